Background: an optimization exercise with open tools, aiming at small area. Do not read the settings as production practice.
RTL that was checked went through simulation tests only; none was proved equivalent to the original.
Runs are listed by start time; runs that overlapped did not see each other's results, and the first one shown may already differ from the original design.
Not every run is shown, and edits may drop behaviour that the tests do not exercise.
For runs 3, 5 to 7, 10, 16 and 19 to 22, only the layout was checked, not whether the RTL still works.
Power figures rest on the tool's default switching activity, not on a simulated workload.

==> flow/design.v <==
module tpumac
 #(parameter BITS_AB=8,
   parameter BITS_C=16)
  (
   input clk, rst_n, WrEn, en,
   input signed [BITS_AB-1:0] Ain,
   input signed [BITS_AB-1:0] Bin,
   input signed [BITS_C-1:0] Cin,
   output reg signed [BITS_AB-1:0] Aout,
   output reg signed [BITS_AB-1:0] Bout,
   output reg signed [BITS_C-1:0] Cout
  );
  reg signed [BITS_C-1:0] Mult;
  reg [BITS_C-1:0] Adder, CMux;
  assign Mult = Ain * Bin;
  assign Adder = Mult + Cout;
  assign CMux = WrEn ? Cin : Adder;
  always@(posedge clk, negedge rst_n) begin
	if (!rst_n) begin
		Aout <= '0;
		Bout <= '0;
		Cout <= '0;
	end
	else if (en) begin
		Aout <= Ain;
		Bout <= Bin;
		Cout <= CMux;
	end
  end
endmodule
==> flow/run.sh <==
#!/bin/bash
# synth_recipe.tcl (not shown) runs the flow's synth.tcl, then flattens the netlist and writes it again
# the make line also repeats each setting of config.mk as NAME=value (left out here)
make -C /OpenROAD-flow-scripts/flow DESIGN_CONFIG=/design/flow/config.mk WORK_HOME=/design/flow/orfs CLKGATE_MAP_FILE= SYNTH_SCRIPT=/design/flow/synth_recipe.tcl finish
==> flow/config.mk <==
export PLATFORM = sky130hd
export DESIGN_NAME = tpumac
export DESIGN_NICKNAME = tpumac
export VERILOG_FILES = /design/flow/design.v
export SDC_FILE = /design/flow/constraint.sdc
export NUM_CORES = 4
export LEC_CHECK = 0
export CAP_MARGIN = 20
export CORE_MARGIN = 2
export CORE_UTILIZATION = 40
export SLEW_MARGIN = 20
==> flow/constraint.sdc <==
create_clock -name core_clock -period 5.2 [get_ports {clk}]
set_input_delay 1.0400 -clock core_clock [delete_from_list [all_inputs] [get_ports {clk}]]
set_output_delay 1.0400 -clock core_clock [all_outputs]
set_load 0.01 [all_outputs]
==> results of run 1 <==
-- layout make-up --
type / count / share of cell area (%)
well taps: 136 / 3.108
clock buffers: 5 / 1.257
clock inverters: 3 / 0.3428
flip-flops and latches: 32 / 14.63
inverters: 75 / 5.165
multi-input cells: 288 / 57.02
repair buffers: 115 / 18.49
-- path summary, 6_finish.rpt --
kind,slack (ns),cells after the start,end,start
setup / recovery,0.16,19,Cout[15],Bin[6]
hold reg to reg,0.51,1,Aout[3],Aout[3]
setup reg to reg,0.79,17,Cout[14],Cout[4]
hold / removal,0.51,1,Aout[3],Aout[3]
min in group asynchronous,1.14,2,Bout[0],rst_n
max in group asynchronous,3.75,2,Cout[12],rst_n
-- cell families (layout without fill, tap and decap cells) --
| kind of cell | count (synthesis) | in the layout | share of synthesized area, % |
|---|---|---|---|
| and+or+nand+nor | 94 | 94 | 11.31 |
| DFF | 32 | 32 | 19.14 |
| AOI/OAI and AO/OA | 43 | 43 | 6.581 |
| buffers and inverters | 86 | 198 | 7.718 |
| adders and majority gates | 108 | 108 | 45.05 |
| xor gates and xnor gates | 19 | 19 | 3.978 |
| muxes | 24 | 24 | 6.222 |
-- cells in the final DEF (no fill, tap or decap), types with 3 or more instances in the layout --
master	Yosys	routed
nand3_1	3	3
clkdlybuf4s50_1	0	50
clkbuf_8	0	5
dfrtp_1	32	32
inv_1	74	74
a21oi_1	17	17
fa_1	71	68
and2_1	32	30
a21o_1	5	5
nand2_1	26	25
o21ai_0	6	5
buf_6	0	3
mux2i_1	8	8
nor2_1	21	21
clkinv_2	0	3
buf_2	0	6
ha_1	37	35
fa_2	0	3
clkdlybuf4s15_2	0	6
xnor2_1	18	18
mux2_2	16	16
nand2b_1	4	3
buf_4	0	45
o211ai_1	3	3
-- critical path: stages --
cell           delay (ns)
dlygate4sd2_1        0.25
buf_4                0.16
and2_1               0.18
fa_1                 0.51
inv_1                0.05
fa_1                 0.50
inv_1                0.05
fa_1                 0.48
inv_1                0.05
fa_1                 0.47
inv_1                0.04
ha_1                 0.27
ha_1                 0.29
a21o_1               0.17
a21o_1               0.15
a21oi_1              0.14
a31oi_1              0.07
xnor2_1              0.16
o221ai_1             0.14
-- state kept, by name, indices dropped and copies added (netlist names) --
| signal | cells |
|---|---|
| Cout | 16 |
| Aout | 8 |
| Bout | 8 |
-- what timing repair did --
item | 4_1_cts | 5_1_grt
buffers inserted | 1 | 0
setup endpoints to repair | 9 | 7
resized for setup | 48 | 15
pin swaps | 11 | 8
-- routing by layer --
layer	global-route usage [%]	routed length [um]	vias up
li1	-	-	1497
met1	22.58	3884	1528
met2	30.31	4728	50
met3	2.636	266	5
met4	2.538	58	0
met5	0	0	-
-- metrics by stage --
step / util, % / setup TNS (ns) / cells / setup slack [ns] / hold WS, ns
2_1_floorplan: - / -0.008672 / 406 / -0.008672 / 0.5512
3_3_place_gp: 52.24 / -4.398 / 645 / -0.5703 / 0.4909
3_5_place_dp: 52.24 / -4.957 / 645 / -0.6533 / 0.4957
4_1_cts: 53.27 / 0 / 654 / 0.0006275 / 0.5151
5_1_grt: 53.52 / 0 / 654 / 0.002376 / 0.5280
6_report: 53.52 / 0 / 654 / 0.1620 / 0.5103
==> flow_summary.json, run 1 <==
{
  "status": "no timing/DRC/antenna violations",
  "fp.dieArea_mm2": 0.01129,
  "cp-end-kind": "flop",
  "synth_edf_count": 0,
  "synth_area_mm2": 0.004183,
  "pin_count": 68,
  "setup_viol": 0,
  "fmax_ghz": 0.1985,
  "yosysTopAreaCellShare_pct": 33.98,
  "place_hpwl_um": 7603,
  "insertion_delay_ns": 0.30,
  "diodes": 0,
  "die_h_um": 106.3,
  "drc_errors": 0,
  "ys_types": 33,
  "via_count": 3080,
  "cts_tree": "built",
  "rsz0062_at_grt": "no",
  "crit_required_ns": 5.35,
  "wirelength_um": 8937,
  "synth_fp_nets": 550,
  "vias_per_cell": 4.709,
  "placed_area_mm2": 0.005345,
  "routabilityCongestion": 0.7912,
  "drive_above_1_share_pct": 19.11,
  "criticalPathCategory": "in -> reg",
  "crit_arrival_ns": 5.18,
  "drtPass1Iterations": 4,
  "grt_usage_pct": 17.09,
  "multiInputGateArea_mm2": 0.003122,
  "cts_buffer_depth": 2,
  "finalNetCount": 661,
  "postCtsHoldBufs": 0,
  "cts_made_buffers": 5,
  "antenna_found_initial": 0,
  "fill_cells": 947,
  "fin_crit_ns": 5.038,
  "drt_iter0_drc": 62,
  "gr-total-overflow": 0,
  "post_drt_wl_per_cell_um": 13.67,
  "path_max_fanout": 7,
  "grt_max_degree": 52,
  "cts.clk_slew.worst_paths_ns": 0.09,
  "syn_area_per_cell_um2": 10.30,
  "ys_top_cells_by_area": "fa_1, dfrtp_1, ha_1, inv_1, and2_1",
  "hp-class": "reg -> reg",
  "rows": 37,
  "synth_common_cells": "inv_1, fa_1, ha_1",
  "yosysWarningCount": 4,
  "cts.sinks": 32,
  "yosysMostFrequentCell": "inv_1",
  "coreArea_mm2": 0.01023,
  "ant_nets": 0,
  "yosys.area.top_type": "fa_1",
  "synth-main-ff-cell": "dfrtp_1",
  "cts.htree.levels": 2,
  "finalHoldViolCount": 0,
  "relSlewSlack_pct": 32.73,
  "syn_to_final_growth_pct": 30.90,
  "fin_crit_sh_pct": 96.88,
  "regArea_um2": 800.8,
  "cp-start-kind": "input port",
  "synth-seq-cells": 32,
  "synth_seq_area_share_pct": 19.14,
  "die_x_um": 106.3,
  "syn-instance-count": 406,
  "cap_violations": 0,
  "fin_area_mm2": 0.005475,
  "grt_pass1_wl_um": 15210,
  "max_slew.worst_pin.slew_ns": 1.006,
  "port_buffers": 67,
  "grt_pass1_vias": 3204,
  "slew_viol_final": 0,
  "synthArstFlopShare_pct": 100.0,
  "clock_skew_ns": 0.009445,
  "root_buffer": "clkbuf_8",
  "start_util_pct": 40.88
}
Power of run 1 is not shown: the default activity estimate is doubtful for this run.
==> inputs of run 2 (changes only) <==
--- a/flow/config.mk
+++ b/flow/config.mk
@@ -8,4 +8,5 @@
 export CAP_MARGIN = 20
 export CORE_MARGIN = 2
 export CORE_UTILIZATION = 40
+export GPL_TIMING_DRIVEN = 0
 export SLEW_MARGIN = 20
==> run 2 against run 1 <==
Against the previous run:
- still clean
- final cell count is 5.5% lower
- wire length rose by 1.1%
- register-to-register slack worse by 0.04 ns
==> flow_summary.json, run 2 <==
{
  "ys_top_cells_by_area": "fa_1, dfrtp_1, ha_1, inv_1, and2_1",
  "synth_fp_nets": 550,
  "detailedPlace.worstSlack_ns": -0.9653,
  "insertion_delay_ns": 0.29,
  "fin_area_mm2": 0.005171,
  "cts_tree": "built",
  "synth_seq_area_share_pct": 19.14,
  "syn-instance-count": 406,
  "cp-start-kind": "input port",
  "yosysMostFrequentCell": "inv_1",
  "drc_errors": 0,
  "fin_crit_ns": 5.029,
  "finalNetCount": 625,
  "top_regs": "Cout: 16 flops, Aout: 8 flops, Bout: 8 flops",
  "slew_viol_final": 0,
  "synthArstFlopShare_pct": 100.0,
  "diodes": 0,
  "cts.sinks": 32,
  "setup_viol": 0,
  "grt_pass1_wl_um": 15600,
  "top_register": "Cout",
  "cap_violations": 0,
  "setup_slack_ns": 0.1709,
  "fmax_ghz": 0.1988,
  "synth_fa_ha_area_share_pct": 45.05,
  "synth_top_family_by_area": "adder cells",
  "synth_area_mm2": 0.004183,
  "synth-main-ff-cell": "dfrtp_1",
  "hp-class": "reg -> reg",
  "max_slew.worst_pin.slew_ns": 0.6687,
  "yosys.area.top_type": "fa_1",
  "relSlewSlack_pct": 55.42,
  "die_x_um": 106.3,
  "mostFrequentLayoutCells": "inv_1, fa_1, clkdlybuf4s50_1",
  "die_h_um": 106.3,
  "crit_arrival_ns": 5.19,
  "synth_simple_gate_area_share_pct": 11.31,
  "mostFrequentLayoutCell": "inv_1",
  "grt_pass1_vias": 3222,
  "postCtsHoldBufs": 0,
  "synth-seq-cells": 32,
  "drive_above_1_share_pct": 12.45,
  "syn_area_per_cell_um2": 10.30,
  "cts_buffer_depth": 2,
  "fin_crit_sh_pct": 96.71,
  "cts.clk_slew.worst_paths_ns": 0.08,
  "wirelength_um": 9032,
  "synthMuxAreaShare_pct": 6.222,
  "dp.cells": 606,
  "ant_nets": 0,
  "rows": 37,
  "grt_max_degree": 18,
  "synth_edf_count": 0,
  "placed_area_mm2": 0.005024,
  "yosysWarningCount": 4,
  "rsz0062_at_grt": "yes",
  "root_buffer": "clkbuf_8",
  "yosysTopAreaCellShare_pct": 33.98,
  "cp-end-kind": "flop",
  "finalHoldViolCount": 0,
  "via_count": 3004,
  "cts_made_buffers": 5,
  "criticalPathCategory": "in -> reg",
  "post_drt_wl_per_cell_um": 14.61,
  "vias_per_cell": 4.861,
  "crit_required_ns": 5.36,
  "place_hpwl_um": 7529,
  "grt_usage_pct": 17.56,
  "path_max_fanout": 9,
  "cts.htree.levels": 2,
  "fin_hold_ws_ns": 0.5100,
  "antenna_found_initial": 0,
  "drt_iter0_drc": 78,
  "syn_to_final_growth_pct": 23.63,
  "gr-total-overflow": 0,
  "synth-compound-area-share_pct": 6.581,
  "pin_count": 68,
  "final_cell_count_no_fill": 618,
  "port_buffers": 63,
  "synth_xor_area_share_pct": 3.978,
  "drtPass1Iterations": 4,
  "fill_cells": 985,
  "coreArea_mm2": 0.01023,
  "start_util_pct": 40.88,
  "clock_skew_ns": 0.005445,
  "synth_common_cells": "inv_1, fa_1, ha_1",
  "routabilityCongestion": 0.8315,
  "status": "no timing/DRC/antenna violations",
  "ys_types": 33,
  "fp.dieArea_mm2": 0.01129,
  "largest_reg_flops": 16
}
==> run 2: cell counts after synthesis <==
Identical to the previous run, type by type.
==> run 2: cells by family after synthesis <==
family	count (synthesis)
and+or+nand+nor	94
adders and majority gates	108
xor gates and xnor gates	19
buffers and inverters	86
DFF	32
AOI/OAI and AO/OA	43
muxes	24
==> run 2: final timing paths <==
path / startpoint / to / slack, ns / cells after the start
setup / recovery: Ain[7] / Cout[15] / 0.17 / 14
hold / removal: Aout[3] / Aout[3] / 0.51 / 1
setup reg to reg: Cout[6] / Cout[10] / 0.75 / 16
hold reg to reg: Aout[3] / Aout[3] / 0.51 / 1
max in group asynchronous: rst_n / Aout[6] / 4.09 / 2
min in group asynchronous: rst_n / Cout[0] / 0.68 / 1
==> run 2: per-stage QoR <==
step                       TNS [ns]  util (%)
after floorplan           -0.008672         -
after global placement       -6.383     48.88
after detailed placement     -6.911     49.10
after CTS                  -0.02212     50.09
after global routing       -0.02314     50.54
final                             0     50.54
==> run 2: area by class of cell <==
| type | count | area [um^2] | share of cell area [%] |
|---|---|---|---|
| sequential | 32 | 800.8 | 15.49 |
| clock buffer | 5 | 68.82 | 1.331 |
| buffer | 11 | 56.30 | 1.089 |
| multi-input combinational | 288 | 3117 | 60.27 |
| inverter | 75 | 286.5 | 5.541 |
| clock inverter | 3 | 18.77 | 0.3629 |
| tap | 136 | 170.2 | 3.291 |
| timing repair buffer | 68 | 653.1 | 12.63 |
==> run 2: per-layer routing <==
| metal | part of all wire (%) | vias up | track usage [%] |
|---|---|---|---|
| li1 | - | 1425 | - |
| met1 | 42 | 1516 | 22.72 |
| met5 | 0 | - | 0 |
| met2 | 53 | 57 | 31.64 |
| met3 | 3.5 | 6 | 2.207 |
| met4 | 1.0 | 0 | 3.477 |
==> run 2: worst max-delay path, cell delays in order <==
cell	delay [ns]
buf_4	0.15
and2_4	0.16
buf_4	0.18
fa_1	0.56
fa_1	0.45
fa_1	0.56
fa_1	0.45
ha_1	0.30
ha_1	0.25
or3_1	0.39
o211ai_1	0.25
a31oi_1	0.15
xnor2_1	0.17
o221ai_1	0.12
==> run 2: timing repair <==
action,4_1_cts,5_1_grt
pin swaps,4,12
resized for setup,49,46
setup buffers,1,3
setup endpoints to repair,9,7
Power of run 2 is not shown: the default activity estimate is doubtful for this run.
==> inputs of run 3 (changes only) <==
==> flow/design.v (replaced) <==
module tpumac
 #(parameter BITS_AB=8,
   parameter BITS_C=16)
  (
   input clk, rst_n, WrEn, en,
   input signed [BITS_AB-1:0] Ain,
   input signed [BITS_AB-1:0] Bin,
   input signed [BITS_C-1:0] Cin,
   output reg signed [BITS_AB-1:0] Aout,
   output reg signed [BITS_AB-1:0] Bout,
   output reg signed [BITS_C-1:0] Cout
  );
  wire acc = en & ~WrEn;           
  wire ld = en & WrEn;             
  wire [7:0] ag = Ain & {8{acc}};  
  wire [15:0] M = ld ? Cin : Cout;
  wire [15:0] X, Y, S;
  wire pp1;
  wire pp2;
  wire pp3;
  wire pp4;
  wire pp5;
  wire pp6;
  wire pp7;
  wire pp8;
  wire pp9;
  wire pp10;
  wire pp11;
  wire pp12;
  wire pp13;
  wire pp14;
  wire pp15;
  wire pp16;
  wire pp17;
  wire pp18;
  wire pp19;
  wire pp20;
  wire pp21;
  wire pp22;
  wire pp23;
  wire pp24;
  wire pp25;
  wire pp26;
  wire pp27;
  wire pp28;
  wire pp29;
  wire pp30;
  wire pp31;
  wire pp32;
  wire pp33;
  wire pp34;
  wire pp35;
  wire pp36;
  wire pp37;
  wire pp38;
  wire pp39;
  wire pp40;
  wire pp41;
  wire pp42;
  wire pp43;
  wire pp44;
  wire pp45;
  wire pp46;
  wire pp47;
  wire pp48;
  wire pp49;
  wire pp50;
  wire pp51;
  wire pp52;
  wire pp53;
  wire pp54;
  wire pp55;
  wire pp56;
  wire pp57;
  wire pp58;
  wire pp59;
  wire pp60;
  wire pp61;
  wire pp62;
  wire pp63;
  wire pp64;
  wire ci65;
  wire ci66;
  wire s67;
  wire c68;
  wire s69;
  wire c70;
  wire s71;
  wire c72;
  wire s73;
  wire c74;
  wire s75;
  wire c76;
  wire s77;
  wire c78;
  wire s79;
  wire c80;
  wire s81;
  wire c82;
  wire s83;
  wire c84;
  wire s85;
  wire c86;
  wire s87;
  wire c88;
  wire s89;
  wire c90;
  wire s91;
  wire c92;
  wire s93;
  wire c94;
  wire s95;
  wire c96;
  wire s97;
  wire c98;
  wire s99;
  wire c100;
  wire s101;
  wire c102;
  wire s103;
  wire c104;
  wire s105;
  wire c106;
  wire s107;
  wire c108;
  wire s109;
  wire c110;
  wire s111;
  wire c112;
  wire s113;
  wire c114;
  wire s115;
  wire c116;
  wire s117;
  wire c118;
  wire s119;
  wire c120;
  wire s121;
  wire c122;
  wire s123;
  wire c124;
  wire s125;
  wire c126;
  wire s127;
  wire c128;
  wire s129;
  wire c130;
  wire s131;
  wire c132;
  wire s133;
  wire c134;
  wire s135;
  wire c136;
  wire s137;
  wire c138;
  wire s139;
  wire c140;
  wire s141;
  wire c142;
  wire s143;
  wire c144;
  wire s145;
  wire c146;
  wire s147;
  wire c148;
  wire s149;
  wire c150;
  wire s151;
  wire c152;
  wire s153;
  wire c154;
  wire s155;
  wire c156;
  wire s157;
  wire c158;
  wire s159;
  wire c160;
  wire s161;
  wire c162;
  wire s163;
  wire c164;
  wire s165;
  wire c166;
  wire s167;
  wire c168;
  wire s169;
  wire c170;
  wire s171;
  wire c172;
  wire s173;
  wire c174;
  wire s175;
  wire c176;
  wire s177;
  wire c178;
  wire s179;
  wire c180;
  wire s181;
  wire c182;
  wire s183;
  wire c184;
  wire s185;
  wire c186;
  wire s187;
  wire c188;
  wire s189;
  wire c190;
  wire s191;
  wire c192;
  assign pp1 = ag[0] & Bin[0];
  assign pp2 = ag[0] & Bin[1];
  assign pp3 = ag[0] & Bin[2];
  assign pp4 = ag[0] & Bin[3];
  assign pp5 = ag[0] & Bin[4];
  assign pp6 = ag[0] & Bin[5];
  assign pp7 = ag[0] & Bin[6];
  assign pp8 = ~(ag[0] & Bin[7]);
  assign pp9 = ag[1] & Bin[0];
  assign pp10 = ag[1] & Bin[1];
  assign pp11 = ag[1] & Bin[2];
  assign pp12 = ag[1] & Bin[3];
  assign pp13 = ag[1] & Bin[4];
  assign pp14 = ag[1] & Bin[5];
  assign pp15 = ag[1] & Bin[6];
  assign pp16 = ~(ag[1] & Bin[7]);
  assign pp17 = ag[2] & Bin[0];
  assign pp18 = ag[2] & Bin[1];
  assign pp19 = ag[2] & Bin[2];
  assign pp20 = ag[2] & Bin[3];
  assign pp21 = ag[2] & Bin[4];
  assign pp22 = ag[2] & Bin[5];
  assign pp23 = ag[2] & Bin[6];
  assign pp24 = ~(ag[2] & Bin[7]);
  assign pp25 = ag[3] & Bin[0];
  assign pp26 = ag[3] & Bin[1];
  assign pp27 = ag[3] & Bin[2];
  assign pp28 = ag[3] & Bin[3];
  assign pp29 = ag[3] & Bin[4];
  assign pp30 = ag[3] & Bin[5];
  assign pp31 = ag[3] & Bin[6];
  assign pp32 = ~(ag[3] & Bin[7]);
  assign pp33 = ag[4] & Bin[0];
  assign pp34 = ag[4] & Bin[1];
  assign pp35 = ag[4] & Bin[2];
  assign pp36 = ag[4] & Bin[3];
  assign pp37 = ag[4] & Bin[4];
  assign pp38 = ag[4] & Bin[5];
  assign pp39 = ag[4] & Bin[6];
  assign pp40 = ~(ag[4] & Bin[7]);
  assign pp41 = ag[5] & Bin[0];
  assign pp42 = ag[5] & Bin[1];
  assign pp43 = ag[5] & Bin[2];
  assign pp44 = ag[5] & Bin[3];
  assign pp45 = ag[5] & Bin[4];
  assign pp46 = ag[5] & Bin[5];
  assign pp47 = ag[5] & Bin[6];
  assign pp48 = ~(ag[5] & Bin[7]);
  assign pp49 = ag[6] & Bin[0];
  assign pp50 = ag[6] & Bin[1];
  assign pp51 = ag[6] & Bin[2];
  assign pp52 = ag[6] & Bin[3];
  assign pp53 = ag[6] & Bin[4];
  assign pp54 = ag[6] & Bin[5];
  assign pp55 = ag[6] & Bin[6];
  assign pp56 = ~(ag[6] & Bin[7]);
  assign pp57 = ~(ag[7] & Bin[0]);
  assign pp58 = ~(ag[7] & Bin[1]);
  assign pp59 = ~(ag[7] & Bin[2]);
  assign pp60 = ~(ag[7] & Bin[3]);
  assign pp61 = ~(ag[7] & Bin[4]);
  assign pp62 = ~(ag[7] & Bin[5]);
  assign pp63 = ~(ag[7] & Bin[6]);
  assign pp64 = ag[7] & Bin[7];
  assign ci65 = ~pp16;
  assign ci66 = ~M[15];
  assign s67 = pp6 ^ pp13;
  assign c68 = pp6 & pp13;
  assign s69 = pp7 ^ pp14 ^ pp21;
  assign c70 = (pp7 & pp14) | (pp7 & pp21) | (pp14 & pp21);
  assign s71 = pp28 ^ pp35;
  assign c72 = pp28 & pp35;
  assign s73 = pp8 ^ pp15 ^ pp22;
  assign c74 = (pp8 & pp15) | (pp8 & pp22) | (pp15 & pp22);
  assign s75 = pp29 ^ pp36 ^ pp43;
  assign c76 = (pp29 & pp36) | (pp29 & pp43) | (pp36 & pp43);
  assign s77 = pp50 ^ pp57;
  assign c78 = pp50 & pp57;
  assign s79 = pp23 ^ pp30 ^ pp37;
  assign c80 = (pp23 & pp30) | (pp23 & pp37) | (pp30 & pp37);
  assign s81 = pp44 ^ pp51 ^ pp58;
  assign c82 = (pp44 & pp51) | (pp44 & pp58) | (pp51 & pp58);
  assign s83 = ci65 ^ M[8];
  assign c84 = ci65 & M[8];
  assign s85 = pp24 ^ pp31 ^ pp38;
  assign c86 = (pp24 & pp31) | (pp24 & pp38) | (pp31 & pp38);
  assign s87 = pp45 ^ pp52 ^ pp59;
  assign c88 = (pp45 & pp52) | (pp45 & pp59) | (pp52 & pp59);
  assign s89 = pp16 ^ M[9];
  assign c90 = pp16 & M[9];
  assign s91 = pp32 ^ pp39 ^ pp46;
  assign c92 = (pp32 & pp39) | (pp32 & pp46) | (pp39 & pp46);
  assign s93 = pp53 ^ pp60;
  assign c94 = pp53 & pp60;
  assign s95 = pp40 ^ pp47;
  assign c96 = pp40 & pp47;
  assign s97 = pp4 ^ pp11;
  assign c98 = pp4 & pp11;
  assign s99 = pp5 ^ pp12 ^ pp19;
  assign c100 = (pp5 & pp12) | (pp5 & pp19) | (pp12 & pp19);
  assign s101 = pp26 ^ pp33;
  assign c102 = pp26 & pp33;
  assign s103 = pp20 ^ pp27 ^ pp34;
  assign c104 = (pp20 & pp27) | (pp20 & pp34) | (pp27 & pp34);
  assign s105 = pp41 ^ M[5] ^ s67;
  assign c106 = (pp41 & M[5]) | (pp41 & s67) | (M[5] & s67);
  assign s107 = pp42 ^ pp49 ^ M[6];
  assign c108 = (pp42 & pp49) | (pp42 & M[6]) | (pp49 & M[6]);
  assign s109 = c68 ^ s71 ^ s69;
  assign c110 = (c68 & s71) | (c68 & s69) | (s71 & s69);
  assign s111 = M[7] ^ c72 ^ s77;
  assign c112 = (M[7] & c72) | (M[7] & s77) | (c72 & s77);
  assign s113 = c70 ^ s73 ^ s75;
  assign c114 = (c70 & s73) | (c70 & s75) | (s73 & s75);
  assign s115 = c78 ^ c74 ^ c76;
  assign c116 = (c78 & c74) | (c78 & c76) | (c74 & c76);
  assign s117 = s83 ^ s79 ^ s81;
  assign c118 = (s83 & s79) | (s83 & s81) | (s79 & s81);
  assign s119 = c84 ^ c80 ^ c82;
  assign c120 = (c84 & c80) | (c84 & c82) | (c80 & c82);
  assign s121 = s89 ^ s85 ^ s87;
  assign c122 = (s89 & s85) | (s89 & s87) | (s85 & s87);
  assign s123 = M[10] ^ s93 ^ c90;
  assign c124 = (M[10] & s93) | (M[10] & c90) | (s93 & c90);
  assign s125 = c86 ^ c88 ^ s91;
  assign c126 = (c86 & c88) | (c86 & s91) | (c88 & s91);
  assign s127 = pp54 ^ pp61 ^ M[11];
  assign c128 = (pp54 & pp61) | (pp54 & M[11]) | (pp61 & M[11]);
  assign s129 = c94 ^ s95 ^ c92;
  assign c130 = (c94 & s95) | (c94 & c92) | (s95 & c92);
  assign s131 = pp48 ^ pp55 ^ pp62;
  assign c132 = (pp48 & pp55) | (pp48 & pp62) | (pp55 & pp62);
  assign s133 = M[12] ^ c96;
  assign c134 = M[12] & c96;
  assign s135 = pp56 ^ pp63;
  assign c136 = pp56 & pp63;
  assign s137 = pp3 ^ pp10;
  assign c138 = pp3 & pp10;
  assign s139 = pp18 ^ pp25 ^ M[3];
  assign c140 = (pp18 & pp25) | (pp18 & M[3]) | (pp25 & M[3]);
  assign s141 = M[4] ^ c98 ^ s101;
  assign c142 = (M[4] & c98) | (M[4] & s101) | (c98 & s101);
  assign s143 = c102 ^ c100 ^ s103;
  assign c144 = (c102 & c100) | (c102 & s103) | (c100 & s103);
  assign s145 = c104 ^ s107 ^ c106;
  assign c146 = (c104 & s107) | (c104 & c106) | (s107 & c106);
  assign s147 = c108 ^ s111 ^ c110;
  assign c148 = (c108 & s111) | (c108 & c110) | (s111 & c110);
  assign s149 = c112 ^ s115 ^ c114;
  assign c150 = (c112 & s115) | (c112 & c114) | (s115 & c114);
  assign s151 = c116 ^ s119 ^ c118;
  assign c152 = (c116 & s119) | (c116 & c118) | (s119 & c118);
  assign s153 = c120 ^ s123 ^ c122;
  assign c154 = (c120 & s123) | (c120 & c122) | (s123 & c122);
  assign s155 = s127 ^ c124 ^ s129;
  assign c156 = (s127 & c124) | (s127 & s129) | (c124 & s129);
  assign s157 = s131 ^ s133 ^ c128;
  assign c158 = (s131 & s133) | (s131 & c128) | (s133 & c128);
  assign s159 = M[13] ^ s135 ^ c132;
  assign c160 = (M[13] & s135) | (M[13] & c132) | (s135 & c132);
  assign s161 = pp64 ^ M[14];
  assign c162 = pp64 & M[14];
  assign s163 = pp2 ^ pp9;
  assign c164 = pp2 & pp9;
  assign s165 = pp17 ^ M[2] ^ s137;
  assign c166 = (pp17 & M[2]) | (pp17 & s137) | (M[2] & s137);
  assign s167 = c138 ^ s97 ^ s139;
  assign c168 = (c138 & s97) | (c138 & s139) | (s97 & s139);
  assign s169 = s99 ^ c140 ^ s141;
  assign c170 = (s99 & c140) | (s99 & s141) | (c140 & s141);
  assign s171 = c142 ^ s105 ^ s143;
  assign c172 = (c142 & s105) | (c142 & s143) | (s105 & s143);
  assign s173 = c144 ^ s109 ^ s145;
  assign c174 = (c144 & s109) | (c144 & s145) | (s109 & s145);
  assign s175 = s113 ^ c146 ^ s147;
  assign c176 = (s113 & c146) | (s113 & s147) | (c146 & s147);
  assign s177 = s117 ^ c148 ^ s149;
  assign c178 = (s117 & c148) | (s117 & s149) | (c148 & s149);
  assign s179 = s121 ^ c150 ^ s151;
  assign c180 = (s121 & c150) | (s121 & s151) | (c150 & s151);
  assign s181 = s125 ^ c152 ^ s153;
  assign c182 = (s125 & c152) | (s125 & s153) | (c152 & s153);
  assign s183 = c126 ^ c154 ^ s155;
  assign c184 = (c126 & c154) | (c126 & s155) | (c154 & s155);
  assign s185 = c130 ^ s157 ^ c156;
  assign c186 = (c130 & s157) | (c130 & c156) | (s157 & c156);
  assign s187 = c134 ^ s159 ^ c158;
  assign c188 = (c134 & s159) | (c134 & c158) | (s159 & c158);
  assign s189 = c136 ^ s161 ^ c160;
  assign c190 = (c136 & s161) | (c136 & c160) | (s161 & c160);
  assign s191 = ci66 ^ c162;
  assign X = {s191, s189, s187, s185, c182, c180, c178, c176, c174, c172, c170, c168, c166, c164, M[1], pp1};
  assign Y = {c190, c188, c186, c184, s183, s181, s179, s177, s175, s173, s171, s169, s167, s165, s163, M[0]};
  assign S = X + Y;
  always @(posedge clk, negedge rst_n) begin
    if (!rst_n) begin
      Aout <= '0;
      Bout <= '0;
      Cout <= '0;
    end else begin
      if (en) begin
        Aout <= Ain;
        Bout <= Bin;
      end
      Cout <= S;
    end
  end
endmodule
==> run 3 against run 2 <==
Against the previous run:
- synthesized cell count is 8.4% lower
- non-clock buffer count rose by 3
- critical path depth grew 2
- clock skew fell by 0.0019 ns
- still clean
- register-to-register slack improved by 0.70 ns
- fmax fell by 0.49%
- via count shrank 1.4%
- core utilization increased by 1.6 points
==> flow_summary.json, run 3 <==
{
  "timing.rr.end": "Cout[15]",
  "start_util_pct": 41.03,
  "wirelength_um": 9126,
  "place_hpwl_um": 7186,
  "fp.dieArea_mm2": 0.01018,
  "syn_area_per_cell_um2": 10.09,
  "synth-seq-cells": 32,
  "yosysMostFrequentCell": "inv_1",
  "top_register": "Cout",
  "synth_xor_area_share_pct": 3.499,
  "pwr-share-comb_pct": 73.9,
  "diodes": 0,
  "fill_cells": 855,
  "r2r_start": "Cout[9]",
  "drtPass1Iterations": 4,
  "swShare_pct": 45.31,
  "multiInputGateArea_mm2": 0.002630,
  "synth_fp_nets": 486,
  "coreArea_mm2": 0.009153,
  "power_frac_clock_pct": 10.3,
  "status": "no timing/DRC/antenna violations",
  "pin_count": 68,
  "yosysTopAreaCellShare_pct": 26.12,
  "regArea_um2": 800.8,
  "yosysWarningCount": 1,
  "synth-main-ff-cell": "dfrtp_1",
  "worstPathCellList": "clkdlybuf4s50_1 > nand3_1 > fa_2 > fa_1 > inv_1 > fa_1 > inv_1 > fa_1 > inv_1 > ha_1 > buf_4 > a21oi_2 > o21ai_1 > a311oi_2 > o41ai_2 > xor2_1",
  "worstSetupPathDepth": 16,
  "p_leak_uw": 0.002456,
  "port_buffers": 65,
  "yosys.area.top_type": "fa_1",
  "die_x_um": 100.9,
  "cp-end-kind": "flop",
  "cts.sinks": 32,
  "postCtsHoldBufs": 0,
  "cts.htree.levels": 2,
  "synth_simple_gate_area_share_pct": 12.33,
  "vdd_drop_max_mv": 0.4897,
  "vias_per_cell": 5.310,
  "crit_arrival_ns": 5.21,
  "crit_required_ns": 5.36,
  "fin_crit_ns": 5.054,
  "synth_area_mm2": 0.003755,
  "hold_path_depth": 1,
  "synth_edf_count": 0,
  "p_switching_uw": 1095,
  "cap_violations": 0,
  "cts_made_buffers": 5,
  "synthMuxAreaShare_pct": 9.364,
  "via_count": 2963,
  "top_regs": "Cout: 16 flops, Aout: 8 flops, Bout: 8 flops",
  "cts.clk_slew.worst_paths_ns": 0.08,
  "max_stage_delay_ns": 0.68,
  "setup_viol": 0,
  "fmax_ghz": 0.1979,
  "antenna_found_initial": 0,
  "syn-instance-count": 372,
  "synth-compound-area-share_pct": 7.664,
  "drc_errors": 0,
  "slew_viol_final": 0,
  "power_frac_seq_pct": 15.8,
  "synth_fa_ha_area_share_pct": 35.79,
  "r2r_cells": 14,
  "synth_top_family_by_area": "adder cells",
  "cts_tree": "built",
  "ys_top_cells_by_area": "fa_1, dfrtp_1, ha_1, inv_1, mux2_2",
  "ys_types": 39,
  "p_int_uw": 1321,
  "power_uw": 2416,
  "clock_skew_ns": 0.003521,
  "path_max_fanout": 9,
  "synth_common_cells": "inv_1, fa_1, and3_1",
  "synth_seq_area_share_pct": 21.33,
  "finalNetCount": 560,
  "post_drt_wl_per_cell_um": 16.35,
  "hp-class": "reg -> reg",
  "routabilityCongestion": 0.8132,
  "root_buffer": "clkbuf_8",
  "syn_to_final_growth_pct": 27.06,
  "fin_crit_sh_pct": 97.19,
  "mostFrequentLayoutCells": "inv_1, clkdlybuf4s50_1, fa_1",
  "relSlewSlack_pct": 69.15,
  "rows": 35,
  "max_slew.worst_pin.slew_ns": 0.4579,
  "ant_nets": 0,
  "reg2reg_slack_ns": 1.45,
  "die_h_um": 100.9,
  "synthArstFlopShare_pct": 100.0,
  "finalHoldViolCount": 0,
  "largest_reg_flops": 16,
  "cts_buffer_depth": 2,
  "grt_max_degree": 20,
  "hold_start": "Bout[1]",
  "insertion_delay_ns": 0.29,
  "crit_family": "adder cells",
  "gr-total-overflow": 0,
  "mostFrequentLayoutCell": "inv_1",
  "drive_above_1_share_pct": 15.21,
  "cp-start-kind": "input port",
  "whs_endpoint": "Bout[1]",
  "critPathBufInv": 5,
  "grt_pass1_vias": 2920,
  "powerDensity_mw_per_mm2": 506.4,
  "drt_iter0_drc": 181,
  "criticalPathCategory": "in -> reg",
  "critPathSlowestCell": "clkdlybuf4s50_1",
  "grt_pass1_wl_um": 14570,
  "grt_usage_pct": 18.58,
  "fin_hold_ws_ns": 0.5095
}
[run 3: changes by cell type after synthesis, sizes merged, moves of 6 or more]
cell   before  now
fa         71   49
a21oi      18    9
nand3       3   20
xnor2      18    8
nor2       21    3
ha         37   29
and3        0   43
and2       32    2
inv        74   80
xor2        1    7
nand2      26   11
mux2       16   25
[run 3: metal layers]
metal / vias to the layer above / share of wire, % / GRT usage, %
met5: - / 0 / 0
li1: 1356 / - / -
met2: 114 / 51 / 30.82
met3: 14 / 7.5 / 3.398
met4: 0 / 1.7 / 5.479
met1: 1479 / 40 / 24.80
[run 3: cells by family after synthesis]
family / count (synthesis)
AO/OA/AOI/OAI: 37
flip-flops: 32
multiplexers: 32
AND/OR/NAND/NOR: 83
buffers and inverters: 95
XOR/XNOR: 15
adder cells (fa/ha/maj): 78
[run 3: final cells by class]
class | instances | area share (%)
Clock buffer | 5 | 1.442
Sequential cell | 32 | 16.78
Inverter | 80 | 6.294
Tap cell | 111 | 2.911
Multi-Input combinational cell | 245 | 55.13
Timing Repair Buffer | 67 | 14.29
Buffer | 15 | 2.255
Clock inverter | 3 | 0.8917
[run 3: power groups by stage]
stage                     combinational, uW  clock (uW)  sequential, uW
final                                  1790         248             383
after global routing                   2010         268             392
after CTS                              1760         255             384
after detailed placement               1740           0             387
after global placement                 1720           0             387
after floorplan                        1230           0             423
[run 3: worst register-to-register path, stage by stage (launching register included)]
cell and delay, ns:
dfrtp_1 0.38, mux2_2 0.28, ha_1 0.29, inv_1 0.05, fa_1 0.41, inv_1 0.07, fa_1 0.42, fa_1 0.44
ha_1 0.29, clkbuf_4 0.18, a21o_2 0.22, a31oi_4 0.16, o31ai_4 0.11, a31oi_1 0.24, xnor2_1 0.14
[run 3: how the worst max path moves through the flow]
stage	startpoint	to	slack, ns
floorplan	en	Cout[14]	0.02
global placement	WrEn	Cout[14]	-0.78
detailed placement	WrEn	Cout[14]	-0.80
CTS	en	Cout[14]	0.07
global route	Ain[2]	Cout[14]	-0.02
finish	Ain[2]	Cout[14]	0.15
[run 3: stage by stage]
step / util [%] / setup TNS (ns) / area, um^2 / worst slack, ns / std cells
5_1_grt: 52.13 / -0.02179 / 4771 / -0.02179 / 558
2_1_floorplan: - / 0 / 3767 / 0.02394 / 372
6_report: 52.13 / 0 / 4771 / 0.1462 / 558
4_1_cts: 51.65 / 0 / 4727 / 0.06617 / 558
3_5_place_dp: 50.03 / -4.720 / 4579 / -0.7957 / 549
3_3_place_gp: 49.79 / -4.749 / 4557 / -0.7834 / 548
[run 3: timing repair]
action,4_1_cts,5_1_grt
setup endpoints to repair,8,3
buffers inserted,1,0
gates resized for setup,12,13
pin swaps,1,2
==> inputs of run 4 (changes only) <==
==> flow/design.v (replaced) <==
module tpumac
 #(parameter BITS_AB=8,
   parameter BITS_C=16)
  (
   input clk, rst_n, WrEn, en,
   input signed [BITS_AB-1:0] Ain,
   input signed [BITS_AB-1:0] Bin,
   input signed [BITS_C-1:0] Cin,
   output reg signed [BITS_AB-1:0] Aout,
   output reg signed [BITS_AB-1:0] Bout,
   output reg signed [BITS_C-1:0] Cout
  );
  wire ld0, ag1, ag2, ag3, ag4, ag5, ag6, ag7, ag8, bg9, bg10, bg11, bg12, bg13, bg14, bg15, bg16, mn17, mn18, mn19, mn20, mn21, mn22, mn23, mn24, mn25, mn26, mn27, mn28, mn29, mn30, mn31, mn32, pp33, pp34, pp35, pp36, pp37, pp38, pp39, pp40, pp41, pp42, pp43, pp44, pp45, pp46, pp47, pp48, pp49, pp50, pp51, pp52, pp53, pp54, pp55, pp56, pp57, pp58, pp59, pp60, pp61, pp62, pp63, pp64, pp65, pp66, pp67, pp68, pp69, pp70, pp71, pp72, pp73, pp74, pp75, pp76, pp77, pp78, pp79, pp80, pp81, pp82, pp83, pp84, pp85, pp86, pp87, pp88, pp89, pp90, pp91, pp92, pp93, pp94, pp95, pp96, pp97, hs98, hc99, f100, f101, hs102, hc103, f104, f105, f106, f107, hs108, hc109, f110, f111, f112, f113, hs114, hc115, f116, f117, f118, f119, hs120, hc121, f122, f123, hs124, hc125, hs126, hc127, hs128, hc129, f130, f131, hs132, hc133, f134, f135, f136, f137, f138, f139, f140, f141, f142, f143, f144, f145, f146, f147, f148, f149, f150, f151, f152, f153, f154, f155, f156, f157, f158, f159, f160, f161, f162, f163, hs164, hc165, hs166, hc167, hs168, hc169, f170, f171, f172, f173, f174, f175, f176, f177, f178, f179, f180, f181, f182, f183, f184, f185, f186, f187, f188, f189, f190, f191, hs192, hc193, hs194, hc195, f196, f197, f198, f199, f200, f201, f202, f203, f204, f205, f206, f207, f208, f209, f210, f211, f212, f213, f214, f215, f216, f217, f218, f219, f220, f221, hs222, hc223, g224, t225, p226, g227, t228, p229, g230, t231, p232, g233, t234, p235, g236, t237, p238, g239, t240, p241, g242, t243, p244, g245, t246, p247, g248, t249, p250, g251, t252, p253, g254, t255, p256, g257, t258, p259, g260, t261, p262, g263, t264, p265, g266, t267, p268, g269, t270, p271, G272, G273, T274, G275, T276, G277, T278, G279, T280, G281, T282, G283, T284, G285, T286, G287, G288, G289, T290, G291, T292, G293, T294, G295, T296, G297, T298, G299, T300, G301, G302, G303, G304, G305, T306, G307, T308, G309, T310, G311, T312, G313, G314, G315, G316, G317, G318, G319, G320, s321, s322, s323, s324, s325, s326, s327, s328, s329, s330, s331, s332, s333, s334, s335;
  assign ld0 = en & WrEn;
  assign ag1 = Ain[0] & en;
  assign ag2 = Ain[1] & en;
  assign ag3 = Ain[2] & en;
  assign ag4 = Ain[3] & en;
  assign ag5 = Ain[4] & en;
  assign ag6 = Ain[5] & en;
  assign ag7 = Ain[6] & en;
  assign ag8 = Ain[7] & en;
  assign bg9 = ~WrEn & Bin[0];
  assign bg10 = ~WrEn & Bin[1];
  assign bg11 = ~WrEn & Bin[2];
  assign bg12 = ~WrEn & Bin[3];
  assign bg13 = ~WrEn & Bin[4];
  assign bg14 = ~WrEn & Bin[5];
  assign bg15 = ~WrEn & Bin[6];
  assign bg16 = ~WrEn & Bin[7];
  assign mn17 = ~(ld0 ? Cin[0] : Cout[0]);
  assign mn18 = ~(ld0 ? Cin[1] : Cout[1]);
  assign mn19 = ~(ld0 ? Cin[2] : Cout[2]);
  assign mn20 = ~(ld0 ? Cin[3] : Cout[3]);
  assign mn21 = ~(ld0 ? Cin[4] : Cout[4]);
  assign mn22 = ~(ld0 ? Cin[5] : Cout[5]);
  assign mn23 = ~(ld0 ? Cin[6] : Cout[6]);
  assign mn24 = ~(ld0 ? Cin[7] : Cout[7]);
  assign mn25 = ~(ld0 ? Cin[8] : Cout[8]);
  assign mn26 = ~(ld0 ? Cin[9] : Cout[9]);
  assign mn27 = ~(ld0 ? Cin[10] : Cout[10]);
  assign mn28 = ~(ld0 ? Cin[11] : Cout[11]);
  assign mn29 = ~(ld0 ? Cin[12] : Cout[12]);
  assign mn30 = ~(ld0 ? Cin[13] : Cout[13]);
  assign mn31 = ~(ld0 ? Cin[14] : Cout[14]);
  assign mn32 = ~(ld0 ? Cin[15] : Cout[15]);
  assign pp33 = ~(ag1 & bg9);
  assign pp34 = ~(ag1 & bg10);
  assign pp35 = ~(ag1 & bg11);
  assign pp36 = ~(ag1 & bg12);
  assign pp37 = ~(ag1 & bg13);
  assign pp38 = ~(ag1 & bg14);
  assign pp39 = ~(ag1 & bg15);
  assign pp40 = ag1 & bg16;
  assign pp41 = ~(ag2 & bg9);
  assign pp42 = ~(ag2 & bg10);
  assign pp43 = ~(ag2 & bg11);
  assign pp44 = ~(ag2 & bg12);
  assign pp45 = ~(ag2 & bg13);
  assign pp46 = ~(ag2 & bg14);
  assign pp47 = ~(ag2 & bg15);
  assign pp48 = ag2 & bg16;
  assign pp49 = ~(ag3 & bg9);
  assign pp50 = ~(ag3 & bg10);
  assign pp51 = ~(ag3 & bg11);
  assign pp52 = ~(ag3 & bg12);
  assign pp53 = ~(ag3 & bg13);
  assign pp54 = ~(ag3 & bg14);
  assign pp55 = ~(ag3 & bg15);
  assign pp56 = ag3 & bg16;
  assign pp57 = ~(ag4 & bg9);
  assign pp58 = ~(ag4 & bg10);
  assign pp59 = ~(ag4 & bg11);
  assign pp60 = ~(ag4 & bg12);
  assign pp61 = ~(ag4 & bg13);
  assign pp62 = ~(ag4 & bg14);
  assign pp63 = ~(ag4 & bg15);
  assign pp64 = ag4 & bg16;
  assign pp65 = ~(ag5 & bg9);
  assign pp66 = ~(ag5 & bg10);
  assign pp67 = ~(ag5 & bg11);
  assign pp68 = ~(ag5 & bg12);
  assign pp69 = ~(ag5 & bg13);
  assign pp70 = ~(ag5 & bg14);
  assign pp71 = ~(ag5 & bg15);
  assign pp72 = ag5 & bg16;
  assign pp73 = ~(ag6 & bg9);
  assign pp74 = ~(ag6 & bg10);
  assign pp75 = ~(ag6 & bg11);
  assign pp76 = ~(ag6 & bg12);
  assign pp77 = ~(ag6 & bg13);
  assign pp78 = ~(ag6 & bg14);
  assign pp79 = ~(ag6 & bg15);
  assign pp80 = ag6 & bg16;
  assign pp81 = ~(ag7 & bg9);
  assign pp82 = ~(ag7 & bg10);
  assign pp83 = ~(ag7 & bg11);
  assign pp84 = ~(ag7 & bg12);
  assign pp85 = ~(ag7 & bg13);
  assign pp86 = ~(ag7 & bg14);
  assign pp87 = ~(ag7 & bg15);
  assign pp88 = ag7 & bg16;
  assign pp89 = ag8 & bg9;
  assign pp90 = ag8 & bg11;
  assign pp91 = ag8 & bg12;
  assign pp92 = ag8 & bg13;
  assign pp93 = ag8 & bg14;
  assign pp94 = ag8 & bg15;
  assign pp95 = ~(ag8 & bg16);
  assign pp96 = ~(ag8 & bg10);
  assign pp97 = ag8 & bg10;
  assign hs98 = ~(pp38 ^ pp45);
  assign hc99 = pp38 | pp45;
  assign f100 = pp39 ^ pp46 ^ pp53;
  assign f101 = (pp39 & pp46) | (pp39 & pp53) | (pp46 & pp53);
  assign hs102 = ~(pp60 ^ pp67);
  assign hc103 = pp60 | pp67;
  assign f104 = pp47 ^ pp54 ^ pp61;
  assign f105 = (pp47 & pp54) | (pp47 & pp61) | (pp54 & pp61);
  assign f106 = pp68 ^ pp75 ^ pp82;
  assign f107 = (pp68 & pp75) | (pp68 & pp82) | (pp75 & pp82);
  assign hs108 = ~(mn24 ^ pp40);
  assign hc109 = mn24 | pp40;
  assign f110 = pp55 ^ pp62 ^ pp69;
  assign f111 = (pp55 & pp62) | (pp55 & pp69) | (pp62 & pp69);
  assign f112 = pp76 ^ pp83 ^ pp96;
  assign f113 = (pp76 & pp83) | (pp76 & pp96) | (pp83 & pp96);
  assign hs114 = ~(mn25 ^ pp48);
  assign hc115 = mn25 | pp48;
  assign f116 = pp63 ^ pp70 ^ pp77;
  assign f117 = (pp63 & pp70) | (pp63 & pp77) | (pp70 & pp77);
  assign f118 = pp84 ^ mn26 ^ pp56;
  assign f119 = (pp84 & mn26) | (pp84 & pp56) | (mn26 & pp56);
  assign hs120 = ~(pp90 ^ pp97);
  assign hc121 = pp90 | pp97;
  assign f122 = pp71 ^ pp78 ^ pp85;
  assign f123 = (pp71 & pp78) | (pp71 & pp85) | (pp78 & pp85);
  assign hs124 = ~(mn27 ^ pp64);
  assign hc125 = mn27 | pp64;
  assign hs126 = ~(pp79 ^ pp86);
  assign hc127 = pp79 | pp86;
  assign hs128 = ~(pp36 ^ pp43);
  assign hc129 = pp36 | pp43;
  assign f130 = pp37 ^ pp44 ^ pp51;
  assign f131 = (pp37 & pp44) | (pp37 & pp51) | (pp44 & pp51);
  assign hs132 = ~(pp58 ^ pp65);
  assign hc133 = pp58 | pp65;
  assign f134 = pp52 ^ pp59 ^ pp66;
  assign f135 = (pp52 & pp59) | (pp52 & pp66) | (pp59 & pp66);
  assign f136 = pp73 ^ mn22 ^ hs98;
  assign f137 = (pp73 & mn22) | (pp73 & hs98) | (mn22 & hs98);
  assign f138 = pp74 ^ pp81 ^ mn23;
  assign f139 = (pp74 & pp81) | (pp74 & mn23) | (pp81 & mn23);
  assign f140 = hs102 ^ hc99 ^ f100;
  assign f141 = (hs102 & hc99) | (hs102 & f100) | (hc99 & f100);
  assign f142 = pp89 ^ hc103 ^ hs108;
  assign f143 = (pp89 & hc103) | (pp89 & hs108) | (hc103 & hs108);
  assign f144 = f101 ^ f104 ^ f106;
  assign f145 = (f101 & f104) | (f101 & f106) | (f104 & f106);
  assign f146 = hs114 ^ hc109 ^ f105;
  assign f147 = (hs114 & hc109) | (hs114 & f105) | (hc109 & f105);
  assign f148 = f107 ^ f110 ^ f112;
  assign f149 = (f107 & f110) | (f107 & f112) | (f110 & f112);
  assign f150 = hs120 ^ hc115 ^ f111;
  assign f151 = (hs120 & hc115) | (hs120 & f111) | (hc115 & f111);
  assign f152 = f113 ^ f116 ^ f118;
  assign f153 = (f113 & f116) | (f113 & f118) | (f116 & f118);
  assign f154 = pp91 ^ hs124 ^ hc121;
  assign f155 = (pp91 & hs124) | (pp91 & hc121) | (hs124 & hc121);
  assign f156 = f117 ^ f122 ^ f119;
  assign f157 = (f117 & f122) | (f117 & f119) | (f122 & f119);
  assign f158 = mn28 ^ pp72 ^ pp92;
  assign f159 = (mn28 & pp72) | (mn28 & pp92) | (pp72 & pp92);
  assign f160 = hs126 ^ hc125 ^ f123;
  assign f161 = (hs126 & hc125) | (hs126 & f123) | (hc125 & f123);
  assign f162 = pp87 ^ mn29 ^ pp80;
  assign f163 = (pp87 & mn29) | (pp87 & pp80) | (mn29 & pp80);
  assign hs164 = ~(pp93 ^ hc127);
  assign hc165 = pp93 | hc127;
  assign hs166 = ~(mn30 ^ pp88);
  assign hc167 = mn30 | pp88;
  assign hs168 = ~(pp35 ^ pp42);
  assign hc169 = pp35 | pp42;
  assign f170 = pp50 ^ pp57 ^ mn20;
  assign f171 = (pp50 & pp57) | (pp50 & mn20) | (pp57 & mn20);
  assign f172 = mn21 ^ hs132 ^ hc129;
  assign f173 = (mn21 & hs132) | (mn21 & hc129) | (hs132 & hc129);
  assign f174 = hc133 ^ f131 ^ f134;
  assign f175 = (hc133 & f131) | (hc133 & f134) | (f131 & f134);
  assign f176 = f135 ^ f138 ^ f137;
  assign f177 = (f135 & f138) | (f135 & f137) | (f138 & f137);
  assign f178 = f139 ^ f142 ^ f141;
  assign f179 = (f139 & f142) | (f139 & f141) | (f142 & f141);
  assign f180 = f143 ^ f146 ^ f145;
  assign f181 = (f143 & f146) | (f143 & f145) | (f146 & f145);
  assign f182 = f147 ^ f150 ^ f149;
  assign f183 = (f147 & f150) | (f147 & f149) | (f150 & f149);
  assign f184 = f154 ^ f151 ^ f156;
  assign f185 = (f154 & f151) | (f154 & f156) | (f151 & f156);
  assign f186 = f158 ^ f155 ^ f160;
  assign f187 = (f158 & f155) | (f158 & f160) | (f155 & f160);
  assign f188 = hs164 ^ f159 ^ f162;
  assign f189 = (hs164 & f159) | (hs164 & f162) | (f159 & f162);
  assign f190 = pp94 ^ hs166 ^ hc165;
  assign f191 = (pp94 & hs166) | (pp94 & hc165) | (hs166 & hc165);
  assign hs192 = ~(pp95 ^ mn31);
  assign hc193 = pp95 | mn31;
  assign hs194 = ~(pp34 ^ pp41);
  assign hc195 = pp34 | pp41;
  assign f196 = pp49 ^ mn19 ^ hs168;
  assign f197 = (pp49 & mn19) | (pp49 & hs168) | (mn19 & hs168);
  assign f198 = hs128 ^ hc169 ^ f170;
  assign f199 = (hs128 & hc169) | (hs128 & f170) | (hc169 & f170);
  assign f200 = f130 ^ f171 ^ f172;
  assign f201 = (f130 & f171) | (f130 & f172) | (f171 & f172);
  assign f202 = f173 ^ f136 ^ f174;
  assign f203 = (f173 & f136) | (f173 & f174) | (f136 & f174);
  assign f204 = f175 ^ f140 ^ f176;
  assign f205 = (f175 & f140) | (f175 & f176) | (f140 & f176);
  assign f206 = f144 ^ f177 ^ f178;
  assign f207 = (f144 & f177) | (f144 & f178) | (f177 & f178);
  assign f208 = f148 ^ f179 ^ f180;
  assign f209 = (f148 & f179) | (f148 & f180) | (f179 & f180);
  assign f210 = f152 ^ f181 ^ f182;
  assign f211 = (f152 & f181) | (f152 & f182) | (f181 & f182);
  assign f212 = f153 ^ f183 ^ f184;
  assign f213 = (f153 & f183) | (f153 & f184) | (f183 & f184);
  assign f214 = f157 ^ f186 ^ f185;
  assign f215 = (f157 & f186) | (f157 & f185) | (f186 & f185);
  assign f216 = f161 ^ f188 ^ f187;
  assign f217 = (f161 & f188) | (f161 & f187) | (f188 & f187);
  assign f218 = f163 ^ f190 ^ f189;
  assign f219 = (f163 & f190) | (f163 & f189) | (f190 & f189);
  assign f220 = hs192 ^ hc167 ^ f191;
  assign f221 = (hs192 & hc167) | (hs192 & f191) | (hc167 & f191);
  assign hs222 = ~(mn32 ^ hc193);
  assign hc223 = mn32 | hc193;
  assign g224 = ~(pp33 | mn17);
  assign t225 = ~(pp33 & mn17);
  assign p226 = pp33 ^ mn17;
  assign g227 = ~(mn18 | hs194);
  assign t228 = ~(mn18 & hs194);
  assign p229 = mn18 ^ hs194;
  assign g230 = ~(hc195 | f196);
  assign t231 = ~(hc195 & f196);
  assign p232 = hc195 ^ f196;
  assign g233 = ~(f197 | f198);
  assign t234 = ~(f197 & f198);
  assign p235 = f197 ^ f198;
  assign g236 = ~(f199 | f200);
  assign t237 = ~(f199 & f200);
  assign p238 = f199 ^ f200;
  assign g239 = ~(f201 | f202);
  assign t240 = ~(f201 & f202);
  assign p241 = f201 ^ f202;
  assign g242 = ~(f203 | f204);
  assign t243 = ~(f203 & f204);
  assign p244 = f203 ^ f204;
  assign g245 = ~(f205 | f206);
  assign t246 = ~(f205 & f206);
  assign p247 = f205 ^ f206;
  assign g248 = ~(f207 | f208);
  assign t249 = ~(f207 & f208);
  assign p250 = f207 ^ f208;
  assign g251 = ~(f209 | f210);
  assign t252 = ~(f209 & f210);
  assign p253 = f209 ^ f210;
  assign g254 = ~(f211 | f212);
  assign t255 = ~(f211 & f212);
  assign p256 = f211 ^ f212;
  assign g257 = ~(f214 | f213);
  assign t258 = ~(f214 & f213);
  assign p259 = f214 ^ f213;
  assign g260 = ~(f216 | f215);
  assign t261 = ~(f216 & f215);
  assign p262 = f216 ^ f215;
  assign g263 = ~(f218 | f217);
  assign t264 = ~(f218 & f217);
  assign p265 = f218 ^ f217;
  assign g266 = ~(f220 | f219);
  assign t267 = ~(f220 & f219);
  assign p268 = f220 ^ f219;
  assign g269 = ~(hs222 | f221);
  assign t270 = ~(hs222 & f221);
  assign p271 = hs222 ^ f221;
  assign G272 = (t228 & g224) | g227;
  assign G273 = (t234 & g230) | g233;
  assign T274 = t234 & t231;
  assign G275 = (t240 & g236) | g239;
  assign T276 = t240 & t237;
  assign G277 = (t246 & g242) | g245;
  assign T278 = t246 & t243;
  assign G279 = (t252 & g248) | g251;
  assign T280 = t252 & t249;
  assign G281 = (t258 & g254) | g257;
  assign T282 = t258 & t255;
  assign G283 = (t264 & g260) | g263;
  assign T284 = t264 & t261;
  assign G285 = (t270 & g266) | g269;
  assign T286 = t270 & t267;
  assign G287 = (t231 & G272) | g230;
  assign G288 = (T274 & G272) | G273;
  assign G289 = (t243 & G275) | g242;
  assign T290 = t243 & T276;
  assign G291 = (T278 & G275) | G277;
  assign T292 = T278 & T276;
  assign G293 = (t255 & G279) | g254;
  assign T294 = t255 & T280;
  assign G295 = (T282 & G279) | G281;
  assign T296 = T282 & T280;
  assign G297 = (t267 & G283) | g266;
  assign T298 = t267 & T284;
  assign G299 = (T286 & G283) | G285;
  assign T300 = T286 & T284;
  assign G301 = (t237 & G288) | g236;
  assign G302 = (T276 & G288) | G275;
  assign G303 = (T290 & G288) | G289;
  assign G304 = (T292 & G288) | G291;
  assign G305 = (t261 & G295) | g260;
  assign T306 = t261 & T296;
  assign G307 = (T284 & G295) | G283;
  assign T308 = T284 & T296;
  assign G309 = (T298 & G295) | G297;
  assign T310 = T298 & T296;
  assign G311 = (T300 & G295) | G299;
  assign T312 = T300 & T296;
  assign G313 = (t249 & G304) | g248;
  assign G314 = (T280 & G304) | G279;
  assign G315 = (T294 & G304) | G293;
  assign G316 = (T296 & G304) | G295;
  assign G317 = (T306 & G304) | G305;
  assign G318 = (T308 & G304) | G307;
  assign G319 = (T310 & G304) | G309;
  assign G320 = (T312 & G304) | G311;
  assign s321 = p229 ^ g224;
  assign s322 = p232 ^ G272;
  assign s323 = p235 ^ G287;
  assign s324 = p238 ^ G288;
  assign s325 = p241 ^ G301;
  assign s326 = p244 ^ G302;
  assign s327 = p247 ^ G303;
  assign s328 = p250 ^ G304;
  assign s329 = p253 ^ G313;
  assign s330 = p256 ^ G314;
  assign s331 = p259 ^ G315;
  assign s332 = p262 ^ G316;
  assign s333 = p265 ^ G317;
  assign s334 = p268 ^ G318;
  assign s335 = ~(p271 ^ G319);
  always @(posedge clk, negedge rst_n) begin
    if (!rst_n) begin
      Aout <= '0;
      Bout <= '0;
      Cout <= '0;
    end else begin
      if (en) begin
        Aout <= Ain;
        Bout <= Bin;
      end
      Cout <= {s335, s334, s333, s332, s331, s330, s329, s328, s327, s326, s325, s324, s323, s322, s321, p226};
    end
  end
endmodule
==> flow/flow/run.sh (new file) <==
#!/bin/bash
# Own layout flow: the standard synthesis is run unchanged (it names the registers), then
# its combinational mapping is replaced by flow/netlist.v, the same circuit as rtl/tpumac.sv
# mapped cell for cell by gen/gen.py, after checking that both have the same registers (name
# and cell type). The rest is the standard layout, with the port buffers made of buf_1.
set -euo pipefail
R=orfs/results/${FLOW_PLATFORM}/tpumac/base
bash standard.sh synth > run_synth.log 2>&1
python3 flow/swap.py "$R/1_2_yosys.v" flow/netlist.v > run_swap.log 2>&1
rm -f "$R/1_synth.odb" "$R/1_synth.sdc"
export BUFFER_PORTS_ARGS="-buffer_cell sky130_fd_sc_hd__buf_1"
bash standard.sh finish > run_finish.log 2>&1
==> flow/flow/netlist.v (new file) <==
module tpumac (clk, rst_n, WrEn, en, Ain, Bin, Cin, Aout, Bout, Cout);
  input clk, rst_n, WrEn, en;
  input [7:0] Ain;
  input [7:0] Bin;
  input [15:0] Cin;
  output [7:0] Aout;
  output [7:0] Bout;
  output [15:0] Cout;
  wire ld0, ag1, ag2, ag3, ag4, ag5, ag6, ag7, ag8, bg9, bg10, bg11, bg12, bg13, bg14, bg15, bg16, mn17, mn18, mn19, mn20, mn21, mn22, mn23, mn24, mn25, mn26, mn27, mn28, mn29, mn30, mn31, mn32, pp33, pp34, pp35, pp36, pp37, pp38, pp39, pp40, pp41, pp42, pp43, pp44, pp45, pp46, pp47, pp48, pp49, pp50, pp51, pp52, pp53, pp54, pp55, pp56, pp57, pp58, pp59, pp60, pp61, pp62, pp63, pp64, pp65, pp66, pp67, pp68, pp69, pp70, pp71, pp72, pp73, pp74, pp75, pp76, pp77, pp78, pp79, pp80, pp81, pp82, pp83, pp84, pp85, pp86, pp87, pp88, pp89, pp90, pp91, pp92, pp93, pp94, pp95, pp96, pp97, hs98, hc99, f100, f101, hs102, hc103, f104, f105, f106, f107, hs108, hc109, f110, f111, f112, f113, hs114, hc115, f116, f117, f118, f119, hs120, hc121, f122, f123, hs124, hc125, hs126, hc127, hs128, hc129, f130, f131, hs132, hc133, f134, f135, f136, f137, f138, f139, f140, f141, f142, f143, f144, f145, f146, f147, f148, f149, f150, f151, f152, f153, f154, f155, f156, f157, f158, f159, f160, f161, f162, f163, hs164, hc165, hs166, hc167, hs168, hc169, f170, f171, f172, f173, f174, f175, f176, f177, f178, f179, f180, f181, f182, f183, f184, f185, f186, f187, f188, f189, f190, f191, hs192, hc193, hs194, hc195, f196, f197, f198, f199, f200, f201, f202, f203, f204, f205, f206, f207, f208, f209, f210, f211, f212, f213, f214, f215, f216, f217, f218, f219, f220, f221, hs222, hc223, g224, t225, p226, g227, t228, p229, g230, t231, p232, g233, t234, p235, g236, t237, p238, g239, t240, p241, g242, t243, p244, g245, t246, p247, g248, t249, p250, g251, t252, p253, g254, t255, p256, g257, t258, p259, g260, t261, p262, g263, t264, p265, g266, t267, p268, g269, t270, p271, G272, G273, T274, G275, T276, G277, T278, G279, T280, G281, T282, G283, T284, G285, T286, G287, G288, G289, T290, G291, T292, G293, T294, G295, T296, G297, T298, G299, T300, G301, G302, G303, G304, G305, T306, G307, T308, G309, T310, G311, T312, G313, G314, G315, G316, G317, G318, G319, G320, s321, s322, s323, s324, s325, s326, s327, s328, s329, s330, s331, s332, s333, s334, s335;
  sky130_fd_sc_hd__and2_1 u0 (.A(en), .B(WrEn), .X(ld0));
  sky130_fd_sc_hd__and2_1 u1 (.A(Ain[0]), .B(en), .X(ag1));
  sky130_fd_sc_hd__and2_1 u2 (.A(Ain[1]), .B(en), .X(ag2));
  sky130_fd_sc_hd__and2_1 u3 (.A(Ain[2]), .B(en), .X(ag3));
  sky130_fd_sc_hd__and2_1 u4 (.A(Ain[3]), .B(en), .X(ag4));
  sky130_fd_sc_hd__and2_1 u5 (.A(Ain[4]), .B(en), .X(ag5));
  sky130_fd_sc_hd__and2_1 u6 (.A(Ain[5]), .B(en), .X(ag6));
  sky130_fd_sc_hd__and2_1 u7 (.A(Ain[6]), .B(en), .X(ag7));
  sky130_fd_sc_hd__and2_1 u8 (.A(Ain[7]), .B(en), .X(ag8));
  sky130_fd_sc_hd__and2b_1 u9 (.A_N(WrEn), .B(Bin[0]), .X(bg9));
  sky130_fd_sc_hd__and2b_1 u10 (.A_N(WrEn), .B(Bin[1]), .X(bg10));
  sky130_fd_sc_hd__and2b_1 u11 (.A_N(WrEn), .B(Bin[2]), .X(bg11));
  sky130_fd_sc_hd__and2b_1 u12 (.A_N(WrEn), .B(Bin[3]), .X(bg12));
  sky130_fd_sc_hd__and2b_1 u13 (.A_N(WrEn), .B(Bin[4]), .X(bg13));
  sky130_fd_sc_hd__and2b_1 u14 (.A_N(WrEn), .B(Bin[5]), .X(bg14));
  sky130_fd_sc_hd__and2b_1 u15 (.A_N(WrEn), .B(Bin[6]), .X(bg15));
  sky130_fd_sc_hd__and2b_1 u16 (.A_N(WrEn), .B(Bin[7]), .X(bg16));
  sky130_fd_sc_hd__mux2i_1 u17 (.A0(Cout[0]), .A1(Cin[0]), .S(ld0), .Y(mn17));
  sky130_fd_sc_hd__mux2i_1 u18 (.A0(Cout[1]), .A1(Cin[1]), .S(ld0), .Y(mn18));
  sky130_fd_sc_hd__mux2i_1 u19 (.A0(Cout[2]), .A1(Cin[2]), .S(ld0), .Y(mn19));
  sky130_fd_sc_hd__mux2i_1 u20 (.A0(Cout[3]), .A1(Cin[3]), .S(ld0), .Y(mn20));
  sky130_fd_sc_hd__mux2i_1 u21 (.A0(Cout[4]), .A1(Cin[4]), .S(ld0), .Y(mn21));
  sky130_fd_sc_hd__mux2i_1 u22 (.A0(Cout[5]), .A1(Cin[5]), .S(ld0), .Y(mn22));
  sky130_fd_sc_hd__mux2i_1 u23 (.A0(Cout[6]), .A1(Cin[6]), .S(ld0), .Y(mn23));
  sky130_fd_sc_hd__mux2i_1 u24 (.A0(Cout[7]), .A1(Cin[7]), .S(ld0), .Y(mn24));
  sky130_fd_sc_hd__mux2i_1 u25 (.A0(Cout[8]), .A1(Cin[8]), .S(ld0), .Y(mn25));
  sky130_fd_sc_hd__mux2i_1 u26 (.A0(Cout[9]), .A1(Cin[9]), .S(ld0), .Y(mn26));
  sky130_fd_sc_hd__mux2i_1 u27 (.A0(Cout[10]), .A1(Cin[10]), .S(ld0), .Y(mn27));
  sky130_fd_sc_hd__mux2i_1 u28 (.A0(Cout[11]), .A1(Cin[11]), .S(ld0), .Y(mn28));
  sky130_fd_sc_hd__mux2i_1 u29 (.A0(Cout[12]), .A1(Cin[12]), .S(ld0), .Y(mn29));
  sky130_fd_sc_hd__mux2i_1 u30 (.A0(Cout[13]), .A1(Cin[13]), .S(ld0), .Y(mn30));
  sky130_fd_sc_hd__mux2i_1 u31 (.A0(Cout[14]), .A1(Cin[14]), .S(ld0), .Y(mn31));
  sky130_fd_sc_hd__mux2i_1 u32 (.A0(Cout[15]), .A1(Cin[15]), .S(ld0), .Y(mn32));
  sky130_fd_sc_hd__nand2_1 u33 (.A(ag1), .B(bg9), .Y(pp33));
  sky130_fd_sc_hd__nand2_1 u34 (.A(ag1), .B(bg10), .Y(pp34));
  sky130_fd_sc_hd__nand2_1 u35 (.A(ag1), .B(bg11), .Y(pp35));
  sky130_fd_sc_hd__nand2_1 u36 (.A(ag1), .B(bg12), .Y(pp36));
  sky130_fd_sc_hd__nand2_1 u37 (.A(ag1), .B(bg13), .Y(pp37));
  sky130_fd_sc_hd__nand2_1 u38 (.A(ag1), .B(bg14), .Y(pp38));
  sky130_fd_sc_hd__nand2_1 u39 (.A(ag1), .B(bg15), .Y(pp39));
  sky130_fd_sc_hd__and2_1 u40 (.A(ag1), .B(bg16), .X(pp40));
  sky130_fd_sc_hd__nand2_1 u41 (.A(ag2), .B(bg9), .Y(pp41));
  sky130_fd_sc_hd__nand2_1 u42 (.A(ag2), .B(bg10), .Y(pp42));
  sky130_fd_sc_hd__nand2_1 u43 (.A(ag2), .B(bg11), .Y(pp43));
  sky130_fd_sc_hd__nand2_1 u44 (.A(ag2), .B(bg12), .Y(pp44));
  sky130_fd_sc_hd__nand2_1 u45 (.A(ag2), .B(bg13), .Y(pp45));
  sky130_fd_sc_hd__nand2_1 u46 (.A(ag2), .B(bg14), .Y(pp46));
  sky130_fd_sc_hd__nand2_1 u47 (.A(ag2), .B(bg15), .Y(pp47));
  sky130_fd_sc_hd__and2_1 u48 (.A(ag2), .B(bg16), .X(pp48));
  sky130_fd_sc_hd__nand2_1 u49 (.A(ag3), .B(bg9), .Y(pp49));
  sky130_fd_sc_hd__nand2_1 u50 (.A(ag3), .B(bg10), .Y(pp50));
  sky130_fd_sc_hd__nand2_1 u51 (.A(ag3), .B(bg11), .Y(pp51));
  sky130_fd_sc_hd__nand2_1 u52 (.A(ag3), .B(bg12), .Y(pp52));
  sky130_fd_sc_hd__nand2_1 u53 (.A(ag3), .B(bg13), .Y(pp53));
  sky130_fd_sc_hd__nand2_1 u54 (.A(ag3), .B(bg14), .Y(pp54));
  sky130_fd_sc_hd__nand2_1 u55 (.A(ag3), .B(bg15), .Y(pp55));
  sky130_fd_sc_hd__and2_1 u56 (.A(ag3), .B(bg16), .X(pp56));
  sky130_fd_sc_hd__nand2_1 u57 (.A(ag4), .B(bg9), .Y(pp57));
  sky130_fd_sc_hd__nand2_1 u58 (.A(ag4), .B(bg10), .Y(pp58));
  sky130_fd_sc_hd__nand2_1 u59 (.A(ag4), .B(bg11), .Y(pp59));
  sky130_fd_sc_hd__nand2_1 u60 (.A(ag4), .B(bg12), .Y(pp60));
  sky130_fd_sc_hd__nand2_1 u61 (.A(ag4), .B(bg13), .Y(pp61));
  sky130_fd_sc_hd__nand2_1 u62 (.A(ag4), .B(bg14), .Y(pp62));
  sky130_fd_sc_hd__nand2_1 u63 (.A(ag4), .B(bg15), .Y(pp63));
  sky130_fd_sc_hd__and2_1 u64 (.A(ag4), .B(bg16), .X(pp64));
  sky130_fd_sc_hd__nand2_1 u65 (.A(ag5), .B(bg9), .Y(pp65));
  sky130_fd_sc_hd__nand2_1 u66 (.A(ag5), .B(bg10), .Y(pp66));
  sky130_fd_sc_hd__nand2_1 u67 (.A(ag5), .B(bg11), .Y(pp67));
  sky130_fd_sc_hd__nand2_1 u68 (.A(ag5), .B(bg12), .Y(pp68));
  sky130_fd_sc_hd__nand2_1 u69 (.A(ag5), .B(bg13), .Y(pp69));
  sky130_fd_sc_hd__nand2_1 u70 (.A(ag5), .B(bg14), .Y(pp70));
  sky130_fd_sc_hd__nand2_1 u71 (.A(ag5), .B(bg15), .Y(pp71));
  sky130_fd_sc_hd__and2_1 u72 (.A(ag5), .B(bg16), .X(pp72));
  sky130_fd_sc_hd__nand2_1 u73 (.A(ag6), .B(bg9), .Y(pp73));
  sky130_fd_sc_hd__nand2_1 u74 (.A(ag6), .B(bg10), .Y(pp74));
  sky130_fd_sc_hd__nand2_1 u75 (.A(ag6), .B(bg11), .Y(pp75));
  sky130_fd_sc_hd__nand2_1 u76 (.A(ag6), .B(bg12), .Y(pp76));
  sky130_fd_sc_hd__nand2_1 u77 (.A(ag6), .B(bg13), .Y(pp77));
  sky130_fd_sc_hd__nand2_1 u78 (.A(ag6), .B(bg14), .Y(pp78));
  sky130_fd_sc_hd__nand2_1 u79 (.A(ag6), .B(bg15), .Y(pp79));
  sky130_fd_sc_hd__and2_1 u80 (.A(ag6), .B(bg16), .X(pp80));
  sky130_fd_sc_hd__nand2_1 u81 (.A(ag7), .B(bg9), .Y(pp81));
  sky130_fd_sc_hd__nand2_1 u82 (.A(ag7), .B(bg10), .Y(pp82));
  sky130_fd_sc_hd__nand2_1 u83 (.A(ag7), .B(bg11), .Y(pp83));
  sky130_fd_sc_hd__nand2_1 u84 (.A(ag7), .B(bg12), .Y(pp84));
  sky130_fd_sc_hd__nand2_1 u85 (.A(ag7), .B(bg13), .Y(pp85));
  sky130_fd_sc_hd__nand2_1 u86 (.A(ag7), .B(bg14), .Y(pp86));
  sky130_fd_sc_hd__nand2_1 u87 (.A(ag7), .B(bg15), .Y(pp87));
  sky130_fd_sc_hd__and2_1 u88 (.A(ag7), .B(bg16), .X(pp88));
  sky130_fd_sc_hd__and2_1 u89 (.A(ag8), .B(bg9), .X(pp89));
  sky130_fd_sc_hd__and2_1 u90 (.A(ag8), .B(bg11), .X(pp90));
  sky130_fd_sc_hd__and2_1 u91 (.A(ag8), .B(bg12), .X(pp91));
  sky130_fd_sc_hd__and2_1 u92 (.A(ag8), .B(bg13), .X(pp92));
  sky130_fd_sc_hd__and2_1 u93 (.A(ag8), .B(bg14), .X(pp93));
  sky130_fd_sc_hd__and2_1 u94 (.A(ag8), .B(bg15), .X(pp94));
  sky130_fd_sc_hd__nand2_1 u95 (.A(ag8), .B(bg16), .Y(pp95));
  sky130_fd_sc_hd__nand2_1 u96 (.A(ag8), .B(bg10), .Y(pp96));
  sky130_fd_sc_hd__and2_1 u97 (.A(ag8), .B(bg10), .X(pp97));
  sky130_fd_sc_hd__xnor2_1 u98 (.A(pp38), .B(pp45), .Y(hs98));
  sky130_fd_sc_hd__or2_1 u99 (.A(pp38), .B(pp45), .X(hc99));
  sky130_fd_sc_hd__fa_1 u100 (.A(pp39), .B(pp46), .CIN(pp53), .SUM(f100), .COUT(f101));
  sky130_fd_sc_hd__xnor2_1 u101 (.A(pp60), .B(pp67), .Y(hs102));
  sky130_fd_sc_hd__or2_1 u102 (.A(pp60), .B(pp67), .X(hc103));
  sky130_fd_sc_hd__fa_1 u103 (.A(pp47), .B(pp54), .CIN(pp61), .SUM(f104), .COUT(f105));
  sky130_fd_sc_hd__fa_1 u104 (.A(pp68), .B(pp75), .CIN(pp82), .SUM(f106), .COUT(f107));
  sky130_fd_sc_hd__xnor2_1 u105 (.A(mn24), .B(pp40), .Y(hs108));
  sky130_fd_sc_hd__or2_1 u106 (.A(mn24), .B(pp40), .X(hc109));
  sky130_fd_sc_hd__fa_1 u107 (.A(pp55), .B(pp62), .CIN(pp69), .SUM(f110), .COUT(f111));
  sky130_fd_sc_hd__fa_1 u108 (.A(pp76), .B(pp83), .CIN(pp96), .SUM(f112), .COUT(f113));
  sky130_fd_sc_hd__xnor2_1 u109 (.A(mn25), .B(pp48), .Y(hs114));
  sky130_fd_sc_hd__or2_1 u110 (.A(mn25), .B(pp48), .X(hc115));
  sky130_fd_sc_hd__fa_1 u111 (.A(pp63), .B(pp70), .CIN(pp77), .SUM(f116), .COUT(f117));
  sky130_fd_sc_hd__fa_1 u112 (.A(pp84), .B(mn26), .CIN(pp56), .SUM(f118), .COUT(f119));
  sky130_fd_sc_hd__xnor2_1 u113 (.A(pp90), .B(pp97), .Y(hs120));
  sky130_fd_sc_hd__or2_1 u114 (.A(pp90), .B(pp97), .X(hc121));
  sky130_fd_sc_hd__fa_1 u115 (.A(pp71), .B(pp78), .CIN(pp85), .SUM(f122), .COUT(f123));
  sky130_fd_sc_hd__xnor2_1 u116 (.A(mn27), .B(pp64), .Y(hs124));
  sky130_fd_sc_hd__or2_1 u117 (.A(mn27), .B(pp64), .X(hc125));
  sky130_fd_sc_hd__xnor2_1 u118 (.A(pp79), .B(pp86), .Y(hs126));
  sky130_fd_sc_hd__or2_1 u119 (.A(pp79), .B(pp86), .X(hc127));
  sky130_fd_sc_hd__xnor2_1 u120 (.A(pp36), .B(pp43), .Y(hs128));
  sky130_fd_sc_hd__or2_1 u121 (.A(pp36), .B(pp43), .X(hc129));
  sky130_fd_sc_hd__fa_1 u122 (.A(pp37), .B(pp44), .CIN(pp51), .SUM(f130), .COUT(f131));
  sky130_fd_sc_hd__xnor2_1 u123 (.A(pp58), .B(pp65), .Y(hs132));
  sky130_fd_sc_hd__or2_1 u124 (.A(pp58), .B(pp65), .X(hc133));
  sky130_fd_sc_hd__fa_1 u125 (.A(pp52), .B(pp59), .CIN(pp66), .SUM(f134), .COUT(f135));
  sky130_fd_sc_hd__fa_1 u126 (.A(pp73), .B(mn22), .CIN(hs98), .SUM(f136), .COUT(f137));
  sky130_fd_sc_hd__fa_1 u127 (.A(pp74), .B(pp81), .CIN(mn23), .SUM(f138), .COUT(f139));
  sky130_fd_sc_hd__fa_1 u128 (.A(hs102), .B(hc99), .CIN(f100), .SUM(f140), .COUT(f141));
  sky130_fd_sc_hd__fa_1 u129 (.A(pp89), .B(hc103), .CIN(hs108), .SUM(f142), .COUT(f143));
  sky130_fd_sc_hd__fa_1 u130 (.A(f101), .B(f104), .CIN(f106), .SUM(f144), .COUT(f145));
  sky130_fd_sc_hd__fa_1 u131 (.A(hs114), .B(hc109), .CIN(f105), .SUM(f146), .COUT(f147));
  sky130_fd_sc_hd__fa_1 u132 (.A(f107), .B(f110), .CIN(f112), .SUM(f148), .COUT(f149));
  sky130_fd_sc_hd__fa_1 u133 (.A(hs120), .B(hc115), .CIN(f111), .SUM(f150), .COUT(f151));
  sky130_fd_sc_hd__fa_1 u134 (.A(f113), .B(f116), .CIN(f118), .SUM(f152), .COUT(f153));
  sky130_fd_sc_hd__fa_1 u135 (.A(pp91), .B(hs124), .CIN(hc121), .SUM(f154), .COUT(f155));
  sky130_fd_sc_hd__fa_1 u136 (.A(f117), .B(f122), .CIN(f119), .SUM(f156), .COUT(f157));
  sky130_fd_sc_hd__fa_1 u137 (.A(mn28), .B(pp72), .CIN(pp92), .SUM(f158), .COUT(f159));
  sky130_fd_sc_hd__fa_1 u138 (.A(hs126), .B(hc125), .CIN(f123), .SUM(f160), .COUT(f161));
  sky130_fd_sc_hd__fa_1 u139 (.A(pp87), .B(mn29), .CIN(pp80), .SUM(f162), .COUT(f163));
  sky130_fd_sc_hd__xnor2_1 u140 (.A(pp93), .B(hc127), .Y(hs164));
  sky130_fd_sc_hd__or2_1 u141 (.A(pp93), .B(hc127), .X(hc165));
  sky130_fd_sc_hd__xnor2_1 u142 (.A(mn30), .B(pp88), .Y(hs166));
  sky130_fd_sc_hd__or2_1 u143 (.A(mn30), .B(pp88), .X(hc167));
  sky130_fd_sc_hd__xnor2_1 u144 (.A(pp35), .B(pp42), .Y(hs168));
  sky130_fd_sc_hd__or2_1 u145 (.A(pp35), .B(pp42), .X(hc169));
  sky130_fd_sc_hd__fa_1 u146 (.A(pp50), .B(pp57), .CIN(mn20), .SUM(f170), .COUT(f171));
  sky130_fd_sc_hd__fa_1 u147 (.A(mn21), .B(hs132), .CIN(hc129), .SUM(f172), .COUT(f173));
  sky130_fd_sc_hd__fa_1 u148 (.A(hc133), .B(f131), .CIN(f134), .SUM(f174), .COUT(f175));
  sky130_fd_sc_hd__fa_1 u149 (.A(f135), .B(f138), .CIN(f137), .SUM(f176), .COUT(f177));
  sky130_fd_sc_hd__fa_1 u150 (.A(f139), .B(f142), .CIN(f141), .SUM(f178), .COUT(f179));
  sky130_fd_sc_hd__fa_1 u151 (.A(f143), .B(f146), .CIN(f145), .SUM(f180), .COUT(f181));
  sky130_fd_sc_hd__fa_1 u152 (.A(f147), .B(f150), .CIN(f149), .SUM(f182), .COUT(f183));
  sky130_fd_sc_hd__fa_1 u153 (.A(f154), .B(f151), .CIN(f156), .SUM(f184), .COUT(f185));
  sky130_fd_sc_hd__fa_1 u154 (.A(f158), .B(f155), .CIN(f160), .SUM(f186), .COUT(f187));
  sky130_fd_sc_hd__fa_1 u155 (.A(hs164), .B(f159), .CIN(f162), .SUM(f188), .COUT(f189));
  sky130_fd_sc_hd__fa_1 u156 (.A(pp94), .B(hs166), .CIN(hc165), .SUM(f190), .COUT(f191));
  sky130_fd_sc_hd__xnor2_1 u157 (.A(pp95), .B(mn31), .Y(hs192));
  sky130_fd_sc_hd__or2_1 u158 (.A(pp95), .B(mn31), .X(hc193));
  sky130_fd_sc_hd__xnor2_1 u159 (.A(pp34), .B(pp41), .Y(hs194));
  sky130_fd_sc_hd__or2_1 u160 (.A(pp34), .B(pp41), .X(hc195));
  sky130_fd_sc_hd__fa_1 u161 (.A(pp49), .B(mn19), .CIN(hs168), .SUM(f196), .COUT(f197));
  sky130_fd_sc_hd__fa_1 u162 (.A(hs128), .B(hc169), .CIN(f170), .SUM(f198), .COUT(f199));
  sky130_fd_sc_hd__fa_1 u163 (.A(f130), .B(f171), .CIN(f172), .SUM(f200), .COUT(f201));
  sky130_fd_sc_hd__fa_1 u164 (.A(f173), .B(f136), .CIN(f174), .SUM(f202), .COUT(f203));
  sky130_fd_sc_hd__fa_1 u165 (.A(f175), .B(f140), .CIN(f176), .SUM(f204), .COUT(f205));
  sky130_fd_sc_hd__fa_1 u166 (.A(f144), .B(f177), .CIN(f178), .SUM(f206), .COUT(f207));
  sky130_fd_sc_hd__fa_1 u167 (.A(f148), .B(f179), .CIN(f180), .SUM(f208), .COUT(f209));
  sky130_fd_sc_hd__fa_1 u168 (.A(f152), .B(f181), .CIN(f182), .SUM(f210), .COUT(f211));
  sky130_fd_sc_hd__fa_1 u169 (.A(f153), .B(f183), .CIN(f184), .SUM(f212), .COUT(f213));
  sky130_fd_sc_hd__fa_1 u170 (.A(f157), .B(f186), .CIN(f185), .SUM(f214), .COUT(f215));
  sky130_fd_sc_hd__fa_1 u171 (.A(f161), .B(f188), .CIN(f187), .SUM(f216), .COUT(f217));
  sky130_fd_sc_hd__fa_1 u172 (.A(f163), .B(f190), .CIN(f189), .SUM(f218), .COUT(f219));
  sky130_fd_sc_hd__fa_1 u173 (.A(hs192), .B(hc167), .CIN(f191), .SUM(f220), .COUT(f221));
  sky130_fd_sc_hd__xnor2_1 u174 (.A(mn32), .B(hc193), .Y(hs222));
  sky130_fd_sc_hd__or2_1 u175 (.A(mn32), .B(hc193), .X(hc223));
  sky130_fd_sc_hd__nor2_1 u176 (.A(pp33), .B(mn17), .Y(g224));
  sky130_fd_sc_hd__nand2_1 u177 (.A(pp33), .B(mn17), .Y(t225));
  sky130_fd_sc_hd__xor2_1 u178 (.A(pp33), .B(mn17), .X(p226));
  sky130_fd_sc_hd__nor2_1 u179 (.A(mn18), .B(hs194), .Y(g227));
  sky130_fd_sc_hd__nand2_1 u180 (.A(mn18), .B(hs194), .Y(t228));
  sky130_fd_sc_hd__xor2_1 u181 (.A(mn18), .B(hs194), .X(p229));
  sky130_fd_sc_hd__nor2_1 u182 (.A(hc195), .B(f196), .Y(g230));
  sky130_fd_sc_hd__nand2_1 u183 (.A(hc195), .B(f196), .Y(t231));
  sky130_fd_sc_hd__xor2_1 u184 (.A(hc195), .B(f196), .X(p232));
  sky130_fd_sc_hd__nor2_1 u185 (.A(f197), .B(f198), .Y(g233));
  sky130_fd_sc_hd__nand2_1 u186 (.A(f197), .B(f198), .Y(t234));
  sky130_fd_sc_hd__xor2_1 u187 (.A(f197), .B(f198), .X(p235));
  sky130_fd_sc_hd__nor2_1 u188 (.A(f199), .B(f200), .Y(g236));
  sky130_fd_sc_hd__nand2_1 u189 (.A(f199), .B(f200), .Y(t237));
  sky130_fd_sc_hd__xor2_1 u190 (.A(f199), .B(f200), .X(p238));
  sky130_fd_sc_hd__nor2_1 u191 (.A(f201), .B(f202), .Y(g239));
  sky130_fd_sc_hd__nand2_1 u192 (.A(f201), .B(f202), .Y(t240));
  sky130_fd_sc_hd__xor2_1 u193 (.A(f201), .B(f202), .X(p241));
  sky130_fd_sc_hd__nor2_1 u194 (.A(f203), .B(f204), .Y(g242));
  sky130_fd_sc_hd__nand2_1 u195 (.A(f203), .B(f204), .Y(t243));
  sky130_fd_sc_hd__xor2_1 u196 (.A(f203), .B(f204), .X(p244));
  sky130_fd_sc_hd__nor2_1 u197 (.A(f205), .B(f206), .Y(g245));
  sky130_fd_sc_hd__nand2_1 u198 (.A(f205), .B(f206), .Y(t246));
  sky130_fd_sc_hd__xor2_1 u199 (.A(f205), .B(f206), .X(p247));
  sky130_fd_sc_hd__nor2_1 u200 (.A(f207), .B(f208), .Y(g248));
  sky130_fd_sc_hd__nand2_1 u201 (.A(f207), .B(f208), .Y(t249));
  sky130_fd_sc_hd__xor2_1 u202 (.A(f207), .B(f208), .X(p250));
  sky130_fd_sc_hd__nor2_1 u203 (.A(f209), .B(f210), .Y(g251));
  sky130_fd_sc_hd__nand2_1 u204 (.A(f209), .B(f210), .Y(t252));
  sky130_fd_sc_hd__xor2_1 u205 (.A(f209), .B(f210), .X(p253));
  sky130_fd_sc_hd__nor2_1 u206 (.A(f211), .B(f212), .Y(g254));
  sky130_fd_sc_hd__nand2_1 u207 (.A(f211), .B(f212), .Y(t255));
  sky130_fd_sc_hd__xor2_1 u208 (.A(f211), .B(f212), .X(p256));
  sky130_fd_sc_hd__nor2_1 u209 (.A(f214), .B(f213), .Y(g257));
  sky130_fd_sc_hd__nand2_1 u210 (.A(f214), .B(f213), .Y(t258));
  sky130_fd_sc_hd__xor2_1 u211 (.A(f214), .B(f213), .X(p259));
  sky130_fd_sc_hd__nor2_1 u212 (.A(f216), .B(f215), .Y(g260));
  sky130_fd_sc_hd__nand2_1 u213 (.A(f216), .B(f215), .Y(t261));
  sky130_fd_sc_hd__xor2_1 u214 (.A(f216), .B(f215), .X(p262));
  sky130_fd_sc_hd__nor2_1 u215 (.A(f218), .B(f217), .Y(g263));
  sky130_fd_sc_hd__nand2_1 u216 (.A(f218), .B(f217), .Y(t264));
  sky130_fd_sc_hd__xor2_1 u217 (.A(f218), .B(f217), .X(p265));
  sky130_fd_sc_hd__nor2_1 u218 (.A(f220), .B(f219), .Y(g266));
  sky130_fd_sc_hd__nand2_1 u219 (.A(f220), .B(f219), .Y(t267));
  sky130_fd_sc_hd__xor2_1 u220 (.A(f220), .B(f219), .X(p268));
  sky130_fd_sc_hd__nor2_1 u221 (.A(hs222), .B(f221), .Y(g269));
  sky130_fd_sc_hd__nand2_1 u222 (.A(hs222), .B(f221), .Y(t270));
  sky130_fd_sc_hd__xor2_1 u223 (.A(hs222), .B(f221), .X(p271));
  sky130_fd_sc_hd__a21o_1 u224 (.A1(t228), .A2(g224), .B1(g227), .X(G272));
  sky130_fd_sc_hd__a21o_1 u225 (.A1(t234), .A2(g230), .B1(g233), .X(G273));
  sky130_fd_sc_hd__and2_1 u226 (.A(t234), .B(t231), .X(T274));
  sky130_fd_sc_hd__a21o_1 u227 (.A1(t240), .A2(g236), .B1(g239), .X(G275));
  sky130_fd_sc_hd__and2_1 u228 (.A(t240), .B(t237), .X(T276));
  sky130_fd_sc_hd__a21o_1 u229 (.A1(t246), .A2(g242), .B1(g245), .X(G277));
  sky130_fd_sc_hd__and2_1 u230 (.A(t246), .B(t243), .X(T278));
  sky130_fd_sc_hd__a21o_1 u231 (.A1(t252), .A2(g248), .B1(g251), .X(G279));
  sky130_fd_sc_hd__and2_1 u232 (.A(t252), .B(t249), .X(T280));
  sky130_fd_sc_hd__a21o_1 u233 (.A1(t258), .A2(g254), .B1(g257), .X(G281));
  sky130_fd_sc_hd__and2_1 u234 (.A(t258), .B(t255), .X(T282));
  sky130_fd_sc_hd__a21o_1 u235 (.A1(t264), .A2(g260), .B1(g263), .X(G283));
  sky130_fd_sc_hd__and2_1 u236 (.A(t264), .B(t261), .X(T284));
  sky130_fd_sc_hd__a21o_1 u237 (.A1(t270), .A2(g266), .B1(g269), .X(G285));
  sky130_fd_sc_hd__and2_1 u238 (.A(t270), .B(t267), .X(T286));
  sky130_fd_sc_hd__a21o_1 u239 (.A1(t231), .A2(G272), .B1(g230), .X(G287));
  sky130_fd_sc_hd__a21o_1 u240 (.A1(T274), .A2(G272), .B1(G273), .X(G288));
  sky130_fd_sc_hd__a21o_1 u241 (.A1(t243), .A2(G275), .B1(g242), .X(G289));
  sky130_fd_sc_hd__and2_1 u242 (.A(t243), .B(T276), .X(T290));
  sky130_fd_sc_hd__a21o_1 u243 (.A1(T278), .A2(G275), .B1(G277), .X(G291));
  sky130_fd_sc_hd__and2_1 u244 (.A(T278), .B(T276), .X(T292));
  sky130_fd_sc_hd__a21o_1 u245 (.A1(t255), .A2(G279), .B1(g254), .X(G293));
  sky130_fd_sc_hd__and2_1 u246 (.A(t255), .B(T280), .X(T294));
  sky130_fd_sc_hd__a21o_1 u247 (.A1(T282), .A2(G279), .B1(G281), .X(G295));
  sky130_fd_sc_hd__and2_1 u248 (.A(T282), .B(T280), .X(T296));
  sky130_fd_sc_hd__a21o_1 u249 (.A1(t267), .A2(G283), .B1(g266), .X(G297));
  sky130_fd_sc_hd__and2_1 u250 (.A(t267), .B(T284), .X(T298));
  sky130_fd_sc_hd__a21o_1 u251 (.A1(T286), .A2(G283), .B1(G285), .X(G299));
  sky130_fd_sc_hd__and2_1 u252 (.A(T286), .B(T284), .X(T300));
  sky130_fd_sc_hd__a21o_1 u253 (.A1(t237), .A2(G288), .B1(g236), .X(G301));
  sky130_fd_sc_hd__a21o_1 u254 (.A1(T276), .A2(G288), .B1(G275), .X(G302));
  sky130_fd_sc_hd__a21o_1 u255 (.A1(T290), .A2(G288), .B1(G289), .X(G303));
  sky130_fd_sc_hd__a21o_1 u256 (.A1(T292), .A2(G288), .B1(G291), .X(G304));
  sky130_fd_sc_hd__a21o_1 u257 (.A1(t261), .A2(G295), .B1(g260), .X(G305));
  sky130_fd_sc_hd__and2_1 u258 (.A(t261), .B(T296), .X(T306));
  sky130_fd_sc_hd__a21o_1 u259 (.A1(T284), .A2(G295), .B1(G283), .X(G307));
  sky130_fd_sc_hd__and2_1 u260 (.A(T284), .B(T296), .X(T308));
  sky130_fd_sc_hd__a21o_1 u261 (.A1(T298), .A2(G295), .B1(G297), .X(G309));
  sky130_fd_sc_hd__and2_1 u262 (.A(T298), .B(T296), .X(T310));
  sky130_fd_sc_hd__a21o_1 u263 (.A1(T300), .A2(G295), .B1(G299), .X(G311));
  sky130_fd_sc_hd__and2_1 u264 (.A(T300), .B(T296), .X(T312));
  sky130_fd_sc_hd__a21o_1 u265 (.A1(t249), .A2(G304), .B1(g248), .X(G313));
  sky130_fd_sc_hd__a21o_1 u266 (.A1(T280), .A2(G304), .B1(G279), .X(G314));
  sky130_fd_sc_hd__a21o_1 u267 (.A1(T294), .A2(G304), .B1(G293), .X(G315));
  sky130_fd_sc_hd__a21o_1 u268 (.A1(T296), .A2(G304), .B1(G295), .X(G316));
  sky130_fd_sc_hd__a21o_1 u269 (.A1(T306), .A2(G304), .B1(G305), .X(G317));
  sky130_fd_sc_hd__a21o_1 u270 (.A1(T308), .A2(G304), .B1(G307), .X(G318));
  sky130_fd_sc_hd__a21o_1 u271 (.A1(T310), .A2(G304), .B1(G309), .X(G319));
  sky130_fd_sc_hd__a21o_1 u272 (.A1(T312), .A2(G304), .B1(G311), .X(G320));
  sky130_fd_sc_hd__xor2_1 u273 (.A(p229), .B(g224), .X(s321));
  sky130_fd_sc_hd__xor2_1 u274 (.A(p232), .B(G272), .X(s322));
  sky130_fd_sc_hd__xor2_1 u275 (.A(p235), .B(G287), .X(s323));
  sky130_fd_sc_hd__xor2_1 u276 (.A(p238), .B(G288), .X(s324));
  sky130_fd_sc_hd__xor2_1 u277 (.A(p241), .B(G301), .X(s325));
  sky130_fd_sc_hd__xor2_1 u278 (.A(p244), .B(G302), .X(s326));
  sky130_fd_sc_hd__xor2_1 u279 (.A(p247), .B(G303), .X(s327));
  sky130_fd_sc_hd__xor2_1 u280 (.A(p250), .B(G304), .X(s328));
  sky130_fd_sc_hd__xor2_1 u281 (.A(p253), .B(G313), .X(s329));
  sky130_fd_sc_hd__xor2_1 u282 (.A(p256), .B(G314), .X(s330));
  sky130_fd_sc_hd__xor2_1 u283 (.A(p259), .B(G315), .X(s331));
  sky130_fd_sc_hd__xor2_1 u284 (.A(p262), .B(G316), .X(s332));
  sky130_fd_sc_hd__xor2_1 u285 (.A(p265), .B(G317), .X(s333));
  sky130_fd_sc_hd__xor2_1 u286 (.A(p268), .B(G318), .X(s334));
  sky130_fd_sc_hd__xnor2_1 u287 (.A(p271), .B(G319), .Y(s335));
  wire d_Aout_0;
  sky130_fd_sc_hd__mux2_1 u288 (.A0(Aout[0]), .A1(Ain[0]), .S(en), .X(d_Aout_0));
  sky130_fd_sc_hd__dfrtp_1 \Aout[0]$_DFFE_PN0P_  (.CLK(clk), .D(d_Aout_0), .Q(Aout[0]), .RESET_B(rst_n));
  wire d_Aout_1;
  sky130_fd_sc_hd__mux2_1 u289 (.A0(Aout[1]), .A1(Ain[1]), .S(en), .X(d_Aout_1));
  sky130_fd_sc_hd__dfrtp_1 \Aout[1]$_DFFE_PN0P_  (.CLK(clk), .D(d_Aout_1), .Q(Aout[1]), .RESET_B(rst_n));
  wire d_Aout_2;
  sky130_fd_sc_hd__mux2_1 u290 (.A0(Aout[2]), .A1(Ain[2]), .S(en), .X(d_Aout_2));
  sky130_fd_sc_hd__dfrtp_1 \Aout[2]$_DFFE_PN0P_  (.CLK(clk), .D(d_Aout_2), .Q(Aout[2]), .RESET_B(rst_n));
  wire d_Aout_3;
  sky130_fd_sc_hd__mux2_1 u291 (.A0(Aout[3]), .A1(Ain[3]), .S(en), .X(d_Aout_3));
  sky130_fd_sc_hd__dfrtp_1 \Aout[3]$_DFFE_PN0P_  (.CLK(clk), .D(d_Aout_3), .Q(Aout[3]), .RESET_B(rst_n));
  wire d_Aout_4;
  sky130_fd_sc_hd__mux2_1 u292 (.A0(Aout[4]), .A1(Ain[4]), .S(en), .X(d_Aout_4));
  sky130_fd_sc_hd__dfrtp_1 \Aout[4]$_DFFE_PN0P_  (.CLK(clk), .D(d_Aout_4), .Q(Aout[4]), .RESET_B(rst_n));
  wire d_Aout_5;
  sky130_fd_sc_hd__mux2_1 u293 (.A0(Aout[5]), .A1(Ain[5]), .S(en), .X(d_Aout_5));
  sky130_fd_sc_hd__dfrtp_1 \Aout[5]$_DFFE_PN0P_  (.CLK(clk), .D(d_Aout_5), .Q(Aout[5]), .RESET_B(rst_n));
  wire d_Aout_6;
  sky130_fd_sc_hd__mux2_1 u294 (.A0(Aout[6]), .A1(Ain[6]), .S(en), .X(d_Aout_6));
  sky130_fd_sc_hd__dfrtp_1 \Aout[6]$_DFFE_PN0P_  (.CLK(clk), .D(d_Aout_6), .Q(Aout[6]), .RESET_B(rst_n));
  wire d_Aout_7;
  sky130_fd_sc_hd__mux2_1 u295 (.A0(Aout[7]), .A1(Ain[7]), .S(en), .X(d_Aout_7));
  sky130_fd_sc_hd__dfrtp_1 \Aout[7]$_DFFE_PN0P_  (.CLK(clk), .D(d_Aout_7), .Q(Aout[7]), .RESET_B(rst_n));
  wire d_Bout_0;
  sky130_fd_sc_hd__mux2_1 u296 (.A0(Bout[0]), .A1(Bin[0]), .S(en), .X(d_Bout_0));
  sky130_fd_sc_hd__dfrtp_1 \Bout[0]$_DFFE_PN0P_  (.CLK(clk), .D(d_Bout_0), .Q(Bout[0]), .RESET_B(rst_n));
  wire d_Bout_1;
  sky130_fd_sc_hd__mux2_1 u297 (.A0(Bout[1]), .A1(Bin[1]), .S(en), .X(d_Bout_1));
  sky130_fd_sc_hd__dfrtp_1 \Bout[1]$_DFFE_PN0P_  (.CLK(clk), .D(d_Bout_1), .Q(Bout[1]), .RESET_B(rst_n));
  wire d_Bout_2;
  sky130_fd_sc_hd__mux2_1 u298 (.A0(Bout[2]), .A1(Bin[2]), .S(en), .X(d_Bout_2));
  sky130_fd_sc_hd__dfrtp_1 \Bout[2]$_DFFE_PN0P_  (.CLK(clk), .D(d_Bout_2), .Q(Bout[2]), .RESET_B(rst_n));
  wire d_Bout_3;
  sky130_fd_sc_hd__mux2_1 u299 (.A0(Bout[3]), .A1(Bin[3]), .S(en), .X(d_Bout_3));
  sky130_fd_sc_hd__dfrtp_1 \Bout[3]$_DFFE_PN0P_  (.CLK(clk), .D(d_Bout_3), .Q(Bout[3]), .RESET_B(rst_n));
  wire d_Bout_4;
  sky130_fd_sc_hd__mux2_1 u300 (.A0(Bout[4]), .A1(Bin[4]), .S(en), .X(d_Bout_4));
  sky130_fd_sc_hd__dfrtp_1 \Bout[4]$_DFFE_PN0P_  (.CLK(clk), .D(d_Bout_4), .Q(Bout[4]), .RESET_B(rst_n));
  wire d_Bout_5;
  sky130_fd_sc_hd__mux2_1 u301 (.A0(Bout[5]), .A1(Bin[5]), .S(en), .X(d_Bout_5));
  sky130_fd_sc_hd__dfrtp_1 \Bout[5]$_DFFE_PN0P_  (.CLK(clk), .D(d_Bout_5), .Q(Bout[5]), .RESET_B(rst_n));
  wire d_Bout_6;
  sky130_fd_sc_hd__mux2_1 u302 (.A0(Bout[6]), .A1(Bin[6]), .S(en), .X(d_Bout_6));
  sky130_fd_sc_hd__dfrtp_1 \Bout[6]$_DFFE_PN0P_  (.CLK(clk), .D(d_Bout_6), .Q(Bout[6]), .RESET_B(rst_n));
  wire d_Bout_7;
  sky130_fd_sc_hd__mux2_1 u303 (.A0(Bout[7]), .A1(Bin[7]), .S(en), .X(d_Bout_7));
  sky130_fd_sc_hd__dfrtp_1 \Bout[7]$_DFFE_PN0P_  (.CLK(clk), .D(d_Bout_7), .Q(Bout[7]), .RESET_B(rst_n));
  sky130_fd_sc_hd__dfrtp_1 \Cout[0]$_DFF_PN0_  (.CLK(clk), .D(p226), .Q(Cout[0]), .RESET_B(rst_n));
  sky130_fd_sc_hd__dfrtp_1 \Cout[1]$_DFF_PN0_  (.CLK(clk), .D(s321), .Q(Cout[1]), .RESET_B(rst_n));
  sky130_fd_sc_hd__dfrtp_1 \Cout[2]$_DFF_PN0_  (.CLK(clk), .D(s322), .Q(Cout[2]), .RESET_B(rst_n));
  sky130_fd_sc_hd__dfrtp_1 \Cout[3]$_DFF_PN0_  (.CLK(clk), .D(s323), .Q(Cout[3]), .RESET_B(rst_n));
  sky130_fd_sc_hd__dfrtp_1 \Cout[4]$_DFF_PN0_  (.CLK(clk), .D(s324), .Q(Cout[4]), .RESET_B(rst_n));
  sky130_fd_sc_hd__dfrtp_1 \Cout[5]$_DFF_PN0_  (.CLK(clk), .D(s325), .Q(Cout[5]), .RESET_B(rst_n));
  sky130_fd_sc_hd__dfrtp_1 \Cout[6]$_DFF_PN0_  (.CLK(clk), .D(s326), .Q(Cout[6]), .RESET_B(rst_n));
  sky130_fd_sc_hd__dfrtp_1 \Cout[7]$_DFF_PN0_  (.CLK(clk), .D(s327), .Q(Cout[7]), .RESET_B(rst_n));
  sky130_fd_sc_hd__dfrtp_1 \Cout[8]$_DFF_PN0_  (.CLK(clk), .D(s328), .Q(Cout[8]), .RESET_B(rst_n));
  sky130_fd_sc_hd__dfrtp_1 \Cout[9]$_DFF_PN0_  (.CLK(clk), .D(s329), .Q(Cout[9]), .RESET_B(rst_n));
  sky130_fd_sc_hd__dfrtp_1 \Cout[10]$_DFF_PN0_  (.CLK(clk), .D(s330), .Q(Cout[10]), .RESET_B(rst_n));
  sky130_fd_sc_hd__dfrtp_1 \Cout[11]$_DFF_PN0_  (.CLK(clk), .D(s331), .Q(Cout[11]), .RESET_B(rst_n));
  sky130_fd_sc_hd__dfrtp_1 \Cout[12]$_DFF_PN0_  (.CLK(clk), .D(s332), .Q(Cout[12]), .RESET_B(rst_n));
  sky130_fd_sc_hd__dfrtp_1 \Cout[13]$_DFF_PN0_  (.CLK(clk), .D(s333), .Q(Cout[13]), .RESET_B(rst_n));
  sky130_fd_sc_hd__dfrtp_1 \Cout[14]$_DFF_PN0_  (.CLK(clk), .D(s334), .Q(Cout[14]), .RESET_B(rst_n));
  sky130_fd_sc_hd__dfrtp_1 \Cout[15]$_DFF_PN0_  (.CLK(clk), .D(s335), .Q(Cout[15]), .RESET_B(rst_n));
endmodule
==> flow/flow/swap.py (new file) <==
#!/usr/bin/env python3
"""swap.py STD_NETLIST NEW_NETLIST: check that NEW has exactly STD's registers (instance name and
cell type, drive strength aside) and the same ports, then write NEW over STD."""
import re, sys, shutil
std, new = sys.argv[1], sys.argv[2]
def regs(path):
    text = open(path).read()
    out = {}
    for m in re.finditer(r'(sky130_fd_sc_hd__(?:df|sdf|edf|dl|sedf)\w*?)_\d+\s+(\\\S+|\w+)\s*\(', text):
        out[m.group(2)] = m.group(1)
    ports = sorted(re.findall(r'^\s*(input|output)\s+(?:\[[^\]]*\]\s*)?([\w, ]+);', text, re.M))
    return out, text
rs, ts = regs(std)
rn, tn = regs(new)
print('standard synthesis registers:', len(rs))
print('netlist registers:', len(rn))
if rs != rn:
    for k in sorted(set(rs) | set(rn)):
        if rs.get(k) != rn.get(k):
            print('MISMATCH', k, rs.get(k), rn.get(k))
    sys.exit('register mismatch')
shutil.copyfile(new, std)
print('replaced', std)
==> flow/standard.sh (new file) <==
#!/bin/bash
# synth_recipe.tcl (not shown) runs the flow's synth.tcl, then flattens the netlist and writes it again
# the make line also repeats each setting of config.mk as NAME=value (left out here)
make -C /OpenROAD-flow-scripts/flow DESIGN_CONFIG=/design/flow/config.mk WORK_HOME=/design/flow/orfs CLKGATE_MAP_FILE= SYNTH_SCRIPT=/design/flow/synth_recipe.tcl "${@:-finish}"
removed: flow/run.sh
==> run 4 against run 3 <==
Against the previous run:
- hold slack got worse by 0.021 ns
- synthesized cell count fell by 13%
- register-to-register slack improved by 0.25 ns
- final cell count fell by 9.3%
- core utilization fell by 4.6 points
- critical path type unchanged
- largest power group unchanged
- highest routed layer unchanged
==> flow_summary.json, run 4 <==
{
  "path_max_fanout": 25,
  "critPathBufInv": 1,
  "start_util_pct": 41.31,
  "wirelength_um": 7116,
  "rsz0062_at_grt": "no",
  "cts_tree": "built",
  "fill_cells": 808,
  "cp-start-kind": "input port",
  "hp-class": "reg -> reg",
  "top_regs": "Cout: 16 flops, Aout: 8 flops, Bout: 8 flops",
  "max_slew.worst_pin.slew_ns": 0.4708,
  "grt_pass1_vias": 2576,
  "antenna_found_initial": 0,
  "insertion_delay_ns": 0.30,
  "root_buffer": "clkbuf_8",
  "powerDensity_mw_per_mm2": 514.6,
  "drive_above_1_share_pct": 2.993,
  "fin_hold_ws_ns": 0.4884,
  "port_buffers": 67,
  "cts_buffer_depth": 2,
  "multiInputGateArea_mm2": 0.002596,
  "drt_iter0_drc": 69,
  "finalHoldViolCount": 0,
  "vdd_drop_max_mv": 0.4166,
  "power_frac_seq_pct": 19.0,
  "criticalPathCategory": "in -> reg",
  "grt_usage_pct": 17.06,
  "placed_area_mm2": 0.003806,
  "mostFrequentLayoutCells": "buf_1, nand2_1, fa_1",
  "power_frac_clock_pct": 10.5,
  "drtPass1Iterations": 4,
  "coreArea_mm2": 0.008217,
  "grt_max_degree": 26,
  "fmax_ghz": 0.2069,
  "critPathSlowestCell": "fa_1",
  "grt_pass1_wl_um": 12010,
  "regArea_um2": 800.8,
  "p_int_uw": 1117,
  "swShare_pct": 44.36,
  "cts_made_buffers": 5,
  "gr-total-overflow": 0,
  "max_stage_delay_ns": 0.57,
  "vias_per_cell": 4.923,
  "slew_viol_final": 0,
  "finalNetCount": 484,
  "ant_nets": 0,
  "synth_area_mm2": 0.003395,
  "die_x_um": 96.12,
  "pwr-share-comb_pct": 70.4,
  "cts.clk_slew.worst_paths_ns": 0.08,
  "rows": 33,
  "postCtsHoldBufs": 0,
  "p_leak_uw": 0.001599,
  "syn_to_final_growth_pct": 14.96,
  "post_drt_wl_per_cell_um": 14.06,
  "cap_violations": 0,
  "yosysWarningCount": 1,
  "syn-instance-count": 325,
  "drc_errors": 0,
  "relSlewSlack_pct": 68.61,
  "diodes": 0,
  "p_switching_uw": 890.8,
  "synth_fp_nets": 409,
  "via_count": 2491,
  "worstPathCellList": "buf_2 > and2_4 > mux2i_1 > xnor2_1 > fa_1 > fa_1 > fa_1 > nor2_1 > a21o_1 > a21o_1 > a21o_1 > a21o_1 > xor2_1",
  "syn_area_per_cell_um2": 10.44,
  "fin_crit_ns": 4.833,
  "cts.sinks": 32,
  "top_register": "Cout",
  "pin_count": 68,
  "crit_arrival_ns": 5.02,
  "routabilityCongestion": 0.8441,
  "worst_path_most_repeated_cell": "a21o_1",
  "fin_crit_sh_pct": 92.95,
  "post-cts-setup-buffers": 0,
  "largest_reg_flops": 16,
  "cts.htree.levels": 2,
  "fin_area_mm2": 0.003902,
  "setup_viol": 0,
  "place_hpwl_um": 5812,
  "clock_skew_ns": 0.01046,
  "crit_family": "adder cells",
  "status": "no timing/DRC/antenna violations",
  "fp.dieArea_mm2": 0.009239,
  "die_h_um": 96.12,
  "cp-end-kind": "flop",
  "crit_required_ns": 5.38
}
==> run 4: area by class of cell <==
type / instances / area share (%)
clock inverter: 2 / 0.2565
multi-input combinational: 293 / 66.53
timing repair buffer: 68 / 7.214
clock buffer: 6 / 2.116
tap: 105 / 3.366
sequential: 32 / 20.52
==> run 4: routing by layer <==
layer  track usage, %  vias up  wire [um]
met5                0        -          0
met4            4.405        0         85
met3            2.741        7        276
met2            28.99       49       3713
met1            22.66     1237       3042
li1                 -     1198          -
==> run 4: worst paths after layout <==
| path | start | to | slack (ns) | cells past startpoint |
|---|---|---|---|---|
| max | en | Cout[14] | 0.37 | 13 |
| min reg2reg | Bout[0] | Bout[0] | 0.49 | 1 |
| min | Bout[0] | Bout[0] | 0.49 | 1 |
| max reg2reg | Cout[8] | Cout[14] | 1.70 | 11 |
| min in group asynchronous | rst_n | Bout[1] | 0.68 | 1 |
| max in group asynchronous | rst_n | Aout[4] | 4.08 | 2 |
==> run 4: stage by stage <==
step,util (%),setup WS [ns],power (uW),setup TNS [ns],std cells
6_report,47.50,0.3665,2008,0,506
5_1_grt,47.50,0.1128,2227,0,506
4_1_cts,47.57,0.1635,2049,0,506
3_5_place_dp,46.32,-1.202,1823,-8.661,498
3_3_place_gp,45.97,-1.192,1783,-8.298,497
2_1_floorplan,-,0.4900,1544,0,325
==> run 4: power by group through the flow <==
| stage | Sequential [uW] | Combinational, uW | Clock, uW |
|---|---|---|---|
| 6_report | 382 | 1410 | 212 |
| 5_1_grt | 394 | 1600 | 229 |
| 4_1_cts | 384 | 1440 | 221 |
| 3_5_place_dp | 387 | 1440 | 0 |
| 3_3_place_gp | 386 | 1400 | 0 |
| 2_1_floorplan | 423 | 1120 | 0 |
==> run 4: worst register-to-register path, cell delays in order, from the launching register on <==
cell and delay, ns:
dfrtp_1 0.38, mux2i_1 0.29, xnor2_1 0.16, fa_1 0.57, fa_1 0.44, fa_1 0.55
nor2_1 0.07, a21o_1 0.21, a21o_1 0.22, a21o_1 0.19, a21o_1 0.16, xor2_1 0.15
==> run 4: what timing repair did <==
| item | in CTS | in global routing |
|---|---|---|
| cloned | 0 | 0 |
| pin swaps | 0 | 1 |
| endpoints found under the setup margin | 8 | 7 |
| gates resized for setup | 4 | 2 |
## Run 5: large edit since run 4, in outline
flow/design.v: 363 -> 346 lines; modules unchanged: 0
  tpumac: edited, 363 -> 346 lines, shown in part
==> module tpumac as of run 5, first 26 of 346 lines <==
module tpumac
 #(parameter BITS_AB=8,
   parameter BITS_C=16)
  (
   input clk, rst_n, WrEn, en,
   input signed [BITS_AB-1:0] Ain,
   input signed [BITS_AB-1:0] Bin,
   input signed [BITS_C-1:0] Cin,
   output reg signed [BITS_AB-1:0] Aout,
   output reg signed [BITS_AB-1:0] Bout,
   output reg signed [BITS_C-1:0] Cout
  );
  wire ld0, ag1, ag2, ag3, ag4, ag5, ag6, ag7, ag8, bg9, bg10, bg11, bg12, bg13, bg14, bg15;
  wire bg16, mn17, mn18, mn19, mn20, mn21, mn22, mn23, mn24, mn25, mn26, mn27, mn28, mn29, mn30, mn31;
  wire mn32, pp33, pp34, pp35, pp36, pp37, pp38, pp39, pp40, pp41, pp42, pp43, pp44, pp45, pp46, pp47;
  wire pp48, pp49, pp50, pp51, pp52, pp53, pp54, pp55, pp56, pp57, pp58, pp59, pp60, pp61, pp62, pp63;
  wire pp64, pp65, pp66, pp67, pp68, pp69, pp70, pp71, pp72, pp73, pp74, pp75, pp76, pp77, pp78, pp79;
  wire pp80, pp81, pp82, pp83, pp84, pp85, pp86, pp87, pp88, pp89, pp90, pp91, pp92, pp93, pp94, pp95;
  wire pp96, pp97, s98, hc99, f100, f101, s102, hc103, f104, f105, f106, f107, s108, hc109, f110, f111;
  wire f112, f113, f114, f115, s116, hc117, f118, f119, f120, f121, f122, f123, f124, f125, s126, hc127;
  wire f128, f129, f130, f131, f132, f133, f134, f135, f136, f137, f138, f139, f140, f141, f142, f143;
  wire f144, f145, f146, f147, hs148, hc149, f150, f151, f152, f153, f154, f155, f156, f157, f158, f159;
  wire f160, f161, f162, f163, f164, f165, f166, f167, f168, f169, f170, f171, f172, f173, f174, f175;
  wire hs176, hc177, f178, f179, f180, f181, f182, f183, f184, f185, f186, f187, f188, f189, hs190, hc191;
  wire f192, f193, f194, f195, f196, f197, f198, f199, f200, f201, hs202, hc203, f204, f205, f206, f207;
  wire f208, f209, f210, f211, hs212, hc213, f214, f215, f216, f217, f218, f219, hs220, hc221, f222, f223;
changed, not shown: flow/flow/netlist.v
==> run 5 against run 4 <==
Against the previous run:
- still clean on timing, DRC and antenna
- count of clock-buffer cells in the layout rose by 1
- cell area decreased by 2.8%
- final cell count fell by 6.7%
- combinational power down 9%
- total power down 3.6%
- critical path depth is 2 higher
- core utilization rose by 1.6 points
- clock skew shrank 0.0051 ns
- fmax decreased by 1.3%
- first-iteration DRC count grew 70%
- largest cell class unchanged
- largest power group unchanged
==> flow_summary.json, run 5 <==
{
  "status": "no timing/DRC/antenna violations",
  "cts.htree.levels": 2,
  "finalHoldViolCount": 0,
  "slew_viol_final": 0,
  "cts_made_buffers": 5,
  "final_util_pct": 49.09,
  "coreArea_mm2": 0.007727,
  "relSlewSlack_pct": 71.73,
  "vias_per_cell": 4.797,
  "grt_pass1_vias": 2393,
  "largest_reg_flops": 16,
  "syn_to_final_growth_pct": 19.32,
  "postCtsHoldBufs": 0,
  "top_register": "Cout",
  "r2r_start": "Cout[9]",
  "mostFrequentLayoutCell": "buf_1",
  "cap_violations": 0,
  "cp-end-kind": "flop",
  "crit_required_ns": 5.41,
  "worst_path_most_repeated_cell": "fa_1",
  "worstPathCellList": "buf_4 > and2_4 > mux2i_2 > fa_1 > fa_1 > fa_1 > fa_1 > xnor2_1 > nand2_1 > a21oi_1 > o21ai_0 > a21oi_2 > inv_1 > a21oi_1 > xnor2_1",
  "fp.dieArea_mm2": 0.008677,
  "ant_nets": 0,
  "rows": 32,
  "drtPass1Iterations": 4,
  "syn_area_per_cell_um2": 11.00,
  "max_slew.worst_pin.slew_ns": 0.4241,
  "insertion_delay_ns": 0.30,
  "final_cell_count_no_fill": 472,
  "detailedPlace.worstSlack_ns": -1.610,
  "pin_count": 68,
  "drt_iter0_drc": 117,
  "grt_usage_pct": 17.18,
  "syn-instance-count": 289,
  "crit_family": "adder cells",
  "criticalPathCategory": "in -> reg",
  "fin_crit_ns": 4.898,
  "critPathBufInv": 2,
  "crit_arrival_ns": 5.11,
  "die_x_um": 93.15,
  "regArea_um2": 800.8,
  "post_drt_wl_per_cell_um": 14.49,
  "setup_slack_ns": 0.3017,
  "clock_skew_ns": 0.005330,
  "cp-start-kind": "input port",
  "antenna_found_initial": 0,
  "grt_max_degree": 26,
  "via_count": 2264,
  "cts.clk_slew.worst_paths_ns": 0.07,
  "path_max_fanout": 25,
  "synth_fp_nets": 381,
  "max_stage_delay_ns": 0.52,
  "fill_cells": 747,
  "drc_errors": 0,
  "rsz0062_at_grt": "no",
  "crit_path_start": "en",
  "fin_crit_sh_pct": 94.20,
  "cts_buffer_depth": 2,
  "wirelength_um": 6840,
  "diodes": 0,
  "fmax_ghz": 0.2042,
  "critPathSlowestCell": "fa_1",
  "dp.cells": 459,
  "cts.sinks": 32,
  "hold_start": "Bout[1]",
  "routabilityCongestion": 0.8162,
  "gr-total-overflow": 0,
  "cts_tree": "built",
  "vdd_drop_max_mv": 0.3436,
  "top_regs": "Cout: 16 flops, Aout: 8 flops, Bout: 8 flops",
  "hp-class": "reg -> reg",
  "mostFrequentLayoutCells": "buf_1, nand2_1, fa_1",
  "root_buffer": "clkbuf_8",
  "drive_above_1_share_pct": 7.568,
  "p_leak_uw": 0.001355,
  "powerDensity_mw_per_mm2": 510.4,
  "start_util_pct": 41.14,
  "yosysWarningCount": 1,
  "finalNetCount": 461,
  "multiInputGateArea_mm2": 0.002366,
  "die_h_um": 93.15,
  "synth_area_mm2": 0.003179,
  "setup_viol": 0,
  "grt_pass1_wl_um": 11350,
  "port_buffers": 67,
  "place_hpwl_um": 5423
}
-- run 5: worst paths after layout --
kind                            end  slack (ns)  cells after the start
max                        Cout[14]        0.30                     15
min                         Bout[1]        0.49                      1
max reg2reg                Cout[14]        1.28                     13
min reg2reg                 Bout[1]        0.49                      1
max in group asynchronous   Bout[2]        4.10                      2
min in group asynchronous  Cout[12]        0.68                      1
-- run 5: stage by stage --
step                      hold WS (ns)  instance area, um^2  TNS, ns  total power [uW]
after floorplan                 0.5288                 3179        0              1397
after global placement          0.4685                 3558   -12.11              1626
after detailed placement        0.4741                 3587   -12.39              1654
after CTS                       0.4906                 3775        0              1956
after global routing            0.5048                 3794        0              2155
final                           0.4918                 3794        0              1936
-- run 5: power by group --
part	total [uW]	switching (uW)	leakage (uW)	internal, uW
registers	381	36.7	0.000374	345
clock network	273	103	0.0000645	169
logic	1280	721	0.000917	561
total	1940	861	0.00135	1080
-- run 5: cell type report --
cell class | instances | area share [%]
multi-input cells | 247 | 62.37
well taps | 102 | 3.364
inverters | 10 | 0.9894
repair buffers | 73 | 8.839
clock buffers | 7 | 2.540
flip-flops and latches | 32 | 21.11
clock inverters | 1 | 0.7916
-- run 5: layer usage --
metal  share of wire, %  track usage [%]
met5                  0                0
met2                 51            30.56
met3                3.8            2.417
met1                 44            22.27
met4                1.1            4.044
-- run 5: timing repair --
action	4_1_cts	5_1_grt
buffers inserted	5	0
pin swaps	1	0
setup endpoints to repair	11	4
resized for setup	12	7
cloned	0	0
==> inputs of run 6 (changes only) <==
--- a/flow/flow/netlist.v
+++ b/flow/flow/netlist.v
@@ -26,7 +26,7 @@
   wire g256, t257, p258, i259, i260, G261, T262, G263, T264, G265, T266, i267, G268, T269, G270, i271;
   wire G272, i273, G274, i275, T276, G277, T278, i279, G280, T281, G282, i283, G284, G285, G286, i287;
   wire G288, G289, G290, s291, s292, s293, s294, s295, s296, s297, s298, s299, s300;
-  sky130_fd_sc_hd__and2_1 u0 (.A(en), .B(WrEn), .X(ld0));
+  sky130_fd_sc_hd__and2_4 u0 (.A(en), .B(WrEn), .X(ld0));
   sky130_fd_sc_hd__and2_1 u1 (.A(Ain[0]), .B(en), .X(ag1));
   sky130_fd_sc_hd__and2_1 u2 (.A(Ain[1]), .B(en), .X(ag2));
   sky130_fd_sc_hd__and2_1 u3 (.A(Ain[2]), .B(en), .X(ag3));
@@ -271,68 +271,72 @@
   sky130_fd_sc_hd__xnor2_1 u242 (.A(p258), .B(G286), .Y(s298));
   sky130_fd_sc_hd__xnor2_1 u243 (.A(i259), .B(G288), .Y(s299));
   sky130_fd_sc_hd__xnor2_1 u244 (.A(i260), .B(G289), .Y(s300));
+  wire rst_b;
+  sky130_fd_sc_hd__buf_2 urst (.A(rst_n), .X(rst_b));
+  wire en_b;
+  sky130_fd_sc_hd__buf_2 uen (.A(en), .X(en_b));
   wire d_Aout_0;
-  sky130_fd_sc_hd__mux2_1 u245 (.A0(Aout[0]), .A1(Ain[0]), .S(en), .X(d_Aout_0));
-  sky130_fd_sc_hd__dfrtp_1 \Aout[0]$_DFFE_PN0P_  (.CLK(clk), .D(d_Aout_0), .Q(Aout[0]), .RESET_B(rst_n));
+  sky130_fd_sc_hd__mux2_1 u245 (.A0(Aout[0]), .A1(Ain[0]), .S(en_b), .X(d_Aout_0));
+  sky130_fd_sc_hd__dfrtp_1 \Aout[0]$_DFFE_PN0P_  (.CLK(clk), .D(d_Aout_0), .Q(Aout[0]), .RESET_B(rst_b));
   wire d_Aout_1;
-  sky130_fd_sc_hd__mux2_1 u246 (.A0(Aout[1]), .A1(Ain[1]), .S(en), .X(d_Aout_1));
-  sky130_fd_sc_hd__dfrtp_1 \Aout[1]$_DFFE_PN0P_  (.CLK(clk), .D(d_Aout_1), .Q(Aout[1]), .RESET_B(rst_n));
+  sky130_fd_sc_hd__mux2_1 u246 (.A0(Aout[1]), .A1(Ain[1]), .S(en_b), .X(d_Aout_1));
+  sky130_fd_sc_hd__dfrtp_1 \Aout[1]$_DFFE_PN0P_  (.CLK(clk), .D(d_Aout_1), .Q(Aout[1]), .RESET_B(rst_b));
   wire d_Aout_2;
-  sky130_fd_sc_hd__mux2_1 u247 (.A0(Aout[2]), .A1(Ain[2]), .S(en), .X(d_Aout_2));
-  sky130_fd_sc_hd__dfrtp_1 \Aout[2]$_DFFE_PN0P_  (.CLK(clk), .D(d_Aout_2), .Q(Aout[2]), .RESET_B(rst_n));
+  sky130_fd_sc_hd__mux2_1 u247 (.A0(Aout[2]), .A1(Ain[2]), .S(en_b), .X(d_Aout_2));
+  sky130_fd_sc_hd__dfrtp_1 \Aout[2]$_DFFE_PN0P_  (.CLK(clk), .D(d_Aout_2), .Q(Aout[2]), .RESET_B(rst_b));
   wire d_Aout_3;
-  sky130_fd_sc_hd__mux2_1 u248 (.A0(Aout[3]), .A1(Ain[3]), .S(en), .X(d_Aout_3));
-  sky130_fd_sc_hd__dfrtp_1 \Aout[3]$_DFFE_PN0P_  (.CLK(clk), .D(d_Aout_3), .Q(Aout[3]), .RESET_B(rst_n));
+  sky130_fd_sc_hd__mux2_1 u248 (.A0(Aout[3]), .A1(Ain[3]), .S(en_b), .X(d_Aout_3));
+  sky130_fd_sc_hd__dfrtp_1 \Aout[3]$_DFFE_PN0P_  (.CLK(clk), .D(d_Aout_3), .Q(Aout[3]), .RESET_B(rst_b));
   wire d_Aout_4;
-  sky130_fd_sc_hd__mux2_1 u249 (.A0(Aout[4]), .A1(Ain[4]), .S(en), .X(d_Aout_4));
-  sky130_fd_sc_hd__dfrtp_1 \Aout[4]$_DFFE_PN0P_  (.CLK(clk), .D(d_Aout_4), .Q(Aout[4]), .RESET_B(rst_n));
+  sky130_fd_sc_hd__mux2_1 u249 (.A0(Aout[4]), .A1(Ain[4]), .S(en_b), .X(d_Aout_4));
+  sky130_fd_sc_hd__dfrtp_1 \Aout[4]$_DFFE_PN0P_  (.CLK(clk), .D(d_Aout_4), .Q(Aout[4]), .RESET_B(rst_b));
   wire d_Aout_5;
-  sky130_fd_sc_hd__mux2_1 u250 (.A0(Aout[5]), .A1(Ain[5]), .S(en), .X(d_Aout_5));
-  sky130_fd_sc_hd__dfrtp_1 \Aout[5]$_DFFE_PN0P_  (.CLK(clk), .D(d_Aout_5), .Q(Aout[5]), .RESET_B(rst_n));
+  sky130_fd_sc_hd__mux2_1 u250 (.A0(Aout[5]), .A1(Ain[5]), .S(en_b), .X(d_Aout_5));
+  sky130_fd_sc_hd__dfrtp_1 \Aout[5]$_DFFE_PN0P_  (.CLK(clk), .D(d_Aout_5), .Q(Aout[5]), .RESET_B(rst_b));
   wire d_Aout_6;
-  sky130_fd_sc_hd__mux2_1 u251 (.A0(Aout[6]), .A1(Ain[6]), .S(en), .X(d_Aout_6));
-  sky130_fd_sc_hd__dfrtp_1 \Aout[6]$_DFFE_PN0P_  (.CLK(clk), .D(d_Aout_6), .Q(Aout[6]), .RESET_B(rst_n));
+  sky130_fd_sc_hd__mux2_1 u251 (.A0(Aout[6]), .A1(Ain[6]), .S(en_b), .X(d_Aout_6));
+  sky130_fd_sc_hd__dfrtp_1 \Aout[6]$_DFFE_PN0P_  (.CLK(clk), .D(d_Aout_6), .Q(Aout[6]), .RESET_B(rst_b));
   wire d_Aout_7;
-  sky130_fd_sc_hd__mux2_1 u252 (.A0(Aout[7]), .A1(Ain[7]), .S(en), .X(d_Aout_7));
-  sky130_fd_sc_hd__dfrtp_1 \Aout[7]$_DFFE_PN0P_  (.CLK(clk), .D(d_Aout_7), .Q(Aout[7]), .RESET_B(rst_n));
+  sky130_fd_sc_hd__mux2_1 u252 (.A0(Aout[7]), .A1(Ain[7]), .S(en_b), .X(d_Aout_7));
+  sky130_fd_sc_hd__dfrtp_1 \Aout[7]$_DFFE_PN0P_  (.CLK(clk), .D(d_Aout_7), .Q(Aout[7]), .RESET_B(rst_b));
   wire d_Bout_0;
-  sky130_fd_sc_hd__mux2_1 u253 (.A0(Bout[0]), .A1(Bin[0]), .S(en), .X(d_Bout_0));
-  sky130_fd_sc_hd__dfrtp_1 \Bout[0]$_DFFE_PN0P_  (.CLK(clk), .D(d_Bout_0), .Q(Bout[0]), .RESET_B(rst_n));
+  sky130_fd_sc_hd__mux2_1 u253 (.A0(Bout[0]), .A1(Bin[0]), .S(en_b), .X(d_Bout_0));
+  sky130_fd_sc_hd__dfrtp_1 \Bout[0]$_DFFE_PN0P_  (.CLK(clk), .D(d_Bout_0), .Q(Bout[0]), .RESET_B(rst_b));
   wire d_Bout_1;
-  sky130_fd_sc_hd__mux2_1 u254 (.A0(Bout[1]), .A1(Bin[1]), .S(en), .X(d_Bout_1));
-  sky130_fd_sc_hd__dfrtp_1 \Bout[1]$_DFFE_PN0P_  (.CLK(clk), .D(d_Bout_1), .Q(Bout[1]), .RESET_B(rst_n));
+  sky130_fd_sc_hd__mux2_1 u254 (.A0(Bout[1]), .A1(Bin[1]), .S(en_b), .X(d_Bout_1));
+  sky130_fd_sc_hd__dfrtp_1 \Bout[1]$_DFFE_PN0P_  (.CLK(clk), .D(d_Bout_1), .Q(Bout[1]), .RESET_B(rst_b));
   wire d_Bout_2;
-  sky130_fd_sc_hd__mux2_1 u255 (.A0(Bout[2]), .A1(Bin[2]), .S(en), .X(d_Bout_2));
-  sky130_fd_sc_hd__dfrtp_1 \Bout[2]$_DFFE_PN0P_  (.CLK(clk), .D(d_Bout_2), .Q(Bout[2]), .RESET_B(rst_n));
+  sky130_fd_sc_hd__mux2_1 u255 (.A0(Bout[2]), .A1(Bin[2]), .S(en_b), .X(d_Bout_2));
+  sky130_fd_sc_hd__dfrtp_1 \Bout[2]$_DFFE_PN0P_  (.CLK(clk), .D(d_Bout_2), .Q(Bout[2]), .RESET_B(rst_b));
   wire d_Bout_3;
-  sky130_fd_sc_hd__mux2_1 u256 (.A0(Bout[3]), .A1(Bin[3]), .S(en), .X(d_Bout_3));
-  sky130_fd_sc_hd__dfrtp_1 \Bout[3]$_DFFE_PN0P_  (.CLK(clk), .D(d_Bout_3), .Q(Bout[3]), .RESET_B(rst_n));
+  sky130_fd_sc_hd__mux2_1 u256 (.A0(Bout[3]), .A1(Bin[3]), .S(en_b), .X(d_Bout_3));
+  sky130_fd_sc_hd__dfrtp_1 \Bout[3]$_DFFE_PN0P_  (.CLK(clk), .D(d_Bout_3), .Q(Bout[3]), .RESET_B(rst_b));
   wire d_Bout_4;
-  sky130_fd_sc_hd__mux2_1 u257 (.A0(Bout[4]), .A1(Bin[4]), .S(en), .X(d_Bout_4));
-  sky130_fd_sc_hd__dfrtp_1 \Bout[4]$_DFFE_PN0P_  (.CLK(clk), .D(d_Bout_4), .Q(Bout[4]), .RESET_B(rst_n));
+  sky130_fd_sc_hd__mux2_1 u257 (.A0(Bout[4]), .A1(Bin[4]), .S(en_b), .X(d_Bout_4));
+  sky130_fd_sc_hd__dfrtp_1 \Bout[4]$_DFFE_PN0P_  (.CLK(clk), .D(d_Bout_4), .Q(Bout[4]), .RESET_B(rst_b));
   wire d_Bout_5;
-  sky130_fd_sc_hd__mux2_1 u258 (.A0(Bout[5]), .A1(Bin[5]), .S(en), .X(d_Bout_5));
-  sky130_fd_sc_hd__dfrtp_1 \Bout[5]$_DFFE_PN0P_  (.CLK(clk), .D(d_Bout_5), .Q(Bout[5]), .RESET_B(rst_n));
+  sky130_fd_sc_hd__mux2_1 u258 (.A0(Bout[5]), .A1(Bin[5]), .S(en_b), .X(d_Bout_5));
+  sky130_fd_sc_hd__dfrtp_1 \Bout[5]$_DFFE_PN0P_  (.CLK(clk), .D(d_Bout_5), .Q(Bout[5]), .RESET_B(rst_b));
   wire d_Bout_6;
-  sky130_fd_sc_hd__mux2_1 u259 (.A0(Bout[6]), .A1(Bin[6]), .S(en), .X(d_Bout_6));
-  sky130_fd_sc_hd__dfrtp_1 \Bout[6]$_DFFE_PN0P_  (.CLK(clk), .D(d_Bout_6), .Q(Bout[6]), .RESET_B(rst_n));
+  sky130_fd_sc_hd__mux2_1 u259 (.A0(Bout[6]), .A1(Bin[6]), .S(en_b), .X(d_Bout_6));
+  sky130_fd_sc_hd__dfrtp_1 \Bout[6]$_DFFE_PN0P_  (.CLK(clk), .D(d_Bout_6), .Q(Bout[6]), .RESET_B(rst_b));
   wire d_Bout_7;
-  sky130_fd_sc_hd__mux2_1 u260 (.A0(Bout[7]), .A1(Bin[7]), .S(en), .X(d_Bout_7));
-  sky130_fd_sc_hd__dfrtp_1 \Bout[7]$_DFFE_PN0P_  (.CLK(clk), .D(d_Bout_7), .Q(Bout[7]), .RESET_B(rst_n));
-  sky130_fd_sc_hd__dfrtp_1 \Cout[0]$_DFF_PN0_  (.CLK(clk), .D(s98), .Q(Cout[0]), .RESET_B(rst_n));
-  sky130_fd_sc_hd__dfrtp_1 \Cout[1]$_DFF_PN0_  (.CLK(clk), .D(s102), .Q(Cout[1]), .RESET_B(rst_n));
-  sky130_fd_sc_hd__dfrtp_1 \Cout[2]$_DFF_PN0_  (.CLK(clk), .D(s108), .Q(Cout[2]), .RESET_B(rst_n));
-  sky130_fd_sc_hd__dfrtp_1 \Cout[3]$_DFF_PN0_  (.CLK(clk), .D(s116), .Q(Cout[3]), .RESET_B(rst_n));
-  sky130_fd_sc_hd__dfrtp_1 \Cout[4]$_DFF_PN0_  (.CLK(clk), .D(s126), .Q(Cout[4]), .RESET_B(rst_n));
-  sky130_fd_sc_hd__dfrtp_1 \Cout[5]$_DFF_PN0_  (.CLK(clk), .D(p236), .Q(Cout[5]), .RESET_B(rst_n));
-  sky130_fd_sc_hd__dfrtp_1 \Cout[6]$_DFF_PN0_  (.CLK(clk), .D(s291), .Q(Cout[6]), .RESET_B(rst_n));
-  sky130_fd_sc_hd__dfrtp_1 \Cout[7]$_DFF_PN0_  (.CLK(clk), .D(s292), .Q(Cout[7]), .RESET_B(rst_n));
-  sky130_fd_sc_hd__dfrtp_1 \Cout[8]$_DFF_PN0_  (.CLK(clk), .D(s293), .Q(Cout[8]), .RESET_B(rst_n));
-  sky130_fd_sc_hd__dfrtp_1 \Cout[9]$_DFF_PN0_  (.CLK(clk), .D(s294), .Q(Cout[9]), .RESET_B(rst_n));
-  sky130_fd_sc_hd__dfrtp_1 \Cout[10]$_DFF_PN0_  (.CLK(clk), .D(s295), .Q(Cout[10]), .RESET_B(rst_n));
-  sky130_fd_sc_hd__dfrtp_1 \Cout[11]$_DFF_PN0_  (.CLK(clk), .D(s296), .Q(Cout[11]), .RESET_B(rst_n));
-  sky130_fd_sc_hd__dfrtp_1 \Cout[12]$_DFF_PN0_  (.CLK(clk), .D(s297), .Q(Cout[12]), .RESET_B(rst_n));
-  sky130_fd_sc_hd__dfrtp_1 \Cout[13]$_DFF_PN0_  (.CLK(clk), .D(s298), .Q(Cout[13]), .RESET_B(rst_n));
-  sky130_fd_sc_hd__dfrtp_1 \Cout[14]$_DFF_PN0_  (.CLK(clk), .D(s299), .Q(Cout[14]), .RESET_B(rst_n));
-  sky130_fd_sc_hd__dfrtp_1 \Cout[15]$_DFF_PN0_  (.CLK(clk), .D(s300), .Q(Cout[15]), .RESET_B(rst_n));
+  sky130_fd_sc_hd__mux2_1 u260 (.A0(Bout[7]), .A1(Bin[7]), .S(en_b), .X(d_Bout_7));
+  sky130_fd_sc_hd__dfrtp_1 \Bout[7]$_DFFE_PN0P_  (.CLK(clk), .D(d_Bout_7), .Q(Bout[7]), .RESET_B(rst_b));
+  sky130_fd_sc_hd__dfrtp_1 \Cout[0]$_DFF_PN0_  (.CLK(clk), .D(s98), .Q(Cout[0]), .RESET_B(rst_b));
+  sky130_fd_sc_hd__dfrtp_1 \Cout[1]$_DFF_PN0_  (.CLK(clk), .D(s102), .Q(Cout[1]), .RESET_B(rst_b));
+  sky130_fd_sc_hd__dfrtp_1 \Cout[2]$_DFF_PN0_  (.CLK(clk), .D(s108), .Q(Cout[2]), .RESET_B(rst_b));
+  sky130_fd_sc_hd__dfrtp_1 \Cout[3]$_DFF_PN0_  (.CLK(clk), .D(s116), .Q(Cout[3]), .RESET_B(rst_b));
+  sky130_fd_sc_hd__dfrtp_1 \Cout[4]$_DFF_PN0_  (.CLK(clk), .D(s126), .Q(Cout[4]), .RESET_B(rst_b));
+  sky130_fd_sc_hd__dfrtp_1 \Cout[5]$_DFF_PN0_  (.CLK(clk), .D(p236), .Q(Cout[5]), .RESET_B(rst_b));
+  sky130_fd_sc_hd__dfrtp_1 \Cout[6]$_DFF_PN0_  (.CLK(clk), .D(s291), .Q(Cout[6]), .RESET_B(rst_b));
+  sky130_fd_sc_hd__dfrtp_1 \Cout[7]$_DFF_PN0_  (.CLK(clk), .D(s292), .Q(Cout[7]), .RESET_B(rst_b));
+  sky130_fd_sc_hd__dfrtp_1 \Cout[8]$_DFF_PN0_  (.CLK(clk), .D(s293), .Q(Cout[8]), .RESET_B(rst_b));
+  sky130_fd_sc_hd__dfrtp_1 \Cout[9]$_DFF_PN0_  (.CLK(clk), .D(s294), .Q(Cout[9]), .RESET_B(rst_b));
+  sky130_fd_sc_hd__dfrtp_1 \Cout[10]$_DFF_PN0_  (.CLK(clk), .D(s295), .Q(Cout[10]), .RESET_B(rst_b));
+  sky130_fd_sc_hd__dfrtp_1 \Cout[11]$_DFF_PN0_  (.CLK(clk), .D(s296), .Q(Cout[11]), .RESET_B(rst_b));
+  sky130_fd_sc_hd__dfrtp_1 \Cout[12]$_DFF_PN0_  (.CLK(clk), .D(s297), .Q(Cout[12]), .RESET_B(rst_b));
+  sky130_fd_sc_hd__dfrtp_1 \Cout[13]$_DFF_PN0_  (.CLK(clk), .D(s298), .Q(Cout[13]), .RESET_B(rst_b));
+  sky130_fd_sc_hd__dfrtp_1 \Cout[14]$_DFF_PN0_  (.CLK(clk), .D(s299), .Q(Cout[14]), .RESET_B(rst_b));
+  sky130_fd_sc_hd__dfrtp_1 \Cout[15]$_DFF_PN0_  (.CLK(clk), .D(s300), .Q(Cout[15]), .RESET_B(rst_b));
 endmodule
==> run 6 against run 5 <==
Against the previous run:
- still clean
- clock power about the same
- global-route usage about the same
- area after synthesis up 0.39%
- first-iteration DRC count down 16%
- largest cell class unchanged
- largest power group unchanged
==> flow_summary.json, run 6 <==
{
  "status": "no timing/DRC/antenna violations",
  "max_slew.worst_pin.slew_ns": 0.7556,
  "fill_cells": 727,
  "grt_usage_pct": 17.19,
  "insertion_delay_ns": 0.29,
  "yosysWarningCount": 1,
  "grt_max_degree": 33,
  "drt_iter0_drc": 98,
  "slew_viol_final": 0,
  "fin_hold_ws_ns": 0.4861,
  "syn-instance-count": 291,
  "rsz0062_at_grt": "no",
  "cts.clk_slew.worst_paths_ns": 0.08,
  "drive_above_1_share_pct": 6.504,
  "place_hpwl_um": 5379,
  "ant_nets": 0,
  "root_buffer": "clkbuf_8",
  "die_x_um": 93.33,
  "mostFrequentLayoutCell": "buf_1",
  "cp-start-kind": "input port",
  "mostFrequentLayoutCells": "buf_1, nand2_1, fa_1",
  "wl_met3_um": 286,
  "placed_area_mm2": 0.003567,
  "hp-class": "reg -> reg",
  "criticalPathCategory": "in -> reg",
  "wl_met1_um": 2891,
  "critPathSlowestCell": "fa_1",
  "fin_crit_ns": 4.844,
  "powerDensity_mw_per_mm2": 514.8,
  "drtPass1Iterations": 4,
  "synth_fp_nets": 383,
  "largest_reg_flops": 16,
  "cts_buffer_depth": 2,
  "die_h_um": 93.33,
  "cts_made_buffers": 5,
  "clock_skew_ns": 0.009265,
  "finalHoldViolCount": 0,
  "final_util_pct": 48.59,
  "p_leak_uw": 0.001337,
  "topRoutingLayerUsed": "met4",
  "final_cell_count_no_fill": 471,
  "post_drt_wl_per_cell_um": 14.60,
  "relSlewSlack_pct": 49.63,
  "finalNetCount": 460,
  "path_max_fanout": 9,
  "worstPathCellList": "buf_1 > and2b_1 > nand2_1 > fa_1 > fa_1 > fa_1 > fa_1 > fa_1 > nor2_1 > a21oi_1 > o21ai_2 > a21oi_2 > inv_1 > a21oi_1 > xnor2_1",
  "fp.dieArea_mm2": 0.008710,
  "fin_crit_sh_pct": 93.16,
  "max_stage_delay_ns": 0.53,
  "cts_tree": "built",
  "r2r_cells": 13,
  "top_register": "Cout",
  "dp.cells": 459,
  "cp-end-kind": "flop",
  "fmax_ghz": 0.2064,
  "syn_to_final_growth_pct": 17.64,
  "vias_per_cell": 4.843,
  "rows": 32,
  "pin_count": 68,
  "wirelength_um": 6878,
  "grt_pass1_wl_um": 11470,
  "dr_wl_met2_um": 3596,
  "coreArea_mm2": 0.007727,
  "drc_errors": 0,
  "antenna_found_initial": 0,
  "setup_viol": 0,
  "crit_arrival_ns": 5.06,
  "fin_area_mm2": 0.003755,
  "diodes": 0,
  "worst_path_most_repeated_cell": "fa_1",
  "synth_area_mm2": 0.003192,
  "syn_area_per_cell_um2": 10.97,
  "power_uw": 1933,
  "cts.htree.levels": 2,
  "cap_violations": 0,
  "gr-total-overflow": 0,
  "routabilityCongestion": 0.8399,
  "crit_required_ns": 5.42,
  "top_regs": "Cout: 16 flops, Aout: 8 flops, Bout: 8 flops",
  "grt_pass1_vias": 2426,
  "via_count": 2281,
  "port_buffers": 66,
  "cts.sinks": 32,
  "hold_path_depth": 1,
  "start_util_pct": 41.31,
  "vdd_drop_max_mv": 0.3705
}
-- run 6: metrics by stage --
stage                     setup TNS (ns)  worst slack, ns
final                                  0           0.3558
after global routing                   0          0.01829
after CTS                              0          0.05058
after detailed placement          -1.657          -0.3999
after global placement            -1.579          -0.3989
after floorplan                        0           0.4269
-- run 6: critical path, delay by kind of cell --
family	cells	cell delay (ns)
and+or+nand+nor	3	0.58
adders and majority gates	5	2.22
xor gates and xnor gates	1	0.14
AOI/OAI and AO/OA	4	0.85
buffers and inverters	2	0.22
-- run 6: final timing paths --
kind / startpoint / to / slack, ns
setup reg to reg: Cout[9] / Cout[14] / 1.33
max in group asynchronous: rst_n / Cout[10] / 3.91
hold / removal: Bout[0] / Bout[0] / 0.49
hold reg to reg: Bout[0] / Bout[0] / 0.49
min in group asynchronous: rst_n / Cout[4] / 0.81
setup / recovery: WrEn / Cout[14] / 0.36
-- run 6: repair_timing --
item,4_1_cts,5_1_grt
gates cloned,0,0
pin swaps,1,0
hold buffers,0,0
setup buffers,4,0
resized for setup,1,9
setup endpoints to repair,2,4
-- run 6: per-layer routing --
layer | track usage, % | vias up
li1 | - | 1066
met2 | 29.80 | 54
met5 | 0 | -
met1 | 21.82 | 1151
met4 | 4.902 | 0
met3 | 3.465 | 10
-- run 6: area by class of cell --
| class | instances | area, um^2 | area share (%) |
|---|---|---|---|
| well taps | 102 | 127.6 | 3.399 |
| repair buffers | 70 | 291.5 | 7.764 |
| plain buffers | 2 | 10.01 | 0.2666 |
| clock inverters | 1 | 30.03 | 0.7997 |
| flip-flops and latches | 32 | 800.8 | 21.33 |
| inverters | 10 | 37.54 | 0.9997 |
| clock buffers | 7 | 96.34 | 2.566 |
| multi-input cells | 247 | 2361 | 62.88 |
-- run 6: report_power, final --
part           internal (uW)  switching, uW
logic                    557            723
registers                345           36.5
clock network            169            103
==> inputs of run 7 (changes only) <==
--- a/flow/flow/run.sh
+++ b/flow/flow/run.sh
@@ -9,4 +9,5 @@
 python3 flow/swap.py "$R/1_2_yosys.v" flow/netlist.v > run_swap.log 2>&1
 rm -f "$R/1_synth.odb" "$R/1_synth.sdc"
 export BUFFER_PORTS_ARGS="-buffer_cell sky130_fd_sc_hd__buf_1"
+export CTS_ARGS="-sink_clustering_enable -repair_clock_nets -dont_use_dummy_load -sink_clustering_size 32 -sink_clustering_max_diameter 200 -buf_list {sky130_fd_sc_hd__clkbuf_4 sky130_fd_sc_hd__clkbuf_8}"
 bash standard.sh finish > run_finish.log 2>&1
==> run 7 against run 6 <==
Against the previous run:
- area after synthesis unchanged
- die area did not move
- wire length fell by 0.99%
- clock power fell by 36%
- sequential cell count unchanged
- combinational power hardly changed
- core utilization fell by 0.74 points
- critical path depth stayed put
- clock skew grew 0.00062 ns
- fmax is 0.19% lower
==> flow_summary.json, run 7 <==
{
  "status": "no timing/DRC/antenna violations",
  "cts_buffer_depth": 2,
  "post_drt_wl_per_cell_um": 14.55,
  "crit_required_ns": 5.41,
  "path_max_fanout": 9,
  "cts.htree.levels": 2,
  "vias_per_cell": 4.855,
  "critPathBufInv": 2,
  "die_x_um": 93.33,
  "gr-total-overflow": 0,
  "max_slew.worst_pin.slew_ns": 0.7638,
  "p_switching_uw": 849.5,
  "antenna_found_initial": 0,
  "vdd_drop_max_mv": 0.3723,
  "cts_tree": "built",
  "regArea_um2": 800.8,
  "powerDensity_mw_per_mm2": 496.9,
  "start_util_pct": 41.31,
  "cts.sinks": 32,
  "pin_count": 68,
  "place_hpwl_um": 5379,
  "wirelength_um": 6810,
  "drive_above_1_share_pct": 5.738,
  "syn_area_per_cell_um2": 10.97,
  "p_leak_uw": 0.001308,
  "port_buffers": 66,
  "power_uw": 1837,
  "finalNetCount": 460,
  "setup_viol": 0,
  "drc_errors": 0,
  "final_cell_count_no_fill": 468,
  "mostFrequentLayoutCell": "buf_1",
  "fill_cells": 735,
  "reg2reg_slack_ns": 1.33,
  "fp.dieArea_mm2": 0.008710,
  "insertion_delay_ns": 0.29,
  "pwr-share-comb_pct": 69.7,
  "grt_pass1_vias": 2387,
  "fmax_ghz": 0.2060,
  "crit_arrival_ns": 5.06,
  "r2r_cells": 13,
  "mostFrequentLayoutCells": "buf_1, nand2_1, fa_1",
  "cts.clk_slew.worst_paths_ns": 0.07,
  "finalHoldViolCount": 0,
  "ant_nets": 0,
  "critPathSlowestCell": "fa_1",
  "cap_violations": 0,
  "via_count": 2272,
  "cp-end-kind": "flop",
  "r2r_start": "Cout[9]",
  "grt_pass1_wl_um": 11300,
  "die_h_um": 93.33,
  "top_regs": "Cout: 16 flops, Aout: 8 flops, Bout: 8 flops",
  "grt_usage_pct": 17.00,
  "drtPass1Iterations": 4,
  "crit_family": "adder cells",
  "dp.cells": 459,
  "timing.rr.end": "Cout[14]",
  "slew_viol_final": 0,
  "drt_iter0_drc": 91,
  "swShare_pct": 46.24,
  "final_util_pct": 47.85,
  "crit_end": "Cout[14]",
  "grt_max_degree": 33,
  "worstSetupPathDepth": 15,
  "coreArea_mm2": 0.007727,
  "yosysWarningCount": 1,
  "rows": 32,
  "worst_path_most_repeated_cell": "fa_1",
  "synth_area_mm2": 0.003192,
  "routabilityCongestion": 0.8399,
  "hp-class": "reg -> reg",
  "criticalPathCategory": "in -> reg",
  "cp-start-kind": "input port",
  "root_buffer": "clkbuf_8",
  "syn_to_final_growth_pct": 15.84,
  "syn-instance-count": 291,
  "crit_path_start": "WrEn",
  "synth_fp_nets": 383,
  "rsz0062_at_grt": "no",
  "fin_crit_sh_pct": 93.34,
  "clock_skew_ns": 0.009880,
  "p_int_uw": 987.5,
  "multiInputGateArea_mm2": 0.002361,
  "cts_made_buffers": 5,
  "power_frac_clock_pct": 9.5,
  "worstPathCellList": "buf_1 > and2b_1 > nand2_1 > fa_1 > fa_1 > fa_1 > fa_1 > fa_1 > nor2_1 > a21oi_1 > o21ai_2 > a21oi_2 > inv_1 > a21oi_1 > xnor2_1",
  "fin_crit_ns": 4.854,
  "top_register": "Cout",
  "largest_reg_flops": 16,
  "max_stage_delay_ns": 0.53,
  "relSlewSlack_pct": 49.08,
  "diodes": 0,
  "power_frac_seq_pct": 20.8
}
-- run 7: changes by cell type in the layout (fill, tap and decap cells not counted), sizes merged --
cell / before / now
clkbuf: 8 / 6
bufinv: 1 / 0
-- run 7: area by class of cell --
| type | count | area share (%) |
|---|---|---|
| buffer | 2 | 0.2707 |
| clock buffer | 5 | 1.861 |
| inverter | 10 | 1.015 |
| multi-input combinational | 247 | 63.86 |
| sequential | 32 | 21.66 |
| tap | 102 | 3.452 |
| timing repair buffer | 70 | 7.885 |
-- run 7: routing by layer --
layer	vias up	wire length (um)	track usage, %
li1	1063	-	-
met1	1139	2887	21.75
met2	63	3498	28.96
met3	7	342	3.626
met4	0	82	5.147
met5	-	0	0
-- run 7: repair_timing --
item	CTS	global route
buffers inserted	4	0
pin swaps	1	0
endpoints found under the setup margin	2	4
hold buffers	0	0
resized for setup	1	9
-- run 7: worst register-to-register path: stages (launching register included) --
cell and delay [ns]:
dfrtp_1 0.38, mux2i_2 0.28, fa_1 0.49, fa_1 0.40, fa_1 0.51, fa_1 0.44
xnor2_1 0.28, nand2_1 0.11, a21oi_1 0.22, o21ai_0 0.13, a21oi_2 0.18, inv_1 0.06
a21oi_1 0.16, xnor2_1 0.14
-- run 7: metrics by stage --
step                TNS, ns  setup WS [ns]  cell area (um^2)  hold slack [ns]
floorplan                 0         0.4269              3192           0.5288
global placement     -1.579        -0.3989              3567           0.4688
detailed placement   -1.657        -0.3999              3567           0.4739
CTS                       0        0.05016              3679           0.4915
global route              0        0.01196              3697           0.5095
finish                    0         0.3464              3697           0.4860
-- run 7: worst min-delay path by stage --
stage             from       to  slack [ns]  cells past startpoint
3_3_place_gp   Bout[0]  Bout[0]        0.47                      1
5_1_grt        Aout[3]  Aout[3]        0.51                      1
2_1_floorplan  Aout[0]  Aout[0]        0.53                      1
4_1_cts        Bout[2]  Bout[2]        0.49                      1
6_report       Bout[0]  Bout[0]        0.49                      1
3_5_place_dp   Bout[2]  Bout[2]        0.47                      1
-- run 7: power by group through the flow --
stage | registers [uW] | logic, uW | clock network, uW
5_1_grt | 393 | 1480 | 191
3_5_place_dp | 386 | 1270 | 0
6_report | 381 | 1280 | 175
3_3_place_gp | 383 | 1250 | 0
4_1_cts | 382 | 1290 | 184
2_1_floorplan | 421 | 983 | 0
## Run 8: large edit since run 7, in outline
flow/design.v: 346 -> 334 lines; modules unchanged: 0
  tpumac: edited, 346 -> 334 lines, shown in part
==> module tpumac as of run 8, first 26 of 334 lines <==
module tpumac
 #(parameter BITS_AB=8,
   parameter BITS_C=16)
  (
   input clk, rst_n, WrEn, en,
   input signed [BITS_AB-1:0] Ain,
   input signed [BITS_AB-1:0] Bin,
   input signed [BITS_C-1:0] Cin,
   output reg signed [BITS_AB-1:0] Aout,
   output reg signed [BITS_AB-1:0] Bout,
   output reg signed [BITS_C-1:0] Cout
  );
  wire ld0, acc1, ag2, ag3, ag4, ag5, ag6, ag7, ag8, ag9, mn10, mn11, mn12, mn13, mn14, mn15;
  wire mn16, mn17, mn18, mn19, mn20, mn21, mn22, mn23, mn24, mn25, pp26, pp27, pp28, pp29, pp30, pp31;
  wire pp32, pp33, pp34, pp35, pp36, pp37, pp38, pp39, pp40, pp41, pp42, pp43, pp44, pp45, pp46, pp47;
  wire pp48, pp49, pp50, pp51, pp52, pp53, pp54, pp55, pp56, pp57, pp58, pp59, pp60, pp61, pp62, pp63;
  wire pp64, pp65, pp66, pp67, pp68, pp69, pp70, pp71, pp72, pp73, pp74, pp75, pp76, pp77, pp78, pp79;
  wire pp80, pp81, pp82, pp83, pp84, pp85, pp86, pp87, pp88, pp89, pp90, s91, hc92, f93, f94, s95;
  wire hc96, f97, f98, f99, f100, s101, hc102, f103, f104, f105, f106, f107, f108, s109, hc110, f111;
  wire f112, f113, f114, f115, f116, f117, f118, s119, hc120, f121, f122, f123, f124, f125, f126, f127;
  wire f128, f129, f130, f131, f132, f133, f134, f135, f136, f137, f138, f139, f140, hs141, hc142, f143;
  wire f144, f145, f146, f147, f148, f149, f150, f151, f152, f153, f154, f155, f156, f157, f158, f159;
  wire f160, f161, f162, f163, f164, f165, f166, f167, f168, hs169, hc170, f171, f172, f173, f174, f175;
  wire f176, f177, f178, f179, f180, f181, f182, f183, f184, f185, f186, f187, f188, f189, f190, f191;
  wire f192, f193, f194, hs195, hc196, f197, f198, f199, f200, f201, f202, f203, f204, hs205, hc206, f207;
  wire f208, f209, f210, f211, f212, hs213, hc214, f215, f216, f217, f218, f219, f220, f221, f222, hs223;
changed, not shown: flow/flow/netlist.v
--- a/flow/flow/run.sh
+++ b/flow/flow/run.sh
@@ -9,5 +9,5 @@
 python3 flow/swap.py "$R/1_2_yosys.v" flow/netlist.v > run_swap.log 2>&1
 rm -f "$R/1_synth.odb" "$R/1_synth.sdc"
 export BUFFER_PORTS_ARGS="-buffer_cell sky130_fd_sc_hd__buf_1"
-export CTS_ARGS="-sink_clustering_enable -repair_clock_nets -dont_use_dummy_load -sink_clustering_size 32 -sink_clustering_max_diameter 200 -buf_list {sky130_fd_sc_hd__clkbuf_4 sky130_fd_sc_hd__clkbuf_8}"
+export CTS_ARGS="-sink_clustering_enable -repair_clock_nets -dont_use_dummy_load"
 bash standard.sh finish > run_finish.log 2>&1
--- a/flow/config.mk
+++ b/flow/config.mk
@@ -7,6 +7,6 @@
 export LEC_CHECK = 0
 export CAP_MARGIN = 20
 export CORE_MARGIN = 2
-export CORE_UTILIZATION = 40
+export CORE_UTILIZATION = 60
 export GPL_TIMING_DRIVEN = 0
 export SLEW_MARGIN = 20
==> run 8 against run 7 <==
Against the previous run:
- setup slack got worse by 0.078 ns
- combinational power fell by 4%
- count of clock-buffer cells in the layout unchanged
- sequential share of layout area increased by 0.70 points
- register-to-register slack got worse by 0.10 ns
- cell area fell by 3.1%
- area after synthesis decreased by 2.5%
- fmax shrank 1.6%
- total power fell by 2.8%
- critical path type unchanged
==> flow_summary.json, run 8 <==
{
  "p_leak_uw": 0.001280,
  "grt_usage_pct": 25.61,
  "root_buffer": "clkbuf_8",
  "hold_path_depth": 1,
  "reg2reg_slack_ns": 1.23,
  "hold_start": "Bout[0]",
  "crit_arrival_ns": 5.11,
  "cts.clk_slew.worst_paths_ns": 0.08,
  "grt_pass1_vias": 2436,
  "detailedPlace.worstSlack_ns": -0.3490,
  "synth_area_mm2": 0.003113,
  "cts.sinks": 32,
  "syn_area_per_cell_um2": 11.24,
  "status": "no timing/DRC/antenna violations",
  "vias_per_cell": 5.203,
  "r2r_start": "Cout[2]",
  "critPathBufInv": 2,
  "via_count": 2206,
  "rows": 26,
  "worstPathCellList": "buf_1 > and2b_1 > and2_2 > nand2_1 > fa_1 > fa_1 > fa_1 > fa_1 > or2_1 > fa_1 > inv_1 > nand2_1 > nor2_1 > a21oi_2 > o21ai_1 > xnor2_1",
  "postCtsHoldBufs": 0,
  "fmax_ghz": 0.2028,
  "setup_viol": 0,
  "cap_violations": 0,
  "hp-class": "reg -> reg",
  "fin_crit_ns": 4.932,
  "crit_required_ns": 5.38,
  "diodes": 0,
  "syn_to_final_growth_pct": 15.03,
  "drtPass1Iterations": 4,
  "setup_slack_ns": 0.2685,
  "mostFrequentLayoutCells": "buf_1, nand2_1, fa_1",
  "insertion_delay_ns": 0.29,
  "gr-total-overflow": 0,
  "wirelength_um": 6431,
  "fin_crit_sh_pct": 94.84,
  "vdd_drop_max_mv": 0.5208,
  "start_util_pct": 61.74,
  "pin_count": 68,
  "antenna_found_initial": 0,
  "drive_above_1_share_pct": 5.932,
  "die_x_um": 76.03,
  "cts_made_buffers": 5,
  "synth_fp_nets": 370,
  "relSlewSlack_pct": 47.85,
  "slew_viol_final": 0,
  "critPathSlowestCell": "fa_1",
  "r2r_cells": 12,
  "port_buffers": 66,
  "timing.rr.end": "Cout[15]",
  "drt_iter0_drc": 100,
  "routabilityCongestion": 0.7770,
  "whs_endpoint": "Bout[0]",
  "grt_max_degree": 33,
  "crit_family": "adder cells",
  "top_register": "Cout",
  "place_hpwl_um": 5086,
  "ant_nets": 0,
  "largest_reg_flops": 16,
  "drc_errors": 0,
  "post_drt_wl_per_cell_um": 15.17,
  "clock_skew_ns": 0.02583,
  "fp.dieArea_mm2": 0.005781,
  "path_max_fanout": 8,
  "die_h_um": 76.03,
  "max_stage_delay_ns": 0.54,
  "yosysWarningCount": 1,
  "rsz0062_at_grt": "no",
  "syn-instance-count": 277,
  "power_uw": 1785,
  "criticalPathCategory": "in -> reg",
  "grt_pass1_wl_um": 11520,
  "cp-end-kind": "flop",
  "finalNetCount": 449,
  "max_slew.worst_pin.slew_ns": 0.7823,
  "finalHoldViolCount": 0,
  "cts.htree.levels": 2,
  "powerDensity_mw_per_mm2": 498.4,
  "cts_buffer_depth": 2,
  "top_regs": "Cout: 16 flops, Aout: 8 flops, Bout: 8 flops",
  "worst_path_most_repeated_cell": "fa_1",
  "cp-start-kind": "input port",
  "cts_tree": "built",
  "mostFrequentLayoutCell": "buf_1",
  "coreArea_mm2": 0.005042
}
## run 8: where the power goes
part	total, uW	leakage (uW)	internal, uW	switching (uW)
clock network	173	0.0000359	86.0	86.8
registers	380	0.000374	344	36.3
logic	1230	0.000870	539	693
total	1780	0.00128	969	816
## run 8: timing repair
action                                  4_1_cts  5_1_grt
buffers inserted                              0        6
pin swaps                                     0        1
endpoints found under the setup margin        2        6
gates resized for setup                       1       10
## run 8: routing by layer
layer | wire length, um | GRT usage [%] | share of wire (%) | vias to the layer above
met2 | 3520 | 45.36 | 55 | 66
li1 | - | - | - | 1024
met3 | 324 | 4.265 | 5.0 | 8
met5 | 0 | 0 | 0 | -
met4 | 82 | 7.091 | 1.3 | 0
met1 | 2502 | 32.95 | 39 | 1108
## run 8: how the worst max path moves through the flow
stage	from	end	slack (ns)	depth (start not counted)
after floorplan	WrEn	Cout[15]	0.33	15
after global placement	WrEn	Cout[15]	-0.33	15
after detailed placement	WrEn	Cout[15]	-0.35	15
after CTS	WrEn	Cout[15]	0.06	15
after global routing	WrEn	Cout[15]	0.02	16
final	WrEn	Cout[15]	0.27	16
## run 8: metrics by stage
step                utilization (%)  std cells  cell area (um^2)  TNS [ns]  hold slack, ns
CTS                           69.83        418              3521         0          0.4868
detailed placement            68.39        413              3448    -1.048          0.4744
floorplan                         -        277              3113         0          0.5288
global placement              68.39        413              3448    -1.001          0.4660
global route                  71.02        424              3581         0          0.5166
finish                        71.02        424              3581         0          0.4863
## run 8: final cells by class
type / count / area [um^2]
buffer: 2 / 10.01
multi-input combinational: 234 / 2287
tap: 70 / 87.58
inverter: 9 / 33.78
sequential: 32 / 800.8
timing repair buffer: 72 / 292.8
clock buffer: 5 / 68.82
fill: 405 / 1461
==> inputs of run 9 (changes only) <==
--- a/flow/flow/run.sh
+++ b/flow/flow/run.sh
@@ -9,5 +9,5 @@
 python3 flow/swap.py "$R/1_2_yosys.v" flow/netlist.v > run_swap.log 2>&1
 rm -f "$R/1_synth.odb" "$R/1_synth.sdc"
 export BUFFER_PORTS_ARGS="-buffer_cell sky130_fd_sc_hd__buf_1"
-export CTS_ARGS="-sink_clustering_enable -repair_clock_nets -dont_use_dummy_load"
+export CTS_ARGS="-sink_clustering_enable -repair_clock_nets -dont_use_dummy_load -root_buf sky130_fd_sc_hd__clkbuf_4 -buf_list {sky130_fd_sc_hd__clkbuf_4}"
 bash standard.sh finish > run_finish.log 2>&1
==> run 9 against run 8 <==
Against the previous run:
- still clean
- clock power down 27%
- first-iteration DRC count down 31%
- clock skew up 0.011 ns
- wire length about the same
- register-to-register slack about the same
- non-clock buffer count down 6
- sequential power about the same
- cell area down 2.3%
- highest routed layer unchanged
==> flow_summary.json, run 9 <==
{
  "pin_count": 68,
  "hold_path_depth": 1,
  "r2r_start": "Cout[2]",
  "cts.htree.levels": 2,
  "drc_errors": 0,
  "drtPass1Iterations": 4,
  "gr-total-overflow": 0,
  "max_slew.worst_pin.slew_ns": 0.7771,
  "grt_usage_pct": 25.69,
  "cts_made_buffers": 5,
  "final_util_pct": 69.38,
  "cap_violations": 0,
  "criticalPathCategory": "in -> reg",
  "diodes": 0,
  "mostFrequentLayoutCells": "buf_1, nand2_1, fa_1",
  "detailedPlace.worstSlack_ns": -0.3490,
  "die_x_um": 76.03,
  "rows": 26,
  "synth_area_mm2": 0.003113,
  "powerDensity_mw_per_mm2": 496.2,
  "insertion_delay_ns": 0.34,
  "fin_crit_ns": 4.957,
  "hold_start": "Bout[0]",
  "r2r_cells": 12,
  "drt_iter0_drc": 69,
  "cts.sinks": 32,
  "whs_endpoint": "Bout[0]",
  "cts_buffer_depth": 2,
  "fp.dieArea_mm2": 0.005781,
  "vias_per_cell": 5.258,
  "timing.rr.end": "Cout[15]",
  "slew_viol_final": 0,
  "reg2reg_slack_ns": 1.23,
  "fin_hold_ws_ns": 0.4892,
  "status": "no timing/DRC/antenna violations",
  "routabilityCongestion": 0.7770,
  "final.setup.tns_ns": 0,
  "vdd_drop_max_mv": 0.5201,
  "crit_arrival_ns": 5.19,
  "synth_fp_nets": 370,
  "cp-end-kind": "flop",
  "grt_pass1_wl_um": 11500,
  "syn_area_per_cell_um2": 11.24,
  "postCtsHoldBufs": 0,
  "dp.cells": 413,
  "top_regs": "Cout: 16 flops, Aout: 8 flops, Bout: 8 flops",
  "fmax_ghz": 0.2018,
  "crit_required_ns": 5.44,
  "via_count": 2198,
  "ant_nets": 0,
  "place_hpwl_um": 5086,
  "cp-start-kind": "input port",
  "path_max_fanout": 8,
  "rsz0062_at_grt": "no",
  "setup_viol": 0,
  "largest_reg_flops": 16,
  "cts_tree": "built",
  "grt_pass1_vias": 2413,
  "syn-instance-count": 277,
  "post-cts-setup-buffers": 0,
  "fin_crit_sh_pct": 95.32,
  "finalHoldViolCount": 0,
  "coreArea_mm2": 0.005042,
  "yosysWarningCount": 1,
  "die_h_um": 76.03,
  "finalNetCount": 443,
  "clock_skew_ns": 0.03721,
  "start_util_pct": 61.74,
  "setup_slack_ns": 0.2435,
  "hp-class": "reg -> reg",
  "post_cts_resized": 0,
  "wirelength_um": 6435,
  "drive_above_1_share_pct": 4.023,
  "mostFrequentLayoutCell": "buf_1",
  "port_buffers": 66,
  "post_drt_wl_per_cell_um": 15.39,
  "antenna_found_initial": 0,
  "grt_max_degree": 33,
  "relSlewSlack_pct": 48.20,
  "root_buffer": "clkbuf_4",
  "final_cell_count_no_fill": 418,
  "top_register": "Cout",
  "cts.clk_slew.worst_paths_ns": 0.11,
  "syn_to_final_growth_pct": 12.38,
  "p_leak_uw": 0.001232
}
run 9: final cells by class:
type                            instances  area (um^2)
Multi-Input combinational cell        234         2281
Inverter                                9        33.78
Timing Repair Buffer                   66        247.7
Buffer                                  2        10.01
Fill cell                             417         1544
Tap cell                               70        87.58
Sequential cell                        32        800.8
Clock buffer                            5        37.54
run 9: per-layer routing:
layer  global-route usage [%]  vias up  routed length (um)
met2                    45.36       66                3453
li1                         -     1012                   -
met1                    32.87     1104                2557
met3                    5.213       16                 314
met4                    6.364        0                 110
met5                        0        -                   0
run 9: through the flow:
step                cell area [um^2]  power [uW]
finish                          3498        1736
global route                    3498        1955
CTS                             3486        1746
detailed placement              3448        1610
global placement                3448        1578
floorplan                       3113        1358
run 9: power by group:
part / total [uW] / internal [uW] / switching, uW
clock network: 127 / 45.2 / 82.1
registers: 380 / 343 / 36.4
logic: 1230 / 535 / 694
run 9: critical path: stages:
cell	delay (ns)
buf_1	0.08
and2b_1	0.30
and2_1	0.39
nand2_1	0.12
fa_1	0.41
fa_1	0.43
fa_1	0.53
fa_1	0.44
or2_1	0.24
fa_1	0.52
inv_1	0.07
nand2_1	0.10
nor2_1	0.06
a21oi_2	0.22
o21ai_1	0.11
xnor2_1	0.13
run 9: how the worst max path moves through the flow:
stage,end,from,cells past startpoint
after CTS,Cout[15],WrEn,15
after global placement,Cout[15],WrEn,15
after detailed placement,Cout[15],WrEn,15
after floorplan,Cout[15],WrEn,15
final,Cout[15],WrEn,16
after global routing,Cout[15],WrEn,16
--- run 10: outline of the changes from run 9 ---
flow/design.v: 334 -> 335 lines; modules unchanged: 0
  tpumac: edited, 334 -> 335 lines, shown in part
==> module tpumac, changes in run 10, first 20 of 615 lines <==
@@ -10,25 +10,25 @@
    output reg signed [BITS_AB-1:0] Bout,
    output reg signed [BITS_C-1:0] Cout
   );
-  wire ld0, acc1, ag2, ag3, ag4, ag5, ag6, ag7, ag8, ag9, mn10, mn11, mn12, mn13, mn14, mn15;
-  wire mn16, mn17, mn18, mn19, mn20, mn21, mn22, mn23, mn24, mn25, pp26, pp27, pp28, pp29, pp30, pp31;
+  wire ld0, acc1, ag2, ag3, ag4, ag5, ag6, ag7, ag8, ag9, ldn10, mn11, mn12, mn13, mn14, mn15;
+  wire mn16, mn17, mn18, mn19, mn20, mn21, mn22, mn23, mn24, mn25, mn26, pp27, pp28, pp29, pp30, pp31;
   wire pp32, pp33, pp34, pp35, pp36, pp37, pp38, pp39, pp40, pp41, pp42, pp43, pp44, pp45, pp46, pp47;
   wire pp48, pp49, pp50, pp51, pp52, pp53, pp54, pp55, pp56, pp57, pp58, pp59, pp60, pp61, pp62, pp63;
   wire pp64, pp65, pp66, pp67, pp68, pp69, pp70, pp71, pp72, pp73, pp74, pp75, pp76, pp77, pp78, pp79;
-  wire pp80, pp81, pp82, pp83, pp84, pp85, pp86, pp87, pp88, pp89, pp90, s91, hc92, f93, f94, s95;
-  wire hc96, f97, f98, f99, f100, s101, hc102, f103, f104, f105, f106, f107, f108, s109, hc110, f111;
-  wire f112, f113, f114, f115, f116, f117, f118, s119, hc120, f121, f122, f123, f124, f125, f126, f127;
-  wire f128, f129, f130, f131, f132, f133, f134, f135, f136, f137, f138, f139, f140, hs141, hc142, f143;
+  wire pp80, pp81, pp82, pp83, pp84, pp85, pp86, pp87, pp88, pp89, pp90, pp91, s92, hc93, f94, f95;
+  wire s96, hc97, f98, f99, f100, f101, s102, hc103, f104, f105, f106, f107, f108, f109, s110, hc111;
+  wire f112, f113, f114, f115, f116, f117, f118, f119, s120, hc121, f122, f123, f124, f125, f126, f127;
+  wire f128, f129, f130, f131, f132, f133, f134, f135, f136, f137, f138, f139, f140, f141, hs142, hc143;
   wire f144, f145, f146, f147, f148, f149, f150, f151, f152, f153, f154, f155, f156, f157, f158, f159;
changed, not shown: flow/flow/netlist.v
==> run 10 against run 9 <==
Against the previous run:
- still clean on timing, DRC and antenna
- register-to-register slack got worse by 0.05 ns
- setup slack got worse by 0.0030 ns
- total power down 2.3%
- sequential power hardly changed
- core utilization is 1.9 points higher
- die area fell by 2.9%
- largest cell class unchanged
==> flow_summary.json, run 10 <==
{
  "r2r_start": "Cout[7]",
  "grt_usage_pct": 27.16,
  "cts_buffer_depth": 2,
  "worst_path_most_repeated_cell": "fa_1",
  "insertion_delay_ns": 0.34,
  "rsz0062_at_grt": "no",
  "cp-start-kind": "input port",
  "largest_reg_flops": 16,
  "syn-instance-count": 279,
  "critPathSlowestCell": "fa_1",
  "critPathBufInv": 2,
  "hp-class": "reg -> reg",
  "gr-total-overflow": 0,
  "setup_slack_ns": 0.2404,
  "post-cts-setup-buffers": 0,
  "relSlewSlack_pct": 49.38,
  "die_x_um": 74.94,
  "setup_viol": 0,
  "final_util_pct": 71.24,
  "grt_max_degree": 33,
  "detailedPlace.worstSlack_ns": -0.4172,
  "fp.dieArea_mm2": 0.005615,
  "coreArea_mm2": 0.004786,
  "crit_path_start": "en",
  "mostFrequentLayoutCell": "buf_1",
  "worstPathCellList": "buf_1 > and2b_2 > and2_2 > nand2_1 > fa_1 > fa_1 > fa_1 > fa_1 > or2_1 > fa_1 > inv_1 > nand2_1 > nor2_1 > a21oi_2 > o21ai_1 > xnor2_1",
  "port_buffers": 66,
  "synth_fp_nets": 372,
  "crit_family": "adder cells",
  "clock_skew_ns": 0.02582,
  "drt_iter0_drc": 172,
  "path_max_fanout": 8,
  "antenna_found_initial": 0,
  "ant_nets": 0,
  "timing.rr.end": "Cout[15]",
  "max_stage_delay_ns": 0.53,
  "post_drt_wl_per_cell_um": 16.40,
  "final.setup.tns_ns": 0,
  "wirelength_um": 6839,
  "cp-end-kind": "flop",
  "synth_area_mm2": 0.003019,
  "drc_errors": 0,
  "cts.clk_slew.worst_paths_ns": 0.09,
  "syn_to_final_growth_pct": 12.93,
  "syn_area_per_cell_um2": 10.82,
  "fmax_ghz": 0.2016,
  "cts_made_buffers": 5,
  "yosysWarningCount": 1,
  "status": "no timing/DRC/antenna violations",
  "vdd_drop_max_mv": 0.5950,
  "postCtsHoldBufs": 0,
  "post_cts_resized": 3,
  "reg2reg_slack_ns": 1.18,
  "vias_per_cell": 5.592,
  "top_regs": "Cout: 16 flops, Aout: 8 flops, Bout: 8 flops",
  "top_register": "Cout",
  "pin_count": 68,
  "cts_tree": "built",
  "p_leak_uw": 0.001172,
  "slew_viol_final": 0,
  "cap_violations": 0,
  "crit_end": "Cout[15]",
  "dp.cells": 412,
  "die_h_um": 74.94,
  "drive_above_1_share_pct": 5.429,
  "routabilityCongestion": 0.8256,
  "crit_arrival_ns": 5.19,
  "fin_crit_ns": 4.960,
  "cts.htree.levels": 2,
  "cts.sinks": 32,
  "finalHoldViolCount": 0,
  "grt_pass1_vias": 2280,
  "grt_pass1_wl_um": 10900,
  "r2r_cells": 13,
  "root_buffer": "clkbuf_4",
  "rows": 25,
  "place_hpwl_um": 5335,
  "finalNetCount": 445,
  "max_slew.worst_pin.slew_ns": 0.7592,
  "diodes": 0,
  "final_cell_count_no_fill": 417,
  "worstSetupPathDepth": 16,
  "criticalPathCategory": "in -> reg",
  "via_count": 2332,
  "crit_required_ns": 5.43,
  "powerDensity_mw_per_mm2": 497.2,
  "drtPass1Iterations": 4,
  "mostFrequentLayoutCells": "buf_1, nand2_1, fa_1",
  "fin_crit_sh_pct": 95.38,
  "start_util_pct": 63.08
}
==> run 10: how the worst min path moves through the flow <==
| stage | from | to | slack, ns | cells past startpoint |
|---|---|---|---|---|
| 2_1_floorplan | Aout[0] | Aout[0] | 0.54 | 1 |
| 3_3_place_gp | Bout[6] | Bout[6] | 0.48 | 1 |
| 3_5_place_dp | Bout[0] | Bout[0] | 0.49 | 1 |
| 4_1_cts | Bout[4] | Bout[4] | 0.51 | 1 |
| 5_1_grt | Bout[0] | Bout[0] | 0.52 | 1 |
| 6_report | Aout[2] | Aout[2] | 0.51 | 1 |
==> run 10: worst reg2reg max path, stage by stage, from the launching register on <==
cell and delay, ns:
dfrtp_1 0.37, o22ai_1 0.26, fa_1 0.46, fa_1 0.40
fa_1 0.53, fa_1 0.44, or2_1 0.24, fa_1 0.53
inv_1 0.08, nand2_1 0.10, nor2_1 0.05, a21oi_2 0.21
o21ai_1 0.12, xnor2_1 0.13
==> run 10: cell type report <==
| cell class | count | area (um^2) |
|---|---|---|
| clock buffer | 5 | 37.54 |
| fill | 419 | 1376 |
| buffer | 2 | 10.01 |
| timing repair buffer | 66 | 247.7 |
| multi-input combinational | 235 | 2192 |
| inverter | 10 | 37.54 |
| tap | 67 | 83.83 |
| sequential | 32 | 800.8 |
==> run 10: through the flow <==
stage | hold slack, ns | instance area (um^2) | total power (uW)
after floorplan | 0.5372 | 3019 | 1309
after global placement | 0.4805 | 3351 | 1518
after detailed placement | 0.4855 | 3351 | 1557
after CTS | 0.5076 | 3398 | 1699
after global routing | 0.5186 | 3410 | 1888
final | 0.5064 | 3410 | 1695
==> run 10: power by group <==
group,switching [uW],internal (uW)
Sequential,37.6,340
Combinational,679,513
Clock,80.8,45.1
Total,797,898
==> run 10: routing by layer <==
layer | share of wire (%) | vias to the layer above | GRT usage (%)
met1 | 38 | 1185 | 34.52
met4 | 1.6 | 0 | 7.540
met2 | 55 | 85 | 48.25
met5 | 0 | - | 0
met3 | 5.6 | 11 | 4.552
li1 | - | 1051 | -
==> inputs of run 11 (changes only) <==
--- a/flow/design.v
+++ b/flow/design.v
@@ -24,11 +24,10 @@
   wire f176, f177, f178, f179, f180, f181, f182, f183, f184, f185, f186, f187, f188, f189, f190, f191;
   wire f192, f193, f194, f195, hs196, hc197, f198, f199, f200, f201, f202, f203, f204, f205, hs206, hc207;
   wire f208, f209, f210, f211, f212, f213, hs214, hc215, f216, f217, f218, f219, f220, f221, f222, f223;
-  wire hs224, hc225, f226, f227, g228, t229, p230, g231, t232, p233, i234, g235, t236, p237, i238, g239;
-  wire t240, p241, g242, t243, p244, g245, t246, p247, i248, g249, t250, p251, i252, G253, T254, T255;
-  wire G256, T257, T258, G259, i260, G261, G262, i263, T264, i265, G266, T267, i268, G269, T270, i271;
-  wire G272, G273, G274, G275, G276, G277, i278, G279, s280, s281, s282, s283, s284, s285, s286, s287;
-  wire s288, s289;
+  wire hs224, hc225, f226, f227, g228, p230, g231, t232, p233, i234, g235, t236, p237, i238, g239, t240;
+  wire p241, g242, t243, p244, g245, t246, p247, i248, g249, t250, p251, i252, G253, T254, T255, G256;
+  wire T257, T258, G259, i260, G261, G262, i263, T264, i265, G266, T267, i268, i271, G272, G273, G274;
+  wire G275, G276, G277, s280, s281, s282, s283, s284, s285, s286, s287, s288, s289;
   assign ld0 = en & WrEn;
   assign acc1 = ~WrEn & en;
   assign ag2 = Ain[0] & acc1;
@@ -258,7 +257,6 @@
   assign f226 = mn26 ^ f223 ^ hc225;
   assign f227 = (mn26 & f223) | (mn26 & hc225) | (f223 & hc225);
   assign g228 = ~(hc121 | f130);
-  assign t229 = ~(hc121 & f130);
   assign p230 = hc121 ^ f130;
   assign g231 = ~(hs142 | f131);
   assign t232 = ~(hs142 & f131);
@@ -298,8 +296,6 @@
   assign G266 = ~((T257 | i265) & G256);
   assign T267 = ~(T257 | T255);
   assign i268 = ~g249;
-  assign G269 = ~(f226 | i268);
-  assign T270 = ~(f226 | T258);
   assign i271 = ~G261;
   assign G272 = ~(f184 | i271);
   assign G273 = ~((i263 & G261) | g239);
@@ -307,8 +303,6 @@
   assign G275 = ~((T267 & G261) | G266);
   assign G276 = ~(f220 | G275);
   assign G277 = ~((T258 | G275) & i268);
-  assign i278 = ~G275;
-  assign G279 = ~((T270 & i278) | G269);
   assign s280 = p233 ^ g228;
   assign s281 = ~(i234 ^ G253);
   assign s282 = p237 ^ G259;
--- a/flow/flow/netlist.v
+++ b/flow/flow/netlist.v
@@ -21,11 +21,10 @@
   wire f176, f177, f178, f179, f180, f181, f182, f183, f184, f185, f186, f187, f188, f189, f190, f191;
   wire f192, f193, f194, f195, hs196, hc197, f198, f199, f200, f201, f202, f203, f204, f205, hs206, hc207;
   wire f208, f209, f210, f211, f212, f213, hs214, hc215, f216, f217, f218, f219, f220, f221, f222, f223;
-  wire hs224, hc225, f226, f227, g228, t229, p230, g231, t232, p233, i234, g235, t236, p237, i238, g239;
-  wire t240, p241, g242, t243, p244, g245, t246, p247, i248, g249, t250, p251, i252, G253, T254, T255;
-  wire G256, T257, T258, G259, i260, G261, G262, i263, T264, i265, G266, T267, i268, G269, T270, i271;
-  wire G272, G273, G274, G275, G276, G277, i278, G279, s280, s281, s282, s283, s284, s285, s286, s287;
-  wire s288, s289;
+  wire hs224, hc225, f226, f227, g228, p230, g231, t232, p233, i234, g235, t236, p237, i238, g239, t240;
+  wire p241, g242, t243, p244, g245, t246, p247, i248, g249, t250, p251, i252, G253, T254, T255, G256;
+  wire T257, T258, G259, i260, G261, G262, i263, T264, i265, G266, T267, i268, i271, G272, G273, G274;
+  wire G275, G276, G277, s280, s281, s282, s283, s284, s285, s286, s287, s288, s289;
   sky130_fd_sc_hd__and2_2 u0 (.A(en), .B(WrEn), .X(ld0));
   sky130_fd_sc_hd__and2b_1 u1 (.A_N(WrEn), .B(en), .X(acc1));
   sky130_fd_sc_hd__and2_1 u2 (.A(Ain[0]), .B(acc1), .X(ag2));
@@ -198,67 +197,62 @@
   sky130_fd_sc_hd__or2_1 u169 (.A(f222), .B(f219), .X(hc225));
   sky130_fd_sc_hd__fa_1 u170 (.A(mn26), .B(f223), .CIN(hc225), .SUM(f226), .COUT(f227));
   sky130_fd_sc_hd__nor2_1 u171 (.A(hc121), .B(f130), .Y(g228));
-  sky130_fd_sc_hd__nand2_1 u172 (.A(hc121), .B(f130), .Y(t229));
-  sky130_fd_sc_hd__xor2_1 u173 (.A(hc121), .B(f130), .X(p230));
-  sky130_fd_sc_hd__nor2_1 u174 (.A(hs142), .B(f131), .Y(g231));
-  sky130_fd_sc_hd__nand2_1 u175 (.A(hs142), .B(f131), .Y(t232));
-  sky130_fd_sc_hd__xor2_1 u176 (.A(hs142), .B(f131), .X(p233));
-  sky130_fd_sc_hd__inv_1 u177 (.A(f156), .Y(i234));
-  sky130_fd_sc_hd__nor2_1 u178 (.A(hs170), .B(f157), .Y(g235));
-  sky130_fd_sc_hd__nand2_1 u179 (.A(hs170), .B(f157), .Y(t236));
-  sky130_fd_sc_hd__xor2_1 u180 (.A(hs170), .B(f157), .X(p237));
-  sky130_fd_sc_hd__inv_1 u181 (.A(f184), .Y(i238));
-  sky130_fd_sc_hd__nor2_1 u182 (.A(hs196), .B(f185), .Y(g239));
-  sky130_fd_sc_hd__nand2_1 u183 (.A(hs196), .B(f185), .Y(t240));
-  sky130_fd_sc_hd__xor2_1 u184 (.A(hs196), .B(f185), .X(p241));
-  sky130_fd_sc_hd__nor2_1 u185 (.A(hs206), .B(hc197), .Y(g242));
-  sky130_fd_sc_hd__nand2_1 u186 (.A(hs206), .B(hc197), .Y(t243));
-  sky130_fd_sc_hd__xor2_1 u187 (.A(hs206), .B(hc197), .X(p244));
-  sky130_fd_sc_hd__nor2_1 u188 (.A(hs214), .B(hc207), .Y(g245));
-  sky130_fd_sc_hd__nand2_1 u189 (.A(hs214), .B(hc207), .Y(t246));
-  sky130_fd_sc_hd__xor2_1 u190 (.A(hs214), .B(hc207), .X(p247));
-  sky130_fd_sc_hd__inv_1 u191 (.A(f220), .Y(i248));
-  sky130_fd_sc_hd__nor2_1 u192 (.A(hs224), .B(f221), .Y(g249));
-  sky130_fd_sc_hd__nand2_1 u193 (.A(hs224), .B(f221), .Y(t250));
-  sky130_fd_sc_hd__xor2_1 u194 (.A(hs224), .B(f221), .X(p251));
-  sky130_fd_sc_hd__inv_1 u195 (.A(f226), .Y(i252));
-  sky130_fd_sc_hd__a21oi_1 u196 (.A1(t232), .A2(g228), .B1(g231), .Y(G253));
-  sky130_fd_sc_hd__nand2_1 u197 (.A(t236), .B(i234), .Y(T254));
-  sky130_fd_sc_hd__nand2_1 u198 (.A(t240), .B(i238), .Y(T255));
-  sky130_fd_sc_hd__a21oi_1 u199 (.A1(t246), .A2(g242), .B1(g245), .Y(G256));
-  sky130_fd_sc_hd__nand2_1 u200 (.A(t246), .B(t243), .Y(T257));
-  sky130_fd_sc_hd__nand2_1 u201 (.A(t250), .B(i248), .Y(T258));
-  sky130_fd_sc_hd__nor2_1 u202 (.A(f156), .B(G253), .Y(G259));
-  sky130_fd_sc_hd__inv_1 u203 (.A(g235), .Y(i260));
-  sky130_fd_sc_hd__o21ai_1 u204 (.A1(T254), .A2(G253), .B1(i260), .Y(G261));
-  sky130_fd_sc_hd__a21oi_1 u205 (.A1(t243), .A2(g239), .B1(g242), .Y(G262));
-  sky130_fd_sc_hd__inv_1 u206 (.A(T255), .Y(i263));
-  sky130_fd_sc_hd__nand2_1 u207 (.A(t243), .B(i263), .Y(T264));
-  sky130_fd_sc_hd__inv_1 u208 (.A(g239), .Y(i265));
-  sky130_fd_sc_hd__o21ai_1 u209 (.A1(T257), .A2(i265), .B1(G256), .Y(G266));
-  sky130_fd_sc_hd__nor2_1 u210 (.A(T257), .B(T255), .Y(T267));
-  sky130_fd_sc_hd__inv_1 u211 (.A(g249), .Y(i268));
-  sky130_fd_sc_hd__nor2_1 u212 (.A(f226), .B(i268), .Y(G269));
-  sky130_fd_sc_hd__nor2_1 u213 (.A(f226), .B(T258), .Y(T270));
-  sky130_fd_sc_hd__inv_1 u214 (.A(G261), .Y(i271));
-  sky130_fd_sc_hd__nor2_1 u215 (.A(f184), .B(i271), .Y(G272));
-  sky130_fd_sc_hd__a21oi_1 u216 (.A1(i263), .A2(G261), .B1(g239), .Y(G273));
-  sky130_fd_sc_hd__o21ai_1 u217 (.A1(T264), .A2(i271), .B1(G262), .Y(G274));
-  sky130_fd_sc_hd__a21oi_1 u218 (.A1(T267), .A2(G261), .B1(G266), .Y(G275));
-  sky130_fd_sc_hd__nor2_1 u219 (.A(f220), .B(G275), .Y(G276));
-  sky130_fd_sc_hd__o21ai_1 u220 (.A1(T258), .A2(G275), .B1(i268), .Y(G277));
-  sky130_fd_sc_hd__inv_1 u221 (.A(G275), .Y(i278));
-  sky130_fd_sc_hd__a21oi_1 u222 (.A1(T270), .A2(i278), .B1(G269), .Y(G279));
-  sky130_fd_sc_hd__xor2_1 u223 (.A(p233), .B(g228), .X(s280));
-  sky130_fd_sc_hd__xnor2_1 u224 (.A(i234), .B(G253), .Y(s281));
-  sky130_fd_sc_hd__xor2_1 u225 (.A(p237), .B(G259), .X(s282));
-  sky130_fd_sc_hd__xor2_1 u226 (.A(i238), .B(G261), .X(s283));
-  sky130_fd_sc_hd__xor2_1 u227 (.A(p241), .B(G272), .X(s284));
-  sky130_fd_sc_hd__xnor2_1 u228 (.A(p244), .B(G273), .Y(s285));
-  sky130_fd_sc_hd__xor2_1 u229 (.A(p247), .B(G274), .X(s286));
-  sky130_fd_sc_hd__xnor2_1 u230 (.A(i248), .B(G275), .Y(s287));
-  sky130_fd_sc_hd__xor2_1 u231 (.A(p251), .B(G276), .X(s288));
-  sky130_fd_sc_hd__xnor2_1 u232 (.A(i252), .B(G277), .Y(s289));
+  sky130_fd_sc_hd__xor2_1 u172 (.A(hc121), .B(f130), .X(p230));
+  sky130_fd_sc_hd__nor2_1 u173 (.A(hs142), .B(f131), .Y(g231));
+  sky130_fd_sc_hd__nand2_1 u174 (.A(hs142), .B(f131), .Y(t232));
+  sky130_fd_sc_hd__xor2_1 u175 (.A(hs142), .B(f131), .X(p233));
+  sky130_fd_sc_hd__inv_1 u176 (.A(f156), .Y(i234));
+  sky130_fd_sc_hd__nor2_1 u177 (.A(hs170), .B(f157), .Y(g235));
+  sky130_fd_sc_hd__nand2_1 u178 (.A(hs170), .B(f157), .Y(t236));
+  sky130_fd_sc_hd__xor2_1 u179 (.A(hs170), .B(f157), .X(p237));
+  sky130_fd_sc_hd__inv_1 u180 (.A(f184), .Y(i238));
+  sky130_fd_sc_hd__nor2_1 u181 (.A(hs196), .B(f185), .Y(g239));
+  sky130_fd_sc_hd__nand2_1 u182 (.A(hs196), .B(f185), .Y(t240));
+  sky130_fd_sc_hd__xor2_1 u183 (.A(hs196), .B(f185), .X(p241));
+  sky130_fd_sc_hd__nor2_1 u184 (.A(hs206), .B(hc197), .Y(g242));
+  sky130_fd_sc_hd__nand2_1 u185 (.A(hs206), .B(hc197), .Y(t243));
+  sky130_fd_sc_hd__xor2_1 u186 (.A(hs206), .B(hc197), .X(p244));
+  sky130_fd_sc_hd__nor2_1 u187 (.A(hs214), .B(hc207), .Y(g245));
+  sky130_fd_sc_hd__nand2_1 u188 (.A(hs214), .B(hc207), .Y(t246));
+  sky130_fd_sc_hd__xor2_1 u189 (.A(hs214), .B(hc207), .X(p247));
+  sky130_fd_sc_hd__inv_1 u190 (.A(f220), .Y(i248));
+  sky130_fd_sc_hd__nor2_1 u191 (.A(hs224), .B(f221), .Y(g249));
+  sky130_fd_sc_hd__nand2_1 u192 (.A(hs224), .B(f221), .Y(t250));
+  sky130_fd_sc_hd__xor2_1 u193 (.A(hs224), .B(f221), .X(p251));
+  sky130_fd_sc_hd__inv_1 u194 (.A(f226), .Y(i252));
+  sky130_fd_sc_hd__a21oi_1 u195 (.A1(t232), .A2(g228), .B1(g231), .Y(G253));
+  sky130_fd_sc_hd__nand2_1 u196 (.A(t236), .B(i234), .Y(T254));
+  sky130_fd_sc_hd__nand2_1 u197 (.A(t240), .B(i238), .Y(T255));
+  sky130_fd_sc_hd__a21oi_1 u198 (.A1(t246), .A2(g242), .B1(g245), .Y(G256));
+  sky130_fd_sc_hd__nand2_1 u199 (.A(t246), .B(t243), .Y(T257));
+  sky130_fd_sc_hd__nand2_1 u200 (.A(t250), .B(i248), .Y(T258));
+  sky130_fd_sc_hd__nor2_1 u201 (.A(f156), .B(G253), .Y(G259));
+  sky130_fd_sc_hd__inv_1 u202 (.A(g235), .Y(i260));
+  sky130_fd_sc_hd__o21ai_1 u203 (.A1(T254), .A2(G253), .B1(i260), .Y(G261));
+  sky130_fd_sc_hd__a21oi_1 u204 (.A1(t243), .A2(g239), .B1(g242), .Y(G262));
+  sky130_fd_sc_hd__inv_1 u205 (.A(T255), .Y(i263));
+  sky130_fd_sc_hd__nand2_1 u206 (.A(t243), .B(i263), .Y(T264));
+  sky130_fd_sc_hd__inv_1 u207 (.A(g239), .Y(i265));
+  sky130_fd_sc_hd__o21ai_1 u208 (.A1(T257), .A2(i265), .B1(G256), .Y(G266));
+  sky130_fd_sc_hd__nor2_1 u209 (.A(T257), .B(T255), .Y(T267));
+  sky130_fd_sc_hd__inv_1 u210 (.A(g249), .Y(i268));
+  sky130_fd_sc_hd__inv_1 u211 (.A(G261), .Y(i271));
+  sky130_fd_sc_hd__nor2_1 u212 (.A(f184), .B(i271), .Y(G272));
+  sky130_fd_sc_hd__a21oi_1 u213 (.A1(i263), .A2(G261), .B1(g239), .Y(G273));
+  sky130_fd_sc_hd__o21ai_1 u214 (.A1(T264), .A2(i271), .B1(G262), .Y(G274));
+  sky130_fd_sc_hd__a21oi_1 u215 (.A1(T267), .A2(G261), .B1(G266), .Y(G275));
+  sky130_fd_sc_hd__nor2_1 u216 (.A(f220), .B(G275), .Y(G276));
+  sky130_fd_sc_hd__o21ai_1 u217 (.A1(T258), .A2(G275), .B1(i268), .Y(G277));
+  sky130_fd_sc_hd__xor2_1 u218 (.A(p233), .B(g228), .X(s280));
+  sky130_fd_sc_hd__xnor2_1 u219 (.A(i234), .B(G253), .Y(s281));
+  sky130_fd_sc_hd__xor2_1 u220 (.A(p237), .B(G259), .X(s282));
+  sky130_fd_sc_hd__xor2_1 u221 (.A(i238), .B(G261), .X(s283));
+  sky130_fd_sc_hd__xor2_1 u222 (.A(p241), .B(G272), .X(s284));
+  sky130_fd_sc_hd__xnor2_1 u223 (.A(p244), .B(G273), .Y(s285));
+  sky130_fd_sc_hd__xor2_1 u224 (.A(p247), .B(G274), .X(s286));
+  sky130_fd_sc_hd__xnor2_1 u225 (.A(i248), .B(G275), .Y(s287));
+  sky130_fd_sc_hd__xor2_1 u226 (.A(p251), .B(G276), .X(s288));
+  sky130_fd_sc_hd__xnor2_1 u227 (.A(i252), .B(G277), .Y(s289));
   wire rst_b;
   sky130_fd_sc_hd__buf_2 urst (.A(rst_n), .X(rst_b));
   wire en_b;
@@ -266,52 +260,52 @@
   wire en_n;
   sky130_fd_sc_hd__inv_2 uenn (.A(en), .Y(en_n));
   wire d_Aout_0;
-  sky130_fd_sc_hd__o22a_1 u233 (.A1(en_b), .A2(Aout[0]), .B1(en_n), .B2(Ain[0]), .X(d_Aout_0));
+  sky130_fd_sc_hd__o22a_1 u228 (.A1(en_b), .A2(Aout[0]), .B1(en_n), .B2(Ain[0]), .X(d_Aout_0));
   sky130_fd_sc_hd__dfrtp_1 \Aout[0]$_DFFE_PN0P_  (.CLK(clk), .D(d_Aout_0), .Q(Aout[0]), .RESET_B(rst_b));
   wire d_Aout_1;
-  sky130_fd_sc_hd__o22a_1 u234 (.A1(en_b), .A2(Aout[1]), .B1(en_n), .B2(Ain[1]), .X(d_Aout_1));
+  sky130_fd_sc_hd__o22a_1 u229 (.A1(en_b), .A2(Aout[1]), .B1(en_n), .B2(Ain[1]), .X(d_Aout_1));
   sky130_fd_sc_hd__dfrtp_1 \Aout[1]$_DFFE_PN0P_  (.CLK(clk), .D(d_Aout_1), .Q(Aout[1]), .RESET_B(rst_b));
   wire d_Aout_2;
-  sky130_fd_sc_hd__o22a_1 u235 (.A1(en_b), .A2(Aout[2]), .B1(en_n), .B2(Ain[2]), .X(d_Aout_2));
+  sky130_fd_sc_hd__o22a_1 u230 (.A1(en_b), .A2(Aout[2]), .B1(en_n), .B2(Ain[2]), .X(d_Aout_2));
   sky130_fd_sc_hd__dfrtp_1 \Aout[2]$_DFFE_PN0P_  (.CLK(clk), .D(d_Aout_2), .Q(Aout[2]), .RESET_B(rst_b));
   wire d_Aout_3;
-  sky130_fd_sc_hd__o22a_1 u236 (.A1(en_b), .A2(Aout[3]), .B1(en_n), .B2(Ain[3]), .X(d_Aout_3));
+  sky130_fd_sc_hd__o22a_1 u231 (.A1(en_b), .A2(Aout[3]), .B1(en_n), .B2(Ain[3]), .X(d_Aout_3));
   sky130_fd_sc_hd__dfrtp_1 \Aout[3]$_DFFE_PN0P_  (.CLK(clk), .D(d_Aout_3), .Q(Aout[3]), .RESET_B(rst_b));
   wire d_Aout_4;
-  sky130_fd_sc_hd__o22a_1 u237 (.A1(en_b), .A2(Aout[4]), .B1(en_n), .B2(Ain[4]), .X(d_Aout_4));
+  sky130_fd_sc_hd__o22a_1 u232 (.A1(en_b), .A2(Aout[4]), .B1(en_n), .B2(Ain[4]), .X(d_Aout_4));
   sky130_fd_sc_hd__dfrtp_1 \Aout[4]$_DFFE_PN0P_  (.CLK(clk), .D(d_Aout_4), .Q(Aout[4]), .RESET_B(rst_b));
   wire d_Aout_5;
-  sky130_fd_sc_hd__o22a_1 u238 (.A1(en_b), .A2(Aout[5]), .B1(en_n), .B2(Ain[5]), .X(d_Aout_5));
+  sky130_fd_sc_hd__o22a_1 u233 (.A1(en_b), .A2(Aout[5]), .B1(en_n), .B2(Ain[5]), .X(d_Aout_5));
   sky130_fd_sc_hd__dfrtp_1 \Aout[5]$_DFFE_PN0P_  (.CLK(clk), .D(d_Aout_5), .Q(Aout[5]), .RESET_B(rst_b));
   wire d_Aout_6;
-  sky130_fd_sc_hd__o22a_1 u239 (.A1(en_b), .A2(Aout[6]), .B1(en_n), .B2(Ain[6]), .X(d_Aout_6));
+  sky130_fd_sc_hd__o22a_1 u234 (.A1(en_b), .A2(Aout[6]), .B1(en_n), .B2(Ain[6]), .X(d_Aout_6));
   sky130_fd_sc_hd__dfrtp_1 \Aout[6]$_DFFE_PN0P_  (.CLK(clk), .D(d_Aout_6), .Q(Aout[6]), .RESET_B(rst_b));
   wire d_Aout_7;
-  sky130_fd_sc_hd__o22a_1 u240 (.A1(en_b), .A2(Aout[7]), .B1(en_n), .B2(Ain[7]), .X(d_Aout_7));
+  sky130_fd_sc_hd__o22a_1 u235 (.A1(en_b), .A2(Aout[7]), .B1(en_n), .B2(Ain[7]), .X(d_Aout_7));
   sky130_fd_sc_hd__dfrtp_1 \Aout[7]$_DFFE_PN0P_  (.CLK(clk), .D(d_Aout_7), .Q(Aout[7]), .RESET_B(rst_b));
   wire d_Bout_0;
-  sky130_fd_sc_hd__o22a_1 u241 (.A1(en_b), .A2(Bout[0]), .B1(en_n), .B2(Bin[0]), .X(d_Bout_0));
+  sky130_fd_sc_hd__o22a_1 u236 (.A1(en_b), .A2(Bout[0]), .B1(en_n), .B2(Bin[0]), .X(d_Bout_0));
   sky130_fd_sc_hd__dfrtp_1 \Bout[0]$_DFFE_PN0P_  (.CLK(clk), .D(d_Bout_0), .Q(Bout[0]), .RESET_B(rst_b));
   wire d_Bout_1;
-  sky130_fd_sc_hd__o22a_1 u242 (.A1(en_b), .A2(Bout[1]), .B1(en_n), .B2(Bin[1]), .X(d_Bout_1));
+  sky130_fd_sc_hd__o22a_1 u237 (.A1(en_b), .A2(Bout[1]), .B1(en_n), .B2(Bin[1]), .X(d_Bout_1));
   sky130_fd_sc_hd__dfrtp_1 \Bout[1]$_DFFE_PN0P_  (.CLK(clk), .D(d_Bout_1), .Q(Bout[1]), .RESET_B(rst_b));
   wire d_Bout_2;
-  sky130_fd_sc_hd__o22a_1 u243 (.A1(en_b), .A2(Bout[2]), .B1(en_n), .B2(Bin[2]), .X(d_Bout_2));
+  sky130_fd_sc_hd__o22a_1 u238 (.A1(en_b), .A2(Bout[2]), .B1(en_n), .B2(Bin[2]), .X(d_Bout_2));
   sky130_fd_sc_hd__dfrtp_1 \Bout[2]$_DFFE_PN0P_  (.CLK(clk), .D(d_Bout_2), .Q(Bout[2]), .RESET_B(rst_b));
   wire d_Bout_3;
-  sky130_fd_sc_hd__o22a_1 u244 (.A1(en_b), .A2(Bout[3]), .B1(en_n), .B2(Bin[3]), .X(d_Bout_3));
+  sky130_fd_sc_hd__o22a_1 u239 (.A1(en_b), .A2(Bout[3]), .B1(en_n), .B2(Bin[3]), .X(d_Bout_3));
   sky130_fd_sc_hd__dfrtp_1 \Bout[3]$_DFFE_PN0P_  (.CLK(clk), .D(d_Bout_3), .Q(Bout[3]), .RESET_B(rst_b));
   wire d_Bout_4;
-  sky130_fd_sc_hd__o22a_1 u245 (.A1(en_b), .A2(Bout[4]), .B1(en_n), .B2(Bin[4]), .X(d_Bout_4));
+  sky130_fd_sc_hd__o22a_1 u240 (.A1(en_b), .A2(Bout[4]), .B1(en_n), .B2(Bin[4]), .X(d_Bout_4));
   sky130_fd_sc_hd__dfrtp_1 \Bout[4]$_DFFE_PN0P_  (.CLK(clk), .D(d_Bout_4), .Q(Bout[4]), .RESET_B(rst_b));
   wire d_Bout_5;
-  sky130_fd_sc_hd__o22a_1 u246 (.A1(en_b), .A2(Bout[5]), .B1(en_n), .B2(Bin[5]), .X(d_Bout_5));
+  sky130_fd_sc_hd__o22a_1 u241 (.A1(en_b), .A2(Bout[5]), .B1(en_n), .B2(Bin[5]), .X(d_Bout_5));
   sky130_fd_sc_hd__dfrtp_1 \Bout[5]$_DFFE_PN0P_  (.CLK(clk), .D(d_Bout_5), .Q(Bout[5]), .RESET_B(rst_b));
   wire d_Bout_6;
-  sky130_fd_sc_hd__o22a_1 u247 (.A1(en_b), .A2(Bout[6]), .B1(en_n), .B2(Bin[6]), .X(d_Bout_6));
+  sky130_fd_sc_hd__o22a_1 u242 (.A1(en_b), .A2(Bout[6]), .B1(en_n), .B2(Bin[6]), .X(d_Bout_6));
   sky130_fd_sc_hd__dfrtp_1 \Bout[6]$_DFFE_PN0P_  (.CLK(clk), .D(d_Bout_6), .Q(Bout[6]), .RESET_B(rst_b));
   wire d_Bout_7;
-  sky130_fd_sc_hd__o22a_1 u248 (.A1(en_b), .A2(Bout[7]), .B1(en_n), .B2(Bin[7]), .X(d_Bout_7));
+  sky130_fd_sc_hd__o22a_1 u243 (.A1(en_b), .A2(Bout[7]), .B1(en_n), .B2(Bin[7]), .X(d_Bout_7));
   sky130_fd_sc_hd__dfrtp_1 \Bout[7]$_DFFE_PN0P_  (.CLK(clk), .D(d_Bout_7), .Q(Bout[7]), .RESET_B(rst_b));
   sky130_fd_sc_hd__dfrtp_1 \Cout[0]$_DFF_PN0_  (.CLK(clk), .D(s92), .Q(Cout[0]), .RESET_B(rst_b));
   sky130_fd_sc_hd__dfrtp_1 \Cout[1]$_DFF_PN0_  (.CLK(clk), .D(s96), .Q(Cout[1]), .RESET_B(rst_b));
==> run 11 against run 10 <==
Against the previous run:
- combinational power barely moved
- count of clock-buffer cells in the layout did not move
- via count grew 1.2%
- non-clock buffer count unchanged
- die area stayed put
- global-route usage increased by 0.80 points
- first-iteration DRC count shrank 28%
- sequential power about the same
- critical path type unchanged
- highest routed layer unchanged
==> flow_summary.json, run 11 <==
{
  "status": "no timing/DRC/antenna violations",
  "mostFrequentLayoutCell": "buf_1",
  "worstPathCellList": "buf_1 > and2b_2 > and2_2 > nand2_1 > fa_1 > fa_1 > fa_1 > fa_1 > or2_1 > fa_1 > nor2_1 > inv_1 > o21ai_1 > a21oi_2 > o21ai_1 > xnor2_1",
  "relSlewSlack_pct": 49.22,
  "rows": 25,
  "post_drt_wl_per_cell_um": 16.56,
  "ant_nets": 0,
  "syn-instance-count": 279,
  "die_h_um": 74.94,
  "rsz0062_at_grt": "no",
  "grt_pass1_vias": 2403,
  "placed_area_mm2": 0.003351,
  "mostFrequentLayoutCells": "buf_1, nand2_1, fa_1",
  "cts.clk_slew.worst_paths_ns": 0.10,
  "cts.htree.levels": 2,
  "swShare_pct": 47.07,
  "powerDensity_mw_per_mm2": 497.3,
  "post-cts-setup-buffers": 0,
  "path_max_fanout": 8,
  "fmax_ghz": 0.1996,
  "cp-start-kind": "input port",
  "routabilityCongestion": 0.8296,
  "grt_pass1_wl_um": 11340,
  "cap_violations": 0,
  "start_util_pct": 63.08,
  "critPathBufInv": 2,
  "yosysWarningCount": 1,
  "drc_errors": 0,
  "top_regs": "Cout: 16 flops, Aout: 8 flops, Bout: 8 flops",
  "vias_per_cell": 5.659,
  "p_int_uw": 896.7,
  "pwr-share-comb_pct": 70.1,
  "finalNetCount": 445,
  "finalHoldViolCount": 0,
  "fin_crit_ns": 5.010,
  "crit_arrival_ns": 5.28,
  "power_frac_clock_pct": 7.7,
  "syn_to_final_growth_pct": 12.85,
  "hold_start": "Bout[4]",
  "cp-end-kind": "flop",
  "port_buffers": 66,
  "drt_iter0_drc": 123,
  "drtPass1Iterations": 4,
  "cts_buffer_depth": 2,
  "final.setup.tns_ns": 0,
  "critPathSlowestCell": "fa_1",
  "insertion_delay_ns": 0.34,
  "top_register": "Cout",
  "r2r_start": "Cout[7]",
  "hp-class": "reg -> reg",
  "setup_slack_ns": 0.1904,
  "setup_viol": 0,
  "largest_reg_flops": 16,
  "reg2reg_slack_ns": 1.15,
  "via_count": 2360,
  "gr-total-overflow": 0,
  "max_slew.worst_pin.slew_ns": 0.7617,
  "worst_path_most_repeated_cell": "fa_1",
  "power_frac_seq_pct": 22.3,
  "crit_path_start": "en",
  "postCtsHoldBufs": 0,
  "pin_count": 68,
  "fin_crit_sh_pct": 96.34,
  "root_buffer": "clkbuf_4",
  "p_leak_uw": 0.001173,
  "fin_area_mm2": 0.003407,
  "diodes": 0,
  "synth_area_mm2": 0.003019,
  "syn_area_per_cell_um2": 10.82,
  "p_switching_uw": 797.6,
  "crit_family": "adder cells",
  "clock_skew_ns": 0.01579,
  "fp.dieArea_mm2": 0.005615,
  "cts_tree": "built",
  "max_stage_delay_ns": 0.55,
  "detailedPlace.worstSlack_ns": -0.4065,
  "drive_above_1_share_pct": 5.143,
  "final_util_pct": 71.19,
  "place_hpwl_um": 5365,
  "wirelength_um": 6904,
  "coreArea_mm2": 0.004786,
  "grt_usage_pct": 27.96,
  "criticalPathCategory": "in -> reg",
  "slew_viol_final": 0,
  "cts_made_buffers": 5,
  "cts.sinks": 32,
  "grt_max_degree": 33,
  "antenna_found_initial": 0,
  "die_x_um": 74.94,
  "crit_required_ns": 5.47,
  "synth_fp_nets": 372,
  "vdd_drop_max_mv": 0.5788,
  "fin_hold_ws_ns": 0.5058
}
[run 11: changes by cell type in the layout (fill, tap and decap cells not counted)]
| cell | before | now |
|---|---|---|
| nor2_1 | 10 | 11 |
| nor2_2 | 1 | 0 |
[run 11: layer usage]
layer  global-route usage (%)  vias to the layer above  routed length (um)
met5                        0                        -                   0
met4                    8.333                        0                 136
met1                    35.16                     1210                2661
li1                         -                     1049                   -
met3                    5.622                       20                 372
met2                    49.12                       81                3734
[run 11: area by class of cell]
type | instances | area [um^2]
Sequential cell | 32 | 800.8
Fill cell | 402 | 1379
Clock buffer | 5 | 37.54
Buffer | 2 | 10.01
Timing Repair Buffer | 66 | 247.7
Tap cell | 67 | 83.83
Multi-Input combinational cell | 235 | 2190
Inverter | 10 | 37.54
[run 11: final timing paths]
path,to,cells past startpoint
hold / removal,Bout[4],1
setup reg to reg,Cout[15],13
max in group asynchronous,Bout[3],1
hold reg to reg,Bout[4],1
setup / recovery,Cout[15],16
min in group asynchronous,Cout[0],1
[run 11: worst reg2reg max path, cell delays in order, from the launching register on]
cell and delay (ns):
dfrtp_1 0.38, o22ai_1 0.26, fa_1 0.46, fa_1 0.40
fa_1 0.55, fa_1 0.45, or2_1 0.24, fa_1 0.44
nor2_1 0.20, inv_1 0.07, o21ai_1 0.15, a21oi_2 0.08
o21ai_1 0.20, xnor2_1 0.14
[run 11: stage by stage]
step / instances / power [uW]
after floorplan: 279 / 1309
after global placement: 412 / 1517
after detailed placement: 412 / 1562
after CTS: 417 / 1698
after global routing: 417 / 1896
final: 417 / 1694
[run 11: repair_timing]
item / CTS / global route
resized for setup: 4 / 6
gates cloned: 0 / 0
endpoints found under the hold margin: 0 / 0
endpoints found under the setup margin: 2 / 3
[run 11: power by group through the flow]
| stage | Sequential [uW] | Combinational (uW) | Clock (uW) |
|---|---|---|---|
| 6_report | 377 | 1190 | 130 |
| 5_1_grt | 388 | 1360 | 145 |
| 4_1_cts | 377 | 1190 | 135 |
| 3_5_place_dp | 381 | 1180 | 0 |
| 3_3_place_gp | 380 | 1140 | 0 |
| 2_1_floorplan | 415 | 893 | 0 |
==> inputs of run 12 (changes only) <==
--- a/flow/design.v
+++ b/flow/design.v
@@ -24,10 +24,10 @@
   wire f176, f177, f178, f179, f180, f181, f182, f183, f184, f185, f186, f187, f188, f189, f190, f191;
   wire f192, f193, f194, f195, hs196, hc197, f198, f199, f200, f201, f202, f203, f204, f205, hs206, hc207;
   wire f208, f209, f210, f211, f212, f213, hs214, hc215, f216, f217, f218, f219, f220, f221, f222, f223;
-  wire hs224, hc225, f226, f227, g228, p230, g231, t232, p233, i234, g235, t236, p237, i238, g239, t240;
-  wire p241, g242, t243, p244, g245, t246, p247, i248, g249, t250, p251, i252, G253, T254, T255, G256;
-  wire T257, T258, G259, i260, G261, G262, i263, T264, i265, G266, T267, i268, i271, G272, G273, G274;
-  wire G275, G276, G277, s280, s281, s282, s283, s284, s285, s286, s287, s288, s289;
+  wire hs224, hc225, f226, f227, g228, p229, g230, p231, i232, g233, p234, i235, g236, p237, g238, p239;
+  wire g240, p241, i242, g243, p244, i245, G246, T247, T248, G249, T250, T251, G252, i253, G254, G255;
+  wire i256, T257, i258, G259, T260, i261, i264, G265, G266, G267, G268, G269, G270, s273, s274, s275;
+  wire s276, s277, s278, s279, s280, s281, s282;
   assign ld0 = en & WrEn;
   assign acc1 = ~WrEn & en;
   assign ag2 = Ain[0] & acc1;
@@ -257,62 +257,56 @@
   assign f226 = mn26 ^ f223 ^ hc225;
   assign f227 = (mn26 & f223) | (mn26 & hc225) | (f223 & hc225);
   assign g228 = ~(hc121 | f130);
-  assign p230 = hc121 ^ f130;
-  assign g231 = ~(hs142 | f131);
-  assign t232 = ~(hs142 & f131);
-  assign p233 = hs142 ^ f131;
-  assign i234 = ~f156;
-  assign g235 = ~(hs170 | f157);
-  assign t236 = ~(hs170 & f157);
-  assign p237 = hs170 ^ f157;
-  assign i238 = ~f184;
-  assign g239 = ~(hs196 | f185);
-  assign t240 = ~(hs196 & f185);
-  assign p241 = hs196 ^ f185;
-  assign g242 = ~(hs206 | hc197);
-  assign t243 = ~(hs206 & hc197);
-  assign p244 = hs206 ^ hc197;
-  assign g245 = ~(hs214 | hc207);
-  assign t246 = ~(hs214 & hc207);
-  assign p247 = hs214 ^ hc207;
-  assign i248 = ~f220;
-  assign g249 = ~(hs224 | f221);
-  assign t250 = ~(hs224 & f221);
-  assign p251 = hs224 ^ f221;
-  assign i252 = ~f226;
-  assign G253 = ~((t232 & g228) | g231);
-  assign T254 = ~(t236 & i234);
-  assign T255 = ~(t240 & i238);
-  assign G256 = ~((t246 & g242) | g245);
-  assign T257 = ~(t246 & t243);
-  assign T258 = ~(t250 & i248);
-  assign G259 = ~(f156 | G253);
-  assign i260 = ~g235;
-  assign G261 = ~((T254 | G253) & i260);
-  assign G262 = ~((t243 & g239) | g242);
-  assign i263 = ~T255;
-  assign T264 = ~(t243 & i263);
-  assign i265 = ~g239;
-  assign G266 = ~((T257 | i265) & G256);
-  assign T267 = ~(T257 | T255);
-  assign i268 = ~g249;
-  assign i271 = ~G261;
-  assign G272 = ~(f184 | i271);
-  assign G273 = ~((i263 & G261) | g239);
-  assign G274 = ~((T264 | i271) & G262);
-  assign G275 = ~((T267 & G261) | G266);
-  assign G276 = ~(f220 | G275);
-  assign G277 = ~((T258 | G275) & i268);
-  assign s280 = p233 ^ g228;
-  assign s281 = ~(i234 ^ G253);
-  assign s282 = p237 ^ G259;
-  assign s283 = i238 ^ G261;
-  assign s284 = p241 ^ G272;
-  assign s285 = ~(p244 ^ G273);
-  assign s286 = p247 ^ G274;
-  assign s287 = ~(i248 ^ G275);
-  assign s288 = p251 ^ G276;
-  assign s289 = ~(i252 ^ G277);
+  assign p229 = hc121 ^ f130;
+  assign g230 = ~(hs142 | f131);
+  assign p231 = hs142 ^ f131;
+  assign i232 = ~f156;
+  assign g233 = ~(hs170 | f157);
+  assign p234 = hs170 ^ f157;
+  assign i235 = ~f184;
+  assign g236 = ~(hs196 | f185);
+  assign p237 = hs196 ^ f185;
+  assign g238 = ~(hs206 | hc197);
+  assign p239 = hs206 ^ hc197;
+  assign g240 = ~(hs214 | hc207);
+  assign p241 = hs214 ^ hc207;
+  assign i242 = ~f220;
+  assign g243 = ~(hs224 | f221);
+  assign p244 = hs224 ^ f221;
+  assign i245 = ~f226;
+  assign G246 = ~((p231 & g228) | g230);
+  assign T247 = ~(p234 & i232);
+  assign T248 = ~(p237 & i235);
+  assign G249 = ~((p241 & g238) | g240);
+  assign T250 = ~(p241 & p239);
+  assign T251 = ~(p244 & i242);
+  assign G252 = ~(f156 | G246);
+  assign i253 = ~g233;
+  assign G254 = ~((T247 | G246) & i253);
+  assign G255 = ~((p239 & g236) | g238);
+  assign i256 = ~T248;
+  assign T257 = ~(p239 & i256);
+  assign i258 = ~g236;
+  assign G259 = ~((T250 | i258) & G249);
+  assign T260 = ~(T250 | T248);
+  assign i261 = ~g243;
+  assign i264 = ~G254;
+  assign G265 = ~(f184 | i264);
+  assign G266 = ~((i256 & G254) | g236);
+  assign G267 = ~((T257 | i264) & G255);
+  assign G268 = ~((T260 & G254) | G259);
+  assign G269 = ~(f220 | G268);
+  assign G270 = ~((T251 | G268) & i261);
+  assign s273 = p231 ^ g228;
+  assign s274 = ~(i232 ^ G246);
+  assign s275 = p234 ^ G252;
+  assign s276 = i235 ^ G254;
+  assign s277 = p237 ^ G265;
+  assign s278 = ~(p239 ^ G266);
+  assign s279 = p241 ^ G267;
+  assign s280 = ~(i242 ^ G268);
+  assign s281 = p244 ^ G269;
+  assign s282 = ~(i245 ^ G270);
   always @(posedge clk, negedge rst_n) begin
     if (!rst_n) begin
       Aout <= '0;
@@ -323,7 +317,7 @@
         Aout <= Ain;
         Bout <= Bin;
       end
-      Cout <= {s289, s288, s287, s286, s285, s284, s283, s282, s281, s280, p230, s120, s110, s102, s96, s92};
+      Cout <= {s282, s281, s280, s279, s278, s277, s276, s275, s274, s273, p229, s120, s110, s102, s96, s92};
     end
   end
 endmodule
--- a/flow/flow/netlist.v
+++ b/flow/flow/netlist.v
@@ -21,10 +21,10 @@
   wire f176, f177, f178, f179, f180, f181, f182, f183, f184, f185, f186, f187, f188, f189, f190, f191;
   wire f192, f193, f194, f195, hs196, hc197, f198, f199, f200, f201, f202, f203, f204, f205, hs206, hc207;
   wire f208, f209, f210, f211, f212, f213, hs214, hc215, f216, f217, f218, f219, f220, f221, f222, f223;
-  wire hs224, hc225, f226, f227, g228, p230, g231, t232, p233, i234, g235, t236, p237, i238, g239, t240;
-  wire p241, g242, t243, p244, g245, t246, p247, i248, g249, t250, p251, i252, G253, T254, T255, G256;
-  wire T257, T258, G259, i260, G261, G262, i263, T264, i265, G266, T267, i268, i271, G272, G273, G274;
-  wire G275, G276, G277, s280, s281, s282, s283, s284, s285, s286, s287, s288, s289;
+  wire hs224, hc225, f226, f227, g228, p229, g230, p231, i232, g233, p234, i235, g236, p237, g238, p239;
+  wire g240, p241, i242, g243, p244, i245, G246, T247, T248, G249, T250, T251, G252, i253, G254, G255;
+  wire i256, T257, i258, G259, T260, i261, i264, G265, G266, G267, G268, G269, G270, s273, s274, s275;
+  wire s276, s277, s278, s279, s280, s281, s282;
   sky130_fd_sc_hd__and2_2 u0 (.A(en), .B(WrEn), .X(ld0));
   sky130_fd_sc_hd__and2b_1 u1 (.A_N(WrEn), .B(en), .X(acc1));
   sky130_fd_sc_hd__and2_1 u2 (.A(Ain[0]), .B(acc1), .X(ag2));
@@ -197,62 +197,56 @@
   sky130_fd_sc_hd__or2_1 u169 (.A(f222), .B(f219), .X(hc225));
   sky130_fd_sc_hd__fa_1 u170 (.A(mn26), .B(f223), .CIN(hc225), .SUM(f226), .COUT(f227));
   sky130_fd_sc_hd__nor2_1 u171 (.A(hc121), .B(f130), .Y(g228));
-  sky130_fd_sc_hd__xor2_1 u172 (.A(hc121), .B(f130), .X(p230));
-  sky130_fd_sc_hd__nor2_1 u173 (.A(hs142), .B(f131), .Y(g231));
-  sky130_fd_sc_hd__nand2_1 u174 (.A(hs142), .B(f131), .Y(t232));
-  sky130_fd_sc_hd__xor2_1 u175 (.A(hs142), .B(f131), .X(p233));
-  sky130_fd_sc_hd__inv_1 u176 (.A(f156), .Y(i234));
-  sky130_fd_sc_hd__nor2_1 u177 (.A(hs170), .B(f157), .Y(g235));
-  sky130_fd_sc_hd__nand2_1 u178 (.A(hs170), .B(f157), .Y(t236));
-  sky130_fd_sc_hd__xor2_1 u179 (.A(hs170), .B(f157), .X(p237));
-  sky130_fd_sc_hd__inv_1 u180 (.A(f184), .Y(i238));
-  sky130_fd_sc_hd__nor2_1 u181 (.A(hs196), .B(f185), .Y(g239));
-  sky130_fd_sc_hd__nand2_1 u182 (.A(hs196), .B(f185), .Y(t240));
-  sky130_fd_sc_hd__xor2_1 u183 (.A(hs196), .B(f185), .X(p241));
-  sky130_fd_sc_hd__nor2_1 u184 (.A(hs206), .B(hc197), .Y(g242));
-  sky130_fd_sc_hd__nand2_1 u185 (.A(hs206), .B(hc197), .Y(t243));
-  sky130_fd_sc_hd__xor2_1 u186 (.A(hs206), .B(hc197), .X(p244));
-  sky130_fd_sc_hd__nor2_1 u187 (.A(hs214), .B(hc207), .Y(g245));
-  sky130_fd_sc_hd__nand2_1 u188 (.A(hs214), .B(hc207), .Y(t246));
-  sky130_fd_sc_hd__xor2_1 u189 (.A(hs214), .B(hc207), .X(p247));
-  sky130_fd_sc_hd__inv_1 u190 (.A(f220), .Y(i248));
-  sky130_fd_sc_hd__nor2_1 u191 (.A(hs224), .B(f221), .Y(g249));
-  sky130_fd_sc_hd__nand2_1 u192 (.A(hs224), .B(f221), .Y(t250));
-  sky130_fd_sc_hd__xor2_1 u193 (.A(hs224), .B(f221), .X(p251));
-  sky130_fd_sc_hd__inv_1 u194 (.A(f226), .Y(i252));
-  sky130_fd_sc_hd__a21oi_1 u195 (.A1(t232), .A2(g228), .B1(g231), .Y(G253));
-  sky130_fd_sc_hd__nand2_1 u196 (.A(t236), .B(i234), .Y(T254));
-  sky130_fd_sc_hd__nand2_1 u197 (.A(t240), .B(i238), .Y(T255));
-  sky130_fd_sc_hd__a21oi_1 u198 (.A1(t246), .A2(g242), .B1(g245), .Y(G256));
-  sky130_fd_sc_hd__nand2_1 u199 (.A(t246), .B(t243), .Y(T257));
-  sky130_fd_sc_hd__nand2_1 u200 (.A(t250), .B(i248), .Y(T258));
-  sky130_fd_sc_hd__nor2_1 u201 (.A(f156), .B(G253), .Y(G259));
-  sky130_fd_sc_hd__inv_1 u202 (.A(g235), .Y(i260));
-  sky130_fd_sc_hd__o21ai_1 u203 (.A1(T254), .A2(G253), .B1(i260), .Y(G261));
-  sky130_fd_sc_hd__a21oi_1 u204 (.A1(t243), .A2(g239), .B1(g242), .Y(G262));
-  sky130_fd_sc_hd__inv_1 u205 (.A(T255), .Y(i263));
-  sky130_fd_sc_hd__nand2_1 u206 (.A(t243), .B(i263), .Y(T264));
-  sky130_fd_sc_hd__inv_1 u207 (.A(g239), .Y(i265));
-  sky130_fd_sc_hd__o21ai_1 u208 (.A1(T257), .A2(i265), .B1(G256), .Y(G266));
-  sky130_fd_sc_hd__nor2_1 u209 (.A(T257), .B(T255), .Y(T267));
-  sky130_fd_sc_hd__inv_1 u210 (.A(g249), .Y(i268));
-  sky130_fd_sc_hd__inv_1 u211 (.A(G261), .Y(i271));
-  sky130_fd_sc_hd__nor2_1 u212 (.A(f184), .B(i271), .Y(G272));
-  sky130_fd_sc_hd__a21oi_1 u213 (.A1(i263), .A2(G261), .B1(g239), .Y(G273));
-  sky130_fd_sc_hd__o21ai_1 u214 (.A1(T264), .A2(i271), .B1(G262), .Y(G274));
-  sky130_fd_sc_hd__a21oi_1 u215 (.A1(T267), .A2(G261), .B1(G266), .Y(G275));
-  sky130_fd_sc_hd__nor2_1 u216 (.A(f220), .B(G275), .Y(G276));
-  sky130_fd_sc_hd__o21ai_1 u217 (.A1(T258), .A2(G275), .B1(i268), .Y(G277));
-  sky130_fd_sc_hd__xor2_1 u218 (.A(p233), .B(g228), .X(s280));
-  sky130_fd_sc_hd__xnor2_1 u219 (.A(i234), .B(G253), .Y(s281));
-  sky130_fd_sc_hd__xor2_1 u220 (.A(p237), .B(G259), .X(s282));
-  sky130_fd_sc_hd__xor2_1 u221 (.A(i238), .B(G261), .X(s283));
-  sky130_fd_sc_hd__xor2_1 u222 (.A(p241), .B(G272), .X(s284));
-  sky130_fd_sc_hd__xnor2_1 u223 (.A(p244), .B(G273), .Y(s285));
-  sky130_fd_sc_hd__xor2_1 u224 (.A(p247), .B(G274), .X(s286));
-  sky130_fd_sc_hd__xnor2_1 u225 (.A(i248), .B(G275), .Y(s287));
-  sky130_fd_sc_hd__xor2_1 u226 (.A(p251), .B(G276), .X(s288));
-  sky130_fd_sc_hd__xnor2_1 u227 (.A(i252), .B(G277), .Y(s289));
+  sky130_fd_sc_hd__xor2_1 u172 (.A(hc121), .B(f130), .X(p229));
+  sky130_fd_sc_hd__nor2_1 u173 (.A(hs142), .B(f131), .Y(g230));
+  sky130_fd_sc_hd__xor2_1 u174 (.A(hs142), .B(f131), .X(p231));
+  sky130_fd_sc_hd__inv_1 u175 (.A(f156), .Y(i232));
+  sky130_fd_sc_hd__nor2_1 u176 (.A(hs170), .B(f157), .Y(g233));
+  sky130_fd_sc_hd__xor2_1 u177 (.A(hs170), .B(f157), .X(p234));
+  sky130_fd_sc_hd__inv_1 u178 (.A(f184), .Y(i235));
+  sky130_fd_sc_hd__nor2_1 u179 (.A(hs196), .B(f185), .Y(g236));
+  sky130_fd_sc_hd__xor2_1 u180 (.A(hs196), .B(f185), .X(p237));
+  sky130_fd_sc_hd__nor2_1 u181 (.A(hs206), .B(hc197), .Y(g238));
+  sky130_fd_sc_hd__xor2_1 u182 (.A(hs206), .B(hc197), .X(p239));
+  sky130_fd_sc_hd__nor2_1 u183 (.A(hs214), .B(hc207), .Y(g240));
+  sky130_fd_sc_hd__xor2_1 u184 (.A(hs214), .B(hc207), .X(p241));
+  sky130_fd_sc_hd__inv_1 u185 (.A(f220), .Y(i242));
+  sky130_fd_sc_hd__nor2_1 u186 (.A(hs224), .B(f221), .Y(g243));
+  sky130_fd_sc_hd__xor2_1 u187 (.A(hs224), .B(f221), .X(p244));
+  sky130_fd_sc_hd__inv_1 u188 (.A(f226), .Y(i245));
+  sky130_fd_sc_hd__a21oi_1 u189 (.A1(p231), .A2(g228), .B1(g230), .Y(G246));
+  sky130_fd_sc_hd__nand2_1 u190 (.A(p234), .B(i232), .Y(T247));
+  sky130_fd_sc_hd__nand2_1 u191 (.A(p237), .B(i235), .Y(T248));
+  sky130_fd_sc_hd__a21oi_1 u192 (.A1(p241), .A2(g238), .B1(g240), .Y(G249));
+  sky130_fd_sc_hd__nand2_1 u193 (.A(p241), .B(p239), .Y(T250));
+  sky130_fd_sc_hd__nand2_1 u194 (.A(p244), .B(i242), .Y(T251));
+  sky130_fd_sc_hd__nor2_1 u195 (.A(f156), .B(G246), .Y(G252));
+  sky130_fd_sc_hd__inv_1 u196 (.A(g233), .Y(i253));
+  sky130_fd_sc_hd__o21ai_1 u197 (.A1(T247), .A2(G246), .B1(i253), .Y(G254));
+  sky130_fd_sc_hd__a21oi_1 u198 (.A1(p239), .A2(g236), .B1(g238), .Y(G255));
+  sky130_fd_sc_hd__inv_1 u199 (.A(T248), .Y(i256));
+  sky130_fd_sc_hd__nand2_1 u200 (.A(p239), .B(i256), .Y(T257));
+  sky130_fd_sc_hd__inv_1 u201 (.A(g236), .Y(i258));
+  sky130_fd_sc_hd__o21ai_1 u202 (.A1(T250), .A2(i258), .B1(G249), .Y(G259));
+  sky130_fd_sc_hd__nor2_1 u203 (.A(T250), .B(T248), .Y(T260));
+  sky130_fd_sc_hd__inv_1 u204 (.A(g243), .Y(i261));
+  sky130_fd_sc_hd__inv_1 u205 (.A(G254), .Y(i264));
+  sky130_fd_sc_hd__nor2_1 u206 (.A(f184), .B(i264), .Y(G265));
+  sky130_fd_sc_hd__a21oi_1 u207 (.A1(i256), .A2(G254), .B1(g236), .Y(G266));
+  sky130_fd_sc_hd__o21ai_1 u208 (.A1(T257), .A2(i264), .B1(G255), .Y(G267));
+  sky130_fd_sc_hd__a21oi_1 u209 (.A1(T260), .A2(G254), .B1(G259), .Y(G268));
+  sky130_fd_sc_hd__nor2_1 u210 (.A(f220), .B(G268), .Y(G269));
+  sky130_fd_sc_hd__o21ai_1 u211 (.A1(T251), .A2(G268), .B1(i261), .Y(G270));
+  sky130_fd_sc_hd__xor2_1 u212 (.A(p231), .B(g228), .X(s273));
+  sky130_fd_sc_hd__xnor2_1 u213 (.A(i232), .B(G246), .Y(s274));
+  sky130_fd_sc_hd__xor2_1 u214 (.A(p234), .B(G252), .X(s275));
+  sky130_fd_sc_hd__xor2_1 u215 (.A(i235), .B(G254), .X(s276));
+  sky130_fd_sc_hd__xor2_1 u216 (.A(p237), .B(G265), .X(s277));
+  sky130_fd_sc_hd__xnor2_1 u217 (.A(p239), .B(G266), .Y(s278));
+  sky130_fd_sc_hd__xor2_1 u218 (.A(p241), .B(G267), .X(s279));
+  sky130_fd_sc_hd__xnor2_1 u219 (.A(i242), .B(G268), .Y(s280));
+  sky130_fd_sc_hd__xor2_1 u220 (.A(p244), .B(G269), .X(s281));
+  sky130_fd_sc_hd__xnor2_1 u221 (.A(i245), .B(G270), .Y(s282));
   wire rst_b;
   sky130_fd_sc_hd__buf_2 urst (.A(rst_n), .X(rst_b));
   wire en_b;
@@ -260,67 +254,67 @@
   wire en_n;
   sky130_fd_sc_hd__inv_2 uenn (.A(en), .Y(en_n));
   wire d_Aout_0;
-  sky130_fd_sc_hd__o22a_1 u228 (.A1(en_b), .A2(Aout[0]), .B1(en_n), .B2(Ain[0]), .X(d_Aout_0));
+  sky130_fd_sc_hd__o22a_1 u222 (.A1(en_b), .A2(Aout[0]), .B1(en_n), .B2(Ain[0]), .X(d_Aout_0));
   sky130_fd_sc_hd__dfrtp_1 \Aout[0]$_DFFE_PN0P_  (.CLK(clk), .D(d_Aout_0), .Q(Aout[0]), .RESET_B(rst_b));
   wire d_Aout_1;
-  sky130_fd_sc_hd__o22a_1 u229 (.A1(en_b), .A2(Aout[1]), .B1(en_n), .B2(Ain[1]), .X(d_Aout_1));
+  sky130_fd_sc_hd__o22a_1 u223 (.A1(en_b), .A2(Aout[1]), .B1(en_n), .B2(Ain[1]), .X(d_Aout_1));
   sky130_fd_sc_hd__dfrtp_1 \Aout[1]$_DFFE_PN0P_  (.CLK(clk), .D(d_Aout_1), .Q(Aout[1]), .RESET_B(rst_b));
   wire d_Aout_2;
-  sky130_fd_sc_hd__o22a_1 u230 (.A1(en_b), .A2(Aout[2]), .B1(en_n), .B2(Ain[2]), .X(d_Aout_2));
+  sky130_fd_sc_hd__o22a_1 u224 (.A1(en_b), .A2(Aout[2]), .B1(en_n), .B2(Ain[2]), .X(d_Aout_2));
   sky130_fd_sc_hd__dfrtp_1 \Aout[2]$_DFFE_PN0P_  (.CLK(clk), .D(d_Aout_2), .Q(Aout[2]), .RESET_B(rst_b));
   wire d_Aout_3;
-  sky130_fd_sc_hd__o22a_1 u231 (.A1(en_b), .A2(Aout[3]), .B1(en_n), .B2(Ain[3]), .X(d_Aout_3));
+  sky130_fd_sc_hd__o22a_1 u225 (.A1(en_b), .A2(Aout[3]), .B1(en_n), .B2(Ain[3]), .X(d_Aout_3));
   sky130_fd_sc_hd__dfrtp_1 \Aout[3]$_DFFE_PN0P_  (.CLK(clk), .D(d_Aout_3), .Q(Aout[3]), .RESET_B(rst_b));
   wire d_Aout_4;
-  sky130_fd_sc_hd__o22a_1 u232 (.A1(en_b), .A2(Aout[4]), .B1(en_n), .B2(Ain[4]), .X(d_Aout_4));
+  sky130_fd_sc_hd__o22a_1 u226 (.A1(en_b), .A2(Aout[4]), .B1(en_n), .B2(Ain[4]), .X(d_Aout_4));
   sky130_fd_sc_hd__dfrtp_1 \Aout[4]$_DFFE_PN0P_  (.CLK(clk), .D(d_Aout_4), .Q(Aout[4]), .RESET_B(rst_b));
   wire d_Aout_5;
-  sky130_fd_sc_hd__o22a_1 u233 (.A1(en_b), .A2(Aout[5]), .B1(en_n), .B2(Ain[5]), .X(d_Aout_5));
+  sky130_fd_sc_hd__o22a_1 u227 (.A1(en_b), .A2(Aout[5]), .B1(en_n), .B2(Ain[5]), .X(d_Aout_5));
   sky130_fd_sc_hd__dfrtp_1 \Aout[5]$_DFFE_PN0P_  (.CLK(clk), .D(d_Aout_5), .Q(Aout[5]), .RESET_B(rst_b));
   wire d_Aout_6;
-  sky130_fd_sc_hd__o22a_1 u234 (.A1(en_b), .A2(Aout[6]), .B1(en_n), .B2(Ain[6]), .X(d_Aout_6));
+  sky130_fd_sc_hd__o22a_1 u228 (.A1(en_b), .A2(Aout[6]), .B1(en_n), .B2(Ain[6]), .X(d_Aout_6));
   sky130_fd_sc_hd__dfrtp_1 \Aout[6]$_DFFE_PN0P_  (.CLK(clk), .D(d_Aout_6), .Q(Aout[6]), .RESET_B(rst_b));
   wire d_Aout_7;
-  sky130_fd_sc_hd__o22a_1 u235 (.A1(en_b), .A2(Aout[7]), .B1(en_n), .B2(Ain[7]), .X(d_Aout_7));
+  sky130_fd_sc_hd__o22a_1 u229 (.A1(en_b), .A2(Aout[7]), .B1(en_n), .B2(Ain[7]), .X(d_Aout_7));
   sky130_fd_sc_hd__dfrtp_1 \Aout[7]$_DFFE_PN0P_  (.CLK(clk), .D(d_Aout_7), .Q(Aout[7]), .RESET_B(rst_b));
   wire d_Bout_0;
-  sky130_fd_sc_hd__o22a_1 u236 (.A1(en_b), .A2(Bout[0]), .B1(en_n), .B2(Bin[0]), .X(d_Bout_0));
+  sky130_fd_sc_hd__o22a_1 u230 (.A1(en_b), .A2(Bout[0]), .B1(en_n), .B2(Bin[0]), .X(d_Bout_0));
   sky130_fd_sc_hd__dfrtp_1 \Bout[0]$_DFFE_PN0P_  (.CLK(clk), .D(d_Bout_0), .Q(Bout[0]), .RESET_B(rst_b));
   wire d_Bout_1;
-  sky130_fd_sc_hd__o22a_1 u237 (.A1(en_b), .A2(Bout[1]), .B1(en_n), .B2(Bin[1]), .X(d_Bout_1));
+  sky130_fd_sc_hd__o22a_1 u231 (.A1(en_b), .A2(Bout[1]), .B1(en_n), .B2(Bin[1]), .X(d_Bout_1));
   sky130_fd_sc_hd__dfrtp_1 \Bout[1]$_DFFE_PN0P_  (.CLK(clk), .D(d_Bout_1), .Q(Bout[1]), .RESET_B(rst_b));
   wire d_Bout_2;
-  sky130_fd_sc_hd__o22a_1 u238 (.A1(en_b), .A2(Bout[2]), .B1(en_n), .B2(Bin[2]), .X(d_Bout_2));
+  sky130_fd_sc_hd__o22a_1 u232 (.A1(en_b), .A2(Bout[2]), .B1(en_n), .B2(Bin[2]), .X(d_Bout_2));
   sky130_fd_sc_hd__dfrtp_1 \Bout[2]$_DFFE_PN0P_  (.CLK(clk), .D(d_Bout_2), .Q(Bout[2]), .RESET_B(rst_b));
   wire d_Bout_3;
-  sky130_fd_sc_hd__o22a_1 u239 (.A1(en_b), .A2(Bout[3]), .B1(en_n), .B2(Bin[3]), .X(d_Bout_3));
+  sky130_fd_sc_hd__o22a_1 u233 (.A1(en_b), .A2(Bout[3]), .B1(en_n), .B2(Bin[3]), .X(d_Bout_3));
   sky130_fd_sc_hd__dfrtp_1 \Bout[3]$_DFFE_PN0P_  (.CLK(clk), .D(d_Bout_3), .Q(Bout[3]), .RESET_B(rst_b));
   wire d_Bout_4;
-  sky130_fd_sc_hd__o22a_1 u240 (.A1(en_b), .A2(Bout[4]), .B1(en_n), .B2(Bin[4]), .X(d_Bout_4));
+  sky130_fd_sc_hd__o22a_1 u234 (.A1(en_b), .A2(Bout[4]), .B1(en_n), .B2(Bin[4]), .X(d_Bout_4));
   sky130_fd_sc_hd__dfrtp_1 \Bout[4]$_DFFE_PN0P_  (.CLK(clk), .D(d_Bout_4), .Q(Bout[4]), .RESET_B(rst_b));
   wire d_Bout_5;
-  sky130_fd_sc_hd__o22a_1 u241 (.A1(en_b), .A2(Bout[5]), .B1(en_n), .B2(Bin[5]), .X(d_Bout_5));
+  sky130_fd_sc_hd__o22a_1 u235 (.A1(en_b), .A2(Bout[5]), .B1(en_n), .B2(Bin[5]), .X(d_Bout_5));
   sky130_fd_sc_hd__dfrtp_1 \Bout[5]$_DFFE_PN0P_  (.CLK(clk), .D(d_Bout_5), .Q(Bout[5]), .RESET_B(rst_b));
   wire d_Bout_6;
-  sky130_fd_sc_hd__o22a_1 u242 (.A1(en_b), .A2(Bout[6]), .B1(en_n), .B2(Bin[6]), .X(d_Bout_6));
+  sky130_fd_sc_hd__o22a_1 u236 (.A1(en_b), .A2(Bout[6]), .B1(en_n), .B2(Bin[6]), .X(d_Bout_6));
   sky130_fd_sc_hd__dfrtp_1 \Bout[6]$_DFFE_PN0P_  (.CLK(clk), .D(d_Bout_6), .Q(Bout[6]), .RESET_B(rst_b));
   wire d_Bout_7;
-  sky130_fd_sc_hd__o22a_1 u243 (.A1(en_b), .A2(Bout[7]), .B1(en_n), .B2(Bin[7]), .X(d_Bout_7));
+  sky130_fd_sc_hd__o22a_1 u237 (.A1(en_b), .A2(Bout[7]), .B1(en_n), .B2(Bin[7]), .X(d_Bout_7));
   sky130_fd_sc_hd__dfrtp_1 \Bout[7]$_DFFE_PN0P_  (.CLK(clk), .D(d_Bout_7), .Q(Bout[7]), .RESET_B(rst_b));
   sky130_fd_sc_hd__dfrtp_1 \Cout[0]$_DFF_PN0_  (.CLK(clk), .D(s92), .Q(Cout[0]), .RESET_B(rst_b));
   sky130_fd_sc_hd__dfrtp_1 \Cout[1]$_DFF_PN0_  (.CLK(clk), .D(s96), .Q(Cout[1]), .RESET_B(rst_b));
   sky130_fd_sc_hd__dfrtp_1 \Cout[2]$_DFF_PN0_  (.CLK(clk), .D(s102), .Q(Cout[2]), .RESET_B(rst_b));
   sky130_fd_sc_hd__dfrtp_1 \Cout[3]$_DFF_PN0_  (.CLK(clk), .D(s110), .Q(Cout[3]), .RESET_B(rst_b));
   sky130_fd_sc_hd__dfrtp_1 \Cout[4]$_DFF_PN0_  (.CLK(clk), .D(s120), .Q(Cout[4]), .RESET_B(rst_b));
-  sky130_fd_sc_hd__dfrtp_1 \Cout[5]$_DFF_PN0_  (.CLK(clk), .D(p230), .Q(Cout[5]), .RESET_B(rst_b));
-  sky130_fd_sc_hd__dfrtp_1 \Cout[6]$_DFF_PN0_  (.CLK(clk), .D(s280), .Q(Cout[6]), .RESET_B(rst_b));
-  sky130_fd_sc_hd__dfrtp_1 \Cout[7]$_DFF_PN0_  (.CLK(clk), .D(s281), .Q(Cout[7]), .RESET_B(rst_b));
-  sky130_fd_sc_hd__dfrtp_1 \Cout[8]$_DFF_PN0_  (.CLK(clk), .D(s282), .Q(Cout[8]), .RESET_B(rst_b));
-  sky130_fd_sc_hd__dfrtp_1 \Cout[9]$_DFF_PN0_  (.CLK(clk), .D(s283), .Q(Cout[9]), .RESET_B(rst_b));
-  sky130_fd_sc_hd__dfrtp_1 \Cout[10]$_DFF_PN0_  (.CLK(clk), .D(s284), .Q(Cout[10]), .RESET_B(rst_b));
-  sky130_fd_sc_hd__dfrtp_1 \Cout[11]$_DFF_PN0_  (.CLK(clk), .D(s285), .Q(Cout[11]), .RESET_B(rst_b));
-  sky130_fd_sc_hd__dfrtp_1 \Cout[12]$_DFF_PN0_  (.CLK(clk), .D(s286), .Q(Cout[12]), .RESET_B(rst_b));
-  sky130_fd_sc_hd__dfrtp_1 \Cout[13]$_DFF_PN0_  (.CLK(clk), .D(s287), .Q(Cout[13]), .RESET_B(rst_b));
-  sky130_fd_sc_hd__dfrtp_1 \Cout[14]$_DFF_PN0_  (.CLK(clk), .D(s288), .Q(Cout[14]), .RESET_B(rst_b));
-  sky130_fd_sc_hd__dfrtp_1 \Cout[15]$_DFF_PN0_  (.CLK(clk), .D(s289), .Q(Cout[15]), .RESET_B(rst_b));
+  sky130_fd_sc_hd__dfrtp_1 \Cout[5]$_DFF_PN0_  (.CLK(clk), .D(p229), .Q(Cout[5]), .RESET_B(rst_b));
+  sky130_fd_sc_hd__dfrtp_1 \Cout[6]$_DFF_PN0_  (.CLK(clk), .D(s273), .Q(Cout[6]), .RESET_B(rst_b));
+  sky130_fd_sc_hd__dfrtp_1 \Cout[7]$_DFF_PN0_  (.CLK(clk), .D(s274), .Q(Cout[7]), .RESET_B(rst_b));
+  sky130_fd_sc_hd__dfrtp_1 \Cout[8]$_DFF_PN0_  (.CLK(clk), .D(s275), .Q(Cout[8]), .RESET_B(rst_b));
+  sky130_fd_sc_hd__dfrtp_1 \Cout[9]$_DFF_PN0_  (.CLK(clk), .D(s276), .Q(Cout[9]), .RESET_B(rst_b));
+  sky130_fd_sc_hd__dfrtp_1 \Cout[10]$_DFF_PN0_  (.CLK(clk), .D(s277), .Q(Cout[10]), .RESET_B(rst_b));
+  sky130_fd_sc_hd__dfrtp_1 \Cout[11]$_DFF_PN0_  (.CLK(clk), .D(s278), .Q(Cout[11]), .RESET_B(rst_b));
+  sky130_fd_sc_hd__dfrtp_1 \Cout[12]$_DFF_PN0_  (.CLK(clk), .D(s279), .Q(Cout[12]), .RESET_B(rst_b));
+  sky130_fd_sc_hd__dfrtp_1 \Cout[13]$_DFF_PN0_  (.CLK(clk), .D(s280), .Q(Cout[13]), .RESET_B(rst_b));
+  sky130_fd_sc_hd__dfrtp_1 \Cout[14]$_DFF_PN0_  (.CLK(clk), .D(s281), .Q(Cout[14]), .RESET_B(rst_b));
+  sky130_fd_sc_hd__dfrtp_1 \Cout[15]$_DFF_PN0_  (.CLK(clk), .D(s282), .Q(Cout[15]), .RESET_B(rst_b));
 endmodule
==> run 12 against run 11 <==
Against the previous run:
- still clean
- area after synthesis down 0.75%
- sequential share of layout area did not move
- total power about the same
- setup slack better by 0.045 ns
- clock power about the same
- critical path depth is 1 lower
- synthesized cell count down 2.2%
- first-iteration DRC count down 7.3%
- critical endpoint unchanged
- largest power group unchanged
- highest routed layer unchanged
==> flow_summary.json, run 12 <==
{
  "ant_nets": 0,
  "antenna_found_initial": 0,
  "power_frac_clock_pct": 7.5,
  "r2r_cells": 13,
  "rsz0062_at_grt": "no",
  "fin_crit_sh_pct": 95.48,
  "post-cts-setup-buffers": 0,
  "synth_area_mm2": 0.002997,
  "syn-instance-count": 273,
  "drt_iter0_drc": 114,
  "worst_path_most_repeated_cell": "fa_1",
  "top_regs": "Cout: 16 flops, Aout: 8 flops, Bout: 8 flops",
  "final_util_pct": 71.66,
  "hp-class": "reg -> reg",
  "p_leak_uw": 0.001163,
  "cp-start-kind": "input port",
  "status": "no timing/DRC/antenna violations",
  "fp.dieArea_mm2": 0.005576,
  "power_frac_seq_pct": 22.3,
  "crit_required_ns": 5.47,
  "p_int_uw": 891.8,
  "yosysWarningCount": 1,
  "relSlewSlack_pct": 50.33,
  "diodes": 0,
  "top_register": "Cout",
  "path_max_fanout": 8,
  "hold_path_depth": 1,
  "drive_above_1_share_pct": 6.395,
  "coreArea_mm2": 0.004755,
  "fin_crit_ns": 4.965,
  "start_util_pct": 63.03,
  "detailedPlace.worstSlack_ns": -0.4366,
  "fmax_ghz": 0.2014,
  "rows": 25,
  "crit_family": "adder cells",
  "postCtsHoldBufs": 0,
  "port_buffers": 66,
  "grt_pass1_vias": 2383,
  "die_x_um": 74.67,
  "pin_count": 68,
  "post_drt_wl_per_cell_um": 16.31,
  "pwr-share-comb_pct": 70.2,
  "cts.sinks": 32,
  "place_hpwl_um": 5195,
  "mostFrequentLayoutCells": "buf_1, fa_1, nand2_1",
  "die_h_um": 74.67,
  "via_count": 2248,
  "syn_area_per_cell_um2": 10.98,
  "insertion_delay_ns": 0.34,
  "cts.htree.levels": 2,
  "cts_buffer_depth": 2,
  "worstPathCellList": "buf_1 > and2b_2 > and2_1 > nand2_1 > fa_1 > fa_1 > fa_1 > fa_1 > or2_1 > xor2_1 > nand2_1 > o21ai_1 > a21oi_2 > o21ai_1 > xnor2_1",
  "drtPass1Iterations": 4,
  "max_slew.worst_pin.slew_ns": 0.7451,
  "cts_tree": "built",
  "slew_viol_final": 0,
  "criticalPathCategory": "in -> reg",
  "setup_slack_ns": 0.2350,
  "syn_to_final_growth_pct": 13.70,
  "wirelength_um": 6705,
  "routabilityCongestion": 0.8180,
  "vdd_drop_max_mv": 0.5102,
  "cap_violations": 0,
  "powerDensity_mw_per_mm2": 496.9,
  "max_stage_delay_ns": 0.54,
  "vias_per_cell": 5.470,
  "synth_fp_nets": 366,
  "gr-total-overflow": 0,
  "finalHoldViolCount": 0,
  "critPathSlowestCell": "fa_1",
  "cts.clk_slew.worst_paths_ns": 0.11,
  "finalNetCount": 439,
  "cts_made_buffers": 5,
  "grt_pass1_wl_um": 11270,
  "critPathBufInv": 1,
  "grt_max_degree": 33,
  "cp-end-kind": "flop",
  "p_switching_uw": 801.3,
  "mostFrequentLayoutCell": "buf_1",
  "crit_arrival_ns": 5.23,
  "root_buffer": "clkbuf_4",
  "worstSetupPathDepth": 15,
  "swShare_pct": 47.33,
  "setup_viol": 0,
  "largest_reg_flops": 16,
  "grt_usage_pct": 27.93,
  "clock_skew_ns": 0.02413,
  "drc_errors": 0
}
run 12: what timing repair did:
| item | 4_1_cts | 5_1_grt |
|---|---|---|
| pin swaps | 0 | 1 |
| setup endpoints to repair | 2 | 6 |
| endpoints found under the hold margin | 0 | 0 |
| resized for setup | 2 | 17 |
run 12: power groups by stage:
stage               clock network, uW  registers (uW)  logic (uW)
floorplan                           0             415         872
finish                            127             377        1190
global placement                    0             379        1110
global route                      147             388        1350
detailed placement                  0             382        1150
CTS                               134             377        1170
run 12: metrics by stage:
| stage | hold WS [ns] | instance area, um^2 | instances | total power (uW) | TNS (ns) |
|---|---|---|---|---|---|
| after floorplan | 0.5372 | 2997 | 273 | 1287 | 0 |
| after global placement | 0.4809 | 3328 | 406 | 1492 | -1.241 |
| after detailed placement | 0.4858 | 3328 | 406 | 1532 | -1.757 |
| after CTS | 0.5114 | 3372 | 411 | 1684 | 0 |
| after global routing | 0.5288 | 3407 | 411 | 1888 | 0 |
| final | 0.5079 | 3407 | 411 | 1693 | 0 |
run 12: final cells by class:
| type | instances | area [um^2] |
|---|---|---|
| Tap cell | 67 | 83.83 |
| Multi-Input combinational cell | 229 | 2188 |
| Sequential cell | 32 | 800.8 |
| Buffer | 2 | 10.01 |
| Timing Repair Buffer | 66 | 249.0 |
| Inverter | 10 | 37.54 |
| Clock buffer | 5 | 37.54 |
| Fill cell | 405 | 1348 |
run 12: path summary, 6_finish.rpt:
path | start | end | slack, ns
worst max-delay path | WrEn | Cout[15] | 0.24
worst min-delay path | Bout[3] | Bout[3] | 0.51
worst max register to register | Cout[7] | Cout[15] | 1.14
worst min register to register | Bout[3] | Bout[3] | 0.51
max in group asynchronous | rst_n | Cout[10] | 3.95
min in group asynchronous | rst_n | Aout[5] | 0.75
run 12: routing by layer:
layer  vias to the layer above  wire [um]  global-route usage, %
li1                       1027          -                      -
met1                      1149       2761                  37.98
met2                        66       3546                  47.69
met3                         6        325                  4.150
met4                         0         72                  7.540
met5                         -          0                      0
==> inputs of run 13 (changes only) <==
--- a/flow/config.mk
+++ b/flow/config.mk
@@ -7,6 +7,6 @@
 export LEC_CHECK = 0
 export CAP_MARGIN = 20
 export CORE_MARGIN = 2
-export CORE_UTILIZATION = 60
+export CORE_UTILIZATION = 85
 export GPL_TIMING_DRIVEN = 0
 export SLEW_MARGIN = 20
==> run 13 against run 12 <==
Against the previous run:
- the run now fails in 3_3_place_gp
- area after synthesis unchanged
- synthesized cell count did not move
==> flow_summary.json, run 13 <==
{
  "die_h_um": 63.38,
  "syn-instance-count": 273,
  "pin_count": 68,
  "rows": 21,
  "firstError": "[ERROR GPL-0301] Utilization 101.502 % exceeds 100%.",
  "yosysWarningCount": 1,
  "synth_area_mm2": 0.002997,
  "die_x_um": 63.38,
  "stop_stage": "3_3_place_gp",
  "port_buffers": 66,
  "status": "did not finish",
  "syn_area_per_cell_um2": 10.98,
  "synth_fp_nets": 366,
  "start_util_pct": 89.10
}
==> inputs of run 14 (changes only) <==
--- a/flow/config.mk
+++ b/flow/config.mk
@@ -7,6 +7,6 @@
 export LEC_CHECK = 0
 export CAP_MARGIN = 20
 export CORE_MARGIN = 2
-export CORE_UTILIZATION = 85
+export CORE_UTILIZATION = 75
 export GPL_TIMING_DRIVEN = 0
 export SLEW_MARGIN = 20
==> run 14 against run 13 <==
Against the previous run:
- synthesized cell count unchanged
- area after synthesis is the same
- now clean on timing, DRC and antenna
==> flow_summary.json, run 14 <==
{
  "grt_usage_pct": 38.96,
  "post_drt_wl_per_cell_um": 19.67,
  "root_buffer": "clkbuf_4",
  "hp-class": "reg -> reg",
  "power_frac_clock_pct": 7.5,
  "vdd_drop_max_mv": 0.7301,
  "drt_iter0_drc": 244,
  "setup_viol": 0,
  "crit_required_ns": 5.41,
  "cts_buffer_depth": 2,
  "power_frac_seq_pct": 21.9,
  "top_register": "Cout",
  "max_slew.worst_pin.slew_ns": 0.7644,
  "power_uw": 1728,
  "reg2reg_slack_ns": 1.12,
  "final_util_pct": 90.41,
  "routabilityCongestion": 0.8475,
  "finalHoldViolCount": 0,
  "swShare_pct": 48.06,
  "wirelength_um": 7710,
  "insertion_delay_ns": 0.34,
  "fill_cells": 160,
  "rows": 22,
  "placed_area_mm2": 0.003304,
  "mostFrequentLayoutCell": "buf_1",
  "place_hpwl_um": 5788,
  "powerDensity_mw_per_mm2": 510.6,
  "grt_pass1_vias": 2643,
  "largest_reg_flops": 16,
  "status": "no timing/DRC/antenna violations",
  "grt_max_degree": 33,
  "fmax_ghz": 0.2004,
  "cts.clk_slew.worst_paths_ns": 0.10,
  "grt_pass1_wl_um": 12300,
  "crit_end": "Cout[14]",
  "cts_made_buffers": 5,
  "cp-start-kind": "input port",
  "criticalPathCategory": "in -> reg",
  "drc_errors": 0,
  "drtPass1Iterations": 4,
  "p_leak_uw": 0.001157,
  "pwr-share-comb_pct": 70.6,
  "via_count": 2442,
  "path_max_fanout": 8,
  "cts_tree": "built",
  "antenna_found_initial": 0,
  "syn_area_per_cell_um2": 10.98,
  "fin_crit_sh_pct": 95.95,
  "cap_violations": 0,
  "fin_area_mm2": 0.003385,
  "syn_to_final_growth_pct": 12.94,
  "start_util_pct": 80.05,
  "timing.rr.end": "Cout[14]",
  "r2r_cells": 13,
  "slew_viol_final": 0,
  "cp-end-kind": "flop",
  "port_buffers": 66,
  "clock_skew_ns": 0.01443,
  "post-cts-setup-buffers": 0,
  "synth_area_mm2": 0.002997,
  "fin_crit_ns": 4.989,
  "postCtsHoldBufs": 0,
  "pin_count": 68,
  "mostFrequentLayoutCells": "buf_1, fa_1, nand2_1",
  "diodes": 0,
  "crit_path_start": "en",
  "relSlewSlack_pct": 49.04,
  "cts.htree.levels": 2,
  "vias_per_cell": 6.230,
  "hold_start": "Aout[4]",
  "top_regs": "Cout: 16 flops, Aout: 8 flops, Bout: 8 flops",
  "r2r_start": "Cout[7]",
  "gr-total-overflow": 0,
  "yosysWarningCount": 1,
  "p_switching_uw": 830.5,
  "drive_above_1_share_pct": 5.814,
  "post_cts_resized": 4,
  "finalNetCount": 439,
  "ant_nets": 0,
  "fp.dieArea_mm2": 0.004517,
  "p_int_uw": 897.6,
  "cts.sinks": 32,
  "die_h_um": 67.21,
  "crit_arrival_ns": 5.20,
  "coreArea_mm2": 0.003744,
  "synth_fp_nets": 366,
  "die_x_um": 67.21,
  "syn-instance-count": 273
}
## run 14: final cells by class
type                       count  area, um^2  share of cell area (%)
buffer                         2       10.01                  0.2957
tap                           48       60.06                   1.774
clock buffer                   5       37.54                   1.109
sequential                    32       800.8                   23.66
inverter                      10       37.54                   1.109
multi-input combinational    229        2191                   64.73
timing repair buffer          66       247.7                   7.320
## run 14: layer usage
metal  global-route usage (%)  wire, um  share of wire (%)
met1                    46.67      2550                 33
met2                    65.10      4040                 52
met4                    22.70       468                6.1
met5                        0         0                  0
met3                    9.000       650                8.4
## run 14: how the worst min path moves through the flow
stage | endpoint | slack, ns | depth (start not counted)
after detailed placement | Aout[4] | 0.49 | 1
after floorplan | Aout[0] | 0.54 | 1
after global routing | Bout[4] | 0.51 | 1
after global placement | Bout[1] | 0.48 | 1
final | Aout[4] | 0.51 | 1
after CTS | Aout[4] | 0.51 | 1
## run 14: worst max-delay path, cell delays in order
cell and delay [ns]:
buf_1 0.20, and2b_2 0.27, and2_4 0.22, nand2_1 0.11
fa_1 0.50, fa_1 0.43, fa_1 0.53, fa_1 0.44
or2_1 0.25, fa_1 0.44, xor2_2 0.19, nand2_1 0.10
nor2_1 0.05, a21oi_2 0.21, nor2_1 0.08, xor2_1 0.14
## run 14: power groups by stage
stage,Sequential (uW),Combinational (uW),Clock (uW)
after floorplan,415,872,0
after global placement,379,1090,0
after detailed placement,382,1170,0
after CTS,379,1180,130
after global routing,388,1370,142
final,379,1220,130
## run 14: per-stage QoR
step,TNS (ns),hold WS (ns),instances,worst slack (ns)
floorplan,0,0.5372,273,0.3124
global placement,-0.8104,0.4807,387,-0.2570
detailed placement,-1.680,0.4856,387,-0.3788
CTS,0,0.5081,392,0.01345
global route,-0.004683,0.5148,392,-0.004683
finish,0,0.5094,392,0.2108
==> inputs of run 15 (changes only) <==
--- a/flow/config.mk
+++ b/flow/config.mk
@@ -9,4 +9,5 @@
 export CORE_MARGIN = 2
 export CORE_UTILIZATION = 75
 export GPL_TIMING_DRIVEN = 0
+export SETUP_SLACK_MARGIN = -0.1
 export SLEW_MARGIN = 20
==> run 15 against run 14 <==
Against the previous run:
- still clean
- global-route usage is the same
- non-clock buffer count is the same
- hold slack about the same
- count of clock-buffer cells in the layout unchanged
- sequential cell count did not move
- via count rose by 2.0%
- fmax decreased by 1.0%
- setup slack got worse by 0.053 ns
- die area stayed put
- critical path depth down 2
- wire length up 0.78%
- critical path type unchanged
- critical endpoint unchanged
==> flow_summary.json, run 15 <==
{
  "status": "no timing/DRC/antenna violations",
  "cts_tree": "built",
  "max_slew.worst_pin.slew_ns": 0.7404,
  "rows": 22,
  "die_x_um": 67.21,
  "yosysWarningCount": 1,
  "grt_max_degree": 33,
  "pin_count": 68,
  "drive_above_1_share_pct": 5.523,
  "post_cts_resized": 0,
  "top_regs": "Cout: 16 flops, Aout: 8 flops, Bout: 8 flops",
  "crit_path_start": "en",
  "drc_errors": 0,
  "top_register": "Cout",
  "postCtsHoldBufs": 0,
  "cts_made_buffers": 5,
  "antenna_found_initial": 0,
  "setup_slack_ns": 0.1580,
  "slew_viol_final": 0,
  "syn-instance-count": 273,
  "diodes": 0,
  "cp-start-kind": "input port",
  "cts.clk_slew.worst_paths_ns": 0.10,
  "start_util_pct": 80.05,
  "die_h_um": 67.21,
  "synth_area_mm2": 0.002997,
  "synth_fp_nets": 366,
  "fin_crit_ns": 5.042,
  "place_hpwl_um": 5788,
  "relSlewSlack_pct": 50.64,
  "timing.rr.end": "Cout[14]",
  "finalHoldViolCount": 0,
  "grt_pass1_vias": 2643,
  "multiInputGateArea_mm2": 0.002173,
  "fin_crit_sh_pct": 96.96,
  "detailedPlace.worstSlack_ns": -0.3788,
  "coreArea_mm2": 0.003744,
  "vdd_drop_max_mv": 0.7349,
  "fill_cells": 165,
  "port_buffers": 66,
  "mostFrequentLayoutCell": "buf_1",
  "max_stage_delay_ns": 0.54,
  "grt_pass1_wl_um": 12300,
  "vias_per_cell": 6.352,
  "critPathSlowestCell": "fa_1",
  "syn_to_final_growth_pct": 12.36,
  "root_buffer": "clkbuf_4",
  "regArea_um2": 800.8,
  "mostFrequentLayoutCells": "buf_1, fa_1, nand2_1",
  "routabilityCongestion": 0.8475,
  "r2r_start": "Cout[7]",
  "fin_hold_ws_ns": 0.5097,
  "finalNetCount": 439,
  "cts_buffer_depth": 2,
  "cap_violations": 0,
  "powerDensity_mw_per_mm2": 511.7,
  "path_max_fanout": 16,
  "largest_reg_flops": 16,
  "worst_path_most_repeated_cell": "fa_1",
  "worstPathCellList": "buf_1 > and2_2 > o22ai_1 > fa_1 > fa_1 > fa_1 > fa_1 > fa_1 > nor2_1 > a21oi_1 > o21ai_2 > a21oi_2 > nor2_1 > xor2_1",
  "crit_arrival_ns": 5.26,
  "hp-class": "reg -> reg",
  "cts.sinks": 32,
  "fp.dieArea_mm2": 0.004517,
  "insertion_delay_ns": 0.34,
  "criticalPathCategory": "in -> reg",
  "grt_usage_pct": 38.96,
  "drt_iter0_drc": 271,
  "crit_end": "Cout[14]",
  "p_leak_uw": 0.001150,
  "post-cts-setup-buffers": 0,
  "cts.htree.levels": 2,
  "cp-end-kind": "flop",
  "ant_nets": 0,
  "syn_area_per_cell_um2": 10.98,
  "reg2reg_slack_ns": 1.12,
  "post_drt_wl_per_cell_um": 19.82,
  "clock_skew_ns": 0.007959,
  "fmax_ghz": 0.1983,
  "r2r_cells": 13,
  "wirelength_um": 7770,
  "setup_viol": 0,
  "crit_required_ns": 5.41,
  "drtPass1Iterations": 5,
  "gr-total-overflow": 0,
  "via_count": 2490
}
## run 15: layout make-up
cell class	instances	area share (%)
Buffer	2	0.2973
Timing Repair Buffer	66	7.358
Sequential cell	32	23.78
Inverter	10	1.115
Clock buffer	5	1.115
Tap cell	48	1.784
Multi-Input combinational cell	229	64.55
## run 15: how the worst min path moves through the flow
stage / start / to / slack [ns] / cells past startpoint
finish: Aout[4] / Aout[4] / 0.51 / 1
CTS: Aout[4] / Aout[4] / 0.51 / 1
detailed placement: Aout[4] / Aout[4] / 0.49 / 1
global route: Bout[4] / Bout[4] / 0.51 / 1
global placement: Bout[1] / Bout[1] / 0.48 / 1
floorplan: Aout[0] / Aout[0] / 0.54 / 1
## run 15: metrics by stage
step	area [um^2]	total power, uW	cells	utilization (%)	setup TNS (ns)
after global placement	3304	1473	387	88.27	-0.8104
final	3367	1723	392	89.94	0
after global routing	3367	1889	392	89.94	-0.2424
after detailed placement	3304	1554	387	88.27	-1.680
after CTS	3342	1683	392	89.27	-0.08649
after floorplan	2997	1287	273	-	0
## run 15: power by group
part / internal, uW / total, uW / switching (uW)
clock: 45.2 / 130 / 85.3
sequential: 340 / 379 / 39.3
combinational: 509 / 1210 / 704
total: 894 / 1720 / 829
## run 15: per-layer routing
metal	global-route usage, %	vias to the layer above	wire [um]
li1	-	1035	-
met1	46.67	1232	2694
met2	65.10	172	4018
met3	9.000	51	579
met4	22.70	0	477
met5	0	-	0
## run 15: worst max-delay path, delay by kind of cell
kind	cells	cell delay [ns]
adders and majority gates	5	2.34
AOI/OAI and AO/OA	4	0.94
and+or+nand+nor	3	0.59
buffers and inverters	1	0.20
xor gates and xnor gates	1	0.14
==> inputs of run 16 (changes only) <==
--- a/flow/design.v
+++ b/flow/design.v
@@ -24,10 +24,10 @@
   wire f176, f177, f178, f179, f180, f181, f182, f183, f184, f185, f186, f187, f188, f189, f190, f191;
   wire f192, f193, f194, f195, hs196, hc197, f198, f199, f200, f201, f202, f203, f204, f205, hs206, hc207;
   wire f208, f209, f210, f211, f212, f213, hs214, hc215, f216, f217, f218, f219, f220, f221, f222, f223;
-  wire hs224, hc225, f226, f227, g228, p229, g230, p231, i232, g233, p234, i235, g236, p237, g238, p239;
-  wire g240, p241, i242, g243, p244, i245, G246, T247, T248, G249, T250, T251, G252, i253, G254, G255;
-  wire i256, T257, i258, G259, T260, i261, i264, G265, G266, G267, G268, G269, G270, s273, s274, s275;
-  wire s276, s277, s278, s279, s280, s281, s282;
+  wire f224, f225, x226, x227, g228, p229, g230, p231, i232, g233, p234, i235, g236, p237, g238, p239;
+  wire g240, p241, i242, i243, i244, G245, T246, T247, G248, T249, T250, G251, i252, G253, G254, i255;
+  wire T256, i257, G258, T259, i261, G262, G263, G264, G265, G266, i267, G268, s270, s271, s272, s273;
+  wire s274, s275, s276, s277, s278, s279;
   assign ld0 = en & WrEn;
   assign acc1 = ~WrEn & en;
   assign ag2 = Ain[0] & acc1;
@@ -252,10 +252,10 @@
   assign f221 = (f218 & f213) | (f218 & hc215) | (f213 & hc215);
   assign f222 = mn25 ^ pp89 ^ f217;
   assign f223 = (mn25 & pp89) | (mn25 & f217) | (pp89 & f217);
-  assign hs224 = ~(f222 ^ f219);
-  assign hc225 = f222 | f219;
-  assign f226 = mn26 ^ f223 ^ hc225;
-  assign f227 = (mn26 & f223) | (mn26 & hc225) | (f223 & hc225);
+  assign f224 = f222 ^ f219 ^ f221;
+  assign f225 = (f222 & f219) | (f222 & f221) | (f219 & f221);
+  assign x226 = mn26 ^ f223;
+  assign x227 = x226 ^ f225;
   assign g228 = ~(hc121 | f130);
   assign p229 = hc121 ^ f130;
   assign g230 = ~(hs142 | f131);
@@ -271,42 +271,41 @@
   assign g240 = ~(hs214 | hc207);
   assign p241 = hs214 ^ hc207;
   assign i242 = ~f220;
-  assign g243 = ~(hs224 | f221);
-  assign p244 = hs224 ^ f221;
-  assign i245 = ~f226;
-  assign G246 = ~((p231 & g228) | g230);
-  assign T247 = ~(p234 & i232);
-  assign T248 = ~(p237 & i235);
-  assign G249 = ~((p241 & g238) | g240);
-  assign T250 = ~(p241 & p239);
-  assign T251 = ~(p244 & i242);
-  assign G252 = ~(f156 | G246);
-  assign i253 = ~g233;
-  assign G254 = ~((T247 | G246) & i253);
-  assign G255 = ~((p239 & g236) | g238);
-  assign i256 = ~T248;
-  assign T257 = ~(p239 & i256);
-  assign i258 = ~g236;
-  assign G259 = ~((T250 | i258) & G249);
-  assign T260 = ~(T250 | T248);
-  assign i261 = ~g243;
-  assign i264 = ~G254;
-  assign G265 = ~(f184 | i264);
-  assign G266 = ~((i256 & G254) | g236);
-  assign G267 = ~((T257 | i264) & G255);
-  assign G268 = ~((T260 & G254) | G259);
-  assign G269 = ~(f220 | G268);
-  assign G270 = ~((T251 | G268) & i261);
-  assign s273 = p231 ^ g228;
-  assign s274 = ~(i232 ^ G246);
-  assign s275 = p234 ^ G252;
-  assign s276 = i235 ^ G254;
-  assign s277 = p237 ^ G265;
-  assign s278 = ~(p239 ^ G266);
-  assign s279 = p241 ^ G267;
-  assign s280 = ~(i242 ^ G268);
-  assign s281 = p244 ^ G269;
-  assign s282 = ~(i245 ^ G270);
+  assign i243 = ~f224;
+  assign i244 = ~x227;
+  assign G245 = ~((p231 & g228) | g230);
+  assign T246 = ~(p234 & i232);
+  assign T247 = ~(p237 & i235);
+  assign G248 = ~((p241 & g238) | g240);
+  assign T249 = ~(p241 & p239);
+  assign T250 = ~(f224 | f220);
+  assign G251 = ~(f156 | G245);
+  assign i252 = ~g233;
+  assign G253 = ~((T246 | G245) & i252);
+  assign G254 = ~((p239 & g236) | g238);
+  assign i255 = ~T247;
+  assign T256 = ~(p239 & i255);
+  assign i257 = ~g236;
+  assign G258 = ~((T249 | i257) & G248);
+  assign T259 = ~(T249 | T247);
+  assign i261 = ~G253;
+  assign G262 = ~(f184 | i261);
+  assign G263 = ~((i255 & G253) | g236);
+  assign G264 = ~((T256 | i261) & G254);
+  assign G265 = ~((T259 & G253) | G258);
+  assign G266 = ~(f220 | G265);
+  assign i267 = ~T250;
+  assign G268 = ~(i267 | G265);
+  assign s270 = p231 ^ g228;
+  assign s271 = ~(i232 ^ G245);
+  assign s272 = p234 ^ G251;
+  assign s273 = i235 ^ G253;
+  assign s274 = p237 ^ G262;
+  assign s275 = ~(p239 ^ G263);
+  assign s276 = p241 ^ G264;
+  assign s277 = ~(i242 ^ G265);
+  assign s278 = i243 ^ G266;
+  assign s279 = ~(i244 ^ G268);
   always @(posedge clk, negedge rst_n) begin
     if (!rst_n) begin
       Aout <= '0;
@@ -317,7 +316,7 @@
         Aout <= Ain;
         Bout <= Bin;
       end
-      Cout <= {s282, s281, s280, s279, s278, s277, s276, s275, s274, s273, p229, s120, s110, s102, s96, s92};
+      Cout <= {s279, s278, s277, s276, s275, s274, s273, s272, s271, s270, p229, s120, s110, s102, s96, s92};
     end
   end
 endmodule
--- a/flow/flow/netlist.v
+++ b/flow/flow/netlist.v
@@ -21,10 +21,10 @@
   wire f176, f177, f178, f179, f180, f181, f182, f183, f184, f185, f186, f187, f188, f189, f190, f191;
   wire f192, f193, f194, f195, hs196, hc197, f198, f199, f200, f201, f202, f203, f204, f205, hs206, hc207;
   wire f208, f209, f210, f211, f212, f213, hs214, hc215, f216, f217, f218, f219, f220, f221, f222, f223;
-  wire hs224, hc225, f226, f227, g228, p229, g230, p231, i232, g233, p234, i235, g236, p237, g238, p239;
-  wire g240, p241, i242, g243, p244, i245, G246, T247, T248, G249, T250, T251, G252, i253, G254, G255;
-  wire i256, T257, i258, G259, T260, i261, i264, G265, G266, G267, G268, G269, G270, s273, s274, s275;
-  wire s276, s277, s278, s279, s280, s281, s282;
+  wire f224, f225, x226, x227, g228, p229, g230, p231, i232, g233, p234, i235, g236, p237, g238, p239;
+  wire g240, p241, i242, i243, i244, G245, T246, T247, G248, T249, T250, G251, i252, G253, G254, i255;
+  wire T256, i257, G258, T259, i261, G262, G263, G264, G265, G266, i267, G268, s270, s271, s272, s273;
+  wire s274, s275, s276, s277, s278, s279;
   sky130_fd_sc_hd__and2_2 u0 (.A(en), .B(WrEn), .X(ld0));
   sky130_fd_sc_hd__and2b_1 u1 (.A_N(WrEn), .B(en), .X(acc1));
   sky130_fd_sc_hd__and2_1 u2 (.A(Ain[0]), .B(acc1), .X(ag2));
@@ -193,9 +193,9 @@
   sky130_fd_sc_hd__fa_1 u165 (.A(f209), .B(f216), .CIN(f211), .SUM(f218), .COUT(f219));
   sky130_fd_sc_hd__fa_1 u166 (.A(f218), .B(f213), .CIN(hc215), .SUM(f220), .COUT(f221));
   sky130_fd_sc_hd__fa_1 u167 (.A(mn25), .B(pp89), .CIN(f217), .SUM(f222), .COUT(f223));
-  sky130_fd_sc_hd__xnor2_1 u168 (.A(f222), .B(f219), .Y(hs224));
-  sky130_fd_sc_hd__or2_1 u169 (.A(f222), .B(f219), .X(hc225));
-  sky130_fd_sc_hd__fa_1 u170 (.A(mn26), .B(f223), .CIN(hc225), .SUM(f226), .COUT(f227));
+  sky130_fd_sc_hd__fa_1 u168 (.A(f222), .B(f219), .CIN(f221), .SUM(f224), .COUT(f225));
+  sky130_fd_sc_hd__xor2_1 u169 (.A(mn26), .B(f223), .X(x226));
+  sky130_fd_sc_hd__xor2_1 u170 (.A(x226), .B(f225), .X(x227));
   sky130_fd_sc_hd__nor2_1 u171 (.A(hc121), .B(f130), .Y(g228));
   sky130_fd_sc_hd__xor2_1 u172 (.A(hc121), .B(f130), .X(p229));
   sky130_fd_sc_hd__nor2_1 u173 (.A(hs142), .B(f131), .Y(g230));
@@ -211,42 +211,41 @@
   sky130_fd_sc_hd__nor2_1 u183 (.A(hs214), .B(hc207), .Y(g240));
   sky130_fd_sc_hd__xor2_1 u184 (.A(hs214), .B(hc207), .X(p241));
   sky130_fd_sc_hd__inv_1 u185 (.A(f220), .Y(i242));
-  sky130_fd_sc_hd__nor2_1 u186 (.A(hs224), .B(f221), .Y(g243));
-  sky130_fd_sc_hd__xor2_1 u187 (.A(hs224), .B(f221), .X(p244));
-  sky130_fd_sc_hd__inv_1 u188 (.A(f226), .Y(i245));
-  sky130_fd_sc_hd__a21oi_1 u189 (.A1(p231), .A2(g228), .B1(g230), .Y(G246));
-  sky130_fd_sc_hd__nand2_1 u190 (.A(p234), .B(i232), .Y(T247));
-  sky130_fd_sc_hd__nand2_1 u191 (.A(p237), .B(i235), .Y(T248));
-  sky130_fd_sc_hd__a21oi_1 u192 (.A1(p241), .A2(g238), .B1(g240), .Y(G249));
-  sky130_fd_sc_hd__nand2_1 u193 (.A(p241), .B(p239), .Y(T250));
-  sky130_fd_sc_hd__nand2_1 u194 (.A(p244), .B(i242), .Y(T251));
-  sky130_fd_sc_hd__nor2_1 u195 (.A(f156), .B(G246), .Y(G252));
-  sky130_fd_sc_hd__inv_1 u196 (.A(g233), .Y(i253));
-  sky130_fd_sc_hd__o21ai_1 u197 (.A1(T247), .A2(G246), .B1(i253), .Y(G254));
-  sky130_fd_sc_hd__a21oi_1 u198 (.A1(p239), .A2(g236), .B1(g238), .Y(G255));
-  sky130_fd_sc_hd__inv_1 u199 (.A(T248), .Y(i256));
-  sky130_fd_sc_hd__nand2_1 u200 (.A(p239), .B(i256), .Y(T257));
-  sky130_fd_sc_hd__inv_1 u201 (.A(g236), .Y(i258));
-  sky130_fd_sc_hd__o21ai_1 u202 (.A1(T250), .A2(i258), .B1(G249), .Y(G259));
-  sky130_fd_sc_hd__nor2_1 u203 (.A(T250), .B(T248), .Y(T260));
-  sky130_fd_sc_hd__inv_1 u204 (.A(g243), .Y(i261));
-  sky130_fd_sc_hd__inv_1 u205 (.A(G254), .Y(i264));
-  sky130_fd_sc_hd__nor2_1 u206 (.A(f184), .B(i264), .Y(G265));
-  sky130_fd_sc_hd__a21oi_1 u207 (.A1(i256), .A2(G254), .B1(g236), .Y(G266));
-  sky130_fd_sc_hd__o21ai_1 u208 (.A1(T257), .A2(i264), .B1(G255), .Y(G267));
-  sky130_fd_sc_hd__a21oi_1 u209 (.A1(T260), .A2(G254), .B1(G259), .Y(G268));
-  sky130_fd_sc_hd__nor2_1 u210 (.A(f220), .B(G268), .Y(G269));
-  sky130_fd_sc_hd__o21ai_1 u211 (.A1(T251), .A2(G268), .B1(i261), .Y(G270));
-  sky130_fd_sc_hd__xor2_1 u212 (.A(p231), .B(g228), .X(s273));
-  sky130_fd_sc_hd__xnor2_1 u213 (.A(i232), .B(G246), .Y(s274));
-  sky130_fd_sc_hd__xor2_1 u214 (.A(p234), .B(G252), .X(s275));
-  sky130_fd_sc_hd__xor2_1 u215 (.A(i235), .B(G254), .X(s276));
-  sky130_fd_sc_hd__xor2_1 u216 (.A(p237), .B(G265), .X(s277));
-  sky130_fd_sc_hd__xnor2_1 u217 (.A(p239), .B(G266), .Y(s278));
-  sky130_fd_sc_hd__xor2_1 u218 (.A(p241), .B(G267), .X(s279));
-  sky130_fd_sc_hd__xnor2_1 u219 (.A(i242), .B(G268), .Y(s280));
-  sky130_fd_sc_hd__xor2_1 u220 (.A(p244), .B(G269), .X(s281));
-  sky130_fd_sc_hd__xnor2_1 u221 (.A(i245), .B(G270), .Y(s282));
+  sky130_fd_sc_hd__inv_1 u186 (.A(f224), .Y(i243));
+  sky130_fd_sc_hd__inv_1 u187 (.A(x227), .Y(i244));
+  sky130_fd_sc_hd__a21oi_1 u188 (.A1(p231), .A2(g228), .B1(g230), .Y(G245));
+  sky130_fd_sc_hd__nand2_1 u189 (.A(p234), .B(i232), .Y(T246));
+  sky130_fd_sc_hd__nand2_1 u190 (.A(p237), .B(i235), .Y(T247));
+  sky130_fd_sc_hd__a21oi_1 u191 (.A1(p241), .A2(g238), .B1(g240), .Y(G248));
+  sky130_fd_sc_hd__nand2_1 u192 (.A(p241), .B(p239), .Y(T249));
+  sky130_fd_sc_hd__nor2_1 u193 (.A(f224), .B(f220), .Y(T250));
+  sky130_fd_sc_hd__nor2_1 u194 (.A(f156), .B(G245), .Y(G251));
+  sky130_fd_sc_hd__inv_1 u195 (.A(g233), .Y(i252));
+  sky130_fd_sc_hd__o21ai_1 u196 (.A1(T246), .A2(G245), .B1(i252), .Y(G253));
+  sky130_fd_sc_hd__a21oi_1 u197 (.A1(p239), .A2(g236), .B1(g238), .Y(G254));
+  sky130_fd_sc_hd__inv_1 u198 (.A(T247), .Y(i255));
+  sky130_fd_sc_hd__nand2_1 u199 (.A(p239), .B(i255), .Y(T256));
+  sky130_fd_sc_hd__inv_1 u200 (.A(g236), .Y(i257));
+  sky130_fd_sc_hd__o21ai_1 u201 (.A1(T249), .A2(i257), .B1(G248), .Y(G258));
+  sky130_fd_sc_hd__nor2_1 u202 (.A(T249), .B(T247), .Y(T259));
+  sky130_fd_sc_hd__inv_1 u203 (.A(G253), .Y(i261));
+  sky130_fd_sc_hd__nor2_1 u204 (.A(f184), .B(i261), .Y(G262));
+  sky130_fd_sc_hd__a21oi_1 u205 (.A1(i255), .A2(G253), .B1(g236), .Y(G263));
+  sky130_fd_sc_hd__o21ai_1 u206 (.A1(T256), .A2(i261), .B1(G254), .Y(G264));
+  sky130_fd_sc_hd__a21oi_1 u207 (.A1(T259), .A2(G253), .B1(G258), .Y(G265));
+  sky130_fd_sc_hd__nor2_1 u208 (.A(f220), .B(G265), .Y(G266));
+  sky130_fd_sc_hd__inv_1 u209 (.A(T250), .Y(i267));
+  sky130_fd_sc_hd__nor2_1 u210 (.A(i267), .B(G265), .Y(G268));
+  sky130_fd_sc_hd__xor2_1 u211 (.A(p231), .B(g228), .X(s270));
+  sky130_fd_sc_hd__xnor2_1 u212 (.A(i232), .B(G245), .Y(s271));
+  sky130_fd_sc_hd__xor2_1 u213 (.A(p234), .B(G251), .X(s272));
+  sky130_fd_sc_hd__xor2_1 u214 (.A(i235), .B(G253), .X(s273));
+  sky130_fd_sc_hd__xor2_1 u215 (.A(p237), .B(G262), .X(s274));
+  sky130_fd_sc_hd__xnor2_1 u216 (.A(p239), .B(G263), .Y(s275));
+  sky130_fd_sc_hd__xor2_1 u217 (.A(p241), .B(G264), .X(s276));
+  sky130_fd_sc_hd__xnor2_1 u218 (.A(i242), .B(G265), .Y(s277));
+  sky130_fd_sc_hd__xor2_1 u219 (.A(i243), .B(G266), .X(s278));
+  sky130_fd_sc_hd__xnor2_1 u220 (.A(i244), .B(G268), .Y(s279));
   wire rst_b;
   sky130_fd_sc_hd__buf_2 urst (.A(rst_n), .X(rst_b));
   wire en_b;
@@ -254,52 +253,52 @@
   wire en_n;
   sky130_fd_sc_hd__inv_2 uenn (.A(en), .Y(en_n));
   wire d_Aout_0;
-  sky130_fd_sc_hd__o22a_1 u222 (.A1(en_b), .A2(Aout[0]), .B1(en_n), .B2(Ain[0]), .X(d_Aout_0));
+  sky130_fd_sc_hd__o22a_1 u221 (.A1(en_b), .A2(Aout[0]), .B1(en_n), .B2(Ain[0]), .X(d_Aout_0));
   sky130_fd_sc_hd__dfrtp_1 \Aout[0]$_DFFE_PN0P_  (.CLK(clk), .D(d_Aout_0), .Q(Aout[0]), .RESET_B(rst_b));
   wire d_Aout_1;
-  sky130_fd_sc_hd__o22a_1 u223 (.A1(en_b), .A2(Aout[1]), .B1(en_n), .B2(Ain[1]), .X(d_Aout_1));
+  sky130_fd_sc_hd__o22a_1 u222 (.A1(en_b), .A2(Aout[1]), .B1(en_n), .B2(Ain[1]), .X(d_Aout_1));
   sky130_fd_sc_hd__dfrtp_1 \Aout[1]$_DFFE_PN0P_  (.CLK(clk), .D(d_Aout_1), .Q(Aout[1]), .RESET_B(rst_b));
   wire d_Aout_2;
-  sky130_fd_sc_hd__o22a_1 u224 (.A1(en_b), .A2(Aout[2]), .B1(en_n), .B2(Ain[2]), .X(d_Aout_2));
+  sky130_fd_sc_hd__o22a_1 u223 (.A1(en_b), .A2(Aout[2]), .B1(en_n), .B2(Ain[2]), .X(d_Aout_2));
   sky130_fd_sc_hd__dfrtp_1 \Aout[2]$_DFFE_PN0P_  (.CLK(clk), .D(d_Aout_2), .Q(Aout[2]), .RESET_B(rst_b));
   wire d_Aout_3;
-  sky130_fd_sc_hd__o22a_1 u225 (.A1(en_b), .A2(Aout[3]), .B1(en_n), .B2(Ain[3]), .X(d_Aout_3));
+  sky130_fd_sc_hd__o22a_1 u224 (.A1(en_b), .A2(Aout[3]), .B1(en_n), .B2(Ain[3]), .X(d_Aout_3));
   sky130_fd_sc_hd__dfrtp_1 \Aout[3]$_DFFE_PN0P_  (.CLK(clk), .D(d_Aout_3), .Q(Aout[3]), .RESET_B(rst_b));
   wire d_Aout_4;
-  sky130_fd_sc_hd__o22a_1 u226 (.A1(en_b), .A2(Aout[4]), .B1(en_n), .B2(Ain[4]), .X(d_Aout_4));
+  sky130_fd_sc_hd__o22a_1 u225 (.A1(en_b), .A2(Aout[4]), .B1(en_n), .B2(Ain[4]), .X(d_Aout_4));
   sky130_fd_sc_hd__dfrtp_1 \Aout[4]$_DFFE_PN0P_  (.CLK(clk), .D(d_Aout_4), .Q(Aout[4]), .RESET_B(rst_b));
   wire d_Aout_5;
-  sky130_fd_sc_hd__o22a_1 u227 (.A1(en_b), .A2(Aout[5]), .B1(en_n), .B2(Ain[5]), .X(d_Aout_5));
+  sky130_fd_sc_hd__o22a_1 u226 (.A1(en_b), .A2(Aout[5]), .B1(en_n), .B2(Ain[5]), .X(d_Aout_5));
   sky130_fd_sc_hd__dfrtp_1 \Aout[5]$_DFFE_PN0P_  (.CLK(clk), .D(d_Aout_5), .Q(Aout[5]), .RESET_B(rst_b));
   wire d_Aout_6;
-  sky130_fd_sc_hd__o22a_1 u228 (.A1(en_b), .A2(Aout[6]), .B1(en_n), .B2(Ain[6]), .X(d_Aout_6));
+  sky130_fd_sc_hd__o22a_1 u227 (.A1(en_b), .A2(Aout[6]), .B1(en_n), .B2(Ain[6]), .X(d_Aout_6));
   sky130_fd_sc_hd__dfrtp_1 \Aout[6]$_DFFE_PN0P_  (.CLK(clk), .D(d_Aout_6), .Q(Aout[6]), .RESET_B(rst_b));
   wire d_Aout_7;
-  sky130_fd_sc_hd__o22a_1 u229 (.A1(en_b), .A2(Aout[7]), .B1(en_n), .B2(Ain[7]), .X(d_Aout_7));
+  sky130_fd_sc_hd__o22a_1 u228 (.A1(en_b), .A2(Aout[7]), .B1(en_n), .B2(Ain[7]), .X(d_Aout_7));
   sky130_fd_sc_hd__dfrtp_1 \Aout[7]$_DFFE_PN0P_  (.CLK(clk), .D(d_Aout_7), .Q(Aout[7]), .RESET_B(rst_b));
   wire d_Bout_0;
-  sky130_fd_sc_hd__o22a_1 u230 (.A1(en_b), .A2(Bout[0]), .B1(en_n), .B2(Bin[0]), .X(d_Bout_0));
+  sky130_fd_sc_hd__o22a_1 u229 (.A1(en_b), .A2(Bout[0]), .B1(en_n), .B2(Bin[0]), .X(d_Bout_0));
   sky130_fd_sc_hd__dfrtp_1 \Bout[0]$_DFFE_PN0P_  (.CLK(clk), .D(d_Bout_0), .Q(Bout[0]), .RESET_B(rst_b));
   wire d_Bout_1;
-  sky130_fd_sc_hd__o22a_1 u231 (.A1(en_b), .A2(Bout[1]), .B1(en_n), .B2(Bin[1]), .X(d_Bout_1));
+  sky130_fd_sc_hd__o22a_1 u230 (.A1(en_b), .A2(Bout[1]), .B1(en_n), .B2(Bin[1]), .X(d_Bout_1));
   sky130_fd_sc_hd__dfrtp_1 \Bout[1]$_DFFE_PN0P_  (.CLK(clk), .D(d_Bout_1), .Q(Bout[1]), .RESET_B(rst_b));
   wire d_Bout_2;
-  sky130_fd_sc_hd__o22a_1 u232 (.A1(en_b), .A2(Bout[2]), .B1(en_n), .B2(Bin[2]), .X(d_Bout_2));
+  sky130_fd_sc_hd__o22a_1 u231 (.A1(en_b), .A2(Bout[2]), .B1(en_n), .B2(Bin[2]), .X(d_Bout_2));
   sky130_fd_sc_hd__dfrtp_1 \Bout[2]$_DFFE_PN0P_  (.CLK(clk), .D(d_Bout_2), .Q(Bout[2]), .RESET_B(rst_b));
   wire d_Bout_3;
-  sky130_fd_sc_hd__o22a_1 u233 (.A1(en_b), .A2(Bout[3]), .B1(en_n), .B2(Bin[3]), .X(d_Bout_3));
+  sky130_fd_sc_hd__o22a_1 u232 (.A1(en_b), .A2(Bout[3]), .B1(en_n), .B2(Bin[3]), .X(d_Bout_3));
   sky130_fd_sc_hd__dfrtp_1 \Bout[3]$_DFFE_PN0P_  (.CLK(clk), .D(d_Bout_3), .Q(Bout[3]), .RESET_B(rst_b));
   wire d_Bout_4;
-  sky130_fd_sc_hd__o22a_1 u234 (.A1(en_b), .A2(Bout[4]), .B1(en_n), .B2(Bin[4]), .X(d_Bout_4));
+  sky130_fd_sc_hd__o22a_1 u233 (.A1(en_b), .A2(Bout[4]), .B1(en_n), .B2(Bin[4]), .X(d_Bout_4));
   sky130_fd_sc_hd__dfrtp_1 \Bout[4]$_DFFE_PN0P_  (.CLK(clk), .D(d_Bout_4), .Q(Bout[4]), .RESET_B(rst_b));
   wire d_Bout_5;
-  sky130_fd_sc_hd__o22a_1 u235 (.A1(en_b), .A2(Bout[5]), .B1(en_n), .B2(Bin[5]), .X(d_Bout_5));
+  sky130_fd_sc_hd__o22a_1 u234 (.A1(en_b), .A2(Bout[5]), .B1(en_n), .B2(Bin[5]), .X(d_Bout_5));
   sky130_fd_sc_hd__dfrtp_1 \Bout[5]$_DFFE_PN0P_  (.CLK(clk), .D(d_Bout_5), .Q(Bout[5]), .RESET_B(rst_b));
   wire d_Bout_6;
-  sky130_fd_sc_hd__o22a_1 u236 (.A1(en_b), .A2(Bout[6]), .B1(en_n), .B2(Bin[6]), .X(d_Bout_6));
+  sky130_fd_sc_hd__o22a_1 u235 (.A1(en_b), .A2(Bout[6]), .B1(en_n), .B2(Bin[6]), .X(d_Bout_6));
   sky130_fd_sc_hd__dfrtp_1 \Bout[6]$_DFFE_PN0P_  (.CLK(clk), .D(d_Bout_6), .Q(Bout[6]), .RESET_B(rst_b));
   wire d_Bout_7;
-  sky130_fd_sc_hd__o22a_1 u237 (.A1(en_b), .A2(Bout[7]), .B1(en_n), .B2(Bin[7]), .X(d_Bout_7));
+  sky130_fd_sc_hd__o22a_1 u236 (.A1(en_b), .A2(Bout[7]), .B1(en_n), .B2(Bin[7]), .X(d_Bout_7));
   sky130_fd_sc_hd__dfrtp_1 \Bout[7]$_DFFE_PN0P_  (.CLK(clk), .D(d_Bout_7), .Q(Bout[7]), .RESET_B(rst_b));
   sky130_fd_sc_hd__dfrtp_1 \Cout[0]$_DFF_PN0_  (.CLK(clk), .D(s92), .Q(Cout[0]), .RESET_B(rst_b));
   sky130_fd_sc_hd__dfrtp_1 \Cout[1]$_DFF_PN0_  (.CLK(clk), .D(s96), .Q(Cout[1]), .RESET_B(rst_b));
@@ -307,14 +306,14 @@
   sky130_fd_sc_hd__dfrtp_1 \Cout[3]$_DFF_PN0_  (.CLK(clk), .D(s110), .Q(Cout[3]), .RESET_B(rst_b));
   sky130_fd_sc_hd__dfrtp_1 \Cout[4]$_DFF_PN0_  (.CLK(clk), .D(s120), .Q(Cout[4]), .RESET_B(rst_b));
   sky130_fd_sc_hd__dfrtp_1 \Cout[5]$_DFF_PN0_  (.CLK(clk), .D(p229), .Q(Cout[5]), .RESET_B(rst_b));
-  sky130_fd_sc_hd__dfrtp_1 \Cout[6]$_DFF_PN0_  (.CLK(clk), .D(s273), .Q(Cout[6]), .RESET_B(rst_b));
-  sky130_fd_sc_hd__dfrtp_1 \Cout[7]$_DFF_PN0_  (.CLK(clk), .D(s274), .Q(Cout[7]), .RESET_B(rst_b));
-  sky130_fd_sc_hd__dfrtp_1 \Cout[8]$_DFF_PN0_  (.CLK(clk), .D(s275), .Q(Cout[8]), .RESET_B(rst_b));
-  sky130_fd_sc_hd__dfrtp_1 \Cout[9]$_DFF_PN0_  (.CLK(clk), .D(s276), .Q(Cout[9]), .RESET_B(rst_b));
-  sky130_fd_sc_hd__dfrtp_1 \Cout[10]$_DFF_PN0_  (.CLK(clk), .D(s277), .Q(Cout[10]), .RESET_B(rst_b));
-  sky130_fd_sc_hd__dfrtp_1 \Cout[11]$_DFF_PN0_  (.CLK(clk), .D(s278), .Q(Cout[11]), .RESET_B(rst_b));
-  sky130_fd_sc_hd__dfrtp_1 \Cout[12]$_DFF_PN0_  (.CLK(clk), .D(s279), .Q(Cout[12]), .RESET_B(rst_b));
-  sky130_fd_sc_hd__dfrtp_1 \Cout[13]$_DFF_PN0_  (.CLK(clk), .D(s280), .Q(Cout[13]), .RESET_B(rst_b));
-  sky130_fd_sc_hd__dfrtp_1 \Cout[14]$_DFF_PN0_  (.CLK(clk), .D(s281), .Q(Cout[14]), .RESET_B(rst_b));
-  sky130_fd_sc_hd__dfrtp_1 \Cout[15]$_DFF_PN0_  (.CLK(clk), .D(s282), .Q(Cout[15]), .RESET_B(rst_b));
+  sky130_fd_sc_hd__dfrtp_1 \Cout[6]$_DFF_PN0_  (.CLK(clk), .D(s270), .Q(Cout[6]), .RESET_B(rst_b));
+  sky130_fd_sc_hd__dfrtp_1 \Cout[7]$_DFF_PN0_  (.CLK(clk), .D(s271), .Q(Cout[7]), .RESET_B(rst_b));
+  sky130_fd_sc_hd__dfrtp_1 \Cout[8]$_DFF_PN0_  (.CLK(clk), .D(s272), .Q(Cout[8]), .RESET_B(rst_b));
+  sky130_fd_sc_hd__dfrtp_1 \Cout[9]$_DFF_PN0_  (.CLK(clk), .D(s273), .Q(Cout[9]), .RESET_B(rst_b));
+  sky130_fd_sc_hd__dfrtp_1 \Cout[10]$_DFF_PN0_  (.CLK(clk), .D(s274), .Q(Cout[10]), .RESET_B(rst_b));
+  sky130_fd_sc_hd__dfrtp_1 \Cout[11]$_DFF_PN0_  (.CLK(clk), .D(s275), .Q(Cout[11]), .RESET_B(rst_b));
+  sky130_fd_sc_hd__dfrtp_1 \Cout[12]$_DFF_PN0_  (.CLK(clk), .D(s276), .Q(Cout[12]), .RESET_B(rst_b));
+  sky130_fd_sc_hd__dfrtp_1 \Cout[13]$_DFF_PN0_  (.CLK(clk), .D(s277), .Q(Cout[13]), .RESET_B(rst_b));
+  sky130_fd_sc_hd__dfrtp_1 \Cout[14]$_DFF_PN0_  (.CLK(clk), .D(s278), .Q(Cout[14]), .RESET_B(rst_b));
+  sky130_fd_sc_hd__dfrtp_1 \Cout[15]$_DFF_PN0_  (.CLK(clk), .D(s279), .Q(Cout[15]), .RESET_B(rst_b));
 endmodule
==> run 16 against run 15 <==
Against the previous run:
- global-route usage decreased by 0.61 points
- final cell count decreased by 0.26%
- synthesized cell count decreased by 0.37%
- largest cell class unchanged
==> flow_summary.json, run 16 <==
{
  "powerDensity_mw_per_mm2": 516.2,
  "cts_tree": "built",
  "relSlewSlack_pct": 51.06,
  "hp-class": "reg -> reg",
  "top_register": "Cout",
  "start_util_pct": 79.85,
  "drive_above_1_share_pct": 4.665,
  "grtUsageMet2_pct": 64.98,
  "mostFrequentLayoutCells": "buf_1, fa_1, nand2_1",
  "path_max_fanout": 8,
  "clock_skew_ns": 0.02471,
  "fill_cells": 184,
  "synth_fp_nets": 365,
  "pin_count": 68,
  "vdd_drop_max_mv": 0.5990,
  "vias_per_cell": 6.182,
  "finalNetCount": 438,
  "insertion_delay_ns": 0.34,
  "mostFrequentLayoutCell": "buf_1",
  "crit_arrival_ns": 5.39,
  "fin_crit_ns": 5.112,
  "cts_buffer_depth": 2,
  "multiInputGateArea_mm2": 0.002152,
  "drtPass1Iterations": 4,
  "cap_violations": 0,
  "dp.cells": 386,
  "grt_use_met1_pct": 45.56,
  "rows": 22,
  "crit_required_ns": 5.47,
  "grt_pass1_wl_um": 12100,
  "fmax_ghz": 0.1956,
  "status": "no timing/DRC/antenna violations",
  "cts.htree.levels": 2,
  "fp.dieArea_mm2": 0.004506,
  "regArea_um2": 800.8,
  "wirelength_um": 7472,
  "p_leak_uw": 0.001152,
  "cts_made_buffers": 5,
  "post-cts-setup-buffers": 0,
  "top_regs": "Cout: 16 flops, Aout: 8 flops, Bout: 8 flops",
  "finalHoldViolCount": 0,
  "syn_area_per_cell_um2": 10.99,
  "gr-total-overflow": 0,
  "drc_errors": 0,
  "antenna_found_initial": 0,
  "max_slew.worst_pin.slew_ns": 0.7341,
  "diodes": 0,
  "cp-end-kind": "flop",
  "syn_to_final_growth_pct": 12.06,
  "grt_use_met3_pct": 9.000,
  "root_buffer": "clkbuf_4",
  "routabilityCongestion": 0.8357,
  "slew_viol_final": 0,
  "die_h_um": 67.13,
  "fin_crit_sh_pct": 98.31,
  "place_hpwl_um": 5795,
  "setup_viol": 0,
  "via_count": 2417,
  "cts.clk_slew.worst_paths_ns": 0.11,
  "grt_pass1_vias": 2626,
  "setup_slack_ns": 0.08798,
  "die_x_um": 67.13,
  "drt_iter0_drc": 213,
  "cts.sinks": 32,
  "final_cell_count_no_fill": 391,
  "criticalPathCategory": "in -> reg",
  "largest_reg_flops": 16,
  "detailedPlace.worstSlack_ns": -0.4279,
  "post_drt_wl_per_cell_um": 19.11,
  "synth_area_mm2": 0.002989,
  "coreArea_mm2": 0.003744,
  "port_buffers": 66,
  "cp-start-kind": "input port",
  "grt_max_degree": 33,
  "busiest_layer": "met2",
  "yosysWarningCount": 1,
  "ant_nets": 0,
  "grt_usage_pct": 38.36,
  "syn-instance-count": 272
}
## run 16: power breakdown
| part | internal (uW) | leakage, uW | total [uW] | switching [uW] |
|---|---|---|---|---|
| combinational | 513 | 0.000766 | 1220 | 708 |
| clock | 45.2 | 0.0000230 | 128 | 83.3 |
| sequential | 339 | 0.000363 | 380 | 40.2 |
| total | 898 | 0.00115 | 1730 | 831 |
## run 16: what timing repair did
| action | CTS | global route |
|---|---|---|
| resized for setup | 0 | 7 |
| setup endpoints to repair | 0 | 5 |
| hold buffers | 0 | 0 |
| hold endpoints to repair | 0 | 0 |
## run 16: routing by layer
metal	up-vias	share of wire, %
met1	1210	35
met4	0	3.5
met2	150	53
li1	1026	-
met5	-	0
met3	31	8.3
## run 16: layout make-up
cell class	count	share of cell area, %
multi-input combinational	227	64.25
inverter	11	1.233
buffer	2	0.2988
sequential	32	23.91
timing repair buffer	66	7.396
tap	48	1.793
clock buffer	5	1.121
## run 16: through the flow
step	util (%)	total power [uW]	TNS (ns)	instance area (um^2)	hold WS, ns
3_5_place_dp	88.07	1566	-1.954	3297	0.4855
5_1_grt	89.47	1902	-0.1716	3349	0.5193
6_report	89.47	1729	0	3349	0.5090
3_3_place_gp	88.07	1480	-0.8593	3297	0.4799
2_1_floorplan	-	1291	0	2989	0.5372
4_1_cts	89.07	1695	-0.1010	3334	0.5108
## run 16: critical path, stage by stage
cell,delay (ns)
buf_1,0.19
and2b_1,0.28
and2_2,0.29
nand2_1,0.12
fa_1,0.44
fa_1,0.40
fa_1,0.54
fa_1,0.47
fa_1,0.45
xor2_1,0.25
nand2_1,0.13
o21ai_2,0.34
a21oi_2,0.15
nor2_1,0.14
xor2_1,0.15
## run 16: worst paths after layout
kind	from	end	cells past startpoint	slack (ns)
max in group asynchronous	rst_n	Bout[0]	1	3.96
setup / recovery	en	Cout[14]	15	0.09
min in group asynchronous	rst_n	Aout[2]	1	0.75
setup reg to reg	Cout[7]	Cout[14]	13	1.15
hold reg to reg	Aout[4]	Aout[4]	1	0.51
hold / removal	Aout[4]	Aout[4]	1	0.51
==> inputs of run 17 (changes only) <==
--- a/flow/design.v
+++ b/flow/design.v
@@ -24,10 +24,10 @@
   wire f176, f177, f178, f179, f180, f181, f182, f183, f184, f185, f186, f187, f188, f189, f190, f191;
   wire f192, f193, f194, f195, hs196, hc197, f198, f199, f200, f201, f202, f203, f204, f205, hs206, hc207;
   wire f208, f209, f210, f211, f212, f213, hs214, hc215, f216, f217, f218, f219, f220, f221, f222, f223;
-  wire f224, f225, x226, x227, g228, p229, g230, p231, i232, g233, p234, i235, g236, p237, g238, p239;
-  wire g240, p241, i242, i243, i244, G245, T246, T247, G248, T249, T250, G251, i252, G253, G254, i255;
-  wire T256, i257, G258, T259, i261, G262, G263, G264, G265, G266, i267, G268, s270, s271, s272, s273;
-  wire s274, s275, s276, s277, s278, s279;
+  wire f224, f225, x226, x227, g228, p229, g230, p231, g232, p233, g234, p235, g236, p237, g238, p239;
+  wire G240, i241, T242, i243, T244, G245, T246, T247, G248, i249, G250, G251, i252, T253, i254, G255;
+  wire T256, i259, G260, G261, G262, G263, G264, i265, G266, s268, s269, s270, s271, s272, s273, s274;
+  wire s275, s276, s277;
   assign ld0 = en & WrEn;
   assign acc1 = ~WrEn & en;
   assign ag2 = Ain[0] & acc1;
@@ -260,52 +260,49 @@
   assign p229 = hc121 ^ f130;
   assign g230 = ~(hs142 | f131);
   assign p231 = hs142 ^ f131;
-  assign i232 = ~f156;
-  assign g233 = ~(hs170 | f157);
-  assign p234 = hs170 ^ f157;
-  assign i235 = ~f184;
-  assign g236 = ~(hs196 | f185);
-  assign p237 = hs196 ^ f185;
-  assign g238 = ~(hs206 | hc197);
-  assign p239 = hs206 ^ hc197;
-  assign g240 = ~(hs214 | hc207);
-  assign p241 = hs214 ^ hc207;
-  assign i242 = ~f220;
-  assign i243 = ~f224;
-  assign i244 = ~x227;
-  assign G245 = ~((p231 & g228) | g230);
-  assign T246 = ~(p234 & i232);
-  assign T247 = ~(p237 & i235);
-  assign G248 = ~((p241 & g238) | g240);
-  assign T249 = ~(p241 & p239);
-  assign T250 = ~(f224 | f220);
-  assign G251 = ~(f156 | G245);
-  assign i252 = ~g233;
-  assign G253 = ~((T246 | G245) & i252);
-  assign G254 = ~((p239 & g236) | g238);
-  assign i255 = ~T247;
-  assign T256 = ~(p239 & i255);
-  assign i257 = ~g236;
-  assign G258 = ~((T249 | i257) & G248);
-  assign T259 = ~(T249 | T247);
-  assign i261 = ~G253;
-  assign G262 = ~(f184 | i261);
-  assign G263 = ~((i255 & G253) | g236);
-  assign G264 = ~((T256 | i261) & G254);
-  assign G265 = ~((T259 & G253) | G258);
-  assign G266 = ~(f220 | G265);
-  assign i267 = ~T250;
-  assign G268 = ~(i267 | G265);
-  assign s270 = p231 ^ g228;
-  assign s271 = ~(i232 ^ G245);
-  assign s272 = p234 ^ G251;
-  assign s273 = i235 ^ G253;
-  assign s274 = p237 ^ G262;
-  assign s275 = ~(p239 ^ G263);
-  assign s276 = p241 ^ G264;
-  assign s277 = ~(i242 ^ G265);
-  assign s278 = i243 ^ G266;
-  assign s279 = ~(i244 ^ G268);
+  assign g232 = ~(hs170 | f157);
+  assign p233 = hs170 ^ f157;
+  assign g234 = ~(hs196 | f185);
+  assign p235 = hs196 ^ f185;
+  assign g236 = ~(hs206 | hc197);
+  assign p237 = hs206 ^ hc197;
+  assign g238 = ~(hs214 | hc207);
+  assign p239 = hs214 ^ hc207;
+  assign G240 = ~((p231 & g228) | g230);
+  assign i241 = ~f156;
+  assign T242 = ~(p233 & i241);
+  assign i243 = ~f184;
+  assign T244 = ~(p235 & i243);
+  assign G245 = ~((p239 & g236) | g238);
+  assign T246 = ~(p239 & p237);
+  assign T247 = ~(f224 | f220);
+  assign G248 = ~(f156 | G240);
+  assign i249 = ~g232;
+  assign G250 = ~((T242 | G240) & i249);
+  assign G251 = ~((p237 & g234) | g236);
+  assign i252 = ~T244;
+  assign T253 = ~(p237 & i252);
+  assign i254 = ~g234;
+  assign G255 = ~((T246 | i254) & G245);
+  assign T256 = ~(T246 | T244);
+  assign i259 = ~G250;
+  assign G260 = ~(f184 | i259);
+  assign G261 = ~((i252 & G250) | g234);
+  assign G262 = ~((T253 | i259) & G251);
+  assign G263 = ~((T256 & G250) | G255);
+  assign G264 = ~(f220 | G263);
+  assign i265 = ~T247;
+  assign G266 = ~(i265 | G263);
+  assign s268 = p231 ^ g228;
+  assign s269 = f156 ^ G240;
+  assign s270 = p233 ^ G248;
+  assign s271 = ~(f184 ^ G250);
+  assign s272 = p235 ^ G260;
+  assign s273 = ~(p237 ^ G261);
+  assign s274 = p239 ^ G262;
+  assign s275 = f220 ^ G263;
+  assign s276 = ~(f224 ^ G264);
+  assign s277 = x227 ^ G266;
   always @(posedge clk, negedge rst_n) begin
     if (!rst_n) begin
       Aout <= '0;
@@ -316,7 +313,7 @@
         Aout <= Ain;
         Bout <= Bin;
       end
-      Cout <= {s279, s278, s277, s276, s275, s274, s273, s272, s271, s270, p229, s120, s110, s102, s96, s92};
+      Cout <= {s277, s276, s275, s274, s273, s272, s271, s270, s269, s268, p229, s120, s110, s102, s96, s92};
     end
   end
 endmodule
--- a/flow/flow/netlist.v
+++ b/flow/flow/netlist.v
@@ -21,10 +21,10 @@
   wire f176, f177, f178, f179, f180, f181, f182, f183, f184, f185, f186, f187, f188, f189, f190, f191;
   wire f192, f193, f194, f195, hs196, hc197, f198, f199, f200, f201, f202, f203, f204, f205, hs206, hc207;
   wire f208, f209, f210, f211, f212, f213, hs214, hc215, f216, f217, f218, f219, f220, f221, f222, f223;
-  wire f224, f225, x226, x227, g228, p229, g230, p231, i232, g233, p234, i235, g236, p237, g238, p239;
-  wire g240, p241, i242, i243, i244, G245, T246, T247, G248, T249, T250, G251, i252, G253, G254, i255;
-  wire T256, i257, G258, T259, i261, G262, G263, G264, G265, G266, i267, G268, s270, s271, s272, s273;
-  wire s274, s275, s276, s277, s278, s279;
+  wire f224, f225, x226, x227, g228, p229, g230, p231, g232, p233, g234, p235, g236, p237, g238, p239;
+  wire G240, i241, T242, i243, T244, G245, T246, T247, G248, i249, G250, G251, i252, T253, i254, G255;
+  wire T256, i259, G260, G261, G262, G263, G264, i265, G266, s268, s269, s270, s271, s272, s273, s274;
+  wire s275, s276, s277;
   sky130_fd_sc_hd__and2_2 u0 (.A(en), .B(WrEn), .X(ld0));
   sky130_fd_sc_hd__and2b_1 u1 (.A_N(WrEn), .B(en), .X(acc1));
   sky130_fd_sc_hd__and2_1 u2 (.A(Ain[0]), .B(acc1), .X(ag2));
@@ -200,52 +200,49 @@
   sky130_fd_sc_hd__xor2_1 u172 (.A(hc121), .B(f130), .X(p229));
   sky130_fd_sc_hd__nor2_1 u173 (.A(hs142), .B(f131), .Y(g230));
   sky130_fd_sc_hd__xor2_1 u174 (.A(hs142), .B(f131), .X(p231));
-  sky130_fd_sc_hd__inv_1 u175 (.A(f156), .Y(i232));
-  sky130_fd_sc_hd__nor2_1 u176 (.A(hs170), .B(f157), .Y(g233));
-  sky130_fd_sc_hd__xor2_1 u177 (.A(hs170), .B(f157), .X(p234));
-  sky130_fd_sc_hd__inv_1 u178 (.A(f184), .Y(i235));
-  sky130_fd_sc_hd__nor2_1 u179 (.A(hs196), .B(f185), .Y(g236));
-  sky130_fd_sc_hd__xor2_1 u180 (.A(hs196), .B(f185), .X(p237));
-  sky130_fd_sc_hd__nor2_1 u181 (.A(hs206), .B(hc197), .Y(g238));
-  sky130_fd_sc_hd__xor2_1 u182 (.A(hs206), .B(hc197), .X(p239));
-  sky130_fd_sc_hd__nor2_1 u183 (.A(hs214), .B(hc207), .Y(g240));
-  sky130_fd_sc_hd__xor2_1 u184 (.A(hs214), .B(hc207), .X(p241));
-  sky130_fd_sc_hd__inv_1 u185 (.A(f220), .Y(i242));
-  sky130_fd_sc_hd__inv_1 u186 (.A(f224), .Y(i243));
-  sky130_fd_sc_hd__inv_1 u187 (.A(x227), .Y(i244));
-  sky130_fd_sc_hd__a21oi_1 u188 (.A1(p231), .A2(g228), .B1(g230), .Y(G245));
-  sky130_fd_sc_hd__nand2_1 u189 (.A(p234), .B(i232), .Y(T246));
-  sky130_fd_sc_hd__nand2_1 u190 (.A(p237), .B(i235), .Y(T247));
-  sky130_fd_sc_hd__a21oi_1 u191 (.A1(p241), .A2(g238), .B1(g240), .Y(G248));
-  sky130_fd_sc_hd__nand2_1 u192 (.A(p241), .B(p239), .Y(T249));
-  sky130_fd_sc_hd__nor2_1 u193 (.A(f224), .B(f220), .Y(T250));
-  sky130_fd_sc_hd__nor2_1 u194 (.A(f156), .B(G245), .Y(G251));
-  sky130_fd_sc_hd__inv_1 u195 (.A(g233), .Y(i252));
-  sky130_fd_sc_hd__o21ai_1 u196 (.A1(T246), .A2(G245), .B1(i252), .Y(G253));
-  sky130_fd_sc_hd__a21oi_1 u197 (.A1(p239), .A2(g236), .B1(g238), .Y(G254));
-  sky130_fd_sc_hd__inv_1 u198 (.A(T247), .Y(i255));
-  sky130_fd_sc_hd__nand2_1 u199 (.A(p239), .B(i255), .Y(T256));
-  sky130_fd_sc_hd__inv_1 u200 (.A(g236), .Y(i257));
-  sky130_fd_sc_hd__o21ai_1 u201 (.A1(T249), .A2(i257), .B1(G248), .Y(G258));
-  sky130_fd_sc_hd__nor2_1 u202 (.A(T249), .B(T247), .Y(T259));
-  sky130_fd_sc_hd__inv_1 u203 (.A(G253), .Y(i261));
-  sky130_fd_sc_hd__nor2_1 u204 (.A(f184), .B(i261), .Y(G262));
-  sky130_fd_sc_hd__a21oi_1 u205 (.A1(i255), .A2(G253), .B1(g236), .Y(G263));
-  sky130_fd_sc_hd__o21ai_1 u206 (.A1(T256), .A2(i261), .B1(G254), .Y(G264));
-  sky130_fd_sc_hd__a21oi_1 u207 (.A1(T259), .A2(G253), .B1(G258), .Y(G265));
-  sky130_fd_sc_hd__nor2_1 u208 (.A(f220), .B(G265), .Y(G266));
-  sky130_fd_sc_hd__inv_1 u209 (.A(T250), .Y(i267));
-  sky130_fd_sc_hd__nor2_1 u210 (.A(i267), .B(G265), .Y(G268));
-  sky130_fd_sc_hd__xor2_1 u211 (.A(p231), .B(g228), .X(s270));
-  sky130_fd_sc_hd__xnor2_1 u212 (.A(i232), .B(G245), .Y(s271));
-  sky130_fd_sc_hd__xor2_1 u213 (.A(p234), .B(G251), .X(s272));
-  sky130_fd_sc_hd__xor2_1 u214 (.A(i235), .B(G253), .X(s273));
-  sky130_fd_sc_hd__xor2_1 u215 (.A(p237), .B(G262), .X(s274));
-  sky130_fd_sc_hd__xnor2_1 u216 (.A(p239), .B(G263), .Y(s275));
-  sky130_fd_sc_hd__xor2_1 u217 (.A(p241), .B(G264), .X(s276));
-  sky130_fd_sc_hd__xnor2_1 u218 (.A(i242), .B(G265), .Y(s277));
-  sky130_fd_sc_hd__xor2_1 u219 (.A(i243), .B(G266), .X(s278));
-  sky130_fd_sc_hd__xnor2_1 u220 (.A(i244), .B(G268), .Y(s279));
+  sky130_fd_sc_hd__nor2_1 u175 (.A(hs170), .B(f157), .Y(g232));
+  sky130_fd_sc_hd__xor2_1 u176 (.A(hs170), .B(f157), .X(p233));
+  sky130_fd_sc_hd__nor2_1 u177 (.A(hs196), .B(f185), .Y(g234));
+  sky130_fd_sc_hd__xor2_1 u178 (.A(hs196), .B(f185), .X(p235));
+  sky130_fd_sc_hd__nor2_1 u179 (.A(hs206), .B(hc197), .Y(g236));
+  sky130_fd_sc_hd__xor2_1 u180 (.A(hs206), .B(hc197), .X(p237));
+  sky130_fd_sc_hd__nor2_1 u181 (.A(hs214), .B(hc207), .Y(g238));
+  sky130_fd_sc_hd__xor2_1 u182 (.A(hs214), .B(hc207), .X(p239));
+  sky130_fd_sc_hd__a21oi_1 u183 (.A1(p231), .A2(g228), .B1(g230), .Y(G240));
+  sky130_fd_sc_hd__inv_1 u184 (.A(f156), .Y(i241));
+  sky130_fd_sc_hd__nand2_1 u185 (.A(p233), .B(i241), .Y(T242));
+  sky130_fd_sc_hd__inv_1 u186 (.A(f184), .Y(i243));
+  sky130_fd_sc_hd__nand2_1 u187 (.A(p235), .B(i243), .Y(T244));
+  sky130_fd_sc_hd__a21oi_1 u188 (.A1(p239), .A2(g236), .B1(g238), .Y(G245));
+  sky130_fd_sc_hd__nand2_1 u189 (.A(p239), .B(p237), .Y(T246));
+  sky130_fd_sc_hd__nor2_1 u190 (.A(f224), .B(f220), .Y(T247));
+  sky130_fd_sc_hd__nor2_1 u191 (.A(f156), .B(G240), .Y(G248));
+  sky130_fd_sc_hd__inv_1 u192 (.A(g232), .Y(i249));
+  sky130_fd_sc_hd__o21ai_1 u193 (.A1(T242), .A2(G240), .B1(i249), .Y(G250));
+  sky130_fd_sc_hd__a21oi_1 u194 (.A1(p237), .A2(g234), .B1(g236), .Y(G251));
+  sky130_fd_sc_hd__inv_1 u195 (.A(T244), .Y(i252));
+  sky130_fd_sc_hd__nand2_1 u196 (.A(p237), .B(i252), .Y(T253));
+  sky130_fd_sc_hd__inv_1 u197 (.A(g234), .Y(i254));
+  sky130_fd_sc_hd__o21ai_1 u198 (.A1(T246), .A2(i254), .B1(G245), .Y(G255));
+  sky130_fd_sc_hd__nor2_1 u199 (.A(T246), .B(T244), .Y(T256));
+  sky130_fd_sc_hd__inv_1 u200 (.A(G250), .Y(i259));
+  sky130_fd_sc_hd__nor2_1 u201 (.A(f184), .B(i259), .Y(G260));
+  sky130_fd_sc_hd__a21oi_1 u202 (.A1(i252), .A2(G250), .B1(g234), .Y(G261));
+  sky130_fd_sc_hd__o21ai_1 u203 (.A1(T253), .A2(i259), .B1(G251), .Y(G262));
+  sky130_fd_sc_hd__a21oi_1 u204 (.A1(T256), .A2(G250), .B1(G255), .Y(G263));
+  sky130_fd_sc_hd__nor2_1 u205 (.A(f220), .B(G263), .Y(G264));
+  sky130_fd_sc_hd__inv_1 u206 (.A(T247), .Y(i265));
+  sky130_fd_sc_hd__nor2_1 u207 (.A(i265), .B(G263), .Y(G266));
+  sky130_fd_sc_hd__xor2_1 u208 (.A(p231), .B(g228), .X(s268));
+  sky130_fd_sc_hd__xor2_1 u209 (.A(f156), .B(G240), .X(s269));
+  sky130_fd_sc_hd__xor2_1 u210 (.A(p233), .B(G248), .X(s270));
+  sky130_fd_sc_hd__xnor2_1 u211 (.A(f184), .B(G250), .Y(s271));
+  sky130_fd_sc_hd__xor2_1 u212 (.A(p235), .B(G260), .X(s272));
+  sky130_fd_sc_hd__xnor2_1 u213 (.A(p237), .B(G261), .Y(s273));
+  sky130_fd_sc_hd__xor2_1 u214 (.A(p239), .B(G262), .X(s274));
+  sky130_fd_sc_hd__xor2_1 u215 (.A(f220), .B(G263), .X(s275));
+  sky130_fd_sc_hd__xnor2_1 u216 (.A(f224), .B(G264), .Y(s276));
+  sky130_fd_sc_hd__xor2_1 u217 (.A(x227), .B(G266), .X(s277));
   wire rst_b;
   sky130_fd_sc_hd__buf_2 urst (.A(rst_n), .X(rst_b));
   wire en_b;
@@ -253,52 +250,52 @@
   wire en_n;
   sky130_fd_sc_hd__inv_2 uenn (.A(en), .Y(en_n));
   wire d_Aout_0;
-  sky130_fd_sc_hd__o22a_1 u221 (.A1(en_b), .A2(Aout[0]), .B1(en_n), .B2(Ain[0]), .X(d_Aout_0));
+  sky130_fd_sc_hd__o22a_1 u218 (.A1(en_b), .A2(Aout[0]), .B1(en_n), .B2(Ain[0]), .X(d_Aout_0));
   sky130_fd_sc_hd__dfrtp_1 \Aout[0]$_DFFE_PN0P_  (.CLK(clk), .D(d_Aout_0), .Q(Aout[0]), .RESET_B(rst_b));
   wire d_Aout_1;
-  sky130_fd_sc_hd__o22a_1 u222 (.A1(en_b), .A2(Aout[1]), .B1(en_n), .B2(Ain[1]), .X(d_Aout_1));
+  sky130_fd_sc_hd__o22a_1 u219 (.A1(en_b), .A2(Aout[1]), .B1(en_n), .B2(Ain[1]), .X(d_Aout_1));
   sky130_fd_sc_hd__dfrtp_1 \Aout[1]$_DFFE_PN0P_  (.CLK(clk), .D(d_Aout_1), .Q(Aout[1]), .RESET_B(rst_b));
   wire d_Aout_2;
-  sky130_fd_sc_hd__o22a_1 u223 (.A1(en_b), .A2(Aout[2]), .B1(en_n), .B2(Ain[2]), .X(d_Aout_2));
+  sky130_fd_sc_hd__o22a_1 u220 (.A1(en_b), .A2(Aout[2]), .B1(en_n), .B2(Ain[2]), .X(d_Aout_2));
   sky130_fd_sc_hd__dfrtp_1 \Aout[2]$_DFFE_PN0P_  (.CLK(clk), .D(d_Aout_2), .Q(Aout[2]), .RESET_B(rst_b));
   wire d_Aout_3;
-  sky130_fd_sc_hd__o22a_1 u224 (.A1(en_b), .A2(Aout[3]), .B1(en_n), .B2(Ain[3]), .X(d_Aout_3));
+  sky130_fd_sc_hd__o22a_1 u221 (.A1(en_b), .A2(Aout[3]), .B1(en_n), .B2(Ain[3]), .X(d_Aout_3));
   sky130_fd_sc_hd__dfrtp_1 \Aout[3]$_DFFE_PN0P_  (.CLK(clk), .D(d_Aout_3), .Q(Aout[3]), .RESET_B(rst_b));
   wire d_Aout_4;
-  sky130_fd_sc_hd__o22a_1 u225 (.A1(en_b), .A2(Aout[4]), .B1(en_n), .B2(Ain[4]), .X(d_Aout_4));
+  sky130_fd_sc_hd__o22a_1 u222 (.A1(en_b), .A2(Aout[4]), .B1(en_n), .B2(Ain[4]), .X(d_Aout_4));
   sky130_fd_sc_hd__dfrtp_1 \Aout[4]$_DFFE_PN0P_  (.CLK(clk), .D(d_Aout_4), .Q(Aout[4]), .RESET_B(rst_b));
   wire d_Aout_5;
-  sky130_fd_sc_hd__o22a_1 u226 (.A1(en_b), .A2(Aout[5]), .B1(en_n), .B2(Ain[5]), .X(d_Aout_5));
+  sky130_fd_sc_hd__o22a_1 u223 (.A1(en_b), .A2(Aout[5]), .B1(en_n), .B2(Ain[5]), .X(d_Aout_5));
   sky130_fd_sc_hd__dfrtp_1 \Aout[5]$_DFFE_PN0P_  (.CLK(clk), .D(d_Aout_5), .Q(Aout[5]), .RESET_B(rst_b));
   wire d_Aout_6;
-  sky130_fd_sc_hd__o22a_1 u227 (.A1(en_b), .A2(Aout[6]), .B1(en_n), .B2(Ain[6]), .X(d_Aout_6));
+  sky130_fd_sc_hd__o22a_1 u224 (.A1(en_b), .A2(Aout[6]), .B1(en_n), .B2(Ain[6]), .X(d_Aout_6));
   sky130_fd_sc_hd__dfrtp_1 \Aout[6]$_DFFE_PN0P_  (.CLK(clk), .D(d_Aout_6), .Q(Aout[6]), .RESET_B(rst_b));
   wire d_Aout_7;
-  sky130_fd_sc_hd__o22a_1 u228 (.A1(en_b), .A2(Aout[7]), .B1(en_n), .B2(Ain[7]), .X(d_Aout_7));
+  sky130_fd_sc_hd__o22a_1 u225 (.A1(en_b), .A2(Aout[7]), .B1(en_n), .B2(Ain[7]), .X(d_Aout_7));
   sky130_fd_sc_hd__dfrtp_1 \Aout[7]$_DFFE_PN0P_  (.CLK(clk), .D(d_Aout_7), .Q(Aout[7]), .RESET_B(rst_b));
   wire d_Bout_0;
-  sky130_fd_sc_hd__o22a_1 u229 (.A1(en_b), .A2(Bout[0]), .B1(en_n), .B2(Bin[0]), .X(d_Bout_0));
+  sky130_fd_sc_hd__o22a_1 u226 (.A1(en_b), .A2(Bout[0]), .B1(en_n), .B2(Bin[0]), .X(d_Bout_0));
   sky130_fd_sc_hd__dfrtp_1 \Bout[0]$_DFFE_PN0P_  (.CLK(clk), .D(d_Bout_0), .Q(Bout[0]), .RESET_B(rst_b));
   wire d_Bout_1;
-  sky130_fd_sc_hd__o22a_1 u230 (.A1(en_b), .A2(Bout[1]), .B1(en_n), .B2(Bin[1]), .X(d_Bout_1));
+  sky130_fd_sc_hd__o22a_1 u227 (.A1(en_b), .A2(Bout[1]), .B1(en_n), .B2(Bin[1]), .X(d_Bout_1));
   sky130_fd_sc_hd__dfrtp_1 \Bout[1]$_DFFE_PN0P_  (.CLK(clk), .D(d_Bout_1), .Q(Bout[1]), .RESET_B(rst_b));
   wire d_Bout_2;
-  sky130_fd_sc_hd__o22a_1 u231 (.A1(en_b), .A2(Bout[2]), .B1(en_n), .B2(Bin[2]), .X(d_Bout_2));
+  sky130_fd_sc_hd__o22a_1 u228 (.A1(en_b), .A2(Bout[2]), .B1(en_n), .B2(Bin[2]), .X(d_Bout_2));
   sky130_fd_sc_hd__dfrtp_1 \Bout[2]$_DFFE_PN0P_  (.CLK(clk), .D(d_Bout_2), .Q(Bout[2]), .RESET_B(rst_b));
   wire d_Bout_3;
-  sky130_fd_sc_hd__o22a_1 u232 (.A1(en_b), .A2(Bout[3]), .B1(en_n), .B2(Bin[3]), .X(d_Bout_3));
+  sky130_fd_sc_hd__o22a_1 u229 (.A1(en_b), .A2(Bout[3]), .B1(en_n), .B2(Bin[3]), .X(d_Bout_3));
   sky130_fd_sc_hd__dfrtp_1 \Bout[3]$_DFFE_PN0P_  (.CLK(clk), .D(d_Bout_3), .Q(Bout[3]), .RESET_B(rst_b));
   wire d_Bout_4;
-  sky130_fd_sc_hd__o22a_1 u233 (.A1(en_b), .A2(Bout[4]), .B1(en_n), .B2(Bin[4]), .X(d_Bout_4));
+  sky130_fd_sc_hd__o22a_1 u230 (.A1(en_b), .A2(Bout[4]), .B1(en_n), .B2(Bin[4]), .X(d_Bout_4));
   sky130_fd_sc_hd__dfrtp_1 \Bout[4]$_DFFE_PN0P_  (.CLK(clk), .D(d_Bout_4), .Q(Bout[4]), .RESET_B(rst_b));
   wire d_Bout_5;
-  sky130_fd_sc_hd__o22a_1 u234 (.A1(en_b), .A2(Bout[5]), .B1(en_n), .B2(Bin[5]), .X(d_Bout_5));
+  sky130_fd_sc_hd__o22a_1 u231 (.A1(en_b), .A2(Bout[5]), .B1(en_n), .B2(Bin[5]), .X(d_Bout_5));
   sky130_fd_sc_hd__dfrtp_1 \Bout[5]$_DFFE_PN0P_  (.CLK(clk), .D(d_Bout_5), .Q(Bout[5]), .RESET_B(rst_b));
   wire d_Bout_6;
-  sky130_fd_sc_hd__o22a_1 u235 (.A1(en_b), .A2(Bout[6]), .B1(en_n), .B2(Bin[6]), .X(d_Bout_6));
+  sky130_fd_sc_hd__o22a_1 u232 (.A1(en_b), .A2(Bout[6]), .B1(en_n), .B2(Bin[6]), .X(d_Bout_6));
   sky130_fd_sc_hd__dfrtp_1 \Bout[6]$_DFFE_PN0P_  (.CLK(clk), .D(d_Bout_6), .Q(Bout[6]), .RESET_B(rst_b));
   wire d_Bout_7;
-  sky130_fd_sc_hd__o22a_1 u236 (.A1(en_b), .A2(Bout[7]), .B1(en_n), .B2(Bin[7]), .X(d_Bout_7));
+  sky130_fd_sc_hd__o22a_1 u233 (.A1(en_b), .A2(Bout[7]), .B1(en_n), .B2(Bin[7]), .X(d_Bout_7));
   sky130_fd_sc_hd__dfrtp_1 \Bout[7]$_DFFE_PN0P_  (.CLK(clk), .D(d_Bout_7), .Q(Bout[7]), .RESET_B(rst_b));
   sky130_fd_sc_hd__dfrtp_1 \Cout[0]$_DFF_PN0_  (.CLK(clk), .D(s92), .Q(Cout[0]), .RESET_B(rst_b));
   sky130_fd_sc_hd__dfrtp_1 \Cout[1]$_DFF_PN0_  (.CLK(clk), .D(s96), .Q(Cout[1]), .RESET_B(rst_b));
@@ -306,14 +303,14 @@
   sky130_fd_sc_hd__dfrtp_1 \Cout[3]$_DFF_PN0_  (.CLK(clk), .D(s110), .Q(Cout[3]), .RESET_B(rst_b));
   sky130_fd_sc_hd__dfrtp_1 \Cout[4]$_DFF_PN0_  (.CLK(clk), .D(s120), .Q(Cout[4]), .RESET_B(rst_b));
   sky130_fd_sc_hd__dfrtp_1 \Cout[5]$_DFF_PN0_  (.CLK(clk), .D(p229), .Q(Cout[5]), .RESET_B(rst_b));
-  sky130_fd_sc_hd__dfrtp_1 \Cout[6]$_DFF_PN0_  (.CLK(clk), .D(s270), .Q(Cout[6]), .RESET_B(rst_b));
-  sky130_fd_sc_hd__dfrtp_1 \Cout[7]$_DFF_PN0_  (.CLK(clk), .D(s271), .Q(Cout[7]), .RESET_B(rst_b));
-  sky130_fd_sc_hd__dfrtp_1 \Cout[8]$_DFF_PN0_  (.CLK(clk), .D(s272), .Q(Cout[8]), .RESET_B(rst_b));
-  sky130_fd_sc_hd__dfrtp_1 \Cout[9]$_DFF_PN0_  (.CLK(clk), .D(s273), .Q(Cout[9]), .RESET_B(rst_b));
-  sky130_fd_sc_hd__dfrtp_1 \Cout[10]$_DFF_PN0_  (.CLK(clk), .D(s274), .Q(Cout[10]), .RESET_B(rst_b));
-  sky130_fd_sc_hd__dfrtp_1 \Cout[11]$_DFF_PN0_  (.CLK(clk), .D(s275), .Q(Cout[11]), .RESET_B(rst_b));
-  sky130_fd_sc_hd__dfrtp_1 \Cout[12]$_DFF_PN0_  (.CLK(clk), .D(s276), .Q(Cout[12]), .RESET_B(rst_b));
-  sky130_fd_sc_hd__dfrtp_1 \Cout[13]$_DFF_PN0_  (.CLK(clk), .D(s277), .Q(Cout[13]), .RESET_B(rst_b));
-  sky130_fd_sc_hd__dfrtp_1 \Cout[14]$_DFF_PN0_  (.CLK(clk), .D(s278), .Q(Cout[14]), .RESET_B(rst_b));
-  sky130_fd_sc_hd__dfrtp_1 \Cout[15]$_DFF_PN0_  (.CLK(clk), .D(s279), .Q(Cout[15]), .RESET_B(rst_b));
+  sky130_fd_sc_hd__dfrtp_1 \Cout[6]$_DFF_PN0_  (.CLK(clk), .D(s268), .Q(Cout[6]), .RESET_B(rst_b));
+  sky130_fd_sc_hd__dfrtp_1 \Cout[7]$_DFF_PN0_  (.CLK(clk), .D(s269), .Q(Cout[7]), .RESET_B(rst_b));
+  sky130_fd_sc_hd__dfrtp_1 \Cout[8]$_DFF_PN0_  (.CLK(clk), .D(s270), .Q(Cout[8]), .RESET_B(rst_b));
+  sky130_fd_sc_hd__dfrtp_1 \Cout[9]$_DFF_PN0_  (.CLK(clk), .D(s271), .Q(Cout[9]), .RESET_B(rst_b));
+  sky130_fd_sc_hd__dfrtp_1 \Cout[10]$_DFF_PN0_  (.CLK(clk), .D(s272), .Q(Cout[10]), .RESET_B(rst_b));
+  sky130_fd_sc_hd__dfrtp_1 \Cout[11]$_DFF_PN0_  (.CLK(clk), .D(s273), .Q(Cout[11]), .RESET_B(rst_b));
+  sky130_fd_sc_hd__dfrtp_1 \Cout[12]$_DFF_PN0_  (.CLK(clk), .D(s274), .Q(Cout[12]), .RESET_B(rst_b));
+  sky130_fd_sc_hd__dfrtp_1 \Cout[13]$_DFF_PN0_  (.CLK(clk), .D(s275), .Q(Cout[13]), .RESET_B(rst_b));
+  sky130_fd_sc_hd__dfrtp_1 \Cout[14]$_DFF_PN0_  (.CLK(clk), .D(s276), .Q(Cout[14]), .RESET_B(rst_b));
+  sky130_fd_sc_hd__dfrtp_1 \Cout[15]$_DFF_PN0_  (.CLK(clk), .D(s277), .Q(Cout[15]), .RESET_B(rst_b));
 endmodule
==> run 17 against run 16 <==
Against the previous run:
- still clean
- synthesized cell count fell by 1.1%
- via count fell by 0.79%
- setup slack improved by 0.016 ns
- register-to-register slack got worse by 0.08 ns
- critical path depth rose by 1
- count of clock-buffer cells in the layout did not move
- cell area fell by 0.19%
- hold slack got worse by 0.0050 ns
- highest routed layer unchanged
- global-route usage fell by 1.5 points
==> flow_summary.json, run 17 <==
{
  "hp-class": "reg -> reg",
  "rows": 22,
  "fin_area_mm2": 0.003343,
  "antenna_found_initial": 0,
  "synth_area_mm2": 0.002978,
  "top_register": "Cout",
  "placed_area_mm2": 0.003286,
  "grt_pass1_vias": 2539,
  "start_util_pct": 79.55,
  "cap_violations": 0,
  "p_leak_uw": 0.001136,
  "cts.htree.levels": 2,
  "fmax_ghz": 0.1962,
  "vdd_drop_max_mv": 0.6663,
  "multiInputGateArea_mm2": 0.002157,
  "final_util_pct": 89.30,
  "slew_viol_final": 0,
  "drc_errors": 0,
  "coreArea_mm2": 0.003744,
  "regArea_um2": 800.8,
  "drive_above_1_share_pct": 5.588,
  "relSlewSlack_pct": 51.53,
  "post_drt_wl_per_cell_um": 18.90,
  "grt_usage_pct": 36.82,
  "detailedPlace.worstSlack_ns": -0.4168,
  "crit_family": "adder cells",
  "critPathBufInv": 2,
  "powerDensity_mw_per_mm2": 510.2,
  "die_x_um": 67.01,
  "worstPathCellList": "buf_1 > and2b_2 > and2_2 > nand2_1 > fa_1 > fa_1 > fa_1 > fa_1 > or2_1 > fa_1 > xor2_1 > nand2_1 > inv_1 > nand2_1 > o21ai_1 > xor2_1",
  "wirelength_um": 7334,
  "setup_slack_ns": 0.1038,
  "wl_met1_um": 2523,
  "wl_met3_um": 650,
  "vias_per_cell": 6.180,
  "via_count": 2398,
  "fin_crit_sh_pct": 98.00,
  "cts_made_buffers": 5,
  "grt_max_degree": 33,
  "syn_area_per_cell_um2": 11.07,
  "cts_tree": "built",
  "status": "no timing/DRC/antenna violations",
  "finalHoldViolCount": 0,
  "fp.dieArea_mm2": 0.004490,
  "max_slew.worst_pin.slew_ns": 0.7270,
  "path_max_fanout": 8,
  "routabilityCongestion": 0.8373,
  "synth_fp_nets": 362,
  "dr_wl_met2_um": 3927,
  "root_buffer": "clkbuf_4",
  "drt_iter0_drc": 183,
  "cts_buffer_depth": 2,
  "syn_to_final_growth_pct": 12.27,
  "critPathSlowestCell": "fa_1",
  "finalNetCount": 435,
  "max_stage_delay_ns": 0.53,
  "crit_required_ns": 5.43,
  "die_h_um": 67.01,
  "cp-start-kind": "input port",
  "fin_crit_ns": 5.096,
  "pin_count": 68,
  "yosysWarningCount": 1,
  "port_buffers": 66,
  "syn-instance-count": 269,
  "insertion_delay_ns": 0.32,
  "place_hpwl_um": 5563,
  "fill_cells": 185,
  "drtPass1Iterations": 4,
  "worst_path_most_repeated_cell": "fa_1",
  "grt_pass1_wl_um": 11770,
  "ant_nets": 0,
  "setup_viol": 0,
  "power_uw": 1706,
  "cts.sinks": 32,
  "cp-end-kind": "flop",
  "cts.clk_slew.worst_paths_ns": 0.10,
  "diodes": 0,
  "top_regs": "Cout: 16 flops, Aout: 8 flops, Bout: 8 flops",
  "mostFrequentLayoutCell": "buf_1",
  "topRoutingLayerUsed": "met4",
  "crit_arrival_ns": 5.33,
  "clock_skew_ns": 0.02294,
  "criticalPathCategory": "in -> reg",
  "largest_reg_flops": 16,
  "final.setup.tns_ns": 0,
  "gr-total-overflow": 0,
  "mostFrequentLayoutCells": "buf_1, fa_1, nand2_1",
  "postCtsHoldBufs": 0
}
[run 17: final cells by class]
type	count	area share, %
flip-flops and latches	32	23.95
plain buffers	2	0.2994
well taps	48	1.796
multi-input cells	227	64.52
clock buffers	5	1.123
inverters	8	0.8982
repair buffers	66	7.410
[run 17: final timing paths]
kind / startpoint / end / slack, ns / cells past startpoint
worst max-delay path: en / Cout[12] / 0.10 / 16
worst min-delay path: Aout[0] / Aout[0] / 0.50 / 1
worst max register to register: Cout[7] / Cout[12] / 1.07 / 13
worst min register to register: Aout[0] / Aout[0] / 0.50 / 1
max in group asynchronous: rst_n / Bout[5] / 3.95 / 1
min in group asynchronous: rst_n / Cout[1] / 0.76 / 1
[run 17: report_power, final]
part | total [uW] | internal, uW | switching [uW] | leakage (uW)
registers | 379 | 339 | 39.4 | 0.000363
clock network | 122 | 45.2 | 77.3 | 0.0000230
logic | 1200 | 501 | 704 | 0.000750
[run 17: routing by layer]
metal | up-vias | track usage, %
li1 | 1015 | -
met1 | 1200 | 44.51
met2 | 154 | 66.09
met3 | 29 | 5.405
met4 | 0 | 14.29
met5 | - | 0
[run 17: what timing repair did]
item,CTS,global route
gates resized for setup,0,11
buffers inserted,0,0
setup endpoints to repair,0,6
[run 17: through the flow]
stage	std cells	hold slack, ns
4_1_cts	388	0.5089
5_1_grt	388	0.5285
6_report	388	0.5040
3_3_place_gp	383	0.4803
3_5_place_dp	383	0.4854
2_1_floorplan	269	0.5372
==> inputs of run 18 (changes only) <==
--- a/flow/config.mk
+++ b/flow/config.mk
@@ -8,6 +8,6 @@
 export CAP_MARGIN = 20
 export CORE_MARGIN = 2
 export CORE_UTILIZATION = 75
-export GPL_TIMING_DRIVEN = 0
+export GPL_TIMING_DRIVEN = 1
 export SETUP_SLACK_MARGIN = -0.1
 export SLEW_MARGIN = 20
==> run 18 against run 17 <==
Against the previous run:
- the flow now stops in 5_1_grt
- area after synthesis stayed put
- synthesized cell count is the same
==> flow_summary.json, run 18 <==
{
  "status": "did not finish",
  "stop_stage": "5_1_grt",
  "firstError": "[ERROR GRT-0232] Routing congestion too high. Check the congestion heatmap in the GUI.",
  "dp.cells": 405,
  "die_x_um": 67.01,
  "cts_buffer_depth": 2,
  "gr-total-overflow": 42,
  "post-cts-setup-buffers": 0,
  "grt-worst-endpoint": "Cout[12]$_DFF_PN0_/D",
  "synth_fp_nets": 362,
  "detailedPlace.worstSlack_ns": -0.4015,
  "syn_area_per_cell_um2": 11.07,
  "grt_max_degree": 33,
  "rows": 22,
  "port_buffers": 67,
  "grt_usage_pct": 75.59,
  "pin_count": 68,
  "root_buffer": "clkbuf_4",
  "endpoint_type": "sequential cell input",
  "die_h_um": 67.01,
  "yosysWarningCount": 1,
  "placed_area_mm2": 0.003453,
  "cts_made_buffers": 5,
  "cts.htree.levels": 2,
  "place_hpwl_um": 7601,
  "start_util_pct": 79.55,
  "syn-instance-count": 269,
  "synth_area_mm2": 0.002978,
  "routabilityCongestion": 0.9120
}
run 18: worst max-delay path by stage:
stage / from / endpoint / slack [ns] / cells after the start
detailed placement: en / Cout[15] / -0.40 / 16
floorplan: WrEn / Cout[15] / 0.30 / 14
global placement: en / Cout[15] / -0.004 / 15
CTS: en / Cout[12] / -0.06 / 16
run 18: layer usage:
metal | global-route usage, % | GRT overflow
met3 | 57.26 | 0
met1 | 72.54 | 0
met2 | 93.56 | 18
met5 | 5.556 | 0
met4 | 85.46 | 24
run 18: stage by stage:
step	hold slack (ns)	utilization, %
after floorplan	0.5372	-
after global placement	0.4803	92.25
after detailed placement	0.4855	92.25
after CTS	0.5136	93.38
run 18: what timing repair did:
item,in CTS
setup endpoints to repair,1
hold buffers,0
pin swaps,0
resized for setup,2
==> run 19: too many edits to list; what changed since run 18 <==
flow/design.v: 319 -> 327 lines; modules unchanged: 0
  tpumac: edited, 319 -> 327 lines, shown in part
==> module tpumac, changes in run 19, first 17 of 369 lines <==
@@ -17,17 +17,17 @@
   wire pp64, pp65, pp66, pp67, pp68, pp69, pp70, pp71, pp72, pp73, pp74, pp75, pp76, pp77, pp78, pp79;
   wire pp80, pp81, pp82, pp83, pp84, pp85, pp86, pp87, pp88, pp89, pp90, pp91, s92, hc93, f94, f95;
   wire s96, hc97, f98, f99, f100, f101, s102, hc103, f104, f105, f106, f107, f108, f109, s110, hc111;
-  wire f112, f113, f114, f115, f116, f117, f118, f119, s120, hc121, f122, f123, f124, f125, f126, f127;
-  wire f128, f129, f130, f131, f132, f133, f134, f135, f136, f137, f138, f139, f140, f141, hs142, hc143;
-  wire f144, f145, f146, f147, f148, f149, f150, f151, f152, f153, f154, f155, f156, f157, f158, f159;
-  wire f160, f161, f162, f163, f164, f165, f166, f167, f168, f169, hs170, hc171, f172, f173, f174, f175;
+  wire hs112, hc113, f114, f115, hs116, hc117, f118, f119, f120, f121, f122, f123, f124, f125, f126, f127;
+  wire f128, f129, hs130, hc131, f132, f133, f134, f135, hs136, hc137, f138, f139, f140, f141, hs142, hc143;
+  wire f144, f145, hs146, hc147, hs148, hc149, f150, f151, f152, f153, f154, f155, f156, f157, f158, f159;
+  wire f160, f161, f162, f163, f164, f165, f166, f167, f168, f169, f170, f171, f172, f173, f174, f175;
   wire f176, f177, f178, f179, f180, f181, f182, f183, f184, f185, f186, f187, f188, f189, f190, f191;
-  wire f192, f193, f194, f195, hs196, hc197, f198, f199, f200, f201, f202, f203, f204, f205, hs206, hc207;
-  wire f208, f209, f210, f211, f212, f213, hs214, hc215, f216, f217, f218, f219, f220, f221, f222, f223;
-  wire f224, f225, x226, x227, g228, p229, g230, p231, g232, p233, g234, p235, g236, p237, g238, p239;
-  wire G240, i241, T242, i243, T244, G245, T246, T247, G248, i249, G250, G251, i252, T253, i254, G255;
changed, not shown: flow/flow/netlist.v
--- a/flow/config.mk
+++ b/flow/config.mk
@@ -8,6 +8,5 @@
 export CAP_MARGIN = 20
 export CORE_MARGIN = 2
 export CORE_UTILIZATION = 75
-export GPL_TIMING_DRIVEN = 1
-export SETUP_SLACK_MARGIN = -0.1
+export GPL_TIMING_DRIVEN = 0
 export SLEW_MARGIN = 20
==> run 19 against run 18 <==
Against the previous run:
- now clean on timing, DRC and antenna
- synthesized cell count grew 3.7%
- area after synthesis grew 1.3%
==> flow_summary.json, run 19 <==
{
  "status": "no timing/DRC/antenna violations",
  "criticalPathCategory": "in -> reg",
  "relSlewSlack_pct": 49.98,
  "post_cts_resized": 0,
  "top_register": "Cout",
  "diodes": 0,
  "grt_max_degree": 33,
  "final.setup.tns_ns": 0,
  "setup_viol": 0,
  "cap_violations": 0,
  "syn_area_per_cell_um2": 10.81,
  "crit_path_start": "en",
  "power_uw": 1566,
  "crit_arrival_ns": 5.19,
  "cts.clk_slew.worst_paths_ns": 0.10,
  "root_buffer": "clkbuf_4",
  "grt_usage_pct": 34.84,
  "synth_area_mm2": 0.003017,
  "gr-total-overflow": 0,
  "cts_buffer_depth": 2,
  "r2r_cells": 12,
  "coreArea_mm2": 0.003943,
  "reg2reg_slack_ns": 1.30,
  "crit_required_ns": 5.46,
  "powerDensity_mw_per_mm2": 463.4,
  "r2r_start": "Cout[10]",
  "drc_errors": 0,
  "die_h_um": 67.42,
  "drive_above_1_share_pct": 4.286,
  "finalNetCount": 443,
  "place_hpwl_um": 5451,
  "drtPass1Iterations": 4,
  "postCtsHoldBufs": 0,
  "p_leak_uw": 0.001151,
  "hp-class": "reg -> reg",
  "fin_crit_ns": 4.925,
  "max_slew.worst_pin.slew_ns": 0.7503,
  "antenna_found_initial": 0,
  "fin_crit_sh_pct": 94.71,
  "post-cts-setup-buffers": 0,
  "hold_path_depth": 1,
  "start_util_pct": 76.52,
  "multiInputGateArea_mm2": 0.002190,
  "ant_nets": 0,
  "cts_tree": "built",
  "die_x_um": 67.42,
  "regArea_um2": 800.8,
  "wirelength_um": 7130,
  "syn-instance-count": 279,
  "slew_viol_final": 0,
  "fmax_ghz": 0.2030,
  "insertion_delay_ns": 0.34,
  "top_regs": "Cout: 16 flops, Aout: 8 flops, Bout: 8 flops",
  "cp-start-kind": "input port",
  "routabilityCongestion": 0.8413,
  "post_drt_wl_per_cell_um": 17.83,
  "crit_end": "Cout[15]",
  "rows": 23,
  "cp-end-kind": "flop",
  "cts_made_buffers": 5,
  "path_max_fanout": 8,
  "mostFrequentLayoutCells": "buf_1, nand2_1, fa_1",
  "fp.dieArea_mm2": 0.004545,
  "drt_iter0_drc": 151,
  "grt_pass1_vias": 2497,
  "port_buffers": 66,
  "pin_count": 68,
  "cts.sinks": 32,
  "cts.htree.levels": 2,
  "mostFrequentLayoutCell": "buf_1",
  "timing.rr.end": "Cout[15]",
  "fill_cells": 234,
  "vdd_drop_max_mv": 0.5782,
  "grt_pass1_wl_um": 11290,
  "syn_to_final_growth_pct": 11.99,
  "yosysWarningCount": 1,
  "via_count": 2436,
  "clock_skew_ns": 0.01751,
  "largest_reg_flops": 16,
  "finalHoldViolCount": 0,
  "vias_per_cell": 6.090,
  "rsz0062_at_grt": "no",
  "synth_fp_nets": 370
}
[run 19: worst min path at each step]
stage                    to    start
global route        Bout[7]  Bout[7]
global placement    Bout[7]  Bout[7]
floorplan           Aout[0]  Aout[0]
finish              Bout[5]  Bout[5]
detailed placement  Bout[7]  Bout[7]
CTS                 Bout[5]  Bout[5]
[run 19: per-stage QoR]
stage / utilization (%) / hold slack [ns] / worst slack [ns] / area [um^2] / instances
3_5_place_dp: 84.39 / 0.4854 / -0.2916 / 3327 / 395
6_report: 85.69 / 0.5023 / 0.2749 / 3378 / 400
4_1_cts: 85.34 / 0.5055 / 0.05604 / 3364 / 400
2_1_floorplan: - / 0.5372 / 0.4585 / 3017 / 279
3_3_place_gp: 84.39 / 0.4810 / -0.05955 / 3327 / 395
5_1_grt: 85.69 / 0.5298 / 0.01136 / 3378 / 400
[run 19: worst max-delay path, cell delays in order]
cell	delay, ns
buf_1	0.19
and2b_1	0.27
and2_2	0.30
nand2_1	0.11
fa_1	0.51
fa_1	0.51
fa_1	0.39
fa_1	0.41
fa_1	0.40
fa_1	0.41
xor2_1	0.18
nand2_1	0.08
inv_1	0.05
a21oi_1	0.19
xnor2_1	0.14
[run 19: area by class of cell]
class	instances	share of cell area [%]
Timing Repair Buffer	66	7.333
Clock buffer	5	1.111
Buffer	2	0.2963
Multi-Input combinational cell	237	64.81
Inverter	8	0.8889
Tap cell	50	1.852
Sequential cell	32	23.70
[run 19: layer usage]
metal,vias up,global-route usage [%],share of wire [%]
met5,-,0,0
met4,0,15.82,3.5
met3,31,7.000,6.0
met2,120,60.89,54
met1,1229,41.79,37
li1,1056,-,-
[run 19: report_power, final]
| part | internal (uW) | switching [uW] |
|---|---|---|
| sequential | 337 | 38.5 |
| clock | 45.2 | 84.1 |
| combinational | 448 | 613 |
| total | 830 | 735 |
==> run 20: too many edits to list; what changed since run 19 <==
flow/design.v: 327 -> 306 lines; modules unchanged: 0
  tpumac: edited, 327 -> 306 lines, shown in part
==> module tpumac as of run 20, first 25 of 306 lines <==
module tpumac
 #(parameter BITS_AB=8,
   parameter BITS_C=16)
  (
   input clk, rst_n, WrEn, en,
   input signed [BITS_AB-1:0] Ain,
   input signed [BITS_AB-1:0] Bin,
   input signed [BITS_C-1:0] Cin,
   output reg signed [BITS_AB-1:0] Aout,
   output reg signed [BITS_AB-1:0] Bout,
   output reg signed [BITS_C-1:0] Cout
  );
  wire ld0, ldn10, mn11, mn12, mn13, mn14, mn15, mn16, mn17, mn18, mn19, mn20, mn21, mn22, mn23, mn24;
  wire mn25, mn26, acc27, one28, two29, ns30, pp31, ns32, pp33, ns34, pp35, ns36, pp37, ns38, pp39, ns40;
  wire pp41, ns42, pp43, ns44, pp45, ns46, pp47, i48, x49, one50, x51, two52, ns53, pp54, ns55, pp56;
  wire ns57, pp58, ns59, pp60, ns61, pp62, ns63, pp64, ns65, pp66, ns67, pp68, ns69, pp70, i71, x72;
  wire one73, x74, two75, ns76, pp77, ns78, pp79, ns80, pp81, ns82, pp83, ns84, pp85, ns86, pp87, ns88;
  wire pp89, ns90, pp91, ns92, pp93, i94, x95, one96, x97, two98, ns99, pp100, ns101, pp102, ns103, pp104;
  wire ns105, pp106, ns107, pp108, ns109, pp110, ns111, pp112, ns113, pp114, ns115, pp116, i117, i118, i119, i120;
  wire i121, f122, f123, i124, f125, f126, i127, f128, f129, f130, f131, i132, f133, f134, f135, f136;
  wire i137, hs138, hc139, f140, f141, f142, f143, f144, f145, hs146, hc147, f148, f149, hs150, hc151, f152;
  wire f153, hs154, hc155, f156, f157, hs158, hc159, f160, f161, hs162, hc163, hs164, hc165, hs166, hc167, f168;
  wire f169, f170, f171, f172, f173, f174, f175, f176, f177, f178, f179, f180, f181, f182, f183, f184;
  wire f185, f186, f187, f188, f189, f190, f191, f192, f193, f194, f195, f196, f197, f198, f199, f200;
  wire f201, f202, f203, f204, f205, f206, f207, f208, f209, x210, x211, g212, p213, g214, p215, g216;
changed, not shown: flow/flow/netlist.v
==> run 20 against run 19 <==
Against the previous run:
- clock power about the same
- count of clock-buffer cells in the layout unchanged
- sequential cell count unchanged
- area after synthesis down 1.9%
- sequential share of layout area up 0.46 points
- setup slack worse by 0.093 ns
- hold slack better by 0.013 ns
- combinational power up 56%
- final cell count down 0.25%
- still clean on timing, DRC and antenna
- synthesized cell count up 0.36%
==> flow_summary.json, run 20 <==
{
  "criticalPathCategory": "in -> reg",
  "max_slew.worst_pin.slew_ns": 0.7514,
  "cts_buffer_depth": 2,
  "mostFrequentLayoutCell": "buf_1",
  "critPathBufInv": 2,
  "grt_usage_pct": 38.71,
  "final.setup.tns_ns": 0,
  "placed_area_mm2": 0.003266,
  "fin_crit_sh_pct": 96.50,
  "status": "no timing/DRC/antenna violations",
  "via_count": 2618,
  "critPathSlowestCell": "fa_1",
  "synth_area_mm2": 0.002958,
  "post-cts-setup-buffers": 0,
  "rows": 22,
  "insertion_delay_ns": 0.33,
  "drc_errors": 0,
  "pin_count": 68,
  "fill_cells": 183,
  "cts.sinks": 32,
  "antenna_found_initial": 0,
  "crit_required_ns": 5.41,
  "drtPass1Iterations": 5,
  "start_util_pct": 79.60,
  "vias_per_cell": 6.561,
  "grt_pass1_wl_um": 12500,
  "final_util_pct": 89.19,
  "diodes": 0,
  "regArea_um2": 800.8,
  "slew_viol_final": 0,
  "die_h_um": 66.80,
  "multiInputGateArea_mm2": 0.002066,
  "vdd_drop_max_mv": 0.6147,
  "clock_skew_ns": 0.007770,
  "drt_iter0_drc": 242,
  "cts.htree.levels": 2,
  "largest_reg_flops": 16,
  "syn_to_final_growth_pct": 12.06,
  "cp-start-kind": "input port",
  "die_x_um": 66.80,
  "cts.clk_slew.worst_paths_ns": 0.12,
  "crit_arrival_ns": 5.22,
  "setup_slack_ns": 0.1821,
  "routabilityCongestion": 0.9306,
  "cts_made_buffers": 5,
  "wirelength_um": 7659,
  "fmax_ghz": 0.1993,
  "drive_above_1_share_pct": 3.704,
  "cp-end-kind": "flop",
  "fin_crit_ns": 5.018,
  "top_regs": "Cout: 16 flops, Aout: 8 flops, Bout: 8 flops",
  "root_buffer": "clkbuf_4",
  "setup_viol": 0,
  "port_buffers": 66,
  "worstPathCellList": "clkdlybuf4s15_2 > xor2_1 > and2_2 > nand2_1 > xor2_1 > fa_1 > fa_1 > fa_1 > xor2_1 > nand2_1 > o21ai_1 > a21oi_1 > inv_1 > a21oi_1 > xor2_1",
  "fp.dieArea_mm2": 0.004462,
  "power_uw": 2181,
  "rsz0062_at_grt": "no",
  "grt_pass1_vias": 2635,
  "mostFrequentLayoutCells": "buf_1, xor2_1, fa_1",
  "finalHoldViolCount": 0,
  "grt_max_degree": 33,
  "powerDensity_mw_per_mm2": 658.0,
  "synth_fp_nets": 350,
  "post_drt_wl_per_cell_um": 19.20,
  "coreArea_mm2": 0.003716,
  "relSlewSlack_pct": 49.91,
  "finalNetCount": 423,
  "ant_nets": 0,
  "worst_path_most_repeated_cell": "xor2_1",
  "hp-class": "reg -> reg",
  "crit_family": "adder cells",
  "cts_tree": "built",
  "syn_area_per_cell_um2": 10.56,
  "cap_violations": 0,
  "gr-total-overflow": 0,
  "max_stage_delay_ns": 0.56,
  "path_max_fanout": 13,
  "yosysWarningCount": 1,
  "fin_area_mm2": 0.003314,
  "syn-instance-count": 280,
  "detailedPlace.worstSlack_ns": -0.4164,
  "place_hpwl_um": 5651,
  "p_leak_uw": 0.001268,
  "top_register": "Cout"
}
run 20: layout make-up:
type                    instances  share of cell area (%)
multi-input cells             224                   62.33
flip-flops and latches         32                   24.16
repair buffers                 66                   7.777
inverters                      22                   2.492
well taps                      48                   1.812
clock buffers                   5                   1.133
plain buffers                   2                  0.3020
run 20: metal layers:
layer | up-vias | part of all wire [%] | track usage, %
met5 | - | 0 | 0
met4 | 0 | 4.3 | 16.58
met3 | 46 | 7.7 | 8.446
met2 | 168 | 51 | 68.00
met1 | 1288 | 37 | 45.56
li1 | 1116 | - | -
run 20: repair_timing:
action / in CTS / in global routing
resized for setup: 2 / 5
endpoints found under the setup margin: 3 / 5
cloned: 0 / 0
hold buffers: 0 / 0
run 20: power by group:
| part | total (uW) | leakage, uW | internal [uW] | switching (uW) |
|---|---|---|---|---|
| sequential | 405 | 0.000365 | 361 | 44.1 |
| clock | 127 | 0.0000230 | 45.2 | 81.8 |
| combinational | 1650 | 0.000881 | 654 | 995 |
| total | 2180 | 0.00127 | 1060 | 1120 |
run 20: stage by stage:
step	std cells	hold WS (ns)
final	399	0.5152
after global routing	399	0.5343
after CTS	399	0.5143
after detailed placement	394	0.4860
after global placement	394	0.4786
after floorplan	280	0.5372
run 20: worst reg2reg max path: stages, from the launching register on:
cell and delay, ns:
dfrtp_1 0.38, o22ai_1 0.26, xnor2_1 0.14, fa_1 0.50, fa_1 0.41, fa_1 0.46, xor2_1 0.32, nand2_1 0.12
o21ai_1 0.38, a21oi_1 0.20, inv_1 0.14, a21oi_1 0.09, xor2_1 0.15
run 20: final timing paths:
kind,endpoint,startpoint,depth (start not counted),slack [ns]
worst max-delay path,Cout[13],Bin[5],15,0.18
worst min-delay path,Aout[3],Aout[3],1,0.52
worst max register to register,Cout[13],Cout[4],12,1.51
worst min register to register,Aout[3],Aout[3],1,0.52
max in group asynchronous,Cout[12],rst_n,1,3.94
min in group asynchronous,Aout[6],rst_n,1,0.74
==> inputs of run 21 (changes only) <==
--- a/flow/flow/run.sh
+++ b/flow/flow/run.sh
@@ -9,5 +9,5 @@
 python3 flow/swap.py "$R/1_2_yosys.v" flow/netlist.v > run_swap.log 2>&1
 rm -f "$R/1_synth.odb" "$R/1_synth.sdc"
 export BUFFER_PORTS_ARGS="-buffer_cell sky130_fd_sc_hd__buf_1"
-export CTS_ARGS="-sink_clustering_enable -repair_clock_nets -dont_use_dummy_load -root_buf sky130_fd_sc_hd__clkbuf_4 -buf_list {sky130_fd_sc_hd__clkbuf_4}"
+export CTS_ARGS="-sink_clustering_enable -repair_clock_nets -dont_use_dummy_load -root_buf sky130_fd_sc_hd__clkbuf_8 -buf_list {sky130_fd_sc_hd__clkbuf_8}"
 bash standard.sh finish > run_finish.log 2>&1
==> run 21 against run 20 <==
Against the previous run:
- critical path type unchanged
- critical endpoint unchanged
- still clean
- clock skew is 0.0010 ns higher
- area after synthesis is the same
- cell area increased by 1.6%
- count of clock-buffer cells in the layout is the same
- largest power group unchanged
- global-route usage grew 2.4 points
- synthesized cell count did not move
==> flow_summary.json, run 21 <==
{
  "status": "no timing/DRC/antenna violations",
  "grt_max_degree": 33,
  "syn_area_per_cell_um2": 10.56,
  "start_util_pct": 79.60,
  "cp-end-kind": "flop",
  "ant_nets": 0,
  "synth_area_mm2": 0.002958,
  "slew_viol_final": 0,
  "path_max_fanout": 13,
  "placed_area_mm2": 0.003266,
  "port_buffers": 66,
  "fin_crit_sh_pct": 98.10,
  "place_hpwl_um": 5651,
  "worstPathCellList": "clkdlybuf4s18_2 > xor2_1 > and2_2 > nand2_1 > xor2_1 > fa_1 > fa_1 > fa_1 > xor2_1 > nand2_1 > o21ai_2 > a21oi_1 > inv_1 > a21oi_1 > xor2_1",
  "power_frac_clock_pct": 7.6,
  "powerDensity_mw_per_mm2": 691.5,
  "cts_tree": "built",
  "postCtsHoldBufs": 0,
  "vias_per_cell": 6.970,
  "p_leak_uw": 0.001294,
  "post_drt_wl_per_cell_um": 22.60,
  "grt_usage_pct": 41.07,
  "crit_required_ns": 5.36,
  "final_util_pct": 90.61,
  "vdd_drop_max_mv": 0.6989,
  "cts.htree.levels": 2,
  "max_stage_delay_ns": 0.56,
  "finalHoldViolCount": 0,
  "die_h_um": 66.80,
  "coreArea_mm2": 0.003716,
  "clock_skew_ns": 0.008816,
  "syn_to_final_growth_pct": 13.83,
  "gr-total-overflow": 0,
  "rows": 22,
  "via_count": 2781,
  "p_int_uw": 1118,
  "diodes": 0,
  "relSlewSlack_pct": 48.27,
  "post-cts-setup-buffers": 0,
  "hp-class": "reg -> reg",
  "crit_arrival_ns": 5.26,
  "syn-instance-count": 280,
  "cts.sinks": 32,
  "hold_start": "Bout[4]",
  "cts.clk_slew.worst_paths_ns": 0.08,
  "worst_path_most_repeated_cell": "xor2_1",
  "drive_above_1_share_pct": 5.413,
  "mostFrequentLayoutCells": "buf_1, xor2_1, fa_1",
  "die_x_um": 66.80,
  "yosysWarningCount": 1,
  "wirelength_um": 9017,
  "crit_path_start": "Bin[5]",
  "setup_viol": 0,
  "synth_fp_nets": 350,
  "insertion_delay_ns": 0.28,
  "critPathBufInv": 2,
  "fp.dieArea_mm2": 0.004462,
  "reg2reg_slack_ns": 1.58,
  "cp-start-kind": "input port",
  "pwr-share-comb_pct": 74.8,
  "grt_pass1_vias": 2805,
  "pin_count": 68,
  "p_switching_uw": 1210,
  "fmax_ghz": 0.1960,
  "final_cell_count_no_fill": 399,
  "drc_errors": 0,
  "critPathSlowestCell": "fa_1",
  "top_regs": "Cout: 16 flops, Aout: 8 flops, Bout: 8 flops",
  "routabilityCongestion": 0.9306,
  "fill_cells": 155,
  "fin_area_mm2": 0.003367,
  "r2r_start": "Cout[6]",
  "dp.cells": 394,
  "crit_family": "adder cells",
  "max_slew.worst_pin.slew_ns": 0.7759,
  "cts_made_buffers": 5,
  "antenna_found_initial": 0,
  "cap_violations": 0,
  "finalNetCount": 423,
  "largest_reg_flops": 16,
  "cts_buffer_depth": 2,
  "root_buffer": "clkbuf_8",
  "power_frac_seq_pct": 17.6,
  "swShare_pct": 51.99,
  "top_register": "Cout",
  "drt_iter0_drc": 349,
  "grt_pass1_wl_um": 13120,
  "criticalPathCategory": "in -> reg",
  "fin_crit_ns": 5.101,
  "mostFrequentLayoutCell": "buf_1",
  "drtPass1Iterations": 6
}
run 21: worst paths after layout:
check                           depth (start not counted)        to
min in group asynchronous                               1   Bout[4]
max in group asynchronous                               1  Cout[11]
worst min register to register                          1   Bout[4]
worst min-delay path                                    1   Bout[4]
worst max-delay path                                   15  Cout[13]
worst max register to register                         11  Cout[13]
run 21: stage by stage:
step	power (uW)	setup TNS [ns]	worst slack [ns]	hold slack, ns
CTS	2202	0	0.001905	0.5064
floorplan	1607	0	0.7549	0.5372
finish	2328	0	0.09867	0.5102
detailed placement	1986	-1.913	-0.4164	0.4860
global placement	1825	-0.4053	-0.1409	0.4786
global route	2471	-0.3148	-0.1146	0.5237
run 21: metal layers:
metal | GRT usage, % | up-vias | wire, um
met1 | 47.46 | 1319 | 2953
met4 | 19.90 | 0 | 645
met2 | 71.25 | 258 | 4516
li1 | - | 1119 | -
met5 | 0 | - | 0
met3 | 9.966 | 85 | 901
run 21: final cells by class:
| cell class | count | area, um^2 | area share, % |
|---|---|---|---|
| clock buffers | 5 | 68.82 | 2.044 |
| repair buffers | 66 | 257.7 | 7.655 |
| plain buffers | 2 | 10.01 | 0.2973 |
| flip-flops and latches | 32 | 800.8 | 23.78 |
| multi-input cells | 224 | 2087 | 61.98 |
| inverters | 22 | 82.58 | 2.453 |
| well taps | 48 | 60.06 | 1.784 |
run 21: power by group through the flow:
stage                     registers [uW]  logic [uW]  clock network, uW
after floorplan                      439        1170                  0
after global placement               399        1430                  0
after detailed placement             409        1580                  0
after CTS                            406        1620                173
after global routing                 415        1870                190
final                                410        1740                176
run 21: repair_timing:
action,CTS,global route
gates resized for setup,2,11
pin swaps,0,0
endpoints found under the setup margin,3,5
run 21: worst register-to-register path: stages (launching register included):
cell	delay (ns)
dfrtp_1	0.38
o22ai_1	0.28
fa_1	0.51
fa_1	0.47
fa_1	0.56
xor2_1	0.32
nand2_1	0.14
o21ai_2	0.29
a21oi_1	0.18
inv_1	0.13
a21oi_1	0.09
xor2_1	0.16
==> run 22: too many edits to list; what changed since run 21 <==
flow/design.v: 306 -> 306 lines; modules unchanged: 0
  tpumac: edited, 306 -> 306 lines, shown in part
==> module tpumac, changes in run 22, first 19 of 319 lines <==
@@ -11,12 +11,12 @@
    output reg signed [BITS_C-1:0] Cout
   );
   wire ld0, ldn10, mn11, mn12, mn13, mn14, mn15, mn16, mn17, mn18, mn19, mn20, mn21, mn22, mn23, mn24;
-  wire mn25, mn26, acc27, one28, two29, ns30, pp31, ns32, pp33, ns34, pp35, ns36, pp37, ns38, pp39, ns40;
-  wire pp41, ns42, pp43, ns44, pp45, ns46, pp47, i48, x49, one50, x51, two52, ns53, pp54, ns55, pp56;
-  wire ns57, pp58, ns59, pp60, ns61, pp62, ns63, pp64, ns65, pp66, ns67, pp68, ns69, pp70, i71, x72;
-  wire one73, x74, two75, ns76, pp77, ns78, pp79, ns80, pp81, ns82, pp83, ns84, pp85, ns86, pp87, ns88;
-  wire pp89, ns90, pp91, ns92, pp93, i94, x95, one96, x97, two98, ns99, pp100, ns101, pp102, ns103, pp104;
-  wire ns105, pp106, ns107, pp108, ns109, pp110, ns111, pp112, ns113, pp114, ns115, pp116, i117, i118, i119, i120;
+  wire mn25, mn26, acc27, one28, two29, nn30, ns31, pp32, ns33, pp34, ns35, pp36, ns37, pp38, ns39, pp40;
+  wire ns41, pp42, ns43, pp44, ns45, pp46, ns47, pp48, x49, one50, x51, two52, nn53, ns54, pp55, ns56;
+  wire pp57, ns58, pp59, ns60, pp61, ns62, pp63, ns64, pp65, ns66, pp67, ns68, pp69, ns70, pp71, x72;
+  wire one73, x74, two75, nn76, ns77, pp78, ns79, pp80, ns81, pp82, ns83, pp84, ns85, pp86, ns87, pp88;
+  wire ns89, pp90, ns91, pp92, ns93, pp94, x95, one96, x97, two98, nn99, ns100, pp101, ns102, pp103, ns104;
+  wire pp105, ns106, pp107, ns108, pp109, ns110, pp111, ns112, pp113, ns114, pp115, ns116, pp117, i118, i119, i120;
   wire i121, f122, f123, i124, f125, f126, i127, f128, f129, f130, f131, i132, f133, f134, f135, f136;
   wire i137, hs138, hc139, f140, f141, f142, f143, f144, f145, hs146, hc147, f148, f149, hs150, hc151, f152;
   wire f153, hs154, hc155, f156, f157, hs158, hc159, f160, f161, hs162, hc163, hs164, hc165, hs166, hc167, f168;
changed, not shown: flow/flow/netlist.v
--- a/flow/flow/run.sh
+++ b/flow/flow/run.sh
@@ -9,5 +9,5 @@
 python3 flow/swap.py "$R/1_2_yosys.v" flow/netlist.v > run_swap.log 2>&1
 rm -f "$R/1_synth.odb" "$R/1_synth.sdc"
 export BUFFER_PORTS_ARGS="-buffer_cell sky130_fd_sc_hd__buf_1"
-export CTS_ARGS="-sink_clustering_enable -repair_clock_nets -dont_use_dummy_load -root_buf sky130_fd_sc_hd__clkbuf_8 -buf_list {sky130_fd_sc_hd__clkbuf_8}"
+export CTS_ARGS="-sink_clustering_enable -repair_clock_nets -dont_use_dummy_load -root_buf sky130_fd_sc_hd__clkbuf_4 -buf_list {sky130_fd_sc_hd__clkbuf_4}"
 bash standard.sh finish > run_finish.log 2>&1
--- a/flow/config.mk
+++ b/flow/config.mk
@@ -7,6 +7,6 @@
 export LEC_CHECK = 0
 export CAP_MARGIN = 20
 export CORE_MARGIN = 2
-export CORE_UTILIZATION = 75
+export CORE_UTILIZATION = 80
 export GPL_TIMING_DRIVEN = 0
 export SLEW_MARGIN = 20
==> run 22 against run 21 <==
Against the previous run:
- still clean
- total power fell by 6.6%
- final cell count did not move
- die area fell by 5.9%
- area after synthesis did not move
- non-clock buffer count did not move
- cell area fell by 1.9%
- global-route usage fell by 1.5 points
- sequential cell count did not move
- core utilization rose by 1.0 points
- setup slack improved by 0.19 ns
- count of clock-buffer cells in the layout did not move
- critical path type unchanged
==> flow_summary.json, run 22 <==
{
  "multiInputGateArea_mm2": 0.002064,
  "postCtsHoldBufs": 0,
  "status": "no timing/DRC/antenna violations",
  "cts.clk_slew.worst_paths_ns": 0.09,
  "antenna_found_initial": 0,
  "pin_count": 68,
  "path_max_fanout": 9,
  "hold_path_depth": 1,
  "reg2reg_slack_ns": 1.52,
  "cts.sinks": 32,
  "post_cts_resized": 0,
  "drt_iter0_drc": 185,
  "fill_cells": 150,
  "whs_endpoint": "Aout[4]",
  "synth_area_mm2": 0.002958,
  "place_hpwl_um": 5571,
  "largest_reg_flops": 16,
  "hold_start": "Aout[4]",
  "fin_crit_sh_pct": 94.41,
  "finalHoldViolCount": 0,
  "gr-total-overflow": 0,
  "crit_arrival_ns": 5.12,
  "p_leak_uw": 0.001255,
  "final_util_pct": 91.60,
  "fmax_ghz": 0.2037,
  "relSlewSlack_pct": 50.96,
  "slew_viol_final": 0,
  "cts.htree.levels": 2,
  "post_drt_wl_per_cell_um": 18.68,
  "syn_to_final_growth_pct": 11.68,
  "regArea_um2": 800.8,
  "mostFrequentLayoutCells": "buf_1, xnor2_1, fa_1",
  "setup_viol": 0,
  "vias_per_cell": 6.343,
  "diodes": 0,
  "yosysWarningCount": 1,
  "grt_pass1_vias": 2599,
  "cts_made_buffers": 5,
  "wirelength_um": 7454,
  "cts_buffer_depth": 2,
  "cp-end-kind": "flop",
  "final.setup.tns_ns": 0,
  "cts_tree": "built",
  "drc_errors": 0,
  "rsz0062_at_grt": "no",
  "critPathSlowestCell": "fa_1",
  "drive_above_1_share_pct": 3.704,
  "insertion_delay_ns": 0.33,
  "grt_max_degree": 33,
  "dp.cells": 394,
  "cp-start-kind": "input port",
  "fin_crit_ns": 4.909,
  "crit_required_ns": 5.41,
  "mostFrequentLayoutCell": "buf_1",
  "die_h_um": 64.81,
  "clock_skew_ns": 0.006212,
  "post-cts-setup-buffers": 0,
  "top_register": "Cout",
  "via_count": 2531,
  "criticalPathCategory": "in -> reg",
  "top_regs": "Cout: 16 flops, Aout: 8 flops, Bout: 8 flops",
  "drtPass1Iterations": 6,
  "synth_fp_nets": 350,
  "hp-class": "reg -> reg",
  "vdd_drop_max_mv": 0.6327,
  "finalNetCount": 423,
  "r2r_cells": 12,
  "start_util_pct": 82.03,
  "grt_pass1_wl_um": 12230,
  "ant_nets": 0,
  "max_slew.worst_pin.slew_ns": 0.7356,
  "cap_violations": 0,
  "timing.rr.end": "Cout[13]",
  "powerDensity_mw_per_mm2": 658.2,
  "routabilityCongestion": 0.9259,
  "port_buffers": 66,
  "rows": 22,
  "max_stage_delay_ns": 0.56,
  "syn-instance-count": 280,
  "worst_path_most_repeated_cell": "fa_1",
  "root_buffer": "clkbuf_4",
  "fp.dieArea_mm2": 0.004200,
  "r2r_start": "Cout[4]",
  "grt_usage_pct": 39.58,
  "final_cell_count_no_fill": 399,
  "syn_area_per_cell_um2": 10.56,
  "coreArea_mm2": 0.003606,
  "setup_slack_ns": 0.2908,
  "power_uw": 2174,
  "worstPathCellList": "buf_1 > and2b_1 > and2_1 > nand2_1 > xnor2_1 > fa_1 > fa_1 > fa_1 > xor2_1 > nand2_1 > o21ai_1 > a21oi_1 > inv_1 > a21oi_1 > xor2_1",
  "detailedPlace.worstSlack_ns": 0.04629,
  "die_x_um": 64.81
}
[run 22: layer usage]
layer / global-route usage (%) / vias up / part of all wire (%)
met3: 10.42 / 29 / 9.6
li1: - / 1114 / -
met2: 70.88 / 172 / 53
met4: 15.96 / 0 / 3.1
met5: 0 / - / 0
met1: 44.76 / 1216 / 34
[run 22: report_power, final]
part           leakage (uW)  internal, uW  switching (uW)  total [uW]
registers          0.000365           361            42.4         403
logic              0.000867           658             988        1650
clock network     0.0000230          45.1            80.5         126
total               0.00125          1060            1110        2170
[run 22: cell type report]
type | instances | share of cell area, %
Multi-Input combinational cell | 224 | 62.50
Sequential cell | 32 | 24.24
Timing Repair Buffer | 66 | 7.500
Inverter | 22 | 2.500
Tap cell | 48 | 1.818
Clock buffer | 5 | 1.136
Buffer | 2 | 0.3030
[run 22: how the worst max path moves through the flow]
stage                     startpoint       end  cells past startpoint
after floorplan                 WrEn  Cout[13]                     14
after global placement            en  Cout[13]                     16
after detailed placement          en  Cout[13]                     15
after CTS                         en  Cout[13]                     15
after global routing              en  Cout[13]                     16
final                             en  Cout[13]                     15
[run 22: stage by stage]
stage / hold slack (ns) / instance area [um^2]
final: 0.5037 / 3303
after global routing: 0.5274 / 3303
after CTS: 0.5057 / 3303
after detailed placement: 0.4856 / 3266
after global placement: 0.4795 / 3266
after floorplan: 0.5372 / 2958
[run 22: worst max-delay path: cells and delay by family]
kind | cells | cell delay [ns]
adder cells (fa/ha/maj) | 3 | 1.49
AND/OR/NAND/NOR | 4 | 0.88
XOR/XNOR | 3 | 0.70
AO/OA/AOI/OAI | 3 | 0.68
buffers and inverters | 2 | 0.33
==> run 23: too many edits to list; what changed since run 22 <==
flow/design.v: 306 -> 289 lines; modules unchanged: 0
  tpumac: edited, 306 -> 289 lines, shown in part
==> module tpumac, changes in run 23, first 18 of 292 lines <==
@@ -18,15 +18,14 @@
   wire ns89, pp90, ns91, pp92, ns93, pp94, x95, one96, x97, two98, nn99, ns100, pp101, ns102, pp103, ns104;
   wire pp105, ns106, pp107, ns108, pp109, ns110, pp111, ns112, pp113, ns114, pp115, ns116, pp117, i118, i119, i120;
   wire i121, f122, f123, i124, f125, f126, i127, f128, f129, f130, f131, i132, f133, f134, f135, f136;
-  wire i137, hs138, hc139, f140, f141, f142, f143, f144, f145, hs146, hc147, f148, f149, hs150, hc151, f152;
-  wire f153, hs154, hc155, f156, f157, hs158, hc159, f160, f161, hs162, hc163, hs164, hc165, hs166, hc167, f168;
-  wire f169, f170, f171, f172, f173, f174, f175, f176, f177, f178, f179, f180, f181, f182, f183, f184;
-  wire f185, f186, f187, f188, f189, f190, f191, f192, f193, f194, f195, f196, f197, f198, f199, f200;
-  wire f201, f202, f203, f204, f205, f206, f207, f208, f209, x210, x211, g212, p213, g214, p215, g216;
-  wire p217, g218, p219, g220, p221, g222, p223, g224, p225, g226, p227, i228, G229, G230, T231, G232;
-  wire T233, G234, T235, i236, G237, T238, i240, G241, G242, i243, G244, i245, T246, G247, T248, G249;
-  wire T250, i251, i253, G255, G256, i257, G258, G259, i260, G261, G262, G263, s265, s266, s267, s268;
-  wire s269, s270, s271, s272, s273, s274, s275;
+  wire i137, f138, f139, f140, f141, f142, f143, i144, hs145, hc146, hs147, hc148, f149, f150, f151, f152;
+  wire f153, f154, f155, f156, f157, f158, f159, f160, f161, f162, f163, f164, f165, f166, f167, f168;
+  wire f169, f170, f171, f172, f173, f174, f175, f176, f177, f178, f179, f180, hs181, hc182, f183, f184;
+  wire f185, f186, f187, f188, hs189, hc190, f191, f192, f193, f194, f195, f196, f197, f198, f199, f200;
+  wire hs201, hc202, f203, f204, f205, f206, f207, f208, f209, f210, x211, x212, g213, p214, g215, p216;
changed, not shown: flow/flow/netlist.v
--- a/flow/config.mk
+++ b/flow/config.mk
@@ -7,6 +7,6 @@
 export LEC_CHECK = 0
 export CAP_MARGIN = 20
 export CORE_MARGIN = 2
-export CORE_UTILIZATION = 80
+export CORE_UTILIZATION = 75
 export GPL_TIMING_DRIVEN = 0
 export SLEW_MARGIN = 20
==> run 23 against run 22 <==
Against the previous run:
- clock power about the same
- sequential share of layout area up 0.51 points
- sequential cell count unchanged
- combinational power about the same
- critical path depth up 2
- fmax down 1.3%
- global-route usage down 3.6 points
- synthesized cell count down 6.8%
- final cell count down 4.8%
- sequential power about the same
- non-clock buffer count unchanged
- critical path type unchanged
- critical endpoint is now Cout[15]
- largest cell class unchanged
==> flow_summary.json, run 23 <==
{
  "drtPass1Iterations": 5,
  "cts_made_buffers": 5,
  "final.setup.tns_ns": 0,
  "relSlewSlack_pct": 51.21,
  "criticalPathCategory": "in -> reg",
  "wirelength_um": 6878,
  "gr-total-overflow": 0,
  "fp.dieArea_mm2": 0.004357,
  "setup_slack_ns": 0.2285,
  "top_register": "Cout",
  "fmax_ghz": 0.2011,
  "die_x_um": 66.01,
  "port_buffers": 66,
  "grt_usage_pct": 35.98,
  "place_hpwl_um": 5257,
  "cp-start-kind": "input port",
  "rows": 22,
  "cts_tree": "built",
  "busiest_layer": "met2",
  "fin_crit_ns": 4.971,
  "path_max_fanout": 8,
  "r2r_start": "Cout[4]",
  "fin_area_mm2": 0.003236,
  "top_regs": "Cout: 16 flops, Aout: 8 flops, Bout: 8 flops",
  "finalNetCount": 407,
  "slew_viol_final": 0,
  "postCtsHoldBufs": 0,
  "cts.sinks": 32,
  "crit_arrival_ns": 5.19,
  "insertion_delay_ns": 0.33,
  "crit_required_ns": 5.42,
  "fill_cells": 197,
  "grt_pass1_wl_um": 11380,
  "crit_path_start": "en",
  "cp-end-kind": "flop",
  "grt_pass1_vias": 2441,
  "yosysWarningCount": 1,
  "drive_above_1_share_pct": 5.120,
  "diodes": 0,
  "cts_buffer_depth": 2,
  "fin_crit_sh_pct": 95.61,
  "root_buffer": "clkbuf_4",
  "cts.clk_slew.worst_paths_ns": 0.12,
  "syn_to_final_growth_pct": 12.19,
  "synth_fp_nets": 334,
  "status": "no timing/DRC/antenna violations",
  "synth_area_mm2": 0.002884,
  "grt_use_met1_pct": 44.47,
  "detailedPlace.worstSlack_ns": -0.2251,
  "placed_area_mm2": 0.003192,
  "routabilityCongestion": 0.9238,
  "setup_viol": 0,
  "clock_skew_ns": 0.01057,
  "coreArea_mm2": 0.003689,
  "die_h_um": 66.01,
  "mostFrequentLayoutCell": "buf_1",
  "final_util_pct": 87.72,
  "cts.htree.levels": 2,
  "max_slew.worst_pin.slew_ns": 0.7318,
  "grt_use_met3_pct": 8.518,
  "syn-instance-count": 261,
  "powerDensity_mw_per_mm2": 679.0,
  "grtUsageMet2_pct": 61.11,
  "ant_nets": 0,
  "grt_max_degree": 33,
  "antenna_found_initial": 0,
  "mostFrequentLayoutCells": "buf_1, xnor2_1, fa_1",
  "p_leak_uw": 0.001214,
  "fin_hold_ws_ns": 0.5145,
  "pin_count": 68,
  "post_drt_wl_per_cell_um": 18.10,
  "drc_errors": 0,
  "vdd_drop_max_mv": 0.6967,
  "drt_iter0_drc": 162,
  "cap_violations": 0,
  "rsz0062_at_grt": "no",
  "finalHoldViolCount": 0,
  "via_count": 2368,
  "start_util_pct": 78.19,
  "syn_area_per_cell_um2": 11.05,
  "hold_start": "Bout[0]",
  "largest_reg_flops": 16,
  "vias_per_cell": 6.232,
  "hp-class": "reg -> reg"
}
[run 23: metrics by stage]
step,std cells,total power [uW]
global route,380,2415
global placement,375,1888
CTS,380,2177
detailed placement,375,2033
floorplan,261,1672
finish,380,2197
[run 23: worst max-delay path, cell delays in order]
cell     delay (ns)
buf_1          0.17
and2b_2        0.25
and3b_1        0.36
a22oi_1        0.15
xnor2_1        0.20
or2_1          0.24
fa_1           0.47
fa_1           0.43
fa_1           0.40
fa_1           0.41
xor2_1         0.31
nand2_1        0.18
nor2_1         0.17
a21oi_1        0.15
inv_1          0.08
nand2_1        0.06
xnor2_1        0.12
[run 23: cell type report]
class / count / area (um^2) / area share, %
multi-input combinational: 208 / 2008 / 62.07
sequential: 32 / 800.8 / 24.75
timing repair buffer: 66 / 247.7 / 7.657
inverter: 19 / 71.32 / 2.204
tap: 48 / 60.06 / 1.856
clock buffer: 5 / 37.54 / 1.160
buffer: 2 / 10.01 / 0.3094
[run 23: worst paths after layout]
path	to	slack, ns	cells after the start
worst max-delay path	Cout[15]	0.23	17
worst max register to register	Cout[15]	1.40	13
worst min-delay path	Bout[0]	0.51	1
max in group asynchronous	Cout[11]	3.97	1
min in group asynchronous	Aout[1]	0.73	1
worst min register to register	Bout[0]	0.51	1
[run 23: per-layer routing]
metal | up-vias | part of all wire (%)
met4 | 0 | 2.6
li1 | 1053 | -
met5 | - | 0
met2 | 122 | 51
met1 | 1170 | 39
met3 | 23 | 8.0
[run 23: report_power, final]
| part | switching, uW | internal (uW) | leakage, uW |
|---|---|---|---|
| registers | 38.8 | 363 | 0.000365 |
| logic | 959 | 712 | 0.000826 |
| clock network | 79.6 | 45.1 | 0.0000230 |
[run 23: timing repair]
action,in CTS,in global routing
setup buffers,0,0
resized for setup,0,4
endpoints found under the setup margin,0,5
==> inputs of run 24 (changes only) <==
--- a/flow/config.mk
+++ b/flow/config.mk
@@ -7,6 +7,6 @@
 export LEC_CHECK = 0
 export CAP_MARGIN = 20
 export CORE_MARGIN = 2
-export CORE_UTILIZATION = 75
+export CORE_UTILIZATION = 70
 export GPL_TIMING_DRIVEN = 0
 export SLEW_MARGIN = 20
==> run 24 against run 23 <==
Against the previous run:
- still clean on timing, DRC and antenna
- setup slack improved by 0.042 ns
- sequential power about the same
- sequential cell count unchanged
- total power decreased by 2.5%
- count of clock-buffer cells in the layout unchanged
- fmax grew 0.85%
- die area is 6.7% higher
- critical path depth increased by 2
- critical endpoint unchanged
==> flow_summary.json, run 24 <==
{
  "status": "no timing/DRC/antenna violations",
  "detailedPlace.worstSlack_ns": -0.05333,
  "cts.sinks": 32,
  "routabilityCongestion": 0.9549,
  "syn_area_per_cell_um2": 11.05,
  "slew_viol_final": 0,
  "mostFrequentLayoutCells": "buf_1, xnor2_1, fa_1",
  "cts.htree.levels": 2,
  "grt_pass1_wl_um": 10170,
  "final_cell_count_no_fill": 382,
  "drtPass1Iterations": 4,
  "hold_path_depth": 1,
  "r2r_cells": 13,
  "mostFrequentLayoutCell": "buf_1",
  "vias_per_cell": 5.887,
  "insertion_delay_ns": 0.32,
  "drc_errors": 0,
  "power_uw": 2143,
  "cp-start-kind": "input port",
  "postCtsHoldBufs": 0,
  "cts_made_buffers": 5,
  "vdd_drop_max_mv": 0.5679,
  "busiest_layer": "met2",
  "start_util_pct": 72.62,
  "wirelength_um": 6258,
  "grt_use_met1_pct": 39.93,
  "max_slew.worst_pin.slew_ns": 0.7220,
  "drive_above_1_share_pct": 3.916,
  "p_leak_uw": 0.001213,
  "synth_fp_nets": 334,
  "setup_slack_ns": 0.2706,
  "post_cts_resized": 0,
  "fmax_ghz": 0.2029,
  "finalNetCount": 407,
  "cts_tree": "built",
  "grtUsageMet2_pct": 50.97,
  "post-cts-setup-buffers": 0,
  "fin_crit_ns": 4.929,
  "fin_hold_ws_ns": 0.5086,
  "ant_nets": 0,
  "cap_violations": 0,
  "top_regs": "Cout: 16 flops, Aout: 8 flops, Bout: 8 flops",
  "relSlewSlack_pct": 51.87,
  "crit_arrival_ns": 5.14,
  "cp-end-kind": "flop",
  "powerDensity_mw_per_mm2": 663.0,
  "criticalPathCategory": "in -> reg",
  "cts.clk_slew.worst_paths_ns": 0.11,
  "coreArea_mm2": 0.003971,
  "grt_usage_pct": 30.45,
  "antenna_found_initial": 0,
  "max_stage_delay_ns": 0.42,
  "yosysWarningCount": 1,
  "root_buffer": "clkbuf_4",
  "grt_use_met3_pct": 6.743,
  "diodes": 0,
  "hp-class": "reg -> reg",
  "path_max_fanout": 9,
  "die_h_um": 68.19,
  "crit_required_ns": 5.41,
  "critPathSlowestCell": "fa_1",
  "grt_max_degree": 33,
  "grt_pass1_vias": 2180,
  "cts_buffer_depth": 2,
  "worst_path_most_repeated_cell": "fa_1",
  "fill_cells": 262,
  "clock_skew_ns": 0.01055,
  "finalHoldViolCount": 0,
  "drt_iter0_drc": 136,
  "rsz0062_at_grt": "no",
  "die_x_um": 68.19,
  "gr-total-overflow": 0,
  "largest_reg_flops": 16,
  "fin_crit_sh_pct": 94.80,
  "place_hpwl_um": 4929,
  "pin_count": 68,
  "setup_viol": 0,
  "top_register": "Cout",
  "synth_area_mm2": 0.002884,
  "via_count": 2249,
  "final.setup.tns_ns": 0,
  "port_buffers": 66,
  "worstPathCellList": "buf_1 > and2b_1 > and2_1 > nand2_1 > xnor2_1 > fa_1 > fa_1 > fa_1 > fa_1 > fa_1 > nor2_1 > a21oi_1 > inv_1 > nand2_1 > inv_1 > a21oi_1 > inv_1 > nand2_1 > xnor2_1",
  "rows": 23,
  "dp.cells": 377,
  "syn_to_final_growth_pct": 12.06,
  "syn-instance-count": 261,
  "post_drt_wl_per_cell_um": 16.38,
  "fp.dieArea_mm2": 0.004649
}
==> run 24: worst max-delay path: cells and delay by family <==
| family | cells | cell delay (ns) |
|---|---|---|
| buffers and inverters | 4 | 0.48 |
| XOR/XNOR | 2 | 0.28 |
| adder cells (fa/ha/maj) | 5 | 1.98 |
| AND/OR/NAND/NOR | 6 | 1.06 |
| AO/OA/AOI/OAI | 2 | 0.31 |
==> run 24: through the flow <==
step / utilization, % / area [um^2]
floorplan: - / 2884
global placement: 80.43 / 3194
detailed placement: 80.43 / 3194
CTS: 81.38 / 3232
global route: 81.38 / 3232
finish: 81.38 / 3232
==> run 24: cell type report <==
class	count	area, um^2	area share [%]
Multi-Input combinational cell	208	2002	61.94
Sequential cell	32	800.8	24.78
Timing Repair Buffer	66	247.7	7.666
Inverter	19	71.32	2.207
Tap cell	50	62.56	1.936
Clock buffer	5	37.54	1.161
Buffer	2	10.01	0.3097
==> run 24: report_power, final <==
| part | switching, uW | internal, uW |
|---|---|---|
| Clock | 76.2 | 45.1 |
| Combinational | 915 | 705 |
| Sequential | 39.2 | 363 |
| Total | 1030 | 1110 |
==> run 24: path summary, 6_finish.rpt <==
check	start	endpoint	slack, ns
min	Aout[6]	Aout[6]	0.51
max	en	Cout[15]	0.27
max reg2reg	Cout[4]	Cout[15]	1.50
max in group asynchronous	rst_n	Cout[11]	3.97
min reg2reg	Aout[6]	Aout[6]	0.51
min in group asynchronous	rst_n	Aout[0]	0.74
==> run 24: metal layers <==
layer	share of wire (%)	vias up
met1	43	1100
met2	51	86
met3	5.5	8
met4	1.2	0
met5	0	-
li1	-	1055
==> inputs of run 25 (changes only) <==
--- a/flow/design.v
+++ b/flow/design.v
@@ -23,9 +23,9 @@
   wire f169, f170, f171, f172, f173, f174, f175, f176, f177, f178, f179, f180, hs181, hc182, f183, f184;
   wire f185, f186, f187, f188, hs189, hc190, f191, f192, f193, f194, f195, f196, f197, f198, f199, f200;
   wire hs201, hc202, f203, f204, f205, f206, f207, f208, f209, f210, x211, x212, g213, p214, g215, p216;
-  wire g217, p218, g219, p220, g221, p222, G223, T224, G225, T226, i227, T228, T229, G230, i231, G232;
-  wire G233, T234, i235, G236, T237, i240, G241, G242, G243, G244, G245, i246, G247, s249, s250, s251;
-  wire s252, s253, s254, s255, s256, s257, s258;
+  wire g217, p218, g219, p220, g221, p222, G223, T225, G226, T227, i228, T229, T230, i231, G232, i235;
+  wire G236, T237, i238, G239, G242, i244, G245, G248, G250, G252, G254, s256, s257, s258, s259, s260;
+  wire s261, s262, s263, s264, s265;
   assign ld0 = en & WrEn;
   assign ldn10 = ~(en & WrEn);
   assign mn11 = ~((ld0 | Cout[0]) & (ldn10 | Cin[0]));
@@ -241,38 +241,36 @@
   assign g221 = ~(hs201 | f196);
   assign p222 = hs201 ^ f196;
   assign G223 = ~((p216 & g213) | g215);
-  assign T224 = ~(f173 | f165);
-  assign G225 = ~((p220 & g217) | g219);
-  assign T226 = ~(p220 & p218);
-  assign i227 = ~f195;
-  assign T228 = ~(p222 & i227);
-  assign T229 = ~(f209 | f205);
-  assign G230 = ~(f165 | G223);
+  assign T225 = ~(f173 | f165);
+  assign G226 = ~((p220 & g217) | g219);
+  assign T227 = ~(p220 & p218);
+  assign i228 = ~f195;
+  assign T229 = ~(p222 & i228);
+  assign T230 = ~(f209 | f205);
   assign i231 = ~G223;
-  assign G232 = ~(T224 & i231);
-  assign G233 = ~(f195 | G225);
-  assign T234 = ~(f195 | T226);
+  assign G232 = ~(T225 & i231);
   assign i235 = ~g221;
-  assign G236 = ~((T228 | G225) & i235);
-  assign T237 = ~(T228 | T226);
-  assign i240 = ~G232;
-  assign G241 = ~((p218 & i240) | g217);
-  assign G242 = ~((T226 | G232) & G225);
-  assign G243 = ~((T234 & i240) | G233);
-  assign G244 = ~((T237 & i240) | G236);
-  assign G245 = ~(f205 | G244);
-  assign i246 = ~G244;
-  assign G247 = ~(T229 & i246);
-  assign s249 = p216 ^ g213;
-  assign s250 = f165 ^ G223;
-  assign s251 = ~(f173 ^ G230);
-  assign s252 = ~(p218 ^ G232);
-  assign s253 = ~(p220 ^ G241);
-  assign s254 = ~(f195 ^ G242);
-  assign s255 = ~(p222 ^ G243);
-  assign s256 = f205 ^ G244;
-  assign s257 = ~(f209 ^ G245);
-  assign s258 = ~(x212 ^ G247);
+  assign G236 = ~((T229 | G226) & i235);
+  assign T237 = ~(T229 | T227);
+  assign i238 = ~G232;
+  assign G239 = ~((T237 & i238) | G236);
+  assign G242 = ~((T227 | G232) & G226);
+  assign i244 = ~G239;
+  assign G245 = ~(T230 & i244);
+  assign G248 = ~(f165 | G223);
+  assign G250 = ~((p218 & i238) | g217);
+  assign G252 = ~(i228 & G242);
+  assign G254 = ~(f205 | G239);
+  assign s256 = p216 ^ g213;
+  assign s257 = f165 ^ G223;
+  assign s258 = ~(f173 ^ G248);
+  assign s259 = ~(p218 ^ G232);
+  assign s260 = ~(p220 ^ G250);
+  assign s261 = ~(f195 ^ G242);
+  assign s262 = ~(p222 ^ G252);
+  assign s263 = f205 ^ G239;
+  assign s264 = ~(f209 ^ G254);
+  assign s265 = ~(x212 ^ G245);
   always @(posedge clk, negedge rst_n) begin
     if (!rst_n) begin
       Aout <= '0;
@@ -283,7 +281,7 @@
         Aout <= Ain;
         Bout <= Bin;
       end
-      Cout <= {s258, s257, s256, s255, s254, s253, s252, s251, s250, s249, p214, i144, i137, i132, i127, i124};
+      Cout <= {s265, s264, s263, s262, s261, s260, s259, s258, s257, s256, p214, i144, i137, i132, i127, i124};
     end
   end
 endmodule
--- a/flow/flow/netlist.v
+++ b/flow/flow/netlist.v
@@ -20,9 +20,9 @@
   wire f169, f170, f171, f172, f173, f174, f175, f176, f177, f178, f179, f180, hs181, hc182, f183, f184;
   wire f185, f186, f187, f188, hs189, hc190, f191, f192, f193, f194, f195, f196, f197, f198, f199, f200;
   wire hs201, hc202, f203, f204, f205, f206, f207, f208, f209, f210, x211, x212, g213, p214, g215, p216;
-  wire g217, p218, g219, p220, g221, p222, G223, T224, G225, T226, i227, T228, T229, G230, i231, G232;
-  wire G233, T234, i235, G236, T237, i240, G241, G242, G243, G244, G245, i246, G247, s249, s250, s251;
-  wire s252, s253, s254, s255, s256, s257, s258;
+  wire g217, p218, g219, p220, g221, p222, G223, T225, G226, T227, i228, T229, T230, i231, G232, i235;
+  wire G236, T237, i238, G239, G242, i244, G245, G248, G250, G252, G254, s256, s257, s258, s259, s260;
+  wire s261, s262, s263, s264, s265;
   sky130_fd_sc_hd__and2_2 u0 (.A(en), .B(WrEn), .X(ld0));
   sky130_fd_sc_hd__nand2_1 u1 (.A(en), .B(WrEn), .Y(ldn10));
   sky130_fd_sc_hd__o22ai_1 u2 (.A1(ld0), .A2(Cout[0]), .B1(ldn10), .B2(Cin[0]), .Y(mn11));
@@ -201,38 +201,36 @@
   sky130_fd_sc_hd__nor2_1 u175 (.A(hs201), .B(f196), .Y(g221));
   sky130_fd_sc_hd__xor2_1 u176 (.A(hs201), .B(f196), .X(p222));
   sky130_fd_sc_hd__a21oi_1 u177 (.A1(p216), .A2(g213), .B1(g215), .Y(G223));
-  sky130_fd_sc_hd__nor2_1 u178 (.A(f173), .B(f165), .Y(T224));
-  sky130_fd_sc_hd__a21oi_1 u179 (.A1(p220), .A2(g217), .B1(g219), .Y(G225));
-  sky130_fd_sc_hd__nand2_1 u180 (.A(p220), .B(p218), .Y(T226));
-  sky130_fd_sc_hd__inv_1 u181 (.A(f195), .Y(i227));
-  sky130_fd_sc_hd__nand2_1 u182 (.A(p222), .B(i227), .Y(T228));
-  sky130_fd_sc_hd__nor2_1 u183 (.A(f209), .B(f205), .Y(T229));
-  sky130_fd_sc_hd__nor2_1 u184 (.A(f165), .B(G223), .Y(G230));
-  sky130_fd_sc_hd__inv_1 u185 (.A(G223), .Y(i231));
-  sky130_fd_sc_hd__nand2_1 u186 (.A(T224), .B(i231), .Y(G232));
-  sky130_fd_sc_hd__nor2_1 u187 (.A(f195), .B(G225), .Y(G233));
-  sky130_fd_sc_hd__nor2_1 u188 (.A(f195), .B(T226), .Y(T234));
-  sky130_fd_sc_hd__inv_1 u189 (.A(g221), .Y(i235));
-  sky130_fd_sc_hd__o21ai_1 u190 (.A1(T228), .A2(G225), .B1(i235), .Y(G236));
-  sky130_fd_sc_hd__nor2_1 u191 (.A(T228), .B(T226), .Y(T237));
-  sky130_fd_sc_hd__inv_1 u192 (.A(G232), .Y(i240));
-  sky130_fd_sc_hd__a21oi_1 u193 (.A1(p218), .A2(i240), .B1(g217), .Y(G241));
-  sky130_fd_sc_hd__o21ai_1 u194 (.A1(T226), .A2(G232), .B1(G225), .Y(G242));
-  sky130_fd_sc_hd__a21oi_1 u195 (.A1(T234), .A2(i240), .B1(G233), .Y(G243));
-  sky130_fd_sc_hd__a21oi_1 u196 (.A1(T237), .A2(i240), .B1(G236), .Y(G244));
-  sky130_fd_sc_hd__nor2_1 u197 (.A(f205), .B(G244), .Y(G245));
-  sky130_fd_sc_hd__inv_1 u198 (.A(G244), .Y(i246));
-  sky130_fd_sc_hd__nand2_1 u199 (.A(T229), .B(i246), .Y(G247));
-  sky130_fd_sc_hd__xor2_1 u200 (.A(p216), .B(g213), .X(s249));
-  sky130_fd_sc_hd__xor2_1 u201 (.A(f165), .B(G223), .X(s250));
-  sky130_fd_sc_hd__xnor2_1 u202 (.A(f173), .B(G230), .Y(s251));
-  sky130_fd_sc_hd__xnor2_1 u203 (.A(p218), .B(G232), .Y(s252));
-  sky130_fd_sc_hd__xnor2_1 u204 (.A(p220), .B(G241), .Y(s253));
-  sky130_fd_sc_hd__xnor2_1 u205 (.A(f195), .B(G242), .Y(s254));
-  sky130_fd_sc_hd__xnor2_1 u206 (.A(p222), .B(G243), .Y(s255));
-  sky130_fd_sc_hd__xor2_1 u207 (.A(f205), .B(G244), .X(s256));
-  sky130_fd_sc_hd__xnor2_1 u208 (.A(f209), .B(G245), .Y(s257));
-  sky130_fd_sc_hd__xnor2_1 u209 (.A(x212), .B(G247), .Y(s258));
+  sky130_fd_sc_hd__nor2_1 u178 (.A(f173), .B(f165), .Y(T225));
+  sky130_fd_sc_hd__a21oi_1 u179 (.A1(p220), .A2(g217), .B1(g219), .Y(G226));
+  sky130_fd_sc_hd__nand2_1 u180 (.A(p220), .B(p218), .Y(T227));
+  sky130_fd_sc_hd__inv_1 u181 (.A(f195), .Y(i228));
+  sky130_fd_sc_hd__nand2_1 u182 (.A(p222), .B(i228), .Y(T229));
+  sky130_fd_sc_hd__nor2_1 u183 (.A(f209), .B(f205), .Y(T230));
+  sky130_fd_sc_hd__inv_1 u184 (.A(G223), .Y(i231));
+  sky130_fd_sc_hd__nand2_1 u185 (.A(T225), .B(i231), .Y(G232));
+  sky130_fd_sc_hd__inv_1 u186 (.A(g221), .Y(i235));
+  sky130_fd_sc_hd__o21ai_1 u187 (.A1(T229), .A2(G226), .B1(i235), .Y(G236));
+  sky130_fd_sc_hd__nor2_1 u188 (.A(T229), .B(T227), .Y(T237));
+  sky130_fd_sc_hd__inv_1 u189 (.A(G232), .Y(i238));
+  sky130_fd_sc_hd__a21oi_1 u190 (.A1(T237), .A2(i238), .B1(G236), .Y(G239));
+  sky130_fd_sc_hd__o21ai_1 u191 (.A1(T227), .A2(G232), .B1(G226), .Y(G242));
+  sky130_fd_sc_hd__inv_1 u192 (.A(G239), .Y(i244));
+  sky130_fd_sc_hd__nand2_1 u193 (.A(T230), .B(i244), .Y(G245));
+  sky130_fd_sc_hd__nor2_1 u194 (.A(f165), .B(G223), .Y(G248));
+  sky130_fd_sc_hd__a21oi_1 u195 (.A1(p218), .A2(i238), .B1(g217), .Y(G250));
+  sky130_fd_sc_hd__nand2_1 u196 (.A(i228), .B(G242), .Y(G252));
+  sky130_fd_sc_hd__nor2_1 u197 (.A(f205), .B(G239), .Y(G254));
+  sky130_fd_sc_hd__xor2_1 u198 (.A(p216), .B(g213), .X(s256));
+  sky130_fd_sc_hd__xor2_1 u199 (.A(f165), .B(G223), .X(s257));
+  sky130_fd_sc_hd__xnor2_1 u200 (.A(f173), .B(G248), .Y(s258));
+  sky130_fd_sc_hd__xnor2_1 u201 (.A(p218), .B(G232), .Y(s259));
+  sky130_fd_sc_hd__xnor2_1 u202 (.A(p220), .B(G250), .Y(s260));
+  sky130_fd_sc_hd__xnor2_1 u203 (.A(f195), .B(G242), .Y(s261));
+  sky130_fd_sc_hd__xnor2_1 u204 (.A(p222), .B(G252), .Y(s262));
+  sky130_fd_sc_hd__xor2_1 u205 (.A(f205), .B(G239), .X(s263));
+  sky130_fd_sc_hd__xnor2_1 u206 (.A(f209), .B(G254), .Y(s264));
+  sky130_fd_sc_hd__xnor2_1 u207 (.A(x212), .B(G245), .Y(s265));
   wire rst_b;
   sky130_fd_sc_hd__buf_2 urst (.A(rst_n), .X(rst_b));
   wire en_b;
@@ -240,52 +238,52 @@
   wire en_n;
   sky130_fd_sc_hd__inv_2 uenn (.A(en), .Y(en_n));
   wire d_Aout_0;
-  sky130_fd_sc_hd__o22a_1 u210 (.A1(en_b), .A2(Aout[0]), .B1(en_n), .B2(Ain[0]), .X(d_Aout_0));
+  sky130_fd_sc_hd__o22a_1 u208 (.A1(en_b), .A2(Aout[0]), .B1(en_n), .B2(Ain[0]), .X(d_Aout_0));
   sky130_fd_sc_hd__dfrtp_1 \Aout[0]$_DFFE_PN0P_  (.CLK(clk), .D(d_Aout_0), .Q(Aout[0]), .RESET_B(rst_b));
   wire d_Aout_1;
-  sky130_fd_sc_hd__o22a_1 u211 (.A1(en_b), .A2(Aout[1]), .B1(en_n), .B2(Ain[1]), .X(d_Aout_1));
+  sky130_fd_sc_hd__o22a_1 u209 (.A1(en_b), .A2(Aout[1]), .B1(en_n), .B2(Ain[1]), .X(d_Aout_1));
   sky130_fd_sc_hd__dfrtp_1 \Aout[1]$_DFFE_PN0P_  (.CLK(clk), .D(d_Aout_1), .Q(Aout[1]), .RESET_B(rst_b));
   wire d_Aout_2;
-  sky130_fd_sc_hd__o22a_1 u212 (.A1(en_b), .A2(Aout[2]), .B1(en_n), .B2(Ain[2]), .X(d_Aout_2));
+  sky130_fd_sc_hd__o22a_1 u210 (.A1(en_b), .A2(Aout[2]), .B1(en_n), .B2(Ain[2]), .X(d_Aout_2));
   sky130_fd_sc_hd__dfrtp_1 \Aout[2]$_DFFE_PN0P_  (.CLK(clk), .D(d_Aout_2), .Q(Aout[2]), .RESET_B(rst_b));
   wire d_Aout_3;
-  sky130_fd_sc_hd__o22a_1 u213 (.A1(en_b), .A2(Aout[3]), .B1(en_n), .B2(Ain[3]), .X(d_Aout_3));
+  sky130_fd_sc_hd__o22a_1 u211 (.A1(en_b), .A2(Aout[3]), .B1(en_n), .B2(Ain[3]), .X(d_Aout_3));
   sky130_fd_sc_hd__dfrtp_1 \Aout[3]$_DFFE_PN0P_  (.CLK(clk), .D(d_Aout_3), .Q(Aout[3]), .RESET_B(rst_b));
   wire d_Aout_4;
-  sky130_fd_sc_hd__o22a_1 u214 (.A1(en_b), .A2(Aout[4]), .B1(en_n), .B2(Ain[4]), .X(d_Aout_4));
+  sky130_fd_sc_hd__o22a_1 u212 (.A1(en_b), .A2(Aout[4]), .B1(en_n), .B2(Ain[4]), .X(d_Aout_4));
   sky130_fd_sc_hd__dfrtp_1 \Aout[4]$_DFFE_PN0P_  (.CLK(clk), .D(d_Aout_4), .Q(Aout[4]), .RESET_B(rst_b));
   wire d_Aout_5;
-  sky130_fd_sc_hd__o22a_1 u215 (.A1(en_b), .A2(Aout[5]), .B1(en_n), .B2(Ain[5]), .X(d_Aout_5));
+  sky130_fd_sc_hd__o22a_1 u213 (.A1(en_b), .A2(Aout[5]), .B1(en_n), .B2(Ain[5]), .X(d_Aout_5));
   sky130_fd_sc_hd__dfrtp_1 \Aout[5]$_DFFE_PN0P_  (.CLK(clk), .D(d_Aout_5), .Q(Aout[5]), .RESET_B(rst_b));
   wire d_Aout_6;
-  sky130_fd_sc_hd__o22a_1 u216 (.A1(en_b), .A2(Aout[6]), .B1(en_n), .B2(Ain[6]), .X(d_Aout_6));
+  sky130_fd_sc_hd__o22a_1 u214 (.A1(en_b), .A2(Aout[6]), .B1(en_n), .B2(Ain[6]), .X(d_Aout_6));
   sky130_fd_sc_hd__dfrtp_1 \Aout[6]$_DFFE_PN0P_  (.CLK(clk), .D(d_Aout_6), .Q(Aout[6]), .RESET_B(rst_b));
   wire d_Aout_7;
-  sky130_fd_sc_hd__o22a_1 u217 (.A1(en_b), .A2(Aout[7]), .B1(en_n), .B2(Ain[7]), .X(d_Aout_7));
+  sky130_fd_sc_hd__o22a_1 u215 (.A1(en_b), .A2(Aout[7]), .B1(en_n), .B2(Ain[7]), .X(d_Aout_7));
   sky130_fd_sc_hd__dfrtp_1 \Aout[7]$_DFFE_PN0P_  (.CLK(clk), .D(d_Aout_7), .Q(Aout[7]), .RESET_B(rst_b));
   wire d_Bout_0;
-  sky130_fd_sc_hd__o22a_1 u218 (.A1(en_b), .A2(Bout[0]), .B1(en_n), .B2(Bin[0]), .X(d_Bout_0));
+  sky130_fd_sc_hd__o22a_1 u216 (.A1(en_b), .A2(Bout[0]), .B1(en_n), .B2(Bin[0]), .X(d_Bout_0));
   sky130_fd_sc_hd__dfrtp_1 \Bout[0]$_DFFE_PN0P_  (.CLK(clk), .D(d_Bout_0), .Q(Bout[0]), .RESET_B(rst_b));
   wire d_Bout_1;
-  sky130_fd_sc_hd__o22a_1 u219 (.A1(en_b), .A2(Bout[1]), .B1(en_n), .B2(Bin[1]), .X(d_Bout_1));
+  sky130_fd_sc_hd__o22a_1 u217 (.A1(en_b), .A2(Bout[1]), .B1(en_n), .B2(Bin[1]), .X(d_Bout_1));
   sky130_fd_sc_hd__dfrtp_1 \Bout[1]$_DFFE_PN0P_  (.CLK(clk), .D(d_Bout_1), .Q(Bout[1]), .RESET_B(rst_b));
   wire d_Bout_2;
-  sky130_fd_sc_hd__o22a_1 u220 (.A1(en_b), .A2(Bout[2]), .B1(en_n), .B2(Bin[2]), .X(d_Bout_2));
+  sky130_fd_sc_hd__o22a_1 u218 (.A1(en_b), .A2(Bout[2]), .B1(en_n), .B2(Bin[2]), .X(d_Bout_2));
   sky130_fd_sc_hd__dfrtp_1 \Bout[2]$_DFFE_PN0P_  (.CLK(clk), .D(d_Bout_2), .Q(Bout[2]), .RESET_B(rst_b));
   wire d_Bout_3;
-  sky130_fd_sc_hd__o22a_1 u221 (.A1(en_b), .A2(Bout[3]), .B1(en_n), .B2(Bin[3]), .X(d_Bout_3));
+  sky130_fd_sc_hd__o22a_1 u219 (.A1(en_b), .A2(Bout[3]), .B1(en_n), .B2(Bin[3]), .X(d_Bout_3));
   sky130_fd_sc_hd__dfrtp_1 \Bout[3]$_DFFE_PN0P_  (.CLK(clk), .D(d_Bout_3), .Q(Bout[3]), .RESET_B(rst_b));
   wire d_Bout_4;
-  sky130_fd_sc_hd__o22a_1 u222 (.A1(en_b), .A2(Bout[4]), .B1(en_n), .B2(Bin[4]), .X(d_Bout_4));
+  sky130_fd_sc_hd__o22a_1 u220 (.A1(en_b), .A2(Bout[4]), .B1(en_n), .B2(Bin[4]), .X(d_Bout_4));
   sky130_fd_sc_hd__dfrtp_1 \Bout[4]$_DFFE_PN0P_  (.CLK(clk), .D(d_Bout_4), .Q(Bout[4]), .RESET_B(rst_b));
   wire d_Bout_5;
-  sky130_fd_sc_hd__o22a_1 u223 (.A1(en_b), .A2(Bout[5]), .B1(en_n), .B2(Bin[5]), .X(d_Bout_5));
+  sky130_fd_sc_hd__o22a_1 u221 (.A1(en_b), .A2(Bout[5]), .B1(en_n), .B2(Bin[5]), .X(d_Bout_5));
   sky130_fd_sc_hd__dfrtp_1 \Bout[5]$_DFFE_PN0P_  (.CLK(clk), .D(d_Bout_5), .Q(Bout[5]), .RESET_B(rst_b));
   wire d_Bout_6;
-  sky130_fd_sc_hd__o22a_1 u224 (.A1(en_b), .A2(Bout[6]), .B1(en_n), .B2(Bin[6]), .X(d_Bout_6));
+  sky130_fd_sc_hd__o22a_1 u222 (.A1(en_b), .A2(Bout[6]), .B1(en_n), .B2(Bin[6]), .X(d_Bout_6));
   sky130_fd_sc_hd__dfrtp_1 \Bout[6]$_DFFE_PN0P_  (.CLK(clk), .D(d_Bout_6), .Q(Bout[6]), .RESET_B(rst_b));
   wire d_Bout_7;
-  sky130_fd_sc_hd__o22a_1 u225 (.A1(en_b), .A2(Bout[7]), .B1(en_n), .B2(Bin[7]), .X(d_Bout_7));
+  sky130_fd_sc_hd__o22a_1 u223 (.A1(en_b), .A2(Bout[7]), .B1(en_n), .B2(Bin[7]), .X(d_Bout_7));
   sky130_fd_sc_hd__dfrtp_1 \Bout[7]$_DFFE_PN0P_  (.CLK(clk), .D(d_Bout_7), .Q(Bout[7]), .RESET_B(rst_b));
   sky130_fd_sc_hd__dfrtp_1 \Cout[0]$_DFF_PN0_  (.CLK(clk), .D(i124), .Q(Cout[0]), .RESET_B(rst_b));
   sky130_fd_sc_hd__dfrtp_1 \Cout[1]$_DFF_PN0_  (.CLK(clk), .D(i127), .Q(Cout[1]), .RESET_B(rst_b));
@@ -293,14 +291,14 @@
   sky130_fd_sc_hd__dfrtp_1 \Cout[3]$_DFF_PN0_  (.CLK(clk), .D(i137), .Q(Cout[3]), .RESET_B(rst_b));
   sky130_fd_sc_hd__dfrtp_1 \Cout[4]$_DFF_PN0_  (.CLK(clk), .D(i144), .Q(Cout[4]), .RESET_B(rst_b));
   sky130_fd_sc_hd__dfrtp_1 \Cout[5]$_DFF_PN0_  (.CLK(clk), .D(p214), .Q(Cout[5]), .RESET_B(rst_b));
-  sky130_fd_sc_hd__dfrtp_1 \Cout[6]$_DFF_PN0_  (.CLK(clk), .D(s249), .Q(Cout[6]), .RESET_B(rst_b));
-  sky130_fd_sc_hd__dfrtp_1 \Cout[7]$_DFF_PN0_  (.CLK(clk), .D(s250), .Q(Cout[7]), .RESET_B(rst_b));
-  sky130_fd_sc_hd__dfrtp_1 \Cout[8]$_DFF_PN0_  (.CLK(clk), .D(s251), .Q(Cout[8]), .RESET_B(rst_b));
-  sky130_fd_sc_hd__dfrtp_1 \Cout[9]$_DFF_PN0_  (.CLK(clk), .D(s252), .Q(Cout[9]), .RESET_B(rst_b));
-  sky130_fd_sc_hd__dfrtp_1 \Cout[10]$_DFF_PN0_  (.CLK(clk), .D(s253), .Q(Cout[10]), .RESET_B(rst_b));
-  sky130_fd_sc_hd__dfrtp_1 \Cout[11]$_DFF_PN0_  (.CLK(clk), .D(s254), .Q(Cout[11]), .RESET_B(rst_b));
-  sky130_fd_sc_hd__dfrtp_1 \Cout[12]$_DFF_PN0_  (.CLK(clk), .D(s255), .Q(Cout[12]), .RESET_B(rst_b));
-  sky130_fd_sc_hd__dfrtp_1 \Cout[13]$_DFF_PN0_  (.CLK(clk), .D(s256), .Q(Cout[13]), .RESET_B(rst_b));
-  sky130_fd_sc_hd__dfrtp_1 \Cout[14]$_DFF_PN0_  (.CLK(clk), .D(s257), .Q(Cout[14]), .RESET_B(rst_b));
-  sky130_fd_sc_hd__dfrtp_1 \Cout[15]$_DFF_PN0_  (.CLK(clk), .D(s258), .Q(Cout[15]), .RESET_B(rst_b));
+  sky130_fd_sc_hd__dfrtp_1 \Cout[6]$_DFF_PN0_  (.CLK(clk), .D(s256), .Q(Cout[6]), .RESET_B(rst_b));
+  sky130_fd_sc_hd__dfrtp_1 \Cout[7]$_DFF_PN0_  (.CLK(clk), .D(s257), .Q(Cout[7]), .RESET_B(rst_b));
+  sky130_fd_sc_hd__dfrtp_1 \Cout[8]$_DFF_PN0_  (.CLK(clk), .D(s258), .Q(Cout[8]), .RESET_B(rst_b));
+  sky130_fd_sc_hd__dfrtp_1 \Cout[9]$_DFF_PN0_  (.CLK(clk), .D(s259), .Q(Cout[9]), .RESET_B(rst_b));
+  sky130_fd_sc_hd__dfrtp_1 \Cout[10]$_DFF_PN0_  (.CLK(clk), .D(s260), .Q(Cout[10]), .RESET_B(rst_b));
+  sky130_fd_sc_hd__dfrtp_1 \Cout[11]$_DFF_PN0_  (.CLK(clk), .D(s261), .Q(Cout[11]), .RESET_B(rst_b));
+  sky130_fd_sc_hd__dfrtp_1 \Cout[12]$_DFF_PN0_  (.CLK(clk), .D(s262), .Q(Cout[12]), .RESET_B(rst_b));
+  sky130_fd_sc_hd__dfrtp_1 \Cout[13]$_DFF_PN0_  (.CLK(clk), .D(s263), .Q(Cout[13]), .RESET_B(rst_b));
+  sky130_fd_sc_hd__dfrtp_1 \Cout[14]$_DFF_PN0_  (.CLK(clk), .D(s264), .Q(Cout[14]), .RESET_B(rst_b));
+  sky130_fd_sc_hd__dfrtp_1 \Cout[15]$_DFF_PN0_  (.CLK(clk), .D(s265), .Q(Cout[15]), .RESET_B(rst_b));
 endmodule
==> run 25 against run 24 <==
Against the previous run:
- sequential power hardly changed
- die area is 0.28% lower
- sequential cell count stayed put
- fmax is 0.51% higher
- setup slack better by 0.025 ns
- synthesized cell count is 0.77% lower
- wire length is 4.3% higher
- still clean on timing, DRC and antenna
==> flow_summary.json, run 25 <==
{
  "status": "no timing/DRC/antenna violations",
  "place_hpwl_um": 5176,
  "slew_viol_final": 0,
  "diodes": 0,
  "detailedPlace.worstSlack_ns": -0.04806,
  "gr-total-overflow": 0,
  "crit_arrival_ns": 5.14,
  "antenna_found_initial": 0,
  "root_buffer": "clkbuf_4",
  "crit_required_ns": 5.44,
  "drtPass1Iterations": 5,
  "grt_usage_pct": 31.29,
  "top_register": "Cout",
  "rsz0062_at_grt": "no",
  "top_regs": "Cout: 16 flops, Aout: 8 flops, Bout: 8 flops",
  "fp.dieArea_mm2": 0.004636,
  "vdd_drop_max_mv": 0.5107,
  "via_count": 2264,
  "cp-start-kind": "input port",
  "path_max_fanout": 9,
  "powerDensity_mw_per_mm2": 659.5,
  "pin_count": 68,
  "fin_area_mm2": 0.003224,
  "grt_max_degree": 33,
  "start_util_pct": 72.40,
  "grt_pass1_wl_um": 10480,
  "reg2reg_slack_ns": 1.46,
  "post_drt_wl_per_cell_um": 17.17,
  "die_h_um": 68.09,
  "cts.sinks": 32,
  "setup_slack_ns": 0.2955,
  "fin_crit_ns": 4.904,
  "post-cts-setup-buffers": 0,
  "port_buffers": 66,
  "fmax_ghz": 0.2039,
  "cts.clk_slew.worst_paths_ns": 0.11,
  "synth_fp_nets": 332,
  "relSlewSlack_pct": 50.09,
  "grt_pass1_vias": 2289,
  "wirelength_um": 6524,
  "cap_violations": 0,
  "criticalPathCategory": "in -> reg",
  "yosysWarningCount": 1,
  "finalNetCount": 405,
  "drt_iter0_drc": 172,
  "hp-class": "reg -> reg",
  "mostFrequentLayoutCell": "buf_1",
  "drive_above_1_share_pct": 4.242,
  "die_x_um": 68.09,
  "cts_tree": "built",
  "coreArea_mm2": 0.003971,
  "fin_crit_sh_pct": 94.32,
  "placed_area_mm2": 0.003186,
  "setup_viol": 0,
  "largest_reg_flops": 16,
  "routabilityCongestion": 0.9026,
  "cp-end-kind": "flop",
  "cts.htree.levels": 2,
  "cts_made_buffers": 5,
  "syn_to_final_growth_pct": 12.14,
  "syn_area_per_cell_um2": 11.10,
  "vias_per_cell": 5.958,
  "ant_nets": 0,
  "p_leak_uw": 0.001210,
  "insertion_delay_ns": 0.31,
  "drc_errors": 0,
  "final.setup.tns_ns": 0,
  "max_slew.worst_pin.slew_ns": 0.7487,
  "rows": 23,
  "final_util_pct": 81.19,
  "syn-instance-count": 259,
  "cts_buffer_depth": 2,
  "clock_skew_ns": 0.01823,
  "finalHoldViolCount": 0,
  "mostFrequentLayoutCells": "buf_1, xnor2_1, fa_1",
  "synth_area_mm2": 0.002875
}
run 25: final timing paths:
path	from	end	cells past startpoint
setup / recovery	en	Cout[15]	17
hold / removal	Bout[6]	Bout[6]	1
setup reg to reg	Cout[0]	Cout[12]	13
hold reg to reg	Bout[6]	Bout[6]	1
max in group asynchronous	rst_n	Cout[11]	1
min in group asynchronous	rst_n	Bout[0]	1
run 25: final cells by class:
cell class / count / area (um^2)
inverter: 19 / 71.32
multi-input combinational: 206 / 1994
timing repair buffer: 66 / 247.7
tap: 50 / 62.56
fill: 264 / 747.0
sequential: 32 / 800.8
clock buffer: 5 / 37.54
buffer: 2 / 10.01
run 25: worst max-delay path, stage by stage:
cell,delay (ns)
buf_1,0.17
and2b_1,0.25
and2_1,0.38
a22oi_1,0.17
xnor2_1,0.19
fa_1,0.42
fa_1,0.40
fa_1,0.50
or2_1,0.24
fa_1,0.53
inv_1,0.06
nand2_1,0.09
o21ai_1,0.08
a21oi_1,0.33
inv_1,0.08
nand2_1,0.09
xnor2_1,0.12
run 25: per-stage QoR:
step           hold WS (ns)  std cells  power, uW
2_1_floorplan        0.5372        259       1644
3_3_place_gp         0.4789        375       1865
6_report             0.5137        380       2126
3_5_place_dp         0.4870        375       2013
4_1_cts              0.5188        380       2141
5_1_grt              0.5295        380       2341
run 25: per-layer routing:
metal | share of wire [%] | routed length, um | track usage (%)
met5 | 0 | 0 | 0
met1 | 40 | 2638 | 40.49
met2 | 52 | 3379 | 54.61
met4 | 1.9 | 125 | 9.750
met3 | 5.8 | 379 | 4.276
run 25: report_power, final:
part           leakage, uW  switching (uW)  internal [uW]
sequential        0.000365            41.1            363
combinational     0.000822             910            692
clock            0.0000230            75.2           45.2
run 25: timing repair:
| item | CTS | global route |
|---|---|---|
| endpoints found under the setup margin | 0 | 3 |
| resized for setup | 0 | 1 |
| hold buffers | 0 | 0 |
==> inputs of run 26 (changes only) <==
--- a/flow/config.mk
+++ b/flow/config.mk
@@ -7,6 +7,6 @@
 export LEC_CHECK = 0
 export CAP_MARGIN = 20
 export CORE_MARGIN = 2
-export CORE_UTILIZATION = 70
+export CORE_UTILIZATION = 65
 export GPL_TIMING_DRIVEN = 0
 export SLEW_MARGIN = 20
==> run 26 against run 25 <==
Against the previous run:
- still clean
- global-route usage down 4.4 points
- sequential power down 1%
- die area up 7.2%
- wire length down 6.9%
- combinational power down 4%
- non-clock buffer count unchanged
- final cell count up 0.53%
==> flow_summary.json, run 26 <==
{
  "fin_crit_sh_pct": 94.23,
  "fin_crit_ns": 4.900,
  "ant_nets": 0,
  "hold_path_depth": 1,
  "cp-start-kind": "input port",
  "drtPass1Iterations": 5,
  "status": "no timing/DRC/antenna violations",
  "antenna_found_initial": 0,
  "mostFrequentLayoutCells": "buf_1, xnor2_1, fa_1",
  "vdd_drop_max_mv": 0.5705,
  "syn-instance-count": 259,
  "whs_endpoint": "Aout[5]",
  "post_cts_resized": 0,
  "post_drt_wl_per_cell_um": 15.90,
  "cts.htree.levels": 2,
  "syn_to_final_growth_pct": 12.18,
  "gr-total-overflow": 0,
  "relSlewSlack_pct": 51.02,
  "drive_above_1_share_pct": 3.939,
  "mostFrequentLayoutCell": "buf_1",
  "rsz0062_at_grt": "no",
  "p_int_uw": 1093,
  "coreArea_mm2": 0.004294,
  "yosysWarningCount": 1,
  "criticalPathCategory": "in -> reg",
  "power_frac_clock_pct": 6.1,
  "fp.dieArea_mm2": 0.004972,
  "clock_skew_ns": 0.02398,
  "swShare_pct": 46.99,
  "rows": 24,
  "wirelength_um": 6073,
  "insertion_delay_ns": 0.33,
  "largest_reg_flops": 16,
  "syn_area_per_cell_um2": 11.10,
  "via_count": 2236,
  "cts.sinks": 32,
  "hp-class": "reg -> reg",
  "place_hpwl_um": 4651,
  "max_stage_delay_ns": 0.53,
  "slew_viol_final": 0,
  "cp-end-kind": "flop",
  "crit_required_ns": 5.45,
  "start_util_pct": 66.96,
  "critPathSlowestCell": "fa_1",
  "drt_iter0_drc": 93,
  "synth_area_mm2": 0.002875,
  "worstPathCellList": "buf_1 > and2b_1 > and2_1 > nand2_1 > xnor2_1 > fa_1 > fa_1 > fa_1 > fa_1 > fa_1 > nor2_1 > nand2_1 > inv_1 > a21oi_1 > inv_1 > nand2_1 > xnor2_1",
  "r2r_cells": 13,
  "drc_errors": 0,
  "timing.rr.end": "Cout[15]",
  "top_regs": "Cout: 16 flops, Aout: 8 flops, Bout: 8 flops",
  "post-cts-setup-buffers": 0,
  "synth_fp_nets": 332,
  "cts_buffer_depth": 2,
  "diodes": 0,
  "detailedPlace.worstSlack_ns": -0.03116,
  "setup_viol": 0,
  "finalNetCount": 405,
  "root_buffer": "clkbuf_4",
  "p_leak_uw": 0.001209,
  "final_cell_count_no_fill": 382,
  "grt_usage_pct": 26.88,
  "grt_pass1_wl_um": 10420,
  "path_max_fanout": 9,
  "port_buffers": 66,
  "grt_pass1_vias": 2257,
  "pwr-share-comb_pct": 74.6,
  "die_h_um": 70.51,
  "top_register": "Cout",
  "r2r_start": "Cout[4]",
  "fill_cells": 336,
  "dp.cells": 377,
  "cts.clk_slew.worst_paths_ns": 0.09,
  "worst_path_most_repeated_cell": "fa_1",
  "vias_per_cell": 5.853,
  "p_switching_uw": 969.0,
  "finalHoldViolCount": 0,
  "crit_arrival_ns": 5.15,
  "routabilityCongestion": 0.8355,
  "power_frac_seq_pct": 19.3,
  "die_x_um": 70.51,
  "cts_made_buffers": 5,
  "cts_tree": "built",
  "cap_violations": 0,
  "reg2reg_slack_ns": 1.48,
  "pin_count": 68,
  "powerDensity_mw_per_mm2": 639.3,
  "max_slew.worst_pin.slew_ns": 0.7346,
  "fmax_ghz": 0.2041,
  "postCtsHoldBufs": 0,
  "grt_max_degree": 33,
  "setup_slack_ns": 0.3001,
  "hold_start": "Aout[5]"
}
[run 26: cell type report]
type / instances / area (um^2) / share of cell area (%)
multi-input combinational: 206 / 1993 / 61.79
sequential: 32 / 800.8 / 24.83
timing repair buffer: 66 / 247.7 / 7.680
inverter: 19 / 71.32 / 2.211
tap: 52 / 65.06 / 2.017
clock buffer: 5 / 37.54 / 1.164
buffer: 2 / 10.01 / 0.3103
[run 26: power by group through the flow]
stage                     clock (uW)  combinational [uW]  sequential [uW]
after floorplan                    0                1200              442
after global placement             0                1480              401
after detailed placement           0                1540              405
after CTS                        131                1560              399
after global routing             140                1740              406
final                            126                1540              398
[run 26: worst max-delay path by stage]
stage,start,endpoint,slack [ns],cells past startpoint
final,en,Cout[15],0.30,17
after detailed placement,en,Cout[15],-0.03,17
after floorplan,WrEn,Cout[15],0.58,16
after CTS,en,Cout[15],0.32,17
after global placement,en,Cout[15],0.05,17
after global routing,en,Cout[15],0.03,19
[run 26: worst max-delay path, delay by kind of cell]
family | cells | cell delay [ns]
buf+inv | 3 | 0.31
simple gates | 6 | 0.97
fa+ha+maj | 5 | 2.18
compound gates | 1 | 0.37
xor+xnor | 2 | 0.28
[run 26: per-layer routing]
metal  GRT usage, %  part of all wire, %  wire length (um)  up-vias
li1               -                    -                 -     1043
met1          36.27                   42              2572     1099
met2          44.97                   50              3056       88
met3          5.772                  6.5               392        6
met4          6.410                 0.84                51        0
met5              0                    0                 0        -
[run 26: through the flow]
| stage | hold WS, ns | util (%) | total power [uW] | setup TNS (ns) | instance area, um^2 |
|---|---|---|---|---|---|
| floorplan | 0.5372 | - | 1644 | 0 | 2875 |
| global placement | 0.4797 | 74.24 | 1878 | 0 | 3188 |
| detailed placement | 0.4854 | 74.24 | 1943 | -0.05659 | 3188 |
| CTS | 0.5112 | 75.12 | 2087 | 0 | 3226 |
| global route | 0.5285 | 75.12 | 2289 | 0 | 3226 |
| finish | 0.5098 | 75.12 | 2062 | 0 | 3226 |

==> what the ideal ports hide <==
Ports are ideal in the flow. The routed layouts listed here were re-timed in OpenROAD.
Step 1 sets driving cells, clkbuf_16 on the clock port and buf_2 on the other inputs (assumed; they add their load-dependent delay and slew).
Step 2 adds t to the input delays and takes it off the output delays; t is the mean of the earliest and latest rising clock arrival at the registers after step 1. Input paths then give back, and output paths get back, about the clock's delay inside the block.
Three values: ideal, step 1, step 2; two values: the first two.
run | t (ns) | setup WS [ns] | latest minus earliest clock arrival (ns) | pins driven straight from the clock port
run 1 | 0.325 | 0.162 / 0.174 / -0.151 | 0.010 / 0.010 | 1
run 2 | 0.321 | 0.171 / 0.180 / -0.141 | 0.006 / 0.006 | 1
run 3 | 0.321 | 0.146 / 0.152 / -0.169 | 0.005 / 0.005 | 1
run 4 | 0.322 | 0.367 / 0.374 / 0.052 | 0.010 / 0.010 | 1
run 5 | 0.321 | 0.302 / 0.305 / -0.015 | 0.006 / 0.005 | 1
run 6 | 0.320 | 0.356 / 0.367 / 0.047 | 0.010 / 0.009 | 1
run 7 | 0.314 | 0.346 / 0.358 / 0.044 | 0.013 / 0.013 | 1
run 8 | 0.303 | 0.268 / 0.270 / -0.033 | 0.026 / 0.026 | 1
run 9 | 0.350 | 0.243 / 0.243 / -0.106 | 0.038 / 0.037 | 1
run 10 | 0.361 | 0.240 / 0.246 / -0.115 | 0.026 / 0.026 | 1
run 11 | 0.358 | 0.190 / 0.194 / -0.164 | 0.016 / 0.016 | 1
run 12 | 0.359 | 0.235 / 0.239 / -0.120 | 0.024 / 0.024 | 1
run 14 | 0.353 | 0.211 / 0.212 / -0.141 | 0.014 / 0.014 | 1
run 15 | 0.356 | 0.158 / 0.160 / -0.196 | 0.008 / 0.008 | 1
run 16 | 0.355 | 0.088 / 0.090 / -0.265 | 0.025 / 0.025 | 1
run 17 | 0.338 | 0.104 / 0.109 / -0.229 | 0.023 / 0.023 | 1
run 19 | 0.352 | 0.275 / 0.262 / -0.090 | 0.018 / 0.018 | 1
run 20 | 0.360 | 0.182 / 0.179 / -0.181 | 0.034 / 0.034 | 1
run 21 | 0.307 | 0.099 / 0.091 / -0.216 | 0.020 / 0.020 | 1
run 22 | 0.355 | 0.291 / 0.293 / -0.062 | 0.016 / 0.016 | 1
run 23 | 0.367 | 0.229 / 0.235 / -0.132 | 0.037 / 0.036 | 1
run 24 | 0.352 | 0.271 / 0.275 / -0.077 | 0.030 / 0.030 | 1
run 25 | 0.337 | 0.296 / 0.298 / -0.038 | 0.033 / 0.033 | 1
run 26 | 0.349 | 0.300 / 0.304 / -0.044 | 0.031 / 0.031 | 1
With both steps, setup timing fails in 21 of these runs, where it was met with ideal ports. For run 19, which loses most, drivers alone change the setup slack by -0.013 ns; drivers and shift together by -0.365 ns.
